This design comes from an exercise in tuning for small area, a short achievable clock period and few clock cycles per item on the open sky130 flow, not from production work. At most, simulation tests tie the RTL to the original design; equivalence was not proved. Runs are listed by start time; runs that overlapped did not see each other's results, and the first one shown may already differ from the original design. The series may have gaps, and a smaller design here may also do less where the tests do not look. No functional check of the RTL was part of runs 2 to 9, 16, 20, 21, 24, 25, 27 to 29, 31, 32, 34, 37 and 41.

`flow/design.v`:
```
module geofence ( clk,reset,X,Y,valid,is_inside);
input clk;
input reset;
input [9:0] X;
input [9:0] Y;
output reg valid;
output reg is_inside;
parameter S_IDLE   = 3'b010;
parameter S_SORT   = 3'b110;
parameter S_CAL    = 3'b111;
parameter S_OUTPUT = 3'b011;
genvar i;
wire signed [21:0] product;
wire signed [10:0] A_s[1:0], B_s[1:0], C_s[1:0];
reg  [9:0] A[1:0], B[1:0], C[1:0];
reg  [9:0] A_nxt[1:0], B_nxt[1:0], C_nxt[1:0];
reg  [9:0] pos_x[6:0], pos_y[6:0];
reg [4:0] flag;
wire [2:0] flag_sum;
reg [2:0] pointer, cnt_sort, cnt;
reg [2:0] cs, ns;
assign product = (A_s[0] - C_s[0])*(B_s[1] - C_s[1]) - (A_s[1] - C_s[1])*(B_s[0] - C_s[0]);
generate 
for (i = 0; i < 2; i = i + 1) begin
    assign A_s[i] = {1'b0, A[i]};
    assign B_s[i] = {1'b0, B[i]};
    assign C_s[i] = {1'b0, C[i]};
end
endgenerate 
always @(*) begin
    case (cs)
        S_SORT : begin
            C[0] = pos_x[1];
            C[1] = pos_y[1];
            A[0] = (cnt == 3'd7) ? pos_x[0] : pos_x[cnt];
            A[1] = (cnt == 3'd7) ? pos_y[0] : pos_y[cnt];
            B[0] = (cnt_sort == 3'd7) ? pos_x[0] : pos_x[cnt_sort];
            B[1] = (cnt_sort == 3'd7) ? pos_y[0] : pos_y[cnt_sort];
        end
        S_CAL : begin
            A[0] = pos_x[0]; 
            A[1] = pos_y[0];
            case (cnt) 
                3'd1 : begin
                    C[0] = pos_x[2];
                    C[1] = pos_y[2];
                    B[0] = pos_x[3];
                    B[1] = pos_y[3];
                end
                3'd2 : begin 
                    C[0] = pos_x[3];
                    C[1] = pos_y[3];
                    B[0] = pos_x[4];
                    B[1] = pos_y[4];
                end
                3'd3 : begin
                    C[0] = pos_x[4];
                    C[1] = pos_y[4];
                    B[0] = pos_x[5];
                    B[1] = pos_y[5];
                end
                3'd4 : begin
                    C[0] = pos_x[5];
                    C[1] = pos_y[5];
                    B[0] = pos_x[6];
                    B[1] = pos_y[6];
                end
                3'd5 : begin
                    C[0] = pos_x[6];
                    C[1] = pos_y[6];
                    B[0] = pos_x[1];
                    B[1] = pos_y[1];
                end
                default : begin
                    C[0] = pos_x[1];
                    C[1] = pos_y[1];
                    B[0] = pos_x[2];
                    B[1] = pos_y[2];
                end
            endcase 
        end
        default : begin
            A[0] = pos_x[2];
            A[1] = pos_y[2];
            B[0] = pos_x[3];
            B[1] = pos_y[3];
            C[0] = pos_x[1];
            C[1] = pos_y[1];
        end
    endcase 
end
generate
for (i = 0; i < 7; i = i + 1) begin
    always @(posedge clk or posedge reset) begin
        if (reset) begin
            pos_x[i] <= 10'd0;
            pos_y[i] <= 10'd0;
        end
        else if (cs == S_IDLE) begin
            if (cnt == i) begin
                pos_x[i] <= X;
                pos_y[i] <= Y;
            end 
            else begin
                pos_x[i] <= pos_x[i];
                pos_y[i] <= pos_y[i];
            end 
        end
        else if (cs == S_SORT) begin
            if (i == 0 || i == 1) begin
                pos_x[i] <= pos_x[i];
                pos_y[i] <= pos_y[i];
            end
            else begin
                if (cnt_sort == 3'd7 && i == pointer) begin
                    pos_x[i] <= pos_x[cnt];    
                    pos_y[i] <= pos_y[cnt];
                end
                else if (cnt_sort == 3'd7 && i == cnt) begin
                    pos_x[i] <= pos_x[pointer];
                    pos_y[i] <= pos_y[pointer];
                end
                else begin
                    pos_x[i] <= pos_x[i];
                    pos_y[i] <= pos_y[i];
                end
            end
        end
        else begin
            pos_x[i] <= pos_x[i];
            pos_y[i] <= pos_y[i];
        end
    end
end
endgenerate
generate 
for (i = 0; i < 5; i = i + 1) begin
    always @(posedge clk or posedge reset) begin
        if (reset) flag[i] <= 1'b0;
        else if (cs == S_SORT) begin
            if (cnt_sort == 3'd7 && i + 2 == pointer) flag[i] <= 1'b1;       
            else                                      flag[i] <= flag[i];
        end
        else flag[i] <= 1'b0;
    end
end
endgenerate
always @(posedge clk or posedge reset) begin
    if (reset) pointer <= 3'd2;
    else if (cs == S_SORT) begin
        if (cnt_sort == 3'd7) pointer <= 3'd2;
        else if (cnt_sort == 3'd0) pointer <= pointer;
        else if (product[21] == 1'b0) pointer <= pointer + 3'd1;  
        else pointer <= pointer;
    end
    else pointer <= 3'd2;
end
always @(posedge clk or posedge reset) begin
    if (reset) cnt_sort <= 3'd3;
    else begin
        case (cs)
            S_IDLE : cnt_sort <= 3'd3;
            S_SORT : begin
                if (cnt_sort == 3'd7) cnt_sort <= 3'd0;  
                else if (cnt_sort == 3'd0 || flag_sum == 3'd4) cnt_sort <= (cnt == 3'd2) ? 3'd3 : 3'd2;  
                else if (cnt_sort == (cnt - 3'd1)) cnt_sort <= cnt_sort + 3'd2;
                else cnt_sort <= cnt_sort + 3'd1;
            end
            S_CAL : begin
                cnt_sort[2] <= cnt_sort[2];
                cnt_sort[1] <= (product[21] == 1'b1) ? 1'b0 : cnt_sort[1];  
                cnt_sort[0] <= cnt_sort[0];
            end
            default : cnt_sort <= cnt_sort;
        endcase
    end
end
assign flag_sum = flag[0] + flag[1] + flag[2] + flag[3] + flag[4];
always @(posedge clk or posedge reset) begin
    if (reset) cnt <= 3'd0;
    else begin
        case (cs) 
            S_IDLE : cnt <= (cnt == 3'b110) ? 3'd2 : cnt + 3'd1;  
            S_SORT : begin
                if (flag_sum == 3'd4) cnt <= 3'd1;
                else begin
                    cnt <= (pointer == cnt && cnt_sort == 3'd7) ? cnt + 3'd1 : cnt;
                end
            end
            S_CAL : cnt <= (cnt == 3'b111) ? cnt : cnt + 3'd1;
            default : cnt <= 3'd7;
        endcase
    end 
end
always @(*) begin
    case (cs) 
        S_IDLE : ns = (cnt == 3'b110) ? S_SORT : cs;
        S_SORT : ns = (flag_sum == 3'd4) ? S_CAL : cs;  
        S_CAL : ns = (cnt == 3'd6) ? S_OUTPUT : cs;
        S_OUTPUT : ns = S_IDLE;
        default : ns = S_IDLE;
    endcase
end
always @(posedge clk or posedge reset) begin
    if (reset) cs <= S_IDLE;
    else       cs <= ns;        
end
always @(posedge clk or posedge reset) begin
    if (reset)               valid <= 1'b0;
    else if (cs == S_OUTPUT) valid <= 1'b1;
    else                     valid <= 1'b0; 
end
always @(posedge clk or posedge reset) begin
    if (reset)               is_inside <= 1'b0;
    else if (cs == S_OUTPUT) is_inside <= cnt_sort[1];
    else                     is_inside <= 1'b0; 
end
endmodule
```
`flow/config.mk`:
```
export PLATFORM = sky130hd
export DESIGN_NAME = geofence
export DESIGN_NICKNAME = geofence
export VERILOG_FILES = /design/flow/design.v
export SDC_FILE = /design/flow/constraint.sdc
export NUM_CORES = 4
export LEC_CHECK = 0
export CAP_MARGIN = 20
export CORE_MARGIN = 2
export CORE_UTILIZATION = 40
export SLEW_MARGIN = 20
```
`flow/run.sh`:
```
#!/bin/bash
# synth_recipe.tcl (not shown) runs the flow's synth.tcl, then flattens the netlist and writes it again
# the make line also repeats each setting of config.mk as NAME=value (left out here)
make -C /OpenROAD-flow-scripts/flow DESIGN_CONFIG=/design/flow/config.mk WORK_HOME=/design/flow/orfs CLKGATE_MAP_FILE= SYNTH_SCRIPT=/design/flow/synth_recipe.tcl finish
```
`flow/constraint.sdc`:
```
create_clock -name core_clock -period 12.0 [get_ports {clk}]
set_input_delay 2.4000 -clock core_clock [delete_from_list [all_inputs] [get_ports {clk}]]
set_output_delay 2.4000 -clock core_clock [all_outputs]
set_load 0.01 [all_outputs]
```
==> results of run 1 <==
==> worst paths after layout <==
| kind | start | to | cells past startpoint |
|---|---|---|---|
| worst max-delay path | cnt[0] | pointer[2] | 35 |
| worst min-delay path | flag[3] | flag[3] | 2 |
| worst max register to register | cnt[0] | pointer[2] | 35 |
| worst min register to register | flag[3] | flag[3] | 2 |
| max in group asynchronous | reset | pos_y[3][5] | 3 |
| min in group asynchronous | reset | pos_x[6][2] | 2 |
==> metal layers <==
| layer | vias to the layer above | track usage, % | wire [um] | share of wire, % |
|---|---|---|---|---|
| li1 | 9528 | - | - | - |
| met1 | 10600 | 36.8 | 34100 | 41 |
| met2 | 1411 | 43.4 | 37100 | 44 |
| met3 | 306 | 5.59 | 8180 | 9.8 |
| met4 | 2 | 13.4 | 4170 | 5.0 |
| met5 | - | 0 | 13 | 0.016 |
==> worst register-to-register path, delay by kind of cell (launching register included) <==
kind	cells	cell delay (ns)
multiplexers	1	0.32
adder cells (fa/ha/maj)	9	4.52
AO/OA/AOI/OAI	11	2.54
flip-flops	1	0.48
XOR/XNOR	5	1.61
buffers and inverters	5	0.50
AND/OR/NAND/NOR	4	1.04
==> through the flow <==
| step | cell area (um2) | setup WS, ns |
|---|---|---|
| floorplan | 23400 | 1.62 |
| global placement | 24600 | 0.701 |
| detailed placement | 24600 | 0.430 |
| CTS | 25200 | 0.402 |
| global route | 25200 | 0.186 |
| finish | 25200 | 0.885 |
==> area by class of cell <==
cell class,count,area [um2],area share (%)
clock inverter,14,169,0.670
antenna,1,2.50,0.00992
tap,765,957,3.80
clock buffer,18,439,1.74
sequential,158,3960,15.7
multi-input combinational,2148,17500,69.4
timing repair buffer,111,903,3.58
inverter,338,1270,5.05
==> kinds of logic after synthesis <==
family	Yosys count	share of synthesized area [%]
fa+ha+maj	407	30.5
simple gates	857	15.5
flops	158	16.9
compound gates	680	19.4
xor+xnor	67	2.51
buf+inv	532	8.59
mux	137	6.57
==> flip-flops by register name, summed over array words and instances (netlist names) <==
register / count
pos_y: 70
cs: 2
flag: 5
valid: 1
is_inside: 1
cnt: 3
cnt_sort: 3
pos_x: 70
pointer: 3
==> cells in the final DEF, fill, tap and decap left out, types with 27 or more instances in the layout <==
master / n
inv_1: 334
o21ai_0: 140
ha_1: 133
mux2_2: 132
nor2_1: 190
nand2b_1: 32
dfrtp_1: 152
xnor2_1: 44
buf_4: 86
a221oi_1: 43
a31oi_1: 119
nand2_1: 488
o211ai_1: 27
a21oi_1: 143
a222oi_1: 73
fa_1: 271
a22oi_1: 40
and2_1: 42
==> flow_summary.yaml, run 1 <==
status:
  outcome: "no timing/DRC/antenna violations"
clock_tree:
  cts_tree: "built"
  clock_latency_ns: 0.46
  cts_sinks: 158
  cts_setup_buffers: 0
  clock_path_buffers: 2
  cts_buffers: 17
  ctsHoldBuffers: 0
  ctsRootBufferMaster: "clkbuf_16"
  htreeDepth: 4
  post_cts_resized: 0
  path_clk_slew_ns: 0.08
worst_setup_path:
  cp_max_fo: 12
  crit_top_cell: "fa_1"
  critPathArrivalTime_ns: 11.47
  worstSetupStartpointType: "flop"
  crit_family: "adder cells"
  slowest_delay_ns: 0.85
  end_kind: "flop"
  r2r_setup_slack_ns: 0.88
  crit_path_top_delay_cell: "fa_1"
  worstPathRequired_ns: 12.36
  criticalPathCategory: "flop to flop"
  crit_buf_inv: 5
sta:
  maxSlewViolCount: 0
  fin_crit_sh_pct: 92.6
  slew_headroom_pct: 27.5
  fin_crit_ns: 11.12
  fin_skew_ns: 0.0143
  holdWs_ns: 0.538
  worst_slew_pin_slew_ns: 1.09
  hold_viol_final: 0
  max_freq_mhz: 90.0
  finalSetupViolations: 0
  rsz0062_at_grt: "no"
  tns_ns: 0
place:
  gp_congestion: 1.03
  dp_cells: 3518
  io_buffers: 23
  hpwlAfterDp_um: 60700
logic_synthesis:
  synth.cell_area_um2: 23400
  synth_top_cells_by_count: "nand2_1 (488), inv_1 (335), fa_1 (271)"
  yosys.area.top_type: "fa_1"
  yosysTopAreaCellShare_pct: 23.2
  synth_most_common_cell: "nand2_1"
  yosys-top-cells-area: "fa_1 (23%), dfrtp_1 (17%), nand2_1 (7.8%), ha_1 (7.3%), mux2_2 (6.4%)"
  async_flop_share_pct: 100
  synth_edf_count: 0
  netlist_instances: 2838
  synth_seq_cells: 158
  yosysUniqueCellTypes: 60
  synth.avg_cell_area_um2: 8.24
  yosysSeqAreaShare_pct: 16.9
  synth_warnings: 6
  synth_ff_type: "dfrtp_1"
drt:
  drt_iter0_drc: 3333
  avgViaCountPerCell: 6.15
  drc: 0
  first_pass_iters: 11
  routed_wl_um: 83600
  dr_total_vias: 21900
  routedWlPerCell_um: 23.5
  postRouteAntennaNets: 0
layout:
  layoutNonFillerInstCount: 3553
  final_core_util_pct: 43.7
  drive_above_1_share_pct: 10.3
  num-nets-final: 3203
  synthToLayoutAreaGrowth_pct: 7.82
  n_fill_cell: 5716
die:
  dieArea_um2: 60400
  start_util_pct: 40.5
  dieWidth_um: 246
  num_rows: 88
  die_h_um: 246
  coreArea_um2: 57700
  io_pins: 24
global_routing:
  grt_first_pass_wirelength_um: 129000
  grt_usage_pct: 27.8
  grt_max_degree: 101
  grt.overflow.total: 0
  grt_pass1_vias: 21700
  antenna_found_initial: 2
job:
  drv_cap: 0
min_path:
  hp-class: "flop to flop"
Testbench counts, summed over its fixed seeds: cycles 48,480, objects 1,200.
Power of run 1 is left out: the tool's default activity adds up to more than one toggle a clock period on the data nets, which glitch-free logic cannot reach.
==> run 2, diff against run 1 <==
==> flow/design.v (replaced) <==
module geofence (clk, reset, X, Y, valid, is_inside);
input clk;
input reset;
input [9:0] X;
input [9:0] Y;
output valid;
output is_inside;
reg  [2:0] cnt;             
reg  [9:0] px, py;
reg  signed [10:0] rx, ry, lx, ly;
reg  in_flag;
wire signed [10:0] dx = $signed({1'b0, X}) - $signed({1'b0, px});
wire signed [10:0] dy = $signed({1'b0, Y}) - $signed({1'b0, py});
function pos_cross;
    input signed [10:0] ux, uy, wx, wy;
    reg tie;
    reg signed [22:0] s;
    begin
        tie = (uy > wy) | ((uy == wy) & (wx > ux));
        s = ux * wy - uy * wx - 23'sd1 + $signed({22'd0, tie});
        pos_cross = ~s[22];
    end
endfunction
wire pa = pos_cross(rx, ry, dx, dy);    
wire pb = pos_cross(dx, dy, lx, ly);    
always @(posedge clk or posedge reset) begin
    if (reset) cnt <= 3'd0;
    else       cnt <= cnt + 3'd1;
end
always @(posedge clk) begin
    if (cnt == 3'd0) begin
        px <= X;
        py <= Y;
    end
    if (cnt == 3'd1) begin
        rx <= dx; ry <= dy;
        lx <= dx; ly <= dy;
        in_flag <= 1'b0;
    end else if (cnt != 3'd0 && cnt != 3'd7) begin
        if (!pa && pb) begin rx <= dx; ry <= dy; end
        if (pa && !pb) begin lx <= dx; ly <= dy; end
        if (!pa && !pb) in_flag <= 1'b1;
    end
end
assign valid = (cnt == 3'd7);
assign is_inside = in_flag;
endmodule
==> flow_summary.yaml, run 2 <==
drt:
  routedWlPerCell_um: 18.8
  drt_iter0_drc: 1222
  dr_total_vias: 15500
  postRouteAntennaNets: 0
  routed_wl_um: 59000
  avgViaCountPerCell: 4.96
  first_pass_iters: 5
  drc: 0
worst_setup_path:
  cp_max_fo: 22
  slowest_delay_ns: 0.57
  r2r_setup_slack_ns: 2.84
  crit_top_cell: "fa_1"
  worstPathRequired_ns: 12.04
  r2r_end: "lx[2]"
  regToRegStartpoint: "px[0]"
  end_kind: "flop"
  criticalPathCategory: "input pin to flop"
  reg2reg_depth: 34
  worstSetupStartpointType: "input pin"
  crit_path_top_delay_cell: "fa_1"
  critPathArrivalTime_ns: 11.41
clock_tree:
  htreeDepth: 3
  cts_sinks: 68
  ctsHoldBuffers: 0
  clock_path_buffers: 2
  cts_setup_buffers: 0
  ctsRootBufferMaster: "clkbuf_16"
  clock_latency_ns: 0.34
  cts_tree: "built"
  path_clk_slew_ns: 0.06
  post_cts_resized: 0
  cts_buffers: 9
layout:
  drive_above_1_share_pct: 4.55
  num_antenna_cells: 0
  final_common_cell: "inv_1"
  synthToLayoutAreaGrowth_pct: 7.52
  mostFrequentLayoutCells: "inv_1 (682), fa_1 (550), ha_1 (238)"
  num-nets-final: 3181
global_routing:
  grt.overflow.total: 0
  grt_first_pass_wirelength_um: 96900
  grt_max_degree: 24
  grt_usage_pct: 21.4
  grt_pass1_vias: 17600
  antenna_found_initial: 0
die:
  num_rows: 87
  coreArea_um2: 56500
  dieArea_um2: 59100
  die_h_um: 243
  start_util_pct: 40.5
  dieWidth_um: 243
  io_pins: 24
sta:
  fin_skew_ns: 0.0122
  maxSlewViolCount: 0
  max_freq_mhz: 88.0
  hold_viol_final: 0
  finalSetupViolations: 0
  tns_ns: 0
  slew_headroom_pct: 45.9
  fin_crit_ns: 11.37
  rsz0062_at_grt: "no"
  fin_crit_sh_pct: 94.7
  worst_slew_pin_slew_ns: 0.812
logic_synthesis:
  yosys.area.top_type: "fa_1"
  synth_ff_type: "edfxtp_1"
  synth_warnings: 1
  synth_edf_count: 64
  netlist_instances: 2359
  async_flop_share_pct: 4.41
  yosys-top-cells-area: "fa_1 (48%), ha_1 (13%), inv_1 (11%), edfxtp_1 (8.4%), nand2_1 (3.7%)"
  synth_most_common_cell: "inv_1"
  synth.avg_cell_area_um2: 9.69
  synth.cell_area_um2: 22900
  yosysSeqAreaShare_pct: 8.82
  synth_top_cells_by_count: "inv_1 (682), fa_1 (550), ha_1 (238)"
  synth_seq_cells: 68
  yosysUniqueCellTypes: 61
  yosysTopAreaCellShare_pct: 48.2
min_path:
  hp-class: "flop to flop"
  min-delay-start: "cnt[0]"
  min_to: "cnt[0]"
  worstHoldPathCells: 1
place:
  io_buffers: 23
  gp_congestion: 0.942
  hpwlAfterDp_um: 49300
status:
  outcome: "no timing/DRC/antenna violations"
job:
  drv_cap: 0
## run 2: changes by cell type in the layout (fill, tap and decap cells not counted), sizes merged, moves of 116 or more
cell	before	now
a21oi	144	27
a31oi	119	3
dfrtp	155	3
fa	271	550
inv	343	685
mux2	132	0
nand2	488	228
o21ai	144	23
## run 2: critical path, delay by kind of cell
family / cells / cell delay [ns]
compound gates: 8 / 1.19
buf+inv: 9 / 1.45
fa+ha+maj: 10 / 4.42
simple gates: 8 / 1.51
xor+xnor: 1 / 0.43
## run 2: kinds of logic (layout without fill, tap and decap cells)
kind of cell / Yosys count / count (layout) / share of synthesized area, %
AO/OA/AOI/OAI: 103 / 103 / 3.11
XOR/XNOR: 47 / 47 / 1.88
adder cells (fa/ha/maj): 788 / 788 / 61.2
buffers and inverters: 760 / 777 / 12.6
flip-flops: 68 / 68 / 8.82
multiplexers: 3 / 3 / 0.148
AND/OR/NAND/NOR: 590 / 590 / 12.2
## run 2: layer usage
metal	routed length, um	track usage, %
met1	24100	28.6
met2	28000	35.3
met4	2250	6.89
met5	0	0
met3	4620	3.70
## run 2: worst max path at each step
stage	startpoint	end	slack, ns	depth (start not counted)
6_report	X[0]	lx[2]	0.63	36
5_1_grt	X[0]	lx[2]	0.06	36
4_1_cts	X[0]	ly[1]	0.60	37
3_5_place_dp	X[0]	ly[2]	0.27	37
3_3_place_gp	X[0]	ly[1]	0.24	36
2_1_floorplan	X[0]	rx[0]	0.60	35
## run 2: final cells by class
class	count	area, um2
Clock buffer	10	239
Tap cell	756	946
Timing Repair Buffer	74	688
Inverter	687	2580
Multi-Input combinational cell	1531	18100
Clock inverter	6	40.0
Sequential cell	68	2020
Fill cell	5491	31900
## run 2: metrics by stage
stage	cell area, um2	hold WS, ns	utilization, %	setup WS [ns]	instances
final	24600	0.491	43.5	0.631	3132
after floorplan	22900	0.448	-	0.596	2359
after detailed placement	24300	0.479	43.0	0.272	3116
after CTS	24600	0.487	43.5	0.605	3132
after global routing	24600	0.511	43.5	0.0553	3132
after global placement	24300	0.463	43.0	0.244	3116
Power of run 2 is left out for the same reason.
==> run 3, diff against run 2 <==
==> flow/design.v (replaced) <==
module geofence (clk, reset, X, Y, valid, is_inside);
input clk;
input reset;
input [9:0] X;
input [9:0] Y;
output valid;
output is_inside;
reg  [2:0] cnt;             
reg  [9:0] px, py;
reg  signed [10:0] rx, ry, lx, ly;
reg  in_flag;
wire signed [10:0] dx = $signed({1'b0, X}) - $signed({1'b0, px});
wire signed [10:0] dy = $signed({1'b0, Y}) - $signed({1'b0, py});
wire tie_a = (ry > dy) | ((ry == dy) & (dx > rx));
wire tie_b = (dy > ly) | ((dy == ly) & (lx > dx));
wire pa, pb;
cross_pos u_a (.ux(rx), .uy(ry), .wx(dx), .wy(dy), .tie(tie_a), .pos(pa));  
cross_pos u_b (.ux(dx), .uy(dy), .wx(lx), .wy(ly), .tie(tie_b), .pos(pb));  
always @(posedge clk or posedge reset) begin
    if (reset) cnt <= 3'd0;
    else       cnt <= cnt + 3'd1;
end
always @(posedge clk) begin
    if (cnt == 3'd0) begin
        px <= X;
        py <= Y;
    end
    if (cnt == 3'd1 || (!pa && pb)) begin rx <= dx; ry <= dy; end
    if (cnt == 3'd1 || (pa && !pb)) begin lx <= dx; ly <= dy; end
    if (cnt == 3'd1)                in_flag <= 1'b0;
    else if (cnt != 3'd7 && !pa && !pb) in_flag <= 1'b1;
end
assign valid = (cnt == 3'd7);
assign is_inside = in_flag;
endmodule
module cross_pos (ux, uy, wx, wy, tie, pos);
input [10:0] ux, uy, wx, wy;
input tie;
output pos;
wire p1;
wire p2;
wire p3;
wire p4;
wire p5;
wire p6;
wire p7;
wire p8;
wire p9;
wire p10;
wire p11;
wire p12;
wire p13;
wire p14;
wire p15;
wire p16;
wire p17;
wire p18;
wire p19;
wire p20;
wire p21;
wire p22;
wire p23;
wire p24;
wire p25;
wire p26;
wire p27;
wire p28;
wire p29;
wire p30;
wire p31;
wire p32;
wire p33;
wire p34;
wire p35;
wire p36;
wire p37;
wire p38;
wire p39;
wire p40;
wire p41;
wire p42;
wire p43;
wire p44;
wire p45;
wire p46;
wire p47;
wire p48;
wire p49;
wire p50;
wire p51;
wire p52;
wire p53;
wire p54;
wire p55;
wire p56;
wire p57;
wire p58;
wire p59;
wire p60;
wire p61;
wire p62;
wire p63;
wire p64;
wire p65;
wire p66;
wire p67;
wire p68;
wire p69;
wire p70;
wire p71;
wire p72;
wire p73;
wire p74;
wire p75;
wire p76;
wire p77;
wire p78;
wire p79;
wire p80;
wire p81;
wire p82;
wire p83;
wire p84;
wire p85;
wire p86;
wire p87;
wire p88;
wire p89;
wire p90;
wire p91;
wire p92;
wire p93;
wire p94;
wire p95;
wire p96;
wire p97;
wire p98;
wire p99;
wire p100;
wire p101;
wire p102;
wire p103;
wire p104;
wire p105;
wire p106;
wire p107;
wire p108;
wire p109;
wire p110;
wire p111;
wire p112;
wire p113;
wire p114;
wire p115;
wire p116;
wire p117;
wire p118;
wire p119;
wire p120;
wire p121;
wire p122;
wire p123;
wire p124;
wire p125;
wire p126;
wire p127;
wire p128;
wire p129;
wire p130;
wire p131;
wire p132;
wire p133;
wire p134;
wire p135;
wire p136;
wire p137;
wire p138;
wire p139;
wire p140;
wire p141;
wire p142;
wire p143;
wire p144;
wire p145;
wire p146;
wire p147;
wire p148;
wire p149;
wire p150;
wire p151;
wire p152;
wire p153;
wire p154;
wire p155;
wire p156;
wire p157;
wire p158;
wire p159;
wire p160;
wire p161;
wire p162;
wire p163;
wire p164;
wire p165;
wire p166;
wire p167;
wire p168;
wire p169;
wire p170;
wire p171;
wire p172;
wire p173;
wire p174;
wire p175;
wire p176;
wire p177;
wire p178;
wire p179;
wire p180;
wire p181;
wire p182;
wire p183;
wire p184;
wire p185;
wire p186;
wire p187;
wire p188;
wire p189;
wire p190;
wire p191;
wire p192;
wire p193;
wire p194;
wire p195;
wire p196;
wire p197;
wire p198;
wire p199;
wire p200;
wire p201;
wire p202;
wire p203;
wire p204;
wire p205;
wire p206;
wire p207;
wire p208;
wire p209;
wire p210;
wire p211;
wire p212;
wire p213;
wire p214;
wire p215;
wire p216;
wire p217;
wire p218;
wire p219;
wire p220;
wire p221;
wire p222;
wire p223;
wire p224;
wire p225;
wire p226;
wire p227;
wire p228;
wire p229;
wire p230;
wire p231;
wire p232;
wire p233;
wire p234;
wire p235;
wire p236;
wire p237;
wire p238;
wire p239;
wire p240;
wire p241;
wire p242;
wire s243;
wire c244;
wire s245;
wire c246;
wire s247;
wire c248;
wire s249;
wire c250;
wire s251;
wire c252;
wire s253;
wire c254;
wire s255;
wire c256;
wire s257;
wire c258;
wire s259;
wire c260;
wire s261;
wire c262;
wire s263;
wire c264;
wire s265;
wire c266;
wire s267;
wire c268;
wire s269;
wire c270;
wire s271;
wire c272;
wire s273;
wire c274;
wire s275;
wire c276;
wire s277;
wire c278;
wire s279;
wire c280;
wire s281;
wire c282;
wire s283;
wire c284;
wire s285;
wire c286;
wire s287;
wire c288;
wire s289;
wire c290;
wire s291;
wire c292;
wire s293;
wire c294;
wire s295;
wire c296;
wire s297;
wire c298;
wire s299;
wire c300;
wire s301;
wire c302;
wire s303;
wire c304;
wire s305;
wire c306;
wire s307;
wire c308;
wire s309;
wire c310;
wire s311;
wire c312;
wire s313;
wire c314;
wire s315;
wire c316;
wire s317;
wire c318;
wire s319;
wire c320;
wire s321;
wire c322;
wire s323;
wire c324;
wire s325;
wire c326;
wire s327;
wire c328;
wire s329;
wire c330;
wire s331;
wire c332;
wire s333;
wire c334;
wire s335;
wire c336;
wire s337;
wire c338;
wire s339;
wire c340;
wire s341;
wire c342;
wire s343;
wire c344;
wire s345;
wire c346;
wire s347;
wire c348;
wire s349;
wire c350;
wire s351;
wire c352;
wire s353;
wire c354;
wire s355;
wire c356;
wire s357;
wire c358;
wire s359;
wire c360;
wire s361;
wire c362;
wire s363;
wire c364;
wire s365;
wire c366;
wire s367;
wire c368;
wire s369;
wire c370;
wire s371;
wire c372;
wire s373;
wire c374;
wire s375;
wire c376;
wire s377;
wire c378;
wire s379;
wire c380;
wire s381;
wire c382;
wire s383;
wire c384;
wire s385;
wire c386;
wire s387;
wire c388;
wire s389;
wire c390;
wire s391;
wire c392;
wire s393;
wire c394;
wire s395;
wire c396;
wire s397;
wire c398;
wire s399;
wire c400;
wire s401;
wire c402;
wire s403;
wire c404;
wire s405;
wire c406;
wire s407;
wire c408;
wire s409;
wire c410;
wire s411;
wire c412;
wire s413;
wire c414;
wire s415;
wire c416;
wire s417;
wire c418;
wire s419;
wire c420;
wire s421;
wire c422;
wire s423;
wire c424;
wire s425;
wire c426;
wire s427;
wire c428;
wire s429;
wire c430;
wire s431;
wire c432;
wire s433;
wire c434;
wire s435;
wire c436;
wire s437;
wire c438;
wire s439;
wire c440;
wire s441;
wire c442;
wire s443;
wire c444;
wire s445;
wire c446;
wire s447;
wire c448;
wire s449;
wire c450;
wire s451;
wire c452;
wire s453;
wire c454;
wire s455;
wire c456;
wire s457;
wire c458;
wire s459;
wire c460;
wire s461;
wire c462;
wire s463;
wire c464;
wire s465;
wire c466;
wire s467;
wire c468;
wire s469;
wire c470;
wire s471;
wire c472;
wire s473;
wire c474;
wire s475;
wire c476;
wire s477;
wire c478;
wire s479;
wire c480;
wire s481;
wire c482;
wire s483;
wire c484;
wire s485;
wire c486;
wire s487;
wire c488;
wire s489;
wire c490;
wire s491;
wire c492;
wire s493;
wire c494;
wire s495;
wire c496;
wire s497;
wire c498;
wire s499;
wire c500;
wire s501;
wire c502;
wire s503;
wire c504;
wire s505;
wire c506;
wire s507;
wire c508;
wire s509;
wire c510;
wire s511;
wire c512;
wire s513;
wire c514;
wire s515;
wire c516;
wire s517;
wire c518;
wire s519;
wire c520;
wire s521;
wire c522;
wire s523;
wire c524;
wire s525;
wire c526;
wire s527;
wire c528;
wire s529;
wire c530;
wire s531;
wire c532;
wire s533;
wire c534;
wire s535;
wire c536;
wire s537;
wire c538;
wire s539;
wire c540;
wire s541;
wire c542;
wire s543;
wire c544;
wire s545;
wire c546;
wire s547;
wire c548;
wire s549;
wire c550;
wire s551;
wire c552;
wire s553;
wire c554;
wire s555;
wire c556;
wire s557;
wire c558;
wire s559;
wire c560;
wire s561;
wire c562;
wire s563;
wire c564;
wire s565;
wire c566;
wire s567;
wire c568;
wire s569;
wire c570;
wire s571;
wire c572;
wire s573;
wire c574;
wire s575;
wire c576;
wire s577;
wire c578;
wire s579;
wire c580;
wire s581;
wire c582;
wire s583;
wire c584;
wire s585;
wire c586;
wire s587;
wire c588;
wire s589;
wire c590;
wire s591;
wire c592;
wire s593;
wire c594;
wire s595;
wire c596;
wire s597;
wire c598;
wire s599;
wire c600;
wire s601;
wire c602;
wire s603;
wire c604;
wire s605;
wire c606;
wire s607;
wire c608;
wire s609;
wire c610;
wire s611;
wire c612;
wire s613;
wire c614;
wire s615;
wire c616;
wire s617;
wire c618;
wire s619;
wire c620;
wire s621;
wire c622;
wire s623;
wire c624;
wire s625;
wire c626;
wire s627;
wire c628;
wire s629;
wire c630;
wire s631;
wire c632;
wire s633;
wire c634;
wire s635;
wire c636;
wire s637;
wire c638;
wire s639;
wire c640;
wire s641;
wire c642;
wire s643;
wire c644;
wire s645;
wire c646;
wire s647;
wire c648;
wire s649;
wire c650;
wire s651;
wire c652;
wire s653;
wire c654;
wire s655;
wire c656;
wire s657;
wire c658;
wire s659;
wire c660;
wire s661;
wire c662;
wire s663;
wire c664;
wire s665;
wire c666;
wire s667;
wire c668;
wire s669;
wire c670;
wire s671;
wire c672;
wire s673;
wire c674;
wire s675;
wire c676;
wire s677;
wire c678;
wire s679;
wire c680;
wire s681;
wire c682;
wire s683;
wire c684;
wire g685;
wire q686;
wire g687;
wire q688;
wire g689;
wire q690;
wire g691;
wire q692;
wire g693;
wire q694;
wire g695;
wire q696;
wire g697;
wire q698;
wire g699;
wire q700;
wire g701;
wire q702;
wire g703;
wire q704;
wire g705;
wire q706;
wire g707;
wire q708;
wire g709;
wire q710;
wire g711;
wire q712;
wire g713;
wire q714;
wire g715;
wire q716;
wire g717;
wire q718;
wire g719;
wire q720;
wire g721;
wire q722;
wire g723;
wire q724;
wire g725;
wire q726;
wire g727;
wire q728;
wire g729;
wire q730;
wire g731;
wire q732;
wire g733;
wire q734;
wire g735;
wire q736;
wire g737;
wire q738;
wire g739;
wire q740;
wire g741;
wire q742;
wire g743;
wire q744;
wire g745;
wire q746;
wire g747;
wire q748;
assign p1 = ux[0] & wy[0];
assign p2 = ux[0] & wy[1];
assign p3 = ux[0] & wy[2];
assign p4 = ux[0] & wy[3];
assign p5 = ux[0] & wy[4];
assign p6 = ux[0] & wy[5];
assign p7 = ux[0] & wy[6];
assign p8 = ux[0] & wy[7];
assign p9 = ux[0] & wy[8];
assign p10 = ux[0] & wy[9];
assign p11 = ~(ux[0] & wy[10]);
assign p12 = ux[1] & wy[0];
assign p13 = ux[1] & wy[1];
assign p14 = ux[1] & wy[2];
assign p15 = ux[1] & wy[3];
assign p16 = ux[1] & wy[4];
assign p17 = ux[1] & wy[5];
assign p18 = ux[1] & wy[6];
assign p19 = ux[1] & wy[7];
assign p20 = ux[1] & wy[8];
assign p21 = ux[1] & wy[9];
assign p22 = ~(ux[1] & wy[10]);
assign p23 = ux[2] & wy[0];
assign p24 = ux[2] & wy[1];
assign p25 = ux[2] & wy[2];
assign p26 = ux[2] & wy[3];
assign p27 = ux[2] & wy[4];
assign p28 = ux[2] & wy[5];
assign p29 = ux[2] & wy[6];
assign p30 = ux[2] & wy[7];
assign p31 = ux[2] & wy[8];
assign p32 = ux[2] & wy[9];
assign p33 = ~(ux[2] & wy[10]);
assign p34 = ux[3] & wy[0];
assign p35 = ux[3] & wy[1];
assign p36 = ux[3] & wy[2];
assign p37 = ux[3] & wy[3];
assign p38 = ux[3] & wy[4];
assign p39 = ux[3] & wy[5];
assign p40 = ux[3] & wy[6];
assign p41 = ux[3] & wy[7];
assign p42 = ux[3] & wy[8];
assign p43 = ux[3] & wy[9];
assign p44 = ~(ux[3] & wy[10]);
assign p45 = ux[4] & wy[0];
assign p46 = ux[4] & wy[1];
assign p47 = ux[4] & wy[2];
assign p48 = ux[4] & wy[3];
assign p49 = ux[4] & wy[4];
assign p50 = ux[4] & wy[5];
assign p51 = ux[4] & wy[6];
assign p52 = ux[4] & wy[7];
assign p53 = ux[4] & wy[8];
assign p54 = ux[4] & wy[9];
assign p55 = ~(ux[4] & wy[10]);
assign p56 = ux[5] & wy[0];
assign p57 = ux[5] & wy[1];
assign p58 = ux[5] & wy[2];
assign p59 = ux[5] & wy[3];
assign p60 = ux[5] & wy[4];
assign p61 = ux[5] & wy[5];
assign p62 = ux[5] & wy[6];
assign p63 = ux[5] & wy[7];
assign p64 = ux[5] & wy[8];
assign p65 = ux[5] & wy[9];
assign p66 = ~(ux[5] & wy[10]);
assign p67 = ux[6] & wy[0];
assign p68 = ux[6] & wy[1];
assign p69 = ux[6] & wy[2];
assign p70 = ux[6] & wy[3];
assign p71 = ux[6] & wy[4];
assign p72 = ux[6] & wy[5];
assign p73 = ux[6] & wy[6];
assign p74 = ux[6] & wy[7];
assign p75 = ux[6] & wy[8];
assign p76 = ux[6] & wy[9];
assign p77 = ~(ux[6] & wy[10]);
assign p78 = ux[7] & wy[0];
assign p79 = ux[7] & wy[1];
assign p80 = ux[7] & wy[2];
assign p81 = ux[7] & wy[3];
assign p82 = ux[7] & wy[4];
assign p83 = ux[7] & wy[5];
assign p84 = ux[7] & wy[6];
assign p85 = ux[7] & wy[7];
assign p86 = ux[7] & wy[8];
assign p87 = ux[7] & wy[9];
assign p88 = ~(ux[7] & wy[10]);
assign p89 = ux[8] & wy[0];
assign p90 = ux[8] & wy[1];
assign p91 = ux[8] & wy[2];
assign p92 = ux[8] & wy[3];
assign p93 = ux[8] & wy[4];
assign p94 = ux[8] & wy[5];
assign p95 = ux[8] & wy[6];
assign p96 = ux[8] & wy[7];
assign p97 = ux[8] & wy[8];
assign p98 = ux[8] & wy[9];
assign p99 = ~(ux[8] & wy[10]);
assign p100 = ux[9] & wy[0];
assign p101 = ux[9] & wy[1];
assign p102 = ux[9] & wy[2];
assign p103 = ux[9] & wy[3];
assign p104 = ux[9] & wy[4];
assign p105 = ux[9] & wy[5];
assign p106 = ux[9] & wy[6];
assign p107 = ux[9] & wy[7];
assign p108 = ux[9] & wy[8];
assign p109 = ux[9] & wy[9];
assign p110 = ~(ux[9] & wy[10]);
assign p111 = ~(ux[10] & wy[0]);
assign p112 = ~(ux[10] & wy[1]);
assign p113 = ~(ux[10] & wy[2]);
assign p114 = ~(ux[10] & wy[3]);
assign p115 = ~(ux[10] & wy[4]);
assign p116 = ~(ux[10] & wy[5]);
assign p117 = ~(ux[10] & wy[6]);
assign p118 = ~(ux[10] & wy[7]);
assign p119 = ~(ux[10] & wy[8]);
assign p120 = ~(ux[10] & wy[9]);
assign p121 = ux[10] & wy[10];
assign p122 = ~(uy[0] & wx[0]);
assign p123 = ~(uy[0] & wx[1]);
assign p124 = ~(uy[0] & wx[2]);
assign p125 = ~(uy[0] & wx[3]);
assign p126 = ~(uy[0] & wx[4]);
assign p127 = ~(uy[0] & wx[5]);
assign p128 = ~(uy[0] & wx[6]);
assign p129 = ~(uy[0] & wx[7]);
assign p130 = ~(uy[0] & wx[8]);
assign p131 = ~(uy[0] & wx[9]);
assign p132 = uy[0] & wx[10];
assign p133 = ~(uy[1] & wx[0]);
assign p134 = ~(uy[1] & wx[1]);
assign p135 = ~(uy[1] & wx[2]);
assign p136 = ~(uy[1] & wx[3]);
assign p137 = ~(uy[1] & wx[4]);
assign p138 = ~(uy[1] & wx[5]);
assign p139 = ~(uy[1] & wx[6]);
assign p140 = ~(uy[1] & wx[7]);
assign p141 = ~(uy[1] & wx[8]);
assign p142 = ~(uy[1] & wx[9]);
assign p143 = uy[1] & wx[10];
assign p144 = ~(uy[2] & wx[0]);
assign p145 = ~(uy[2] & wx[1]);
assign p146 = ~(uy[2] & wx[2]);
assign p147 = ~(uy[2] & wx[3]);
assign p148 = ~(uy[2] & wx[4]);
assign p149 = ~(uy[2] & wx[5]);
assign p150 = ~(uy[2] & wx[6]);
assign p151 = ~(uy[2] & wx[7]);
assign p152 = ~(uy[2] & wx[8]);
assign p153 = ~(uy[2] & wx[9]);
assign p154 = uy[2] & wx[10];
assign p155 = ~(uy[3] & wx[0]);
assign p156 = ~(uy[3] & wx[1]);
assign p157 = ~(uy[3] & wx[2]);
assign p158 = ~(uy[3] & wx[3]);
assign p159 = ~(uy[3] & wx[4]);
assign p160 = ~(uy[3] & wx[5]);
assign p161 = ~(uy[3] & wx[6]);
assign p162 = ~(uy[3] & wx[7]);
assign p163 = ~(uy[3] & wx[8]);
assign p164 = ~(uy[3] & wx[9]);
assign p165 = uy[3] & wx[10];
assign p166 = ~(uy[4] & wx[0]);
assign p167 = ~(uy[4] & wx[1]);
assign p168 = ~(uy[4] & wx[2]);
assign p169 = ~(uy[4] & wx[3]);
assign p170 = ~(uy[4] & wx[4]);
assign p171 = ~(uy[4] & wx[5]);
assign p172 = ~(uy[4] & wx[6]);
assign p173 = ~(uy[4] & wx[7]);
assign p174 = ~(uy[4] & wx[8]);
assign p175 = ~(uy[4] & wx[9]);
assign p176 = uy[4] & wx[10];
assign p177 = ~(uy[5] & wx[0]);
assign p178 = ~(uy[5] & wx[1]);
assign p179 = ~(uy[5] & wx[2]);
assign p180 = ~(uy[5] & wx[3]);
assign p181 = ~(uy[5] & wx[4]);
assign p182 = ~(uy[5] & wx[5]);
assign p183 = ~(uy[5] & wx[6]);
assign p184 = ~(uy[5] & wx[7]);
assign p185 = ~(uy[5] & wx[8]);
assign p186 = ~(uy[5] & wx[9]);
assign p187 = uy[5] & wx[10];
assign p188 = ~(uy[6] & wx[0]);
assign p189 = ~(uy[6] & wx[1]);
assign p190 = ~(uy[6] & wx[2]);
assign p191 = ~(uy[6] & wx[3]);
assign p192 = ~(uy[6] & wx[4]);
assign p193 = ~(uy[6] & wx[5]);
assign p194 = ~(uy[6] & wx[6]);
assign p195 = ~(uy[6] & wx[7]);
assign p196 = ~(uy[6] & wx[8]);
assign p197 = ~(uy[6] & wx[9]);
assign p198 = uy[6] & wx[10];
assign p199 = ~(uy[7] & wx[0]);
assign p200 = ~(uy[7] & wx[1]);
assign p201 = ~(uy[7] & wx[2]);
assign p202 = ~(uy[7] & wx[3]);
assign p203 = ~(uy[7] & wx[4]);
assign p204 = ~(uy[7] & wx[5]);
assign p205 = ~(uy[7] & wx[6]);
assign p206 = ~(uy[7] & wx[7]);
assign p207 = ~(uy[7] & wx[8]);
assign p208 = ~(uy[7] & wx[9]);
assign p209 = uy[7] & wx[10];
assign p210 = ~(uy[8] & wx[0]);
assign p211 = ~(uy[8] & wx[1]);
assign p212 = ~(uy[8] & wx[2]);
assign p213 = ~(uy[8] & wx[3]);
assign p214 = ~(uy[8] & wx[4]);
assign p215 = ~(uy[8] & wx[5]);
assign p216 = ~(uy[8] & wx[6]);
assign p217 = ~(uy[8] & wx[7]);
assign p218 = ~(uy[8] & wx[8]);
assign p219 = ~(uy[8] & wx[9]);
assign p220 = uy[8] & wx[10];
assign p221 = ~(uy[9] & wx[0]);
assign p222 = ~(uy[9] & wx[1]);
assign p223 = ~(uy[9] & wx[2]);
assign p224 = ~(uy[9] & wx[3]);
assign p225 = ~(uy[9] & wx[4]);
assign p226 = ~(uy[9] & wx[5]);
assign p227 = ~(uy[9] & wx[6]);
assign p228 = ~(uy[9] & wx[7]);
assign p229 = ~(uy[9] & wx[8]);
assign p230 = ~(uy[9] & wx[9]);
assign p231 = uy[9] & wx[10];
assign p232 = uy[10] & wx[0];
assign p233 = uy[10] & wx[1];
assign p234 = uy[10] & wx[2];
assign p235 = uy[10] & wx[3];
assign p236 = uy[10] & wx[4];
assign p237 = uy[10] & wx[5];
assign p238 = uy[10] & wx[6];
assign p239 = uy[10] & wx[7];
assign p240 = uy[10] & wx[8];
assign p241 = uy[10] & wx[9];
assign p242 = ~(uy[10] & wx[10]);
assign s243 = p1 ^ p122 ^ tie;
assign c244 = (p1 & p122) | (p1 & tie) | (p122 & tie);
assign s245 = 1'b1 ^ p12 ^ p123;
assign c246 = (1'b1 & p12) | (1'b1 & p123) | (p12 & p123);
assign s247 = p133 ^ p2 ^ s245;
assign c248 = (p133 & p2) | (p133 & s245) | (p2 & s245);
assign s249 = 1'b1 ^ p124 ^ p13;
assign c250 = (1'b1 & p124) | (1'b1 & p13) | (p124 & p13);
assign s251 = p134 ^ p144 ^ p23;
assign c252 = (p134 & p144) | (p134 & p23) | (p144 & p23);
assign s253 = p3 ^ c246 ^ s249;
assign c254 = (p3 & c246) | (p3 & s249) | (c246 & s249);
assign s255 = s251 ^ c248 ^ s253;
assign c256 = (s251 & c248) | (s251 & s253) | (c248 & s253);
assign s257 = 1'b1 ^ p125 ^ p135;
assign c258 = (1'b1 & p125) | (1'b1 & p135) | (p125 & p135);
assign s259 = p14 ^ p145 ^ p155;
assign c260 = (p14 & p145) | (p14 & p155) | (p145 & p155);
assign s261 = p24 ^ p34 ^ p4;
assign c262 = (p24 & p34) | (p24 & p4) | (p34 & p4);
assign s263 = c250 ^ c252 ^ s257;
assign c264 = (c250 & c252) | (c250 & s257) | (c252 & s257);
assign s265 = s259 ^ s261 ^ c254;
assign c266 = (s259 & s261) | (s259 & c254) | (s261 & c254);
assign s267 = s263 ^ c256 ^ s265;
assign c268 = (s263 & c256) | (s263 & s265) | (c256 & s265);
assign s269 = 1'b1 ^ p126 ^ p136;
assign c270 = (1'b1 & p126) | (1'b1 & p136) | (p126 & p136);
assign s271 = p146 ^ p15 ^ p156;
assign c272 = (p146 & p15) | (p146 & p156) | (p15 & p156);
assign s273 = p166 ^ p25 ^ p35;
assign c274 = (p166 & p25) | (p166 & p35) | (p25 & p35);
assign s275 = p45 ^ p5 ^ c258;
assign c276 = (p45 & p5) | (p45 & c258) | (p5 & c258);
assign s277 = c260 ^ c262 ^ s269;
assign c278 = (c260 & c262) | (c260 & s269) | (c262 & s269);
assign s279 = s271 ^ s273 ^ c264;
assign c280 = (s271 & s273) | (s271 & c264) | (s273 & c264);
assign s281 = s275 ^ s277 ^ c266;
assign c282 = (s275 & s277) | (s275 & c266) | (s277 & c266);
assign s283 = s279 ^ c268 ^ s281;
assign c284 = (s279 & c268) | (s279 & s281) | (c268 & s281);
assign s285 = 1'b1 ^ p127 ^ p137;
assign c286 = (1'b1 & p127) | (1'b1 & p137) | (p127 & p137);
assign s287 = p147 ^ p157 ^ p16;
assign c288 = (p147 & p157) | (p147 & p16) | (p157 & p16);
assign s289 = p167 ^ p177 ^ p26;
assign c290 = (p167 & p177) | (p167 & p26) | (p177 & p26);
assign s291 = p36 ^ p46 ^ p56;
assign c292 = (p36 & p46) | (p36 & p56) | (p46 & p56);
assign s293 = p6 ^ c270 ^ c272;
assign c294 = (p6 & c270) | (p6 & c272) | (c270 & c272);
assign s295 = c274 ^ s285 ^ s287;
assign c296 = (c274 & s285) | (c274 & s287) | (s285 & s287);
assign s297 = s289 ^ s291 ^ c276;
assign c298 = (s289 & s291) | (s289 & c276) | (s291 & c276);
assign s299 = c278 ^ s293 ^ s295;
assign c300 = (c278 & s293) | (c278 & s295) | (s293 & s295);
assign s301 = c280 ^ s297 ^ s299;
assign c302 = (c280 & s297) | (c280 & s299) | (s297 & s299);
assign s303 = c282 ^ s301 ^ c284;
assign c304 = (c282 & s301) | (c282 & c284) | (s301 & c284);
assign s305 = 1'b1 ^ p128 ^ p138;
assign c306 = (1'b1 & p128) | (1'b1 & p138) | (p128 & p138);
assign s307 = p148 ^ p158 ^ p168;
assign c308 = (p148 & p158) | (p148 & p168) | (p158 & p168);
assign s309 = p17 ^ p178 ^ p188;
assign c310 = (p17 & p178) | (p17 & p188) | (p178 & p188);
assign s311 = p27 ^ p37 ^ p47;
assign c312 = (p27 & p37) | (p27 & p47) | (p37 & p47);
assign s313 = p57 ^ p67 ^ p7;
assign c314 = (p57 & p67) | (p57 & p7) | (p67 & p7);
assign s315 = c286 ^ c288 ^ c290;
assign c316 = (c286 & c288) | (c286 & c290) | (c288 & c290);
assign s317 = c292 ^ s305 ^ s307;
assign c318 = (c292 & s305) | (c292 & s307) | (s305 & s307);
assign s319 = s309 ^ s311 ^ s313;
assign c320 = (s309 & s311) | (s309 & s313) | (s311 & s313);
assign s321 = c294 ^ c296 ^ s315;
assign c322 = (c294 & c296) | (c294 & s315) | (c296 & s315);
assign s323 = s317 ^ s319 ^ c298;
assign c324 = (s317 & s319) | (s317 & c298) | (s319 & c298);
assign s325 = c300 ^ s321 ^ s323;
assign c326 = (c300 & s321) | (c300 & s323) | (s321 & s323);
assign s327 = c302 ^ s325 ^ c304;
assign c328 = (c302 & s325) | (c302 & c304) | (s325 & c304);
assign s329 = 1'b1 ^ p129 ^ p139;
assign c330 = (1'b1 & p129) | (1'b1 & p139) | (p129 & p139);
assign s331 = p149 ^ p159 ^ p169;
assign c332 = (p149 & p159) | (p149 & p169) | (p159 & p169);
assign s333 = p179 ^ p18 ^ p189;
assign c334 = (p179 & p18) | (p179 & p189) | (p18 & p189);
assign s335 = p199 ^ p28 ^ p38;
assign c336 = (p199 & p28) | (p199 & p38) | (p28 & p38);
assign s337 = p48 ^ p58 ^ p68;
assign c338 = (p48 & p58) | (p48 & p68) | (p58 & p68);
assign s339 = p78 ^ p8 ^ c306;
assign c340 = (p78 & p8) | (p78 & c306) | (p8 & c306);
assign s341 = c308 ^ c310 ^ c312;
assign c342 = (c308 & c310) | (c308 & c312) | (c310 & c312);
assign s343 = c314 ^ s329 ^ s331;
assign c344 = (c314 & s329) | (c314 & s331) | (s329 & s331);
assign s345 = s333 ^ s335 ^ s337;
assign c346 = (s333 & s335) | (s333 & s337) | (s335 & s337);
assign s347 = c316 ^ c318 ^ c320;
assign c348 = (c316 & c318) | (c316 & c320) | (c318 & c320);
assign s349 = s339 ^ s341 ^ s343;
assign c350 = (s339 & s341) | (s339 & s343) | (s341 & s343);
assign s351 = s345 ^ c322 ^ s347;
assign c352 = (s345 & c322) | (s345 & s347) | (c322 & s347);
assign s353 = s349 ^ c324 ^ s351;
assign c354 = (s349 & c324) | (s349 & s351) | (c324 & s351);
assign s355 = c326 ^ s353 ^ c328;
assign c356 = (c326 & s353) | (c326 & c328) | (s353 & c328);
assign s357 = 1'b1 ^ p130 ^ p140;
assign c358 = (1'b1 & p130) | (1'b1 & p140) | (p130 & p140);
assign s359 = p150 ^ p160 ^ p170;
assign c360 = (p150 & p160) | (p150 & p170) | (p160 & p170);
assign s361 = p180 ^ p19 ^ p190;
assign c362 = (p180 & p19) | (p180 & p190) | (p19 & p190);
assign s363 = p200 ^ p210 ^ p29;
assign c364 = (p200 & p210) | (p200 & p29) | (p210 & p29);
assign s365 = p39 ^ p49 ^ p59;
assign c366 = (p39 & p49) | (p39 & p59) | (p49 & p59);
assign s367 = p69 ^ p79 ^ p89;
assign c368 = (p69 & p79) | (p69 & p89) | (p79 & p89);
assign s369 = p9 ^ c330 ^ c332;
assign c370 = (p9 & c330) | (p9 & c332) | (c330 & c332);
assign s371 = c334 ^ c336 ^ c338;
assign c372 = (c334 & c336) | (c334 & c338) | (c336 & c338);
assign s373 = s357 ^ s359 ^ s361;
assign c374 = (s357 & s359) | (s357 & s361) | (s359 & s361);
assign s375 = s363 ^ s365 ^ s367;
assign c376 = (s363 & s365) | (s363 & s367) | (s365 & s367);
assign s377 = c340 ^ c342 ^ c344;
assign c378 = (c340 & c342) | (c340 & c344) | (c342 & c344);
assign s379 = c346 ^ s369 ^ s371;
assign c380 = (c346 & s369) | (c346 & s371) | (s369 & s371);
assign s381 = s373 ^ s375 ^ c348;
assign c382 = (s373 & s375) | (s373 & c348) | (s375 & c348);
assign s383 = c350 ^ s377 ^ s379;
assign c384 = (c350 & s377) | (c350 & s379) | (s377 & s379);
assign s385 = c352 ^ s381 ^ s383;
assign c386 = (c352 & s381) | (c352 & s383) | (s381 & s383);
assign s387 = c354 ^ s385 ^ c356;
assign c388 = (c354 & s385) | (c354 & c356) | (s385 & c356);
assign s389 = 1'b1 ^ p10 ^ p100;
assign c390 = (1'b1 & p10) | (1'b1 & p100) | (p10 & p100);
assign s391 = p131 ^ p141 ^ p151;
assign c392 = (p131 & p141) | (p131 & p151) | (p141 & p151);
assign s393 = p161 ^ p171 ^ p181;
assign c394 = (p161 & p171) | (p161 & p181) | (p171 & p181);
assign s395 = p191 ^ p20 ^ p201;
assign c396 = (p191 & p20) | (p191 & p201) | (p20 & p201);
assign s397 = p211 ^ p221 ^ p30;
assign c398 = (p211 & p221) | (p211 & p30) | (p221 & p30);
assign s399 = p40 ^ p50 ^ p60;
assign c400 = (p40 & p50) | (p40 & p60) | (p50 & p60);
assign s401 = p70 ^ p80 ^ p90;
assign c402 = (p70 & p80) | (p70 & p90) | (p80 & p90);
assign s403 = c358 ^ c360 ^ c362;
assign c404 = (c358 & c360) | (c358 & c362) | (c360 & c362);
assign s405 = c364 ^ c366 ^ c368;
assign c406 = (c364 & c366) | (c364 & c368) | (c366 & c368);
assign s407 = s389 ^ s391 ^ s393;
assign c408 = (s389 & s391) | (s389 & s393) | (s391 & s393);
assign s409 = s395 ^ s397 ^ s399;
assign c410 = (s395 & s397) | (s395 & s399) | (s397 & s399);
assign s411 = s401 ^ c370 ^ c372;
assign c412 = (s401 & c370) | (s401 & c372) | (c370 & c372);
assign s413 = c374 ^ c376 ^ s403;
assign c414 = (c374 & c376) | (c374 & s403) | (c376 & s403);
assign s415 = s405 ^ s407 ^ s409;
assign c416 = (s405 & s407) | (s405 & s409) | (s407 & s409);
assign s417 = c378 ^ c380 ^ s411;
assign c418 = (c378 & c380) | (c378 & s411) | (c380 & s411);
assign s419 = s413 ^ s415 ^ c382;
assign c420 = (s413 & s415) | (s413 & c382) | (s415 & c382);
assign s421 = c384 ^ s417 ^ s419;
assign c422 = (c384 & s417) | (c384 & s419) | (s417 & s419);
assign s423 = c386 ^ s421 ^ c388;
assign c424 = (c386 & s421) | (c386 & c388) | (s421 & c388);
assign s425 = 1'b1 ^ p101 ^ p11;
assign c426 = (1'b1 & p101) | (1'b1 & p11) | (p101 & p11);
assign s427 = p111 ^ p132 ^ p142;
assign c428 = (p111 & p132) | (p111 & p142) | (p132 & p142);
assign s429 = p152 ^ p162 ^ p172;
assign c430 = (p152 & p162) | (p152 & p172) | (p162 & p172);
assign s431 = p182 ^ p192 ^ p202;
assign c432 = (p182 & p192) | (p182 & p202) | (p192 & p202);
assign s433 = p21 ^ p212 ^ p222;
assign c434 = (p21 & p212) | (p21 & p222) | (p212 & p222);
assign s435 = p232 ^ p31 ^ p41;
assign c436 = (p232 & p31) | (p232 & p41) | (p31 & p41);
assign s437 = p51 ^ p61 ^ p71;
assign c438 = (p51 & p61) | (p51 & p71) | (p61 & p71);
assign s439 = p81 ^ p91 ^ c390;
assign c440 = (p81 & p91) | (p81 & c390) | (p91 & c390);
assign s441 = c392 ^ c394 ^ c396;
assign c442 = (c392 & c394) | (c392 & c396) | (c394 & c396);
assign s443 = c398 ^ c400 ^ c402;
assign c444 = (c398 & c400) | (c398 & c402) | (c400 & c402);
assign s445 = s425 ^ s427 ^ s429;
assign c446 = (s425 & s427) | (s425 & s429) | (s427 & s429);
assign s447 = s431 ^ s433 ^ s435;
assign c448 = (s431 & s433) | (s431 & s435) | (s433 & s435);
assign s449 = s437 ^ c404 ^ c406;
assign c450 = (s437 & c404) | (s437 & c406) | (c404 & c406);
assign s451 = c408 ^ c410 ^ s439;
assign c452 = (c408 & c410) | (c408 & s439) | (c410 & s439);
assign s453 = s441 ^ s443 ^ s445;
assign c454 = (s441 & s443) | (s441 & s445) | (s443 & s445);
assign s455 = s447 ^ c412 ^ c414;
assign c456 = (s447 & c412) | (s447 & c414) | (c412 & c414);
assign s457 = s449 ^ c416 ^ s451;
assign c458 = (s449 & c416) | (s449 & s451) | (c416 & s451);
assign s459 = s453 ^ c418 ^ s455;
assign c460 = (s453 & c418) | (s453 & s455) | (c418 & s455);
assign s461 = s457 ^ c420 ^ s459;
assign c462 = (s457 & c420) | (s457 & s459) | (c420 & s459);
assign s463 = c422 ^ s461 ^ c424;
assign c464 = (c422 & s461) | (c422 & c424) | (s461 & c424);
assign s465 = 1'b1 ^ p102 ^ p112;
assign c466 = (1'b1 & p102) | (1'b1 & p112) | (p102 & p112);
assign s467 = p143 ^ p153 ^ p163;
assign c468 = (p143 & p153) | (p143 & p163) | (p153 & p163);
assign s469 = p173 ^ p183 ^ p193;
assign c470 = (p173 & p183) | (p173 & p193) | (p183 & p193);
assign s471 = p203 ^ p213 ^ p22;
assign c472 = (p203 & p213) | (p203 & p22) | (p213 & p22);
assign s473 = p223 ^ p233 ^ p32;
assign c474 = (p223 & p233) | (p223 & p32) | (p233 & p32);
assign s475 = p42 ^ p52 ^ p62;
assign c476 = (p42 & p52) | (p42 & p62) | (p52 & p62);
assign s477 = p72 ^ p82 ^ p92;
assign c478 = (p72 & p82) | (p72 & p92) | (p82 & p92);
assign s479 = c426 ^ c428 ^ c430;
assign c480 = (c426 & c428) | (c426 & c430) | (c428 & c430);
assign s481 = c432 ^ c434 ^ c436;
assign c482 = (c432 & c434) | (c432 & c436) | (c434 & c436);
assign s483 = c438 ^ s465 ^ s467;
assign c484 = (c438 & s465) | (c438 & s467) | (s465 & s467);
assign s485 = s469 ^ s471 ^ s473;
assign c486 = (s469 & s471) | (s469 & s473) | (s471 & s473);
assign s487 = s475 ^ s477 ^ c440;
assign c488 = (s475 & s477) | (s475 & c440) | (s477 & c440);
assign s489 = c442 ^ c444 ^ c446;
assign c490 = (c442 & c444) | (c442 & c446) | (c444 & c446);
assign s491 = c448 ^ s479 ^ s481;
assign c492 = (c448 & s479) | (c448 & s481) | (s479 & s481);
assign s493 = s483 ^ s485 ^ c450;
assign c494 = (s483 & s485) | (s483 & c450) | (s485 & c450);
assign s495 = c452 ^ s487 ^ c454;
assign c496 = (c452 & s487) | (c452 & c454) | (s487 & c454);
assign s497 = s489 ^ s491 ^ s493;
assign c498 = (s489 & s491) | (s489 & s493) | (s491 & s493);
assign s499 = c456 ^ c458 ^ s495;
assign c500 = (c456 & c458) | (c456 & s495) | (c458 & s495);
assign s501 = s497 ^ c460 ^ s499;
assign c502 = (s497 & c460) | (s497 & s499) | (c460 & s499);
assign s503 = c462 ^ s501 ^ c464;
assign c504 = (c462 & s501) | (c462 & c464) | (s501 & c464);
assign s505 = p103 ^ p113 ^ p154;
assign c506 = (p103 & p113) | (p103 & p154) | (p113 & p154);
assign s507 = p164 ^ p174 ^ p184;
assign c508 = (p164 & p174) | (p164 & p184) | (p174 & p184);
assign s509 = p194 ^ p204 ^ p214;
assign c510 = (p194 & p204) | (p194 & p214) | (p204 & p214);
assign s511 = p224 ^ p234 ^ p33;
assign c512 = (p224 & p234) | (p224 & p33) | (p234 & p33);
assign s513 = p43 ^ p53 ^ p63;
assign c514 = (p43 & p53) | (p43 & p63) | (p53 & p63);
assign s515 = p73 ^ p83 ^ p93;
assign c516 = (p73 & p83) | (p73 & p93) | (p83 & p93);
assign s517 = c466 ^ c468 ^ c470;
assign c518 = (c466 & c468) | (c466 & c470) | (c468 & c470);
assign s519 = c472 ^ c474 ^ c476;
assign c520 = (c472 & c474) | (c472 & c476) | (c474 & c476);
assign s521 = c478 ^ s505 ^ s507;
assign c522 = (c478 & s505) | (c478 & s507) | (s505 & s507);
assign s523 = s509 ^ s511 ^ s513;
assign c524 = (s509 & s511) | (s509 & s513) | (s511 & s513);
assign s525 = s515 ^ c480 ^ c482;
assign c526 = (s515 & c480) | (s515 & c482) | (c480 & c482);
assign s527 = c484 ^ c486 ^ s517;
assign c528 = (c484 & c486) | (c484 & s517) | (c486 & s517);
assign s529 = s519 ^ s521 ^ s523;
assign c530 = (s519 & s521) | (s519 & s523) | (s521 & s523);
assign s531 = c488 ^ c490 ^ c492;
assign c532 = (c488 & c490) | (c488 & c492) | (c490 & c492);
assign s533 = s525 ^ s527 ^ s529;
assign c534 = (s525 & s527) | (s525 & s529) | (s527 & s529);
assign s535 = c494 ^ c496 ^ s531;
assign c536 = (c494 & c496) | (c494 & s531) | (c496 & s531);
assign s537 = s533 ^ c498 ^ s535;
assign c538 = (s533 & c498) | (s533 & s535) | (c498 & s535);
assign s539 = c500 ^ s537 ^ c502;
assign c540 = (c500 & s537) | (c500 & c502) | (s537 & c502);
assign s541 = p104 ^ p114 ^ p165;
assign c542 = (p104 & p114) | (p104 & p165) | (p114 & p165);
assign s543 = p175 ^ p185 ^ p195;
assign c544 = (p175 & p185) | (p175 & p195) | (p185 & p195);
assign s545 = p205 ^ p215 ^ p225;
assign c546 = (p205 & p215) | (p205 & p225) | (p215 & p225);
assign s547 = p235 ^ p44 ^ p54;
assign c548 = (p235 & p44) | (p235 & p54) | (p44 & p54);
assign s549 = p64 ^ p74 ^ p84;
assign c550 = (p64 & p74) | (p64 & p84) | (p74 & p84);
assign s551 = p94 ^ c506 ^ c508;
assign c552 = (p94 & c506) | (p94 & c508) | (c506 & c508);
assign s553 = c510 ^ c512 ^ c514;
assign c554 = (c510 & c512) | (c510 & c514) | (c512 & c514);
assign s555 = c516 ^ s541 ^ s543;
assign c556 = (c516 & s541) | (c516 & s543) | (s541 & s543);
assign s557 = s545 ^ s547 ^ s549;
assign c558 = (s545 & s547) | (s545 & s549) | (s547 & s549);
assign s559 = c518 ^ c520 ^ c522;
assign c560 = (c518 & c520) | (c518 & c522) | (c520 & c522);
assign s561 = c524 ^ s551 ^ s553;
assign c562 = (c524 & s551) | (c524 & s553) | (s551 & s553);
assign s563 = s555 ^ s557 ^ c526;
assign c564 = (s555 & s557) | (s555 & c526) | (s557 & c526);
assign s565 = c528 ^ c530 ^ s559;
assign c566 = (c528 & c530) | (c528 & s559) | (c530 & s559);
assign s567 = s561 ^ s563 ^ c532;
assign c568 = (s561 & s563) | (s561 & c532) | (s563 & c532);
assign s569 = c534 ^ s565 ^ c536;
assign c570 = (c534 & s565) | (c534 & c536) | (s565 & c536);
assign s571 = s567 ^ c538 ^ s569;
assign c572 = (s567 & c538) | (s567 & s569) | (c538 & s569);
assign s573 = p105 ^ p115 ^ p176;
assign c574 = (p105 & p115) | (p105 & p176) | (p115 & p176);
assign s575 = p186 ^ p196 ^ p206;
assign c576 = (p186 & p196) | (p186 & p206) | (p196 & p206);
assign s577 = p216 ^ p226 ^ p236;
assign c578 = (p216 & p226) | (p216 & p236) | (p226 & p236);
assign s579 = p55 ^ p65 ^ p75;
assign c580 = (p55 & p65) | (p55 & p75) | (p65 & p75);
assign s581 = p85 ^ p95 ^ c542;
assign c582 = (p85 & p95) | (p85 & c542) | (p95 & c542);
assign s583 = c544 ^ c546 ^ c548;
assign c584 = (c544 & c546) | (c544 & c548) | (c546 & c548);
assign s585 = c550 ^ s573 ^ s575;
assign c586 = (c550 & s573) | (c550 & s575) | (s573 & s575);
assign s587 = s577 ^ s579 ^ c552;
assign c588 = (s577 & s579) | (s577 & c552) | (s579 & c552);
assign s589 = c554 ^ c556 ^ c558;
assign c590 = (c554 & c556) | (c554 & c558) | (c556 & c558);
assign s591 = s581 ^ s583 ^ s585;
assign c592 = (s581 & s583) | (s581 & s585) | (s583 & s585);
assign s593 = c560 ^ c562 ^ s587;
assign c594 = (c560 & c562) | (c560 & s587) | (c562 & s587);
assign s595 = s589 ^ s591 ^ c564;
assign c596 = (s589 & s591) | (s589 & c564) | (s591 & c564);
assign s597 = c566 ^ s593 ^ s595;
assign c598 = (c566 & s593) | (c566 & s595) | (s593 & s595);
assign s599 = c568 ^ s597 ^ c570;
assign c600 = (c568 & s597) | (c568 & c570) | (s597 & c570);
assign s601 = p106 ^ p116 ^ p187;
assign c602 = (p106 & p116) | (p106 & p187) | (p116 & p187);
assign s603 = p197 ^ p207 ^ p217;
assign c604 = (p197 & p207) | (p197 & p217) | (p207 & p217);
assign s605 = p227 ^ p237 ^ p66;
assign c606 = (p227 & p237) | (p227 & p66) | (p237 & p66);
assign s607 = p76 ^ p86 ^ p96;
assign c608 = (p76 & p86) | (p76 & p96) | (p86 & p96);
assign s609 = c574 ^ c576 ^ c578;
assign c610 = (c574 & c576) | (c574 & c578) | (c576 & c578);
assign s611 = c580 ^ s601 ^ s603;
assign c612 = (c580 & s601) | (c580 & s603) | (s601 & s603);
assign s613 = s605 ^ s607 ^ c582;
assign c614 = (s605 & s607) | (s605 & c582) | (s607 & c582);
assign s615 = c584 ^ c586 ^ s609;
assign c616 = (c584 & c586) | (c584 & s609) | (c586 & s609);
assign s617 = s611 ^ c588 ^ c590;
assign c618 = (s611 & c588) | (s611 & c590) | (c588 & c590);
assign s619 = s613 ^ c592 ^ s615;
assign c620 = (s613 & c592) | (s613 & s615) | (c592 & s615);
assign s621 = c594 ^ s617 ^ s619;
assign c622 = (c594 & s617) | (c594 & s619) | (s617 & s619);
assign s623 = c596 ^ s621 ^ c598;
assign c624 = (c596 & s621) | (c596 & c598) | (s621 & c598);
assign s625 = p107 ^ p117 ^ p198;
assign c626 = (p107 & p117) | (p107 & p198) | (p117 & p198);
assign s627 = p208 ^ p218 ^ p228;
assign c628 = (p208 & p218) | (p208 & p228) | (p218 & p228);
assign s629 = p238 ^ p77 ^ p87;
assign c630 = (p238 & p77) | (p238 & p87) | (p77 & p87);
assign s631 = p97 ^ c602 ^ c604;
assign c632 = (p97 & c602) | (p97 & c604) | (c602 & c604);
assign s633 = c606 ^ c608 ^ s625;
assign c634 = (c606 & c608) | (c606 & s625) | (c608 & s625);
assign s635 = s627 ^ s629 ^ c610;
assign c636 = (s627 & s629) | (s627 & c610) | (s629 & c610);
assign s637 = c612 ^ s631 ^ s633;
assign c638 = (c612 & s631) | (c612 & s633) | (s631 & s633);
assign s639 = c614 ^ c616 ^ s635;
assign c640 = (c614 & c616) | (c614 & s635) | (c616 & s635);
assign s641 = s637 ^ c618 ^ c620;
assign c642 = (s637 & c618) | (s637 & c620) | (c618 & c620);
assign s643 = s639 ^ s641 ^ c622;
assign c644 = (s639 & s641) | (s639 & c622) | (s641 & c622);
assign s645 = p108 ^ p118 ^ p209;
assign c646 = (p108 & p118) | (p108 & p209) | (p118 & p209);
assign s647 = p219 ^ p229 ^ p239;
assign c648 = (p219 & p229) | (p219 & p239) | (p229 & p239);
assign s649 = p88 ^ p98 ^ c626;
assign c650 = (p88 & p98) | (p88 & c626) | (p98 & c626);
assign s651 = c628 ^ c630 ^ s645;
assign c652 = (c628 & c630) | (c628 & s645) | (c630 & s645);
assign s653 = s647 ^ c632 ^ c634;
assign c654 = (s647 & c632) | (s647 & c634) | (c632 & c634);
assign s655 = s649 ^ s651 ^ c636;
assign c656 = (s649 & s651) | (s649 & c636) | (s651 & c636);
assign s657 = c638 ^ s653 ^ s655;
assign c658 = (c638 & s653) | (c638 & s655) | (s653 & s655);
assign s659 = c640 ^ s657 ^ c642;
assign c660 = (c640 & s657) | (c640 & c642) | (s657 & c642);
assign s661 = p109 ^ p119 ^ p220;
assign c662 = (p109 & p119) | (p109 & p220) | (p119 & p220);
assign s663 = p230 ^ p240 ^ p99;
assign c664 = (p230 & p240) | (p230 & p99) | (p240 & p99);
assign s665 = c646 ^ c648 ^ s661;
assign c666 = (c646 & c648) | (c646 & s661) | (c648 & s661);
assign s667 = s663 ^ c650 ^ c652;
assign c668 = (s663 & c650) | (s663 & c652) | (c650 & c652);
assign s669 = s665 ^ c654 ^ s667;
assign c670 = (s665 & c654) | (s665 & s667) | (c654 & s667);
assign s671 = c656 ^ s669 ^ c658;
assign c672 = (c656 & s669) | (c656 & c658) | (s669 & c658);
assign s673 = p110 ^ p120 ^ p231;
assign c674 = (p110 & p120) | (p110 & p231) | (p120 & p231);
assign s675 = p241 ^ c662 ^ c664;
assign c676 = (p241 & c662) | (p241 & c664) | (c662 & c664);
assign s677 = s673 ^ c666 ^ s675;
assign c678 = (s673 & c666) | (s673 & s675) | (c666 & s675);
assign s679 = c668 ^ s677 ^ c670;
assign c680 = (c668 & s677) | (c668 & c670) | (s677 & c670);
assign s681 = p121 ^ p242 ^ c674;
assign c682 = (p121 & p242) | (p121 & c674) | (p242 & c674);
assign s683 = c676 ^ s681 ^ c678;
assign c684 = (c676 & s681) | (c676 & c678) | (s681 & c678);
assign g685 = s247 & c244;
assign q686 = s247 | c244;
assign g687 = s539 & c504;
assign q688 = s539 | c504;
assign g689 = s571 & c540;
assign q690 = s571 | c540;
assign g691 = c572 & s599;
assign q692 = c572 | s599;
assign g693 = s623 & c600;
assign q694 = s623 | c600;
assign g695 = s643 & c624;
assign q696 = s643 | c624;
assign g697 = s659 & c644;
assign q698 = s659 | c644;
assign g699 = s671 & c660;
assign q700 = s671 | c660;
assign g701 = s679 & c672;
assign q702 = s679 | c672;
assign g703 = s683 & c680;
assign q704 = s683 | c680;
assign g705 = c682 & c684;
assign q706 = c682 | c684;
assign g707 = g685 | (q686 & 1'b0);
assign q708 = q686 & s243;
assign g709 = 1'b0 | (s267 & 1'b0);
assign q710 = s267 & s255;
assign g711 = 1'b0 | (s303 & 1'b0);
assign q712 = s303 & s283;
assign g713 = 1'b0 | (s355 & 1'b0);
assign q714 = s355 & s327;
assign g715 = 1'b0 | (s423 & 1'b0);
assign q716 = s423 & s387;
assign g717 = 1'b0 | (s503 & 1'b0);
assign q718 = s503 & s463;
assign g719 = g689 | (q690 & g687);
assign q720 = q690 & q688;
assign g721 = g693 | (q694 & g691);
assign q722 = q694 & q692;
assign g723 = g697 | (q698 & g695);
assign q724 = q698 & q696;
assign g725 = g701 | (q702 & g699);
assign q726 = q702 & q700;
assign g727 = g705 | (q706 & g703);
assign q728 = q706 & q704;
assign g729 = g709 | (q710 & g707);
assign q730 = q710 & q708;
assign g731 = g713 | (q714 & g711);
assign q732 = q714 & q712;
assign g733 = g717 | (q718 & g715);
assign q734 = q718 & q716;
assign g735 = g721 | (q722 & g719);
assign q736 = q722 & q720;
assign g737 = g725 | (q726 & g723);
assign q738 = q726 & q724;
assign g739 = g731 | (q732 & g729);
assign q740 = q732 & q730;
assign g741 = g735 | (q736 & g733);
assign q742 = q736 & q734;
assign g743 = g727 | (q728 & g737);
assign q744 = q728 & q738;
assign g745 = g741 | (q742 & g739);
assign q746 = q742 & q740;
assign g747 = g743 | (q744 & g745);
assign q748 = q744 & q746;
assign pos = ~(g747 ^ 1'b1);
endmodule
==> flow_summary.yaml, run 3 <==
worst_setup_path:
  crit_top_cell: "fa_1"
  reg2reg_depth: 29
  cp_max_fo: 22
  crit_buf_inv: 8
  slowest_delay_ns: 0.61
  cp.depth: 31
  end_kind: "flop"
  r2r_end: "rx[6]"
  worstSetupStartpointType: "input pin"
  cp-startpoint: "X[0]"
  crit_family: "adder cells"
  r2r_setup_slack_ns: 2.93
  criticalPathCategory: "input pin to flop"
  worstPathRequired_ns: 11.98
  crit_path_top_delay_cell: "o21ai_4"
  regToRegStartpoint: "px[0]"
  critPathArrivalTime_ns: 11.27
die:
  die_h_um: 218
  start_util_pct: 40.5
  coreArea_um2: 45300
  num_rows: 78
  dieWidth_um: 218
  dieArea_um2: 47600
  io_pins: 24
sta:
  rsz0062_at_grt: "no"
  worst_slew_pin_slew_ns: 1.07
  fin_skew_ns: 0.00747
  fin_crit_ns: 11.29
  tns_ns: 0
  max_freq_mhz: 88.6
  hold_viol_final: 0
  fin_crit_sh_pct: 94.1
  maxSlewViolCount: 0
  slew_headroom_pct: 28.4
  finalSetupViolations: 0
place:
  gp_congestion: 0.939
  io_buffers: 23
  hpwlAfterDp_um: 45700
logic_synthesis:
  yosysUniqueCellTypes: 69
  yosysSeqAreaShare_pct: 11.0
  yosys.area.top_type: "fa_1"
  yosysTopAreaCellShare_pct: 45.8
  synth_most_common_cell: "inv_1"
  synth_seq_cells: 68
  synth_edf_count: 64
  synth_top_cells_by_count: "inv_1 (451), fa_1 (420), nand2_1 (198)"
  synth_ff_type: "edfxtp_1"
  synth.avg_cell_area_um2: 9.44
  async_flop_share_pct: 4.41
  yosys-top-cells-area: "fa_1 (46%), edfxtp_1 (10%), inv_1 (9.2%), ha_1 (6.2%), nand2_1 (4.0%)"
  synth.cell_area_um2: 18400
  netlist_instances: 1943
  synth_warnings: 1
clock_tree:
  clock_path_buffers: 2
  ctsHoldBuffers: 0
  path_clk_slew_ns: 0.06
  clock_latency_ns: 0.35
  htreeDepth: 3
  post_cts_resized: 0
  cts_tree: "built"
  cts_setup_buffers: 0
  cts_buffers: 9
  ctsRootBufferMaster: "clkbuf_16"
  cts_sinks: 68
drt:
  routed_wl_um: 58700
  postRouteAntennaNets: 0
  routedWlPerCell_um: 23.0
  dr_total_vias: 14000
  drc: 0
  first_pass_iters: 7
  drt_iter0_drc: 1426
  avgViaCountPerCell: 5.50
global_routing:
  antenna_found_initial: 0
  grt_max_degree: 28
  grt_usage_pct: 26.0
  grt_first_pass_wirelength_um: 91800
  grt.overflow.total: 0
  grt_pass1_vias: 15500
layout:
  drive_above_1_share_pct: 6.30
  synthToLayoutAreaGrowth_pct: 8.41
  final_common_cell: "inv_1"
  mostFrequentLayoutCells: "inv_1 (451), fa_1 (420), nand2_1 (198)"
  num-nets-final: 2481
  n_fill_cell: 4456
status:
  outcome: "no timing/DRC/antenna violations"
min_path:
  hp-class: "flop to flop"
  min_to: "cnt[0]"
  min-delay-start: "cnt[0]"
  worstHoldPathCells: 1
job:
  drv_cap: 0
run 3: logic make-up (layout without fill, tap and decap cells):
kind of cell	Yosys count	in the layout	share of synthesized area [%]
buffers and inverters	559	568	11.5
AND/OR/NAND/NOR	557	557	14.5
adder cells (fa/ha/maj)	513	513	52.1
AO/OA/AOI/OAI	190	190	7.79
flip-flops	68	68	11.0
multiplexers	44	44	2.52
XOR/XNOR	12	12	0.573
other	0	2	0
run 3: worst max path at each step:
stage / end / slack, ns
after detailed placement: rx[5] / 0.14
after floorplan: rx[0] / 0.73
after global routing: rx[0] / 0.25
final: rx[6] / 0.71
after global placement: rx[6] / 0.29
after CTS: rx[8] / 0.40
run 3: cell type report:
| type | count | area [um2] | share of cell area (%) |
|---|---|---|---|
| clock buffers | 10 | 229 | 1.15 |
| well taps | 600 | 751 | 3.77 |
| flip-flops and latches | 68 | 2020 | 10.1 |
| diodes | 2 | 5.00 | 0.0252 |
| multi-input cells | 1316 | 14300 | 72.0 |
| inverters | 458 | 1720 | 8.64 |
| repair buffers | 95 | 771 | 3.87 |
| clock inverters | 5 | 77.6 | 0.390 |
run 3: metrics by stage:
stage | util [%] | std cells | worst slack, ns | instance area, um2 | hold WS, ns
detailed placement | 43.2 | 2537 | 0.137 | 19600 | 0.496
finish | 43.9 | 2554 | 0.711 | 19900 | 0.487
global route | 43.9 | 2552 | 0.250 | 19900 | 0.553
floorplan | - | 1943 | 0.725 | 18400 | 0.448
global placement | 43.2 | 2537 | 0.291 | 19600 | 0.461
CTS | 43.9 | 2552 | 0.397 | 19900 | 0.505
run 3: per-layer routing:
| layer | GRT usage [%] | vias to the layer above | part of all wire, % |
|---|---|---|---|
| met2 | 41.1 | 763 | 45 |
| met5 | 0 | - | 0 |
| met4 | 10.7 | 0 | 4.7 |
| met3 | 5.72 | 157 | 10 |
| li1 | - | 5961 | - |
| met1 | 34.7 | 7155 | 40 |
Power of run 3 is left out for the same reason.
==> run 4: too many edits to list; what changed since run 3 <==
flow/design.v: 1537 -> 1322 lines; modules unchanged: 1
  cross_pos: edited, 1502 -> 1281 lines, shown in part
  fa_cell: new, 6 lines
==> module cross_pos as of run 4, first 168 of 1281 lines <==
module cross_pos (ux, uy, wx, wy, tie, pos);
input [10:0] ux, uy, wx, wy;
input tie;
output pos;
wire p1;
wire p2;
wire p3;
wire p4;
wire p5;
wire p6;
wire p7;
wire p8;
wire p9;
wire p10;
wire p11;
wire p12;
wire p13;
wire p14;
wire p15;
wire p16;
wire p17;
wire p18;
wire p19;
wire p20;
wire p21;
wire p22;
wire p23;
wire p24;
wire p25;
wire p26;
wire p27;
wire p28;
wire p29;
wire p30;
wire p31;
wire p32;
wire p33;
wire p34;
wire p35;
wire p36;
wire p37;
wire p38;
wire p39;
wire p40;
wire p41;
wire p42;
wire p43;
wire p44;
wire p45;
wire p46;
wire p47;
wire p48;
wire p49;
wire p50;
wire p51;
wire p52;
wire p53;
wire p54;
wire p55;
wire p56;
wire p57;
wire p58;
wire p59;
wire p60;
wire p61;
wire p62;
wire p63;
wire p64;
wire p65;
wire p66;
wire p67;
wire p68;
wire p69;
wire p70;
wire p71;
wire p72;
wire p73;
wire p74;
wire p75;
wire p76;
wire p77;
wire p78;
wire p79;
wire p80;
wire p81;
wire p82;
wire p83;
wire p84;
wire p85;
wire p86;
wire p87;
wire p88;
wire p89;
wire p90;
wire p91;
wire p92;
wire p93;
wire p94;
wire p95;
wire p96;
wire p97;
wire p98;
wire p99;
wire p100;
wire p101;
wire p102;
wire p103;
wire p104;
wire p105;
wire p106;
wire p107;
wire p108;
wire p109;
wire p110;
wire p111;
wire p112;
wire p113;
wire p114;
wire p115;
wire p116;
wire p117;
wire p118;
wire p119;
wire p120;
wire p121;
wire p122;
wire p123;
wire p124;
wire p125;
wire p126;
wire p127;
wire p128;
wire p129;
wire p130;
wire p131;
wire p132;
wire p133;
wire p134;
wire p135;
wire p136;
wire p137;
wire p138;
wire p139;
wire p140;
wire p141;
wire p142;
wire p143;
wire p144;
wire p145;
wire p146;
wire p147;
wire p148;
wire p149;
wire p150;
wire p151;
wire p152;
wire p153;
wire p154;
wire p155;
wire p156;
wire p157;
wire p158;
wire p159;
wire p160;
wire p161;
wire p162;
wire p163;
wire p164;
==> module fa_cell as of run 4 <==
module fa_cell (a, b, c, s, co);
input a, b, c;
output s, co;
assign s = a ^ b ^ c;
assign co = (a & b) | (a & c) | (b & c);
endmodule
--- a/flow/config.mk
+++ b/flow/config.mk
@@ -10,2 +10,3 @@
 export CORE_UTILIZATION = 40
 export SLEW_MARGIN = 20
+export SYNTH_HIERARCHICAL = 1
==> flow_summary.yaml, run 4 <==
status:
  outcome: "no timing/DRC/antenna violations"
place:
  hpwlAfterDp_um: 35800
  post-place-ws_ns: 0.534
  post_dp_cell_area_um2: 17300
  io_buffers: 23
  gp_congestion: 0.900
sta:
  fin_crit_sh_pct: 92.9
  maxSlewViolCount: 0
  rsz0062_at_grt: "no"
  hold_viol_final: 0
  worst_slew_pin_slew_ns: 0.813
  finalSetupViolations: 0
  setup_ws_ns: 0.854
  tns_ns: 0
  fin_skew_ns: 0.00592
  slew_headroom_pct: 45.3
  fin_crit_ns: 11.15
  max_freq_mhz: 89.7
clock_tree:
  cts_buffers: 9
  cts_tree: "built"
  ctsHoldBuffers: 0
  post_cts_resized: 0
  clock_path_buffers: 2
  clock_latency_ns: 0.33
  cts_sinks: 68
  htreeDepth: 3
  cts_setup_buffers: 0
  path_clk_slew_ns: 0.05
  ctsRootBufferMaster: "clkbuf_16"
die:
  num_rows: 73
  coreArea_um2: 39900
  start_util_pct: 40.8
  dieWidth_um: 206
  dieArea_um2: 42300
  die_h_um: 206
  io_pins: 24
logic_synthesis:
  synth_warnings: 7
  synth_top_cells_by_count: "fa_1 (444), nand2_1 (254), and2_1 (245)"
  yosysUniqueCellTypes: 75
  synth.cell_area_um2: 16300
  synth.avg_cell_area_um2: 11.2
  synth_seq_cells: 68
  async_flop_share_pct: 4.41
  synth_most_common_cell: "fa_1"
  yosysTopAreaCellShare_pct: 54.6
  netlist_instances: 1448
  yosys.area.top_type: "fa_1"
  yosys-top-cells-area: "fa_1 (55%), edfxtp_1 (12%), and2_1 (9.4%), nand2_1 (5.9%), ha_1 (4.0%)"
  synth_edf_count: 64
  yosysSeqAreaShare_pct: 12.4
  synth_ff_type: "edfxtp_1"
drt:
  drc: 0
  routedWlPerCell_um: 23.2
  postRouteAntennaNets: 0
  dr_total_vias: 10900
  drt_iter0_drc: 863
  routed_wl_um: 46000
  first_pass_iters: 5
  avgViaCountPerCell: 5.48
global_routing:
  grt.overflow.total: 0
  grt_usage_pct: 23.4
  busiest_layer: "met2"
  gr-usage-met2_pct: 37.7
  grt_pass1_vias: 12200
  grt_use_met1_pct: 32.4
  antenna_found_initial: 3
  grt_first_pass_wirelength_um: 73000
  grt_use_met3_pct: 4.32
  grt_max_degree: 24
worst_setup_path:
  critPathArrivalTime_ns: 11.15
  worstPathRequired_ns: 12.00
  end_kind: "flop"
  cp_max_fo: 22
  slowest_delay_ns: 0.60
  worstSetupStartpointType: "input pin"
  crit_top_cell: "fa_1"
  crit_path_top_delay_cell: "or4_1"
  criticalPathCategory: "input pin to flop"
layout:
  num_antenna_cells: 0
  final_cell_area_um2: 17600
  n_fill_cell: 3696
  synthToLayoutAreaGrowth_pct: 7.93
  final_common_cell: "fa_1"
  num-nets-final: 1973
  mostFrequentLayoutCells: "fa_1 (444), nand2_1 (254), and2_1 (245)"
  drive_above_1_share_pct: 6.64
job:
  drv_cap: 0
min_path:
  hp-class: "flop to flop"
[run 4: per-layer routing]
metal  vias to the layer above  wire (um)
li1                       4531          -
met1                      5784      18800
met2                       464      22100
met3                        94       3660
met4                         4       1400
met5                         -         27
[run 4: worst max-delay path, delay by kind of cell]
family / cells / cell delay, ns
AOI/OAI and AO/OA: 6 / 1.06
xor gates and xnor gates: 1 / 0.37
and+or+nand+nor: 4 / 1.08
adders and majority gates: 12 / 5.02
buffers and inverters: 6 / 1.21
[run 4: final cells by class]
type	instances	area [um2]	area share, %
repair buffers	66	553	3.15
flip-flops and latches	68	2020	11.5
multi-input cells	1233	13800	78.5
well taps	525	657	3.74
inverters	77	289	1.65
clock inverters	5	28.8	0.164
clock buffers	11	233	1.33
[run 4: logic make-up (layout without fill, tap and decap cells)]
kind of cell             count (synthesis)  in the layout  share of synthesized area (%)
AND/OR/NAND/NOR                        585            585                           18.3
AO/OA/AOI/OAI                           97             97                           4.57
other                                    2             22                         0.0462
XOR/XNOR                                25             25                           1.65
buffers and inverters                  167            159                           3.86
flip-flops                              68             68                           12.4
adder cells (fa/ha/maj)                504            504                           59.2
[run 4: final timing paths]
check	startpoint	endpoint	slack (ns)	cells past startpoint
max in group asynchronous	reset	cnt[0]	9.65	2
min in group asynchronous	reset	cnt[1]	2.23	2
max reg2reg	px[0]	rx[2]	3.14	27
min reg2reg	cnt[0]	cnt[0]	0.48	1
min	cnt[0]	cnt[0]	0.48	1
max	X[0]	rx[2]	0.85	29
[run 4: per-stage QoR]
| step | instances | hold slack [ns] | utilization (%) |
|---|---|---|---|
| 5_1_grt | 1985 | 0.507 | 44.0 |
| 6_report | 1985 | 0.477 | 44.0 |
| 2_1_floorplan | 1468 | 0.448 | - |
| 3_5_place_dp | 1969 | 0.473 | 43.3 |
| 3_3_place_gp | 1969 | 0.462 | 43.3 |
| 4_1_cts | 1985 | 0.481 | 44.0 |
[run 4: modules after synthesis, one instance, submodules excluded]
| module | cell area [um2] | cells inside | times used |
|---|---|---|---|
| geofence | 4330 | 376 | 1 |
| fa_cell | 20.0 | 1 | 442 |
| cross_pos | 1540 | 315 | 2 |
Power of run 4 is left out for the same reason.
==> run 5, diff against run 4 <==
--- a/flow/config.mk
+++ b/flow/config.mk
@@ -6,7 +6,9 @@
 export NUM_CORES = 4
 export LEC_CHECK = 0
+export ABC_CLOCK_PERIOD_IN_PS = 5000
 export CAP_MARGIN = 20
 export CORE_MARGIN = 2
 export CORE_UTILIZATION = 40
+export SETUP_SLACK_MARGIN = 3
 export SLEW_MARGIN = 20
 export SYNTH_HIERARCHICAL = 1
==> flow_summary.yaml, run 5 <==
drt:
  drc: 0
  dr_total_vias: 11300
  postRouteAntennaNets: 0
  drt_iter0_drc: 971
  avgViaCountPerCell: 5.53
  first_pass_iters: 6
  routed_wl_um: 48700
  routedWlPerCell_um: 23.8
sta:
  fin_crit_sh_pct: 82.4
  setup_ws_ns: 2.11
  finalSetupViolations: 0
  rsz0062_at_grt: "yes"
  maxSlewViolCount: 0
  fin_crit_ns: 9.89
  fin_skew_ns: 0.00947
  hold_viol_final: 0
  max_freq_mhz: 101
  slew_headroom_pct: 43.8
  tns_ns: 0
  worst_slew_pin_slew_ns: 0.836
logic_synthesis:
  async_flop_share_pct: 4.41
  netlist_instances: 1448
  synth.cell_area_um2: 16300
  synth_most_common_cell: "fa_1"
  yosysTopAreaCellShare_pct: 54.6
  synth_compound_area_share_pct: 4.57
  synth_seq_cells: 68
  synth.avg_cell_area_um2: 11.2
  synth_edf_count: 64
  synth-simple-area-share_pct: 18.3
  synth_top_cells_by_count: "fa_1 (444), nand2_1 (254), and2_1 (245)"
  synth_xor_area_share_pct: 1.65
  synth_ff_type: "edfxtp_1"
  synth_fa_ha_area_share_pct: 59.2
  yosysUniqueCellTypes: 75
  yosys.area.top_type: "fa_1"
  synth_warnings: 7
  yosys-top-cells-area: "fa_1 (55%), edfxtp_1 (12%), and2_1 (9.4%), nand2_1 (5.9%), ha_1 (4.0%)"
  synth_top_family_by_area: "adder cells"
  yosysSeqAreaShare_pct: 12.4
  muxShareOfSynthArea_pct: 0
worst_setup_path:
  worstPathRequired_ns: 12.06
  end_kind: "flop"
  reg2reg_depth: 29
  cp_max_fo: 6
  criticalPathCategory: "input pin to flop"
  crit_family: "adder cells"
  critPathArrivalTime_ns: 9.95
  crit_path_top_delay_cell: "fa_2"
  crit_top_cell: "fa_2"
  slowest_delay_ns: 0.71
  crit_buf_inv: 7
  worstSetupStartpointType: "input pin"
  cp.depth: 27
place:
  post_dp_cell_area_um2: 17400
  gp_congestion: 0.843
  hpwlAfterDp_um: 35400
  post-place-ws_ns: 0.652
  io_buffers: 23
  dp_cells: 1968
layout:
  ff_latch_area_um2: 2020
  num-nets-final: 2032
  layoutNonFillerInstCount: 2044
  num_antenna_cells: 0
  multi_input_area_um2: 14300
  synthToLayoutAreaGrowth_pct: 15.4
  n_fill_cell: 3589
  final_cell_area_um2: 18800
  drive_above_1_share_pct: 14.9
  final_common_cell: "fa_1"
  mostFrequentLayoutCells: "fa_1 (420), nand2_1 (248), and2_1 (243)"
clock_tree:
  clock_path_buffers: 2
  cts_tree: "built"
  cts_buffers: 9
  cts_sinks: 68
  path_clk_slew_ns: 0.06
  clock_latency_ns: 0.35
  ctsRootBufferMaster: "clkbuf_16"
  ctsHoldBuffers: 0
  htreeDepth: 3
die:
  num_rows: 73
  dieArea_um2: 42300
  dieWidth_um: 206
  start_util_pct: 40.8
  coreArea_um2: 39900
  io_pins: 24
  die_h_um: 206
global_routing:
  grt_pass1_vias: 12900
  grt.overflow.total: 0
  antenna_found_initial: 0
  grt_max_degree: 21
  grt_first_pass_wirelength_um: 76300
  grt_usage_pct: 24.6
min_path:
  hp-class: "flop to flop"
  worstHoldPathCells: 1
job:
  drv_cap: 0
status:
  outcome: "no timing/DRC/antenna violations"
## run 5: cell counts after synthesis
Identical to the previous run, type by type.
## run 5: per-module statistics from Yosys (local to each module, per instance)
module | copies in the design | cell area, um2
geofence | 1 | 4330
cross_pos | 2 | 1540
fa_cell | 442 | 20.0
## run 5: area by class of cell
cell class                      instances  share of cell area (%)
Multi-Input combinational cell       1235                    76.0
Sequential cell                        68                    10.7
Timing Repair Buffer                  123                    6.25
Tap cell                              525                    3.50
Inverter                               77                    1.75
Clock buffer                            9                    1.20
Clock inverter                          7                   0.526
## run 5: through the flow
step,hold WS (ns),util (%)
finish,0.457,47.0
global route,0.501,47.0
CTS,0.475,46.6
detailed placement,0.457,43.6
global placement,0.463,43.6
floorplan,0.448,-
## run 5: repair_timing
action                                 in CTS  in global routing
setup buffers                              45                 11
resized for setup                         100                 25
setup endpoints to repair                  45                 45
pin swaps                                  34                 20
endpoints found under the hold margin       0                  0
cloned                                      4                  0
## run 5: kinds of logic (layout without fill, tap and decap cells)
| logic type | after synthesis | count (layout) |
|---|---|---|
| XOR/XNOR | 25 | 25 |
| flip-flops | 68 | 68 |
| buffers and inverters | 167 | 216 |
| adder cells (fa/ha/maj) | 504 | 504 |
| AO/OA/AOI/OAI | 97 | 99 |
| AND/OR/NAND/NOR | 585 | 585 |
| other | 2 | 22 |
## run 5: path summary, 6_finish.rpt
check / from / end / slack (ns)
max: X[0] / rx[7] / 2.11
min: in_flag / in_flag / 0.46
max reg2reg: px[1] / rx[7] / 3.88
min reg2reg: in_flag / in_flag / 0.46
max in group asynchronous: reset / cnt[1] / 9.66
min in group asynchronous: reset / cnt[0] / 2.21
## run 5: metal layers
| metal | global-route usage [%] | up-vias | share of wire [%] |
|---|---|---|---|
| met5 | 0.833 | - | 0 |
| met4 | 6.01 | 0 | 2.5 |
| met3 | 6.22 | 90 | 8.9 |
| met2 | 40.5 | 544 | 48 |
| met1 | 32.6 | 6018 | 40 |
| li1 | - | 4658 | - |
Power of run 5 is left out for the same reason.
## Run 6: large edit since run 5, in outline
flow/design.v: 1322 -> 1136 lines; modules unchanged: 1
  geofence: edited, 35 -> 56 lines, not shown
  cross_pos: edited, 1281 -> 1074 lines, shown in part
==> module cross_pos, changes in run 6, first 144 of 1618 lines <==
@@ -1,248 +1,252 @@
-module cross_pos (ux, uy, wx, wy, tie, pos);
-input [10:0] ux, uy, wx, wy;
-input tie;
+module cross_pos (usx, umx, usy, umy, wsx, wmx, wsy, wmy, tie, pos);
+input usx, usy, wsx, wsy, tie;
+input [9:0] umx, umy, wmx, wmy;
 output pos;
+wire sa = usx ^ wsy;    
+wire sb = usy ^ wsx;    
+wire t = tie ^ sa;      
+wire ge;                
 wire p1;
-wire p2;
+wire n2;
 wire p3;
-wire p4;
+wire n4;
 wire p5;
-wire p6;
+wire n6;
 wire p7;
-wire p8;
+wire n8;
 wire p9;
-wire p10;
+wire n10;
 wire p11;
-wire p12;
+wire n12;
 wire p13;
-wire p14;
+wire n14;
 wire p15;
-wire p16;
+wire n16;
 wire p17;
-wire p18;
+wire n18;
 wire p19;
-wire p20;
+wire n20;
 wire p21;
-wire p22;
+wire n22;
 wire p23;
-wire p24;
+wire n24;
 wire p25;
-wire p26;
+wire n26;
 wire p27;
-wire p28;
+wire n28;
 wire p29;
-wire p30;
+wire n30;
 wire p31;
-wire p32;
+wire n32;
 wire p33;
-wire p34;
+wire n34;
 wire p35;
-wire p36;
+wire n36;
 wire p37;
-wire p38;
+wire n38;
 wire p39;
-wire p40;
+wire n40;
 wire p41;
-wire p42;
+wire n42;
 wire p43;
-wire p44;
+wire n44;
 wire p45;
-wire p46;
+wire n46;
 wire p47;
-wire p48;
+wire n48;
 wire p49;
-wire p50;
+wire n50;
 wire p51;
-wire p52;
+wire n52;
 wire p53;
-wire p54;
+wire n54;
 wire p55;
-wire p56;
+wire n56;
 wire p57;
-wire p58;
+wire n58;
 wire p59;
-wire p60;
+wire n60;
 wire p61;
-wire p62;
+wire n62;
 wire p63;
-wire p64;
+wire n64;
 wire p65;
-wire p66;
+wire n66;
 wire p67;
-wire p68;
+wire n68;
 wire p69;
-wire p70;
+wire n70;
 wire p71;
-wire p72;
+wire n72;
 wire p73;
-wire p74;
+wire n74;
 wire p75;
-wire p76;
+wire n76;
 wire p77;
-wire p78;
+wire n78;
 wire p79;
-wire p80;
+wire n80;
 wire p81;
-wire p82;
+wire n82;
 wire p83;
-wire p84;
+wire n84;
 wire p85;
-wire p86;
+wire n86;
 wire p87;
-wire p88;
+wire n88;
--- a/flow/config.mk
+++ b/flow/config.mk
@@ -6,9 +6,7 @@
 export NUM_CORES = 4
 export LEC_CHECK = 0
-export ABC_CLOCK_PERIOD_IN_PS = 5000
 export CAP_MARGIN = 20
 export CORE_MARGIN = 2
 export CORE_UTILIZATION = 40
-export SETUP_SLACK_MARGIN = 3
 export SLEW_MARGIN = 20
 export SYNTH_HIERARCHICAL = 1
==> flow_summary.yaml, run 6 <==
worst_setup_path:
  endpoint: "is_inside"
  r2r_setup_slack_ns: 3.77
  reg2reg_depth: 20
  regToRegStartpoint: "dmx[1]"
  worstPathRequired_ns: 9.60
  r2r_end: "lmx[3]"
  cp-startpoint: "dmx[1]"
  crit_chain: "buf_4, nand2_1, fa_1, fa_1, fa_1, fa_1, fa_1, fa_1, fa_1, fa_1, fa_1, fa_1, fa_1, nand4_1, o41ai_2, a211oi_1, o21ai_1, mux2i_1, inv_1, a21o_1, clkdlybuf4s50_1"
  criticalPathCategory: "flop to primary output"
  crit_top_cell: "fa_1"
  cp_max_fo: 13
  worstSetupStartpointType: "flop"
  end_kind: "primary output"
  slowest_delay_ns: 0.62
  critPathArrivalTime_ns: 8.18
  crit_path_top_delay_cell: "dfxtp_1"
drt:
  routed_wl_um: 38500
  dr_total_vias: 9922
  postRouteAntennaNets: 0
  routedWlPerCell_um: 20.3
  drc: 0
  avgViaCountPerCell: 5.24
  first_pass_iters: 5
  drt_iter0_drc: 656
logic_synthesis:
  synth_top_cells_by_count: "fa_1 (366), nand2_1 (226), and2_1 (205)"
  yosysUniqueCellTypes: 59
  yosys.area.top_type: "fa_1"
  synth_most_common_cell: "fa_1"
  netlist_instances: 1351
  synth_ff_type: "edfxtp_1"
  synth.avg_cell_area_um2: 11.2
  yosysTopAreaCellShare_pct: 48.3
  synth_edf_count: 64
  yosys-top-cells-area: "fa_1 (48%), edfxtp_1 (13%), and2_1 (8.5%), ha_1 (6.8%), nand2_1 (5.6%)"
  synth.cell_area_um2: 15200
  async_flop_share_pct: 3.33
  synth_seq_cells: 90
  synth_warnings: 7
  yosysSeqAreaShare_pct: 16.2
sta:
  fin_crit_ns: 10.58
  hold_viol_final: 0
  fin_skew_ns: 0.00996
  slew_headroom_pct: 32.4
  worst_slew_pin_slew_ns: 1.01
  setup_ws_ns: 1.42
  finalSetupViolations: 0
  tns_ns: 0
  holdWs_ns: 0.476
  max_freq_mhz: 94.6
  fin_crit_sh_pct: 88.1
  maxSlewViolCount: 0
  rsz0062_at_grt: "no"
die:
  dieWidth_um: 199
  io_pins: 24
  die_h_um: 199
  start_util_pct: 40.5
  dieArea_um2: 39500
  num_rows: 71
  coreArea_um2: 37500
clock_tree:
  ctsRootBufferMaster: "clkbuf_16"
  clock_path_buffers: 2
  post_cts_resized: 0
  cts_setup_buffers: 0
  cts_sinks: 90
  cts_buffers: 9
  htreeDepth: 3
  clock_latency_ns: 0.36
  cts_tree: "built"
  ctsHoldBuffers: 0
  path_clk_slew_ns: 0.07
place:
  post-place-ws_ns: 1.87
  hpwlAfterDp_um: 29000
  io_buffers: 23
  gp_congestion: 0.886
layout:
  final_common_cell: "fa_1"
  synthToLayoutAreaGrowth_pct: 7.97
  drive_above_1_share_pct: 4.12
  final_core_util_pct: 43.7
  num-nets-final: 1848
  num_antenna_cells: 0
  mostFrequentLayoutCells: "fa_1 (366), nand2_1 (226), and2_1 (205)"
global_routing:
  grt_pass1_vias: 11100
  grt.overflow.total: 0
  grt_first_pass_wirelength_um: 62300
  antenna_found_initial: 0
  grt_max_degree: 25
  grt_usage_pct: 20.8
job:
  drv_cap: 0
status:
  outcome: "no timing/DRC/antenna violations"
min_path:
  hp-class: "flop to flop"
## run 6: Yosys stat by module (local to each module, per instance)
module | cells inside | area [um2] | flops+latches
geofence | 487 | 5400 | 90
cross_pos | 251 | 1260 | 0
fa_cell | 1 | 20.0 | 0
## run 6: metal layers
metal  GRT usage, %  vias up  part of all wire (%)
met1           28.0     5221                    43
met2           36.2      297                    51
li1               -     4373                     -
met3           2.68       31                   4.8
met5              0        -                     0
met4           3.95        0                   1.4
## run 6: worst min path at each step
| stage | startpoint | end | slack [ns] | cells past startpoint |
|---|---|---|---|---|
| after floorplan | cnt[0] | cnt[0] | 0.43 | 1 |
| after global placement | cnt[0] | cnt[0] | 0.45 | 1 |
| after detailed placement | cnt[0] | cnt[0] | 0.47 | 1 |
| after CTS | cnt[0] | cnt[0] | 0.48 | 1 |
| after global routing | cnt[0] | cnt[0] | 0.50 | 1 |
| final | cnt[0] | cnt[0] | 0.48 | 1 |
## run 6: worst max-delay path, delay by kind of cell, from the launching register on
kind	cells	cell delay, ns
adder cells (fa/ha/maj)	11	4.71
AO/OA/AOI/OAI	4	1.05
AND/OR/NAND/NOR	2	0.19
flip-flops	1	0.62
buffers and inverters	3	0.84
multiplexers	1	0.41
## run 6: metrics by stage
| step | cell area (um2) | cells |
|---|---|---|
| floorplan | 15200 | 1369 |
| global placement | 16100 | 1878 |
| detailed placement | 16100 | 1878 |
| CTS | 16400 | 1894 |
| global route | 16400 | 1894 |
| finish | 16400 | 1894 |
## run 6: final cells by class
cell class	count	area, um2
fill	3573	21100
clock inverter	7	66.3
clock buffer	9	225
inverter	91	342
sequential	90	2460
tap	511	639
timing repair buffer	45	395
multi-input combinational	1141	12300
## run 6: cells by family after synthesis
logic type               share of synthesized area [%]
other                                           0.0495
multiplexers                                      1.27
AO/OA/AOI/OAI                                     5.85
buffers and inverters                             3.55
flip-flops                                        16.2
adder cells (fa/ha/maj)                           55.0
AND/OR/NAND/NOR                                   16.9
XOR/XNOR                                          1.15
Power of run 6 is left out for the same reason.
==> run 7, diff against run 6 <==
--- a/flow/config.mk
+++ b/flow/config.mk
@@ -6,7 +6,9 @@
 export NUM_CORES = 4
 export LEC_CHECK = 0
+export ABC_CLOCK_PERIOD_IN_PS = 4000
 export CAP_MARGIN = 20
 export CORE_MARGIN = 2
 export CORE_UTILIZATION = 40
+export SETUP_SLACK_MARGIN = 4
 export SLEW_MARGIN = 20
 export SYNTH_HIERARCHICAL = 1
==> flow_summary.yaml, run 7 <==
status:
  outcome: "no timing/DRC/antenna violations"
layout:
  synthToLayoutAreaGrowth_pct: 12.0
  mostFrequentLayoutCells: "fa_1 (347), nand2_1 (225), and2_1 (205)"
  num_antenna_cells: 0
  final_common_cell: "fa_1"
  drive_above_1_share_pct: 9.97
  num-nets-final: 1899
  n_fill_cell: 3519
place:
  io_buffers: 23
  gp_congestion: 0.863
  hpwlAfterDp_um: 29500
logic_synthesis:
  synth_ff_type: "edfxtp_1"
  yosysTopAreaCellShare_pct: 48.3
  yosysSeqAreaShare_pct: 16.2
  synth_top_cells_by_count: "fa_1 (366), nand2_1 (226), and2_1 (205)"
  synth_warnings: 7
  synth_seq_cells: 90
  synth.avg_cell_area_um2: 11.2
  yosys.area.top_type: "fa_1"
  synth_edf_count: 64
  netlist_instances: 1351
  yosysUniqueCellTypes: 59
  synth.cell_area_um2: 15200
  synth_most_common_cell: "fa_1"
  yosys-top-cells-area: "fa_1 (48%), edfxtp_1 (13%), and2_1 (8.5%), ha_1 (6.8%), nand2_1 (5.6%)"
  async_flop_share_pct: 3.33
sta:
  hold_viol_final: 0
  finalSetupViolations: 0
  maxSlewViolCount: 0
  rsz0062_at_grt: "yes"
  fin_crit_ns: 9.18
  worst_slew_pin_slew_ns: 0.916
  fin_crit_sh_pct: 76.5
  tns_ns: 0
  max_freq_mhz: 109
  fin_skew_ns: 0.00516
  slew_headroom_pct: 38.8
clock_tree:
  clock_path_buffers: 2
  cts_sinks: 90
  path_clk_slew_ns: 0.07
  ctsHoldBuffers: 0
  cts_tree: "built"
  ctsRootBufferMaster: "clkbuf_16"
  clock_latency_ns: 0.34
  cts_buffers: 9
  htreeDepth: 3
drt:
  drc: 0
  postRouteAntennaNets: 0
  routed_wl_um: 40400
  drt_iter0_drc: 632
  first_pass_iters: 7
  dr_total_vias: 10400
  avgViaCountPerCell: 5.33
  routedWlPerCell_um: 20.8
global_routing:
  grt_first_pass_wirelength_um: 65300
  grt_usage_pct: 22.0
  grt_max_degree: 25
  grt_pass1_vias: 11600
  antenna_found_initial: 1
  grt.overflow.total: 0
min_path:
  hp-class: "flop to flop"
die:
  start_util_pct: 40.5
  dieWidth_um: 199
  io_pins: 24
  coreArea_um2: 37500
  dieArea_um2: 39500
  die_h_um: 199
  num_rows: 71
worst_setup_path:
  criticalPathCategory: "flop to primary output"
  slowest_delay_ns: 0.58
  critPathArrivalTime_ns: 6.78
  end_kind: "primary output"
  crit_chain: "buf_4, buf_6, nand2_1, fa_1, fa_1, fa_1, fa_1, fa_2, fa_2, fa_2, fa_2, fa_2, fa_1, nand4_1, o41ai_4, a211oi_2, o21ai_2, mux2i_2, inv_1, a21o_1, buf_2"
  cp_max_fo: 3
  crit_path_top_delay_cell: "fa_1"
  worstSetupStartpointType: "flop"
  worstPathRequired_ns: 9.60
job:
  drv_cap: 0
-- run 7: cell counts after synthesis --
Identical to the previous run, type by type.
-- run 7: worst paths after layout --
check / start / endpoint / slack [ns] / depth (start not counted)
max in group asynchronous: reset / cnt[1] / 9.66 / 2
worst min register to register: cnt[0] / cnt[0] / 0.48 / 1
worst min-delay path: cnt[0] / cnt[0] / 0.48 / 1
min in group asynchronous: reset / cnt[2] / 2.22 / 2
worst max-delay path: rmy[1] / is_inside / 2.82 / 21
worst max register to register: rmy[1] / lmy[6] / 4.70 / 21
-- run 7: timing repair --
item,in CTS,in global routing
pin swaps,16,1
buffers inserted,51,2
cloned,2,0
setup endpoints to repair,1,1
hold endpoints to repair,0,0
gates resized for setup,33,1
-- run 7: metal layers --
layer  share of wire, %  global-route usage [%]
met1                 42                    29.3
met2                 50                    37.6
met3                5.1                    2.64
met4                2.9                    6.80
met5                  0                       0
-- run 7: area by class of cell --
class | count | area (um2) | area share, %
multi-input combinational | 1141 | 12400 | 72.7
sequential | 90 | 2480 | 14.6
timing repair buffer | 96 | 880 | 5.17
tap | 511 | 639 | 3.76
inverter | 91 | 342 | 2.01
clock buffer | 10 | 239 | 1.41
clock inverter | 6 | 71.3 | 0.419
-- run 7: per-stage QoR --
stage          worst slack, ns  instances  hold slack, ns  cell area (um2)  util, %
2_1_floorplan             3.77       1369           0.434            15400        -
3_3_place_gp              2.37       1874           0.451            16100     43.0
3_5_place_dp              2.20       1874           0.477            16100     43.0
5_1_grt                   2.67       1945           0.531            17000     45.4
6_report                  2.82       1945           0.478            17000     45.4
4_1_cts                   2.79       1943           0.486            17000     45.3
-- run 7: kinds of logic (layout without fill, tap and decap cells) --
logic type | Yosys count | after routing | synth area share (%)
AO/OA/AOI/OAI | 124 | 124 | 5.85
XOR/XNOR | 20 | 20 | 1.15
adder cells (fa/ha/maj) | 448 | 448 | 55.0
buffers and inverters | 138 | 203 | 3.55
flip-flops | 90 | 90 | 16.2
multiplexers | 19 | 19 | 1.27
other | 2 | 20 | 0.0495
AND/OR/NAND/NOR | 510 | 510 | 16.9
-- run 7: Yosys stat by module (local to each module, per instance) --
module | area (um2) | cells inside | times used
cross_pos | 1260 | 251 | 2
fa_cell | 20.0 | 1 | 362
geofence | 5400 | 487 | 1
-- run 7: worst max-delay path: cells and delay by family (launching register included) --
family	cells	cell delay, ns
adders and majority gates	10	4.26
AOI/OAI and AO/OA	4	0.81
buffers and inverters	4	0.48
DFF	1	0.40
muxes	1	0.27
and+or+nand+nor	2	0.20
Power of run 7 is left out for the same reason.
==> run 8: too many edits to list; what changed since run 7 <==
flow/design.v: 1136 -> 1194 lines; modules unchanged: 2
  cross_pos: edited, 1074 -> 1132 lines, shown in part
==> module cross_pos, changes in run 8, first 62 of 565 lines <==
@@ -569,8 +569,8 @@
 wire s561;
 wire c562;
-wire g563;
-wire q564;
-wire g565;
-wire q566;
+wire s563;
+wire c564;
+wire s565;
+wire c566;
 wire g567;
 wire q568;
@@ -629,4 +629,28 @@
 wire g621;
 wire q622;
+wire g623;
+wire q624;
+wire g625;
+wire q626;
+wire g627;
+wire q628;
+wire g629;
+wire q630;
+wire g631;
+wire q632;
+wire g633;
+wire q634;
+wire g635;
+wire q636;
+wire g637;
+wire q638;
+wire g639;
+wire q640;
+wire g641;
+wire q642;
+wire g643;
+wire q644;
+wire g645;
+wire q646;
 assign p1 = umx[0] & wmy[0];
 assign n2 = ~(umy[0] & wmx[0]);
@@ -829,246 +853,280 @@
 assign p199 = umx[9] & wmy[9];
 assign n200 = ~(umy[9] & wmx[9]);
-fa_cell us201 (.a(n2), .b(p1), .c(t), .s(s201), .co(c202));
-fa_cell us203 (.a(1'b1), .b(n22), .c(n4), .s(s203), .co(c204));
-fa_cell us205 (.a(p21), .b(p3), .c(s203), .s(s205), .co(c206));
-fa_cell us207 (.a(1'b1), .b(n24), .c(n42), .s(s207), .co(c208));
-fa_cell us209 (.a(n6), .b(p23), .c(p41), .s(s209), .co(c210));
-fa_cell us211 (.a(p5), .b(c204), .c(s207), .s(s211), .co(c212));
-fa_cell us213 (.a(s209), .b(c206), .c(s211), .s(s213), .co(c214));
-fa_cell us215 (.a(1'b1), .b(n26), .c(n44), .s(s215), .co(c216));
-fa_cell us217 (.a(n62), .b(n8), .c(p25), .s(s217), .co(c218));
-fa_cell us219 (.a(p43), .b(p61), .c(p7), .s(s219), .co(c220));
-fa_cell us221 (.a(c208), .b(c210), .c(s215), .s(s221), .co(c222));
-fa_cell us223 (.a(s217), .b(s219), .c(c212), .s(s223), .co(c224));
-fa_cell us225 (.a(s221), .b(c214), .c(s223), .s(s225), .co(c226));
-fa_cell us227 (.a(1'b1), .b(n10), .c(n28), .s(s227), .co(c228));
-fa_cell us229 (.a(n46), .b(n64), .c(n82), .s(s229), .co(c230));
-fa_cell us231 (.a(p27), .b(p45), .c(p63), .s(s231), .co(c232));
-fa_cell us233 (.a(p81), .b(p9), .c(c216), .s(s233), .co(c234));
--- a/flow/config.mk
+++ b/flow/config.mk
@@ -10,5 +10,5 @@
 export CORE_MARGIN = 2
 export CORE_UTILIZATION = 40
-export SETUP_SLACK_MARGIN = 4
+export SETUP_SLACK_MARGIN = 5
 export SLEW_MARGIN = 20
 export SYNTH_HIERARCHICAL = 1
==> flow_summary.yaml, run 8 <==
sta:
  tns_ns: 0
  maxSlewViolCount: 0
  hold_viol_final: 0
  rsz0062_at_grt: "yes"
  fin_crit_ns: 7.99
  max_freq_mhz: 125
  fin_crit_sh_pct: 66.6
  fin_skew_ns: 0.0137
  slew_headroom_pct: 31.8
  setup_ws_ns: 4.01
  worst_slew_pin_slew_ns: 1.02
  finalSetupViolations: 0
global_routing:
  grt.overflow.total: 0
  grt_pass1_vias: 12000
  gr-usage-met2_pct: 38.7
  grt_max_degree: 25
  grt_first_pass_wirelength_um: 68500
  grt_use_met1_pct: 30.8
  grt_usage_pct: 23.2
  busiest_layer: "met2"
  grt_use_met3_pct: 4.57
  antenna_found_initial: 4
die:
  start_util_pct: 40.6
  dieArea_um2: 39800
  io_pins: 24
  num_rows: 71
  die_h_um: 199
  dieWidth_um: 199
  coreArea_um2: 37700
logic_synthesis:
  synth.avg_cell_area_um2: 10.9
  yosysTopAreaCellShare_pct: 45.3
  yosysUniqueCellTypes: 63
  yosys.area.top_type: "fa_1"
  async_flop_share_pct: 3.33
  synth_seq_cells: 90
  synth_edf_count: 64
  synth.cell_area_um2: 15300
  synth_top_cells_by_count: "fa_1 (346), nand2_1 (226), and2_1 (205)"
  netlist_instances: 1397
  synth_most_common_cell: "fa_1"
  synth_ff_type: "edfxtp_1"
  yosys-top-cells-area: "fa_1 (45%), edfxtp_1 (13%), and2_1 (8.4%), ha_1 (8.2%), nand2_1 (5.6%)"
  synth_warnings: 7
  yosysSeqAreaShare_pct: 16.1
worst_setup_path:
  cp_max_fo: 6
  worstSetupStartpointType: "flop"
  criticalPathCategory: "flop to primary output"
  critPathArrivalTime_ns: 5.59
  end_kind: "primary output"
  worstPathRequired_ns: 9.60
clock_tree:
  clock_path_buffers: 2
  cts_buffers: 9
  path_clk_slew_ns: 0.07
  cts_sinks: 90
  cts_tree: "built"
  ctsRootBufferMaster: "clkbuf_16"
  clock_latency_ns: 0.36
  htreeDepth: 3
place:
  io_buffers: 23
  post-place-ws_ns: 3.49
  gp_congestion: 0.818
  hpwlAfterDp_um: 28300
  dp_cells: 1902
  post_dp_cell_area_um2: 16100
layout:
  mostFrequentLayoutCells: "fa_1 (330), nand2_1 (226), and2_1 (196)"
  layoutNonFillerInstCount: 2021
  final_cell_area_um2: 17400
  synthToLayoutAreaGrowth_pct: 14.0
  drive_above_1_share_pct: 12.5
  num-nets-final: 1972
  n_fill_cell: 3484
  final_common_cell: "fa_1"
drt:
  routed_wl_um: 43200
  drc: 0
  first_pass_iters: 5
  postRouteAntennaNets: 0
  dr_total_vias: 11000
  drt_iter0_drc: 845
  avgViaCountPerCell: 5.44
  routedWlPerCell_um: 21.4
job:
  drv_cap: 0
status:
  outcome: "no timing/DRC/antenna violations"
min_path:
  hp-class: "flop to flop"
## run 8: cell count changes after synthesis, sizes merged, moves of 4 or more
cell	change
a21oi	+8
a22o	+4
a31oi	+4
fa	-20
ha	+18
inv	+6
nand4	-4
nor2	+6
o21ai	+8
o22ai	+8
## run 8: layout make-up
type / instances / area [um2] / area share (%)
clock buffers: 9 / 225 / 1.29
inverters: 97 / 364 / 2.09
multi-input cells: 1175 / 12400 / 71.2
repair buffers: 131 / 1190 / 6.85
flip-flops and latches: 90 / 2510 / 14.4
well taps: 511 / 639 / 3.67
clock inverters: 7 / 75.1 / 0.431
diodes: 1 / 2.50 / 0.0144
## run 8: modules after synthesis, one instance, submodules excluded
module	area, um2	flops+latches
fa_cell	20.0	0
cross_pos	1520	0
geofence	5400	90
## run 8: repair_timing
item / in CTS / in global routing
buffers inserted: 101 / 1
hold buffers: 0 / 0
gates cloned: 0 / 0
pin swaps: 12 / 7
hold endpoints to repair: 0 / 0
gates resized for setup: 45 / 9
endpoints found under the setup margin: 1 / 1
## run 8: cells by family (layout without fill, tap and decap cells)
family | Yosys count | count (layout) | synth area share, %
AOI/OAI and AO/OA | 166 | 166 | 7.57
muxes | 19 | 19 | 1.28
DFF | 90 | 90 | 16.1
xor gates and xnor gates | 20 | 20 | 1.15
buffers and inverters | 144 | 244 | 3.68
adders and majority gates | 446 | 446 | 53.5
other | 2 | 15 | 0.0491
and+or+nand+nor | 510 | 510 | 16.7
## run 8: metrics by stage
stage / hold slack, ns / util (%)
3_5_place_dp: 0.467 / 42.7
6_report: 0.469 / 46.2
4_1_cts: 0.477 / 46.1
5_1_grt: 0.515 / 46.2
2_1_floorplan: 0.434 / -
3_3_place_gp: 0.445 / 42.7
## run 8: worst max-delay path, cell delays in order, from the launching register on
cell      delay, ns
edfxtp_1       0.53
buf_4          0.22
and2_1         0.17
fa_1           0.41
fa_1           0.52
fa_1           0.45
fa_1           0.39
fa_1           0.51
fa_1           0.46
o22ai_1        0.19
nor2_1         0.08
o211ai_1       0.10
nor2_1         0.07
a211oi_2       0.37
mux2_4         0.37
a21o_4         0.25
buf_2          0.14
## run 8: worst paths after layout
kind	startpoint	endpoint	slack (ns)	cells after the start
hold / removal	cnt[0]	cnt[0]	0.47	1
setup reg to reg	rmx[9]	lmy[6]	5.96	17
min in group asynchronous	reset	cnt[2]	2.21	2
hold reg to reg	cnt[0]	cnt[0]	0.47	1
setup / recovery	lmx[5]	is_inside	4.01	16
max in group asynchronous	reset	cnt[0]	9.66	2
## run 8: per-layer routing
layer,routed length [um],vias to the layer above
met4,1350,4
met2,20900,417
li1,-,4745
met1,17700,5730
met5,27,-
met3,3240,97
Power of run 8 is left out for the same reason.
==> run 9, diff against run 8 <==
--- a/flow/config.mk
+++ b/flow/config.mk
@@ -6,9 +6,9 @@
 export NUM_CORES = 4
 export LEC_CHECK = 0
-export ABC_CLOCK_PERIOD_IN_PS = 4000
+export ABC_CLOCK_PERIOD_IN_PS = 6000
 export CAP_MARGIN = 20
 export CORE_MARGIN = 2
 export CORE_UTILIZATION = 40
-export SETUP_SLACK_MARGIN = 5
+export SETUP_SLACK_MARGIN = 3
 export SLEW_MARGIN = 20
 export SYNTH_HIERARCHICAL = 1
==> flow_summary.yaml, run 9 <==
status:
  outcome: "no timing/DRC/antenna violations"
worst_setup_path:
  end_kind: "primary output"
  regToRegStartpoint: "lmy[5]"
  crit_top_cell: "fa_1"
  r2r_end: "lsx"
  reg2reg_depth: 15
  slowest_delay_ns: 0.64
  crit_path_top_delay_cell: "edfxtp_1"
  crit_chain: "and2_1, fa_1, fa_1, fa_1, fa_1, fa_1, fa_1, o2111ai_1, o21ai_0, o21ai_0, a21oi_1, a211oi_2, mux2_1, inv_1, a21o_1, clkdlybuf4s50_1"
  crit_family: "adder cells"
  cp_max_fo: 11
  worstSetupStartpointType: "flop"
  cp-startpoint: "rmx[6]"
  crit_buf_inv: 2
  critPathArrivalTime_ns: 6.30
  criticalPathCategory: "flop to primary output"
  endpoint: "is_inside"
  cp.depth: 16
  r2r_setup_slack_ns: 5.75
  worstPathRequired_ns: 9.60
clock_tree:
  ctsHoldBuffers: 0
  htreeDepth: 3
  clock_path_buffers: 2
  ctsRootBufferMaster: "clkbuf_16"
  cts_sinks: 90
  cts_buffers: 9
  cts_setup_buffers: 0
  cts_tree: "built"
  clock_latency_ns: 0.35
  path_clk_slew_ns: 0.07
layout:
  synthToLayoutAreaGrowth_pct: 7.52
  layoutNonFillerInstCount: 1928
  num-nets-final: 1880
  drive_above_1_share_pct: 4.02
  final_common_cell: "fa_1"
  num_antenna_cells: 0
  mostFrequentLayoutCells: "fa_1 (346), nand2_1 (226), and2_1 (205)"
logic_synthesis:
  yosysTopAreaCellShare_pct: 45.3
  synth_edf_count: 64
  synth_top_cells_by_count: "fa_1 (346), nand2_1 (226), and2_1 (205)"
  synth_compound_area_share_pct: 7.57
  synth_top_family_by_area: "adder cells"
  synth_ff_type: "edfxtp_1"
  muxShareOfSynthArea_pct: 1.28
  synth_fa_ha_area_share_pct: 53.5
  yosys.area.top_type: "fa_1"
  synth.cell_area_um2: 15300
  yosysSeqAreaShare_pct: 16.1
  synth_xor_area_share_pct: 1.15
  synth_warnings: 7
  synth-simple-area-share_pct: 16.7
  yosys-top-cells-area: "fa_1 (45%), edfxtp_1 (13%), and2_1 (8.4%), ha_1 (8.2%), nand2_1 (5.6%)"
  synth_most_common_cell: "fa_1"
  yosysUniqueCellTypes: 63
  async_flop_share_pct: 3.33
  synth_seq_cells: 90
  synth.avg_cell_area_um2: 10.9
  netlist_instances: 1397
min_path:
  min-delay-start: "cnt[0]"
  hp-class: "flop to flop"
global_routing:
  grt_first_pass_wirelength_um: 63500
  grt_usage_pct: 20.8
  grt.overflow.total: 0
  grt_pass1_vias: 11800
  antenna_found_initial: 0
  grt_max_degree: 25
drt:
  drt_iter0_drc: 676
  routedWlPerCell_um: 19.6
  routed_wl_um: 37800
  avgViaCountPerCell: 5.35
  drc: 0
  postRouteAntennaNets: 0
  dr_total_vias: 10300
  first_pass_iters: 5
sta:
  hold_viol_final: 0
  slew_headroom_pct: 32.5
  tns_ns: 0
  fin_crit_sh_pct: 72.5
  worst_slew_pin_slew_ns: 1.01
  maxSlewViolCount: 0
  fin_crit_ns: 8.70
  max_freq_mhz: 115
  finalSetupViolations: 0
  fin_skew_ns: 0.0154
  setup_ws_ns: 3.30
  rsz0062_at_grt: "no"
die:
  num_rows: 71
  dieArea_um2: 39800
  io_pins: 24
  die_h_um: 199
  start_util_pct: 40.6
  coreArea_um2: 37700
  dieWidth_um: 199
place:
  dp_cells: 1912
  post-place-ws_ns: 3.38
  hpwlAfterDp_um: 28300
  io_buffers: 23
  gp_congestion: 0.877
job:
  drv_cap: 0
## run 9: cell count changes in the layout (fill, tap and decap cells not counted), moves of 7 or more
cell,change
and2_1,+9
and2_4,-9
buf_4,-69
buf_6,-11
buf_8,-7
dfxtp_1,+9
dfxtp_4,-13
fa_1,+16
fa_2,-16
## run 9: repair_timing
action / 4_1_cts / 5_1_grt
pin swaps: 0 / 0
gates resized for setup: 2 / 5
setup endpoints to repair: 1 / 1
## run 9: per-stage QoR
step	hold slack [ns]	cell area, um2	utilization [%]
5_1_grt	0.496	16400	43.6
3_5_place_dp	0.466	16100	42.8
4_1_cts	0.474	16400	43.6
6_report	0.470	16400	43.6
3_3_place_gp	0.448	16100	42.8
2_1_floorplan	0.434	15300	-
## run 9: cell type report
cell class                 count  area, um2
timing repair buffer          39        350
clock buffer                   9        225
clock inverter                 7       63.8
inverter                      97        364
multi-input combinational   1175      12300
fill                        3571      21200
tap                          511        639
sequential                    90       2470
## run 9: how the worst min path moves through the flow
stage	endpoint	slack, ns	depth (start not counted)
after detailed placement	cnt[0]	0.47	1
after floorplan	cnt[0]	0.43	1
after global routing	cnt[0]	0.50	1
after CTS	cnt[0]	0.47	1
after global placement	cnt[0]	0.45	1
final	cnt[0]	0.47	1
## run 9: cells by family after synthesis
family,Yosys count
AO/OA/AOI/OAI,166
XOR/XNOR,20
adder cells (fa/ha/maj),446
buffers and inverters,144
flip-flops,90
multiplexers,19
other,2
AND/OR/NAND/NOR,510
## run 9: layer usage
metal	track usage (%)	wire, um
met1	29.1	16900
met2	34.5	18500
met3	2.77	1670
met4	5.24	720
met5	0	0
## run 9: Yosys stat by module, one instance, submodules excluded
module / flops+latches / area [um2]
fa_cell: 0 / 20.0
geofence: 90 / 5400
cross_pos: 0 / 1520
Power of run 9 is left out for the same reason.
==> run 10, diff against run 9 <==
--- a/flow/design.v
+++ b/flow/design.v
@@ -23,13 +23,10 @@
     dsy <= ny | (zy & ~nx);
 end
-wire gt_r = {dmy, dmx} > {rmy, rmx};
-wire gt_l = {dmy, dmx} > {lmy, lmx};
-wire tie_a = ~rsy ^ ((rsy == dsy) & gt_r);
-wire tie_b = ~lsy ^ ((lsy == dsy) & gt_l);
+wire tie = ~dsy;
 wire pa, ql;
 cross_pos u_a (.usx(rsx), .umx(rmx), .usy(rsy), .umy(rmy),
-               .wsx(dsx), .wmx(dmx), .wsy(dsy), .wmy(dmy), .tie(tie_a), .pos(pa));
+               .wsx(dsx), .wmx(dmx), .wsy(dsy), .wmy(dmy), .tie(tie), .pos(pa));
 cross_pos u_b (.usx(lsx), .umx(lmx), .usy(lsy), .umy(lmy),
-               .wsx(dsx), .wmx(dmx), .wsy(dsy), .wmy(dmy), .tie(tie_b), .pos(ql));
+               .wsx(dsx), .wmx(dmx), .wsy(dsy), .wmy(dmy), .tie(tie), .pos(ql));
 wire pb = ~ql;        
 always @(posedge clk or posedge reset) begin
--- a/flow/config.mk
+++ b/flow/config.mk
@@ -6,9 +6,9 @@
 export NUM_CORES = 4
 export LEC_CHECK = 0
-export ABC_CLOCK_PERIOD_IN_PS = 6000
+export ABC_CLOCK_PERIOD_IN_PS = 4000
 export CAP_MARGIN = 20
 export CORE_MARGIN = 2
 export CORE_UTILIZATION = 40
-export SETUP_SLACK_MARGIN = 3
+export SETUP_SLACK_MARGIN = 5
 export SLEW_MARGIN = 20
 export SYNTH_HIERARCHICAL = 1
==> flow_summary.yaml, run 10 <==
sta:
  hold_viol_final: 0
  slew_headroom_pct: 35.5
  rsz0062_at_grt: "yes"
  maxSlewViolCount: 0
  worst_slew_pin_slew_ns: 0.965
  finalSetupViolations: 0
  tns_ns: 0
  fin_skew_ns: 0.0160
  fin_crit_ns: 7.92
  fin_crit_sh_pct: 66.0
  max_freq_mhz: 126
worst_setup_path:
  reg2reg_depth: 16
  crit_path_top_delay_cell: "fa_1"
  worstPathRequired_ns: 9.60
  crit_buf_inv: 1
  crit_family: "adder cells"
  worstSetupStartpointType: "flop"
  cp.depth: 15
  end_kind: "primary output"
  slowest_delay_ns: 0.58
  criticalPathCategory: "flop to primary output"
  crit_chain: "and2_4, fa_1, fa_1, fa_1, fa_2, fa_1, fa_1, o22ai_1, nor2_1, a31oi_1, a21oi_1, a211oi_2, mux2_4, a21o_1, buf_6"
  crit_top_cell: "fa_1"
  critPathArrivalTime_ns: 5.52
  cp_max_fo: 6
global_routing:
  grt_usage_pct: 21.3
  grt_pass1_vias: 10700
  antenna_found_initial: 0
  grt.overflow.total: 0
  grt_first_pass_wirelength_um: 59100
  grt_max_degree: 23
clock_tree:
  ctsHoldBuffers: 0
  clock_latency_ns: 0.37
  cts_buffers: 9
  path_clk_slew_ns: 0.07
  htreeDepth: 3
  ctsRootBufferMaster: "clkbuf_16"
  cts_sinks: 90
  clock_path_buffers: 2
  cts_tree: "built"
logic_synthesis:
  synth_top_cells_by_count: "fa_1 (346), nand2_1 (209), and2_1 (202)"
  synth_seq_cells: 90
  yosys.area.top_type: "fa_1"
  synth_fa_ha_area_share_pct: 53.9
  muxShareOfSynthArea_pct: 1.28
  async_flop_share_pct: 3.33
  synth.avg_cell_area_um2: 11.4
  synth_warnings: 7
  yosysUniqueCellTypes: 51
  yosysSeqAreaShare_pct: 17.3
  synth-simple-area-share_pct: 16.3
  synth_edf_count: 64
  synth_compound_area_share_pct: 6.83
  synth_most_common_cell: "fa_1"
  synth_xor_area_share_pct: 1.35
  yosysTopAreaCellShare_pct: 48.7
  synth_ff_type: "edfxtp_1"
  synth_top_family_by_area: "adder cells"
  synth.cell_area_um2: 14200
  netlist_instances: 1251
  yosys-top-cells-area: "fa_1 (49%), edfxtp_1 (14%), and2_1 (8.9%), nand2_1 (5.5%), ha_1 (5.3%)"
drt:
  routedWlPerCell_um: 20.5
  dr_total_vias: 9625
  postRouteAntennaNets: 0
  drt_iter0_drc: 645
  first_pass_iters: 5
  routed_wl_um: 37100
  drc: 0
  avgViaCountPerCell: 5.33
job:
  drv_cap: 0
layout:
  n_fill_cell: 3264
  mostFrequentLayoutCells: "fa_1 (329), nand2_1 (209), and2_1 (186)"
  synthToLayoutAreaGrowth_pct: 13.0
  drive_above_1_share_pct: 12.7
  num_antenna_cells: 0
  num-nets-final: 1768
  final_common_cell: "fa_1"
die:
  die_h_um: 193
  dieWidth_um: 193
  io_pins: 24
  coreArea_um2: 35300
  dieArea_um2: 37100
  start_util_pct: 40.3
  num_rows: 69
status:
  outcome: "no timing/DRC/antenna violations"
place:
  io_buffers: 23
  gp_congestion: 0.869
  hpwlAfterDp_um: 26500
min_path:
  worstHoldPathCells: 1
  hp-class: "flop to flop"
-- run 10: kinds of logic (layout without fill, tap and decap cells) --
logic type	Yosys count	in the layout
AO/OA/AOI/OAI	140	140
buffers and inverters	108	190
other	2	14
multiplexers	18	18
flip-flops	90	90
AND/OR/NAND/NOR	465	465
adder cells (fa/ha/maj)	406	406
XOR/XNOR	22	22
-- run 10: worst register-to-register path: stages (launching register included) --
cell	delay, ns
edfxtp_1	0.53
and2_4	0.21
fa_1	0.48
fa_1	0.58
fa_1	0.46
fa_2	0.39
fa_1	0.56
fa_1	0.48
o22ai_1	0.17
nor2_1	0.07
a31oi_1	0.16
a21oi_1	0.10
a211oi_2	0.30
mux2_4	0.34
buf_4	0.15
nand2_1	0.05
nand2_1	0.55
-- run 10: through the flow --
stage                     setup WS, ns  area [um2]  cells  hold slack [ns]  util, %
after floorplan                   4.98       14400   1263            0.434        -
after global placement            3.66       15000   1702            0.445     42.3
after detailed placement          3.56       15000   1702            0.463     42.4
after CTS                         4.03       15900   1793            0.477     45.1
after global routing              3.95       16100   1806            0.510     45.6
final                             4.08       16100   1806            0.475     45.6
-- run 10: worst paths after layout --
path,from,end,slack (ns)
worst max-delay path,lmx[5],is_inside,4.08
worst max register to register,lmx[5],lmy[8],5.92
min in group asynchronous,reset,cnt[2],2.19
max in group asynchronous,reset,cnt[1],9.69
worst min-delay path,cnt[0],cnt[0],0.48
worst min register to register,cnt[0],cnt[0],0.48
-- run 10: routing by layer --
layer	up-vias	share of wire (%)	track usage (%)
li1	4201	-	-
met5	-	0	0
met1	5039	41	27.9
met3	55	5.9	3.84
met2	330	50	36.3
met4	0	2.7	6.17
-- run 10: cell type report --
class | count | area, um2 | area share (%)
multi-input combinational | 1065 | 11500 | 71.6
timing repair buffer | 117 | 988 | 6.15
clock inverter | 6 | 56.3 | 0.350
sequential | 90 | 2510 | 15.6
clock buffer | 10 | 229 | 1.42
tap | 461 | 577 | 3.59
inverter | 57 | 214 | 1.33
-- run 10: Yosys stat by module, one instance, submodules excluded --
module	cells	area, um2	flip-flops and latches
fa_cell	1	20.0	0
cross_pos	284	1520	0
geofence	341	4350	90
-- run 10: timing repair --
item,in CTS,in global routing
pin swaps,21,11
cloned,0,0
setup endpoints to repair,1,1
buffers inserted,75,13
gates resized for setup,50,17
Testbench counts for the RTL of run 10, summed over its fixed seeds: cycles 9,600, objects 1,200.
Power of run 10 is left out for the same reason.
==> run 11, diff against run 10 <==
--- a/flow/design.v
+++ b/flow/design.v
@@ -6,5 +6,5 @@
 output valid;
 output is_inside;
-reg  [2:0] cnt;       
+reg  [3:0] cnt;       
 reg  [9:0] px, py;
 reg  [9:0] dmx, dmy, rmx, rmy, lmx, lmy;    
@@ -31,10 +31,11 @@
 wire pb = ~ql;        
 always @(posedge clk or posedge reset) begin
-    if (reset) cnt <= 3'd0;
-    else       cnt <= cnt + 3'd1;
+    if (reset)            cnt <= 4'd0;
+    else if (cnt[3])      cnt <= 4'd0;
+    else                  cnt <= cnt + 4'd1;
 end
-wire first = (cnt == 3'd2);
+wire first = (cnt == 4'd2);
 always @(posedge clk) begin
-    if (cnt == 3'd0) begin
+    if (cnt == 4'd0) begin
         px <= X;
         py <= Y;
@@ -46,9 +47,9 @@
         lmx <= dmx; lsx <= dsx; lmy <= dmy; lsy <= dsy;
     end
-    if (first)              in_flag <= 1'b0;
-    else if (!pa && !pb)    in_flag <= 1'b1;
+    if (first)                          in_flag <= 1'b0;
+    else if (!pa && !pb)               in_flag <= 1'b1;
 end
-assign valid = (cnt == 3'd7);
-assign is_inside = in_flag | (!pa && !pb);
+assign valid = cnt[3];
+assign is_inside = in_flag;
 endmodule
 module cross_pos (usx, umx, usy, umy, wsx, wmx, wsy, wmy, tie, pos);
==> flow_summary.yaml, run 11 <==
status:
  outcome: "no timing/DRC/antenna violations"
logic_synthesis:
  synth.cell_area_um2: 14200
  yosysUniqueCellTypes: 53
  synth_ff_type: "edfxtp_1"
  synth_warnings: 7
  async_flop_share_pct: 4.40
  yosysTopAreaCellShare_pct: 48.7
  netlist_instances: 1253
  yosys.area.top_type: "fa_1"
  yosysSeqAreaShare_pct: 17.5
  synth_edf_count: 64
  synth.avg_cell_area_um2: 11.4
  synth_seq_cells: 91
  synth_most_common_cell: "fa_1"
  yosys-top-cells-area: "fa_1 (49%), edfxtp_1 (14%), and2_1 (8.9%), nand2_1 (5.5%), ha_1 (5.2%)"
  synth_top_cells_by_count: "fa_1 (346), nand2_1 (209), and2_1 (203)"
drt:
  dr_total_vias: 9213
  routedWlPerCell_um: 19.9
  drc: 0
  drt_iter0_drc: 624
  postRouteAntennaNets: 0
  first_pass_iters: 5
  routed_wl_um: 34400
  avgViaCountPerCell: 5.33
place:
  hpwlAfterDp_um: 26000
  gp_congestion: 0.847
  io_buffers: 23
clock_tree:
  ctsHoldBuffers: 0
  clock_path_buffers: 2
  post_cts_resized: 0
  htreeDepth: 3
  clock_latency_ns: 0.36
  cts_tree: "built"
  cts_buffers: 9
  cts_sinks: 91
  cts_setup_buffers: 0
  path_clk_slew_ns: 0.07
  ctsRootBufferMaster: "clkbuf_16"
layout:
  mostFrequentLayoutCells: "fa_1 (346), nand2_1 (209), and2_1 (203)"
  num_antenna_cells: 0
  multi_input_area_um2: 11400
  num-nets-final: 1689
  final_common_cell: "fa_1"
  ff_latch_area_um2: 2480
  n_fill_cell: 3323
  synthToLayoutAreaGrowth_pct: 7.64
  drive_above_1_share_pct: 2.92
sta:
  fin_skew_ns: 0.0196
  worst_slew_pin_slew_ns: 1.11
  tns_ns: 0
  slew_headroom_pct: 26.0
  fin_crit_sh_pct: 53.7
  finalSetupViolations: 0
  maxSlewViolCount: 0
  max_freq_mhz: 155
  hold_viol_final: 0
  fin_crit_ns: 6.45
  rsz0062_at_grt: "no"
worst_setup_path:
  worstSetupStartpointType: "flop"
  worstPathRequired_ns: 11.97
  cp-startpoint: "dmx[4]"
  critPathArrivalTime_ns: 6.41
  r2r_setup_slack_ns: 5.55
  cp_max_fo: 22
  criticalPathCategory: "flop to flop"
  regToRegStartpoint: "dmx[4]"
  r2r_end: "lmx[1]"
  end_kind: "flop"
  reg2reg_depth: 14
global_routing:
  antenna_found_initial: 0
  grt_usage_pct: 20.6
  grt_max_degree: 23
  grt.overflow.total: 0
  grt_pass1_vias: 10700
  grt_first_pass_wirelength_um: 58200
min_path:
  min-delay-start: "cnt[0]"
  hp-class: "flop to flop"
  worstHoldPathCells: 1
  min_to: "cnt[0]"
die:
  dieWidth_um: 193
  start_util_pct: 40.3
  coreArea_um2: 35300
  num_rows: 69
  dieArea_um2: 37100
  die_h_um: 193
  io_pins: 24
job:
  drv_cap: 0
==> run 11: how the worst max path moves through the flow <==
stage | to | depth (start not counted) | slack (ns)
5_1_grt | lmx[1] | 14 | 5.18
3_5_place_dp | rmx[6] | 14 | 5.33
2_1_floorplan | rmx[0] | 15 | 5.92
3_3_place_gp | rmx[9] | 14 | 5.43
6_report | lmx[1] | 14 | 5.55
4_1_cts | rmy[3] | 14 | 5.31
==> run 11: metal layers <==
layer  share of wire, %  vias up  global-route usage [%]
met1                 44     4864                    27.9
met2                 50      271                    34.9
li1                   -     4042                       -
met5                  0        -                       0
met3                5.2       36                    3.73
met4                1.5        0                    4.02
==> run 11: logic make-up after synthesis <==
family	count (synthesis)	synth area share (%)
other	2	0.0528
and+or+nand+nor	469	16.4
muxes	18	1.28
DFF	91	17.5
xor gates and xnor gates	23	1.42
AOI/OAI and AO/OA	139	6.51
buffers and inverters	106	2.98
adders and majority gates	405	53.9
==> run 11: modules after synthesis, one instance, submodules excluded <==
module     flip-flops and latches  cells inside
cross_pos                       0           284
fa_cell                         0             1
geofence                       91           343
==> run 11: stage by stage <==
| step | area [um2] | hold slack, ns | util [%] | cells | worst slack [ns] |
|---|---|---|---|---|---|
| after detailed placement | 15000 | 0.452 | 42.4 | 1711 | 5.33 |
| after CTS | 15300 | 0.463 | 43.3 | 1727 | 5.31 |
| after floorplan | 14300 | 0.432 | - | 1265 | 5.92 |
| after global routing | 15300 | 0.519 | 43.4 | 1728 | 5.18 |
| final | 15300 | 0.463 | 43.4 | 1728 | 5.55 |
| after global placement | 15000 | 0.450 | 42.4 | 1711 | 5.43 |
==> run 11: area by class of cell <==
cell class              count  share of cell area (%)
inverters                  57                    1.40
repair buffers             35                    2.12
multi-input cells        1068                    74.3
well taps                 461                    3.77
flip-flops and latches     91                    16.2
clock buffers               9                    1.47
clock inverters             7                   0.760
==> run 11: critical path: stages (launching register included) <==
cell	delay [ns]
dfxtp_1	1.05
nand2_1	0.19
fa_1	0.58
fa_1	0.44
fa_1	0.45
fa_1	0.49
fa_1	0.54
fa_1	0.47
o2111ai_1	0.21
o21ai_0	0.11
o21ai_0	0.17
a21oi_1	0.10
a211oi_2	0.28
mux2_1	0.24
a21o_1	0.72
Testbench counts for the RTL of run 11, summed over its fixed seeds: cycles 10,800, objects 1,200.
Power of run 11 is left out for the same reason.
==> run 12, diff against run 11 <==
--- a/flow/design.v
+++ b/flow/design.v
@@ -6,5 +6,5 @@
 output valid;
 output is_inside;
-reg  [3:0] cnt;       
+reg  [2:0] cnt;       
 reg  [9:0] px, py;
 reg  [9:0] dmx, dmy, rmx, rmy, lmx, lmy;    
@@ -31,11 +31,10 @@
 wire pb = ~ql;        
 always @(posedge clk or posedge reset) begin
-    if (reset)            cnt <= 4'd0;
-    else if (cnt[3])      cnt <= 4'd0;
-    else                  cnt <= cnt + 4'd1;
+    if (reset) cnt <= 3'd0;
+    else       cnt <= cnt + 3'd1;
 end
-wire first = (cnt == 4'd2);
+wire first = (cnt == 3'd2);
 always @(posedge clk) begin
-    if (cnt == 4'd0) begin
+    if (cnt == 3'd0) begin
         px <= X;
         py <= Y;
@@ -47,9 +46,9 @@
         lmx <= dmx; lsx <= dsx; lmy <= dmy; lsy <= dsy;
     end
-    if (first)                          in_flag <= 1'b0;
-    else if (!pa && !pb)               in_flag <= 1'b1;
+    if (first)              in_flag <= 1'b0;
+    else if (!pa && !pb)    in_flag <= 1'b1;
 end
-assign valid = cnt[3];
-assign is_inside = in_flag;
+assign valid = (cnt == 3'd7);
+assign is_inside = in_flag | (!pa && !pb);
 endmodule
 module cross_pos (usx, umx, usy, umy, wsx, wmx, wsy, wmy, tie, pos);
--- a/flow/config.mk
+++ b/flow/config.mk
@@ -9,5 +9,5 @@
 export CAP_MARGIN = 20
 export CORE_MARGIN = 2
-export CORE_UTILIZATION = 40
+export CORE_UTILIZATION = 65
 export SETUP_SLACK_MARGIN = 5
 export SLEW_MARGIN = 20
==> flow_summary.yaml, run 12 <==
worst_setup_path:
  critPathArrivalTime_ns: 5.44
  criticalPathCategory: "flop to primary output"
  r2r_setup_slack_ns: 5.90
  cp_max_fo: 5
  crit_chain: "buf_4, and2_1, fa_1, fa_1, fa_2, fa_1, fa_1, fa_1, o22ai_1, nor2_1, a31oi_1, a21oi_1, a211oi_2, mux2_4, a21o_1, buf_2"
  worstPathRequired_ns: 9.60
  reg2reg_depth: 18
  end_kind: "primary output"
  slowest_delay_ns: 0.58
  worstSetupStartpointType: "flop"
  regToRegStartpoint: "lmx[5]"
  crit_top_cell: "fa_1"
  r2r_end: "lmy[6]"
  crit_path_top_delay_cell: "fa_1"
sta:
  setup_ws_ns: 4.16
  max_freq_mhz: 128
  worst_slew_pin_slew_ns: 0.931
  finalSetupViolations: 0
  fin_skew_ns: 0.00678
  tns_ns: 0
  fin_crit_ns: 7.84
  maxSlewViolCount: 0
  holdWs_ns: 0.468
  slew_headroom_pct: 37.8
  hold_viol_final: 0
  rsz0062_at_grt: "yes"
  fin_crit_sh_pct: 65.3
layout:
  final_cell_area_um2: 15900
  synthToLayoutAreaGrowth_pct: 12.0
  mostFrequentLayoutCells: "fa_1 (328), nand2_1 (209), and2_1 (190)"
  num-nets-final: 1778
  drive_above_1_share_pct: 13.2
  n_fill_cell: 1512
  multi_input_area_um2: 11500
  final_common_cell: "fa_1"
  num_antenna_cells: 0
  ff_latch_area_um2: 2520
logic_synthesis:
  yosys.area.top_type: "fa_1"
  synth_edf_count: 64
  synth.avg_cell_area_um2: 11.4
  yosysTopAreaCellShare_pct: 48.7
  synth_top_cells_by_count: "fa_1 (346), nand2_1 (209), and2_1 (202)"
  synth_warnings: 7
  yosysSeqAreaShare_pct: 17.3
  synth_seq_cells: 90
  synth.cell_area_um2: 14200
  netlist_instances: 1251
  yosysUniqueCellTypes: 51
  synth_ff_type: "edfxtp_1"
  yosys-top-cells-area: "fa_1 (49%), edfxtp_1 (14%), and2_1 (8.9%), nand2_1 (5.5%), ha_1 (5.3%)"
  async_flop_share_pct: 3.33
  synth_most_common_cell: "fa_1"
drt:
  postRouteAntennaNets: 0
  first_pass_iters: 6
  drc: 0
  routed_wl_um: 37100
  avgViaCountPerCell: 6.16
  dr_total_vias: 10100
  drt_iter0_drc: 895
  routedWlPerCell_um: 22.7
clock_tree:
  cts_sinks: 90
  ctsRootBufferMaster: "clkbuf_16"
  clock_path_buffers: 2
  clock_latency_ns: 0.36
  cts_tree: "built"
  htreeDepth: 3
  cts_buffers: 9
  path_clk_slew_ns: 0.07
global_routing:
  grt_usage_pct: 33.9
  grt_max_degree: 23
  grt_pass1_vias: 11100
  grt.overflow.total: 0
  grt_first_pass_wirelength_um: 59400
  antenna_found_initial: 0
place:
  gp_congestion: 0.884
  hpwlAfterDp_um: 25700
  post-place-ws_ns: 3.56
  io_buffers: 23
  post_dp_cell_area_um2: 14700
status:
  outcome: "no timing/DRC/antenna violations"
die:
  coreArea_um2: 21700
  die_h_um: 152
  num_rows: 54
  io_pins: 24
  start_util_pct: 65.6
  dieWidth_um: 152
  dieArea_um2: 23100
min_path:
  hp-class: "flop to flop"
  min-delay-start: "cnt[0]"
  worstHoldPathCells: 1
  min_to: "cnt[0]"
job:
  drv_cap: 0
==> run 12: cell types whose count changed after synthesis, sizes merged, moves of 3 or more <==
cell and change:
nor2 -6, xnor2 -3, a221o -3, a31oi +3, nand2b +4, nor3b -3, buf +4, o21bai -3
a21o +3
==> run 12: metal layers <==
layer | GRT usage [%] | vias to the layer above | wire [um]
met2 | 57.4 | 539 | 18500
li1 | - | 4226 | -
met1 | 43.7 | 5151 | 13700
met4 | 15.1 | 0 | 1990
met5 | 0 | - | 0
met3 | 5.65 | 151 | 2930
==> run 12: worst max-delay path by stage <==
| stage | from | end | slack (ns) | cells past startpoint |
|---|---|---|---|---|
| after floorplan | rmx[6] | is_inside | 4.98 | 15 |
| after global placement | dmx[4] | is_inside | 3.62 | 15 |
| after detailed placement | dmx[6] | is_inside | 3.56 | 16 |
| after CTS | dmy[8] | is_inside | 4.11 | 16 |
| after global routing | lmx[6] | is_inside | 4.02 | 15 |
| final | lmx[5] | is_inside | 4.16 | 16 |
==> run 12: cell families after synthesis <==
kind of cell	after synthesis	share of synthesized area (%)
muxes	18	1.28
and+or+nand+nor	465	16.3
DFF	90	17.3
adders and majority gates	406	53.9
AOI/OAI and AO/OA	140	6.83
xor gates and xnor gates	22	1.35
other	2	0.0528
buffers and inverters	108	3.01
==> run 12: worst max-delay path, delay by kind of cell (launching register included) <==
| family | cells | cell delay, ns |
|---|---|---|
| adders and majority gates | 6 | 2.85 |
| muxes | 1 | 0.36 |
| buffers and inverters | 2 | 0.32 |
| DFF | 1 | 0.40 |
| and+or+nand+nor | 2 | 0.24 |
| AOI/OAI and AO/OA | 5 | 0.92 |
==> run 12: layout make-up <==
| cell class | count | share of cell area (%) |
|---|---|---|
| multi-input combinational | 1065 | 72.1 |
| sequential | 90 | 15.8 |
| timing repair buffer | 127 | 6.74 |
| tap | 280 | 2.20 |
| clock buffer | 9 | 1.41 |
| inverter | 57 | 1.34 |
| clock inverter | 7 | 0.369 |
==> run 12: per-module statistics from Yosys (local to each module, per instance) <==
module | flops+latches | copies in the design | cell area (um2) | cells inside
cross_pos | 0 | 2 | 1520 | 284
fa_cell | 0 | 342 | 20.0 | 1
geofence | 90 | 1 | 4350 | 341
==> run 12: repair_timing <==
| action | CTS | global route |
|---|---|---|
| setup buffers | 93 | 4 |
| endpoints found under the setup margin | 1 | 1 |
| cloned | 1 | 0 |
| hold buffers | 0 | 0 |
| pin swaps | 26 | 12 |
| resized for setup | 56 | 9 |
==> run 12: stage by stage <==
stage          utilization, %  std cells
6_report                 73.5       1635
5_1_grt                  73.5       1635
4_1_cts                  73.2       1630
3_5_place_dp             67.9       1520
3_3_place_gp             67.9       1520
2_1_floorplan               -       1263
Testbench counts for the RTL of run 12, summed over its fixed seeds: cycles 9,600, objects 1,200.
Power of run 12 is left out for the same reason.
==> run 13, diff against run 12 <==
--- a/flow/design.v
+++ b/flow/design.v
@@ -6,5 +6,5 @@
 output valid;
 output is_inside;
-reg  [2:0] cnt;       
+reg  [3:0] cnt;       
 reg  [9:0] px, py;
 reg  [9:0] dmx, dmy, rmx, rmy, lmx, lmy;    
@@ -31,10 +31,11 @@
 wire pb = ~ql;        
 always @(posedge clk or posedge reset) begin
-    if (reset) cnt <= 3'd0;
-    else       cnt <= cnt + 3'd1;
+    if (reset)            cnt <= 4'd0;
+    else if (cnt[3])      cnt <= 4'd0;
+    else                  cnt <= cnt + 4'd1;
 end
-wire first = (cnt == 3'd2);
+wire first = (cnt == 4'd2);
 always @(posedge clk) begin
-    if (cnt == 3'd0) begin
+    if (cnt == 4'd0) begin
         px <= X;
         py <= Y;
@@ -46,9 +47,9 @@
         lmx <= dmx; lsx <= dsx; lmy <= dmy; lsy <= dsy;
     end
-    if (first)              in_flag <= 1'b0;
-    else if (!pa && !pb)    in_flag <= 1'b1;
+    if (first)                          in_flag <= 1'b0;
+    else if (!pa && !pb)               in_flag <= 1'b1;
 end
-assign valid = (cnt == 3'd7);
-assign is_inside = in_flag | (!pa && !pb);
+assign valid = cnt[3];
+assign is_inside = in_flag;
 endmodule
 module cross_pos (usx, umx, usy, umy, wsx, wmx, wsy, wmy, tie, pos);
==> flow/flow/run.sh (new file) <==
#!/bin/bash
set -euo pipefail
bash standard.sh SETUP_SLACK_MARGIN=7 finish > standard.log 2>&1
==> flow/standard.sh (new file) <==
#!/bin/bash
# synth_recipe.tcl (not shown) runs the flow's synth.tcl, then flattens the netlist and writes it again
# the make line also repeats each setting of config.mk as NAME=value (left out here)
make -C /OpenROAD-flow-scripts/flow DESIGN_CONFIG=/design/flow/config.mk WORK_HOME=/design/flow/orfs CLKGATE_MAP_FILE= SYNTH_SCRIPT=/design/flow/synth_recipe.tcl "${@:-finish}"
--- a/flow/config.mk
+++ b/flow/config.mk
@@ -9,6 +9,5 @@
 export CAP_MARGIN = 20
 export CORE_MARGIN = 2
-export CORE_UTILIZATION = 65
-export SETUP_SLACK_MARGIN = 5
+export CORE_UTILIZATION = 40
 export SLEW_MARGIN = 20
 export SYNTH_HIERARCHICAL = 1
removed: flow/run.sh
==> flow_summary.yaml, run 13 <==
die:
  coreArea_um2: 35300
  start_util_pct: 40.3
  die_h_um: 193
  num_rows: 69
  io_pins: 24
  dieWidth_um: 193
  dieArea_um2: 37100
clock_tree:
  htreeDepth: 3
  clock_path_buffers: 2
  cts_tree: "built"
  cts_buffers: 9
  ctsHoldBuffers: 0
  ctsRootBufferMaster: "clkbuf_16"
  path_clk_slew_ns: 0.07
  clock_latency_ns: 0.34
  cts_sinks: 91
worst_setup_path:
  critPathArrivalTime_ns: 5.55
  crit_top_cell: "fa_1"
  crit_buf_inv: 1
  cp-startpoint: "lmx[5]"
  regToRegStartpoint: "lmx[5]"
  crit_family: "adder cells"
  cp_max_fo: 11
  slowest_delay_ns: 0.57
  end_kind: "flop"
  crit_path_top_delay_cell: "fa_1"
  worstSetupStartpointType: "flop"
  criticalPathCategory: "flop to flop"
  worstPathRequired_ns: 12.04
  crit_chain: "and2_4, fa_1, fa_1, fa_1, fa_2, fa_1, fa_2, o22ai_1, nor2_1, a31oi_1, a21oi_1, a211oi_2, mux2_4, o21bai_4, buf_12"
global_routing:
  grt_pass1_vias: 11100
  grt_usage_pct: 21.9
  grt.overflow.total: 0
  grt_max_degree: 23
  grt_first_pass_wirelength_um: 61200
  antenna_found_initial: 2
logic_synthesis:
  yosys-top-cells-area: "fa_1 (49%), edfxtp_1 (14%), and2_1 (8.9%), nand2_1 (5.5%), ha_1 (5.2%)"
  yosysTopAreaCellShare_pct: 48.7
  synth_seq_cells: 91
  synth_edf_count: 64
  synth.cell_area_um2: 14200
  synth_ff_type: "edfxtp_1"
  synth.avg_cell_area_um2: 11.4
  async_flop_share_pct: 4.40
  synth_warnings: 7
  synth_most_common_cell: "fa_1"
  yosysSeqAreaShare_pct: 17.5
  netlist_instances: 1253
  yosysUniqueCellTypes: 53
  synth_top_cells_by_count: "fa_1 (346), nand2_1 (209), and2_1 (203)"
  yosys.area.top_type: "fa_1"
min_path:
  hp-class: "flop to flop"
  min-delay-start: "cnt[0]"
sta:
  fin_skew_ns: 0.0118
  tns_ns: 0
  maxSlewViolCount: 0
  worst_slew_pin_slew_ns: 0.725
  rsz0062_at_grt: "yes"
  hold_viol_final: 0
  fin_crit_sh_pct: 45.9
  slew_headroom_pct: 51.5
  finalSetupViolations: 0
  fin_crit_ns: 5.51
  max_freq_mhz: 182
layout:
  num-nets-final: 1778
  final_common_cell: "fa_1"
  drive_above_1_share_pct: 13.0
  n_fill_cell: 3233
  synthToLayoutAreaGrowth_pct: 14.7
  mostFrequentLayoutCells: "fa_1 (325), nand2_1 (209), and2_1 (190)"
place:
  gp_congestion: 0.858
  io_buffers: 23
  hpwlAfterDp_um: 26100
drt:
  routedWlPerCell_um: 21.1
  drc: 0
  dr_total_vias: 9868
  drt_iter0_drc: 874
  routed_wl_um: 38400
  postRouteAntennaNets: 0
  avgViaCountPerCell: 5.43
  first_pass_iters: 5
job:
  drv_cap: 0
status:
  outcome: "no timing/DRC/antenna violations"
run 13: metrics by stage:
stage	util (%)	cell area [um2]	instances	hold WS (ns)	worst slack, ns
6_report	46.2	16300	1818	0.464	6.49
5_1_grt	46.2	16300	1817	0.490	6.34
4_1_cts	45.7	16100	1803	0.468	6.53
3_5_place_dp	42.6	15000	1711	0.459	5.69
3_3_place_gp	42.6	15000	1711	0.450	5.78
2_1_floorplan	-	14500	1265	0.432	6.80
run 13: cell families (layout without fill, tap and decap cells):
group,after synthesis,after routing,synth area share (%)
fa+ha+maj,405,405,53.9
other cells,2,15,0.0528
buf+inv,106,194,2.98
xor+xnor,23,23,1.42
compound gates,139,142,6.51
simple gates,469,469,16.4
mux,18,18,1.28
flops,91,91,17.5
run 13: per-layer routing:
layer	share of wire [%]	global-route usage, %	vias to the layer above
met2	48	36.6	394
met3	7.2	4.04	95
li1	-	-	4231
met1	41	29.3	5148
met5	0	0	-
met4	3.5	6.46	0
run 13: worst paths after layout:
kind | cells past startpoint | endpoint | slack [ns]
max in group asynchronous | 2 | cnt[1] | 9.62
hold reg to reg | 1 | cnt[0] | 0.46
setup reg to reg | 15 | rmy[6] | 6.49
min in group asynchronous | 2 | cnt[3] | 2.24
hold / removal | 1 | cnt[0] | 0.46
setup / recovery | 15 | rmy[6] | 6.49
run 13: worst register-to-register path, cell delays in order, from the launching register on:
cell and delay [ns]:
edfxtp_1 0.53, and2_4 0.23, fa_1 0.48, fa_1 0.57, fa_1 0.43, fa_2 0.35
fa_1 0.53, fa_2 0.49, o22ai_1 0.18, nor2_1 0.08, a31oi_1 0.16, a21oi_1 0.09
a211oi_2 0.37, mux2_4 0.41, o21bai_4 0.16, buf_12 0.16
run 13: layout make-up:
cell class	count	area [um2]	share of cell area (%)
multi-input cells	1071	11500	70.7
inverters	57	214	1.31
clock inverters	7	92.6	0.567
repair buffers	121	1150	7.04
well taps	461	577	3.53
clock buffers	9	225	1.38
flip-flops and latches	91	2520	15.4
diodes	1	2.50	0.0153
run 13: per-module statistics from Yosys (local to each module, per instance):
module	flops+latches	copies in the design	area [um2]
cross_pos	0	2	1520
geofence	91	1	4340
fa_cell	0	342	20.0
run 13: timing repair:
action                     4_1_cts  5_1_grt
setup endpoints to repair       48       55
buffers inserted                73       14
cloned                           3        0
pin swaps                       13        9
resized for setup               35       12
Testbench counts for the RTL of run 13, summed over its fixed seeds: cycles 10,800, objects 1,200.
Power of run 13 is left out for the same reason.
==> run 14, diff against run 13 <==
==> flow/flow/run.sh (replaced) <==
#!/bin/bash
set -euo pipefail
bash standard.sh SETUP_SLACK_MARGIN=6 finish > standard.log 2>&1
==> flow_summary.yaml, run 14 <==
worst_setup_path:
  cp_max_fo: 22
  regToRegStartpoint: "rmx[1]"
  r2r_end: "lmx[7]"
  reg2reg_depth: 14
  critPathArrivalTime_ns: 5.83
  worstPathRequired_ns: 12.07
  end_kind: "flop"
  worstSetupStartpointType: "flop"
  criticalPathCategory: "flop to flop"
  r2r_setup_slack_ns: 6.23
clock_tree:
  clock_latency_ns: 0.35
  cts_sinks: 91
  cts_tree: "built"
  htreeDepth: 3
  clock_path_buffers: 2
  cts_buffers: 9
  path_clk_slew_ns: 0.07
  ctsRootBufferMaster: "clkbuf_16"
sta:
  worst_slew_pin_slew_ns: 1.20
  fin_skew_ns: 0.0175
  slew_headroom_pct: 20.2
  finalSetupViolations: 0
  hold_viol_final: 0
  fin_crit_ns: 5.77
  maxSlewViolCount: 0
  max_freq_mhz: 173
  fin_crit_sh_pct: 48.0
  rsz0062_at_grt: "no"
  tns_ns: 0
global_routing:
  grt.overflow.total: 0
  grt_usage_pct: 20.2
  gr-usage-met2_pct: 34.3
  grt_first_pass_wirelength_um: 56700
  busiest_layer: "met2"
  grt_max_degree: 23
  grt_use_met3_pct: 3.22
  grt_pass1_vias: 10400
  antenna_found_initial: 0
  grt_use_met1_pct: 27.0
logic_synthesis:
  synth_top_cells_by_count: "fa_1 (346), nand2_1 (209), and2_1 (203)"
  synth_warnings: 7
  synth.avg_cell_area_um2: 11.4
  yosys.area.top_type: "fa_1"
  synth_ff_type: "edfxtp_1"
  yosysSeqAreaShare_pct: 17.5
  yosysTopAreaCellShare_pct: 48.7
  async_flop_share_pct: 4.40
  yosysUniqueCellTypes: 53
  synth.cell_area_um2: 14200
  synth_seq_cells: 91
  synth_most_common_cell: "fa_1"
  synth_edf_count: 64
  yosys-top-cells-area: "fa_1 (49%), edfxtp_1 (14%), and2_1 (8.9%), nand2_1 (5.5%), ha_1 (5.2%)"
  netlist_instances: 1253
layout:
  drive_above_1_share_pct: 4.08
  mostFrequentLayoutCells: "fa_1 (346), nand2_1 (209), and2_1 (203)"
  n_fill_cell: 3348
  synthToLayoutAreaGrowth_pct: 8.06
  final_common_cell: "fa_1"
  final_core_util_pct: 43.5
  num-nets-final: 1695
  final_cell_area_um2: 15400
  layoutNonFillerInstCount: 1734
  num_antenna_cells: 0
drt:
  drt_iter0_drc: 667
  first_pass_iters: 6
  drc: 0
  postRouteAntennaNets: 0
  routedWlPerCell_um: 19.9
  dr_total_vias: 9250
  routed_wl_um: 34600
  avgViaCountPerCell: 5.33
job:
  drv_cap: 0
die:
  dieWidth_um: 193
  die_h_um: 193
  io_pins: 24
  num_rows: 69
  dieArea_um2: 37100
  coreArea_um2: 35300
  start_util_pct: 40.3
place:
  dp_cells: 1712
  hpwlAfterDp_um: 26200
  post_dp_cell_area_um2: 15000
  io_buffers: 23
  gp_congestion: 0.834
min_path:
  min-delay-start: "cnt[0]"
  hp-class: "flop to flop"
  min_to: "cnt[0]"
  worstHoldPathCells: 1
status:
  outcome: "no timing/DRC/antenna violations"
run 14: cell counts after synthesis:
Identical to the previous run, type by type.
run 14: layout make-up:
class / count / area [um2] / share of cell area [%]
multi-input cells: 1069 / 11400 / 74.2
flip-flops and latches: 91 / 2510 / 16.3
well taps: 461 / 577 / 3.75
repair buffers: 40 / 383 / 2.49
clock buffers: 10 / 229 / 1.49
inverters: 57 / 214 / 1.39
clock inverters: 6 / 56.3 / 0.366
run 14: stage by stage:
stage                     hold slack, ns  worst slack [ns]
after floorplan                    0.432              6.36
after global placement             0.449              5.52
after detailed placement           0.456              5.37
after CTS                          0.467              6.11
after global routing               0.510              6.02
final                              0.457              6.23
run 14: per-layer routing:
metal	wire, um	up-vias
li1	-	4058
met5	0	-
met2	17200	364
met3	2220	62
met4	842	0
met1	14300	4766
run 14: worst max-delay path by stage:
stage                     startpoint     end  slack (ns)  depth (start not counted)
after global routing          dmx[8]  lmx[3]        6.02                         15
after global placement        dmx[2]  rmx[8]        5.52                         14
after floorplan               dmx[7]  rmx[0]        6.36                         15
after detailed placement      dmx[7]  rmx[5]        5.37                         14
after CTS                     dmx[7]  lmx[0]        6.11                         14
final                         rmx[1]  lmx[7]        6.23                         14
run 14: worst max-delay path, stage by stage, from the launching register on:
cell and delay, ns:
edfxtp_1 0.62, and2_1 0.28, fa_1 0.42, fa_1 0.48
fa_1 0.46, fa_1 0.49, fa_1 0.53, fa_1 0.48
o2111ai_1 0.20, o21ai_0 0.11, o21ai_0 0.17, a21oi_1 0.09
a211oi_2 0.29, mux2_1 0.48, a21o_4 0.37
run 14: Yosys stat by module (local to each module, per instance):
module,copies in the design,cell area [um2]
cross_pos,2,1520
fa_cell,342,20.0
geofence,1,4340
run 14: cells by family (layout without fill, tap and decap cells):
family | Yosys count | after routing | synth area share (%)
adders and majority gates | 405 | 405 | 53.9
xor gates and xnor gates | 23 | 23 | 1.42
AOI/OAI and AO/OA | 139 | 140 | 6.51
buffers and inverters | 106 | 113 | 2.98
muxes | 18 | 18 | 1.28
and+or+nand+nor | 469 | 469 | 16.4
DFF | 91 | 91 | 17.5
other | 2 | 14 | 0.0528
run 14: what timing repair did:
action	4_1_cts	5_1_grt
buffers inserted	0	5
hold buffers	0	0
gates cloned	1	0
endpoints found under the setup margin	44	44
pin swaps	1	2
resized for setup	12	6
Power of run 14 is left out for the same reason.
==> run 15, diff against run 14 <==
==> flow/flow/run.sh (replaced) <==
#!/bin/bash
set -euo pipefail
bash standard.sh SETUP_SLACK_MARGIN=6.5 finish > standard.log 2>&1
==> flow_summary.yaml, run 15 <==
drt:
  drc: 0
  first_pass_iters: 7
  avgViaCountPerCell: 5.36
  drt_iter0_drc: 706
  postRouteAntennaNets: 0
  dr_total_vias: 9794
  routed_wl_um: 37400
  routedWlPerCell_um: 20.5
layout:
  drive_above_1_share_pct: 13.3
  final_core_util_pct: 46.2
  num_antenna_cells: 0
  final_common_cell: "fa_1"
  final_cell_area_um2: 16300
  num-nets-final: 1787
  mostFrequentLayoutCells: "fa_1 (327), nand2_1 (209), and2_1 (190)"
  synthToLayoutAreaGrowth_pct: 14.6
sta:
  max_freq_mhz: 183
  rsz0062_at_grt: "yes"
  maxSlewViolCount: 0
  finalSetupViolations: 0
  fin_crit_ns: 5.46
  fin_skew_ns: 0.0110
  worst_slew_pin_slew_ns: 1.32
  tns_ns: 0
  hold_viol_final: 0
  fin_crit_sh_pct: 45.5
  slew_headroom_pct: 12.0
global_routing:
  grt_first_pass_wirelength_um: 58300
  grt_pass1_vias: 10700
  antenna_found_initial: 1
  grt_usage_pct: 20.8
  grt_max_degree: 23
  grt.overflow.total: 0
worst_setup_path:
  worstPathRequired_ns: 12.07
  r2r_setup_slack_ns: 6.54
  slowest_delay_ns: 0.59
  critPathArrivalTime_ns: 5.52
  cp_max_fo: 11
  crit_chain: "and2_1, fa_1, fa_1, fa_1, fa_2, fa_1, fa_2, o22ai_1, nor2_1, a31oi_1, a21oi_1, a211oi_2, mux2_4, o21bai_4, buf_12"
  worstSetupStartpointType: "flop"
  crit_path_top_delay_cell: "fa_1"
  end_kind: "flop"
  crit_top_cell: "fa_1"
  cp-startpoint: "lmx[9]"
  criticalPathCategory: "flop to flop"
  regToRegStartpoint: "lmx[9]"
status:
  outcome: "no timing/DRC/antenna violations"
die:
  dieWidth_um: 193
  num_rows: 69
  io_pins: 24
  dieArea_um2: 37100
  coreArea_um2: 35300
  die_h_um: 193
  start_util_pct: 40.3
logic_synthesis:
  synth_most_common_cell: "fa_1"
  netlist_instances: 1253
  synth.avg_cell_area_um2: 11.4
  synth_ff_type: "edfxtp_1"
  yosys.area.top_type: "fa_1"
  yosys-top-cells-area: "fa_1 (49%), edfxtp_1 (14%), and2_1 (8.9%), nand2_1 (5.5%), ha_1 (5.2%)"
  async_flop_share_pct: 4.40
  synth_warnings: 7
  yosysUniqueCellTypes: 53
  synth_edf_count: 64
  synth.cell_area_um2: 14200
  yosysSeqAreaShare_pct: 17.5
  yosysTopAreaCellShare_pct: 48.7
  synth_top_cells_by_count: "fa_1 (346), nand2_1 (209), and2_1 (203)"
  synth_seq_cells: 91
place:
  gp_congestion: 0.819
  hpwlAfterDp_um: 26200
  post_dp_cell_area_um2: 15000
  io_buffers: 23
clock_tree:
  cts_buffers: 9
  path_clk_slew_ns: 0.07
  htreeDepth: 3
  clock_latency_ns: 0.35
  ctsHoldBuffers: 0
  cts_sinks: 91
  cts_tree: "built"
  clock_path_buffers: 2
  ctsRootBufferMaster: "clkbuf_16"
min_path:
  min-delay-start: "cnt[0]"
  hp-class: "flop to flop"
job:
  drv_cap: 0
## run 15: cell count changes in the layout (fill, tap and decap cells not counted), moves of 3 or more
cell	change
buf_4	+72
buf_6	+13
and2_4	+13
o21ai_1	+3
dfxtp_4	+4
and2_1	-13
dfxtp_2	-4
buf_12	+4
fa_2	+19
fa_1	-19
o21ai_0	-3
## run 15: area by class of cell
cell class | instances | area [um2]
Multi-Input combinational cell | 1070 | 11500
Sequential cell | 91 | 2520
Timing Repair Buffer | 131 | 1180
Inverter | 57 | 214
Clock inverter | 7 | 65.1
Clock buffer | 9 | 225
Fill cell | 3221 | 19000
Tap cell | 461 | 577
## run 15: what timing repair did
| action | in CTS | in global routing |
|---|---|---|
| pin swaps | 12 | 14 |
| resized for setup | 47 | 32 |
| cloned | 1 | 1 |
| setup endpoints to repair | 45 | 45 |
| setup buffers | 79 | 17 |
## run 15: final timing paths
kind	cells past startpoint	endpoint
setup / recovery	15	rmx[2]
hold / removal	1	cnt[0]
setup reg to reg	15	rmx[2]
hold reg to reg	1	cnt[0]
max in group asynchronous	2	cnt[1]
min in group asynchronous	2	cnt[3]
## run 15: critical path: cells and delay by family (launching register included)
kind / cells / cell delay [ns]
DFF: 1 / 0.51
AOI/OAI and AO/OA: 5 / 0.89
adders and majority gates: 6 / 2.91
and+or+nand+nor: 2 / 0.31
muxes: 1 / 0.40
buffers and inverters: 1 / 0.15
## run 15: per-module statistics from Yosys (local to each module, per instance)
module / cells / times used
geofence: 343 / 1
fa_cell: 1 / 342
cross_pos: 284 / 2
## run 15: cell families (layout without fill, tap and decap cells)
family	after synthesis	in the layout	synth area share [%]
AND/OR/NAND/NOR	469	469	16.4
adder cells (fa/ha/maj)	405	405	53.9
AO/OA/AOI/OAI	139	141	6.51
buffers and inverters	106	204	2.98
flip-flops	91	91	17.5
XOR/XNOR	23	23	1.42
multiplexers	18	18	1.28
other	2	14	0.0528
## run 15: stage by stage
stage	hold slack (ns)	setup WS, ns	std cells
floorplan	0.432	6.58	1265
global placement	0.449	5.74	1712
detailed placement	0.454	5.68	1712
CTS	0.463	6.50	1808
global route	0.480	6.42	1826
finish	0.463	6.54	1826
## run 15: routing by layer
metal	global-route usage [%]	vias up	wire [um]	share of wire [%]
met2	35.2	438	18400	49
met4	5.58	2	892	2.4
met3	2.75	69	2640	7.1
li1	-	4243	-	-
met1	28.3	5042	15400	41
met5	0	-	13	0.035
Power of run 15 is left out for the same reason.
--- run 16: outline of the changes from run 15 ---
flow/design.v: 1192 -> 2316 lines; modules unchanged: 1
  geofence: edited, 54 -> 2310 lines, shown in part
  removed: cross_pos
==> module geofence, changes in run 16, first 111 of 2269 lines <==
@@ -25,8 +25,2264 @@
 wire tie = ~dsy;
 wire pa, ql;
-cross_pos u_a (.usx(rsx), .umx(rmx), .usy(rsy), .umy(rmy),
-               .wsx(dsx), .wmx(dmx), .wsy(dsy), .wmy(dmy), .tie(tie), .pos(pa));
-cross_pos u_b (.usx(lsx), .umx(lmx), .usy(lsy), .umy(lmy),
-               .wsx(dsx), .wmx(dmx), .wsy(dsy), .wmy(dmy), .tie(tie), .pos(ql));
+wire xa_p1;
+wire xa_n2;
+wire xa_p3;
+wire xa_n4;
+wire xa_p5;
+wire xa_n6;
+wire xa_p7;
+wire xa_n8;
+wire xa_p9;
+wire xa_n10;
+wire xa_p11;
+wire xa_n12;
+wire xa_p13;
+wire xa_n14;
+wire xa_p15;
+wire xa_n16;
+wire xa_p17;
+wire xa_n18;
+wire xa_p19;
+wire xa_n20;
+wire xa_p21;
+wire xa_n22;
+wire xa_p23;
+wire xa_n24;
+wire xa_p25;
+wire xa_n26;
+wire xa_p27;
+wire xa_n28;
+wire xa_p29;
+wire xa_n30;
+wire xa_p31;
+wire xa_n32;
+wire xa_p33;
+wire xa_n34;
+wire xa_p35;
+wire xa_n36;
+wire xa_p37;
+wire xa_n38;
+wire xa_p39;
+wire xa_n40;
+wire xa_p41;
+wire xa_n42;
+wire xa_p43;
+wire xa_n44;
+wire xa_p45;
+wire xa_n46;
+wire xa_p47;
+wire xa_n48;
+wire xa_p49;
+wire xa_n50;
+wire xa_p51;
+wire xa_n52;
+wire xa_p53;
+wire xa_n54;
+wire xa_p55;
+wire xa_n56;
+wire xa_p57;
+wire xa_n58;
+wire xa_p59;
+wire xa_n60;
+wire xa_p61;
+wire xa_n62;
+wire xa_p63;
+wire xa_n64;
+wire xa_p65;
+wire xa_n66;
+wire xa_p67;
+wire xa_n68;
+wire xa_p69;
+wire xa_n70;
+wire xa_p71;
+wire xa_n72;
+wire xa_p73;
+wire xa_n74;
+wire xa_p75;
+wire xa_n76;
+wire xa_p77;
+wire xa_n78;
+wire xa_p79;
+wire xa_n80;
+wire xa_p81;
+wire xa_n82;
+wire xa_p83;
+wire xa_n84;
+wire xa_p85;
+wire xa_n86;
+wire xa_p87;
+wire xa_n88;
+wire xa_p89;
+wire xa_n90;
+wire xa_p91;
+wire xa_n92;
+wire xa_p93;
+wire xa_n94;
+wire xa_p95;
+wire xa_n96;
+wire xa_p97;
+wire xa_n98;
+wire xa_p99;
+wire xa_n100;
+wire xa_p101;
+wire xa_n102;
+wire xa_p103;
+wire xa_n104;
==> flow/flow/run.sh (replaced) <==
#!/bin/bash
set -euo pipefail
bash standard.sh SETUP_SLACK_MARGIN=6 finish > standard.log 2>&1
==> flow_summary.yaml, run 16 <==
worst_setup_path:
  critPathArrivalTime_ns: 5.93
  cp_max_fo: 22
  worstSetupStartpointType: "flop"
  criticalPathCategory: "flop to flop"
  worstPathRequired_ns: 12.07
  end_kind: "flop"
sta:
  fin_skew_ns: 0.0161
  finalSetupViolations: 0
  fin_crit_ns: 5.85
  holdWs_ns: 0.466
  maxSlewViolCount: 0
  fin_crit_sh_pct: 48.8
  worst_slew_pin_slew_ns: 0.896
  tns_ns: 0
  hold_viol_final: 0
  max_freq_mhz: 171
  slew_headroom_pct: 40.3
  rsz0062_at_grt: "no"
layout:
  mostFrequentLayoutCells: "fa_1 (344), nand2_1 (228), and2_1 (201)"
  drive_above_1_share_pct: 10.5
  num-nets-final: 1789
  ff_latch_area_um2: 2520
  multi_input_area_um2: 11700
  synthToLayoutAreaGrowth_pct: 12.5
  layoutNonFillerInstCount: 1829
  final_common_cell: "fa_1"
  final_cell_area_um2: 16300
  n_fill_cell: 3288
global_routing:
  grt_use_met3_pct: 3.28
  busiest_layer: "met2"
  grt_max_degree: 23
  grt_usage_pct: 20.5
  grt.overflow.total: 0
  gr-usage-met2_pct: 34.4
  antenna_found_initial: 0
  grt_first_pass_wirelength_um: 59700
  grt_use_met1_pct: 27.8
  grt_pass1_vias: 10800
die:
  dieArea_um2: 37800
  dieWidth_um: 194
  start_util_pct: 40.7
  die_h_um: 194
  coreArea_um2: 35700
  io_pins: 24
  num_rows: 69
logic_synthesis:
  netlist_instances: 1299
  async_flop_share_pct: 4.40
  synth.cell_area_um2: 14500
  yosys-top-cells-area: "fa_1 (48%), edfxtp_1 (13%), and2_1 (8.8%), nand2_1 (5.9%), ha_1 (5.1%)"
  synth_warnings: 7
  synth_ff_type: "edfxtp_1"
  synth.avg_cell_area_um2: 11.2
  yosysUniqueCellTypes: 57
  synth_seq_cells: 91
  synth_top_cells_by_count: "fa_1 (346), nand2_1 (228), and2_1 (204)"
  synth_edf_count: 64
  synth_most_common_cell: "fa_1"
  yosysSeqAreaShare_pct: 17.1
  yosys.area.top_type: "fa_1"
  yosysTopAreaCellShare_pct: 47.7
clock_tree:
  clock_path_buffers: 2
  cts_buffers: 9
  path_clk_slew_ns: 0.07
  cts_sinks: 91
  htreeDepth: 3
  clock_latency_ns: 0.36
  cts_tree: "built"
  ctsHoldBuffers: 0
  ctsRootBufferMaster: "clkbuf_16"
place:
  gp_congestion: 0.829
  post_dp_cell_area_um2: 15200
  hpwlAfterDp_um: 27300
  dp_cells: 1737
  io_buffers: 23
min_path:
  hp-class: "flop to flop"
drt:
  drc: 0
  routed_wl_um: 37700
  dr_total_vias: 9846
  postRouteAntennaNets: 0
  drt_iter0_drc: 769
  routedWlPerCell_um: 20.6
  first_pass_iters: 5
  avgViaCountPerCell: 5.38
job:
  drv_cap: 0
status:
  outcome: "no timing/DRC/antenna violations"
[run 16: worst max-delay path, cell delays in order (launching register included)]
cell     delay, ns
dfxtp_4       0.53
nand2_1       0.14
fa_1          0.48
fa_1          0.54
fa_1          0.44
fa_1          0.40
fa_1          0.46
fa_1          0.56
o22ai_1       0.14
o41ai_2       0.46
a21o_1        0.23
o21ai_4       0.08
maj3_1        0.39
mux2i_2       0.22
o31ai_4       0.30
buf_12        0.18
[run 16: cells by family after synthesis]
kind of cell	share of synthesized area (%)
compound gates	6.46
xor+xnor	1.03
fa+ha+maj	53.0
buf+inv	3.40
flops	17.1
mux	1.78
other cells	0.0258
simple gates	17.2
[run 16: what timing repair did]
item	CTS	global route
pin swaps	4	3
buffers inserted	13	60
cloned	2	0
endpoints found under the setup margin	45	45
resized for setup	22	27
[run 16: metrics by stage]
step	util [%]	setup WS (ns)
2_1_floorplan	-	6.04
3_3_place_gp	42.6	4.90
3_5_place_dp	42.6	4.89
4_1_cts	44.1	6.00
5_1_grt	45.8	5.99
6_report	45.8	6.15
[run 16: path summary, 6_finish.rpt]
check | start | to | slack [ns] | cells after the start
setup / recovery | dmx[2] | rmx[1] | 6.15 | 15
hold reg to reg | cnt[0] | cnt[0] | 0.47 | 1
max in group asynchronous | reset | cnt[1] | 9.63 | 2
hold / removal | cnt[0] | cnt[0] | 0.47 | 1
min in group asynchronous | reset | cnt[3] | 2.22 | 2
setup reg to reg | dmx[2] | rmx[1] | 6.15 | 15
[run 16: metal layers]
metal | wire (um) | vias up
met1 | 16100 | 5174
met2 | 18900 | 325
met4 | 634 | 0
met3 | 2070 | 48
li1 | - | 4299
met5 | 0 | -
[run 16: Yosys stat by module (local to each module, per instance)]
module,area [um2],flip-flops and latches,times used
fa_cell,20.0,0,342
geofence,7660,91,1
[run 16: layout make-up]
class	instances	share of cell area, %
multi-input cells	1093	71.7
flip-flops and latches	91	15.5
repair buffers	105	6.04
well taps	461	3.53
inverters	62	1.43
clock buffers	9	1.38
clock inverters	7	0.422
diodes	1	0.0153
Power of run 16 is left out for the same reason.
==> run 17, diff against run 16 <==
==> flow/design.v: back to that of run 11 <==
--- a/flow/config.mk
+++ b/flow/config.mk
@@ -9,5 +9,5 @@
 export CAP_MARGIN = 20
 export CORE_MARGIN = 2
-export CORE_UTILIZATION = 40
+export CORE_UTILIZATION = 60
 export SLEW_MARGIN = 20
 export SYNTH_HIERARCHICAL = 1
==> flow_summary.yaml, run 17 <==
sta:
  tns_ns: 0
  fin_crit_ns: 5.75
  finalSetupViolations: 0
  worst_slew_pin_slew_ns: 0.991
  slew_headroom_pct: 33.8
  max_freq_mhz: 174
  hold_viol_final: 0
  maxSlewViolCount: 0
  fin_crit_sh_pct: 47.9
  rsz0062_at_grt: "no"
  fin_skew_ns: 0.00924
logic_synthesis:
  synth_top_cells_by_count: "fa_1 (346), nand2_1 (209), and2_1 (203)"
  synth_most_common_cell: "fa_1"
  yosysSeqAreaShare_pct: 17.5
  synth_ff_type: "edfxtp_1"
  synth.cell_area_um2: 14200
  yosys-top-cells-area: "fa_1 (49%), edfxtp_1 (14%), and2_1 (8.9%), nand2_1 (5.5%), ha_1 (5.2%)"
  synth_seq_cells: 91
  yosysTopAreaCellShare_pct: 48.7
  synth_warnings: 7
  netlist_instances: 1253
  yosys.area.top_type: "fa_1"
  yosysUniqueCellTypes: 53
  async_flop_share_pct: 4.40
  synth_edf_count: 64
  synth.avg_cell_area_um2: 11.4
die:
  die_h_um: 158
  io_pins: 24
  dieArea_um2: 25000
  dieWidth_um: 158
  coreArea_um2: 23400
  num_rows: 56
  start_util_pct: 60.8
worst_setup_path:
  end_kind: "flop"
  worstPathRequired_ns: 12.06
  criticalPathCategory: "flop to flop"
  critPathArrivalTime_ns: 5.82
  crit_chain: "and2_1, fa_1, fa_1, fa_1, fa_1, fa_1, fa_1, o2111ai_1, o21ai_0, o21ai_0, a21oi_1, a211oi_2, mux2_2, o21bai_4, buf_12"
  endpoint: "rmx[5]"
  reg2reg_depth: 15
  cp-startpoint: "rmx[6]"
  cp.depth: 15
  slowest_delay_ns: 0.61
  r2r_setup_slack_ns: 6.25
  crit_path_top_delay_cell: "edfxtp_1"
  worstSetupStartpointType: "flop"
  crit_buf_inv: 1
  r2r_end: "rmx[5]"
  crit_top_cell: "fa_1"
  crit_family: "adder cells"
  regToRegStartpoint: "rmx[6]"
  cp_max_fo: 11
layout:
  final_cell_area_um2: 15200
  num_antenna_cells: 0
  drive_above_1_share_pct: 3.94
  synthToLayoutAreaGrowth_pct: 6.61
  layoutNonFillerInstCount: 1588
  mostFrequentLayoutCells: "fa_1 (346), nand2_1 (209), and2_1 (203)"
  final_common_cell: "fa_1"
  num-nets-final: 1691
global_routing:
  grt_usage_pct: 30.5
  grt_first_pass_wirelength_um: 56400
  grt_pass1_vias: 10300
  grt.overflow.total: 0
  antenna_found_initial: 0
  grt_max_degree: 23
drt:
  postRouteAntennaNets: 0
  routed_wl_um: 35300
  routedWlPerCell_um: 22.2
  first_pass_iters: 5
  drt_iter0_drc: 701
  drc: 0
  avgViaCountPerCell: 5.91
  dr_total_vias: 9386
clock_tree:
  cts_tree: "built"
  cts_buffers: 9
  ctsHoldBuffers: 0
  ctsRootBufferMaster: "clkbuf_16"
  clock_path_buffers: 2
  cts_sinks: 91
  clock_latency_ns: 0.35
  path_clk_slew_ns: 0.07
  htreeDepth: 3
place:
  dp_cells: 1569
  io_buffers: 23
  gp_congestion: 0.888
  post_dp_cell_area_um2: 14800
  hpwlAfterDp_um: 25700
status:
  outcome: "no timing/DRC/antenna violations"
min_path:
  hp-class: "flop to flop"
  min-delay-start: "cnt[0]"
job:
  drv_cap: 0
-- run 17: cell count changes in the layout (fill, tap and decap cells not counted), sizes merged, moves of 7 or more --
cell / change
buf: -67
a21o: +10
nand2: -19
o31ai: -7
nand3: +7
a21oi: +10
-- run 17: worst min-delay path by stage --
stage | to | cells after the start
finish | cnt[0] | 1
detailed placement | cnt[0] | 1
global placement | cnt[0] | 1
floorplan | cnt[0] | 1
CTS | cnt[0] | 1
global route | cnt[0] | 1
-- run 17: area by class of cell --
cell class / count / area [um2]
multi-input combinational: 1069 / 11400
clock inverter: 5 / 42.5
fill: 1931 / 8240
tap: 319 / 399
timing repair buffer: 36 / 357
sequential: 91 / 2510
clock buffer: 11 / 233
inverter: 57 / 214
-- run 17: cell families after synthesis --
logic type	synth area share, %
AND/OR/NAND/NOR	16.4
adder cells (fa/ha/maj)	53.9
AO/OA/AOI/OAI	6.51
buffers and inverters	2.98
flip-flops	17.5
XOR/XNOR	1.42
multiplexers	1.28
other	0.0528
-- run 17: per-stage QoR --
step | util (%) | hold slack (ns) | setup slack [ns]
after floorplan | - | 0.432 | 6.36
after global placement | 63.1 | 0.452 | 5.39
after detailed placement | 63.1 | 0.460 | 5.32
after CTS | 64.5 | 0.469 | 6.00
after global routing | 64.8 | 0.492 | 5.99
final | 64.8 | 0.470 | 6.25
-- run 17: layer usage --
layer / up-vias / global-route usage [%] / wire (um)
met3: 64 / 5.17 / 2020
met2: 322 / 50.9 / 17600
met4: 0 / 7.51 / 761
li1: 4048 / - / -
met5: - / 0 / 0
met1: 4952 / 42.1 / 15000
-- run 17: per-module statistics from Yosys (local to each module, per instance) --
module / flip-flops and latches / cell area (um2) / times used
fa_cell: 0 / 20.0 / 342
geofence: 91 / 4340 / 1
cross_pos: 0 / 1520 / 2
-- run 17: repair_timing --
item,in CTS,in global routing
gates resized for setup,12,12
pin swaps,0,2
buffers inserted,0,2
gates cloned,1,0
endpoints found under the hold margin,0,0
setup endpoints to repair,44,44
Testbench counts for the RTL of run 17, summed over its fixed seeds: cycles 10,800, objects 1,200.
Power of run 17 is left out for the same reason.
==> run 18, diff against run 17 <==
--- a/flow/config.mk
+++ b/flow/config.mk
@@ -9,5 +9,6 @@
 export CAP_MARGIN = 20
 export CORE_MARGIN = 2
-export CORE_UTILIZATION = 60
+export CORE_UTILIZATION = 40
+export PLACE_DENSITY = 0.75
 export SLEW_MARGIN = 20
 export SYNTH_HIERARCHICAL = 1
==> flow_summary.yaml, run 18 <==
status:
  outcome: "no timing/DRC/antenna violations"
worst_setup_path:
  worstPathRequired_ns: 12.06
  criticalPathCategory: "flop to flop"
  worstSetupStartpointType: "flop"
  cp_max_fo: 22
  critPathArrivalTime_ns: 5.81
  end_kind: "flop"
sta:
  hold_viol_final: 0
  slew_headroom_pct: 26.2
  finalSetupViolations: 0
  tns_ns: 0
  fin_crit_sh_pct: 47.9
  rsz0062_at_grt: "no"
  maxSlewViolCount: 0
  worst_slew_pin_slew_ns: 1.10
  fin_skew_ns: 0.0138
  fin_crit_ns: 5.75
  max_freq_mhz: 174
logic_synthesis:
  netlist_instances: 1253
  synth_top_cells_by_count: "fa_1 (346), nand2_1 (209), and2_1 (203)"
  synth.cell_area_um2: 14200
  yosys-top-cells-area: "fa_1 (49%), edfxtp_1 (14%), and2_1 (8.9%), nand2_1 (5.5%), ha_1 (5.2%)"
  async_flop_share_pct: 4.40
  yosysUniqueCellTypes: 53
  synth_seq_cells: 91
  yosysSeqAreaShare_pct: 17.5
  synth_warnings: 7
  synth_edf_count: 64
  synth_ff_type: "edfxtp_1"
  yosys.area.top_type: "fa_1"
  synth.avg_cell_area_um2: 11.4
  synth_most_common_cell: "fa_1"
  yosysTopAreaCellShare_pct: 48.7
die:
  die_h_um: 193
  io_pins: 24
  num_rows: 69
  dieArea_um2: 37100
  dieWidth_um: 193
  coreArea_um2: 35300
  start_util_pct: 40.3
global_routing:
  grt_first_pass_wirelength_um: 56200
  antenna_found_initial: 0
  grt.overflow.total: 0
  grt_usage_pct: 19.6
  grt_max_degree: 23
  grt_pass1_vias: 11000
drt:
  dr_total_vias: 9617
  postRouteAntennaNets: 0
  drt_iter0_drc: 990
  routedWlPerCell_um: 19.6
  avgViaCountPerCell: 5.54
  routed_wl_um: 34000
  drc: 0
  first_pass_iters: 5
place:
  hpwlAfterDp_um: 25500
  gp_congestion: 0.882
  io_buffers: 23
layout:
  mostFrequentLayoutCells: "fa_1 (346), nand2_1 (209), and2_1 (203)"
  synthToLayoutAreaGrowth_pct: 8.33
  final_common_cell: "fa_1"
  drive_above_1_share_pct: 4.55
  num-nets-final: 1696
  num_antenna_cells: 0
clock_tree:
  clock_latency_ns: 0.35
  htreeDepth: 3
  ctsRootBufferMaster: "clkbuf_16"
  cts_tree: "built"
  ctsHoldBuffers: 0
  clock_path_buffers: 2
  cts_buffers: 9
  path_clk_slew_ns: 0.07
  cts_sinks: 91
min_path:
  hp-class: "flop to flop"
job:
  drv_cap: 0
[run 18: layer usage]
layer / wire length (um) / track usage [%] / part of all wire [%]
met1: 13000 / 24.5 / 38
met2: 17100 / 33.2 / 50
met3: 2980 / 5.07 / 8.8
met5: 0 / 0 / 0
met4: 913 / 6.58 / 2.7
[run 18: repair_timing]
item                                    4_1_cts  5_1_grt
endpoints found under the setup margin       44       44
cloned                                        1        0
resized for setup                            17       10
buffers inserted                              0       11
pin swaps                                     0        2
[run 18: path summary, 6_finish.rpt]
path                              from     end  slack (ns)  cells after the start
worst min-delay path            cnt[0]  cnt[0]        0.46                      1
worst max register to register  rmy[5]  lmy[1]        6.25                     14
worst min register to register  cnt[0]  cnt[0]        0.46                      1
max in group asynchronous        reset  cnt[1]        9.61                      2
min in group asynchronous        reset  cnt[0]        2.24                      2
worst max-delay path            rmy[5]  lmy[1]        6.25                     14
[run 18: worst max-delay path, stage by stage (launching register included)]
cell and delay, ns:
edfxtp_1 0.62, nand2_1 0.15, fa_1 0.60, fa_1 0.47
fa_1 0.50, fa_1 0.40, fa_1 0.51, fa_1 0.46
o2111ai_1 0.22, o21ai_0 0.13, o21ai_0 0.18, a21oi_1 0.10
a211oi_2 0.26, mux2_1 0.48, a21o_4 0.37
[run 18: through the flow]
step	cells	setup slack [ns]	hold slack, ns	util, %	instance area, um2
6_report	1735	6.25	0.464	43.6	15400
5_1_grt	1735	5.99	0.487	43.6	15400
4_1_cts	1724	6.10	0.463	43.2	15300
3_5_place_dp	1707	5.40	0.453	42.3	14900
3_3_place_gp	1707	5.55	0.445	42.3	14900
2_1_floorplan	1265	6.36	0.432	-	14300
[run 18: modules after synthesis, one instance, submodules excluded]
module     cells  flip-flops and latches
fa_cell        1                       0
geofence     343                      91
cross_pos    284                       0
[run 18: final cells by class]
type | count | area, um2
clock buffers | 9 | 225
clock inverters | 7 | 62.6
fillers | 3212 | 19900
inverters | 57 | 214
multi-input cells | 1069 | 11400
flip-flops and latches | 91 | 2520
well taps | 461 | 577
repair buffers | 41 | 403
[run 18: kinds of logic (layout without fill, tap and decap cells)]
family,Yosys count,after routing,share of synthesized area [%]
DFF,91,91,17.5
other,2,14,0.0528
adders and majority gates,405,405,53.9
muxes,18,18,1.28
buffers and inverters,106,114,2.98
xor gates and xnor gates,23,23,1.42
AOI/OAI and AO/OA,139,140,6.51
and+or+nand+nor,469,469,16.4
Power of run 18 is left out for the same reason.
==> run 19, diff against run 18 <==
--- a/flow/config.mk
+++ b/flow/config.mk
@@ -10,5 +10,5 @@
 export CORE_MARGIN = 2
 export CORE_UTILIZATION = 40
-export PLACE_DENSITY = 0.75
+export GPL_ROUTABILITY_DRIVEN = 0
 export SLEW_MARGIN = 20
 export SYNTH_HIERARCHICAL = 1
==> flow_summary.yaml, run 19 <==
logic_synthesis:
  synth_seq_cells: 91
  synth_edf_count: 64
  synth_warnings: 7
  yosysSeqAreaShare_pct: 17.5
  synth_ff_type: "edfxtp_1"
  yosys.area.top_type: "fa_1"
  yosysUniqueCellTypes: 53
  synth.cell_area_um2: 14200
  synth_top_cells_by_count: "fa_1 (346), nand2_1 (209), and2_1 (203)"
  async_flop_share_pct: 4.40
  yosysTopAreaCellShare_pct: 48.7
  netlist_instances: 1253
  yosys-top-cells-area: "fa_1 (49%), edfxtp_1 (14%), and2_1 (8.9%), nand2_1 (5.5%), ha_1 (5.2%)"
  synth.avg_cell_area_um2: 11.4
  synth_most_common_cell: "fa_1"
clock_tree:
  path_clk_slew_ns: 0.07
  htreeDepth: 3
  ctsRootBufferMaster: "clkbuf_16"
  clock_path_buffers: 2
  cts_tree: "built"
  clock_latency_ns: 0.35
  cts_buffers: 9
  cts_sinks: 91
job:
  drv_cap: 0
die:
  num_rows: 69
  start_util_pct: 40.3
  dieArea_um2: 37100
  coreArea_um2: 35300
  die_h_um: 193
  io_pins: 24
  dieWidth_um: 193
layout:
  drive_above_1_share_pct: 4.08
  num_antenna_cells: 0
  n_fill_cell: 3348
  synthToLayoutAreaGrowth_pct: 8.06
  final_common_cell: "fa_1"
  multi_input_area_um2: 11400
  layoutNonFillerInstCount: 1734
  ff_latch_area_um2: 2510
  mostFrequentLayoutCells: "fa_1 (346), nand2_1 (209), and2_1 (203)"
  num-nets-final: 1695
worst_setup_path:
  worstPathRequired_ns: 12.07
  criticalPathCategory: "flop to flop"
  crit_family: "adder cells"
  regToRegStartpoint: "rmx[1]"
  crit_buf_inv: 0
  crit_chain: "and2_1, fa_1, fa_1, fa_1, fa_1, fa_1, fa_1, o2111ai_1, o21ai_0, o21ai_0, a21oi_1, a211oi_2, mux2_1, a21o_4"
  crit_top_cell: "fa_1"
  worstSetupStartpointType: "flop"
  r2r_setup_slack_ns: 6.23
  critPathArrivalTime_ns: 5.83
  r2r_end: "lmx[7]"
  reg2reg_depth: 14
  slowest_delay_ns: 0.62
  crit_path_top_delay_cell: "edfxtp_1"
  cp_max_fo: 22
  end_kind: "flop"
global_routing:
  grt_usage_pct: 20.2
  antenna_found_initial: 0
  grt_pass1_vias: 10400
  grt.overflow.total: 0
  grt_first_pass_wirelength_um: 56700
  grt_max_degree: 23
sta:
  finalSetupViolations: 0
  maxSlewViolCount: 0
  max_freq_mhz: 173
  tns_ns: 0
  holdWs_ns: 0.457
  rsz0062_at_grt: "no"
  setup_ws_ns: 6.23
  slew_headroom_pct: 20.2
  hold_viol_final: 0
  fin_skew_ns: 0.0175
  fin_crit_sh_pct: 48.0
  fin_crit_ns: 5.77
  worst_slew_pin_slew_ns: 1.20
drt:
  drt_iter0_drc: 667
  dr_total_vias: 9250
  drc: 0
  first_pass_iters: 6
  routed_wl_um: 34600
  routedWlPerCell_um: 19.9
  avgViaCountPerCell: 5.33
  postRouteAntennaNets: 0
place:
  post-place-ws_ns: 5.37
  hpwlAfterDp_um: 26200
  dp_cells: 1712
  io_buffers: 23
status:
  outcome: "no timing/DRC/antenna violations"
min_path:
  worstHoldPathCells: 1
  min-delay-start: "cnt[0]"
  hp-class: "flop to flop"
  min_to: "cnt[0]"
==> run 19: final cells by class <==
class,instances,area share [%]
Multi-Input combinational cell,1069,74.2
Sequential cell,91,16.3
Tap cell,461,3.75
Timing Repair Buffer,40,2.49
Clock buffer,10,1.49
Inverter,57,1.39
Clock inverter,6,0.366
==> run 19: Yosys stat by module (local to each module, per instance) <==
| module | flops+latches | cells | times used |
|---|---|---|---|
| geofence | 91 | 343 | 1 |
| cross_pos | 0 | 284 | 2 |
| fa_cell | 0 | 1 | 342 |
==> run 19: worst max-delay path by stage <==
stage           start      to  slack (ns)  cells after the start
2_1_floorplan  dmx[7]  rmx[0]        6.36                     15
3_3_place_gp   dmx[2]  rmx[8]        5.52                     14
3_5_place_dp   dmx[7]  rmx[5]        5.37                     14
4_1_cts        dmx[7]  lmx[0]        6.11                     14
5_1_grt        dmx[8]  lmx[3]        6.02                     15
6_report       rmx[1]  lmx[7]        6.23                     14
==> run 19: routing by layer <==
metal / GRT usage, % / routed length [um] / vias up
met5: 0 / 0 / -
met4: 5.02 / 842 / 0
met3: 3.22 / 2220 / 62
met2: 34.3 / 17200 / 364
met1: 27.0 / 14300 / 4766
li1: - / - / 4058
==> run 19: kinds of logic after synthesis <==
| group | Yosys count | synth area share [%] |
|---|---|---|
| AOI/OAI and AO/OA | 139 | 6.51 |
| xor gates and xnor gates | 23 | 1.42 |
| adders and majority gates | 405 | 53.9 |
| buffers and inverters | 106 | 2.98 |
| DFF | 91 | 17.5 |
| muxes | 18 | 1.28 |
| other | 2 | 0.0528 |
| and+or+nand+nor | 469 | 16.4 |
==> run 19: repair_timing <==
item,CTS,global route
endpoints found under the setup margin,44,44
gates resized for setup,12,6
cloned,1,0
pin swaps,1,2
hold buffers,0,0
setup buffers,0,5
==> run 19: metrics by stage <==
step                area [um2]  util, %
floorplan                14300        -
global placement         15000     42.4
detailed placement       15000     42.4
CTS                      15300     43.3
global route             15400     43.5
finish                   15400     43.5
Power of run 19 is left out for the same reason.
==> run 20: too many edits to list; what changed since run 19 <==
flow/design.v: 1192 -> 988 lines; modules unchanged: 1
  geofence: edited, 54 -> 61 lines, not shown
  cross_pos: edited, 1132 -> 916 lines, shown in part
  pp3_cell: new, 5 lines
==> module cross_pos, changes in run 20, first 140 of 1601 lines <==
@@ -1,5 +1,6 @@
-module cross_pos (usx, umx, usy, umy, wsx, wmx, wsy, wmy, tie, pos);
+module cross_pos (usx, umx, usy, umy, wsx, wmx, wsy, wmy, wmx3, wmy3, tie, pos);
 input usx, usy, wsx, wsy, tie;
 input [9:0] umx, umy, wmx, wmy;
+input [11:0] wmx3, wmy3;    
 output pos;
 wire sa = usx ^ wsy;    
@@ -7,214 +8,214 @@
 wire t = tie ^ sa;      
 wire ge;                
-wire p1;
-wire n2;
-wire p3;
-wire n4;
+wire s1_1;
+wire s2_2;
+wire s3_3;
+wire y4;
 wire p5;
-wire n6;
+wire y6;
 wire p7;
-wire n8;
+wire y8;
 wire p9;
-wire n10;
+wire y10;
 wire p11;
-wire n12;
+wire y12;
 wire p13;
-wire n14;
+wire y14;
 wire p15;
-wire n16;
+wire y16;
 wire p17;
-wire n18;
+wire y18;
 wire p19;
-wire n20;
+wire y20;
 wire p21;
-wire n22;
+wire y22;
 wire p23;
-wire n24;
+wire y24;
 wire p25;
-wire n26;
+wire y26;
 wire p27;
-wire n28;
-wire p29;
-wire n30;
-wire p31;
-wire n32;
-wire p33;
-wire n34;
-wire p35;
-wire n36;
-wire p37;
-wire n38;
-wire p39;
-wire n40;
-wire p41;
-wire n42;
-wire p43;
-wire n44;
-wire p45;
-wire n46;
-wire p47;
-wire n48;
-wire p49;
-wire n50;
-wire p51;
-wire n52;
-wire p53;
-wire n54;
-wire p55;
-wire n56;
-wire p57;
-wire n58;
+wire s1_28;
+wire s2_29;
+wire s3_30;
+wire y31;
+wire p32;
+wire y33;
+wire p34;
+wire y35;
+wire p36;
+wire y37;
+wire p38;
+wire y39;
+wire p40;
+wire y41;
+wire p42;
+wire y43;
+wire p44;
+wire y45;
+wire p46;
+wire y47;
+wire p48;
+wire y49;
+wire p50;
+wire y51;
+wire p52;
+wire y53;
+wire p54;
+wire s1_55;
+wire s2_56;
+wire s3_57;
+wire y58;
 wire p59;
-wire n60;
+wire y60;
 wire p61;
-wire n62;
+wire y62;
 wire p63;
-wire n64;
+wire y64;
 wire p65;
-wire n66;
+wire y66;
 wire p67;
-wire n68;
+wire y68;
 wire p69;
-wire n70;
+wire y70;
 wire p71;
-wire n72;
+wire y72;
 wire p73;
-wire n74;
+wire y74;
 wire p75;
==> module pp3_cell as of run 20 <==
module pp3_cell (a1, a2, b1, b2, c1, c2, y);
input a1, a2, b1, b2, c1, c2;
output y;
assign y = ~((a1 & a2) | (b1 & b2) | (c1 & c2));
endmodule
==> flow/flow/run.sh (replaced) <==
#!/bin/bash
set -euo pipefail
bash standard.sh SETUP_SLACK_MARGIN=6.5 finish > standard.log 2>&1
--- a/flow/config.mk
+++ b/flow/config.mk
@@ -10,5 +10,4 @@
 export CORE_MARGIN = 2
 export CORE_UTILIZATION = 40
-export GPL_ROUTABILITY_DRIVEN = 0
 export SLEW_MARGIN = 20
 export SYNTH_HIERARCHICAL = 1
==> flow_summary.yaml, run 20 <==
status:
  outcome: "no timing/DRC/antenna violations"
sta:
  fin_crit_sh_pct: 46.8
  fin_crit_ns: 5.61
  rsz0062_at_grt: "yes"
  finalSetupViolations: 0
  max_freq_mhz: 178
  tns_ns: 0
  fin_skew_ns: 0.0162
  slew_headroom_pct: 28.2
  worst_slew_pin_slew_ns: 1.08
  hold_viol_final: 0
  maxSlewViolCount: 0
logic_synthesis:
  synth_fa_ha_area_share_pct: 34.7
  synth_most_common_cell: "a222oi_1"
  synth_compound_area_share_pct: 21.9
  yosysUniqueCellTypes: 79
  synth_top_family_by_area: "adder cells"
  yosys-top-cells-area: "fa_1 (27%), edfxtp_1 (14%), a222oi_1 (14%), ha_1 (7.3%), dfxtp_1 (6.7%)"
  synth_ff_type: "edfxtp_1"
  yosysTopAreaCellShare_pct: 27.1
  yosysSeqAreaShare_pct: 21.8
  synth_edf_count: 64
  netlist_instances: 1218
  synth_xor_area_share_pct: 2.93
  synth.avg_cell_area_um2: 11.0
  synth.cell_area_um2: 13400
  async_flop_share_pct: 3.54
  muxShareOfSynthArea_pct: 4.27
  synth_warnings: 7
  synth_top_cells_by_count: "a222oi_1 (182), fa_1 (181), inv_1 (159)"
  synth-simple-area-share_pct: 9.57
  synth_seq_cells: 113
  yosys.area.top_type: "fa_1"
clock_tree:
  clock_latency_ns: 0.43
  path_clk_slew_ns: 0.07
  htreeDepth: 4
  ctsHoldBuffers: 0
  cts_tree: "built"
  cts_sinks: 113
  clock_path_buffers: 2
  cts_buffers: 17
  ctsRootBufferMaster: "clkbuf_16"
place:
  io_buffers: 23
  post_dp_cell_area_um2: 14400
  gp_congestion: 0.921
  hpwlAfterDp_um: 29900
worst_setup_path:
  critPathArrivalTime_ns: 5.79
  worstPathRequired_ns: 12.18
  crit_top_cell: "fa_1"
  r2r_end: "rmy[4]"
  criticalPathCategory: "flop to flop"
  cp-startpoint: "rmx[3]"
  regToRegStartpoint: "rmx[3]"
  end_kind: "flop"
  reg2reg_depth: 17
  r2r_setup_slack_ns: 6.39
  crit_path_top_delay_cell: "fa_1"
  slowest_delay_ns: 0.62
  worstSetupStartpointType: "flop"
  endpoint: "rmy[4]"
  cp_max_fo: 22
  crit_chain: "and2_4, a222oi_1, inv_1, fa_1, fa_1, fa_2, fa_1, fa_1, o22ai_2, nor2_2, a31oi_1, a21oi_2, nor3_4, mux2i_4, buf_6, o21bai_2, buf_12"
die:
  io_pins: 24
  dieWidth_um: 187
  die_h_um: 187
  start_util_pct: 40.8
  coreArea_um2: 32800
  dieArea_um2: 35000
  num_rows: 66
global_routing:
  grt_usage_pct: 25.4
  grt_max_degree: 33
  gr-usage-met2_pct: 41.5
  grt_use_met3_pct: 5.78
  grt_first_pass_wirelength_um: 68600
  busiest_layer: "met2"
  grt.overflow.total: 0
  antenna_found_initial: 0
  grt_use_met1_pct: 32.0
  grt_pass1_vias: 11800
layout:
  final_cell_area_um2: 16600
  final_common_cell: "a222oi_1"
  drive_above_1_share_pct: 22.9
  num-nets-final: 1656
  mostFrequentLayoutCells: "a222oi_1 (182), fa_1 (175), inv_1 (153)"
  synthToLayoutAreaGrowth_pct: 23.6
  reg_top3: "dmx3 (12), dmy3 (12)"
  final_core_util_pct: 50.5
  num_antenna_cells: 0
min_path:
  hp-class: "flop to flop"
drt:
  routed_wl_um: 45600
  dr_total_vias: 11900
  first_pass_iters: 18
  postRouteAntennaNets: 0
  avgViaCountPerCell: 6.48
  drt_iter0_drc: 2932
  routedWlPerCell_um: 24.9
  drc: 0
job:
  drv_cap: 0
## run 20: area by class of cell
class	instances	area, um2
well taps	442	553
inverters	160	603
clock buffers	17	425
flip-flops and latches	113	2930
fillers	2915	16200
repair buffers	134	1100
clock inverters	15	179
multi-input cells	949	10800
## run 20: logic make-up (layout without fill, tap and decap cells)
group | after synthesis | count (layout)
AO/OA/AOI/OAI | 333 | 338
XOR/XNOR | 40 | 40
adder cells (fa/ha/maj) | 263 | 263
buffers and inverters | 167 | 326
flip-flops | 113 | 113
multiplexers | 53 | 53
other | 2 | 8
AND/OR/NAND/NOR | 247 | 247
## run 20: metrics by stage
| stage | hold WS (ns) | setup slack [ns] | std cells |
|---|---|---|---|
| after floorplan | 0.432 | 6.35 | 1224 |
| after CTS | 0.467 | 6.50 | 1793 |
| after global routing | 0.482 | 6.29 | 1830 |
| final | 0.466 | 6.39 | 1830 |
| after global placement | 0.449 | 5.43 | 1705 |
| after detailed placement | 0.459 | 5.31 | 1705 |
## run 20: modules after synthesis (local to each module, per instance)
module / cells inside / flip-flops and latches
geofence: 490 / 113
fa_cell: 1 / 0
cross_pos: 186 / 0
pp3_cell: 1 / 0
## run 20: routing by layer
metal  up-vias  share of wire (%)  wire [um]
li1       5067                  -          -
met1      5787                 37      16800
met2       837                 47      21300
met3       166                 11       5070
met4         0                5.3       2440
met5         -                  0          0
## run 20: timing repair
action,CTS,global route
buffers inserted,51,37
pin swaps,58,68
gates cloned,5,0
endpoints found under the setup margin,60,53
endpoints found under the hold margin,0,0
gates resized for setup,134,70
## run 20: worst max-delay path, delay by kind of cell, from the launching register on
family	cells	cell delay, ns
flops	1	0.49
compound gates	5	0.89
buf+inv	3	0.44
mux	1	0.38
simple gates	3	0.70
fa+ha+maj	5	2.43
## run 20: worst min-delay path by stage
stage	start	to	cells past startpoint
finish	cnt[0]	cnt[0]	1
global route	cnt[0]	cnt[0]	1
CTS	cnt[0]	cnt[0]	1
detailed placement	cnt[0]	cnt[0]	1
global placement	cnt[0]	cnt[0]	1
floorplan	cnt[0]	cnt[0]	1
Power of run 20 is left out for the same reason.
==> run 21, diff against run 20 <==
==> flow/flow/run.sh (replaced) <==
#!/bin/bash
set -euo pipefail
bash standard.sh SETUP_SLACK_MARGIN=7 finish > standard.log 2>&1
==> flow_summary.yaml, run 21 <==
clock_tree:
  cts_tree: "built"
  cts_sinks: 113
  path_clk_slew_ns: 0.06
  clock_latency_ns: 0.42
  ctsRootBufferMaster: "clkbuf_16"
  clock_path_buffers: 2
  htreeDepth: 4
  cts_buffers: 17
sta:
  fin_skew_ns: 0.0130
  hold_viol_final: 0
  rsz0062_at_grt: "yes"
  slew_headroom_pct: 43.3
  setup_ws_ns: 6.53
  fin_crit_sh_pct: 45.6
  tns_ns: 0
  worst_slew_pin_slew_ns: 0.846
  finalSetupViolations: 0
  maxSlewViolCount: 0
  max_freq_mhz: 183
  fin_crit_ns: 5.47
drt:
  drc: 0
  routedWlPerCell_um: 23.8
  drt_iter0_drc: 2640
  routed_wl_um: 44600
  postRouteAntennaNets: 0
  dr_total_vias: 12000
  first_pass_iters: 17
  avgViaCountPerCell: 6.39
logic_synthesis:
  synth_top_family_by_area: "adder cells"
  yosysUniqueCellTypes: 79
  muxShareOfSynthArea_pct: 4.27
  synth_edf_count: 64
  synth_seq_cells: 113
  synth_xor_area_share_pct: 2.93
  synth_warnings: 7
  synth_compound_area_share_pct: 21.9
  synth_top_cells_by_count: "a222oi_1 (182), fa_1 (181), inv_1 (159)"
  netlist_instances: 1218
  synth-simple-area-share_pct: 9.57
  synth_ff_type: "edfxtp_1"
  yosys-top-cells-area: "fa_1 (27%), edfxtp_1 (14%), a222oi_1 (14%), ha_1 (7.3%), dfxtp_1 (6.7%)"
  synth.cell_area_um2: 13400
  synth_fa_ha_area_share_pct: 34.7
  synth_most_common_cell: "a222oi_1"
  yosysSeqAreaShare_pct: 21.8
  async_flop_share_pct: 3.54
  yosys.area.top_type: "fa_1"
  yosysTopAreaCellShare_pct: 27.1
  synth.avg_cell_area_um2: 11.0
layout:
  num_antenna_cells: 0
  num-nets-final: 1700
  reg_top3: "dmx3 (12), dmy3 (12)"
  synthToLayoutAreaGrowth_pct: 29.8
  final_common_cell: "a222oi_1"
  mostFrequentLayoutCells: "a222oi_1 (182), fa_1 (171), inv_1 (148)"
  final_cell_area_um2: 17400
  drive_above_1_share_pct: 28.8
  layoutNonFillerInstCount: 1874
  n_fill_cell: 2810
place:
  post_dp_cell_area_um2: 14600
  io_buffers: 23
  dp_cells: 1703
  gp_congestion: 0.888
  post-place-ws_ns: 5.31
  hpwlAfterDp_um: 29000
status:
  outcome: "no timing/DRC/antenna violations"
die:
  dieArea_um2: 35000
  coreArea_um2: 32800
  die_h_um: 187
  start_util_pct: 40.8
  dieWidth_um: 187
  io_pins: 24
  num_rows: 66
job:
  drv_cap: 0
worst_setup_path:
  worstPathRequired_ns: 12.13
  reg2reg_depth: 18
  end_kind: "flop"
  critPathArrivalTime_ns: 5.60
  worstSetupStartpointType: "flop"
  cp_max_fo: 6
  criticalPathCategory: "flop to flop"
global_routing:
  antenna_found_initial: 0
  grt_first_pass_wirelength_um: 67200
  grt.overflow.total: 0
  grt_max_degree: 33
  grt_pass1_vias: 12200
  grt_usage_pct: 24.7
min_path:
  worstHoldPathCells: 1
  hp-class: "flop to flop"
-- run 21: cell counts after synthesis --
No cell type changed its count.
-- run 21: final cells by class --
| type | instances | area (um2) | area share [%] |
|---|---|---|---|
| clock buffers | 17 | 425 | 2.45 |
| clock inverters | 15 | 171 | 0.986 |
| inverters | 160 | 628 | 3.61 |
| multi-input cells | 950 | 11100 | 63.9 |
| flip-flops and latches | 113 | 2930 | 16.8 |
| well taps | 442 | 553 | 3.18 |
| repair buffers | 177 | 1570 | 9.01 |
-- run 21: worst max-delay path, stage by stage, from the launching register on --
cell	delay (ns)
edfxtp_1	0.47
nor2b_4	0.19
a222oi_1	0.40
inv_1	0.10
fa_1	0.55
fa_1	0.44
fa_1	0.39
fa_1	0.46
fa_1	0.54
o22ai_2	0.10
nor2_2	0.13
o211ai_1	0.11
nor3_2	0.33
nor3_4	0.10
mux2i_4	0.21
buf_6	0.14
buf_6	0.12
o21bai_4	0.23
buf_12	0.16
-- run 21: repair_timing --
action	CTS	global route
endpoints found under the setup margin	71	58
gates resized for setup	200	61
cloned	8	0
endpoints found under the hold margin	0	0
hold buffers	0	0
buffers inserted	97	33
pin swaps	83	43
-- run 21: worst paths after layout --
| check | startpoint | to | slack, ns |
|---|---|---|---|
| max | lmx[8] | rmx[3] | 6.53 |
| min | cnt[0] | cnt[0] | 0.47 |
| max reg2reg | lmx[8] | rmx[3] | 6.53 |
| min reg2reg | cnt[0] | cnt[0] | 0.47 |
| max in group asynchronous | reset | cnt[3] | 9.70 |
| min in group asynchronous | reset | cnt[1] | 2.15 |
-- run 21: kinds of logic after synthesis --
logic type,Yosys count
AO/OA/AOI/OAI,333
adder cells (fa/ha/maj),263
AND/OR/NAND/NOR,247
buffers and inverters,167
flip-flops,113
multiplexers,53
XOR/XNOR,40
other,2
-- run 21: per-stage QoR --
stage | util (%) | hold WS [ns]
after floorplan | - | 0.432
after detailed placement | 44.4 | 0.458
after CTS | 51.3 | 0.467
after global routing | 53.0 | 0.507
after global placement | 44.4 | 0.451
final | 53.0 | 0.467
-- run 21: Yosys stat by module, one instance, submodules excluded --
module     copies in the design  cell area [um2]  flops+latches  cells inside
cross_pos                     2             1170              0           186
fa_cell                     176             20.0              0             1
geofence                      1             5730            113           490
pp3_cell                    180             10.0              0             1
-- run 21: per-layer routing --
| layer | track usage (%) | wire length [um] |
|---|---|---|
| met5 | 0.137 | 0 |
| met4 | 9.04 | 1420 |
| met3 | 6.81 | 5020 |
| met2 | 40.0 | 20700 |
| met1 | 31.6 | 17400 |
Power of run 21 is left out for the same reason.
==> run 22, diff against run 21 <==
==> flow/design.v: back to that of run 11 <==
==> flow/flow/run.sh (replaced) <==
#!/bin/bash
set -euo pipefail
bash standard.sh SETUP_SLACK_MARGIN=6 finish > standard.log 2>&1
--- a/flow/config.mk
+++ b/flow/config.mk
@@ -10,4 +10,5 @@
 export CORE_MARGIN = 2
 export CORE_UTILIZATION = 40
+export CTS_BUF_LIST = sky130_fd_sc_hd__clkbuf_4 sky130_fd_sc_hd__clkbuf_8
 export SLEW_MARGIN = 20
 export SYNTH_HIERARCHICAL = 1
==> flow_summary.yaml, run 22 <==
logic_synthesis:
  synth.avg_cell_area_um2: 11.4
  yosys.area.top_type: "fa_1"
  synth_warnings: 7
  yosysTopAreaCellShare_pct: 48.7
  synth_edf_count: 64
  yosysSeqAreaShare_pct: 17.5
  synth_ff_type: "edfxtp_1"
  muxShareOfSynthArea_pct: 1.28
  yosys-top-cells-area: "fa_1 (49%), edfxtp_1 (14%), and2_1 (8.9%), nand2_1 (5.5%), ha_1 (5.2%)"
  async_flop_share_pct: 4.40
  synth_seq_cells: 91
  synth_compound_area_share_pct: 6.51
  synth_top_cells_by_count: "fa_1 (346), nand2_1 (209), and2_1 (203)"
  synth_fa_ha_area_share_pct: 53.9
  synth.cell_area_um2: 14200
  synth_xor_area_share_pct: 1.42
  synth_top_family_by_area: "adder cells"
  synth_most_common_cell: "fa_1"
  yosysUniqueCellTypes: 53
  synth-simple-area-share_pct: 16.4
  netlist_instances: 1253
sta:
  fin_skew_ns: 0.0252
  finalSetupViolations: 0
  rsz0062_at_grt: "yes"
  hold_viol_final: 0
  fin_crit_sh_pct: 48.2
  tns_ns: 0
  worst_slew_pin_slew_ns: 1.15
  fin_crit_ns: 5.79
  max_freq_mhz: 173
  maxSlewViolCount: 0
  slew_headroom_pct: 23.1
die:
  io_pins: 24
  dieArea_um2: 37100
  num_rows: 69
  coreArea_um2: 35300
  dieWidth_um: 193
  start_util_pct: 40.3
  die_h_um: 193
worst_setup_path:
  regToRegStartpoint: "rmx[1]"
  r2r_setup_slack_ns: 6.21
  cp_max_fo: 22
  r2r_end: "lmy[8]"
  critPathArrivalTime_ns: 5.88
  end_kind: "flop"
  worstSetupStartpointType: "flop"
  criticalPathCategory: "flop to flop"
  cp-startpoint: "rmx[1]"
  reg2reg_depth: 14
  worstPathRequired_ns: 12.09
layout:
  final_core_util_pct: 43.3
  mostFrequentLayoutCells: "fa_1 (346), nand2_1 (209), and2_1 (203)"
  final_common_cell: "fa_1"
  synthToLayoutAreaGrowth_pct: 7.42
  num_antenna_cells: 0
  num-nets-final: 1696
  drive_above_1_share_pct: 4.24
min_path:
  min-delay-start: "cnt[0]"
  min_to: "cnt[0]"
  hp-class: "flop to flop"
  worstHoldPathCells: 1
place:
  io_buffers: 23
  hpwlAfterDp_um: 26200
  gp_congestion: 0.834
global_routing:
  antenna_found_initial: 0
  grt_pass1_vias: 10400
  grt_first_pass_wirelength_um: 56600
  grt_max_degree: 23
  grt_usage_pct: 20.2
  grt.overflow.total: 0
clock_tree:
  ctsRootBufferMaster: "clkbuf_8"
  path_clk_slew_ns: 0.10
  cts_buffers: 9
  clock_latency_ns: 0.38
  clock_path_buffers: 2
  cts_tree: "built"
  cts_sinks: 91
  htreeDepth: 3
  ctsHoldBuffers: 0
status:
  outcome: "no timing/DRC/antenna violations"
job:
  drv_cap: 0
drt:
  first_pass_iters: 5
  routed_wl_um: 34500
  routedWlPerCell_um: 19.9
  postRouteAntennaNets: 0
  avgViaCountPerCell: 5.28
  dr_total_vias: 9165
  drc: 0
  drt_iter0_drc: 691
-- run 22: changes by cell type in the layout (fill, tap and decap cells not counted), sizes merged, moves of 14 or more --
cell / change
a222oi: -180
dfxtp: -22
nand2: +146
inv: -106
mux2i: -14
ha: -19
clkdlybuf4s50: +19
fa: +165
buf: -140
and2: +180
nor2: -17
mux2: -21
nor2b: -58
-- run 22: cell families (layout without fill, tap and decap cells) --
logic type	Yosys count	in the layout
compound gates	139	140
xor+xnor	23	23
fa+ha+maj	405	405
buf+inv	106	114
flops	91	91
mux	18	18
other cells	2	14
simple gates	469	469
-- run 22: stage by stage --
step                setup WS (ns)  std cells  hold WS, ns  area (um2)
floorplan                    6.36       1265        0.432       14300
CTS                          6.09       1729        0.472       15200
detailed placement           5.37       1712        0.456       15000
global placement             5.52       1712        0.449       15000
global route                 6.01       1735        0.515       15300
finish                       6.21       1735        0.462       15300
-- run 22: layer usage --
metal,wire [um],vias to the layer above,GRT usage (%)
li1,-,4059,-
met1,14400,4732,27.0
met2,17300,325,34.3
met3,2060,49,3.26
met4,713,0,4.96
met5,0,-,0
-- run 22: layout make-up --
type / count / area [um2]
clock buffer: 10 / 131
clock inverter: 6 / 56.3
fill: 3355 / 20000
inverter: 57 / 214
multi-input combinational: 1069 / 11400
sequential: 91 / 2510
tap: 461 / 577
timing repair buffer: 41 / 390
-- run 22: worst max-delay path by stage --
stage / endpoint / cells past startpoint
after CTS: lmx[0] / 14
after global placement: rmx[8] / 14
after floorplan: rmx[0] / 15
after detailed placement: rmx[5] / 14
after global routing: lmx[7] / 15
final: lmy[8] / 14
-- run 22: critical path, cell delays in order, from the launching register on --
cell and delay [ns]:
edfxtp_1 0.64, and2_1 0.28, fa_1 0.42, fa_1 0.48, fa_1 0.46, fa_1 0.49, fa_1 0.53, fa_1 0.48
o2111ai_1 0.20, o21ai_0 0.11, o21ai_0 0.17, a21oi_1 0.09, a211oi_2 0.29, mux2_1 0.48, a21o_4 0.37
-- run 22: repair_timing --
action	4_1_cts	5_1_grt
pin swaps	0	2
endpoints found under the setup margin	44	44
setup buffers	0	6
cloned	1	0
resized for setup	12	6
-- run 22: modules after synthesis (local to each module, per instance) --
module | cells inside | times used
geofence | 343 | 1
fa_cell | 1 | 342
cross_pos | 284 | 2
Testbench counts for the RTL of run 22, summed over its fixed seeds: cycles 10,800, objects 1,200.
Power of run 22 is left out for the same reason.
==> run 23, diff against run 22 <==
--- a/flow/config.mk
+++ b/flow/config.mk
@@ -6,9 +6,8 @@
 export NUM_CORES = 4
 export LEC_CHECK = 0
-export ABC_CLOCK_PERIOD_IN_PS = 4000
+export ABC_AREA = 1
 export CAP_MARGIN = 20
 export CORE_MARGIN = 2
 export CORE_UTILIZATION = 40
-export CTS_BUF_LIST = sky130_fd_sc_hd__clkbuf_4 sky130_fd_sc_hd__clkbuf_8
 export SLEW_MARGIN = 20
 export SYNTH_HIERARCHICAL = 1
==> flow_summary.yaml, run 23 <==
drt:
  dr_total_vias: 11000
  drt_iter0_drc: 714
  postRouteAntennaNets: 0
  routedWlPerCell_um: 17.0
  avgViaCountPerCell: 4.92
  first_pass_iters: 7
  routed_wl_um: 38100
  drc: 0
die:
  dieArea_um2: 39900
  die_h_um: 200
  coreArea_um2: 37800
  io_pins: 24
  start_util_pct: 40.6
  num_rows: 71
  dieWidth_um: 200
place:
  io_buffers: 23
  hpwlAfterDp_um: 29000
  gp_congestion: 0.857
worst_setup_path:
  end_kind: "flop"
  cp_max_fo: 22
  criticalPathCategory: "flop to flop"
  worstSetupStartpointType: "flop"
  critPathArrivalTime_ns: 5.59
  worstPathRequired_ns: 12.01
  reg2reg_depth: 20
global_routing:
  grt_max_degree: 23
  antenna_found_initial: 0
  grt_pass1_vias: 12000
  grt.overflow.total: 0
  grt_first_pass_wirelength_um: 63100
  grt_usage_pct: 20.6
logic_synthesis:
  synth.cell_area_um2: 15300
  yosysUniqueCellTypes: 36
  netlist_instances: 1755
  synth_most_common_cell: "nand2_1"
  async_flop_share_pct: 4.40
  yosysSeqAreaShare_pct: 16.2
  yosys-top-cells-area: "fa_1 (45%), nand2_1 (16%), edfxtp_1 (13%), inv_1 (7.5%), ha_1 (4.8%)"
  yosysTopAreaCellShare_pct: 45.2
  yosys.area.top_type: "fa_1"
  synth.avg_cell_area_um2: 8.74
  synth_edf_count: 64
  synth_ff_type: "edfxtp_1"
  synth_top_cells_by_count: "nand2_1 (640), fa_1 (346), inv_1 (306)"
  synth_seq_cells: 91
  synth_warnings: 7
clock_tree:
  cts_sinks: 91
  ctsHoldBuffers: 0
  ctsRootBufferMaster: "clkbuf_16"
  clock_path_buffers: 2
  path_clk_slew_ns: 0.07
  htreeDepth: 3
  cts_tree: "built"
  cts_buffers: 9
  clock_latency_ns: 0.35
layout:
  num_antenna_cells: 0
  synthToLayoutAreaGrowth_pct: 6.65
  multi_input_area_um2: 11400
  final_common_cell: "nand2_1"
  mostFrequentLayoutCells: "nand2_1 (639), fa_1 (346), inv_1 (306)"
  num-nets-final: 2154
  drive_above_1_share_pct: 4.33
  ff_latch_area_um2: 2500
  n_fill_cell: 3705
sta:
  maxSlewViolCount: 0
  hold_viol_final: 0
  worst_slew_pin_slew_ns: 0.653
  rsz0062_at_grt: "no"
  fin_skew_ns: 0.0139
  max_freq_mhz: 179
  slew_headroom_pct: 56.5
  tns_ns: 0
  fin_crit_sh_pct: 46.4
  finalSetupViolations: 0
  fin_crit_ns: 5.57
status:
  outcome: "no timing/DRC/antenna violations"
min_path:
  worstHoldPathCells: 1
  hp-class: "flop to flop"
job:
  drv_cap: 0
[run 23: changes by cell type after synthesis, moves of 13 or more]
cell	change
inv_1	+249
mux2i_1	-16
nor2_1	+27
and2_1	-203
nand3_1	+41
nand2_1	+431
a31oi_1	-13
clkbuf_1	+35
[run 23: final timing paths]
| check | startpoint | slack [ns] | to |
|---|---|---|---|
| max in group asynchronous | reset | 9.61 | cnt[2] |
| setup reg to reg | dmx[8] | 6.43 | lmy[9] |
| setup / recovery | dmx[8] | 6.43 | lmy[9] |
| min in group asynchronous | reset | 2.25 | cnt[0] |
| hold reg to reg | cnt[0] | 0.47 | cnt[0] |
| hold / removal | cnt[0] | 0.47 | cnt[0] |
[run 23: kinds of logic after synthesis]
logic type               count (synthesis)  synth area share, %
flip-flops                              91                 16.2
AND/OR/NAND/NOR                        775                 20.0
adder cells (fa/ha/maj)                405                 50.0
AO/OA/AOI/OAI                           68                 3.05
XOR/XNOR                                14                0.799
other                                    2               0.0490
buffers and inverters                  400                 9.95
[run 23: critical path, cell delays in order, from the launching register on]
cell and delay, ns:
dfxtp_2 0.49, buf_4 0.27, nand2_1 0.10, fa_1 0.52, fa_1 0.47, fa_1 0.42
fa_1 0.54, fa_1 0.43, fa_1 0.52, nor2_1 0.06, nor2_1 0.15, nand3_1 0.11
a21oi_1 0.16, nor2_1 0.06, nand2_1 0.09, nand2_2 0.07, nand2_1 0.08, nand2_1 0.07
nand2_1 0.22, nand2_1 0.15, nand2_4 0.27
[run 23: Yosys stat by module (local to each module, per instance)]
module / cells / flip-flops and latches / copies in the design / area (um2)
geofence: 547 / 91 / 1 / 4900
cross_pos: 433 / 0 / 2 / 1800
fa_cell: 1 / 0 / 342 / 20.0
[run 23: cell type report]
cell class                      instances  area share (%)
Multi-Input combinational cell       1277            69.8
Sequential cell                        91            15.3
Inverter                              313            7.18
Tap cell                              511            3.91
Timing Repair Buffer                   35            1.96
Clock buffer                            9            1.38
Clock inverter                          7           0.497
[run 23: timing repair]
item                                    CTS  global route
buffers inserted                          0             0
endpoints found under the setup margin   44            44
gates resized for setup                  11             6
pin swaps                                 0             1
cloned                                    0             1
[run 23: layer usage]
layer | vias up | wire, um | track usage, % | part of all wire [%]
li1 | 5081 | - | - | -
met1 | 5539 | 15800 | 27.1 | 42
met2 | 363 | 18800 | 35.7 | 49
met3 | 54 | 2550 | 3.07 | 6.7
met4 | 0 | 931 | 5.35 | 2.4
met5 | - | 0 | 0 | 0
[run 23: through the flow]
step	worst slack [ns]	util (%)	cells	hold slack, ns	area [um2]
4_1_cts	6.18	43.2	2242	0.471	16300
2_1_floorplan	6.30	-	1767	0.432	15400
6_report	6.43	43.3	2243	0.468	16400
5_1_grt	6.08	43.3	2243	0.500	16400
3_5_place_dp	5.70	42.4	2226	0.460	16000
3_3_place_gp	5.80	42.4	2226	0.448	16000
Power of run 23 is left out for the same reason.
==> run 24, diff against run 23 <==
--- a/flow/design.v
+++ b/flow/design.v
@@ -24,9 +24,10 @@
 end
 wire tie = ~dsy;
-wire pa, ql;
+wire npa, nql;
+wire pa = ~npa, ql = ~nql;
 cross_pos u_a (.usx(rsx), .umx(rmx), .usy(rsy), .umy(rmy),
-               .wsx(dsx), .wmx(dmx), .wsy(dsy), .wmy(dmy), .tie(tie), .pos(pa));
+               .wsx(dsx), .wmx(dmx), .wsy(dsy), .wmy(dmy), .tie(tie), .npos(npa));
 cross_pos u_b (.usx(lsx), .umx(lmx), .usy(lsy), .umy(lmy),
-               .wsx(dsx), .wmx(dmx), .wsy(dsy), .wmy(dmy), .tie(tie), .pos(ql));
+               .wsx(dsx), .wmx(dmx), .wsy(dsy), .wmy(dmy), .tie(tie), .npos(nql));
 wire pb = ~ql;        
 always @(posedge clk or posedge reset) begin
@@ -53,12 +54,12 @@
 assign is_inside = in_flag;
 endmodule
-module cross_pos (usx, umx, usy, umy, wsx, wmx, wsy, wmy, tie, pos);
+module cross_pos (usx, umx, usy, umy, wsx, wmx, wsy, wmy, tie, npos);
 input usx, usy, wsx, wsy, tie;
 input [9:0] umx, umy, wmx, wmy;
-output pos;
+output npos;            
 wire sa = usx ^ wsy;    
 wire sb = usy ^ wsx;    
 wire t = tie ^ sa;      
-wire ge;                
+wire nsa = ~sa;
 wire p1;
 wire n2;
@@ -627,84 +628,80 @@
 wire s565;
 wire c566;
-wire g567;
-wire q568;
-wire g569;
-wire q570;
-wire g571;
-wire q572;
-wire g573;
-wire q574;
-wire g575;
-wire q576;
-wire g577;
-wire q578;
-wire g579;
-wire q580;
-wire g581;
-wire q582;
-wire g583;
-wire q584;
-wire g585;
-wire q586;
-wire g587;
-wire q588;
-wire g589;
-wire q590;
-wire g591;
-wire q592;
-wire g593;
-wire q594;
-wire g595;
-wire q596;
-wire g597;
-wire q598;
-wire g599;
-wire q600;
-wire g601;
-wire q602;
-wire g603;
-wire q604;
-wire g605;
-wire q606;
-wire g607;
-wire q608;
-wire g609;
-wire q610;
-wire g611;
-wire q612;
-wire g613;
-wire q614;
-wire g615;
-wire q616;
-wire g617;
-wire q618;
-wire g619;
-wire q620;
-wire g621;
-wire q622;
-wire g623;
-wire q624;
-wire g625;
-wire q626;
-wire g627;
-wire q628;
-wire g629;
-wire q630;
-wire g631;
-wire q632;
-wire g633;
-wire q634;
-wire g635;
-wire q636;
-wire g637;
-wire q638;
-wire g639;
-wire q640;
-wire g641;
-wire q642;
-wire g643;
-wire q644;
-wire g645;
-wire q646;
+wire k567;
+wire k568;
+wire k569;
+wire k570;
+wire k571;
+wire k572;
+wire k573;
+wire k574;
+wire k575;
+wire k576;
+wire k577;
+wire k578;
+wire k579;
+wire k580;
+wire k581;
+wire k582;
+wire k583;
+wire k584;
+wire k585;
+wire k586;
+wire k587;
+wire k588;
+wire k589;
+wire k590;
+wire k591;
+wire k592;
+wire k593;
+wire k594;
+wire k595;
+wire k596;
+wire k597;
+wire k598;
+wire k599;
+wire k600;
+wire k601;
+wire k602;
+wire k603;
+wire k604;
+wire k605;
+wire k606;
+wire k607;
+wire k608;
+wire k609;
+wire k610;
+wire k611;
+wire k612;
+wire k613;
+wire k614;
+wire k615;
+wire k616;
+wire k617;
+wire k618;
+wire k619;
+wire k620;
+wire k621;
+wire k622;
+wire k623;
+wire k624;
+wire k625;
+wire k626;
+wire k627;
+wire k628;
+wire k629;
+wire k630;
+wire k631;
+wire k632;
+wire k633;
+wire k634;
+wire k635;
+wire k636;
+wire k637;
+wire k638;
+wire k639;
+wire k640;
+wire k641;
+wire k642;
 assign p1 = umx[0] & wmy[0];
 assign n2 = ~(umy[0] & wmx[0]);
@@ -1102,86 +1099,111 @@
 fa_cell us563 (.a(c488), .b(s525), .c(c524), .s(s563), .co(c564));
 fa_cell us565 (.a(c492), .b(s527), .c(c526), .s(s565), .co(c566));
-assign g567 = s529 & t;
-assign q568 = s529 | t;
-assign g569 = c530 & s531;
-assign q570 = c530 | s531;
-assign g571 = c532 & s533;
-assign q572 = c532 | s533;
-assign g573 = c534 & s535;
-assign q574 = c534 | s535;
-assign g575 = c536 & s537;
-assign q576 = c536 | s537;
-assign g577 = c538 & s539;
-assign q578 = c538 | s539;
-assign g579 = c540 & s541;
-assign q580 = c540 | s541;
-assign g581 = c542 & s543;
-assign q582 = c542 | s543;
-assign g583 = c544 & s545;
-assign q584 = c544 | s545;
-assign g585 = c546 & s547;
-assign q586 = c546 | s547;
-assign g587 = c548 & s549;
-assign q588 = c548 | s549;
-assign g589 = c550 & s551;
-assign q590 = c550 | s551;
-assign g591 = c552 & s553;
-assign q592 = c552 | s553;
-assign g593 = c554 & s555;
-assign q594 = c554 | s555;
-assign g595 = c556 & s557;
-assign q596 = c556 | s557;
-assign g597 = s559 & c558;
-assign q598 = s559 | c558;
-assign g599 = s561 & c560;
-assign q600 = s561 | c560;
-assign g601 = s563 & c562;
-assign q602 = s563 | c562;
-assign g603 = s565 & c564;
-assign q604 = s565 | c564;
-assign g605 = c528 & c566;
-assign q606 = c528 | c566;
-assign g607 = g569 | (q570 & g567);
-assign q608 = q570 & q568;
-assign g609 = g573 | (q574 & g571);
-assign q610 = q574 & q572;
-assign g611 = g577 | (q578 & g575);
-assign q612 = q578 & q576;
-assign g613 = g581 | (q582 & g579);
-assign q614 = q582 & q580;
-assign g615 = g585 | (q586 & g583);
-assign q616 = q586 & q584;
-assign g617 = g589 | (q590 & g587);
-assign q618 = q590 & q588;
-assign g619 = g593 | (q594 & g591);
-assign q620 = q594 & q592;
-assign g621 = g597 | (q598 & g595);
-assign q622 = q598 & q596;
-assign g623 = g601 | (q602 & g599);
-assign q624 = q602 & q600;
-assign g625 = g605 | (q606 & g603);
-assign q626 = q606 & q604;
-assign g627 = g609 | (q610 & g607);
-assign q628 = q610 & q608;
-assign g629 = g613 | (q614 & g611);
-assign q630 = q614 & q612;
-assign g631 = g617 | (q618 & g615);
-assign q632 = q618 & q616;
-assign g633 = g621 | (q622 & g619);
-assign q634 = q622 & q620;
-assign g635 = g625 | (q626 & g623);
-assign q636 = q626 & q624;
-assign g637 = g629 | (q630 & g627);
-assign q638 = q630 & q628;
-assign g639 = g633 | (q634 & g631);
-assign q640 = q634 & q632;
-assign g641 = 1'b0 | (1'b1 & g635);
-assign q642 = 1'b1 & q636;
-assign g643 = g639 | (q640 & g637);
-assign q644 = q640 & q638;
-assign g645 = g641 | (q642 & g643);
-assign q646 = q642 & q644;
-assign ge = ~(g645 ^ 1'b1);
-assign pos = (sa ^ sb) ? ~sa : (ge ^ sa);
+nand2_cell uk567 (.a(s529), .b(t), .y(k567));
+nand2_cell uk568 (.a(c530), .b(s531), .y(k568));
+nor2_cell uk569 (.a(c530), .b(s531), .y(k569));
+nand2_cell uk570 (.a(c532), .b(s533), .y(k570));
+nor2_cell uk571 (.a(c532), .b(s533), .y(k571));
+nand2_cell uk572 (.a(c534), .b(s535), .y(k572));
+nor2_cell uk573 (.a(c534), .b(s535), .y(k573));
+nand2_cell uk574 (.a(c536), .b(s537), .y(k574));
+nor2_cell uk575 (.a(c536), .b(s537), .y(k575));
+nand2_cell uk576 (.a(c538), .b(s539), .y(k576));
+nor2_cell uk577 (.a(c538), .b(s539), .y(k577));
+nand2_cell uk578 (.a(c540), .b(s541), .y(k578));
+nor2_cell uk579 (.a(c540), .b(s541), .y(k579));
+nand2_cell uk580 (.a(c542), .b(s543), .y(k580));
+nor2_cell uk581 (.a(c542), .b(s543), .y(k581));
+nand2_cell uk582 (.a(c544), .b(s545), .y(k582));
+nor2_cell uk583 (.a(c544), .b(s545), .y(k583));
+nand2_cell uk584 (.a(c546), .b(s547), .y(k584));
+nor2_cell uk585 (.a(c546), .b(s547), .y(k585));
+nand2_cell uk586 (.a(c548), .b(s549), .y(k586));
+nor2_cell uk587 (.a(c548), .b(s549), .y(k587));
+nand2_cell uk588 (.a(c550), .b(s551), .y(k588));
+nor2_cell uk589 (.a(c550), .b(s551), .y(k589));
+nand2_cell uk590 (.a(c552), .b(s553), .y(k590));
+nor2_cell uk591 (.a(c552), .b(s553), .y(k591));
+nand2_cell uk592 (.a(c554), .b(s555), .y(k592));
+nor2_cell uk593 (.a(c554), .b(s555), .y(k593));
+nand2_cell uk594 (.a(c556), .b(s557), .y(k594));
+nor2_cell uk595 (.a(c556), .b(s557), .y(k595));
+nand2_cell uk596 (.a(c558), .b(s559), .y(k596));
+nor2_cell uk597 (.a(c558), .b(s559), .y(k597));
+nand2_cell uk598 (.a(c560), .b(s561), .y(k598));
+nor2_cell uk599 (.a(c560), .b(s561), .y(k599));
+nand2_cell uk600 (.a(c562), .b(s563), .y(k600));
+nor2_cell uk601 (.a(c562), .b(s563), .y(k601));
+nand2_cell uk602 (.a(c564), .b(s565), .y(k602));
+nor2_cell uk603 (.a(c564), .b(s565), .y(k603));
+nand2_cell uk604 (.a(c566), .b(c528), .y(k604));
+nor2_cell uk605 (.a(c566), .b(c528), .y(k605));
+oai21_cell uk606 (.a1(k605), .a2(k602), .b1(k604), .y(k606));
+nor2_cell uk607 (.a(k605), .b(k603), .y(k607));
+oai21_cell uk608 (.a1(k601), .a2(k598), .b1(k600), .y(k608));
+nor2_cell uk609 (.a(k601), .b(k599), .y(k609));
+oai21_cell uk610 (.a1(k597), .a2(k594), .b1(k596), .y(k610));
+nor2_cell uk611 (.a(k597), .b(k595), .y(k611));
+oai21_cell uk612 (.a1(k593), .a2(k590), .b1(k592), .y(k612));
+nor2_cell uk613 (.a(k593), .b(k591), .y(k613));
+oai21_cell uk614 (.a1(k589), .a2(k586), .b1(k588), .y(k614));
+nor2_cell uk615 (.a(k589), .b(k587), .y(k615));
+oai21_cell uk616 (.a1(k585), .a2(k582), .b1(k584), .y(k616));
+nor2_cell uk617 (.a(k585), .b(k583), .y(k617));
+oai21_cell uk618 (.a1(k581), .a2(k578), .b1(k580), .y(k618));
+nor2_cell uk619 (.a(k581), .b(k579), .y(k619));
+oai21_cell uk620 (.a1(k577), .a2(k574), .b1(k576), .y(k620));
+nor2_cell uk621 (.a(k577), .b(k575), .y(k621));
+oai21_cell uk622 (.a1(k573), .a2(k570), .b1(k572), .y(k622));
+nor2_cell uk623 (.a(k573), .b(k571), .y(k623));
+oai21_cell uk624 (.a1(k569), .a2(k567), .b1(k568), .y(k624));
+aoi21_cell uk625 (.a1(k607), .a2(k608), .b1(k606), .y(k625));
+nand2_cell uk626 (.a(k607), .b(k609), .y(k626));
+aoi21_cell uk627 (.a1(k611), .a2(k612), .b1(k610), .y(k627));
+nand2_cell uk628 (.a(k611), .b(k613), .y(k628));
+aoi21_cell uk629 (.a1(k615), .a2(k616), .b1(k614), .y(k629));
+nand2_cell uk630 (.a(k615), .b(k617), .y(k630));
+aoi21_cell uk631 (.a1(k619), .a2(k620), .b1(k618), .y(k631));
+nand2_cell uk632 (.a(k619), .b(k621), .y(k632));
+aoi21_cell uk633 (.a1(k623), .a2(k624), .b1(k622), .y(k633));
+oai21_cell uk634 (.a1(k626), .a2(k627), .b1(k625), .y(k634));
+nor2_cell uk635 (.a(k626), .b(k628), .y(k635));
+oai21_cell uk636 (.a1(k630), .a2(k631), .b1(k629), .y(k636));
+nor2_cell uk637 (.a(k630), .b(k632), .y(k637));
+inv_cell uk638 (.a(k633), .y(k638));
+aoi21_cell uk639 (.a1(k635), .a2(k636), .b1(k634), .y(k639));
+nand2_cell uk640 (.a(k635), .b(k637), .y(k640));
+inv_cell uk641 (.a(k638), .y(k641));
+oai21_cell uk642 (.a1(k640), .a2(k641), .b1(k639), .y(k642));
+mux2i_cell u_sel (.s(k642), .a1(nsa), .a0(sb), .y(npos));
+endmodule
+module nand2_cell (a, b, y);
+input a, b;
+output y;
+assign y = ~(a & b);
+endmodule
+module nor2_cell (a, b, y);
+input a, b;
+output y;
+assign y = ~(a | b);
+endmodule
+module inv_cell (a, y);
+input a;
+output y;
+assign y = ~a;
+endmodule
+module aoi21_cell (a1, a2, b1, y);
+input a1, a2, b1;
+output y;
+assign y = ~((a1 & a2) | b1);
+endmodule
+module oai21_cell (a1, a2, b1, y);
+input a1, a2, b1;
+output y;
+assign y = ~((a1 | a2) & b1);
+endmodule
+module mux2i_cell (s, a1, a0, y);
+input s, a1, a0;
+output y;
+assign y = ~(s ? a1 : a0);
 endmodule
 module fa_cell (a, b, c, s, co);
--- a/flow/config.mk
+++ b/flow/config.mk
@@ -6,5 +6,5 @@
 export NUM_CORES = 4
 export LEC_CHECK = 0
-export ABC_AREA = 1
+export ABC_CLOCK_PERIOD_IN_PS = 4000
 export CAP_MARGIN = 20
 export CORE_MARGIN = 2
==> flow_summary.yaml, run 24 <==
drt:
  drc: 0
  drt_iter0_drc: 600
  avgViaCountPerCell: 5.26
  routed.top_layer: "met4"
  dr_wl_met3_um: 2050
  dr_wl_met2_um: 17400
  postRouteAntennaNets: 0
  routed_wl_um: 35500
  first_pass_iters: 5
  routedWlPerCell_um: 19.8
  met1_length_um: 15300
  dr_total_vias: 9449
worst_setup_path:
  criticalPathCategory: "flop to flop"
  worstPathRequired_ns: 11.99
  crit_chain: "buf_4, and2_1, fa_1, fa_1, fa_1, fa_1, fa_1, fa_1, nor2_1, nor2_1, nand2_1, nor2_1, nand2_1, o21ai_1, mux2i_2, o21bai_2"
  cp_max_fo: 13
  slowest_delay_ns: 0.53
  crit_buf_inv: 1
  critPathArrivalTime_ns: 5.67
  crit_path_top_delay_cell: "o21bai_2"
  crit_top_cell: "fa_1"
  end_kind: "flop"
  crit_family: "adder cells"
  worstSetupStartpointType: "flop"
status:
  outcome: "no timing/DRC/antenna violations"
sta:
  maxSlewViolCount: 0
  slew_headroom_pct: 26.1
  max_freq_mhz: 176
  fin_skew_ns: 0.0112
  holdWs_ns: 0.461
  rsz0062_at_grt: "no"
  tns_ns: 0
  worst_slew_pin_slew_ns: 1.11
  hold_viol_final: 0
  fin_crit_ns: 5.68
  finalSetupViolations: 0
  fin_crit_sh_pct: 47.3
layout:
  num-nets-final: 1757
  final_core_util_pct: 43.9
  mostFrequentLayoutCells: "fa_1 (346), nand2_1 (256), and2_1 (208)"
  drive_above_1_share_pct: 5.24
  synthToLayoutAreaGrowth_pct: 7.92
  final_common_cell: "fa_1"
  final_cell_area_um2: 15600
logic_synthesis:
  synth_ff_type: "edfxtp_1"
  synth_seq_cells: 91
  synth_most_common_cell: "fa_1"
  synth.avg_cell_area_um2: 11.0
  yosysTopAreaCellShare_pct: 47.9
  synth_edf_count: 64
  synth_top_cells_by_count: "fa_1 (346), nand2_1 (256), and2_1 (208)"
  yosys-top-cells-area: "fa_1 (48%), edfxtp_1 (13%), and2_1 (9.0%), nand2_1 (6.6%), ha_1 (5.1%)"
  async_flop_share_pct: 4.40
  synth.cell_area_um2: 14500
  synth_warnings: 7
  yosysUniqueCellTypes: 48
  netlist_instances: 1314
  yosys.area.top_type: "fa_1"
  yosysSeqAreaShare_pct: 17.2
clock_tree:
  ctsRootBufferMaster: "clkbuf_16"
  cts_buffers: 9
  clock_path_buffers: 2
  cts_sinks: 91
  cts_tree: "built"
  htreeDepth: 3
  path_clk_slew_ns: 0.07
  clock_latency_ns: 0.35
die:
  start_util_pct: 40.7
  num_rows: 69
  dieWidth_um: 194
  dieArea_um2: 37700
  coreArea_um2: 35600
  io_pins: 24
  die_h_um: 194
global_routing:
  antenna_found_initial: 0
  grt_max_degree: 25
  grt_pass1_vias: 10500
  grt_usage_pct: 19.9
  grt.overflow.total: 0
  grt_first_pass_wirelength_um: 58400
job:
  drv_cap: 0
place:
  post_dp_cell_area_um2: 15200
  gp_congestion: 0.829
  io_buffers: 23
  hpwlAfterDp_um: 26300
min_path:
  hp-class: "flop to flop"
## run 24: cell types whose count changed in the layout (fill, tap and decap cells not counted), moves of 12 or more
cell | before | now
nand2_1 | 639 | 256
nor2_1 | 56 | 69
mux2i_1 | 0 | 16
inv_1 | 306 | 53
o21ai_1 | 5 | 25
nand3_1 | 48 | 6
a21o_1 | 0 | 12
and2_1 | 0 | 208
## run 24: kinds of logic (layout without fill, tap and decap cells)
kind of cell             after synthesis  in the layout  share of synthesized area, %
AND/OR/NAND/NOR                      560            560                          18.6
adder cells (fa/ha/maj)              405            405                          53.0
AO/OA/AOI/OAI                        111            112                          5.07
buffers and inverters                104            112                          3.28
flip-flops                            91             91                          17.2
XOR/XNOR                              22             22                          1.54
multiplexers                          19             19                          1.32
other                                  2             15                        0.0519
## run 24: worst paths after layout
| check | to | start | cells past startpoint | slack [ns] |
|---|---|---|---|---|
| hold / removal | cnt[0] | cnt[0] | 1 | 0.46 |
| min in group asynchronous | cnt[0] | reset | 2 | 2.23 |
| max in group asynchronous | cnt[2] | reset | 2 | 9.62 |
| hold reg to reg | cnt[0] | cnt[0] | 1 | 0.46 |
| setup reg to reg | lmx[3] | dmy[9] | 16 | 6.32 |
| setup / recovery | lmx[3] | dmy[9] | 16 | 6.32 |
## run 24: through the flow
step	instances	setup WS [ns]
after floorplan	1326	6.38
after global placement	1772	5.60
after detailed placement	1772	5.52
after CTS	1788	6.00
after global routing	1796	6.05
final	1797	6.32
## run 24: repair_timing
item | in CTS | in global routing
setup buffers | 0 | 7
endpoints found under the hold margin | 0 | 0
setup endpoints to repair | 44 | 44
resized for setup | 11 | 13
cloned | 0 | 1
pin swaps | 0 | 1
hold buffers | 0 | 0
## run 24: per-module statistics from Yosys (local to each module, per instance)
module      times used  cell area [um2]
nand2_cell          50             3.75
nor2_cell           60             3.75
geofence             1             4390
oai21_cell          26             5.00
inv_cell             4             3.75
mux2i_cell           2             10.0
fa_cell            342             20.0
aoi21_cell          12             8.76
cross_pos            2             1280
## run 24: cell type report
cell class | count | area, um2
fillers | 3353 | 20000
multi-input cells | 1132 | 11600
flip-flops and latches | 91 | 2510
well taps | 461 | 577
repair buffers | 43 | 393
clock buffers | 9 | 225
inverters | 53 | 199
clock inverters | 7 | 92.6
diodes | 1 | 2.50
## run 24: routing by layer
metal | track usage, % | vias to the layer above
met4 | 5.33 | 0
met2 | 33.1 | 314
met1 | 27.5 | 4911
met3 | 2.75 | 53
li1 | - | 4171
met5 | 0 | -
Power of run 24 is left out for the same reason.
==> run 25, diff against run 24 <==
==> flow/flow/run.sh (replaced) <==
#!/bin/bash
set -euo pipefail
bash standard.sh SETUP_SLACK_MARGIN=6.5 finish > standard.log 2>&1
==> flow_summary.yaml, run 25 <==
min_path:
  min_to: "cnt[0]"
  worstHoldPathCells: 1
  min-delay-start: "cnt[0]"
  hp-class: "flop to flop"
worst_setup_path:
  worstSetupStartpointType: "flop"
  crit_top_cell: "fa_1"
  critPathArrivalTime_ns: 5.51
  crit_chain: "and2_4, fa_1, fa_1, fa_1, fa_1, fa_1, fa_1, nor2_2, nor2_2, nand2_1, nor2_2, nand2_1, o21ai_4, mux2i_4, buf_4, o21bai_4, buf_12"
  r2r_setup_slack_ns: 6.60
  criticalPathCategory: "flop to flop"
  regToRegStartpoint: "rmx[5]"
  crit_family: "adder cells"
  worstPathRequired_ns: 12.12
  reg2reg_depth: 17
  crit_buf_inv: 2
  cp_max_fo: 11
  slowest_delay_ns: 0.57
  end_kind: "flop"
  r2r_end: "lmx[6]"
  cp-startpoint: "rmx[5]"
  crit_path_top_delay_cell: "fa_1"
drt:
  avgViaCountPerCell: 5.32
  postRouteAntennaNets: 0
  routedWlPerCell_um: 20.4
  first_pass_iters: 5
  drc: 0
  drt_iter0_drc: 730
  routed_wl_um: 38300
  dr_total_vias: 10000
sta:
  fin_skew_ns: 0.0101
  fin_crit_sh_pct: 45.0
  slew_headroom_pct: 24.7
  rsz0062_at_grt: "yes"
  hold_viol_final: 0
  max_freq_mhz: 185
  tns_ns: 0
  finalSetupViolations: 0
  fin_crit_ns: 5.40
  worst_slew_pin_slew_ns: 1.13
  maxSlewViolCount: 0
layout:
  n_fill_cell: 3288
  drive_above_1_share_pct: 12.4
  num-nets-final: 1839
  mostFrequentLayoutCells: "fa_1 (340), nand2_1 (256), and2_1 (199)"
  synthToLayoutAreaGrowth_pct: 14.1
  final_common_cell: "fa_1"
global_routing:
  grt_max_degree: 25
  grt.overflow.total: 0
  antenna_found_initial: 0
  grt_pass1_vias: 10800
  grt_first_pass_wirelength_um: 60100
  grt_usage_pct: 20.6
job:
  drv_cap: 0
logic_synthesis:
  async_flop_share_pct: 4.40
  yosys-top-cells-area: "fa_1 (48%), edfxtp_1 (13%), and2_1 (9.0%), nand2_1 (6.6%), ha_1 (5.1%)"
  synth_most_common_cell: "fa_1"
  netlist_instances: 1314
  synth_warnings: 7
  synth_seq_cells: 91
  synth.cell_area_um2: 14500
  synth_top_cells_by_count: "fa_1 (346), nand2_1 (256), and2_1 (208)"
  synth_edf_count: 64
  synth.avg_cell_area_um2: 11.0
  synth_ff_type: "edfxtp_1"
  yosys.area.top_type: "fa_1"
  yosysTopAreaCellShare_pct: 47.9
  yosysSeqAreaShare_pct: 17.2
  yosysUniqueCellTypes: 48
die:
  io_pins: 24
  dieWidth_um: 194
  die_h_um: 194
  dieArea_um2: 37700
  num_rows: 69
  start_util_pct: 40.7
  coreArea_um2: 35600
clock_tree:
  clock_latency_ns: 0.35
  cts_buffers: 9
  ctsHoldBuffers: 0
  cts_sinks: 91
  ctsRootBufferMaster: "clkbuf_16"
  clock_path_buffers: 2
  cts_tree: "built"
  path_clk_slew_ns: 0.07
  htreeDepth: 3
place:
  io_buffers: 23
  gp_congestion: 0.842
  hpwlAfterDp_um: 26100
status:
  outcome: "no timing/DRC/antenna violations"
==> run 25: layout make-up <==
class | count | area, um2 | area share (%)
antenna | 1 | 2.50 | 0.0152
clock buffer | 9 | 225 | 1.36
clock inverter | 7 | 70.1 | 0.424
inverter | 53 | 199 | 1.20
multi-input combinational | 1133 | 11700 | 71.0
sequential | 91 | 2510 | 15.2
tap | 461 | 577 | 3.49
timing repair buffer | 124 | 1200 | 7.29
==> run 25: worst max-delay path by stage <==
stage	endpoint	slack, ns	cells after the start
3_3_place_gp	lmx[7]	5.65	15
3_5_place_dp	rmx[5]	5.52	15
5_1_grt	lmy[6]	6.45	17
2_1_floorplan	rmx[0]	6.76	16
4_1_cts	lmx[1]	6.50	16
6_report	lmx[6]	6.60	17
==> run 25: per-module statistics from Yosys, one instance, submodules excluded <==
| module | cells | times used | flops+latches | area (um2) |
|---|---|---|---|---|
| oai21_cell | 1 | 26 | 0 | 5.00 |
| inv_cell | 1 | 4 | 0 | 3.75 |
| mux2i_cell | 1 | 2 | 0 | 10.0 |
| fa_cell | 1 | 342 | 0 | 20.0 |
| cross_pos | 236 | 2 | 0 | 1280 |
| aoi21_cell | 1 | 12 | 0 | 8.76 |
| geofence | 346 | 1 | 91 | 4390 |
| nor2_cell | 1 | 60 | 0 | 3.75 |
| nand2_cell | 1 | 50 | 0 | 3.75 |
==> run 25: cell families (layout without fill, tap and decap cells) <==
logic type,after synthesis,after routing,share of synthesized area [%]
buf+inv,104,193,3.28
xor+xnor,22,22,1.54
other cells,2,15,0.0519
mux,19,19,1.32
flops,91,91,17.2
simple gates,560,560,18.6
compound gates,111,113,5.07
fa+ha+maj,405,405,53.0
==> run 25: repair_timing <==
action,4_1_cts,5_1_grt
setup buffers,22,64
endpoints found under the setup margin,45,45
pin swaps,2,5
cloned,2,0
gates resized for setup,25,48
==> run 25: layer usage <==
metal	global-route usage (%)	wire [um]	up-vias
li1	-	-	4341
met1	28.6	16100	5164
met2	34.6	18900	431
met3	2.33	2500	64
met4	4.99	818	0
met5	0	0	-
==> run 25: metrics by stage <==
step,hold slack (ns),util [%],area (um2),worst slack [ns],cells
floorplan,0.432,-,14500,6.76,1326
global placement,0.446,42.6,15200,5.65,1774
detailed placement,0.465,42.6,15200,5.52,1774
CTS,0.477,44.3,15800,6.50,1814
global route,0.485,46.4,16500,6.45,1878
finish,0.468,46.4,16500,6.60,1879
==> run 25: worst register-to-register path, cell delays in order, from the launching register on <==
cell and delay [ns]:
edfxtp_1 0.56, and2_4 0.25, fa_1 0.47, fa_1 0.57, fa_1 0.42, fa_1 0.42, fa_1 0.46, fa_1 0.53
nor2_2 0.06, nor2_2 0.14, nand2_1 0.10, nor2_2 0.11, nand2_1 0.10, o21ai_4 0.23, mux2i_4 0.34, buf_4 0.18
o21bai_4 0.08, buf_12 0.15
Power of run 25 is left out for the same reason.
==> run 26, diff against run 25 <==
==> flow/design.v: back to that of run 11 <==
==> flow/flow/run.sh (replaced) <==
#!/bin/bash
set -euo pipefail
bash standard.sh SETUP_SLACK_MARGIN=6.25 finish > standard.log 2>&1
==> flow_summary.yaml, run 26 <==
logic_synthesis:
  synth_most_common_cell: "fa_1"
  synth.avg_cell_area_um2: 11.4
  yosysTopAreaCellShare_pct: 48.7
  async_flop_share_pct: 4.40
  yosys-top-cells-area: "fa_1 (49%), edfxtp_1 (14%), and2_1 (8.9%), nand2_1 (5.5%), ha_1 (5.2%)"
  synth.cell_area_um2: 14200
  synth_edf_count: 64
  yosys.area.top_type: "fa_1"
  synth_ff_type: "edfxtp_1"
  yosysSeqAreaShare_pct: 17.5
  synth_warnings: 7
  yosysUniqueCellTypes: 53
  synth_top_cells_by_count: "fa_1 (346), nand2_1 (209), and2_1 (203)"
  synth_seq_cells: 91
  netlist_instances: 1253
worst_setup_path:
  r2r_end: "rmx[9]"
  slowest_delay_ns: 0.54
  worstPathRequired_ns: 12.06
  cp-startpoint: "rmx[6]"
  crit_buf_inv: 1
  r2r_setup_slack_ns: 6.40
  cp_max_fo: 11
  crit_path_top_delay_cell: "edfxtp_1"
  endpoint: "rmx[9]"
  end_kind: "flop"
  crit_top_cell: "fa_1"
  criticalPathCategory: "flop to flop"
  crit_chain: "and2_1, fa_1, fa_1, fa_1, fa_1, fa_1, fa_2, o2111ai_1, o21ai_0, o21ai_1, a21oi_1, a211oi_2, mux2_4, o21bai_4, buf_12"
  critPathArrivalTime_ns: 5.66
  regToRegStartpoint: "rmx[6]"
  crit_family: "adder cells"
  cp.depth: 15
  worstSetupStartpointType: "flop"
  reg2reg_depth: 15
place:
  io_buffers: 23
  post-place-ws_ns: 5.37
  hpwlAfterDp_um: 26200
  gp_congestion: 0.834
global_routing:
  grt_usage_pct: 20.2
  grt_first_pass_wirelength_um: 56800
  grt_max_degree: 23
  grt_pass1_vias: 10500
  antenna_found_initial: 0
  grt.overflow.total: 0
die:
  dieArea_um2: 37100
  start_util_pct: 40.3
  io_pins: 24
  dieWidth_um: 193
  coreArea_um2: 35300
  num_rows: 69
  die_h_um: 193
layout:
  num-nets-final: 1753
  drive_above_1_share_pct: 8.79
  num_antenna_cells: 0
  final_common_cell: "fa_1"
  synthToLayoutAreaGrowth_pct: 12.1
  mostFrequentLayoutCells: "fa_1 (344), nand2_1 (209), and2_1 (200)"
  final_core_util_pct: 45.1
clock_tree:
  cts_tree: "built"
  ctsHoldBuffers: 0
  clock_path_buffers: 2
  ctsRootBufferMaster: "clkbuf_16"
  clock_latency_ns: 0.35
  path_clk_slew_ns: 0.07
  htreeDepth: 3
  cts_sinks: 91
  cts_buffers: 9
sta:
  fin_crit_sh_pct: 46.6
  rsz0062_at_grt: "no"
  finalSetupViolations: 0
  fin_crit_ns: 5.60
  worst_slew_pin_slew_ns: 1.37
  setup_ws_ns: 6.40
  maxSlewViolCount: 0
  max_freq_mhz: 179
  hold_viol_final: 0
  fin_skew_ns: 0.0164
  slew_headroom_pct: 8.42
  holdWs_ns: 0.457
  tns_ns: 0
drt:
  first_pass_iters: 6
  postRouteAntennaNets: 0
  drc: 0
  drt_iter0_drc: 661
  avgViaCountPerCell: 5.31
  dr_total_vias: 9515
  routed_wl_um: 35000
  routedWlPerCell_um: 19.5
min_path:
  hp-class: "flop to flop"
job:
  drv_cap: 0
status:
  outcome: "no timing/DRC/antenna violations"
[run 26: metal layers]
metal	wire length (um)	share of wire, %	vias to the layer above	global-route usage [%]
li1	-	-	4176	-
met1	14700	42	4918	27.0
met2	17500	50	371	34.3
met3	2120	6.1	50	3.31
met4	744	2.1	0	5.20
met5	0	0	-	0
[run 26: cell type report]
class | count | area, um2
fill | 3314 | 19400
multi-input combinational | 1070 | 11400
sequential | 91 | 2510
timing repair buffer | 97 | 916
tap | 461 | 577
clock buffer | 10 | 229
inverter | 57 | 214
clock inverter | 6 | 56.3
[run 26: Yosys stat by module (local to each module, per instance)]
| module | cells inside | flip-flops and latches |
|---|---|---|
| cross_pos | 284 | 0 |
| fa_cell | 1 | 0 |
| geofence | 343 | 91 |
[run 26: how the worst min path moves through the flow]
stage / to / depth (start not counted) / startpoint / slack, ns
6_report: cnt[0] / 1 / cnt[0] / 0.46
5_1_grt: cnt[0] / 1 / cnt[0] / 0.51
4_1_cts: cnt[0] / 1 / cnt[0] / 0.47
3_5_place_dp: cnt[0] / 1 / cnt[0] / 0.46
3_3_place_gp: cnt[0] / 1 / cnt[0] / 0.45
2_1_floorplan: cnt[0] / 1 / cnt[0] / 0.43
[run 26: cell families after synthesis]
kind of cell	Yosys count	synth area share, %
compound gates	139	6.51
other cells	2	0.0528
xor+xnor	23	1.42
fa+ha+maj	405	53.9
flops	91	17.5
buf+inv	106	2.98
simple gates	469	16.4
mux	18	1.28
[run 26: what timing repair did]
action,CTS,global route
pin swaps,2,3
resized for setup,17,22
endpoints found under the setup margin,44,44
buffers inserted,4,58
gates cloned,1,1
[run 26: through the flow]
step	area (um2)	cells
floorplan	14300	1265
global placement	15000	1712
detailed placement	15000	1712
CTS	15400	1733
global route	15900	1792
finish	15900	1792
Testbench counts for the RTL of run 26, summed over its fixed seeds: cycles 10,800, objects 1,200.
Power of run 26 is left out for the same reason.
==> run 27, diff against run 26 <==
==> flow/design.v: back to that of run 24 <==
==> flow_summary.yaml, run 27 <==
logic_synthesis:
  synth_edf_count: 64
  synth_warnings: 7
  synth_top_cells_by_count: "fa_1 (346), nand2_1 (256), and2_1 (208)"
  synth.cell_area_um2: 14500
  yosysTopAreaCellShare_pct: 47.9
  yosys.area.top_type: "fa_1"
  netlist_instances: 1314
  synth.avg_cell_area_um2: 11.0
  yosysSeqAreaShare_pct: 17.2
  synth_ff_type: "edfxtp_1"
  async_flop_share_pct: 4.40
  synth_seq_cells: 91
  synth_most_common_cell: "fa_1"
  yosysUniqueCellTypes: 48
  yosys-top-cells-area: "fa_1 (48%), edfxtp_1 (13%), and2_1 (9.0%), nand2_1 (6.6%), ha_1 (5.1%)"
min_path:
  min-delay-start: "cnt[0]"
  hp-class: "flop to flop"
layout:
  drive_above_1_share_pct: 7.34
  final_common_cell: "fa_1"
  multi_input_area_um2: 11700
  num-nets-final: 1785
  num_antenna_cells: 0
  final_cell_area_um2: 15900
  n_fill_cell: 3324
  synthToLayoutAreaGrowth_pct: 9.65
  final_core_util_pct: 44.6
  ff_latch_area_um2: 2520
  mostFrequentLayoutCells: "fa_1 (346), nand2_1 (256), and2_1 (208)"
sta:
  max_freq_mhz: 181
  slew_headroom_pct: 54.8
  maxSlewViolCount: 0
  rsz0062_at_grt: "no"
  tns_ns: 0
  finalSetupViolations: 0
  setup_ws_ns: 6.47
  hold_viol_final: 0
  worst_slew_pin_slew_ns: 0.675
  fin_crit_sh_pct: 46.1
  fin_crit_ns: 5.53
  fin_skew_ns: 0.0104
clock_tree:
  cts_buffers: 9
  cts_tree: "built"
  path_clk_slew_ns: 0.07
  clock_path_buffers: 2
  clock_latency_ns: 0.35
  ctsRootBufferMaster: "clkbuf_16"
  cts_sinks: 91
  ctsHoldBuffers: 0
  htreeDepth: 3
place:
  post-place-ws_ns: 5.52
  gp_congestion: 0.829
  hpwlAfterDp_um: 26300
  post_dp_cell_area_um2: 15200
  io_buffers: 23
worst_setup_path:
  slowest_delay_ns: 0.64
  crit_path_top_delay_cell: "edfxtp_1"
  crit_top_cell: "fa_1"
  end_kind: "flop"
  regToRegStartpoint: "lmx[3]"
  cp_max_fo: 11
  crit_chain: "and2_1, fa_1, fa_1, fa_1, fa_1, fa_1, fa_1, nor2_1, nor2_1, nand2_1, nor2_1, nand2_1, o21ai_2, mux2i_4, buf_4, o21bai_4"
  cp-startpoint: "lmx[3]"
  worstPathRequired_ns: 12.08
  critPathArrivalTime_ns: 5.61
  worstSetupStartpointType: "flop"
  criticalPathCategory: "flop to flop"
die:
  dieArea_um2: 37700
  die_h_um: 194
  io_pins: 24
  coreArea_um2: 35600
  start_util_pct: 40.7
  num_rows: 69
  dieWidth_um: 194
global_routing:
  grt_usage_pct: 20.0
  grt_pass1_vias: 10600
  grt.overflow.total: 0
  antenna_found_initial: 1
  grt_first_pass_wirelength_um: 58600
  grt_max_degree: 25
drt:
  routed_wl_um: 36000
  routedWlPerCell_um: 19.7
  first_pass_iters: 8
  postRouteAntennaNets: 0
  dr_total_vias: 9568
  drt_iter0_drc: 609
  avgViaCountPerCell: 5.25
  drc: 0
job:
  drv_cap: 0
status:
  outcome: "no timing/DRC/antenna violations"
[run 27: cell types whose count changed after synthesis, sizes merged, moves of 4 or more]
cell | previous run | this run
a31oi | 13 | 5
and2 | 203 | 208
nor3 | 5 | 0
o22ai | 12 | 0
clkbuf | 45 | 0
xnor2 | 11 | 7
a22o | 6 | 0
inv | 57 | 53
o21ai | 23 | 38
nor2 | 29 | 69
nand2b | 3 | 7
buf | 4 | 51
nand2 | 209 | 256
[run 27: final timing paths]
path | endpoint | slack (ns) | cells after the start
worst max-delay path | lmy[7] | 6.47 | 16
worst min-delay path | cnt[0] | 0.46 | 1
worst max register to register | lmy[7] | 6.47 | 16
worst min register to register | cnt[0] | 0.46 | 1
max in group asynchronous | cnt[2] | 9.62 | 2
min in group asynchronous | cnt[0] | 2.23 | 2
[run 27: critical path, delay by kind of cell, from the launching register on]
| kind | cells | cell delay, ns |
|---|---|---|
| AND/OR/NAND/NOR | 6 | 0.88 |
| adder cells (fa/ha/maj) | 6 | 2.77 |
| buffers and inverters | 1 | 0.19 |
| multiplexers | 1 | 0.40 |
| AO/OA/AOI/OAI | 2 | 0.37 |
| flip-flops | 1 | 0.64 |
[run 27: cells by family (layout without fill, tap and decap cells)]
logic type,after synthesis,count (layout),share of synthesized area [%]
mux,19,19,1.32
xor+xnor,22,22,1.54
simple gates,560,560,18.6
compound gates,111,113,5.07
buf+inv,104,139,3.28
fa+ha+maj,405,405,53.0
flops,91,91,17.2
other cells,2,14,0.0519
[run 27: repair_timing]
action | 4_1_cts | 5_1_grt
setup buffers | 6 | 28
endpoints found under the setup margin | 44 | 45
gates resized for setup | 17 | 13
gates cloned | 1 | 1
pin swaps | 1 | 2
[run 27: area by class of cell]
| class | count | area share (%) |
|---|---|---|
| Clock inverter | 7 | 0.584 |
| Inverter | 53 | 1.25 |
| Multi-Input combinational cell | 1133 | 73.5 |
| Tap cell | 461 | 3.64 |
| Clock buffer | 9 | 1.42 |
| Timing Repair Buffer | 70 | 3.75 |
| Sequential cell | 91 | 15.9 |
[run 27: Yosys stat by module, one instance, submodules excluded]
module	area [um2]	times used
nor2_cell	3.75	60
mux2i_cell	10.0	2
oai21_cell	5.00	26
fa_cell	20.0	342
nand2_cell	3.75	50
aoi21_cell	8.76	12
cross_pos	1280	2
inv_cell	3.75	4
geofence	4390	1
[run 27: per-stage QoR]
| step | hold slack (ns) | std cells |
|---|---|---|
| after floorplan | 0.432 | 1326 |
| after global placement | 0.450 | 1772 |
| after detailed placement | 0.454 | 1772 |
| after CTS | 0.463 | 1795 |
| after global routing | 0.480 | 1824 |
| final | 0.458 | 1824 |
[run 27: layer usage]
metal	routed length, um	track usage [%]	vias up
li1	-	-	4227
met4	809	5.36	0
met5	0	0	-
met2	17500	33.1	322
met3	2220	2.87	66
met1	15400	27.7	4953
Power of run 27 is left out for the same reason.
==> run 28: too many edits to list; what changed since run 27 <==
flow/design.v: 1214 -> 1265 lines; modules unchanged: 8
  cross_pos: edited, 1123 -> 1164 lines, shown in part
  xnor2_cell: new, 5 lines
  or2_cell: new, 5 lines
==> module cross_pos as of run 28, first 158 of 1164 lines <==
module cross_pos (usx, umx, usy, umy, wsx, wmx, wsy, wmy, tie, npos);
input usx, usy, wsx, wsy, tie;
input [9:0] umx, umy, wmx, wmy;
output npos;            
wire sa = usx ^ wsy;    
wire sb = usy ^ wsx;    
wire t = tie ^ sa;      
wire nsa = ~sa;
wire k1;
wire k2;
wire k3;
wire k4;
wire k5;
wire k6;
wire k7;
wire k8;
wire k9;
wire k10;
wire k11;
wire k12;
wire k13;
wire k14;
wire k15;
wire k16;
wire k17;
wire k18;
wire k19;
wire k20;
wire k21;
wire k22;
wire k23;
wire k24;
wire k25;
wire k26;
wire k27;
wire k28;
wire k29;
wire k30;
wire k31;
wire k32;
wire k33;
wire k34;
wire k35;
wire k36;
wire k37;
wire k38;
wire k39;
wire k40;
wire k41;
wire k42;
wire k43;
wire k44;
wire k45;
wire k46;
wire k47;
wire k48;
wire k49;
wire k50;
wire k51;
wire k52;
wire k53;
wire k54;
wire k55;
wire k56;
wire k57;
wire k58;
wire k59;
wire k60;
wire k61;
wire k62;
wire k63;
wire k64;
wire k65;
wire k66;
wire k67;
wire k68;
wire k69;
wire k70;
wire k71;
wire k72;
wire k73;
wire k74;
wire k75;
wire k76;
wire k77;
wire k78;
wire k79;
wire k80;
wire k81;
wire k82;
wire k83;
wire k84;
wire k85;
wire k86;
wire k87;
wire k88;
wire k89;
wire k90;
wire k91;
wire k92;
wire k93;
wire k94;
wire k95;
wire k96;
wire k97;
wire k98;
wire k99;
wire k100;
wire k101;
wire k102;
wire k103;
wire k104;
wire k105;
wire k106;
wire k107;
wire k108;
wire k109;
wire k110;
wire k111;
wire k112;
wire k113;
wire k114;
wire k115;
wire k116;
wire k117;
wire k118;
wire k119;
wire k120;
wire k121;
wire k122;
wire k123;
wire k124;
wire k125;
wire k126;
wire k127;
wire k128;
wire k129;
wire k130;
wire k131;
wire k132;
wire k133;
wire k134;
wire k135;
wire k136;
wire k137;
wire k138;
wire k139;
wire k140;
wire k141;
wire k142;
wire k143;
wire k144;
wire k145;
wire k146;
wire k147;
wire k148;
wire k149;
wire k150;
==> module xnor2_cell as of run 28 <==
module xnor2_cell (a, b, y);
input a, b;
output y;
assign y = ~(a ^ b);
endmodule
==> module or2_cell as of run 28 <==
module or2_cell (a, b, y);
input a, b;
output y;
assign y = a | b;
endmodule
==> flow/flow/run.sh (replaced) <==
#!/bin/bash
set -euo pipefail
bash standard.sh SETUP_SLACK_MARGIN=6 finish > standard.log 2>&1
==> flow_summary.yaml, run 28 <==
logic_synthesis:
  synth.avg_cell_area_um2: 10.4
  yosysTopAreaCellShare_pct: 47.7
  synth_compound_area_share_pct: 5.57
  yosysUniqueCellTypes: 56
  synth_edf_count: 64
  synth_ff_type: "edfxtp_1"
  yosys.area.top_type: "fa_1"
  synth_seq_cells: 91
  yosysSeqAreaShare_pct: 17.8
  synth_fa_ha_area_share_pct: 53.0
  synth-simple-area-share_pct: 16.6
  async_flop_share_pct: 4.40
  synth_warnings: 7
  yosys-top-cells-area: "fa_1 (48%), edfxtp_1 (14%), nor2_1 (7.4%), nand2_1 (6.9%), ha_1 (5.3%)"
  synth_most_common_cell: "fa_1"
  synth_xor_area_share_pct: 2.54
  muxShareOfSynthArea_pct: 1.34
  synth_top_cells_by_count: "fa_1 (332), nor2_1 (274), nand2_1 (255)"
  netlist_instances: 1339
  synth_top_family_by_area: "adder cells"
  synth.cell_area_um2: 13900
layout:
  num-nets-final: 1792
  final_core_util_pct: 44.1
  layoutNonFillerInstCount: 1839
  num_antenna_cells: 0
  final_common_cell: "fa_1"
  synthToLayoutAreaGrowth_pct: 8.90
  ff_latch_area_um2: 2500
  drive_above_1_share_pct: 5.27
  mostFrequentLayoutCells: "fa_1 (332), nor2_1 (274), nand2_1 (255)"
  multi_input_area_um2: 11100
  n_fill_cell: 3247
sta:
  maxSlewViolCount: 0
  worst_slew_pin_slew_ns: 1.23
  tns_ns: 0
  max_freq_mhz: 173
  slew_headroom_pct: 17.8
  fin_crit_ns: 5.79
  fin_skew_ns: 0.0109
  fin_crit_sh_pct: 48.2
  rsz0062_at_grt: "no"
  hold_viol_final: 0
  finalSetupViolations: 0
drt:
  dr_total_vias: 9835
  routed_wl_um: 35000
  first_pass_iters: 5
  drc: 0
  avgViaCountPerCell: 5.35
  drt_iter0_drc: 800
  postRouteAntennaNets: 0
  routedWlPerCell_um: 19.0
worst_setup_path:
  crit_top_cell: "fa_1"
  critPathArrivalTime_ns: 5.83
  cp_max_fo: 11
  end_kind: "flop"
  slowest_delay_ns: 0.58
  criticalPathCategory: "flop to flop"
  worstSetupStartpointType: "flop"
  worstPathRequired_ns: 12.04
  crit_path_top_delay_cell: "fa_1"
  crit_chain: "inv_1, nor2_1, fa_1, fa_1, fa_1, fa_1, fa_1, fa_1, nor2_1, nor2_1, nand2_1, nor2_1, nand2_1, o21ai_2, mux2i_4, a21o_4"
clock_tree:
  clock_latency_ns: 0.34
  cts_buffers: 9
  ctsRootBufferMaster: "clkbuf_16"
  ctsHoldBuffers: 0
  htreeDepth: 3
  cts_tree: "built"
  clock_path_buffers: 2
  path_clk_slew_ns: 0.07
  cts_sinks: 91
global_routing:
  grt_first_pass_wirelength_um: 56500
  grt_pass1_vias: 10700
  grt_max_degree: 23
  antenna_found_initial: 0
  grt_usage_pct: 20.2
  grt.overflow.total: 0
job:
  drv_cap: 0
die:
  coreArea_um2: 34500
  start_util_pct: 40.5
  num_rows: 68
  dieWidth_um: 191
  io_pins: 24
  dieArea_um2: 36400
  die_h_um: 191
place:
  dp_cells: 1808
  hpwlAfterDp_um: 26500
  gp_congestion: 0.845
  io_buffers: 23
status:
  outcome: "no timing/DRC/antenna violations"
min_path:
  hp-class: "flop to flop"
run 28: cell types whose count changed after synthesis, sizes merged, moves of 4 or more:
cell / delta
or2: +15
o211ai: -6
clkbuf: +4
nor2b: +5
and2: -207
fa: -14
buf: -44
inv: +46
xnor2: +16
nor2: +205
run 28: final timing paths:
kind	startpoint	endpoint	slack (ns)	cells after the start
max in group asynchronous	reset	cnt[3]	9.62	2
max	dmy[3]	rmx[8]	6.21	16
min	cnt[0]	cnt[0]	0.47	1
min in group asynchronous	reset	cnt[1]	2.23	2
min reg2reg	cnt[0]	cnt[0]	0.47	1
max reg2reg	dmy[3]	rmx[8]	6.21	16
run 28: cell type report:
| class | instances | share of cell area, % |
|---|---|---|
| tap | 455 | 3.75 |
| sequential | 91 | 16.5 |
| inverter | 99 | 2.55 |
| clock buffer | 9 | 1.48 |
| timing repair buffer | 38 | 2.26 |
| multi-input combinational | 1140 | 73.1 |
| clock inverter | 7 | 0.395 |
run 28: per-stage QoR:
stage          area, um2  hold WS, ns  setup WS (ns)
3_3_place_gp       14700        0.449           5.49
4_1_cts            15000        0.468           6.01
2_1_floorplan      13900        0.432           6.20
6_report           15200        0.466           6.21
5_1_grt            15200        0.511           5.98
3_5_place_dp       14700        0.459           5.39
run 28: routing by layer:
metal  global-route usage [%]  vias to the layer above  wire [um]
met1                     27.8                     5040      14700
li1                         -                     4323          -
met5                        0                        -          0
met2                     33.7                      419      17200
met4                     5.78                        0        709
met3                     2.59                       53       2380
run 28: kinds of logic after synthesis:
family                   Yosys count
flip-flops                        91
buffers and inverters            110
AND/OR/NAND/NOR                  579
adder cells (fa/ha/maj)          391
AO/OA/AOI/OAI                    113
multiplexers                      18
XOR/XNOR                          37
run 28: timing repair:
action,4_1_cts,5_1_grt
gates cloned,0,2
setup buffers,0,13
gates resized for setup,12,15
endpoints found under the setup margin,44,44
pin swaps,0,1
run 28: Yosys stat by module (local to each module, per instance), excerpt:
module / area (um2) / cells / flops+latches
inv_cell: 3.75 / 1 / 0
oai21_cell: 5.00 / 1 / 0
xnor2_cell: 8.76 / 1 / 0
or2_cell: 6.26 / 1 / 0
cross_pos: 154 / 12 / 0
geofence: 4500 / 359 / 91
nand2_cell: 3.75 / 1 / 0
fa_cell: 20.0 / 1 / 0
aoi21_cell: 8.76 / 1 / 0
run 28: critical path: cells and delay by family, from the launching register on:
| family | cells | cell delay, ns |
|---|---|---|
| muxes | 1 | 0.43 |
| AOI/OAI and AO/OA | 2 | 0.54 |
| DFF | 1 | 0.36 |
| buffers and inverters | 1 | 0.45 |
| and+or+nand+nor | 6 | 0.80 |
| adders and majority gates | 6 | 2.90 |
Power of run 28 is left out for the same reason.
==> run 29, diff against run 28 <==
==> flow/flow/run.sh (replaced) <==
#!/bin/bash
set -euo pipefail
bash standard.sh SETUP_SLACK_MARGIN=6.25 finish > standard.log 2>&1
==> flow_summary.yaml, run 29 <==
sta:
  finalSetupViolations: 0
  rsz0062_at_grt: "no"
  max_freq_mhz: 178
  tns_ns: 0
  fin_crit_ns: 5.63
  maxSlewViolCount: 0
  slew_headroom_pct: 38.4
  fin_skew_ns: 0.0106
  worst_slew_pin_slew_ns: 0.921
  hold_viol_final: 0
  fin_crit_sh_pct: 46.9
clock_tree:
  cts_buffers: 9
  ctsRootBufferMaster: "clkbuf_16"
  cts_sinks: 91
  path_clk_slew_ns: 0.07
  clock_latency_ns: 0.34
  htreeDepth: 3
  cts_tree: "built"
  clock_path_buffers: 2
layout:
  final_cell_area_um2: 15800
  num-nets-final: 1854
  n_fill_cell: 3250
  num_antenna_cells: 0
  mostFrequentLayoutCells: "fa_1 (332), nor2_1 (271), nand2_1 (255)"
  synthToLayoutAreaGrowth_pct: 13.5
  final_common_cell: "fa_1"
  drive_above_1_share_pct: 11.6
worst_setup_path:
  criticalPathCategory: "flop to flop"
  crit_path_top_delay_cell: "edfxtp_1"
  worstPathRequired_ns: 12.11
  critPathArrivalTime_ns: 5.74
  slowest_delay_ns: 0.68
  crit_top_cell: "fa_1"
  end_kind: "flop"
  worstSetupStartpointType: "flop"
  cp_max_fo: 11
  crit_chain: "nand2_1, fa_1, fa_1, fa_1, fa_1, fa_1, fa_1, nor2_1, nor2_1, nand2_1, nor2_2, nand2_1, o21ai_2, mux2i_4, buf_4, o21bai_4, buf_12"
logic_synthesis:
  yosys.area.top_type: "fa_1"
  synth_edf_count: 64
  netlist_instances: 1339
  synth_ff_type: "edfxtp_1"
  async_flop_share_pct: 4.40
  synth_most_common_cell: "fa_1"
  synth.avg_cell_area_um2: 10.4
  synth_warnings: 7
  synth.cell_area_um2: 13900
  yosys-top-cells-area: "fa_1 (48%), edfxtp_1 (14%), nor2_1 (7.4%), nand2_1 (6.9%), ha_1 (5.3%)"
  yosysTopAreaCellShare_pct: 47.7
  synth_top_cells_by_count: "fa_1 (332), nor2_1 (274), nand2_1 (255)"
  synth_seq_cells: 91
  yosysUniqueCellTypes: 56
  yosysSeqAreaShare_pct: 17.8
drt:
  routedWlPerCell_um: 18.7
  dr_total_vias: 10000
  first_pass_iters: 6
  drc: 0
  postRouteAntennaNets: 0
  drt_iter0_drc: 660
  routed_wl_um: 35600
  avgViaCountPerCell: 5.27
place:
  post_dp_cell_area_um2: 14700
  io_buffers: 23
  hpwlAfterDp_um: 26500
  gp_congestion: 0.861
min_path:
  hp-class: "flop to flop"
job:
  drv_cap: 0
global_routing:
  grt_usage_pct: 20.6
  grt_pass1_vias: 11000
  grt.overflow.total: 0
  grt_first_pass_wirelength_um: 57600
  grt_max_degree: 23
  antenna_found_initial: 0
die:
  io_pins: 24
  coreArea_um2: 34500
  num_rows: 68
  start_util_pct: 40.5
  dieWidth_um: 191
  dieArea_um2: 36400
  die_h_um: 191
status:
  outcome: "no timing/DRC/antenna violations"
-- run 29: cell counts after synthesis --
No cell type changed its count.
-- run 29: worst max-delay path: cells and delay by family (launching register included) --
kind / cells / cell delay (ns)
fa+ha+maj: 6 / 2.91
simple gates: 6 / 0.75
flops: 1 / 0.68
mux: 1 / 0.37
compound gates: 2 / 0.34
buf+inv: 2 / 0.33
-- run 29: cell families after synthesis --
kind of cell / count (synthesis) / synth area share (%)
muxes: 18 / 1.34
DFF: 91 / 17.8
xor gates and xnor gates: 37 / 2.54
and+or+nand+nor: 579 / 16.6
AOI/OAI and AO/OA: 113 / 5.57
adders and majority gates: 391 / 53.0
buffers and inverters: 110 / 3.24
-- run 29: final timing paths --
check | from | endpoint | slack (ns) | cells past startpoint
worst max-delay path | rmy[5] | lmy[6] | 6.37 | 17
worst min-delay path | cnt[0] | cnt[0] | 0.46 | 1
worst max register to register | rmy[5] | lmy[6] | 6.37 | 17
worst min register to register | cnt[0] | cnt[0] | 0.46 | 1
max in group asynchronous | reset | cnt[1] | 9.62 | 2
min in group asynchronous | reset | cnt[2] | 2.23 | 2
-- run 29: metal layers --
layer,part of all wire (%),vias to the layer above,global-route usage (%)
met5,0,-,0
met4,2.4,0,5.58
met3,6.9,77,3.68
met2,50,408,34.9
met1,41,5079,27.2
li1,-,4451,-
-- run 29: final cells by class --
cell class | instances | area [um2] | share of cell area, %
Multi-Input combinational cell | 1140 | 11100 | 70.2
Timing Repair Buffer | 100 | 850 | 5.37
Clock buffer | 9 | 225 | 1.42
Clock inverter | 7 | 81.3 | 0.514
Tap cell | 455 | 569 | 3.60
Inverter | 99 | 480 | 3.04
Sequential cell | 91 | 2510 | 15.8
-- run 29: metrics by stage --
stage	utilization (%)	std cells	hold slack, ns	setup slack (ns)
3_3_place_gp	42.7	1813	0.447	5.57
2_1_floorplan	-	1339	0.432	6.58
3_5_place_dp	42.7	1813	0.457	5.45
4_1_cts	44.0	1837	0.466	6.22
6_report	45.9	1901	0.460	6.37
5_1_grt	45.9	1901	0.474	6.20
-- run 29: what timing repair did --
| item | CTS | global route |
|---|---|---|
| pin swaps | 1 | 1 |
| endpoints found under the setup margin | 44 | 45 |
| buffers inserted | 6 | 64 |
| gates resized for setup | 16 | 44 |
| hold buffers | 0 | 0 |
| cloned | 2 | 0 |
-- run 29: Yosys stat by module (local to each module, per instance) --
module	area, um2	flops+latches
geofence	4500	91
cross_pos	154	0
fa_cell	20.0	0
mux2i_cell	10.0	0
aoi21_cell	8.76	0
xnor2_cell	8.76	0
or2_cell	6.26	0
oai21_cell	5.00	0
inv_cell	3.75	0
nand2_cell	3.75	0
nor2_cell	3.75	0
Power of run 29 is left out for the same reason.
==> run 30, diff against run 29 <==
--- a/flow/design.v
+++ b/flow/design.v
@@ -13,11 +13,19 @@
 wire [10:0] ex = {1'b0, X} - {1'b0, px};
 wire [10:0] ey = {1'b0, Y} - {1'b0, py};
-wire [9:0]  fx = px - X;
-wire [9:0]  fy = py - Y;
 wire        nx = ex[10], ny = ey[10];
 wire        zx = (X == px), zy = (Y == py);
+wire [9:0]  ox, oy;
+assign ox[0] = 1'b0;
+assign oy[0] = 1'b0;
+genvar j;
+generate
+    for (j = 1; j < 10; j = j + 1) begin : g_abs
+        assign ox[j] = ox[j-1] | ex[j-1];
+        assign oy[j] = oy[j-1] | ey[j-1];
+    end
+endgenerate
 always @(posedge clk) begin
-    dmx <= nx ? fx : ex[9:0];
-    dmy <= ny ? fy : ey[9:0];
+    dmx <= ex[9:0] ^ ({10{nx}} & ox);
+    dmy <= ey[9:0] ^ ({10{ny}} & oy);
     dsx <= nx | (zx & ny);
     dsy <= ny | (zy & ~nx);
==> flow/flow/run.sh (replaced) <==
#!/bin/bash
set -euo pipefail
bash standard.sh SETUP_SLACK_MARGIN=6 finish > standard.log 2>&1
==> flow_summary.yaml, run 30 <==
logic_synthesis:
  yosys.area.top_type: "fa_1"
  synth.avg_cell_area_um2: 10.4
  synth_warnings: 7
  synth_seq_cells: 91
  yosysTopAreaCellShare_pct: 48.6
  async_flop_share_pct: 4.40
  synth_top_cells_by_count: "fa_1 (330), nor2_1 (274), nand2_1 (269)"
  synth_ff_type: "edfxtp_1"
  synth.cell_area_um2: 13600
  synth_edf_count: 64
  synth_most_common_cell: "fa_1"
  yosysUniqueCellTypes: 55
  netlist_instances: 1304
  yosys-top-cells-area: "fa_1 (49%), edfxtp_1 (14%), nor2_1 (7.6%), nand2_1 (7.4%), ha_1 (3.8%)"
  yosysSeqAreaShare_pct: 18.3
clock_tree:
  cts_sinks: 91
  clock_latency_ns: 0.35
  clock_path_buffers: 2
  htreeDepth: 3
  ctsRootBufferMaster: "clkbuf_16"
  cts_tree: "built"
  ctsHoldBuffers: 0
  path_clk_slew_ns: 0.07
  cts_buffers: 9
global_routing:
  grt_pass1_vias: 10700
  grt_usage_pct: 20.3
  grt_max_degree: 23
  antenna_found_initial: 0
  grt_first_pass_wirelength_um: 55800
  grt.overflow.total: 0
place:
  gp_congestion: 0.860
  hpwlAfterDp_um: 25600
  io_buffers: 23
  post_dp_cell_area_um2: 14400
  post-place-ws_ns: 5.42
layout:
  final_common_cell: "fa_1"
  drive_above_1_share_pct: 5.10
  final_core_util_pct: 44.2
  n_fill_cell: 3233
  num-nets-final: 1741
  synthToLayoutAreaGrowth_pct: 9.10
  num_antenna_cells: 0
  mostFrequentLayoutCells: "fa_1 (330), nor2_1 (274), nand2_1 (269)"
  final_cell_area_um2: 14800
sta:
  rsz0062_at_grt: "yes"
  fin_skew_ns: 0.00830
  finalSetupViolations: 0
  fin_crit_sh_pct: 48.6
  max_freq_mhz: 171
  slew_headroom_pct: 22.7
  maxSlewViolCount: 0
  tns_ns: 0
  worst_slew_pin_slew_ns: 1.16
  setup_ws_ns: 6.17
  fin_crit_ns: 5.83
  hold_viol_final: 0
die:
  coreArea_um2: 33500
  dieArea_um2: 35500
  io_pins: 24
  start_util_pct: 40.5
  die_h_um: 188
  num_rows: 67
  dieWidth_um: 188
worst_setup_path:
  crit_chain: "nand2_1, fa_1, fa_1, fa_1, fa_1, fa_1, fa_1, nor2_1, nor2_1, nand2_1, nor2_1, nand2_1, o21ai_1, mux2i_2, a21o_4"
  crit_top_cell: "fa_1"
  end_kind: "flop"
  worstPathRequired_ns: 12.05
  crit_path_top_delay_cell: "dfxtp_2"
  worstSetupStartpointType: "flop"
  criticalPathCategory: "flop to flop"
  cp_max_fo: 22
  critPathArrivalTime_ns: 5.88
  slowest_delay_ns: 0.67
drt:
  avgViaCountPerCell: 5.36
  drt_iter0_drc: 741
  drc: 0
  routed_wl_um: 34200
  postRouteAntennaNets: 0
  first_pass_iters: 6
  routedWlPerCell_um: 19.0
  dr_total_vias: 9654
status:
  outcome: "no timing/DRC/antenna violations"
job:
  drv_cap: 0
min_path:
  hp-class: "flop to flop"
[run 30: final timing paths]
| kind | startpoint | endpoint | slack (ns) | cells past startpoint |
|---|---|---|---|---|
| worst max-delay path | dmx[9] | rsx | 6.17 | 15 |
| worst max register to register | dmx[9] | rsx | 6.17 | 15 |
| worst min-delay path | cnt[0] | cnt[0] | 0.46 | 1 |
| worst min register to register | cnt[0] | cnt[0] | 0.46 | 1 |
| min in group asynchronous | reset | cnt[1] | 2.23 | 2 |
| max in group asynchronous | reset | cnt[2] | 9.62 | 2 |
[run 30: per-layer routing]
| metal | vias to the layer above | global-route usage [%] | share of wire, % |
|---|---|---|---|
| met3 | 67 | 4.08 | 6.7 |
| met2 | 369 | 34.2 | 49 |
| met5 | - | 0 | 0 |
| met4 | 0 | 5.95 | 2.8 |
| li1 | 4226 | - | - |
| met1 | 4992 | 26.7 | 42 |
[run 30: repair_timing]
action	in CTS	in global routing
setup endpoints to repair	44	45
setup buffers	0	7
gates cloned	0	2
resized for setup	6	11
pin swaps	0	1
[run 30: kinds of logic after synthesis]
group | Yosys count | synth area share (%)
simple gates | 605 | 18.0
fa+ha+maj | 371 | 52.4
compound gates | 92 | 4.98
buf+inv | 91 | 2.57
flops | 91 | 18.3
xor+xnor | 50 | 3.44
mux | 4 | 0.387
[run 30: metrics by stage]
stage               cells  hold slack (ns)
floorplan            1304            0.432
detailed placement   1776            0.453
CTS                  1792            0.462
global placement     1776            0.449
global route         1801            0.468
finish               1801            0.462
[run 30: per-module statistics from Yosys (local to each module, per instance)]
module | flip-flops and latches | times used | cells inside
oai21_cell | 0 | 26 | 1
cross_pos | 0 | 2 | 12
nor2_cell | 0 | 260 | 1
xnor2_cell | 0 | 14 | 1
inv_cell | 0 | 50 | 1
or2_cell | 0 | 14 | 1
aoi21_cell | 0 | 12 | 1
nand2_cell | 0 | 250 | 1
mux2i_cell | 0 | 2 | 1
geofence | 91 | 1 | 324
fa_cell | 0 | 328 | 1
[run 30: final cells by class]
type / count / area [um2] / area share [%]
Clock buffer: 10 / 229 / 1.54
Inverter: 85 / 327 / 2.20
Multi-Input combinational cell: 1124 / 10800 / 73.1
Clock inverter: 6 / 47.5 / 0.321
Sequential cell: 91 / 2490 / 16.8
Timing Repair Buffer: 37 / 335 / 2.26
Tap cell: 448 / 561 / 3.78
[run 30: critical path, delay by kind of cell, from the launching register on]
family	cells	cell delay (ns)
compound gates	2	0.63
simple gates	6	0.75
mux	1	0.58
flops	1	0.67
fa+ha+maj	6	2.88
Testbench counts for the RTL of run 30, summed over its fixed seeds: cycles 10,800, objects 1,200.
Power of run 30 is left out for the same reason.
## Run 31: large edit since run 30, in outline
flow/design.v: 1273 -> 1233 lines; modules unchanged: 9
  geofence: edited, 63 -> 63 lines, not shown
  cross_pos: edited, 1164 -> 1124 lines, shown in part
==> module cross_pos, changes in run 31, first 128 of 1196 lines <==
@@ -1,5 +1,5 @@
-module cross_pos (usx, umx, usy, umy, wsx, wmx, wsy, wmy, tie, npos);
+module cross_pos (usx, unx, usy, umy, wsx, wmx, wsy, nwy, tie, npos);
 input usx, usy, wsx, wsy, tie;
-input [9:0] umx, umy, wmx, wmy;
+input [9:0] unx, umy, wmx, nwy;    
 output npos;            
 wire sa = usx ^ wsy;    
@@ -214,30 +214,30 @@
 wire k206;
 wire k207;
-wire k208;
-wire k209;
-wire k210;
-wire k211;
+wire s208;
+wire c209;
+wire s210;
+wire c211;
 wire k212;
 wire k213;
-wire k214;
-wire k215;
-wire k216;
-wire k217;
-wire k218;
-wire k219;
-wire k220;
-wire k221;
-wire k222;
-wire k223;
-wire k224;
-wire k225;
-wire k226;
-wire k227;
+wire s214;
+wire c215;
+wire s216;
+wire c217;
+wire s218;
+wire c219;
+wire s220;
+wire c221;
+wire s222;
+wire c223;
+wire s224;
+wire c225;
+wire s226;
+wire c227;
 wire s228;
 wire c229;
 wire s230;
 wire c231;
-wire k232;
-wire k233;
+wire s232;
+wire c233;
 wire s234;
 wire c235;
@@ -270,8 +270,8 @@
 wire s262;
 wire c263;
-wire s264;
-wire c265;
-wire s266;
-wire c267;
+wire k264;
+wire k265;
+wire k266;
+wire k267;
 wire s268;
 wire c269;
@@ -290,8 +290,8 @@
 wire s282;
 wire c283;
-wire k284;
-wire k285;
-wire k286;
-wire k287;
+wire s284;
+wire c285;
+wire s286;
+wire c287;
 wire s288;
 wire c289;
@@ -350,27 +350,27 @@
 wire s342;
 wire c343;
-wire s344;
-wire c345;
-wire s346;
-wire c347;
-wire s348;
-wire c349;
-wire s350;
-wire c351;
-wire s352;
-wire c353;
-wire s354;
-wire c355;
-wire s356;
-wire c357;
-wire s358;
-wire c359;
-wire s360;
-wire c361;
-wire s362;
-wire c363;
-wire k364;
-wire k365;
-wire k366;
+wire k344;
+wire k345;
+wire k346;
+wire s347;
+wire c348;
+wire s349;
+wire c350;
+wire s351;
+wire c352;
+wire s353;
+wire c354;
+wire s355;
+wire c356;
+wire s357;
+wire c358;
+wire s359;
+wire c360;
==> flow/flow/run.sh (replaced) <==
#!/bin/bash
set -euo pipefail
bash standard.sh SETUP_SLACK_MARGIN=6.25 finish > standard.log 2>&1
==> flow_summary.yaml, run 31 <==
logic_synthesis:
  synth_ff_type: "edfxtp_1"
  async_flop_share_pct: 4.40
  synth_edf_count: 64
  synth_top_cells_by_count: "fa_1 (330), nor2_1 (274), nand2_1 (268)"
  muxShareOfSynthArea_pct: 0.295
  synth_seq_cells: 91
  yosysUniqueCellTypes: 58
  synth-simple-area-share_pct: 18.2
  synth.cell_area_um2: 13600
  synth_top_family_by_area: "adder cells"
  synth_compound_area_share_pct: 4.99
  yosys-top-cells-area: "fa_1 (49%), edfxtp_1 (14%), nor2_1 (7.6%), nand2_1 (7.4%), ha_1 (3.9%)"
  synth_xor_area_share_pct: 3.45
  synth_most_common_cell: "fa_1"
  netlist_instances: 1289
  yosysTopAreaCellShare_pct: 48.7
  synth_warnings: 7
  synth_fa_ha_area_share_pct: 52.6
  yosysSeqAreaShare_pct: 18.3
  synth.avg_cell_area_um2: 10.5
  yosys.area.top_type: "fa_1"
drt:
  drc: 0
  dr_total_vias: 9831
  drt_iter0_drc: 910
  routedWlPerCell_um: 19.2
  avgViaCountPerCell: 5.36
  routed_wl_um: 35300
  postRouteAntennaNets: 0
  first_pass_iters: 5
layout:
  drive_above_1_share_pct: 9.31
  synthToLayoutAreaGrowth_pct: 12.7
  final_common_cell: "fa_1"
  n_fill_cell: 3113
  num_antenna_cells: 0
  layoutNonFillerInstCount: 1834
  mostFrequentLayoutCells: "fa_1 (330), nor2_1 (274), nand2_1 (268)"
  final_core_util_pct: 45.7
  num-nets-final: 1775
job:
  drv_cap: 0
sta:
  fin_crit_sh_pct: 47.2
  max_freq_mhz: 177
  rsz0062_at_grt: "no"
  finalSetupViolations: 0
  tns_ns: 0
  maxSlewViolCount: 0
  hold_viol_final: 0
  holdWs_ns: 0.455
  worst_slew_pin_slew_ns: 0.735
  fin_skew_ns: 0.00661
  fin_crit_ns: 5.66
  slew_headroom_pct: 50.8
worst_setup_path:
  cp_max_fo: 11
  critPathArrivalTime_ns: 5.77
  worstSetupStartpointType: "flop"
  r2r_setup_slack_ns: 6.34
  end_kind: "flop"
  criticalPathCategory: "flop to flop"
  crit_path_top_delay_cell: "edfxtp_1"
  slowest_delay_ns: 0.64
  crit_top_cell: "fa_1"
  worstPathRequired_ns: 12.11
  crit_chain: "nand2_1, fa_1, fa_1, fa_1, fa_1, fa_1, fa_1, nor2_1, nor2_1, nand2_1, nor2_1, nand2_1, o21ai_4, mux2i_4, buf_4, o21bai_4, buf_12"
die:
  die_h_um: 188
  coreArea_um2: 33400
  dieWidth_um: 188
  start_util_pct: 40.6
  dieArea_um2: 35400
  num_rows: 67
  io_pins: 24
global_routing:
  grt.overflow.total: 0
  antenna_found_initial: 0
  grt_usage_pct: 20.7
  grt_pass1_vias: 10800
  grt_max_degree: 22
  grt_first_pass_wirelength_um: 57000
status:
  outcome: "no timing/DRC/antenna violations"
place:
  hpwlAfterDp_um: 25700
  gp_congestion: 0.849
  dp_cells: 1761
  io_buffers: 23
clock_tree:
  cts_sinks: 91
  clock_path_buffers: 2
  ctsRootBufferMaster: "clkbuf_16"
  htreeDepth: 3
  cts_buffers: 9
  clock_latency_ns: 0.34
  cts_tree: "built"
  path_clk_slew_ns: 0.06
  ctsHoldBuffers: 0
min_path:
  hp-class: "flop to flop"
==> run 31: cell count changes after synthesis, moves of 4 or more <==
cell and delta:
a211oi_1 -4, a21o_1 -4, a21oi_1 +4, inv_1 -21, nand3_1 +4, nor3_1 -4
xnor2_1 -5, xor2_1 +5
==> run 31: critical path: cells and delay by family, from the launching register on <==
kind	cells	cell delay, ns
fa+ha+maj	6	2.93
buf+inv	2	0.33
compound gates	2	0.29
flops	1	0.64
simple gates	6	0.84
mux	1	0.37
==> run 31: final timing paths <==
check                      cells after the start  endpoint    from
setup / recovery                              17    lmy[8]  lmy[8]
hold / removal                                 1    cnt[0]  cnt[0]
setup reg to reg                              17    lmy[8]  lmy[8]
hold reg to reg                                1    cnt[0]  cnt[0]
max in group asynchronous                      2    cnt[2]   reset
min in group asynchronous                      2    cnt[0]   reset
==> run 31: cells by family (layout without fill, tap and decap cells) <==
group / Yosys count / after routing
xor+xnor: 50 / 50
mux: 4 / 4
fa+ha+maj: 372 / 372
compound gates: 92 / 94
simple gates: 609 / 609
flops: 91 / 91
buf+inv: 71 / 166
==> run 31: timing repair <==
item | CTS | global route
hold endpoints to repair | 0 | 0
gates cloned | 2 | 0
endpoints found under the setup margin | 45 | 45
pin swaps | 2 | 2
gates resized for setup | 33 | 9
setup buffers | 14 | 41
==> run 31: layer usage <==
layer	global-route usage (%)	routed length (um)
met5	0	0
met4	5.42	822
met3	3.30	2790
met2	35.7	17600
met1	27.3	14100
==> run 31: layout make-up <==
cell class / instances / area, um2 / area share, %
clock buffer: 10 / 229 / 1.50
clock inverter: 6 / 50.0 / 0.327
inverter: 64 / 240 / 1.57
multi-input combinational: 1129 / 10900 / 71.2
sequential: 91 / 2530 / 16.6
tap: 448 / 561 / 3.66
timing repair buffer: 86 / 790 / 5.16
==> run 31: stage by stage <==
step	instance area (um2)	worst slack, ns
3_5_place_dp	14400	5.41
5_1_grt	15300	6.23
3_3_place_gp	14400	5.46
2_1_floorplan	13600	6.59
4_1_cts	14900	6.30
6_report	15300	6.34
==> run 31: Yosys stat by module (local to each module, per instance) <==
module,area (um2),cells
aoi21_cell,8.76,1
cross_pos,154,12
fa_cell,20.0,1
geofence,4280,349
inv_cell,3.75,1
mux2i_cell,10.0,1
nand2_cell,3.75,1
nor2_cell,3.75,1
oai21_cell,5.00,1
or2_cell,6.26,1
xnor2_cell,8.76,1
Power of run 31 is left out for the same reason.
==> run 32, diff against run 31 <==
==> flow/flow/run.sh (replaced) <==
#!/bin/bash
set -euo pipefail
bash standard.sh SETUP_SLACK_MARGIN=6.5 finish > standard.log 2>&1
==> flow_summary.yaml, run 32 <==
global_routing:
  grt_pass1_vias: 11100
  antenna_found_initial: 0
  grt_max_degree: 22
  grt_first_pass_wirelength_um: 58700
  grt_usage_pct: 21.5
  grt.overflow.total: 0
job:
  drv_cap: 0
logic_synthesis:
  netlist_instances: 1289
  yosysUniqueCellTypes: 58
  yosys.area.top_type: "fa_1"
  synth_most_common_cell: "fa_1"
  async_flop_share_pct: 4.40
  synth.cell_area_um2: 13600
  synth_ff_type: "edfxtp_1"
  synth_warnings: 7
  synth_top_cells_by_count: "fa_1 (330), nor2_1 (274), nand2_1 (268)"
  yosysTopAreaCellShare_pct: 48.7
  synth.avg_cell_area_um2: 10.5
  yosysSeqAreaShare_pct: 18.3
  synth_edf_count: 64
  synth_seq_cells: 91
  yosys-top-cells-area: "fa_1 (49%), edfxtp_1 (14%), nor2_1 (7.6%), nand2_1 (7.4%), ha_1 (3.9%)"
min_path:
  worstHoldPathCells: 1
  min_to: "cnt[0]"
  hp-class: "flop to flop"
  min-delay-start: "cnt[0]"
sta:
  setup_ws_ns: 6.57
  worst_slew_pin_slew_ns: 0.685
  finalSetupViolations: 0
  maxSlewViolCount: 0
  fin_crit_sh_pct: 45.3
  rsz0062_at_grt: "yes"
  slew_headroom_pct: 54.1
  fin_crit_ns: 5.43
  hold_viol_final: 0
  fin_skew_ns: 0.00968
  tns_ns: 0
  max_freq_mhz: 184
worst_setup_path:
  criticalPathCategory: "flop to flop"
  r2r_end: "lmx_n[5]"
  worstSetupStartpointType: "flop"
  reg2reg_depth: 18
  slowest_delay_ns: 0.56
  end_kind: "flop"
  crit_top_cell: "fa_1"
  regToRegStartpoint: "lmx_n[8]"
  critPathArrivalTime_ns: 5.54
  crit_chain: "buf_4, nor2_2, fa_1, fa_2, fa_1, fa_2, fa_1, fa_1, nor2_2, nor2_2, nand2_2, nor2_4, nand2_1, o21ai_4, mux2i_4, buf_12, o21bai_4, buf_12"
  crit_path_top_delay_cell: "fa_1"
  r2r_setup_slack_ns: 6.57
  cp_max_fo: 10
  worstPathRequired_ns: 12.11
clock_tree:
  clock_path_buffers: 2
  path_clk_slew_ns: 0.06
  cts_tree: "built"
  cts_sinks: 91
  cts_buffers: 9
  clock_latency_ns: 0.35
  ctsRootBufferMaster: "clkbuf_16"
  htreeDepth: 3
  ctsHoldBuffers: 0
layout:
  num_antenna_cells: 0
  num-nets-final: 1822
  drive_above_1_share_pct: 17.2
  mostFrequentLayoutCells: "fa_1 (300), nand2_1 (265), nor2_1 (240)"
  synthToLayoutAreaGrowth_pct: 17.8
  final_common_cell: "fa_1"
  final_core_util_pct: 47.8
  layoutNonFillerInstCount: 1881
drt:
  drt_iter0_drc: 918
  routed_wl_um: 38400
  routedWlPerCell_um: 20.4
  drc: 0
  dr_total_vias: 10200
  avgViaCountPerCell: 5.40
  first_pass_iters: 6
  postRouteAntennaNets: 0
place:
  gp_congestion: 0.849
  post-place-ws_ns: 5.41
  io_buffers: 23
  dp_cells: 1761
  hpwlAfterDp_um: 25700
die:
  start_util_pct: 40.6
  dieArea_um2: 35400
  num_rows: 67
  coreArea_um2: 33400
  dieWidth_um: 188
  die_h_um: 188
  io_pins: 24
status:
  outcome: "no timing/DRC/antenna violations"
-- run 32: changes by cell type in the layout (fill, tap and decap cells not counted), moves of 2 or more --
| cell | previous run | this run |
|---|---|---|
| fa_2 | 0 | 30 |
| nor2_4 | 0 | 3 |
| buf_12 | 6 | 11 |
| fa_1 | 330 | 300 |
| nand2_1 | 268 | 265 |
| dfxtp_4 | 13 | 15 |
| nor2_2 | 0 | 31 |
| nand2_2 | 0 | 3 |
| buf_6 | 3 | 12 |
| nor2_1 | 274 | 240 |
| o21ai_1 | 27 | 25 |
| buf_4 | 54 | 84 |
| buf_8 | 0 | 2 |
-- run 32: final cells by class --
cell class                      count  area [um2]
Tap cell                          448         561
Sequential cell                    91        2540
Fill cell                        3062       17500
Clock buffer                       10         229
Clock inverter                      6        50.0
Multi-Input combinational cell   1129       11100
Inverter                           64         240
Timing Repair Buffer              133        1270
-- run 32: modules after synthesis, one instance, submodules excluded, excerpt --
module / cells inside / cell area, um2 / times used
xnor2_cell: 1 / 8.76 / 14
geofence: 349 / 4280 / 1
nand2_cell: 1 / 3.75 / 250
inv_cell: 1 / 3.75 / 10
aoi21_cell: 1 / 8.76 / 12
oai21_cell: 1 / 5.00 / 26
fa_cell: 1 / 20.0 / 328
-- run 32: cell families (layout without fill, tap and decap cells) --
logic type                 count (synthesis)  count (layout)  synth area share (%)
xor gates and xnor gates                  50              50                  3.45
muxes                                      4               4                 0.295
AOI/OAI and AO/OA                         92              94                  4.99
DFF                                       91              91                  18.3
adders and majority gates                372             372                  52.6
buffers and inverters                     71             213                  2.16
and+or+nand+nor                          609             609                  18.2
-- run 32: worst max-delay path by stage --
stage | slack [ns] | cells after the start | to | startpoint
finish | 6.57 | 18 | lmx_n[5] | lmx_n[8]
global route | 6.45 | 17 | lmy[8] | lmx_n[6]
CTS | 6.51 | 18 | lmx_n[5] | dmx[9]
detailed placement | 5.41 | 15 | rmx_n[7] | dmx[5]
global placement | 5.46 | 15 | rmx_n[7] | dmx[5]
floorplan | 6.59 | 15 | rmx_n[0] | dmy_n[7]
-- run 32: metrics by stage --
step                      hold slack [ns]  cell area [um2]
after floorplan                     0.432            13600
after detailed placement            0.451            14400
after global routing                0.489            16000
final                               0.455            16000
after CTS                           0.460            15400
after global placement              0.451            14400
-- run 32: routing by layer --
metal  wire length (um)  GRT usage [%]  vias up  part of all wire, %
li1                   -              -     4397                    -
met1              15100           28.0     5169                   39
met2              18800           36.4      512                   49
met3               3460           4.36       83                  9.0
met4               1140           6.39        0                  3.0
met5                  0              0        -                    0
-- run 32: repair_timing --
action | in CTS | in global routing
setup endpoints to repair | 45 | 45
buffers inserted | 62 | 39
pin swaps | 2 | 21
gates cloned | 2 | 1
endpoints found under the hold margin | 0 | 0
gates resized for setup | 45 | 91
-- run 32: critical path: cells and delay by family (launching register included) --
| kind | cells | cell delay (ns) |
|---|---|---|
| AO/OA/AOI/OAI | 2 | 0.33 |
| adder cells (fa/ha/maj) | 6 | 2.78 |
| buffers and inverters | 3 | 0.51 |
| flip-flops | 1 | 0.53 |
| multiplexers | 1 | 0.38 |
| AND/OR/NAND/NOR | 6 | 0.63 |
Power of run 32 is left out for the same reason.
==> run 33, diff against run 32 <==
==> flow/design.v: back to that of run 30 <==
==> flow/flow/run.sh (replaced) <==
#!/bin/bash
set -euo pipefail
bash standard.sh SETUP_SLACK_MARGIN=6.25 finish > standard.log 2>&1
==> flow_summary.yaml, run 33 <==
status:
  outcome: "no timing/DRC/antenna violations"
min_path:
  hp-class: "flop to flop"
  min_to: "cnt[0]"
  min-delay-start: "cnt[0]"
  worstHoldPathCells: 1
logic_synthesis:
  synth_ff_type: "edfxtp_1"
  netlist_instances: 1304
  yosysTopAreaCellShare_pct: 48.6
  async_flop_share_pct: 4.40
  synth_edf_count: 64
  yosysSeqAreaShare_pct: 18.3
  yosys-top-cells-area: "fa_1 (49%), edfxtp_1 (14%), nor2_1 (7.6%), nand2_1 (7.4%), ha_1 (3.8%)"
  synth.avg_cell_area_um2: 10.4
  synth_top_cells_by_count: "fa_1 (330), nor2_1 (274), nand2_1 (269)"
  synth_warnings: 7
  synth_seq_cells: 91
  synth.cell_area_um2: 13600
  yosys.area.top_type: "fa_1"
  yosysUniqueCellTypes: 55
  synth_most_common_cell: "fa_1"
global_routing:
  grt_first_pass_wirelength_um: 55400
  grt.overflow.total: 0
  grt_max_degree: 23
  grt_pass1_vias: 10500
  antenna_found_initial: 0
  grt_usage_pct: 19.9
worst_setup_path:
  critPathArrivalTime_ns: 5.68
  criticalPathCategory: "flop to flop"
  end_kind: "flop"
  r2r_end: "lmx[7]"
  worstSetupStartpointType: "flop"
  regToRegStartpoint: "lmy[7]"
  reg2reg_depth: 17
  cp_max_fo: 11
  r2r_setup_slack_ns: 6.42
  worstPathRequired_ns: 12.09
clock_tree:
  cts_tree: "built"
  htreeDepth: 3
  cts_buffers: 9
  clock_latency_ns: 0.33
  ctsHoldBuffers: 0
  ctsRootBufferMaster: "clkbuf_16"
  cts_sinks: 91
  clock_path_buffers: 2
  path_clk_slew_ns: 0.07
drt:
  routedWlPerCell_um: 18.4
  dr_total_vias: 9645
  postRouteAntennaNets: 0
  avgViaCountPerCell: 5.26
  drt_iter0_drc: 685
  first_pass_iters: 5
  drc: 0
  routed_wl_um: 33800
layout:
  n_fill_cell: 3152
  drive_above_1_share_pct: 9.03
  num_antenna_cells: 0
  ff_latch_area_um2: 2510
  mostFrequentLayoutCells: "fa_1 (330), nor2_1 (273), nand2_1 (269)"
  final_common_cell: "fa_1"
  multi_input_area_um2: 10900
  num-nets-final: 1773
  synthToLayoutAreaGrowth_pct: 11.9
die:
  num_rows: 67
  start_util_pct: 40.5
  coreArea_um2: 33500
  io_pins: 24
  dieArea_um2: 35500
  die_h_um: 188
  dieWidth_um: 188
sta:
  rsz0062_at_grt: "no"
  fin_skew_ns: 0.00768
  tns_ns: 0
  fin_crit_ns: 5.58
  finalSetupViolations: 0
  worst_slew_pin_slew_ns: 0.695
  slew_headroom_pct: 53.2
  max_freq_mhz: 179
  maxSlewViolCount: 0
  holdWs_ns: 0.475
  hold_viol_final: 0
  fin_crit_sh_pct: 46.5
place:
  hpwlAfterDp_um: 25800
  io_buffers: 23
  gp_congestion: 0.868
job:
  drv_cap: 0
==> run 33: cells by family after synthesis <==
group / synth area share, %
buf+inv: 2.57
xor+xnor: 3.44
compound gates: 4.98
simple gates: 18.0
mux: 0.387
fa+ha+maj: 52.4
flops: 18.3
==> run 33: metal layers <==
layer | global-route usage [%] | up-vias | share of wire (%)
li1 | - | 4298 | -
met4 | 4.30 | 0 | 1.8
met5 | 0 | - | 0
met3 | 2.87 | 46 | 6.5
met1 | 27.6 | 4941 | 43
met2 | 33.4 | 360 | 49
==> run 33: per-module statistics from Yosys (local to each module, per instance), excerpt <==
module	flops+latches	copies in the design	area, um2
geofence	91	1	4150
cross_pos	0	2	154
mux2i_cell	0	2	10.0
aoi21_cell	0	12	8.76
xnor2_cell	0	14	8.76
or2_cell	0	14	6.26
nor2_cell	0	260	3.75
inv_cell	0	50	3.75
nand2_cell	0	250	3.75
==> run 33: worst max-delay path by stage <==
stage,to,depth (start not counted),startpoint
2_1_floorplan,rmx[0],15,dmx[9]
3_3_place_gp,rmy[7],15,dmx[2]
3_5_place_dp,rmx[7],15,dmx[6]
4_1_cts,rmy[0],16,dmy[2]
5_1_grt,lmx[7],18,dmy[2]
6_report,lmx[7],17,lmy[7]
==> run 33: what timing repair did <==
item / CTS / global route
buffers inserted: 3 / 39
endpoints found under the setup margin: 45 / 45
pin swaps: 2 / 2
gates cloned: 2 / 0
resized for setup: 19 / 28
==> run 33: worst max-delay path: stages, from the launching register on <==
cell	delay [ns]
edfxtp_1	0.62
nand2_1	0.15
fa_1	0.55
fa_1	0.59
fa_1	0.44
fa_1	0.40
fa_1	0.45
fa_1	0.54
nor2_1	0.08
nor2_1	0.16
nand2_1	0.12
nor2_2	0.18
nand2_1	0.12
o21ai_4	0.20
mux2i_4	0.36
buf_4	0.18
o21bai_4	0.06
buf_12	0.15
==> run 33: final cells by class <==
class	instances	area share (%)
Timing Repair Buffer	69	4.09
Sequential cell	91	16.5
Multi-Input combinational cell	1124	71.5
Clock buffer	10	1.51
Clock inverter	6	0.313
Tap cell	448	3.69
Inverter	85	2.42
==> run 33: through the flow <==
stage	instance area (um2)	setup slack, ns	utilization [%]	cells
floorplan	13600	6.58	-	1304
global placement	14400	5.58	42.9	1773
detailed placement	14400	5.50	42.9	1773
CTS	14800	6.23	44.1	1794
global route	15200	6.23	45.4	1833
finish	15200	6.42	45.4	1833
Testbench counts for the RTL of run 33, summed over its fixed seeds: cycles 10,800, objects 1,200.
Power of run 33 is left out for the same reason.
## Run 34: large edit since run 33, in outline
flow/design.v: 1273 -> 1233 lines; modules unchanged: 9
  geofence: edited, 63 -> 63 lines, not shown
  cross_pos: edited, 1164 -> 1124 lines, shown in part
==> module cross_pos, changes in run 34, first 128 of 1196 lines <==
@@ -1,5 +1,5 @@
-module cross_pos (usx, umx, usy, umy, wsx, wmx, wsy, wmy, tie, npos);
+module cross_pos (usx, unx, usy, umy, wsx, wmx, wsy, nwy, tie, npos);
 input usx, usy, wsx, wsy, tie;
-input [9:0] umx, umy, wmx, wmy;
+input [9:0] unx, umy, wmx, nwy;    
 output npos;            
 wire sa = usx ^ wsy;    
@@ -214,30 +214,30 @@
 wire k206;
 wire k207;
-wire k208;
-wire k209;
-wire k210;
-wire k211;
+wire s208;
+wire c209;
+wire s210;
+wire c211;
 wire k212;
 wire k213;
-wire k214;
-wire k215;
-wire k216;
-wire k217;
-wire k218;
-wire k219;
-wire k220;
-wire k221;
-wire k222;
-wire k223;
-wire k224;
-wire k225;
-wire k226;
-wire k227;
+wire s214;
+wire c215;
+wire s216;
+wire c217;
+wire s218;
+wire c219;
+wire s220;
+wire c221;
+wire s222;
+wire c223;
+wire s224;
+wire c225;
+wire s226;
+wire c227;
 wire s228;
 wire c229;
 wire s230;
 wire c231;
-wire k232;
-wire k233;
+wire s232;
+wire c233;
 wire s234;
 wire c235;
@@ -270,8 +270,8 @@
 wire s262;
 wire c263;
-wire s264;
-wire c265;
-wire s266;
-wire c267;
+wire k264;
+wire k265;
+wire k266;
+wire k267;
 wire s268;
 wire c269;
@@ -290,8 +290,8 @@
 wire s282;
 wire c283;
-wire k284;
-wire k285;
-wire k286;
-wire k287;
+wire s284;
+wire c285;
+wire s286;
+wire c287;
 wire s288;
 wire c289;
@@ -350,27 +350,27 @@
 wire s342;
 wire c343;
-wire s344;
-wire c345;
-wire s346;
-wire c347;
-wire s348;
-wire c349;
-wire s350;
-wire c351;
-wire s352;
-wire c353;
-wire s354;
-wire c355;
-wire s356;
-wire c357;
-wire s358;
-wire c359;
-wire s360;
-wire c361;
-wire s362;
-wire c363;
-wire k364;
-wire k365;
-wire k366;
+wire k344;
+wire k345;
+wire k346;
+wire s347;
+wire c348;
+wire s349;
+wire c350;
+wire s351;
+wire c352;
+wire s353;
+wire c354;
+wire s355;
+wire c356;
+wire s357;
+wire c358;
+wire s359;
+wire c360;
==> flow_summary.yaml, run 34 <==
status:
  outcome: "no timing/DRC/antenna violations"
global_routing:
  grt_usage_pct: 20.6
  grt_use_met1_pct: 27.6
  grt_pass1_vias: 10400
  grt.overflow.total: 0
  grt_use_met3_pct: 3.92
  grt_first_pass_wirelength_um: 56100
  busiest_layer: "met2"
  antenna_found_initial: 0
  gr-usage-met2_pct: 34.6
  grt_max_degree: 23
logic_synthesis:
  synth_most_common_cell: "fa_1"
  yosysUniqueCellTypes: 55
  yosys-top-cells-area: "fa_1 (49%), edfxtp_1 (14%), nor2_1 (7.8%), nand2_1 (7.3%), ha_1 (3.9%)"
  synth_top_cells_by_count: "fa_1 (329), nor2_1 (279), nand2_1 (262)"
  yosysSeqAreaShare_pct: 18.6
  synth_edf_count: 64
  async_flop_share_pct: 4.40
  synth_warnings: 7
  synth_seq_cells: 91
  yosys.area.top_type: "fa_1"
  yosysTopAreaCellShare_pct: 49.2
  netlist_instances: 1269
  synth_ff_type: "edfxtp_1"
  synth.avg_cell_area_um2: 10.5
  synth.cell_area_um2: 13400
job:
  drv_cap: 0
drt:
  routedWlPerCell_um: 19.2
  drt_iter0_drc: 915
  routed_wl_um: 34900
  drc: 0
  avgViaCountPerCell: 5.32
  postRouteAntennaNets: 0
  first_pass_iters: 5
  dr_total_vias: 9665
clock_tree:
  cts_tree: "built"
  ctsRootBufferMaster: "clkbuf_16"
  cts_buffers: 9
  clock_latency_ns: 0.35
  ctsHoldBuffers: 0
  htreeDepth: 3
  clock_path_buffers: 2
  cts_sinks: 91
  path_clk_slew_ns: 0.07
sta:
  worst_slew_pin_slew_ns: 1.15
  tns_ns: 0
  slew_headroom_pct: 23.0
  finalSetupViolations: 0
  fin_crit_sh_pct: 46.6
  fin_crit_ns: 5.59
  maxSlewViolCount: 0
  rsz0062_at_grt: "no"
  max_freq_mhz: 179
  hold_viol_final: 0
  fin_skew_ns: 0.00886
worst_setup_path:
  critPathArrivalTime_ns: 5.71
  crit_chain: "nand2_1, fa_1, fa_1, fa_1, fa_1, fa_1, fa_1, nor2_1, nor2_1, nand2_1, o21ai_1, a21oi_2, o21ai_2, mux2i_4, buf_4, o21bai_4, buf_12"
  criticalPathCategory: "flop to flop"
  crit_path_top_delay_cell: "edfxtp_1"
  worstPathRequired_ns: 12.11
  worstSetupStartpointType: "flop"
  slowest_delay_ns: 0.69
  end_kind: "flop"
  cp_max_fo: 11
  reg2reg_depth: 17
  crit_top_cell: "fa_1"
die:
  start_util_pct: 40.9
  dieArea_um2: 34900
  io_pins: 24
  coreArea_um2: 32700
  num_rows: 66
  die_h_um: 187
  dieWidth_um: 187
place:
  io_buffers: 23
  hpwlAfterDp_um: 24900
  gp_congestion: 0.836
min_path:
  worstHoldPathCells: 1
  hp-class: "flop to flop"
layout:
  final_common_cell: "fa_1"
  n_fill_cell: 3077
  num-nets-final: 1764
  drive_above_1_share_pct: 9.08
  synthToLayoutAreaGrowth_pct: 13.1
  mostFrequentLayoutCells: "fa_1 (329), nor2_1 (278), nand2_1 (262)"
  num_antenna_cells: 0
==> run 34: layer usage <==
layer	wire [um]	vias to the layer above
met5	0	-
met2	17200	440
met1	13900	4924
li1	-	4250
met4	648	0
met3	3040	51
==> run 34: metrics by stage <==
stage | instances | area, um2 | hold WS [ns] | setup slack, ns | utilization, %
global route | 1818 | 15100 | 0.482 | 6.17 | 46.3
detailed placement | 1742 | 14200 | 0.458 | 5.39 | 43.5
floorplan | 1269 | 13400 | 0.432 | 6.59 | -
finish | 1818 | 15100 | 0.459 | 6.41 | 46.3
CTS | 1779 | 14700 | 0.468 | 6.25 | 45.0
global placement | 1742 | 14200 | 0.457 | 5.44 | 43.5
==> run 34: final cells by class <==
cell class | instances | area (um2) | share of cell area [%]
Clock buffer | 10 | 229 | 1.51
Timing Repair Buffer | 91 | 806 | 5.32
Clock inverter | 6 | 47.5 | 0.314
Multi-Input combinational cell | 1117 | 10700 | 71.0
Inverter | 61 | 229 | 1.51
Sequential cell | 91 | 2520 | 16.7
Tap cell | 442 | 553 | 3.65
==> run 34: worst paths after layout <==
path	startpoint	to	slack (ns)
setup / recovery	rmy[3]	lmx_n[9]	6.41
hold / removal	cnt[0]	cnt[0]	0.46
setup reg to reg	rmy[3]	lmx_n[9]	6.41
hold reg to reg	cnt[0]	cnt[0]	0.46
max in group asynchronous	reset	cnt[2]	9.62
min in group asynchronous	reset	cnt[1]	2.23
==> run 34: what timing repair did <==
action	4_1_cts	5_1_grt
pin swaps	1	2
buffers inserted	20	38
gates cloned	1	1
gates resized for setup	24	12
endpoints found under the setup margin	45	45
==> run 34: logic make-up after synthesis <==
group / synth area share, %
and+or+nand+nor: 17.6
adders and majority gates: 53.1
AOI/OAI and AO/OA: 5.22
DFF: 18.6
buffers and inverters: 1.82
xor gates and xnor gates: 3.50
muxes: 0.150
==> run 34: Yosys stat by module (local to each module, per instance) <==
module,area (um2),times used,cells inside
fa_cell,20.0,328,1
nor2_cell,3.75,260,1
mux2i_cell,10.0,2,1
aoi21_cell,8.76,12,1
geofence,4090,1,329
xnor2_cell,8.76,14,1
inv_cell,3.75,10,1
oai21_cell,5.00,26,1
cross_pos,154,2,12
or2_cell,6.26,14,1
nand2_cell,3.75,250,1
==> run 34: critical path, delay by kind of cell, from the launching register on <==
family | cells | cell delay [ns]
flops | 1 | 0.69
compound gates | 4 | 0.63
simple gates | 4 | 0.50
fa+ha+maj | 6 | 2.83
mux | 1 | 0.38
buf+inv | 2 | 0.32
Power of run 34 is left out for the same reason.
==> run 35: too many edits to list; what changed since run 34 <==
flow/design.v: 1233 -> 1273 lines; modules unchanged: 9
  geofence: edited, 63 -> 63 lines, not shown
  cross_pos: edited, 1124 -> 1164 lines, shown in part
==> module cross_pos, changes in run 35, first 128 of 1196 lines <==
@@ -1,5 +1,5 @@
-module cross_pos (usx, unx, usy, umy, wsx, wmx, wsy, nwy, tie, npos);
+module cross_pos (usx, umx, usy, umy, wsx, wmx, wsy, wmy, tie, npos);
 input usx, usy, wsx, wsy, tie;
-input [9:0] unx, umy, wmx, nwy;    
+input [9:0] umx, umy, wmx, wmy;
 output npos;            
 wire sa = usx ^ wsy;    
@@ -214,30 +214,30 @@
 wire k206;
 wire k207;
-wire s208;
-wire c209;
-wire s210;
-wire c211;
+wire k208;
+wire k209;
+wire k210;
+wire k211;
 wire k212;
 wire k213;
-wire s214;
-wire c215;
-wire s216;
-wire c217;
-wire s218;
-wire c219;
-wire s220;
-wire c221;
-wire s222;
-wire c223;
-wire s224;
-wire c225;
-wire s226;
-wire c227;
+wire k214;
+wire k215;
+wire k216;
+wire k217;
+wire k218;
+wire k219;
+wire k220;
+wire k221;
+wire k222;
+wire k223;
+wire k224;
+wire k225;
+wire k226;
+wire k227;
 wire s228;
 wire c229;
 wire s230;
 wire c231;
-wire s232;
-wire c233;
+wire k232;
+wire k233;
 wire s234;
 wire c235;
@@ -270,8 +270,8 @@
 wire s262;
 wire c263;
-wire k264;
-wire k265;
-wire k266;
-wire k267;
+wire s264;
+wire c265;
+wire s266;
+wire c267;
 wire s268;
 wire c269;
@@ -290,8 +290,8 @@
 wire s282;
 wire c283;
-wire s284;
-wire c285;
-wire s286;
-wire c287;
+wire k284;
+wire k285;
+wire k286;
+wire k287;
 wire s288;
 wire c289;
@@ -350,27 +350,27 @@
 wire s342;
 wire c343;
-wire k344;
-wire k345;
-wire k346;
-wire s347;
-wire c348;
-wire s349;
-wire c350;
-wire s351;
-wire c352;
-wire s353;
-wire c354;
-wire s355;
-wire c356;
-wire s357;
-wire c358;
-wire s359;
-wire c360;
-wire s361;
-wire c362;
-wire s363;
-wire c364;
-wire s365;
-wire c366;
+wire s344;
+wire c345;
+wire s346;
+wire c347;
+wire s348;
+wire c349;
+wire s350;
+wire c351;
+wire s352;
+wire c353;
+wire s354;
+wire c355;
+wire s356;
+wire c357;
+wire s358;
+wire c359;
+wire s360;
==> flow_summary.yaml, run 35 <==
worst_setup_path:
  worstPathRequired_ns: 12.09
  crit_top_cell: "fa_1"
  worstSetupStartpointType: "flop"
  crit_chain: "inv_1, nor2_1, fa_1, fa_1, fa_1, fa_1, fa_1, fa_1, nor2_1, nor2_1, nand2_1, nor2_1, nand2_1, o21ai_2, mux2i_4, buf_4, o21bai_4, buf_12"
  cp_max_fo: 11
  cp-startpoint: "lmx[5]"
  slowest_delay_ns: 0.58
  criticalPathCategory: "flop to flop"
  regToRegStartpoint: "lmx[5]"
  crit_path_top_delay_cell: "fa_1"
  critPathArrivalTime_ns: 5.61
  end_kind: "flop"
logic_synthesis:
  synth_top_cells_by_count: "fa_1 (330), nor2_1 (278), nand2_1 (271)"
  synth_seq_cells: 91
  yosysTopAreaCellShare_pct: 49.1
  async_flop_share_pct: 4.40
  netlist_instances: 1283
  synth.avg_cell_area_um2: 10.5
  yosys-top-cells-area: "fa_1 (49%), edfxtp_1 (14%), nor2_1 (7.8%), nand2_1 (7.6%), ha_1 (3.8%)"
  synth_edf_count: 64
  yosysSeqAreaShare_pct: 18.5
  yosysUniqueCellTypes: 57
  yosys.area.top_type: "fa_1"
  synth_ff_type: "edfxtp_1"
  synth.cell_area_um2: 13500
  synth_warnings: 7
  synth_most_common_cell: "fa_1"
sta:
  holdWs_ns: 0.460
  fin_crit_ns: 5.52
  finalSetupViolations: 0
  tns_ns: 0
  setup_ws_ns: 6.48
  max_freq_mhz: 181
  slew_headroom_pct: 26.5
  fin_crit_sh_pct: 46.0
  hold_viol_final: 0
  worst_slew_pin_slew_ns: 1.10
  rsz0062_at_grt: "no"
  maxSlewViolCount: 0
  fin_skew_ns: 0.00850
layout:
  mostFrequentLayoutCells: "fa_1 (330), nor2_1 (277), nand2_1 (271)"
  final_common_cell: "fa_1"
  num_antenna_cells: 0
  final_cell_area_um2: 15100
  synthToLayoutAreaGrowth_pct: 12.5
  drive_above_1_share_pct: 9.61
  n_fill_cell: 3093
  num-nets-final: 1762
global_routing:
  grt_usage_pct: 20.1
  antenna_found_initial: 0
  grt_first_pass_wirelength_um: 55300
  grt.overflow.total: 0
  grt_max_degree: 23
  grt_pass1_vias: 10600
drt:
  routedWlPerCell_um: 18.5
  drt_iter0_drc: 602
  dr_total_vias: 9564
  avgViaCountPerCell: 5.25
  postRouteAntennaNets: 0
  first_pass_iters: 5
  drc: 0
  routed_wl_um: 33700
clock_tree:
  ctsRootBufferMaster: "clkbuf_16"
  cts_buffers: 9
  htreeDepth: 3
  cts_sinks: 91
  cts_tree: "built"
  ctsHoldBuffers: 0
  clock_latency_ns: 0.33
  clock_path_buffers: 2
  path_clk_slew_ns: 0.07
die:
  start_util_pct: 40.4
  die_h_um: 187
  dieArea_um2: 35100
  coreArea_um2: 33300
  num_rows: 67
  dieWidth_um: 187
  io_pins: 24
place:
  hpwlAfterDp_um: 25400
  gp_congestion: 0.867
  post_dp_cell_area_um2: 14300
  io_buffers: 23
  post-place-ws_ns: 5.43
job:
  drv_cap: 0
min_path:
  min-delay-start: "cnt[0]"
  hp-class: "flop to flop"
status:
  outcome: "no timing/DRC/antenna violations"
run 35: kinds of logic (layout without fill, tap and decap cells):
group | after synthesis | count (layout) | synth area share [%]
AND/OR/NAND/NOR | 593 | 593 | 17.4
adder cells (fa/ha/maj) | 371 | 371 | 52.9
AO/OA/AOI/OAI | 94 | 96 | 4.95
flip-flops | 91 | 91 | 18.5
buffers and inverters | 81 | 170 | 2.27
XOR/XNOR | 49 | 49 | 3.61
multiplexers | 4 | 4 | 0.391
run 35: modules after synthesis, one instance, submodules excluded:
| module | flip-flops and latches | cell area [um2] | cells inside | copies in the design |
|---|---|---|---|---|
| geofence | 91 | 4010 | 303 | 1 |
| cross_pos | 0 | 154 | 12 | 2 |
| fa_cell | 0 | 20.0 | 1 | 328 |
| mux2i_cell | 0 | 10.0 | 1 | 2 |
| aoi21_cell | 0 | 8.76 | 1 | 12 |
| xnor2_cell | 0 | 8.76 | 1 | 14 |
| or2_cell | 0 | 6.26 | 1 | 14 |
| oai21_cell | 0 | 5.00 | 1 | 26 |
| inv_cell | 0 | 3.75 | 1 | 50 |
| nand2_cell | 0 | 3.75 | 1 | 250 |
| nor2_cell | 0 | 3.75 | 1 | 260 |
run 35: worst paths after layout:
kind / end / slack, ns / depth (start not counted)
min: cnt[0] / 0.46 / 1
max in group asynchronous: cnt[1] / 9.61 / 2
max: lmx[9] / 6.48 / 18
max reg2reg: lmx[9] / 6.48 / 18
min reg2reg: cnt[0] / 0.46 / 1
min in group asynchronous: cnt[0] / 2.24 / 2
run 35: repair_timing:
item	in CTS	in global routing
setup buffers	6	39
resized for setup	22	31
setup endpoints to repair	45	45
pin swaps	1	1
gates cloned	2	1
run 35: layout make-up:
type,instances,area (um2),share of cell area [%]
clock buffer,10,229,1.51
tap,448,561,3.70
inverter,80,372,2.45
timing repair buffer,73,618,4.08
sequential,91,2520,16.6
timing repair inverter,1,5.00,0.0331
multi-input combinational,1113,10800,71.1
clock inverter,6,73.8,0.488
run 35: metal layers:
| metal | share of wire (%) | track usage (%) | up-vias | wire length, um |
|---|---|---|---|---|
| li1 | - | - | 4232 | - |
| met1 | 41 | 26.9 | 4881 | 13900 |
| met2 | 50 | 34.4 | 381 | 16800 |
| met3 | 6.1 | 2.40 | 70 | 2070 |
| met4 | 2.7 | 6.39 | 0 | 896 |
| met5 | 0 | 0 | - | 0 |
run 35: worst max-delay path: cells and delay by family (launching register included):
family / cells / cell delay, ns
adder cells (fa/ha/maj): 6 / 2.87
AO/OA/AOI/OAI: 2 / 0.32
buffers and inverters: 3 / 0.67
multiplexers: 1 / 0.35
flip-flops: 1 / 0.36
AND/OR/NAND/NOR: 6 / 0.71
run 35: through the flow:
| step | instances | util, % |
|---|---|---|
| finish | 1822 | 45.5 |
| global placement | 1758 | 42.9 |
| CTS | 1782 | 44.2 |
| floorplan | 1283 | - |
| detailed placement | 1758 | 42.9 |
| global route | 1822 | 45.5 |
Testbench counts for the RTL of run 35, summed over its fixed seeds: cycles 10,800, objects 1,200.
Power of run 35 is left out for the same reason.
==> run 36, diff against run 35 <==
==> flow/flow/run.sh (replaced) <==
#!/bin/bash
set -euo pipefail
bash standard.sh SETUP_SLACK_MARGIN=6.5 finish > standard.log 2>&1
==> flow_summary.yaml, run 36 <==
layout:
  final_common_cell: "fa_1"
  ff_latch_area_um2: 2540
  num_antenna_cells: 0
  mostFrequentLayoutCells: "fa_1 (305), nand2_1 (267), nor2_1 (235)"
  multi_input_area_um2: 11100
  n_fill_cell: 2973
  synthToLayoutAreaGrowth_pct: 21.4
  num-nets-final: 1857
  drive_above_1_share_pct: 22.2
worst_setup_path:
  critPathArrivalTime_ns: 5.42
  end_kind: "flop"
  cp_max_fo: 6
  reg2reg_depth: 18
  criticalPathCategory: "flop to flop"
  worstPathRequired_ns: 12.02
  r2r_end: "lmx[5]"
  worstSetupStartpointType: "flop"
  regToRegStartpoint: "dmy[8]"
  endpoint: "lmx[5]"
  r2r_setup_slack_ns: 6.61
  cp-startpoint: "dmy[8]"
drt:
  drt_iter0_drc: 743
  routedWlPerCell_um: 18.7
  drc: 0
  avgViaCountPerCell: 5.25
  first_pass_iters: 5
  postRouteAntennaNets: 0
  routed_wl_um: 35800
  dr_total_vias: 10100
place:
  gp_congestion: 0.867
  hpwlAfterDp_um: 25400
  io_buffers: 23
logic_synthesis:
  yosysTopAreaCellShare_pct: 49.1
  async_flop_share_pct: 4.40
  synth_edf_count: 64
  yosysUniqueCellTypes: 57
  synth_warnings: 7
  synth_most_common_cell: "fa_1"
  yosys.area.top_type: "fa_1"
  synth.avg_cell_area_um2: 10.5
  yosysSeqAreaShare_pct: 18.5
  synth_ff_type: "edfxtp_1"
  synth_seq_cells: 91
  synth.cell_area_um2: 13500
  synth_top_cells_by_count: "fa_1 (330), nor2_1 (278), nand2_1 (271)"
  netlist_instances: 1283
  yosys-top-cells-area: "fa_1 (49%), edfxtp_1 (14%), nor2_1 (7.8%), nand2_1 (7.6%), ha_1 (3.8%)"
clock_tree:
  clock_path_buffers: 2
  cts_sinks: 91
  ctsRootBufferMaster: "clkbuf_16"
  htreeDepth: 3
  cts_tree: "built"
  clock_latency_ns: 0.33
  cts_buffers: 9
  path_clk_slew_ns: 0.07
die:
  start_util_pct: 40.4
  dieWidth_um: 187
  coreArea_um2: 33300
  num_rows: 67
  dieArea_um2: 35100
  io_pins: 24
  die_h_um: 187
global_routing:
  grt_first_pass_wirelength_um: 55600
  grt_usage_pct: 20.2
  grt_max_degree: 23
  grt_pass1_vias: 10600
  grt.overflow.total: 0
  antenna_found_initial: 0
sta:
  fin_skew_ns: 0.00733
  slew_headroom_pct: 49.3
  fin_crit_sh_pct: 45.0
  maxSlewViolCount: 0
  finalSetupViolations: 0
  hold_viol_final: 0
  worst_slew_pin_slew_ns: 0.757
  rsz0062_at_grt: "yes"
  tns_ns: 0
  fin_crit_ns: 5.39
  max_freq_mhz: 185
min_path:
  hp-class: "flop to flop"
status:
  outcome: "no timing/DRC/antenna violations"
job:
  drv_cap: 0
run 36: how the worst min path moves through the flow:
| stage | start | endpoint | cells past startpoint |
|---|---|---|---|
| after CTS | cnt[0] | cnt[0] | 1 |
| after global placement | cnt[0] | cnt[0] | 1 |
| final | cnt[0] | cnt[0] | 1 |
| after global routing | cnt[0] | cnt[0] | 1 |
| after detailed placement | cnt[0] | cnt[0] | 1 |
| after floorplan | cnt[0] | cnt[0] | 1 |
run 36: layout make-up:
cell class / instances / area share [%]
clock buffers: 10 / 1.40
clock inverters: 6 / 0.452
inverters: 80 / 2.71
multi-input cells: 1114 / 67.7
flip-flops and latches: 91 / 15.6
well taps: 448 / 3.43
repair buffers: 166 / 8.65
repair inverters: 2 / 0.0919
run 36: critical path, cell delays in order, from the launching register on:
cell        delay (ns)
dfxtp_4           0.39
clkinvlp_4        0.20
buf_4             0.19
nor2_2            0.13
fa_1              0.47
fa_1              0.57
fa_2              0.45
fa_1              0.38
fa_1              0.50
fa_1              0.46
nor2_2            0.15
o21ai_1           0.09
a21oi_2           0.11
o21ai_1           0.08
a21oi_2           0.15
o21ai_4           0.10
mux2i_4           0.22
buf_4             0.19
o21bai_4          0.24
run 36: routing by layer:
layer	GRT usage, %	part of all wire, %	vias up
met3	2.70	6.8	77
met2	34.8	50	475
met5	0	0	-
met4	5.94	2.6	0
li1	-	-	4431
met1	26.9	41	5083
run 36: kinds of logic after synthesis:
kind of cell	share of synthesized area, %
adders and majority gates	52.9
DFF	18.5
muxes	0.391
AOI/OAI and AO/OA	4.95
xor gates and xnor gates	3.61
and+or+nand+nor	17.4
buffers and inverters	2.27
run 36: per-stage QoR:
step / cells / cell area [um2] / worst slack, ns / hold slack [ns] / utilization (%)
6_report: 1917 / 16300 / 6.61 / 0.460 / 49.1
5_1_grt: 1917 / 16300 / 6.41 / 0.503 / 49.1
4_1_cts: 1803 / 15000 / 6.50 / 0.462 / 44.9
3_5_place_dp: 1758 / 14300 / 5.43 / 0.453 / 42.9
3_3_place_gp: 1758 / 14300 / 5.57 / 0.449 / 42.9
2_1_floorplan: 1283 / 13500 / 6.58 / 0.432 / -
run 36: repair_timing:
| action | in CTS | in global routing |
|---|---|---|
| pin swaps | 1 | 35 |
| cloned | 2 | 3 |
| resized for setup | 42 | 142 |
| buffers inserted | 27 | 111 |
| hold buffers | 0 | 0 |
| endpoints found under the setup margin | 45 | 45 |
run 36: modules after synthesis (local to each module, per instance):
module	cell area [um2]	flops+latches	cells
cross_pos	154	0	12
fa_cell	20.0	0	1
aoi21_cell	8.76	0	1
geofence	4010	91	303
nor2_cell	3.75	0	1
inv_cell	3.75	0	1
or2_cell	6.26	0	1
xnor2_cell	8.76	0	1
mux2i_cell	10.0	0	1
oai21_cell	5.00	0	1
nand2_cell	3.75	0	1
Power of run 36 is left out for the same reason.
==> run 37, diff against run 36 <==
--- a/flow/design.v
+++ b/flow/design.v
@@ -45,4 +45,9 @@
 end
 wire first = (cnt == 4'd2);
+wire en_rx, en_ry, en_lx, en_ly;
+en_cell u_enrx (.first(first), .a(npa), .b(nql), .y(en_rx));
+en_cell u_enry (.first(first), .a(npa), .b(nql), .y(en_ry));
+en_n_cell u_enlx (.first(first), .a(npa), .b(nql), .y(en_lx));
+en_n_cell u_enly (.first(first), .a(npa), .b(nql), .y(en_ly));
 always @(posedge clk) begin
     if (cnt == 4'd0) begin
@@ -50,10 +55,8 @@
         py <= Y;
     end
-    if (first || (!pa && pb)) begin
-        rmx <= dmx; rsx <= dsx; rmy <= dmy; rsy <= dsy;
-    end
-    if (first || (pa && !pb)) begin
-        lmx <= dmx; lsx <= dsx; lmy <= dmy; lsy <= dsy;
-    end
+    if (en_rx) begin rmx <= dmx; rsx <= dsx; end
+    if (en_ry) begin rmy <= dmy; rsy <= dsy; end
+    if (en_lx) begin lmx <= dmx; lsx <= dsx; end
+    if (en_ly) begin lmy <= dmy; lsy <= dsy; end
     if (first)                          in_flag <= 1'b0;
     else if (!pa && !pb)               in_flag <= 1'b1;
@@ -62,4 +65,14 @@
 assign is_inside = in_flag;
 endmodule
+module en_cell (first, a, b, y);
+input first, a, b;
+output y;
+assign y = first | (a & b);
+endmodule
+module en_n_cell (first, a, b, y);
+input first, a, b;
+output y;
+assign y = first | ~(a | b);
+endmodule
 module cross_pos (usx, umx, usy, umy, wsx, wmx, wsy, wmy, tie, npos);
 input usx, usy, wsx, wsy, tie;
==> flow/flow/run.sh (replaced) <==
#!/bin/bash
set -euo pipefail
bash standard.sh SETUP_SLACK_MARGIN=6.25 finish > standard.log 2>&1
==> flow_summary.yaml, run 37 <==
clock_tree:
  clock_latency_ns: 0.34
  ctsRootBufferMaster: "clkbuf_16"
  path_clk_slew_ns: 0.06
  clock_path_buffers: 2
  ctsHoldBuffers: 0
  htreeDepth: 3
  cts_tree: "built"
  cts_sinks: 91
  cts_buffers: 9
min_path:
  min-delay-start: "cnt[0]"
  worstHoldPathCells: 1
  min_to: "cnt[0]"
  hp-class: "flop to flop"
place:
  hpwlAfterDp_um: 25800
  io_buffers: 23
  dp_cells: 1764
  gp_congestion: 0.867
global_routing:
  grt_usage_pct: 20.1
  grt_first_pass_wirelength_um: 55300
  grt.overflow.total: 0
  grt_pass1_vias: 10500
  grt_max_degree: 23
  antenna_found_initial: 0
drt:
  drc: 0
  routed_wl_um: 33800
  first_pass_iters: 5
  routedWlPerCell_um: 18.5
  drt_iter0_drc: 725
  avgViaCountPerCell: 5.22
  postRouteAntennaNets: 0
  dr_total_vias: 9525
logic_synthesis:
  synth_ff_type: "edfxtp_1"
  synth_top_cells_by_count: "fa_1 (330), nor2_1 (278), nand2_1 (271)"
  synth_warnings: 7
  yosys-top-cells-area: "fa_1 (49%), edfxtp_1 (14%), nor2_1 (7.7%), nand2_1 (7.6%), ha_1 (3.8%)"
  yosys.area.top_type: "fa_1"
  yosysUniqueCellTypes: 57
  synth.cell_area_um2: 13500
  synth.avg_cell_area_um2: 10.5
  synth_most_common_cell: "fa_1"
  yosysTopAreaCellShare_pct: 49.1
  yosysSeqAreaShare_pct: 18.4
  synth_edf_count: 64
  netlist_instances: 1285
  synth_seq_cells: 91
  async_flop_share_pct: 4.40
sta:
  holdWs_ns: 0.470
  fin_crit_ns: 5.56
  finalSetupViolations: 0
  hold_viol_final: 0
  tns_ns: 0
  rsz0062_at_grt: "yes"
  maxSlewViolCount: 0
  fin_crit_sh_pct: 46.3
  slew_headroom_pct: 27.7
  max_freq_mhz: 180
  worst_slew_pin_slew_ns: 1.08
  fin_skew_ns: 0.00714
worst_setup_path:
  cp_max_fo: 11
  critPathArrivalTime_ns: 5.66
  regToRegStartpoint: "dmy[5]"
  worstSetupStartpointType: "flop"
  worstPathRequired_ns: 12.10
  r2r_end: "lmy[1]"
  r2r_setup_slack_ns: 6.44
  reg2reg_depth: 18
  end_kind: "flop"
  criticalPathCategory: "flop to flop"
job:
  drv_cap: 0
layout:
  num-nets-final: 1765
  layoutNonFillerInstCount: 1825
  final_common_cell: "fa_1"
  synthToLayoutAreaGrowth_pct: 12.7
  drive_above_1_share_pct: 9.51
  mostFrequentLayoutCells: "fa_1 (330), nor2_1 (278), nand2_1 (271)"
  num_antenna_cells: 0
die:
  io_pins: 24
  start_util_pct: 40.4
  dieWidth_um: 187
  coreArea_um2: 33400
  dieArea_um2: 35100
  die_h_um: 187
  num_rows: 67
status:
  outcome: "no timing/DRC/antenna violations"
==> run 37: changes by cell type in the layout (fill, tap and decap cells not counted), sizes merged <==
| cell | previous run | this run |
|---|---|---|
| clkinvlp | 40 | 20 |
| clkbuf | 12 | 15 |
| clkinv | 3 | 2 |
| bufinv | 1 | 0 |
| o21bai | 3 | 2 |
| inv | 44 | 60 |
| buf | 141 | 53 |
==> run 37: through the flow <==
step	instance area, um2	util, %	setup WS [ns]
2_1_floorplan	13500	-	6.69
3_3_place_gp	14300	42.9	5.66
3_5_place_dp	14300	42.9	5.41
4_1_cts	14700	44.1	6.26
5_1_grt	15200	45.5	6.21
6_report	15200	45.5	6.44
==> run 37: timing repair <==
| action | 4_1_cts | 5_1_grt |
|---|---|---|
| buffers inserted | 5 | 40 |
| setup endpoints to repair | 45 | 45 |
| gates resized for setup | 14 | 36 |
| cloned | 0 | 0 |
| pin swaps | 0 | 1 |
==> run 37: worst max-delay path by stage <==
stage	start	to	slack (ns)	cells after the start
after floorplan	dmx[9]	lmx[0]	6.69	15
after global placement	dmx[6]	lmy[7]	5.66	15
after detailed placement	dmx[6]	lmx[5]	5.41	15
after CTS	dmx[7]	rmy[5]	6.26	16
after global routing	rmx[5]	lmy[1]	6.21	18
final	dmy[5]	lmy[1]	6.44	18
==> run 37: logic make-up (layout without fill, tap and decap cells) <==
logic type      Yosys count  after routing  share of synthesized area, %
fa+ha+maj               371            371                          52.9
buf+inv                  81            173                          2.27
flops                    91             91                          18.4
mux                       4              4                         0.390
xor+xnor                 49             49                          3.61
simple gates            593            593                          17.4
compound gates           96             96                          5.05
==> run 37: cell type report <==
type | count | area [um2]
fillers | 3177 | 18200
multi-input cells | 1113 | 10800
flip-flops and latches | 91 | 2510
repair buffers | 77 | 674
well taps | 448 | 561
inverters | 80 | 375
clock buffers | 14 | 297
clock inverters | 2 | 13.8
==> run 37: worst max-delay path, cell delays in order (launching register included) <==
cell and delay (ns):
dfxtp_1 0.36, inv_1 0.37, nor2_1 0.14, fa_1 0.44, fa_1 0.47, fa_1 0.52
fa_1 0.43, fa_1 0.48, fa_1 0.53, nor2_1 0.05, nor2_1 0.16, nand2_1 0.07
nor2_1 0.16, nand2_1 0.09, o21ai_2 0.25, mux2i_4 0.39, buf_4 0.18, o21bai_4 0.07
buf_12 0.14
==> run 37: metal layers <==
metal / track usage [%] / vias to the layer above / part of all wire, %
met5: 0 / - / 0
li1: - / 4230 / -
met4: 6.00 / 0 / 2.7
met1: 26.7 / 4860 / 41
met2: 34.3 / 370 / 50
met3: 3.04 / 65 / 6.8
==> run 37: Yosys stat by module (local to each module, per instance) <==
module      times used  cells inside  flip-flops and latches
geofence             1           301                      91
cross_pos            2            12                       0
fa_cell            328             1                       0
mux2i_cell           2             1                       0
aoi21_cell          12             1                       0
xnor2_cell          14             1                       0
en_cell              2             1                       0
en_n_cell            2             1                       0
or2_cell            14             1                       0
oai21_cell          26             1                       0
inv_cell            50             1                       0
nand2_cell         250             1                       0
nor2_cell          260             1                       0
Power of run 37 is left out for the same reason.
==> run 38, diff against run 37 <==
--- a/flow/design.v
+++ b/flow/design.v
@@ -45,9 +45,4 @@
 end
 wire first = (cnt == 4'd2);
-wire en_rx, en_ry, en_lx, en_ly;
-en_cell u_enrx (.first(first), .a(npa), .b(nql), .y(en_rx));
-en_cell u_enry (.first(first), .a(npa), .b(nql), .y(en_ry));
-en_n_cell u_enlx (.first(first), .a(npa), .b(nql), .y(en_lx));
-en_n_cell u_enly (.first(first), .a(npa), .b(nql), .y(en_ly));
 always @(posedge clk) begin
     if (cnt == 4'd0) begin
@@ -55,8 +50,10 @@
         py <= Y;
     end
-    if (en_rx) begin rmx <= dmx; rsx <= dsx; end
-    if (en_ry) begin rmy <= dmy; rsy <= dsy; end
-    if (en_lx) begin lmx <= dmx; lsx <= dsx; end
-    if (en_ly) begin lmy <= dmy; lsy <= dsy; end
+    if (first || (!pa && pb)) begin
+        rmx <= dmx; rsx <= dsx; rmy <= dmy; rsy <= dsy;
+    end
+    if (first || (pa && !pb)) begin
+        lmx <= dmx; lsx <= dsx; lmy <= dmy; lsy <= dsy;
+    end
     if (first)                          in_flag <= 1'b0;
     else if (!pa && !pb)               in_flag <= 1'b1;
@@ -65,14 +62,4 @@
 assign is_inside = in_flag;
 endmodule
-module en_cell (first, a, b, y);
-input first, a, b;
-output y;
-assign y = first | (a & b);
-endmodule
-module en_n_cell (first, a, b, y);
-input first, a, b;
-output y;
-assign y = first | ~(a | b);
-endmodule
 module cross_pos (usx, umx, usy, umy, wsx, wmx, wsy, wmy, tie, npos);
 input usx, usy, wsx, wsy, tie;
--- a/flow/config.mk
+++ b/flow/config.mk
@@ -9,5 +9,5 @@
 export CAP_MARGIN = 20
 export CORE_MARGIN = 2
-export CORE_UTILIZATION = 40
+export CORE_UTILIZATION = 30
 export SLEW_MARGIN = 20
 export SYNTH_HIERARCHICAL = 1
==> flow_summary.yaml, run 38 <==
status:
  outcome: "no timing/DRC/antenna violations"
sta:
  max_freq_mhz: 178
  slew_headroom_pct: 55.7
  fin_crit_sh_pct: 46.8
  maxSlewViolCount: 0
  tns_ns: 0
  finalSetupViolations: 0
  fin_crit_ns: 5.62
  hold_viol_final: 0
  worst_slew_pin_slew_ns: 0.662
  rsz0062_at_grt: "yes"
  fin_skew_ns: 0.00971
logic_synthesis:
  async_flop_share_pct: 4.40
  netlist_instances: 1283
  yosys-top-cells-area: "fa_1 (49%), edfxtp_1 (14%), nor2_1 (7.8%), nand2_1 (7.6%), ha_1 (3.8%)"
  yosysTopAreaCellShare_pct: 49.1
  yosys.area.top_type: "fa_1"
  yosysUniqueCellTypes: 57
  synth_most_common_cell: "fa_1"
  synth_seq_cells: 91
  synth_ff_type: "edfxtp_1"
  yosysSeqAreaShare_pct: 18.5
  synth_warnings: 7
  synth_edf_count: 64
  synth.cell_area_um2: 13500
  synth.avg_cell_area_um2: 10.5
  synth_top_cells_by_count: "fa_1 (330), nor2_1 (278), nand2_1 (271)"
die:
  start_util_pct: 30.4
  num_rows: 77
  dieWidth_um: 216
  dieArea_um2: 46500
  coreArea_um2: 44200
  io_pins: 24
  die_h_um: 216
worst_setup_path:
  critPathArrivalTime_ns: 5.66
  crit_buf_inv: 1
  end_kind: "flop"
  criticalPathCategory: "flop to flop"
  r2r_setup_slack_ns: 6.38
  r2r_end: "rmx[9]"
  cp_max_fo: 12
  endpoint: "rmx[9]"
  cp-startpoint: "dmx[8]"
  crit_top_cell: "fa_1"
  slowest_delay_ns: 0.57
  regToRegStartpoint: "dmx[8]"
  worstPathRequired_ns: 12.04
  cp.depth: 16
  reg2reg_depth: 16
  crit_path_top_delay_cell: "fa_1"
  crit_chain: "buf_4, nand2_1, fa_1, fa_1, fa_1, fa_1, fa_1, fa_1, nor2_1, nor2_1, nand2_1, nor2_1, nand2_1, o21ai_4, mux2i_4, a21o_4"
  worstSetupStartpointType: "flop"
  crit_family: "adder cells"
layout:
  synthToLayoutAreaGrowth_pct: 17.4
  final_common_cell: "fa_1"
  num_antenna_cells: 0
  mostFrequentLayoutCells: "fa_1 (330), nor2_1 (273), nand2_1 (271)"
  num-nets-final: 1810
  drive_above_1_share_pct: 14.1
  n_fill_cell: 4351
  ff_latch_area_um2: 2520
  final_cell_area_um2: 15800
  multi_input_area_um2: 10800
global_routing:
  grt.overflow.total: 0
  antenna_found_initial: 0
  grt_pass1_vias: 10500
  grt_first_pass_wirelength_um: 55600
  grt_max_degree: 23
  grt_usage_pct: 15.1
job:
  drv_cap: 0
clock_tree:
  ctsRootBufferMaster: "clkbuf_16"
  clock_path_buffers: 2
  clock_latency_ns: 0.34
  htreeDepth: 3
  cts_buffers: 9
  cts_tree: "built"
  path_clk_slew_ns: 0.07
  cts_sinks: 91
  ctsHoldBuffers: 0
place:
  io_buffers: 23
  gp_congestion: 0.835
  post_dp_cell_area_um2: 14500
  hpwlAfterDp_um: 25900
drt:
  routed_wl_um: 34500
  first_pass_iters: 5
  avgViaCountPerCell: 4.86
  routedWlPerCell_um: 17.1
  drt_iter0_drc: 739
  drc: 0
  dr_total_vias: 9797
  postRouteAntennaNets: 0
min_path:
  hp-class: "flop to flop"
run 38: cell count changes after synthesis, sizes merged:
cell / delta
o21bai: -1
a21o: -1
run 38: kinds of logic (layout without fill, tap and decap cells):
logic type / Yosys count / in the layout / share of synthesized area [%]
buffers and inverters: 81 / 218 / 2.27
AOI/OAI and AO/OA: 94 / 96 / 4.95
and+or+nand+nor: 593 / 593 / 17.4
adders and majority gates: 371 / 371 / 52.9
muxes: 4 / 4 / 0.391
DFF: 91 / 91 / 18.5
xor gates and xnor gates: 49 / 49 / 3.61
run 38: layout make-up:
cell class / instances / area share, %
clock buffer: 9 / 1.43
multi-input combinational: 1113 / 68.3
sequential: 91 / 16.0
tap: 592 / 4.69
clock inverter: 7 / 0.602
timing repair buffer: 122 / 6.41
inverter: 80 / 2.57
run 38: per-stage QoR:
stage,hold WS (ns),util [%],worst slack [ns],cells
global placement,0.450,32.7,5.50,1902
floorplan,0.432,-,6.58,1283
global route,0.515,35.7,6.20,2014
detailed placement,0.458,32.7,5.38,1902
CTS,0.467,33.7,6.25,1925
finish,0.462,35.7,6.38,2014
run 38: how the worst min path moves through the flow:
stage | start | to | slack (ns) | cells after the start
6_report | cnt[0] | cnt[0] | 0.46 | 1
5_1_grt | cnt[0] | cnt[0] | 0.52 | 1
2_1_floorplan | cnt[0] | cnt[0] | 0.43 | 1
3_5_place_dp | cnt[0] | cnt[0] | 0.46 | 1
3_3_place_gp | cnt[0] | cnt[0] | 0.45 | 1
4_1_cts | cnt[0] | cnt[0] | 0.47 | 1
run 38: worst reg2reg max path: cells and delay by family (launching register included):
family,cells,cell delay (ns)
compound gates,2,0.48
fa+ha+maj,6,2.86
buf+inv,1,0.28
flops,1,0.52
mux,1,0.41
simple gates,6,0.76
run 38: what timing repair did:
action | in CTS | in global routing
cloned | 2 | 0
setup endpoints to repair | 45 | 45
pin swaps | 2 | 1
resized for setup | 23 | 49
buffers inserted | 5 | 89
run 38: per-module statistics from Yosys, one instance, submodules excluded, a selection:
module      flops+latches  cells inside
cross_pos               0            12
fa_cell                 0             1
aoi21_cell              0             1
or2_cell                0             1
nand2_cell              0             1
inv_cell                0             1
run 38: layer usage:
metal  GRT usage [%]  routed length, um  up-vias
met2            25.4              16900      376
met5               0                  0        -
met3            2.42               2430       56
li1                -                  -     4325
met4            4.02                779        0
met1            20.4              14300     5040
Testbench counts for the RTL of run 38, summed over its fixed seeds: cycles 10,800, objects 1,200.
Power of run 38 is left out for the same reason.
==> run 39, diff against run 38 <==
--- a/flow/config.mk
+++ b/flow/config.mk
@@ -9,5 +9,5 @@
 export CAP_MARGIN = 20
 export CORE_MARGIN = 2
-export CORE_UTILIZATION = 30
+export CORE_UTILIZATION = 55
 export SLEW_MARGIN = 20
 export SYNTH_HIERARCHICAL = 1
==> flow_summary.yaml, run 39 <==
logic_synthesis:
  synth_seq_cells: 91
  synth.avg_cell_area_um2: 10.5
  synth_top_cells_by_count: "fa_1 (330), nor2_1 (278), nand2_1 (271)"
  yosys.area.top_type: "fa_1"
  synth_most_common_cell: "fa_1"
  netlist_instances: 1283
  yosysSeqAreaShare_pct: 18.5
  yosysTopAreaCellShare_pct: 49.1
  synth_warnings: 7
  yosys-top-cells-area: "fa_1 (49%), edfxtp_1 (14%), nor2_1 (7.8%), nand2_1 (7.6%), ha_1 (3.8%)"
  synth.cell_area_um2: 13500
  async_flop_share_pct: 4.40
  synth_ff_type: "edfxtp_1"
  synth_edf_count: 64
  yosysUniqueCellTypes: 57
die:
  start_util_pct: 55.6
  num_rows: 57
  die_h_um: 160
  dieArea_um2: 25700
  coreArea_um2: 24200
  io_pins: 24
  dieWidth_um: 160
drt:
  routedWlPerCell_um: 19.8
  postRouteAntennaNets: 0
  avgViaCountPerCell: 5.63
  drt_iter0_drc: 609
  first_pass_iters: 5
  dr_total_vias: 9709
  routed_wl_um: 34200
  drc: 0
clock_tree:
  cts_buffers: 9
  path_clk_slew_ns: 0.07
  clock_path_buffers: 2
  htreeDepth: 3
  cts_tree: "built"
  ctsHoldBuffers: 0
  ctsRootBufferMaster: "clkbuf_16"
  cts_sinks: 91
  clock_latency_ns: 0.34
layout:
  drive_above_1_share_pct: 12.1
  mostFrequentLayoutCells: "fa_1 (330), nor2_1 (276), nand2_1 (271)"
  final_core_util_pct: 62.9
  synthToLayoutAreaGrowth_pct: 13.1
  final_common_cell: "fa_1"
  num-nets-final: 1787
  num_antenna_cells: 0
  n_fill_cell: 1974
place:
  io_buffers: 23
  gp_congestion: 0.864
  post-place-ws_ns: 5.46
  hpwlAfterDp_um: 25600
global_routing:
  grt_usage_pct: 28.0
  grt_pass1_vias: 10600
  antenna_found_initial: 0
  grt_max_degree: 23
  grt_first_pass_wirelength_um: 55400
  grt.overflow.total: 0
worst_setup_path:
  crit_chain: "inv_1, nor2_1, fa_1, fa_1, fa_1, fa_1, fa_1, fa_1, nor2_1, nor2_1, nand2_1, nor2_1, nand2_1, o21ai_4, mux2i_4, buf_4, o21bai_4, buf_12"
  crit_family: "adder cells"
  crit_path_top_delay_cell: "fa_1"
  criticalPathCategory: "flop to flop"
  crit_top_cell: "fa_1"
  worstPathRequired_ns: 12.10
  slowest_delay_ns: 0.56
  cp_max_fo: 11
  crit_buf_inv: 3
  worstSetupStartpointType: "flop"
  end_kind: "flop"
  critPathArrivalTime_ns: 5.76
  r2r_setup_slack_ns: 6.34
sta:
  fin_crit_sh_pct: 47.2
  tns_ns: 0
  slew_headroom_pct: 51.5
  hold_viol_final: 0
  fin_skew_ns: 0.0114
  max_freq_mhz: 177
  fin_crit_ns: 5.66
  worst_slew_pin_slew_ns: 0.725
  setup_ws_ns: 6.34
  finalSetupViolations: 0
  maxSlewViolCount: 0
  rsz0062_at_grt: "no"
status:
  outcome: "no timing/DRC/antenna violations"
job:
  drv_cap: 0
min_path:
  hp-class: "flop to flop"
[run 39: cell counts after synthesis]
No cell type changed its count.
[run 39: cell families (layout without fill, tap and decap cells)]
kind of cell	Yosys count	after routing	synth area share, %
and+or+nand+nor	593	593	17.4
xor gates and xnor gates	49	49	3.61
adders and majority gates	371	371	52.9
buffers and inverters	81	195	2.27
muxes	4	4	0.391
AOI/OAI and AO/OA	94	96	4.95
DFF	91	91	18.5
[run 39: through the flow]
step,cell area [um2],hold slack [ns],instances
after detailed placement,14100,0.453,1637
after CTS,14600,0.462,1661
after floorplan,13500,0.432,1283
final,15200,0.459,1723
after global placement,14100,0.449,1637
after global routing,15200,0.494,1723
[run 39: layout make-up]
type,count,area (um2),share of cell area (%)
Inverter,80,409,2.69
Timing Repair Buffer,99,813,5.35
Multi-Input combinational cell,1113,10800,70.9
Sequential cell,91,2510,16.5
Tap cell,324,405,2.67
Clock buffer,10,239,1.57
Clock inverter,6,53.8,0.354
[run 39: Yosys stat by module (local to each module, per instance), excerpt]
module | area [um2] | cells inside | flops+latches | copies in the design
geofence | 4010 | 303 | 91 | 1
nor2_cell | 3.75 | 1 | 0 | 260
fa_cell | 20.0 | 1 | 0 | 328
aoi21_cell | 8.76 | 1 | 0 | 12
oai21_cell | 5.00 | 1 | 0 | 26
xnor2_cell | 8.76 | 1 | 0 | 14
mux2i_cell | 10.0 | 1 | 0 | 2
[run 39: timing repair]
item | 4_1_cts | 5_1_grt
setup endpoints to repair | 45 | 45
resized for setup | 15 | 46
gates cloned | 2 | 0
pin swaps | 1 | 1
buffers inserted | 6 | 62
[run 39: worst paths after layout]
path | endpoint | start | cells after the start
worst max-delay path | lmx[6] | rmx[2] | 18
worst min-delay path | cnt[0] | cnt[0] | 1
worst max register to register | lmx[6] | rmx[2] | 18
worst min register to register | cnt[0] | cnt[0] | 1
max in group asynchronous | cnt[3] | reset | 2
min in group asynchronous | cnt[1] | reset | 2
[run 39: metal layers]
| metal | global-route usage, % | part of all wire, % | vias up |
|---|---|---|---|
| met5 | 0 | 0 | - |
| met4 | 9.01 | 2.7 | 0 |
| met3 | 4.24 | 7.3 | 65 |
| li1 | - | - | 4280 |
| met1 | 38.6 | 41 | 4936 |
| met2 | 46.3 | 49 | 428 |
Power of run 39 is left out for the same reason.
==> run 40, diff against run 39 <==
==> flow/flow/run.sh (replaced) <==
#!/bin/bash
set -euo pipefail
bash standard.sh SETUP_SLACK_MARGIN=6.25 "BUFFER_PORTS_ARGS=-buffer_cell sky130_fd_sc_hd__buf_1" finish > standard.log 2>&1
--- a/flow/config.mk
+++ b/flow/config.mk
@@ -9,5 +9,5 @@
 export CAP_MARGIN = 20
 export CORE_MARGIN = 2
-export CORE_UTILIZATION = 55
+export CORE_UTILIZATION = 40
 export SLEW_MARGIN = 20
 export SYNTH_HIERARCHICAL = 1
==> flow_summary.yaml, run 40 <==
clock_tree:
  cts_sinks: 91
  path_clk_slew_ns: 0.07
  cts_tree: "built"
  clock_latency_ns: 0.33
  ctsHoldBuffers: 0
  ctsRootBufferMaster: "clkbuf_16"
  htreeDepth: 3
  cts_buffers: 9
  clock_path_buffers: 2
worst_setup_path:
  r2r_setup_slack_ns: 6.44
  slowest_delay_ns: 0.69
  r2r_end: "lmy[1]"
  cp_max_fo: 11
  reg2reg_depth: 16
  worstSetupStartpointType: "flop"
  regToRegStartpoint: "rmy[1]"
  crit_top_cell: "fa_1"
  worstPathRequired_ns: 12.00
  end_kind: "flop"
  crit_path_top_delay_cell: "edfxtp_1"
  crit_chain: "nand2_1, fa_1, fa_1, fa_1, fa_1, fa_1, fa_1, nor2_1, nor2_1, nand2_1, nor2_2, nand2_1, o21ai_4, mux2i_4, buf_4, o21bai_4"
  criticalPathCategory: "flop to flop"
  critPathArrivalTime_ns: 5.56
sta:
  fin_crit_ns: 5.56
  maxSlewViolCount: 0
  fin_skew_ns: 0.00502
  fin_crit_sh_pct: 46.3
  hold_viol_final: 0
  rsz0062_at_grt: "no"
  holdWs_ns: 0.461
  finalSetupViolations: 0
  max_freq_mhz: 180
  worst_slew_pin_slew_ns: 1.11
  tns_ns: 0
  slew_headroom_pct: 26.1
place:
  io_buffers: 23
  hpwlAfterDp_um: 25500
  gp_congestion: 0.849
die:
  start_util_pct: 40.4
  dieArea_um2: 35100
  coreArea_um2: 33300
  die_h_um: 187
  num_rows: 67
  dieWidth_um: 187
  io_pins: 24
logic_synthesis:
  yosysUniqueCellTypes: 57
  netlist_instances: 1283
  synth_top_cells_by_count: "fa_1 (330), nor2_1 (278), nand2_1 (271)"
  synth.avg_cell_area_um2: 10.5
  synth_warnings: 7
  synth.cell_area_um2: 13500
  yosys.area.top_type: "fa_1"
  synth_ff_type: "edfxtp_1"
  yosys-top-cells-area: "fa_1 (49%), edfxtp_1 (14%), nor2_1 (7.8%), nand2_1 (7.6%), ha_1 (3.8%)"
  async_flop_share_pct: 4.40
  yosysSeqAreaShare_pct: 18.5
  synth_edf_count: 64
  yosysTopAreaCellShare_pct: 49.1
  synth_seq_cells: 91
  synth_most_common_cell: "fa_1"
layout:
  multi_input_area_um2: 10800
  mostFrequentLayoutCells: "fa_1 (330), nor2_1 (277), nand2_1 (271)"
  ff_latch_area_um2: 2510
  final_common_cell: "fa_1"
  drive_above_1_share_pct: 9.93
  n_fill_cell: 3094
  synthToLayoutAreaGrowth_pct: 12.3
  num_antenna_cells: 0
  num-nets-final: 1767
global_routing:
  grt.overflow.total: 0
  grt_max_degree: 23
  grt_first_pass_wirelength_um: 55700
  antenna_found_initial: 0
  grt_pass1_vias: 10500
  grt_usage_pct: 20.3
min_path:
  min-delay-start: "cnt[0]"
  worstHoldPathCells: 1
  hp-class: "flop to flop"
  min_to: "cnt[0]"
drt:
  routed_wl_um: 34100
  routedWlPerCell_um: 18.7
  dr_wl_met3_um: 2270
  drc: 0
  postRouteAntennaNets: 0
  drt_iter0_drc: 791
  dr_wl_met2_um: 17000
  first_pass_iters: 5
  dr_total_vias: 9561
  avgViaCountPerCell: 5.23
  routed.top_layer: "met4"
  met1_length_um: 14200
status:
  outcome: "no timing/DRC/antenna violations"
job:
  drv_cap: 0
## run 40: cell counts after synthesis
No cell type changed its count.
## run 40: worst max-delay path, delay by kind of cell, from the launching register on
kind / cells / cell delay [ns]
AO/OA/AOI/OAI: 2 / 0.53
adder cells (fa/ha/maj): 6 / 2.88
buffers and inverters: 1 / 0.17
flip-flops: 1 / 0.69
multiplexers: 1 / 0.11
AND/OR/NAND/NOR: 6 / 0.82
## run 40: Yosys stat by module (local to each module, per instance), a selection
module | flops+latches | area (um2) | cells inside
cross_pos | 0 | 154 | 12
fa_cell | 0 | 20.0 | 1
xnor2_cell | 0 | 8.76 | 1
aoi21_cell | 0 | 8.76 | 1
or2_cell | 0 | 6.26 | 1
nor2_cell | 0 | 3.75 | 1
inv_cell | 0 | 3.75 | 1
## run 40: area by class of cell
cell class / instances / share of cell area [%]
Multi-Input combinational cell: 1113 / 71.3
Sequential cell: 91 / 16.6
Timing Repair Buffer: 79 / 3.90
Tap cell: 448 / 3.71
Inverter: 80 / 2.49
Clock buffer: 10 / 1.52
Clock inverter: 6 / 0.472
## run 40: what timing repair did
action                     CTS  global route
setup endpoints to repair   45            45
pin swaps                    1             1
cloned                       2             0
setup buffers                9            39
gates resized for setup     24            29
## run 40: worst max-delay path by stage
| stage | start | slack (ns) | endpoint | cells after the start |
|---|---|---|---|---|
| finish | rmy[1] | 6.44 | lmy[1] | 16 |
| global route | dmy[7] | 6.21 | rmx[6] | 17 |
| CTS | rmy[6] | 6.25 | lmy[7] | 16 |
| detailed placement | dmx[3] | 5.41 | rmy[8] | 15 |
| global placement | dmx[3] | 5.50 | rmy[7] | 15 |
| floorplan | dmx[9] | 6.58 | rmx[0] | 15 |
## run 40: per-layer routing
metal | GRT usage, % | up-vias
li1 | - | 4237
met1 | 27.4 | 4869
met2 | 34.5 | 406
met3 | 2.44 | 49
met4 | 6.27 | 0
met5 | 0 | -
## run 40: metrics by stage
step	setup WS (ns)	instances	utilization, %	cell area, um2
after global placement	5.50	1761	42.6	14200
after detailed placement	5.41	1761	42.6	14200
after CTS	6.25	1788	44.0	14600
after global routing	6.21	1827	45.4	15100
final	6.44	1827	45.4	15100
after floorplan	6.58	1283	-	13500
## run 40: logic make-up (layout without fill, tap and decap cells)
logic type	after synthesis	after routing	synth area share, %
simple gates	593	593	17.4
fa+ha+maj	371	371	52.9
compound gates	94	96	4.95
flops	91	91	18.5
buf+inv	81	175	2.27
xor+xnor	49	49	3.61
mux	4	4	0.391
Power of run 40 is left out for the same reason.
==> run 41, diff against run 40 <==
--- a/flow/design.v
+++ b/flow/design.v
@@ -949,144 +949,144 @@
 nor2_cell uk219 (.a(k10), .b(k20), .y(k219));
 nand2_cell uk220 (.a(umy[9]), .b(wmx[9]), .y(k220));
-xnor2_cell uk221 (.a(k111), .b(k112), .y(k221));
-or2_cell uk222 (.a(k111), .b(k112), .y(k222));
-inv_cell uk223 (.a(k113), .y(k223));
-xnor2_cell uk224 (.a(k105), .b(k106), .y(k224));
-or2_cell uk225 (.a(k105), .b(k106), .y(k225));
-xnor2_cell uk226 (.a(k107), .b(k108), .y(k226));
-or2_cell uk227 (.a(k107), .b(k108), .y(k227));
-fa_cell us228 (.a(k125), .b(k126), .c(k143), .s(s228), .co(c229));
-assign s230 = k144 ^ k161;
-assign c231 = k144 & k161;
-xnor2_cell uk232 (.a(k109), .b(k110), .y(k232));
-or2_cell uk233 (.a(k109), .b(k110), .y(k233));
-fa_cell us234 (.a(k127), .b(k128), .c(k145), .s(s234), .co(c235));
-fa_cell us236 (.a(k146), .b(k163), .c(k164), .s(s236), .co(c237));
-fa_cell us238 (.a(k181), .b(k182), .c(k37), .s(s238), .co(c239));
-assign s240 = k38 ^ k55;
-assign c241 = k38 & k55;
-fa_cell us242 (.a(k129), .b(k130), .c(k147), .s(s242), .co(c243));
-fa_cell us244 (.a(k148), .b(k165), .c(k166), .s(s244), .co(c245));
-fa_cell us246 (.a(k183), .b(k184), .c(k201), .s(s246), .co(c247));
-fa_cell us248 (.a(k202), .b(k39), .c(k40), .s(s248), .co(c249));
-fa_cell us250 (.a(k57), .b(k58), .c(k75), .s(s250), .co(c251));
-assign s252 = k76 ^ k93;
-assign c253 = k76 & k93;
-fa_cell us254 (.a(k114), .b(k131), .c(k132), .s(s254), .co(c255));
-fa_cell us256 (.a(k149), .b(k150), .c(k167), .s(s256), .co(c257));
-fa_cell us258 (.a(k168), .b(k185), .c(k186), .s(s258), .co(c259));
-fa_cell us260 (.a(k203), .b(k204), .c(k59), .s(s260), .co(c261));
-fa_cell us262 (.a(k60), .b(k77), .c(k78), .s(s262), .co(c263));
-fa_cell us264 (.a(k95), .b(k96), .c(k222), .s(s264), .co(c265));
-fa_cell us266 (.a(k115), .b(k116), .c(k133), .s(s266), .co(c267));
-fa_cell us268 (.a(k134), .b(k151), .c(k152), .s(s268), .co(c269));
-fa_cell us270 (.a(k169), .b(k170), .c(k187), .s(s270), .co(c271));
-fa_cell us272 (.a(k188), .b(k205), .c(k206), .s(s272), .co(c273));
-fa_cell us274 (.a(k79), .b(k80), .c(k97), .s(s274), .co(c275));
-fa_cell us276 (.a(k100), .b(k117), .c(k118), .s(s276), .co(c277));
-fa_cell us278 (.a(k135), .b(k136), .c(k153), .s(s278), .co(c279));
-fa_cell us280 (.a(k154), .b(k171), .c(k172), .s(s280), .co(c281));
-fa_cell us282 (.a(k119), .b(k120), .c(k137), .s(s282), .co(c283));
-xnor2_cell uk284 (.a(k101), .b(k102), .y(k284));
-or2_cell uk285 (.a(k101), .b(k102), .y(k285));
-xnor2_cell uk286 (.a(k103), .b(k104), .y(k286));
-or2_cell uk287 (.a(k103), .b(k104), .y(k287));
-fa_cell us288 (.a(k121), .b(k122), .c(k31), .s(s288), .co(c289));
-assign s290 = k32 ^ k49;
-assign c291 = k32 & k49;
-fa_cell us292 (.a(k123), .b(k124), .c(k141), .s(s292), .co(c293));
-fa_cell us294 (.a(k142), .b(k33), .c(k34), .s(s294), .co(c295));
-fa_cell us296 (.a(k51), .b(k52), .c(k69), .s(s296), .co(c297));
-assign s298 = k70 ^ k87;
-assign c299 = k70 & k87;
-fa_cell us300 (.a(k162), .b(k35), .c(k36), .s(s300), .co(c301));
-fa_cell us302 (.a(k53), .b(k54), .c(k71), .s(s302), .co(c303));
-fa_cell us304 (.a(k72), .b(k89), .c(k90), .s(s304), .co(c305));
+xnor2_cell uk221 (.a(k112), .b(k130), .y(k221));
+or2_cell uk222 (.a(k112), .b(k130), .y(k222));
+inv_cell uk223 (.a(k114), .y(k223));
+xnor2_cell uk224 (.a(k106), .b(k124), .y(k224));
+or2_cell uk225 (.a(k106), .b(k124), .y(k225));
+xnor2_cell uk226 (.a(k108), .b(k126), .y(k226));
+or2_cell uk227 (.a(k108), .b(k126), .y(k227));
+fa_cell us228 (.a(k144), .b(k162), .c(k36), .s(s228), .co(c229));
+assign s230 = k54 ^ k72;
+assign c231 = k54 & k72;
+xnor2_cell uk232 (.a(k110), .b(k128), .y(k232));
+or2_cell uk233 (.a(k110), .b(k128), .y(k233));
+fa_cell us234 (.a(k146), .b(k164), .c(k182), .s(s234), .co(c235));
+fa_cell us236 (.a(k38), .b(k56), .c(k74), .s(s236), .co(c237));
+fa_cell us238 (.a(k92), .b(k109), .c(k127), .s(s238), .co(c239));
+assign s240 = k145 ^ k163;
+assign c241 = k145 & k163;
+fa_cell us242 (.a(k148), .b(k166), .c(k184), .s(s242), .co(c243));
+fa_cell us244 (.a(k202), .b(k40), .c(k58), .s(s244), .co(c245));
+fa_cell us246 (.a(k76), .b(k94), .c(k111), .s(s246), .co(c247));
+fa_cell us248 (.a(k129), .b(k147), .c(k165), .s(s248), .co(c249));
+fa_cell us250 (.a(k183), .b(k201), .c(k39), .s(s250), .co(c251));
+assign s252 = k57 ^ k75;
+assign c253 = k57 & k75;
+fa_cell us254 (.a(k132), .b(k150), .c(k168), .s(s254), .co(c255));
+fa_cell us256 (.a(k186), .b(k204), .c(k60), .s(s256), .co(c257));
+fa_cell us258 (.a(k78), .b(k96), .c(k113), .s(s258), .co(c259));
+fa_cell us260 (.a(k131), .b(k149), .c(k167), .s(s260), .co(c261));
+fa_cell us262 (.a(k185), .b(k203), .c(k59), .s(s262), .co(c263));
+fa_cell us264 (.a(k77), .b(k95), .c(k222), .s(s264), .co(c265));
+fa_cell us266 (.a(k116), .b(k134), .c(k152), .s(s266), .co(c267));
+fa_cell us268 (.a(k170), .b(k188), .c(k206), .s(s268), .co(c269));
+fa_cell us270 (.a(k80), .b(k98), .c(k115), .s(s270), .co(c271));
+fa_cell us272 (.a(k133), .b(k151), .c(k169), .s(s272), .co(c273));
+fa_cell us274 (.a(k187), .b(k205), .c(k79), .s(s274), .co(c275));
+fa_cell us276 (.a(k100), .b(k118), .c(k136), .s(s276), .co(c277));
+fa_cell us278 (.a(k154), .b(k172), .c(k190), .s(s278), .co(c279));
+fa_cell us280 (.a(k208), .b(k117), .c(k135), .s(s280), .co(c281));
+fa_cell us282 (.a(k120), .b(k138), .c(k156), .s(s282), .co(c283));
+xnor2_cell uk284 (.a(k102), .b(k30), .y(k284));
+or2_cell uk285 (.a(k102), .b(k30), .y(k285));
+xnor2_cell uk286 (.a(k104), .b(k122), .y(k286));
+or2_cell uk287 (.a(k104), .b(k122), .y(k287));
+fa_cell us288 (.a(k32), .b(k50), .c(k68), .s(s288), .co(c289));
+assign s290 = k86 ^ k103;
+assign c291 = k86 & k103;
+fa_cell us292 (.a(k142), .b(k34), .c(k52), .s(s292), .co(c293));
+fa_cell us294 (.a(k70), .b(k88), .c(k105), .s(s294), .co(c295));
+fa_cell us296 (.a(k123), .b(k141), .c(k33), .s(s296), .co(c297));
+assign s298 = k51 ^ k69;
+assign c299 = k51 & k69;
+fa_cell us300 (.a(k90), .b(k107), .c(k125), .s(s300), .co(c301));
+fa_cell us302 (.a(k143), .b(k161), .c(k35), .s(s302), .co(c303));
+fa_cell us304 (.a(k53), .b(k71), .c(k89), .s(s304), .co(c305));
 fa_cell us306 (.a(k225), .b(k226), .c(s230), .s(s306), .co(c307));
-fa_cell us308 (.a(k56), .b(k73), .c(k74), .s(s308), .co(c309));
-fa_cell us310 (.a(k91), .b(k92), .c(k227), .s(s310), .co(c311));
-fa_cell us312 (.a(c231), .b(k232), .c(s240), .s(s312), .co(c313));
-fa_cell us314 (.a(c229), .b(s234), .c(s236), .s(s314), .co(c315));
-fa_cell us316 (.a(k94), .b(k233), .c(c241), .s(s316), .co(c317));
-fa_cell us318 (.a(k221), .b(s252), .c(c235), .s(s318), .co(c319));
-fa_cell us320 (.a(c237), .b(c239), .c(s242), .s(s320), .co(c321));
-fa_cell us322 (.a(s244), .b(s246), .c(s248), .s(s322), .co(c323));
-fa_cell us324 (.a(c253), .b(k223), .c(c243), .s(s324), .co(c325));
-fa_cell us326 (.a(c245), .b(c247), .c(c249), .s(s326), .co(c327));
-fa_cell us328 (.a(c251), .b(s254), .c(s256), .s(s328), .co(c329));
+fa_cell us308 (.a(k181), .b(k37), .c(k55), .s(s308), .co(c309));
+fa_cell us310 (.a(k73), .b(k91), .c(k227), .s(s310), .co(c311));
+fa_cell us312 (.a(c231), .b(k232), .c(c229), .s(s312), .co(c313));
+fa_cell us314 (.a(s240), .b(s234), .c(s236), .s(s314), .co(c315));
+fa_cell us316 (.a(k93), .b(k233), .c(k221), .s(s316), .co(c317));
+fa_cell us318 (.a(c241), .b(c235), .c(c237), .s(s318), .co(c319));
+fa_cell us320 (.a(s252), .b(s242), .c(s244), .s(s320), .co(c321));
+fa_cell us322 (.a(c239), .b(s246), .c(s248), .s(s322), .co(c323));
+fa_cell us324 (.a(k223), .b(c253), .c(c243), .s(s324), .co(c325));
+fa_cell us326 (.a(c245), .b(s254), .c(s256), .s(s326), .co(c327));
+fa_cell us328 (.a(c247), .b(c249), .c(c251), .s(s328), .co(c329));
 fa_cell us330 (.a(s258), .b(s260), .c(s262), .s(s330), .co(c331));
-fa_cell us332 (.a(k98), .b(k113), .c(c255), .s(s332), .co(c333));
-fa_cell us334 (.a(c257), .b(c259), .c(c261), .s(s334), .co(c335));
-fa_cell us336 (.a(c263), .b(s266), .c(s268), .s(s336), .co(c337));
-fa_cell us338 (.a(s270), .b(s272), .c(s274), .s(s338), .co(c339));
-fa_cell us340 (.a(k189), .b(k190), .c(k207), .s(s340), .co(c341));
-fa_cell us342 (.a(k208), .b(k99), .c(c267), .s(s342), .co(c343));
-fa_cell us344 (.a(c269), .b(c271), .c(c273), .s(s344), .co(c345));
-fa_cell us346 (.a(c275), .b(s276), .c(s278), .s(s346), .co(c347));
-fa_cell us348 (.a(k138), .b(k155), .c(k156), .s(s348), .co(c349));
-fa_cell us350 (.a(k173), .b(k174), .c(k191), .s(s350), .co(c351));
-fa_cell us352 (.a(k192), .b(k209), .c(k210), .s(s352), .co(c353));
-fa_cell us354 (.a(c277), .b(c279), .c(c281), .s(s354), .co(c355));
-fa_cell us356 (.a(k139), .b(k140), .c(k157), .s(s356), .co(c357));
-fa_cell us358 (.a(k158), .b(k175), .c(k176), .s(s358), .co(c359));
-fa_cell us360 (.a(k193), .b(k194), .c(k211), .s(s360), .co(c361));
-fa_cell us362 (.a(k159), .b(k160), .c(k177), .s(s362), .co(c363));
-inv_cell uk364 (.a(k25), .y(k364));
-xnor2_cell uk365 (.a(k27), .b(k28), .y(k365));
-or2_cell uk366 (.a(k27), .b(k28), .y(k366));
-fa_cell us367 (.a(k45), .b(k46), .c(k63), .s(s367), .co(c368));
-fa_cell us369 (.a(k29), .b(k30), .c(k47), .s(s369), .co(c370));
-fa_cell us371 (.a(k48), .b(k65), .c(k66), .s(s371), .co(c372));
-assign s373 = k83 ^ k84;
-assign c374 = k83 & k84;
-fa_cell us375 (.a(k50), .b(k67), .c(k68), .s(s375), .co(c376));
-fa_cell us377 (.a(k85), .b(k86), .c(k285), .s(s377), .co(c378));
+fa_cell us332 (.a(k97), .b(k114), .c(c255), .s(s332), .co(c333));
+fa_cell us334 (.a(c257), .b(s266), .c(s268), .s(s334), .co(c335));
+fa_cell us336 (.a(c259), .b(c261), .c(c263), .s(s336), .co(c337));
+fa_cell us338 (.a(c265), .b(s270), .c(s272), .s(s338), .co(c339));
+fa_cell us340 (.a(k153), .b(k171), .c(k189), .s(s340), .co(c341));
+fa_cell us342 (.a(k207), .b(k99), .c(c267), .s(s342), .co(c343));
+fa_cell us344 (.a(c269), .b(s276), .c(s278), .s(s344), .co(c345));
+fa_cell us346 (.a(c271), .b(c273), .c(c275), .s(s346), .co(c347));
+fa_cell us348 (.a(k174), .b(k192), .c(k210), .s(s348), .co(c349));
+fa_cell us350 (.a(k119), .b(k137), .c(k155), .s(s350), .co(c351));
+fa_cell us352 (.a(k173), .b(k191), .c(k209), .s(s352), .co(c353));
+fa_cell us354 (.a(c277), .b(c279), .c(s282), .s(s354), .co(c355));
+fa_cell us356 (.a(k140), .b(k158), .c(k176), .s(s356), .co(c357));
+fa_cell us358 (.a(k194), .b(k212), .c(k139), .s(s358), .co(c359));
+fa_cell us360 (.a(k157), .b(k175), .c(k193), .s(s360), .co(c361));
+fa_cell us362 (.a(k160), .b(k178), .c(k196), .s(s362), .co(c363));
+inv_cell uk364 (.a(k26), .y(k364));
+xnor2_cell uk365 (.a(k28), .b(k46), .y(k365));
+or2_cell uk366 (.a(k28), .b(k46), .y(k366));
+fa_cell us367 (.a(k64), .b(k82), .c(k27), .s(s367), .co(c368));
+fa_cell us369 (.a(k48), .b(k66), .c(k84), .s(s369), .co(c370));
+fa_cell us371 (.a(k101), .b(k29), .c(k47), .s(s371), .co(c372));
+assign s373 = k65 ^ k83;
+assign c374 = k65 & k83;
+fa_cell us375 (.a(k121), .b(k31), .c(k49), .s(s375), .co(c376));
+fa_cell us377 (.a(k67), .b(k85), .c(k285), .s(s377), .co(c378));
 fa_cell us379 (.a(k286), .b(s290), .c(s288), .s(s379), .co(c380));
-fa_cell us381 (.a(k88), .b(k287), .c(c291), .s(s381), .co(c382));
-fa_cell us383 (.a(k224), .b(s298), .c(c289), .s(s383), .co(c384));
+fa_cell us381 (.a(k87), .b(k287), .c(k224), .s(s381), .co(c382));
+fa_cell us383 (.a(c291), .b(c289), .c(s298), .s(s383), .co(c384));
 fa_cell us385 (.a(s292), .b(s294), .c(s296), .s(s385), .co(c386));
-fa_cell us387 (.a(c299), .b(c293), .c(c295), .s(s387), .co(c388));
-fa_cell us389 (.a(c297), .b(s228), .c(s300), .s(s389), .co(c390));
+fa_cell us387 (.a(c299), .b(c293), .c(s228), .s(s387), .co(c388));
+fa_cell us389 (.a(c295), .b(c297), .c(s300), .s(s389), .co(c390));
 fa_cell us391 (.a(s302), .b(s304), .c(s306), .s(s391), .co(c392));
 fa_cell us393 (.a(c301), .b(c303), .c(c305), .s(s393), .co(c394));
 fa_cell us395 (.a(s238), .b(s308), .c(s310), .s(s395), .co(c396));
 fa_cell us397 (.a(c307), .b(s312), .c(s314), .s(s397), .co(c398));
-fa_cell us399 (.a(c309), .b(s250), .c(c311), .s(s399), .co(c400));
-fa_cell us401 (.a(c313), .b(s316), .c(c315), .s(s401), .co(c402));
+fa_cell us399 (.a(c309), .b(c311), .c(s250), .s(s399), .co(c400));
+fa_cell us401 (.a(s316), .b(c313), .c(c315), .s(s401), .co(c402));
 fa_cell us403 (.a(s318), .b(s320), .c(s322), .s(s403), .co(c404));
 fa_cell us405 (.a(c317), .b(s264), .c(c319), .s(s405), .co(c406));
-fa_cell us407 (.a(c321), .b(c323), .c(s324), .s(s407), .co(c408));
-fa_cell us409 (.a(s326), .b(s328), .c(s330), .s(s409), .co(c410));
-fa_cell us411 (.a(c265), .b(c325), .c(c327), .s(s411), .co(c412));
-fa_cell us413 (.a(c329), .b(c331), .c(s332), .s(s413), .co(c414));
-fa_cell us415 (.a(s334), .b(s336), .c(s338), .s(s415), .co(c416));
+fa_cell us407 (.a(c321), .b(s324), .c(s326), .s(s407), .co(c408));
+fa_cell us409 (.a(c323), .b(s328), .c(s330), .s(s409), .co(c410));
+fa_cell us411 (.a(s274), .b(c325), .c(c327), .s(s411), .co(c412));
+fa_cell us413 (.a(s332), .b(s334), .c(c329), .s(s413), .co(c414));
+fa_cell us415 (.a(c331), .b(s336), .c(s338), .s(s415), .co(c416));
 fa_cell us417 (.a(s280), .b(s340), .c(c333), .s(s417), .co(c418));
-fa_cell us419 (.a(c335), .b(c337), .c(c339), .s(s419), .co(c420));
-fa_cell us421 (.a(s342), .b(s344), .c(s346), .s(s421), .co(c422));
-fa_cell us423 (.a(c341), .b(s282), .c(s348), .s(s423), .co(c424));
+fa_cell us419 (.a(c335), .b(s342), .c(s344), .s(s419), .co(c420));
+fa_cell us421 (.a(c337), .b(c339), .c(s346), .s(s421), .co(c422));
+fa_cell us423 (.a(s348), .b(c281), .c(c341), .s(s423), .co(c424));
 fa_cell us425 (.a(s350), .b(s352), .c(c343), .s(s425), .co(c426));
-fa_cell us427 (.a(c345), .b(c347), .c(s354), .s(s427), .co(c428));
-fa_cell us429 (.a(k212), .b(c283), .c(c349), .s(s429), .co(c430));
-fa_cell us431 (.a(c351), .b(c353), .c(s356), .s(s431), .co(c432));
+fa_cell us427 (.a(c345), .b(s354), .c(c347), .s(s427), .co(c428));
+fa_cell us429 (.a(k211), .b(c283), .c(c349), .s(s429), .co(c430));
+fa_cell us431 (.a(s356), .b(c351), .c(c353), .s(s431), .co(c432));
 fa_cell us433 (.a(s358), .b(s360), .c(c355), .s(s433), .co(c434));
-fa_cell us435 (.a(k178), .b(k195), .c(k196), .s(s435), .co(c436));
-fa_cell us437 (.a(k213), .b(k214), .c(c357), .s(s437), .co(c438));
-fa_cell us439 (.a(c359), .b(c361), .c(s362), .s(s439), .co(c440));
-fa_cell us441 (.a(k179), .b(k180), .c(k197), .s(s441), .co(c442));
-fa_cell us443 (.a(k198), .b(k215), .c(k216), .s(s443), .co(c444));
-inv_cell uk445 (.a(k23), .y(k445));
-fa_cell us446 (.a(k26), .b(k43), .c(k44), .s(s446), .co(c447));
-assign s448 = k61 ^ k62;
-assign c449 = k61 & k62;
-fa_cell us450 (.a(k64), .b(k81), .c(k82), .s(s450), .co(c451));
-fa_cell us452 (.a(k25), .b(k365), .c(s367), .s(s452), .co(c453));
+fa_cell us435 (.a(k214), .b(k159), .c(k177), .s(s435), .co(c436));
+fa_cell us437 (.a(k195), .b(k213), .c(c357), .s(s437), .co(c438));
+fa_cell us439 (.a(s362), .b(c359), .c(c361), .s(s439), .co(c440));
+fa_cell us441 (.a(k180), .b(k198), .c(k216), .s(s441), .co(c442));
+fa_cell us443 (.a(k179), .b(k197), .c(k215), .s(s443), .co(c444));
+inv_cell uk445 (.a(k24), .y(k445));
+fa_cell us446 (.a(k44), .b(k62), .c(k25), .s(s446), .co(c447));
+assign s448 = k43 ^ k61;
+assign c449 = k43 & k61;
+fa_cell us450 (.a(k45), .b(k63), .c(k81), .s(s450), .co(c451));
+fa_cell us452 (.a(k26), .b(k365), .c(s367), .s(s452), .co(c453));
 fa_cell us454 (.a(k366), .b(k284), .c(s373), .s(s454), .co(c455));
-fa_cell us456 (.a(c368), .b(s369), .c(s371), .s(s456), .co(c457));
+fa_cell us456 (.a(s369), .b(c368), .c(s371), .s(s456), .co(c457));
 fa_cell us458 (.a(c374), .b(c370), .c(c372), .s(s458), .co(c459));
 fa_cell us460 (.a(s375), .b(s377), .c(s379), .s(s460), .co(c461));
 fa_cell us462 (.a(c376), .b(c378), .c(s381), .s(s462), .co(c463));
 fa_cell us464 (.a(c380), .b(s383), .c(s385), .s(s464), .co(c465));
-fa_cell us466 (.a(c382), .b(c384), .c(c386), .s(s466), .co(c467));
-fa_cell us468 (.a(s387), .b(s389), .c(s391), .s(s468), .co(c469));
+fa_cell us466 (.a(c382), .b(c384), .c(s387), .s(s466), .co(c467));
+fa_cell us468 (.a(c386), .b(s389), .c(s391), .s(s468), .co(c469));
 fa_cell us470 (.a(c388), .b(c390), .c(s393), .s(s470), .co(c471));
 fa_cell us472 (.a(s395), .b(c392), .c(s397), .s(s472), .co(c473));
@@ -1094,27 +1094,27 @@
 fa_cell us476 (.a(c398), .b(s401), .c(s403), .s(s476), .co(c477));
 fa_cell us478 (.a(c400), .b(c402), .c(s405), .s(s478), .co(c479));
-fa_cell us480 (.a(c404), .b(s407), .c(s409), .s(s480), .co(c481));
+fa_cell us480 (.a(s407), .b(c404), .c(s409), .s(s480), .co(c481));
 fa_cell us482 (.a(c406), .b(c408), .c(s411), .s(s482), .co(c483));
-fa_cell us484 (.a(c410), .b(s413), .c(s415), .s(s484), .co(c485));
-fa_cell us486 (.a(c412), .b(c414), .c(s417), .s(s486), .co(c487));
-fa_cell us488 (.a(c416), .b(s419), .c(s421), .s(s488), .co(c489));
-fa_cell us490 (.a(s423), .b(c418), .c(c420), .s(s490), .co(c491));
-fa_cell us492 (.a(s425), .b(c422), .c(s427), .s(s492), .co(c493));
-fa_cell us494 (.a(c424), .b(s429), .c(s431), .s(s494), .co(c495));
-fa_cell us496 (.a(c426), .b(c428), .c(s433), .s(s496), .co(c497));
-fa_cell us498 (.a(s435), .b(c430), .c(c432), .s(s498), .co(c499));
-fa_cell us500 (.a(s437), .b(s439), .c(c434), .s(s500), .co(c501));
-fa_cell us502 (.a(c363), .b(c436), .c(s441), .s(s502), .co(c503));
+fa_cell us484 (.a(s413), .b(c410), .c(s415), .s(s484), .co(c485));
+fa_cell us486 (.a(c412), .b(s417), .c(c414), .s(s486), .co(c487));
+fa_cell us488 (.a(s419), .b(c416), .c(s421), .s(s488), .co(c489));
+fa_cell us490 (.a(s423), .b(c418), .c(s425), .s(s490), .co(c491));
+fa_cell us492 (.a(c420), .b(s427), .c(c422), .s(s492), .co(c493));
+fa_cell us494 (.a(s429), .b(c424), .c(s431), .s(s494), .co(c495));
+fa_cell us496 (.a(c426), .b(s433), .c(c428), .s(s496), .co(c497));
+fa_cell us498 (.a(s435), .b(c430), .c(s437), .s(s498), .co(c499));
+fa_cell us500 (.a(c432), .b(s439), .c(c434), .s(s500), .co(c501));
+fa_cell us502 (.a(c363), .b(s441), .c(c436), .s(s502), .co(c503));
 fa_cell us504 (.a(s443), .b(c438), .c(c440), .s(s504), .co(c505));
-fa_cell us506 (.a(k199), .b(k200), .c(k217), .s(s506), .co(c507));
-fa_cell us508 (.a(k218), .b(c442), .c(c444), .s(s508), .co(c509));
-assign s510 = k24 ^ k41;
-assign c511 = k24 & k41;
-fa_cell us512 (.a(k23), .b(k364), .c(s448), .s(s512), .co(c513));
+fa_cell us506 (.a(k200), .b(k218), .c(k199), .s(s506), .co(c507));
+fa_cell us508 (.a(k217), .b(c442), .c(c444), .s(s508), .co(c509));
+assign s510 = k42 ^ k23;
+assign c511 = k42 & k23;
+fa_cell us512 (.a(k24), .b(k364), .c(s448), .s(s512), .co(c513));
 fa_cell us514 (.a(c449), .b(c447), .c(s450), .s(s514), .co(c515));
 fa_cell us516 (.a(c451), .b(s454), .c(c453), .s(s516), .co(c517));
 fa_cell us518 (.a(c455), .b(c457), .c(s458), .s(s518), .co(c519));
 fa_cell us520 (.a(c459), .b(s462), .c(c461), .s(s520), .co(c521));
-fa_cell us522 (.a(c463), .b(c465), .c(s466), .s(s522), .co(c523));
+fa_cell us522 (.a(c463), .b(s466), .c(c465), .s(s522), .co(c523));
 fa_cell us524 (.a(c467), .b(s470), .c(c469), .s(s524), .co(c525));
 fa_cell us526 (.a(c471), .b(s474), .c(c473), .s(s526), .co(c527));
@@ -1122,20 +1122,20 @@
 fa_cell us530 (.a(c479), .b(s482), .c(c481), .s(s530), .co(c531));
 fa_cell us532 (.a(c483), .b(s486), .c(c485), .s(s532), .co(c533));
-fa_cell us534 (.a(c487), .b(s490), .c(c489), .s(s534), .co(c535));
-fa_cell us536 (.a(s494), .b(c491), .c(c493), .s(s536), .co(c537));
-fa_cell us538 (.a(c495), .b(s498), .c(s500), .s(s538), .co(c539));
+fa_cell us534 (.a(s490), .b(c487), .c(c489), .s(s534), .co(c535));
+fa_cell us536 (.a(s494), .b(c491), .c(s496), .s(s536), .co(c537));
+fa_cell us538 (.a(s498), .b(c495), .c(s500), .s(s538), .co(c539));
 fa_cell us540 (.a(s502), .b(c499), .c(s504), .s(s540), .co(c541));
 fa_cell us542 (.a(s506), .b(c503), .c(s508), .s(s542), .co(c543));
-fa_cell us544 (.a(k219), .b(k220), .c(c507), .s(s544), .co(c545));
-assign s546 = t ^ k21;
-assign c547 = t & k21;
-fa_cell us548 (.a(k42), .b(k445), .c(s510), .s(s548), .co(c549));
+fa_cell us544 (.a(k220), .b(k219), .c(c507), .s(s544), .co(c545));
+assign s546 = t ^ k22;
+assign c547 = t & k22;
+fa_cell us548 (.a(k41), .b(k445), .c(s510), .s(s548), .co(c549));
 fa_cell us550 (.a(c511), .b(s446), .c(s512), .s(s550), .co(c551));
 fa_cell us552 (.a(c513), .b(s452), .c(s514), .s(s552), .co(c553));
 fa_cell us554 (.a(c515), .b(s456), .c(s516), .s(s554), .co(c555));
-fa_cell us556 (.a(c517), .b(s518), .c(s460), .s(s556), .co(c557));
+fa_cell us556 (.a(s460), .b(c517), .c(s518), .s(s556), .co(c557));
 fa_cell us558 (.a(c519), .b(s464), .c(s520), .s(s558), .co(c559));
 fa_cell us560 (.a(s468), .b(c521), .c(s522), .s(s560), .co(c561));
-fa_cell us562 (.a(c523), .b(s472), .c(s524), .s(s562), .co(c563));
+fa_cell us562 (.a(s472), .b(c523), .c(s524), .s(s562), .co(c563));
 fa_cell us564 (.a(s476), .b(c525), .c(s526), .s(s564), .co(c565));
 fa_cell us566 (.a(s480), .b(c527), .c(s528), .s(s566), .co(c567));
@@ -1143,10 +1143,10 @@
 fa_cell us570 (.a(s488), .b(c531), .c(s532), .s(s570), .co(c571));
 fa_cell us572 (.a(s492), .b(c533), .c(s534), .s(s572), .co(c573));
-fa_cell us574 (.a(s496), .b(s536), .c(c535), .s(s574), .co(c575));
+fa_cell us574 (.a(c493), .b(s536), .c(c535), .s(s574), .co(c575));
 fa_cell us576 (.a(c497), .b(s538), .c(c537), .s(s576), .co(c577));
 fa_cell us578 (.a(c501), .b(s540), .c(c539), .s(s578), .co(c579));
 fa_cell us580 (.a(c505), .b(s542), .c(c541), .s(s580), .co(c581));
 fa_cell us582 (.a(c509), .b(s544), .c(c543), .s(s582), .co(c583));
-nand2_cell uk584 (.a(s546), .b(k22), .y(k584));
+nand2_cell uk584 (.a(s546), .b(k21), .y(k584));
 nand2_cell uk585 (.a(c547), .b(s548), .y(k585));
 nor2_cell uk586 (.a(c547), .b(s548), .y(k586));
==> flow/flow/run.sh (replaced) <==
#!/bin/bash
set -euo pipefail
bash standard.sh SETUP_SLACK_MARGIN=6.25 finish > standard.log 2>&1
==> flow_summary.yaml, run 41 <==
sta:
  rsz0062_at_grt: "no"
  slew_headroom_pct: 15.7
  maxSlewViolCount: 0
  setup_ws_ns: 6.39
  finalSetupViolations: 0
  fin_crit_sh_pct: 46.7
  fin_crit_ns: 5.61
  fin_skew_ns: 0.00614
  hold_viol_final: 0
  tns_ns: 0
  worst_slew_pin_slew_ns: 1.26
  max_freq_mhz: 178
clock_tree:
  ctsRootBufferMaster: "clkbuf_16"
  path_clk_slew_ns: 0.07
  cts_tree: "built"
  clock_latency_ns: 0.34
  clock_path_buffers: 2
  ctsHoldBuffers: 0
  cts_sinks: 91
  htreeDepth: 3
  cts_buffers: 9
logic_synthesis:
  synth_warnings: 7
  yosys.area.top_type: "fa_1"
  yosysUniqueCellTypes: 57
  async_flop_share_pct: 4.40
  synth_edf_count: 64
  synth.avg_cell_area_um2: 10.5
  yosys-top-cells-area: "fa_1 (49%), edfxtp_1 (14%), nor2_1 (7.8%), nand2_1 (7.6%), ha_1 (3.8%)"
  yosysSeqAreaShare_pct: 18.5
  synth_ff_type: "edfxtp_1"
  synth_top_cells_by_count: "fa_1 (330), nor2_1 (278), nand2_1 (271)"
  synth_most_common_cell: "fa_1"
  netlist_instances: 1283
  synth.cell_area_um2: 13500
  yosysTopAreaCellShare_pct: 49.1
  synth_seq_cells: 91
die:
  num_rows: 67
  die_h_um: 187
  coreArea_um2: 33300
  io_pins: 24
  dieWidth_um: 187
  start_util_pct: 40.4
  dieArea_um2: 35100
layout:
  final_core_util_pct: 45.9
  drive_above_1_share_pct: 10.6
  num_antenna_cells: 0
  mostFrequentLayoutCells: "fa_1 (330), nor2_1 (277), nand2_1 (271)"
  synthToLayoutAreaGrowth_pct: 13.6
  final_common_cell: "fa_1"
  n_fill_cell: 3148
  num-nets-final: 1778
worst_setup_path:
  end_kind: "flop"
  r2r_end: "lmx[7]"
  reg2reg_depth: 17
  r2r_setup_slack_ns: 6.39
  cp_max_fo: 22
  endpoint: "lmx[7]"
  cp-startpoint: "dmx[5]"
  critPathArrivalTime_ns: 5.71
  worstSetupStartpointType: "flop"
  regToRegStartpoint: "dmx[5]"
  criticalPathCategory: "flop to flop"
  worstPathRequired_ns: 12.10
drt:
  first_pass_iters: 5
  routed_wl_um: 33000
  postRouteAntennaNets: 0
  dr_total_vias: 9542
  avgViaCountPerCell: 5.19
  routedWlPerCell_um: 18.0
  drc: 0
  drt_iter0_drc: 616
global_routing:
  antenna_found_initial: 0
  grt_first_pass_wirelength_um: 53900
  grt_use_met1_pct: 26.7
  grt_max_degree: 23
  grt_pass1_vias: 10400
  grt_usage_pct: 19.5
  grt.overflow.total: 0
  gr-usage-met2_pct: 33.2
  grt_use_met3_pct: 2.59
  busiest_layer: "met2"
place:
  gp_congestion: 0.842
  post-place-ws_ns: 5.37
  hpwlAfterDp_um: 24900
  io_buffers: 23
job:
  drv_cap: 0
min_path:
  hp-class: "flop to flop"
status:
  outcome: "no timing/DRC/antenna violations"
## run 41: cell counts after synthesis
No cell type changed its count.
## run 41: Yosys stat by module, one instance, submodules excluded
module,flops+latches,times used
nand2_cell,0,250
aoi21_cell,0,12
oai21_cell,0,26
mux2i_cell,0,2
nor2_cell,0,260
xnor2_cell,0,14
geofence,91,1
inv_cell,0,50
fa_cell,0,328
or2_cell,0,14
cross_pos,0,2
## run 41: layer usage
metal	vias to the layer above	share of wire [%]	wire, um
met5	-	0	0
met4	0	1.6	539
met3	40	5.3	1750
li1	4263	-	-
met2	321	50	16600
met1	4918	43	14100
## run 41: critical path, cell delays in order (launching register included)
cell and delay, ns:
dfxtp_4 0.55, nand2_1 0.13, fa_1 0.58, fa_1 0.45, fa_1 0.40, fa_1 0.59, fa_1 0.45, fa_1 0.53
nor2_1 0.07, nor2_1 0.18, nand2_1 0.11, nor2_1 0.19, nand2_1 0.10, o21ai_2 0.25, mux2i_4 0.38, buf_4 0.18
o21bai_4 0.07, buf_12 0.15
## run 41: worst min-delay path by stage
| stage | to | depth (start not counted) | from |
|---|---|---|---|
| 2_1_floorplan | cnt[0] | 1 | cnt[0] |
| 3_3_place_gp | cnt[0] | 1 | cnt[0] |
| 3_5_place_dp | cnt[0] | 1 | cnt[0] |
| 4_1_cts | cnt[0] | 1 | cnt[0] |
| 5_1_grt | cnt[0] | 1 | cnt[0] |
| 6_report | cnt[0] | 1 | cnt[0] |
## run 41: final cells by class
cell class / instances / area [um2] / area share (%)
inverters: 80 / 368 / 2.41
clock buffers: 9 / 225 / 1.47
well taps: 448 / 561 / 3.67
multi-input cells: 1113 / 10800 / 70.4
flip-flops and latches: 91 / 2520 / 16.5
repair buffers: 90 / 778 / 5.09
clock inverters: 7 / 72.6 / 0.475
## run 41: kinds of logic after synthesis
logic type,Yosys count,share of synthesized area (%)
xor+xnor,49,3.61
buf+inv,81,2.27
mux,4,0.391
flops,91,18.5
simple gates,593,17.4
fa+ha+maj,371,52.9
compound gates,94,4.95
## run 41: repair_timing
action / in CTS / in global routing
setup endpoints to repair: 45 / 44
pin swaps: 1 / 2
gates resized for setup: 25 / 29
buffers inserted: 6 / 58
cloned: 2 / 0
## run 41: through the flow
step | hold WS (ns) | instances | area [um2]
6_report | 0.456 | 1838 | 15300
2_1_floorplan | 0.432 | 1283 | 13500
5_1_grt | 0.493 | 1838 | 15300
3_3_place_gp | 0.449 | 1756 | 14300
4_1_cts | 0.460 | 1780 | 14700
3_5_place_dp | 0.450 | 1756 | 14300
Power of run 41 is left out for the same reason.

static timing again, ports no longer ideal:
The results above use ideal ports. As a check the final layouts listed here were re-extracted and re-timed, cells and wires unchanged. Step 1: set_driving_cell puts a clkbuf_16 on clk and a buf_2 on each other input, an assumption about the parent block. Step 2 adds t to the input delays and takes it off the output delays; t is the mean of the earliest and latest rising clock arrival at the registers after step 1. Input paths then give back, and output paths get back, about the clock's delay inside the block. Slacks: no drivers / after step 1 / after step 2; pairs: no drivers / after step 1.
run	t, ns	setup WS [ns]	worst register clock-pin slew, ns	cell pins on the clock port's net
run 1	0.510	0.885 / 0.885 / 0.885	0.08 / 0.08	1
run 2	0.377	0.631 / 0.649 / 0.272	0.06 / 0.06	1
run 3	0.395	0.711 / 0.737 / 0.342	0.06 / 0.06	1
run 4	0.370	0.854 / 0.870 / 0.500	0.06 / 0.06	1
run 5	0.385	2.110 / 2.114 / 1.730	0.06 / 0.06	1
run 6	0.389	1.424 / 1.386 / 1.775	0.07 / 0.07	1
run 7	0.384	2.820 / 2.779 / 3.162	0.07 / 0.07	1
run 8	0.395	4.011 / 3.967 / 4.362	0.08 / 0.08	1
run 9	0.387	3.301 / 3.261 / 3.648	0.08 / 0.08	1
run 10	0.406	4.084 / 4.040 / 4.446	0.08 / 0.08	1
run 11	0.394	5.554 / 5.554 / 5.554	0.08 / 0.08	1
run 12	0.397	4.159 / 4.115 / 4.512	0.07 / 0.07	1
run 13	0.373	6.491 / 6.491 / 6.491	0.07 / 0.07	1
run 14	0.387	6.234 / 6.234 / 6.234	0.08 / 0.08	1
run 15	0.382	6.545 / 6.545 / 6.545	0.07 / 0.07	1
run 16	0.389	6.149 / 6.149 / 6.092	0.08 / 0.08	1
run 17	0.388	6.247 / 6.247 / 6.247	0.07 / 0.07	1
run 18	0.384	6.252 / 6.252 / 6.252	0.07 / 0.07	1
run 19	0.387	6.234 / 6.234 / 6.234	0.08 / 0.08	1
run 20	0.471	6.389 / 6.389 / 6.070	0.07 / 0.07	1
run 21	0.467	6.533 / 6.533 / 6.125	0.06 / 0.06	1
run 22	0.405	6.212 / 6.212 / 6.212	0.11 / 0.11	1
run 23	0.382	6.427 / 6.427 / 6.427	0.07 / 0.07	1
run 24	0.386	6.322 / 6.322 / 6.322	0.08 / 0.08	1
run 25	0.382	6.603 / 6.603 / 6.603	0.07 / 0.07	1
run 26	0.387	6.402 / 6.402 / 6.402	0.08 / 0.08	1
run 27	0.384	6.472 / 6.472 / 6.472	0.08 / 0.08	1
run 28	0.377	6.211 / 6.211 / 6.211	0.07 / 0.07	1
run 29	0.378	6.372 / 6.372 / 6.372	0.08 / 0.08	1
run 30	0.377	6.166 / 6.166 / 6.166	0.07 / 0.07	1
run 31	0.377	6.340 / 6.340 / 6.340	0.07 / 0.07	1
run 32	0.379	6.565 / 6.565 / 6.565	0.07 / 0.07	1
run 33	0.360	6.417 / 6.417 / 6.417	0.07 / 0.07	1
run 34	0.385	6.407 / 6.407 / 6.407	0.07 / 0.07	1
run 35	0.367	6.484 / 6.484 / 6.484	0.07 / 0.07	1
run 36	0.369	6.605 / 6.605 / 6.605	0.07 / 0.07	1
run 37	0.376	6.445 / 6.445 / 6.445	0.06 / 0.06	1
run 38	0.379	6.380 / 6.380 / 6.380	0.07 / 0.07	1
run 39	0.376	6.341 / 6.341 / 6.341	0.07 / 0.07	1
run 40	0.367	6.439 / 6.439 / 6.439	0.07 / 0.07	1
run 41	0.372	6.392 / 6.392 / 6.392	0.07 / 0.07	1
After both steps every run listed still meets setup and hold. The setup slack of run 21, which loses most, moves by 0.000 ns with the drivers and by -0.408 ns with both steps.
